Background: an optimization exercise with open tools, aiming at small area, a short achievable clock period and few clock cycles. Do not read the settings as production practice.
Where RTL was checked, it was by simulation tests only, not by an equivalence proof against the original.
Runs are listed by start time; runs that overlapped did not see each other's results, and the first one shown may already differ from the original design.
Not every run is shown, and edits may drop behaviour that the tests do not exercise.
No functional check of the RTL was part of runs 10 to 16, 25, 36 and 37.
Power figures rest on the tool's default switching activity, not on a simulated workload.

### flow/config.mk
export PLATFORM = sky130hd
export DESIGN_NAME = bch_encoder
export DESIGN_NICKNAME = bch_encoder
export VERILOG_FILES = /design/flow/design.v
export SDC_FILE = /design/flow/constraint.sdc
export NUM_CORES = 4
export LEC_CHECK = 0
export CAP_MARGIN = 20
export CORE_MARGIN = 2
export CORE_UTILIZATION = 40
export SLEW_MARGIN = 20
### flow/constraint.sdc
create_clock -name core_clock -period 6.0 [get_ports {clk}]
set_input_delay 1.2000 -clock core_clock [delete_from_list [all_inputs] [get_ports {clk}]]
set_output_delay 1.2000 -clock core_clock [all_outputs]
set_load 0.01 [all_outputs]
### flow/design.v
module bch_encoder(rst, clk, msg, bch_dataout, done);
    input rst;
    input clk;
    input [190:0] msg;
    output [254:0] bch_dataout;
    output reg done;
    reg [190:0] m;
    always @(posedge clk) begin
        if (rst) done <= 1'b0;
        else done <= 1'b1;
        if (!done) m <= msg;
    end
    wire x191 = m[121] ^ m[147];
    wire x192 = m[51] ^ m[75];
    wire x193 = m[30] ^ m[33];
    wire x194 = m[52] ^ m[179];
    wire x195 = m[80] ^ m[122];
    wire x196 = m[74] ^ m[177];
    wire x197 = m[73] ^ m[176];
    wire x198 = m[2] ^ m[174];
    wire x199 = m[63] ^ m[98];
    wire x200 = m[0] ^ m[175];
    wire x201 = m[107] ^ m[136];
    wire x202 = m[32] ^ m[137];
    wire x203 = m[22] ^ m[44];
    wire x204 = m[76] ^ m[139];
    wire x205 = m[78] ^ m[84];
    wire x206 = m[9] ^ m[25];
    wire x207 = m[10] ^ m[26];
    wire x208 = m[48] ^ m[165];
    wire x209 = m[178] ^ m[190];
    wire x210 = m[138] ^ m[185];
    wire x211 = m[5] ^ m[85];
    wire x212 = m[123] ^ m[128];
    wire x213 = m[1] ^ m[135];
    wire x214 = m[6] ^ m[86];
    wire x215 = m[8] ^ m[166];
    wire x216 = m[61] ^ m[96];
    wire x217 = m[7] ^ m[88];
    wire x218 = m[24] ^ m[116];
    wire x219 = m[62] ^ m[97];
    wire x220 = m[124] ^ m[129];
    wire x221 = m[11] ^ m[115];
    wire x222 = m[157] ^ m[164];
    wire x223 = m[27] ^ m[172];
    wire x224 = m[106] ^ m[183];
    wire x225 = m[53] ^ m[146];
    wire x226 = m[23] ^ m[45];
    wire x227 = m[4] ^ m[156];
    wire x228 = m[89] ^ m[169];
    wire x229 = m[108] ^ m[114];
    wire x230 = m[28] ^ m[173];
    wire x231 = m[134] ^ m[184];
    wire x232 = m[14] ^ m[90];
    wire x233 = m[13] ^ m[110];
    wire x234 = m[56] ^ m[150];
    wire x235 = m[127] ^ m[186];
    wire x236 = m[29] ^ m[120];
    wire x237 = m[111] ^ m[119];
    wire x238 = m[47] ^ m[112];
    wire x239 = m[125] ^ x191;
    wire x240 = m[105] ^ m[109];
    wire x241 = m[31] ^ m[91];
    wire x242 = m[126] ^ m[151];
    wire x243 = m[153] ^ m[188];
    wire x244 = m[148] ^ m[171];
    wire x245 = m[55] ^ m[79];
    wire x246 = m[154] ^ m[189];
    wire x247 = m[66] ^ x199;
    wire x248 = m[155] ^ x192;
    wire x249 = m[87] ^ m[149];
    wire x250 = m[99] ^ m[152];
    wire x251 = m[50] ^ m[104];
    wire x252 = m[20] ^ m[42];
    wire x253 = m[21] ^ m[43];
    wire x254 = m[170] ^ x196;
    wire x255 = m[38] ^ x206;
    wire x256 = m[40] ^ x195;
    wire x257 = m[113] ^ x205;
    wire x258 = m[39] ^ x207;
    wire x259 = m[35] ^ x198;
    wire x260 = m[140] ^ m[167];
    wire x261 = m[58] ^ m[103];
    wire x262 = m[36] ^ m[168];
    wire x263 = m[59] ^ m[94];
    wire x264 = m[60] ^ m[95];
    wire x265 = m[81] ^ m[145];
    wire x266 = m[57] ^ m[92];
    wire x267 = m[77] ^ m[83];
    wire x268 = m[34] ^ m[144];
    wire x269 = m[54] ^ x194;
    wire x270 = m[37] ^ x211;
    wire x271 = m[101] ^ m[117];
    wire x272 = m[141] ^ m[161];
    wire x273 = m[41] ^ m[132];
    wire x274 = m[102] ^ m[143];
    wire x275 = m[72] ^ m[100];
    wire x276 = m[46] ^ m[93];
    wire x277 = m[49] ^ m[69];
    wire x278 = m[142] ^ m[162];
    wire x279 = m[67] ^ x210;
    wire x280 = m[3] ^ m[187];
    wire x281 = m[15] ^ m[118];
    wire x282 = x202 ^ x230;
    wire x283 = m[71] ^ x201;
    wire x284 = m[68] ^ x215;
    wire x285 = m[82] ^ x197;
    wire x286 = m[64] ^ m[159];
    wire x287 = m[158] ^ m[181];
    wire x288 = m[65] ^ m[160];
    wire x289 = m[182] ^ x213;
    wire x290 = m[133] ^ x200;
    wire x291 = x193 ^ x216;
    wire x292 = x203 ^ x204;
    wire x293 = m[12] ^ x217;
    wire x294 = m[17] ^ m[163];
    wire x295 = m[19] ^ m[70];
    wire x296 = m[131] ^ x209;
    wire x297 = x214 ^ x220;
    wire x298 = m[130] ^ x247;
    wire x299 = m[16] ^ m[180];
    wire x300 = m[18] ^ x221;
    wire x301 = x208 ^ x219;
    wire x302 = x224 ^ x231;
    wire x303 = x228 ^ x233;
    wire x304 = x226 ^ x239;
    wire x305 = x212 ^ x267;
    wire x306 = x218 ^ x235;
    wire x307 = x223 ^ x232;
    wire x308 = x241 ^ x268;
    wire x309 = x222 ^ x244;
    wire x310 = x238 ^ x270;
    wire x311 = x227 ^ x285;
    wire x312 = x262 ^ x266;
    wire x313 = m[18] ^ x229;
    wire x314 = m[61] ^ x249;
    wire x315 = x246 ^ x272;
    wire x316 = m[111] ^ x240;
    wire x317 = m[80] ^ x264;
    wire x318 = x250 ^ x275;
    wire x319 = x261 ^ x276;
    wire x320 = m[128] ^ x252;
    wire x321 = x237 ^ x278;
    wire x322 = m[73] ^ x225;
    wire x323 = m[126] ^ x256;
    wire x324 = x248 ^ x257;
    wire x325 = m[155] ^ x258;
    wire x326 = m[1] ^ m[182];
    wire x327 = m[125] ^ x243;
    wire x328 = m[62] ^ x234;
    wire x329 = m[175] ^ x265;
    wire x330 = m[55] ^ x273;
    wire x331 = x245 ^ x253;
    wire x332 = x254 ^ x255;
    wire x333 = x263 ^ x300;
    wire x334 = x269 ^ x282;
    wire x335 = m[75] ^ m[152];
    wire x336 = m[76] ^ m[143];
    wire x337 = m[94] ^ m[153];
    wire x338 = m[4] ^ m[167];
    wire x339 = m[65] ^ m[122];
    wire x340 = m[137] ^ m[146];
    wire x341 = m[95] ^ m[154];
    wire x342 = m[142] ^ m[185];
    wire x343 = m[56] ^ m[148];
    wire x344 = m[60] ^ m[164];
    wire x345 = m[106] ^ m[158];
    wire x346 = m[114] ^ m[178];
    wire x347 = m[53] ^ m[129];
    wire x348 = m[100] ^ m[141];
    wire x349 = m[41] ^ x260;
    wire x350 = m[104] ^ x200;
    wire x351 = m[71] ^ x242;
    wire x352 = m[138] ^ x236;
    wire x353 = m[69] ^ x271;
    wire x354 = m[151] ^ x277;
    wire x355 = m[74] ^ x281;
    wire x356 = x237 ^ x251;
    wire x357 = m[145] ^ x292;
    wire x358 = m[77] ^ x259;
    wire x359 = m[177] ^ x306;
    wire x360 = x197 ^ x283;
    wire x361 = m[109] ^ x289;
    wire x362 = m[16] ^ m[110];
    wire x363 = m[78] ^ m[97];
    wire x364 = m[28] ^ m[102];
    wire x365 = m[46] ^ m[98];
    wire x366 = m[49] ^ m[183];
    wire x367 = m[113] ^ m[159];
    wire x368 = m[12] ^ m[149];
    wire x369 = m[58] ^ m[168];
    wire x370 = m[11] ^ m[190];
    wire x371 = m[13] ^ m[163];
    wire x372 = m[70] ^ m[179];
    wire x373 = m[88] ^ m[96];
    wire x374 = m[57] ^ m[105];
    wire x375 = m[116] ^ m[127];
    wire x376 = m[31] ^ m[108];
    wire x377 = m[33] ^ m[144];
    wire x378 = m[87] ^ m[103];
    wire x379 = m[27] ^ m[184];
    wire x380 = m[101] ^ m[165];
    wire x381 = m[17] ^ m[67];
    wire x382 = m[121] ^ m[130];
    wire x383 = m[86] ^ m[112];
    wire x384 = m[48] ^ m[180];
    wire x385 = m[166] ^ x234;
    wire x386 = m[30] ^ x235;
    wire x387 = m[83] ^ x287;
    wire x388 = m[81] ^ x232;
    wire x389 = x212 ^ x227;
    wire x390 = m[93] ^ x286;
    wire x391 = m[123] ^ x274;
    wire x392 = m[174] ^ x208;
    wire x393 = m[2] ^ x228;
    wire x394 = m[9] ^ x193;
    wire x395 = m[3] ^ x226;
    wire x396 = m[32] ^ x280;
    wire x397 = m[47] ^ x294;
    wire x398 = m[52] ^ x279;
    wire x399 = x290 ^ x291;
    wire x400 = m[19] ^ x293;
    wire x401 = m[188] ^ x296;
    wire x402 = m[189] ^ x269;
    wire x403 = m[59] ^ m[118];
    wire x404 = m[32] ^ m[120];
    wire x405 = m[35] ^ m[45];
    wire x406 = m[10] ^ m[89];
    wire x407 = m[34] ^ m[136];
    wire x408 = m[82] ^ m[132];
    wire x409 = m[0] ^ m[119];
    wire x410 = m[51] ^ m[162];
    wire x411 = m[99] ^ m[115];
    wire x412 = m[90] ^ m[172];
    wire x413 = m[14] ^ m[171];
    wire x414 = m[37] ^ m[63];
    wire x415 = m[133] ^ m[154];
    wire x416 = m[140] ^ m[143];
    wire x417 = m[29] ^ m[38];
    wire x418 = m[15] ^ m[131];
    wire x419 = m[79] ^ m[150];
    wire x420 = m[5] ^ m[186];
    wire x421 = m[40] ^ x209;
    wire x422 = m[160] ^ x243;
    wire x423 = m[42] ^ x240;
    wire x424 = m[181] ^ x204;
    wire x425 = m[84] ^ x246;
    wire x426 = m[46] ^ x288;
    wire x427 = x217 ^ x231;
    wire x428 = x205 ^ x229;
    wire x429 = m[139] ^ x201;
    wire x430 = m[157] ^ x264;
    wire x431 = m[11] ^ x218;
    wire x432 = m[31] ^ x236;
    wire x433 = x245 ^ x252;
    wire x434 = m[23] ^ x250;
    wire x435 = m[43] ^ x220;
    wire x436 = m[12] ^ x219;
    wire x437 = m[85] ^ x223;
    wire x438 = m[39] ^ x233;
    wire x439 = m[179] ^ x242;
    wire x440 = m[64] ^ x322;
    wire x441 = m[187] ^ x303;
    wire x442 = m[92] ^ x284;
    wire x443 = x196 ^ x259;
    wire x444 = x288 ^ x318;
    wire x445 = m[134] ^ x321;
    wire x446 = x221 ^ x239;
    wire x447 = x202 ^ x297;
    wire x448 = m[72] ^ x258;
    wire x449 = x222 ^ x293;
    wire x450 = x298 ^ x305;
    wire x451 = m[50] ^ x304;
    wire x452 = m[124] ^ m[135];
    wire x453 = m[59] ^ m[68];
    wire x454 = m[156] ^ m[167];
    wire x455 = m[71] ^ m[85];
    wire x456 = m[159] ^ m[170];
    wire x457 = m[8] ^ m[136];
    wire x458 = m[6] ^ m[91];
    wire x459 = m[20] ^ m[24];
    wire x460 = m[22] ^ m[161];
    wire x461 = m[36] ^ m[105];
    wire x462 = m[64] ^ m[183];
    wire x463 = m[131] ^ m[190];
    wire x464 = m[19] ^ m[107];
    wire x465 = m[7] ^ m[75];
    wire x466 = m[50] ^ m[120];
    wire x467 = x249 ^ x287;
    wire x468 = m[141] ^ x225;
    wire x469 = x277 ^ x295;
    wire x470 = m[173] ^ x280;
    wire x471 = x278 ^ x299;
    wire x472 = x195 ^ x341;
    wire x473 = x224 ^ x418;
    wire x474 = x213 ^ x266;
    wire x475 = x212 ^ x274;
    wire x476 = x191 ^ x251;
    wire x477 = x198 ^ x263;
    wire x478 = x241 ^ x370;
    wire x479 = m[36] ^ x253;
    wire x480 = m[54] ^ x260;
    wire x481 = m[176] ^ x194;
    wire x482 = x216 ^ x238;
    wire x483 = x206 ^ x295;
    wire x484 = m[112] ^ x268;
    wire x485 = m[153] ^ x273;
    wire x486 = m[44] ^ x267;
    wire x487 = m[124] ^ x263;
    wire x488 = m[129] ^ x214;
    wire x489 = m[115] ^ x248;
    wire x490 = x302 ^ x318;
    wire x491 = m[109] ^ x355;
    wire x492 = x284 ^ x301;
    wire x493 = x199 ^ x291;
    wire x494 = x308 ^ x313;
    wire x495 = x192 ^ x255;
    wire x496 = x279 ^ x317;
    wire x497 = x312 ^ x352;
    wire x498 = m[117] ^ x301;
    wire x499 = x281 ^ x309;
    wire x500 = m[82] ^ x283;
    wire x501 = x244 ^ x290;
    wire x502 = x203 ^ x297;
    wire x503 = x254 ^ x314;
    wire x504 = m[145] ^ x311;
    wire x505 = x307 ^ x310;
    wire x506 = x332 ^ x400;
    wire x507 = m[76] ^ m[160];
    wire x508 = m[79] ^ m[156];
    wire x509 = m[13] ^ m[140];
    wire x510 = m[144] ^ m[158];
    wire x511 = m[25] ^ m[180];
    wire x512 = m[14] ^ m[169];
    wire x513 = m[66] ^ m[88];
    wire x514 = m[30] ^ m[99];
    wire x515 = m[106] ^ m[176];
    wire x516 = m[16] ^ m[90];
    wire x517 = m[0] ^ m[26];
    wire x518 = m[107] ^ m[139];
    wire x519 = m[7] ^ m[134];
    wire x520 = m[101] ^ m[151];
    wire x521 = m[10] ^ m[169];
    wire x522 = m[68] ^ m[165];
    wire x523 = m[33] ^ m[157];
    wire x524 = m[152] ^ m[170];
    wire x525 = m[122] ^ m[162];
    wire x526 = m[40] ^ m[178];
    wire x527 = m[2] ^ m[172];
    wire x528 = m[19] ^ m[182];
    wire x529 = m[37] ^ m[126];
    wire x530 = m[98] ^ m[105];
    wire x531 = m[66] ^ m[174];
    wire x532 = m[3] ^ m[24];
    wire x533 = m[118] ^ m[147];
    wire x534 = m[21] ^ m[137];
    wire x535 = m[41] ^ m[42];
    wire x536 = m[1] ^ m[29];
    wire x537 = m[57] ^ m[93];
    wire x538 = m[35] ^ m[130];
    wire x539 = m[63] ^ m[146];
    wire x540 = m[121] ^ m[161];
    wire x541 = m[65] ^ m[149];
    wire x542 = m[9] ^ m[89];
    wire x543 = m[127] ^ m[146];
    wire x544 = m[49] ^ m[113];
    wire x545 = m[17] ^ m[56];
    wire x546 = m[55] ^ m[84];
    wire x547 = m[10] ^ m[150];
    wire x548 = m[103] ^ m[187];
    wire x549 = m[22] ^ m[34];
    wire x550 = m[110] ^ m[125];
    wire x551 = m[53] ^ m[168];
    wire x552 = m[70] ^ m[116];
    wire x553 = x230 ^ x271;
    wire x554 = m[108] ^ x207;
    wire x555 = m[54] ^ x362;
    wire x556 = m[102] ^ x194;
    wire x557 = x340 ^ x364;
    wire x558 = m[184] ^ x275;
    wire x559 = x215 ^ x375;
    wire x560 = x201 ^ x272;
    wire x561 = x209 ^ x382;
    wire x562 = x225 ^ x287;
    wire x563 = x346 ^ x380;
    wire x564 = x295 ^ x299;
    wire x565 = x199 ^ x343;
    wire x566 = x276 ^ x379;
    wire x567 = x265 ^ x335;
    wire x568 = m[86] ^ x208;
    wire x569 = m[166] ^ x210;
    wire x570 = m[117] ^ x384;
    wire x571 = x220 ^ x344;
    wire x572 = x211 ^ x378;
    wire x573 = m[144] ^ x408;
    wire x574 = x231 ^ x262;
    wire x575 = x326 ^ x338;
    wire x576 = x223 ^ x413;
    wire x577 = x261 ^ x415;
    wire x578 = m[119] ^ x342;
    wire x579 = x326 ^ x345;
    wire x580 = x251 ^ x348;
    wire x581 = m[181] ^ x368;
    wire x582 = m[72] ^ x347;
    wire x583 = m[96] ^ x242;
    wire x584 = x210 ^ x363;
    wire x585 = x218 ^ x372;
    wire x586 = m[92] ^ x383;
    wire x587 = m[164] ^ x336;
    wire x588 = m[171] ^ x412;
    wire x589 = m[74] ^ x381;
    wire x590 = x371 ^ x464;
    wire x591 = m[188] ^ x227;
    wire x592 = x252 ^ x299;
    wire x593 = x204 ^ x241;
    wire x594 = x373 ^ x529;
    wire x595 = m[139] ^ x193;
    wire x596 = x197 ^ x274;
    wire x597 = x194 ^ x374;
    wire x598 = x319 ^ x342;
    wire x599 = x254 ^ x423;
    wire x600 = x256 ^ x316;
    wire x601 = m[52] ^ x350;
    wire x602 = x249 ^ x259;
    wire x603 = x307 ^ x385;
    wire x604 = x257 ^ x284;
    wire x605 = x285 ^ x390;
    wire x606 = x270 ^ x387;
    wire x607 = x392 ^ x396;
    wire x608 = x269 ^ x291;
    wire x609 = x328 ^ x483;
    wire x610 = x353 ^ x579;
    wire x611 = x203 ^ x302;
    wire x612 = x395 ^ x404;
    wire x613 = x279 ^ x292;
    wire x614 = x218 ^ x303;
    wire x615 = x391 ^ x417;
    wire x616 = m[113] ^ x425;
    wire x617 = x234 ^ x308;
    wire x618 = x224 ^ x248;
    wire x619 = m[39] ^ x479;
    wire x620 = x257 ^ x419;
    wire x621 = x250 ^ x484;
    wire x622 = x331 ^ x482;
    wire x623 = m[123] ^ x327;
    wire x624 = m[160] ^ x320;
    wire x625 = m[181] ^ x386;
    wire x626 = x397 ^ x437;
    wire x627 = x315 ^ x426;
    wire x628 = x349 ^ x407;
    wire x629 = m[111] ^ x289;
    wire x630 = x195 ^ x577;
    wire x631 = x331 ^ x432;
    wire x632 = x354 ^ x455;
    wire x633 = x323 ^ x334;
    wire x634 = x305 ^ x325;
    wire x635 = x333 ^ x401;
    wire x636 = x402 ^ x436;
    wire x637 = x244 ^ x448;
    wire x638 = x377 ^ x443;
    wire x639 = x323 ^ x475;
    wire x640 = m[156] ^ m[189];
    wire x641 = m[87] ^ m[104];
    wire x642 = m[8] ^ m[82];
    wire x643 = m[23] ^ m[115];
    wire x644 = m[13] ^ m[77];
    wire x645 = m[64] ^ m[141];
    wire x646 = m[118] ^ m[138];
    wire x647 = m[17] ^ m[116];
    wire x648 = m[83] ^ m[91];
    wire x649 = m[68] ^ m[153];
    wire x650 = m[60] ^ m[70];
    wire x651 = m[18] ^ m[108];
    wire x652 = m[26] ^ m[79];
    wire x653 = m[41] ^ m[167];
    wire x654 = m[70] ^ m[84];
    wire x655 = m[72] ^ m[156];
    wire x656 = m[51] ^ m[67];
    wire x657 = m[4] ^ m[134];
    wire x658 = m[44] ^ m[45];
    wire x659 = m[120] ^ m[189];
    wire x660 = m[1] ^ m[110];
    wire x661 = m[15] ^ m[58];
    wire x662 = m[50] ^ m[56];
    wire x663 = m[36] ^ m[83];
    wire x664 = m[47] ^ m[140];
    wire x665 = m[54] ^ m[80];
    wire x666 = m[92] ^ m[123];
    wire x667 = m[5] ^ m[161];
    wire x668 = m[133] ^ m[162];
    wire x669 = m[6] ^ m[150];
    wire x670 = m[94] ^ m[136];
    wire x671 = m[27] ^ m[143];
    wire x672 = m[104] ^ m[114];
    wire x673 = m[174] ^ m[177];
    wire x674 = m[25] ^ m[173];
    wire x675 = m[37] ^ m[109];
    wire x676 = m[9] ^ m[176];
    wire x677 = m[16] ^ m[20];
    wire x678 = m[110] ^ m[170];
    wire x679 = m[27] ^ m[49];
    wire x680 = m[21] ^ m[103];
    wire x681 = m[91] ^ m[95];
    wire x682 = m[33] ^ m[155];
    wire x683 = m[14] ^ m[127];
    wire x684 = m[32] ^ m[86];
    wire x685 = m[101] ^ m[102];
    wire x686 = m[78] ^ m[142];
    wire x687 = m[100] ^ m[166];
    wire x688 = m[76] ^ m[135];
    wire x689 = m[34] ^ m[62];
    wire x690 = m[24] ^ m[133];
    wire x691 = m[142] ^ m[169];
    wire x692 = m[76] ^ m[81];
    wire x693 = m[164] ^ m[187];
    wire x694 = m[0] ^ m[61];
    wire x695 = m[63] ^ m[140];
    wire x696 = m[93] ^ m[170];
    wire x697 = m[15] ^ m[51];
    wire x698 = m[38] ^ m[188];
    wire x699 = m[7] ^ m[147];
    wire x700 = m[43] ^ m[87];
    wire x701 = m[4] ^ m[151];
    wire x702 = m[39] ^ m[97];
    wire x703 = m[67] ^ m[163];
    wire x704 = m[48] ^ m[119];
    wire x705 = m[69] ^ m[125];
    wire x706 = m[43] ^ m[138];
    wire x707 = m[18] ^ m[69];
    wire x708 = x346 ^ x510;
    wire x709 = m[122] ^ x265;
    wire x710 = x245 ^ x382;
    wire x711 = x253 ^ x679;
    wire x712 = x271 ^ x281;
    wire x713 = x260 ^ x262;
    wire x714 = x210 ^ x238;
    wire x715 = x262 ^ x280;
    wire x716 = m[127] ^ x213;
    wire x717 = x462 ^ x540;
    wire x718 = m[99] ^ x229;
    wire x719 = x196 ^ x278;
    wire x720 = m[128] ^ x344;
    wire x721 = x228 ^ x246;
    wire x722 = x452 ^ x519;
    wire x723 = x212 ^ x534;
    wire x724 = x207 ^ x527;
    wire x725 = m[185] ^ x406;
    wire x726 = x215 ^ x405;
    wire x727 = x240 ^ x662;
    wire x728 = x240 ^ x414;
    wire x729 = x261 ^ x341;
    wire x730 = x339 ^ x547;
    wire x731 = x294 ^ x552;
    wire x732 = x198 ^ x367;
    wire x733 = x192 ^ x550;
    wire x734 = x211 ^ x365;
    wire x735 = x203 ^ x542;
    wire x736 = x337 ^ x465;
    wire x737 = x345 ^ x466;
    wire x738 = x366 ^ x460;
    wire x739 = x348 ^ x371;
    wire x740 = m[175] ^ x337;
    wire x741 = m[48] ^ x411;
    wire x742 = x458 ^ x538;
    wire x743 = x458 ^ x700;
    wire x744 = m[88] ^ x227;
    wire x745 = x243 ^ x409;
    wire x746 = x381 ^ x688;
    wire x747 = m[185] ^ x665;
    wire x748 = m[187] ^ x367;
    wire x749 = m[163] ^ x232;
    wire x750 = x217 ^ x460;
    wire x751 = x216 ^ x383;
    wire x752 = x193 ^ x232;
    wire x753 = x452 ^ x541;
    wire x754 = m[175] ^ x532;
    wire x755 = x242 ^ x286;
    wire x756 = x513 ^ x704;
    wire x757 = m[74] ^ x463;
    wire x758 = m[3] ^ x275;
    wire x759 = x233 ^ x286;
    wire x760 = x277 ^ x462;
    wire x761 = x233 ^ x403;
    wire x762 = m[121] ^ x403;
    wire x763 = x453 ^ x544;
    wire x764 = m[30] ^ x202;
    wire x765 = x219 ^ x526;
    wire x766 = m[95] ^ x376;
    wire x767 = x222 ^ x271;
    wire x768 = m[148] ^ x642;
    wire x769 = x253 ^ x266;
    wire x770 = x230 ^ x236;
    wire x771 = x221 ^ x276;
    wire x772 = m[135] ^ x416;
    wire x773 = x198 ^ x420;
    wire x774 = x208 ^ x288;
    wire x775 = m[96] ^ x465;
    wire x776 = x222 ^ x651;
    wire x777 = x214 ^ x640;
    wire x778 = x209 ^ x288;
    wire x779 = x378 ^ x524;
    wire x780 = x326 ^ x369;
    wire x781 = x339 ^ x543;
    wire x782 = x226 ^ x294;
    wire x783 = m[52] ^ x528;
    wire x784 = x273 ^ x694;
    wire x785 = m[60] ^ x237;
    wire x786 = x238 ^ x454;
    wire x787 = x236 ^ x546;
    wire x788 = x338 ^ x380;
    wire x789 = x208 ^ x514;
    wire x790 = x223 ^ x234;
    wire x791 = m[114] ^ x461;
    wire x792 = x200 ^ x687;
    wire x793 = m[15] ^ x228;
    wire x794 = x251 ^ x647;
    wire x795 = x340 ^ x655;
    wire x796 = x251 ^ x416;
    wire x797 = m[12] ^ x224;
    wire x798 = m[68] ^ x375;
    wire x799 = m[77] ^ x225;
    wire x800 = x264 ^ x539;
    wire x801 = m[65] ^ x652;
    wire x802 = x246 ^ x339;
    wire x803 = m[173] ^ x191;
    wire x804 = x243 ^ x549;
    wire x805 = x213 ^ x377;
    wire x806 = x367 ^ x692;
    wire x807 = x200 ^ x219;
    wire x808 = x268 ^ x411;
    wire x809 = x459 ^ x698;
    wire x810 = m[149] ^ x272;
    wire x811 = m[78] ^ x214;
    wire x812 = x213 ^ x531;
    wire x813 = x229 ^ x276;
    wire x814 = x366 ^ x667;
    wire x815 = x336 ^ x663;
    wire x816 = m[23] ^ x347;
    wire x817 = m[6] ^ x202;
    wire x818 = x191 ^ x364;
    wire x819 = x412 ^ x641;
    wire x820 = x294 ^ x372;
    wire x821 = m[97] ^ x522;
    wire x822 = x466 ^ x705;
    wire x823 = x362 ^ x525;
    wire x824 = x405 ^ x410;
    wire x825 = x215 ^ x701;
    wire x826 = x348 ^ x557;
    wire x827 = x247 ^ x435;
    wire x828 = x356 ^ x752;
    wire x829 = x296 ^ x428;
    wire x830 = x317 ^ x329;
    wire x831 = x328 ^ x511;
    wire x832 = x429 ^ x583;
    wire x833 = x315 ^ x520;
    wire x834 = x315 ^ x676;
    wire x835 = x248 ^ x309;
    wire x836 = x309 ^ x438;
    wire x837 = x239 ^ x597;
    wire x838 = x431 ^ x789;
    wire x839 = x319 ^ x594;
    wire x840 = x420 ^ x421;
    wire x841 = x297 ^ x329;
    wire x842 = m[42] ^ x356;
    wire x843 = x206 ^ x425;
    wire x844 = x256 ^ x284;
    wire x845 = x385 ^ x515;
    wire x846 = x472 ^ x563;
    wire x847 = x301 ^ x785;
    wire x848 = x259 ^ x801;
    wire x849 = x320 ^ x424;
    wire x850 = x322 ^ x533;
    wire x851 = x468 ^ x530;
    wire x852 = x335 ^ x476;
    wire x853 = x394 ^ x469;
    wire x854 = x270 ^ x393;
    wire x855 = x306 ^ x750;
    wire x856 = x349 ^ x351;
    wire x857 = x235 ^ x582;
    wire x858 = x319 ^ x814;
    wire x859 = x297 ^ x320;
    wire x860 = x488 ^ x712;
    wire x861 = x296 ^ x431;
    wire x862 = x303 ^ x330;
    wire x863 = x316 ^ x422;
    wire x864 = x292 ^ x312;
    wire x865 = x293 ^ x302;
    wire x866 = x427 ^ x564;
    wire x867 = x393 ^ x439;
    wire x868 = x735 ^ x795;
    wire x869 = x387 ^ x487;
    wire x870 = x296 ^ x353;
    wire x871 = x421 ^ x585;
    wire x872 = x282 ^ x555;
    wire x873 = x299 ^ x569;
    wire x874 = x390 ^ x477;
    wire x875 = x313 ^ x454;
    wire x876 = x574 ^ x718;
    wire x877 = x254 ^ x467;
    wire x878 = x282 ^ x816;
    wire x879 = x430 ^ x778;
    wire x880 = x196 ^ x756;
    wire x881 = x715 ^ x797;
    wire x882 = x257 ^ x575;
    wire x883 = x558 ^ x788;
    wire x884 = x559 ^ x565;
    wire x885 = x236 ^ x724;
    wire x886 = x351 ^ x572;
    wire x887 = x434 ^ x470;
    wire x888 = x329 ^ x507;
    wire x889 = x374 ^ x745;
    wire x890 = x221 ^ x748;
    wire x891 = x388 ^ x773;
    wire x892 = x457 ^ x717;
    wire x893 = x312 ^ x709;
    wire x894 = x485 ^ x596;
    wire x895 = x308 ^ x352;
    wire x896 = x350 ^ x434;
    wire x897 = x316 ^ x413;
    wire x898 = x578 ^ x730;
    wire x899 = x394 ^ x481;
    wire x900 = x433 ^ x770;
    wire x901 = x389 ^ x571;
    wire x902 = x389 ^ x587;
    wire x903 = x290 ^ x351;
    wire x904 = x256 ^ x289;
    wire x905 = x321 ^ x354;
    wire x906 = x258 ^ x808;
    wire x907 = x314 ^ x397;
    wire x908 = x430 ^ x590;
    wire x909 = x388 ^ x820;
    wire x910 = x239 ^ x436;
    wire x911 = x255 ^ x786;
    wire x912 = x664 ^ x811;
    wire x913 = x586 ^ x723;
    wire x914 = x751 ^ x761;
    wire x915 = x247 ^ x473;
    wire x916 = x593 ^ x708;
    wire x917 = x270 ^ x719;
    wire x918 = x491 ^ x800;
    wire x919 = x497 ^ x779;
    wire x920 = x445 ^ x910;
    wire x921 = x298 ^ x602;
    wire x922 = x359 ^ x361;
    wire x923 = x324 ^ x793;
    wire x924 = x255 ^ x617;
    wire x925 = x489 ^ x523;
    wire x926 = x298 ^ x310;
    wire x927 = x611 ^ x913;
    wire x928 = x446 ^ x619;
    wire x929 = x399 ^ x911;
    wire x930 = x311 ^ x492;
    wire x931 = x498 ^ x622;
    wire x932 = x327 ^ x601;
    wire x933 = x603 ^ x729;
    wire x934 = x360 ^ x477;
    wire x935 = x343 ^ x360;
    wire x936 = x295 ^ x830;
    wire x937 = x490 ^ x885;
    wire x938 = x444 ^ x907;
    wire x939 = x500 ^ x606;
    wire x940 = x417 ^ x447;
    wire x941 = x489 ^ x554;
    wire x942 = x358 ^ x361;
    wire x943 = x325 ^ x855;
    wire x944 = x332 ^ x859;
    wire x945 = x442 ^ x517;
    wire x946 = x428 ^ x440;
    wire x947 = x444 ^ x612;
    wire x948 = x300 ^ x324;
    wire x949 = x304 ^ x499;
    wire x950 = x424 ^ x494;
    wire x951 = x357 ^ x358;
    wire x952 = x359 ^ x916;
    wire x953 = x503 ^ x863;
    wire x954 = x441 ^ x605;
    wire x955 = x324 ^ x836;
    wire x956 = x501 ^ x901;
    wire x957 = x398 ^ x878;
    wire x958 = x304 ^ x874;
    wire x959 = x357 ^ x614;
    wire x960 = x311 ^ x344;
    wire x961 = x442 ^ x856;
    wire x962 = x360 ^ x495;
    wire x963 = x310 ^ x620;
    wire x964 = x398 ^ x630;
    wire x965 = m[80] ^ x500;
    wire x966 = x443 ^ x740;
    wire x967 = x298 ^ x615;
    wire x968 = x480 ^ x827;
    wire x969 = x449 ^ x625;
    wire x970 = x637 ^ x950;
    wire x971 = x450 ^ x506;
    wire x972 = m[112] ^ x212;
    wire x973 = x216 ^ x366;
    wire x974 = x459 ^ x514;
    wire x975 = x542 ^ x644;
    wire x976 = x657 ^ x697;
    wire x977 = x467 ^ x478;
    wire x978 = x565 ^ x570;
    wire x979 = x580 ^ x710;
    wire x980 = x747 ^ x972;
    wire x981 = x973 ^ x974;
    wire x982 = x975 ^ x976;
    wire x983 = x449 ^ x502;
    wire x984 = x612 ^ x628;
    wire x985 = x889 ^ x891;
    wire x986 = x977 ^ x978;
    wire x987 = x979 ^ x980;
    wire x988 = x981 ^ x982;
    wire x989 = x946 ^ x983;
    wire x990 = x984 ^ x985;
    wire x991 = x986 ^ x987;
    wire x992 = x988 ^ x989;
    wire x993 = x990 ^ x991;
    wire x994 = x992 ^ x993;
    wire x995 = m[46] ^ m[85];
    wire x996 = x229 ^ x369;
    wire x997 = x995 ^ x301;
    wire x998 = x592 ^ x757;
    wire x999 = x767 ^ x768;
    wire x1000 = x996 ^ x493;
    wire x1001 = x628 ^ x843;
    wire x1002 = x850 ^ x890;
    wire x1003 = x898 ^ x997;
    wire x1004 = x998 ^ x999;
    wire x1005 = x927 ^ x932;
    wire x1006 = x942 ^ x1000;
    wire x1007 = x1001 ^ x1002;
    wire x1008 = x1003 ^ x1004;
    wire x1009 = x1005 ^ x1006;
    wire x1010 = x1007 ^ x1008;
    wire x1011 = x1009 ^ x1010;
    wire x1012 = m[4] ^ m[59];
    wire x1013 = m[80] ^ m[107];
    wire x1014 = m[138] ^ m[146];
    wire x1015 = m[180] ^ x211;
    wire x1016 = x222 ^ x242;
    wire x1017 = x537 ^ x545;
    wire x1018 = x1012 ^ x1013;
    wire x1019 = x1014 ^ x388;
    wire x1020 = x427 ^ x476;
    wire x1021 = x486 ^ x713;
    wire x1022 = x742 ^ x764;
    wire x1023 = x792 ^ x812;
    wire x1024 = x1015 ^ x1016;
    wire x1025 = x1017 ^ x1018;
    wire x1026 = x491 ^ x614;
    wire x1027 = x616 ^ x624;
    wire x1028 = x894 ^ x1019;
    wire x1029 = x1020 ^ x1021;
    wire x1030 = x1022 ^ x1023;
    wire x1031 = x1024 ^ x1025;
    wire x1032 = x931 ^ x941;
    wire x1033 = x1026 ^ x1027;
    wire x1034 = x1028 ^ x1029;
    wire x1035 = x1030 ^ x1031;
    wire x1036 = x1032 ^ x1033;
    wire x1037 = x1034 ^ x1035;
    wire x1038 = x1036 ^ x1037;
    wire x1039 = m[25] ^ m[45];
    wire x1040 = m[82] ^ m[131];
    wire x1041 = m[152] ^ m[175];
    wire x1042 = m[176] ^ x272;
    wire x1043 = x287 ^ x362;
    wire x1044 = x670 ^ x699;
    wire x1045 = x1039 ^ x1040;
    wire x1046 = x1041 ^ x388;
    wire x1047 = x478 ^ x711;
    wire x1048 = x805 ^ x1042;
    wire x1049 = x1043 ^ x1044;
    wire x1050 = x1045 ^ x324;
    wire x1051 = x599 ^ x847;
    wire x1052 = x854 ^ x860;
    wire x1053 = x864 ^ x875;
    wire x1054 = x884 ^ x1046;
    wire x1055 = x1047 ^ x1048;
    wire x1056 = x1049 ^ x964;
    wire x1057 = x1050 ^ x1051;
    wire x1058 = x1052 ^ x1053;
    wire x1059 = x1054 ^ x1055;
    wire x1060 = x1056 ^ x1057;
    wire x1061 = x1058 ^ x1059;
    wire x1062 = x1060 ^ x1061;
    wire x1063 = m[30] ^ m[48];
    wire x1064 = m[164] ^ x204;
    wire x1065 = x205 ^ x209;
    wire x1066 = x369 ^ x373;
    wire x1067 = x456 ^ x545;
    wire x1068 = x673 ^ x1063;
    wire x1069 = x435 ^ x471;
    wire x1070 = x747 ^ x762;
    wire x1071 = x766 ^ x771;
    wire x1072 = x783 ^ x809;
    wire x1073 = x1064 ^ x1065;
    wire x1074 = x1066 ^ x1067;
    wire x1075 = x1068 ^ x606;
    wire x1076 = x618 ^ x826;
    wire x1077 = x862 ^ x897;
    wire x1078 = x1069 ^ x1070;
    wire x1079 = x1071 ^ x1072;
    wire x1080 = x1073 ^ x1074;
    wire x1081 = x504 ^ x945;
    wire x1082 = x1075 ^ x1076;
    wire x1083 = x1077 ^ x1078;
    wire x1084 = x1079 ^ x1080;
    wire x1085 = x1081 ^ x1082;
    wire x1086 = x1083 ^ x1084;
    wire x1087 = x1085 ^ x1086;
    wire x1088 = m[3] ^ m[38];
    wire x1089 = m[51] ^ m[73];
    wire x1090 = x195 ^ x199;
    wire x1091 = x201 ^ x209;
    wire x1092 = x236 ^ x336;
    wire x1093 = x511 ^ x535;
    wire x1094 = x549 ^ x648;
    wire x1095 = x680 ^ x691;
    wire x1096 = x1088 ^ x1089;
    wire x1097 = x313 ^ x427;
    wire x1098 = x438 ^ x580;
    wire x1099 = x584 ^ x1090;
    wire x1100 = x1091 ^ x1092;
    wire x1101 = x1093 ^ x1094;
    wire x1102 = x1095 ^ x1096;
    wire x1103 = x402 ^ x610;
    wire x1104 = x626 ^ x838;
    wire x1105 = x1097 ^ x1098;
    wire x1106 = x1099 ^ x1100;
    wire x1107 = x1101 ^ x1102;
    wire x1108 = x953 ^ x956;
    wire x1109 = x958 ^ x1103;
    wire x1110 = x1104 ^ x1105;
    wire x1111 = x1106 ^ x1107;
    wire x1112 = x1108 ^ x1109;
    wire x1113 = x1110 ^ x1111;
    wire x1114 = x1112 ^ x1113;
    wire x1115 = m[26] ^ m[44];
    wire x1116 = m[94] ^ m[174];
    wire x1117 = x200 ^ x237;
    wire x1118 = x268 ^ x456;
    wire x1119 = x686 ^ x1115;
    wire x1120 = x1116 ^ x300;
    wire x1121 = x320 ^ x327;
    wire x1122 = x349 ^ x429;
    wire x1123 = x438 ^ x474;
    wire x1124 = x563 ^ x588;
    wire x1125 = x596 ^ x726;
    wire x1126 = x737 ^ x743;
    wire x1127 = x775 ^ x1117;
    wire x1128 = x1118 ^ x1119;
    wire x1129 = x609 ^ x627;
    wire x1130 = x1120 ^ x1121;
    wire x1131 = x1122 ^ x1123;
    wire x1132 = x1124 ^ x1125;
    wire x1133 = x1126 ^ x1127;
    wire x1134 = x1128 ^ x633;
    wire x1135 = x918 ^ x1129;
    wire x1136 = x1130 ^ x1131;
    wire x1137 = x1132 ^ x1133;
    wire x1138 = x1134 ^ x1135;
    wire x1139 = x1136 ^ x1137;
    wire x1140 = x1138 ^ x1139;
    wire x1141 = m[40] ^ m[63];
    wire x1142 = m[66] ^ m[97];
    wire x1143 = m[137] ^ m[190];
    wire x1144 = x286 ^ x347;
    wire x1145 = x658 ^ x660;
    wire x1146 = x681 ^ x1141;
    wire x1147 = x1142 ^ x1143;
    wire x1148 = x283 ^ x319;
    wire x1149 = x321 ^ x349;
    wire x1150 = x391 ^ x439;
    wire x1151 = x559 ^ x576;
    wire x1152 = x592 ^ x803;
    wire x1153 = x1144 ^ x1145;
    wire x1154 = x1146 ^ x1147;
    wire x1155 = x400 ^ x497;
    wire x1156 = x622 ^ x834;
    wire x1157 = x888 ^ x1148;
    wire x1158 = x1149 ^ x1150;
    wire x1159 = x1151 ^ x1152;
    wire x1160 = x1153 ^ x1154;
    wire x1161 = x638 ^ x941;
    wire x1162 = x1155 ^ x1156;
    wire x1163 = x1157 ^ x1158;
    wire x1164 = x1159 ^ x1160;
    wire x1165 = x1161 ^ x1162;
    wire x1166 = x1163 ^ x1164;
    wire x1167 = x1165 ^ x1166;
    wire x1168 = m[50] ^ m[123];
    wire x1169 = x214 ^ x243;
    wire x1170 = x263 ^ x414;
    wire x1171 = x416 ^ x457;
    wire x1172 = x521 ^ x1168;
    wire x1173 = x307 ^ x331;
    wire x1174 = x423 ^ x807;
    wire x1175 = x1169 ^ x1170;
    wire x1176 = x1171 ^ x1172;
    wire x1177 = x311 ^ x324;
    wire x1178 = x445 ^ x449;
    wire x1179 = x858 ^ x893;
    wire x1180 = x1173 ^ x1174;
    wire x1181 = x1175 ^ x1176;
    wire x1182 = x938 ^ x952;
    wire x1183 = x957 ^ x1177;
    wire x1184 = x1178 ^ x1179;
    wire x1185 = x1180 ^ x1181;
    wire x1186 = x1182 ^ x1183;
    wire x1187 = x1184 ^ x1185;
    wire x1188 = x1186 ^ x1187;
    wire x1189 = m[8] ^ m[24];
    wire x1190 = m[92] ^ m[100];
    wire x1191 = m[124] ^ m[163];
    wire x1192 = m[184] ^ m[186];
    wire x1193 = x217 ^ x225;
    wire x1194 = x345 ^ x346;
    wire x1195 = x410 ^ x508;
    wire x1196 = x649 ^ x661;
    wire x1197 = x1189 ^ x1190;
    wire x1198 = x1191 ^ x1192;
    wire x1199 = x305 ^ x315;
    wire x1200 = x317 ^ x328;
    wire x1201 = x352 ^ x392;
    wire x1202 = x743 ^ x767;
    wire x1203 = x796 ^ x805;
    wire x1204 = x1193 ^ x1194;
    wire x1205 = x1195 ^ x1196;
    wire x1206 = x1197 ^ x1198;
    wire x1207 = x332 ^ x333;
    wire x1208 = x334 ^ x357;
    wire x1209 = x1199 ^ x1200;
    wire x1210 = x1201 ^ x1202;
    wire x1211 = x1203 ^ x1204;
    wire x1212 = x1205 ^ x1206;
    wire x1213 = x926 ^ x954;
    wire x1214 = x1207 ^ x1208;
    wire x1215 = x1209 ^ x1210;
    wire x1216 = x1211 ^ x1212;
    wire x1217 = x1213 ^ x1214;
    wire x1218 = x1215 ^ x1216;
    wire x1219 = x1217 ^ x1218;
    wire x1220 = m[29] ^ m[55];
    wire x1221 = m[89] ^ m[105];
    wire x1222 = m[111] ^ m[116];
    wire x1223 = m[118] ^ m[154];
    wire x1224 = m[158] ^ m[163];
    wire x1225 = m[171] ^ m[187];
    wire x1226 = x215 ^ x222;
    wire x1227 = x232 ^ x266;
    wire x1228 = x685 ^ x695;
    wire x1229 = x1220 ^ x1221;
    wire x1230 = x1222 ^ x1223;
    wire x1231 = x1224 ^ x1225;
    wire x1232 = x354 ^ x429;
    wire x1233 = x468 ^ x471;
    wire x1234 = x486 ^ x774;
    wire x1235 = x1226 ^ x1227;
    wire x1236 = x1228 ^ x1229;
    wire x1237 = x1230 ^ x1231;
    wire x1238 = x324 ^ x401;
    wire x1239 = x496 ^ x608;
    wire x1240 = x841 ^ x906;
    wire x1241 = x1232 ^ x1233;
    wire x1242 = x1234 ^ x1235;
    wire x1243 = x1236 ^ x1237;
    wire x1244 = x506 ^ x958;
    wire x1245 = x1238 ^ x1239;
    wire x1246 = x1240 ^ x1241;
    wire x1247 = x1242 ^ x1243;
    wire x1248 = x1244 ^ x1245;
    wire x1249 = x1246 ^ x1247;
    wire x1250 = x1248 ^ x1249;
    wire x1251 = m[88] ^ m[134];
    wire x1252 = m[136] ^ m[159];
    wire x1253 = m[161] ^ x211;
    wire x1254 = x273 ^ x337;
    wire x1255 = x368 ^ x659;
    wire x1256 = x1251 ^ x1252;
    wire x1257 = x247 ^ x258;
    wire x1258 = x576 ^ x731;
    wire x1259 = x1253 ^ x1254;
    wire x1260 = x1255 ^ x1256;
    wire x1261 = x447 ^ x598;
    wire x1262 = x618 ^ x837;
    wire x1263 = x879 ^ x896;
    wire x1264 = x1257 ^ x1258;
    wire x1265 = x1259 ^ x1260;
    wire x1266 = x639 ^ x930;
    wire x1267 = x951 ^ x1261;
    wire x1268 = x1262 ^ x1263;
    wire x1269 = x1264 ^ x1265;
    wire x1270 = x1266 ^ x1267;
    wire x1271 = x1268 ^ x1269;
    wire x1272 = x1270 ^ x1271;
    wire x1273 = m[57] ^ m[84];
    wire x1274 = x193 ^ x238;
    wire x1275 = x245 ^ x272;
    wire x1276 = x410 ^ x1273;
    wire x1277 = x279 ^ x290;
    wire x1278 = x581 ^ x591;
    wire x1279 = x716 ^ x815;
    wire x1280 = x822 ^ x1274;
    wire x1281 = x1275 ^ x1276;
    wire x1282 = x494 ^ x611;
    wire x1283 = x624 ^ x880;
    wire x1284 = x1277 ^ x1278;
    wire x1285 = x1279 ^ x1280;
    wire x1286 = x1281 ^ x633;
    wire x1287 = x933 ^ x934;
    wire x1288 = x1282 ^ x1283;
    wire x1289 = x1284 ^ x1285;
    wire x1290 = x1286 ^ x1287;
    wire x1291 = x1288 ^ x1289;
    wire x1292 = x1290 ^ x1291;
    wire x1293 = m[89] ^ m[104];
    wire x1294 = m[108] ^ m[176];
    wire x1295 = m[178] ^ m[189];
    wire x1296 = x212 ^ x231;
    wire x1297 = x371 ^ x384;
    wire x1298 = x540 ^ x653;
    wire x1299 = x661 ^ x1293;
    wire x1300 = x1294 ^ x1295;
    wire x1301 = x282 ^ x395;
    wire x1302 = x763 ^ x769;
    wire x1303 = x787 ^ x1296;
    wire x1304 = x1297 ^ x1298;
    wire x1305 = x1299 ^ x1300;
    wire x1306 = x398 ^ x617;
    wire x1307 = x832 ^ x857;
    wire x1308 = x917 ^ x1301;
    wire x1309 = x1302 ^ x1303;
    wire x1310 = x1304 ^ x1305;
    wire x1311 = x925 ^ x936;
    wire x1312 = x942 ^ x1306;
    wire x1313 = x1307 ^ x1308;
    wire x1314 = x1309 ^ x1310;
    wire x1315 = x1311 ^ x1312;
    wire x1316 = x1313 ^ x1314;
    wire x1317 = x1315 ^ x1316;
    wire x1318 = m[58] ^ m[183];
    wire x1319 = x280 ^ x335;
    wire x1320 = x407 ^ x453;
    wire x1321 = x1318 ^ x259;
    wire x1322 = x320 ^ x329;
    wire x1323 = x561 ^ x562;
    wire x1324 = x584 ^ x727;
    wire x1325 = x749 ^ x772;
    wire x1326 = x813 ^ x823;
    wire x1327 = x1319 ^ x1320;
    wire x1328 = x359 ^ x608;
    wire x1329 = x632 ^ x864;
    wire x1330 = x1321 ^ x1322;
    wire x1331 = x1323 ^ x1324;
    wire x1332 = x1325 ^ x1326;
    wire x1333 = x1327 ^ x940;
    wire x1334 = x960 ^ x1328;
    wire x1335 = x1329 ^ x1330;
    wire x1336 = x1331 ^ x1332;
    wire x1337 = x1333 ^ x1334;
    wire x1338 = x1335 ^ x1336;
    wire x1339 = x1337 ^ x1338;
    wire x1340 = m[58] ^ m[120];
    wire x1341 = m[182] ^ x195;
    wire x1342 = x206 ^ x277;
    wire x1343 = x343 ^ x368;
    wire x1344 = x373 ^ x459;
    wire x1345 = x653 ^ x1340;
    wire x1346 = x292 ^ x350;
    wire x1347 = x714 ^ x728;
    wire x1348 = x817 ^ x1341;
    wire x1349 = x1342 ^ x1343;
    wire x1350 = x1344 ^ x1345;
    wire x1351 = x490 ^ x829;
    wire x1352 = x847 ^ x869;
    wire x1353 = x909 ^ x1346;
    wire x1354 = x1347 ^ x1348;
    wire x1355 = x1349 ^ x1350;
    wire x1356 = x638 ^ x928;
    wire x1357 = x954 ^ x1351;
    wire x1358 = x1352 ^ x1353;
    wire x1359 = x1354 ^ x1355;
    wire x1360 = x1356 ^ x1357;
    wire x1361 = x1358 ^ x1359;
    wire x1362 = x1360 ^ x1361;
    wire x1363 = m[21] ^ m[31];
    wire x1364 = m[32] ^ m[54];
    wire x1365 = m[87] ^ m[130];
    wire x1366 = m[138] ^ m[145];
    wire x1367 = x207 ^ x237;
    wire x1368 = x271 ^ x338;
    wire x1369 = x363 ^ x373;
    wire x1370 = x1363 ^ x1364;
    wire x1371 = x1365 ^ x1366;
    wire x1372 = x330 ^ x350;
    wire x1373 = x468 ^ x585;
    wire x1374 = x595 ^ x732;
    wire x1375 = x733 ^ x1367;
    wire x1376 = x1368 ^ x1369;
    wire x1377 = x1370 ^ x1371;
    wire x1378 = x323 ^ x333;
    wire x1379 = x361 ^ x845;
    wire x1380 = x876 ^ x879;
    wire x1381 = x1372 ^ x1373;
    wire x1382 = x1374 ^ x1375;
    wire x1383 = x1376 ^ x1377;
    wire x1384 = x939 ^ x944;
    wire x1385 = x1378 ^ x1379;
    wire x1386 = x1380 ^ x1381;
    wire x1387 = x1382 ^ x1383;
    wire x1388 = x1384 ^ x1385;
    wire x1389 = x1386 ^ x1387;
    wire x1390 = x1388 ^ x1389;
    wire x1391 = m[91] ^ m[124];
    wire x1392 = m[137] ^ x197;
    wire x1393 = x363 ^ x414;
    wire x1394 = x464 ^ x531;
    wire x1395 = x551 ^ x657;
    wire x1396 = x691 ^ x1391;
    wire x1397 = x296 ^ x317;
    wire x1398 = x422 ^ x486;
    wire x1399 = x556 ^ x711;
    wire x1400 = x741 ^ x759;
    wire x1401 = x810 ^ x1392;
    wire x1402 = x1393 ^ x1394;
    wire x1403 = x1395 ^ x1396;
    wire x1404 = x448 ^ x495;
    wire x1405 = x828 ^ x849;
    wire x1406 = x903 ^ x1397;
    wire x1407 = x1398 ^ x1399;
    wire x1408 = x1400 ^ x1401;
    wire x1409 = x1402 ^ x1403;
    wire x1410 = x922 ^ x949;
    wire x1411 = x1404 ^ x1405;
    wire x1412 = x1406 ^ x1407;
    wire x1413 = x1408 ^ x1409;
    wire x1414 = x1410 ^ x1411;
    wire x1415 = x1412 ^ x1413;
    wire x1416 = x1414 ^ x1415;
    wire x1417 = m[28] ^ m[114];
    wire x1418 = m[116] ^ m[124];
    wire x1419 = x214 ^ x278;
    wire x1420 = x336 ^ x338;
    wire x1421 = x378 ^ x516;
    wire x1422 = x539 ^ x1417;
    wire x1423 = x1418 ^ x279;
    wire x1424 = x481 ^ x561;
    wire x1425 = x769 ^ x790;
    wire x1426 = x1419 ^ x1420;
    wire x1427 = x1421 ^ x1422;
    wire x1428 = x323 ^ x332;
    wire x1429 = x448 ^ x607;
    wire x1430 = x623 ^ x627;
    wire x1431 = x629 ^ x862;
    wire x1432 = x896 ^ x1423;
    wire x1433 = x1424 ^ x1425;
    wire x1434 = x1426 ^ x1427;
    wire x1435 = x969 ^ x1428;
    wire x1436 = x1429 ^ x1430;
    wire x1437 = x1431 ^ x1432;
    wire x1438 = x1433 ^ x1434;
    wire x1439 = x1435 ^ x1436;
    wire x1440 = x1437 ^ x1438;
    wire x1441 = x1439 ^ x1440;
    wire x1442 = m[139] ^ m[177];
    wire x1443 = m[178] ^ m[185];
    wire x1444 = x418 ^ x543;
    wire x1445 = x671 ^ x696;
    wire x1446 = x1442 ^ x1443;
    wire x1447 = x397 ^ x428;
    wire x1448 = x439 ^ x480;
    wire x1449 = x488 ^ x581;
    wire x1450 = x780 ^ x1444;
    wire x1451 = x1445 ^ x1446;
    wire x1452 = x298 ^ x399;
    wire x1453 = x445 ^ x607;
    wire x1454 = x834 ^ x835;
    wire x1455 = x844 ^ x900;
    wire x1456 = x906 ^ x1447;
    wire x1457 = x1448 ^ x1449;
    wire x1458 = x1450 ^ x1451;
    wire x1459 = x451 ^ x1452;
    wire x1460 = x1453 ^ x1454;
    wire x1461 = x1455 ^ x1456;
    wire x1462 = x1457 ^ x1458;
    wire x1463 = x1459 ^ x1460;
    wire x1464 = x1461 ^ x1462;
    wire x1465 = x1463 ^ x1464;
    wire x1466 = m[28] ^ m[46];
    wire x1467 = m[130] ^ m[155];
    wire x1468 = m[158] ^ m[168];
    wire x1469 = x191 ^ x244;
    wire x1470 = x260 ^ x273;
    wire x1471 = x519 ^ x521;
    wire x1472 = x656 ^ x1466;
    wire x1473 = x1467 ^ x1468;
    wire x1474 = x301 ^ x329;
    wire x1475 = x385 ^ x437;
    wire x1476 = x471 ^ x739;
    wire x1477 = x760 ^ x1469;
    wire x1478 = x1470 ^ x1471;
    wire x1479 = x1472 ^ x1473;
    wire x1480 = x323 ^ x602;
    wire x1481 = x621 ^ x631;
    wire x1482 = x899 ^ x902;
    wire x1483 = x1474 ^ x1475;
    wire x1484 = x1476 ^ x1477;
    wire x1485 = x1478 ^ x1479;
    wire x1486 = x635 ^ x922;
    wire x1487 = x1480 ^ x1481;
    wire x1488 = x1482 ^ x1483;
    wire x1489 = x1484 ^ x1485;
    wire x1490 = x1486 ^ x1487;
    wire x1491 = x1488 ^ x1489;
    wire x1492 = x1490 ^ x1491;
    wire x1493 = m[7] ^ m[105];
    wire x1494 = m[132] ^ m[170];
    wire x1495 = x264 ^ x286;
    wire x1496 = x510 ^ x520;
    wire x1497 = x697 ^ x1493;
    wire x1498 = x1494 ^ x290;
    wire x1499 = x392 ^ x482;
    wire x1500 = x483 ^ x742;
    wire x1501 = x772 ^ x782;
    wire x1502 = x819 ^ x1495;
    wire x1503 = x1496 ^ x1497;
    wire x1504 = x359 ^ x401;
    wire x1505 = x402 ^ x441;
    wire x1506 = x604 ^ x876;
    wire x1507 = x898 ^ x900;
    wire x1508 = x1498 ^ x1499;
    wire x1509 = x1500 ^ x1501;
    wire x1510 = x1502 ^ x1503;
    wire x1511 = x504 ^ x1504;
    wire x1512 = x1505 ^ x1506;
    wire x1513 = x1507 ^ x1508;
    wire x1514 = x1509 ^ x1510;
    wire x1515 = x1511 ^ x1512;
    wire x1516 = x1513 ^ x1514;
    wire x1517 = x1515 ^ x1516;
    wire x1518 = m[16] ^ m[29];
    wire x1519 = m[51] ^ m[115];
    wire x1520 = m[178] ^ x207;
    wire x1521 = x226 ^ x265;
    wire x1522 = x267 ^ x286;
    wire x1523 = x376 ^ x455;
    wire x1524 = x509 ^ x674;
    wire x1525 = x675 ^ x707;
    wire x1526 = x1518 ^ x1519;
    wire x1527 = x257 ^ x356;
    wire x1528 = x393 ^ x396;
    wire x1529 = x426 ^ x473;
    wire x1530 = x474 ^ x479;
    wire x1531 = x825 ^ x1520;
    wire x1532 = x1521 ^ x1522;
    wire x1533 = x1523 ^ x1524;
    wire x1534 = x1525 ^ x1526;
    wire x1535 = x298 ^ x501;
    wire x1536 = x502 ^ x621;
    wire x1537 = x877 ^ x894;
    wire x1538 = x1527 ^ x1528;
    wire x1539 = x1529 ^ x1530;
    wire x1540 = x1531 ^ x1532;
    wire x1541 = x1533 ^ x1534;
    wire x1542 = x636 ^ x1535;
    wire x1543 = x1536 ^ x1537;
    wire x1544 = x1538 ^ x1539;
    wire x1545 = x1540 ^ x1541;
    wire x1546 = x1542 ^ x1543;
    wire x1547 = x1544 ^ x1545;
    wire x1548 = x1546 ^ x1547;
    wire x1549 = m[26] ^ m[38];
    wire x1550 = m[86] ^ m[114];
    wire x1551 = m[145] ^ m[150];
    wire x1552 = m[171] ^ x192;
    wire x1553 = x203 ^ x225;
    wire x1554 = x245 ^ x381;
    wire x1555 = x415 ^ x1549;
    wire x1556 = x1550 ^ x1551;
    wire x1557 = x319 ^ x327;
    wire x1558 = x560 ^ x573;
    wire x1559 = x759 ^ x1552;
    wire x1560 = x1553 ^ x1554;
    wire x1561 = x1555 ^ x1556;
    wire x1562 = x599 ^ x861;
    wire x1563 = x866 ^ x882;
    wire x1564 = x899 ^ x1557;
    wire x1565 = x1558 ^ x1559;
    wire x1566 = x1560 ^ x1561;
    wire x1567 = x505 ^ x921;
    wire x1568 = x947 ^ x1562;
    wire x1569 = x1563 ^ x1564;
    wire x1570 = x1565 ^ x1566;
    wire x1571 = x1567 ^ x1568;
    wire x1572 = x1569 ^ x1570;
    wire x1573 = x1571 ^ x1572;
    wire x1574 = m[49] ^ m[68];
    wire x1575 = m[90] ^ m[101];
    wire x1576 = m[149] ^ m[186];
    wire x1577 = x203 ^ x238;
    wire x1578 = x265 ^ x457;
    wire x1579 = x547 ^ x673;
    wire x1580 = x699 ^ x1574;
    wire x1581 = x1575 ^ x1576;
    wire x1582 = x255 ^ x282;
    wire x1583 = x321 ^ x330;
    wire x1584 = x351 ^ x435;
    wire x1585 = x437 ^ x597;
    wire x1586 = x713 ^ x737;
    wire x1587 = x746 ^ x1577;
    wire x1588 = x1578 ^ x1579;
    wire x1589 = x1580 ^ x1581;
    wire x1590 = x399 ^ x627;
    wire x1591 = x1582 ^ x1583;
    wire x1592 = x1584 ^ x1585;
    wire x1593 = x1586 ^ x1587;
    wire x1594 = x1588 ^ x1589;
    wire x1595 = x450 ^ x635;
    wire x1596 = x955 ^ x1590;
    wire x1597 = x1591 ^ x1592;
    wire x1598 = x1593 ^ x1594;
    wire x1599 = x1595 ^ x1596;
    wire x1600 = x1597 ^ x1598;
    wire x1601 = x1599 ^ x1600;
    wire x1602 = m[8] ^ m[47];
    wire x1603 = m[117] ^ m[152];
    wire x1604 = m[181] ^ m[189];
    wire x1605 = x252 ^ x260;
    wire x1606 = x275 ^ x280;
    wire x1607 = x369 ^ x374;
    wire x1608 = x522 ^ x536;
    wire x1609 = x669 ^ x1602;
    wire x1610 = x1603 ^ x1604;
    wire x1611 = x327 ^ x330;
    wire x1612 = x475 ^ x590;
    wire x1613 = x765 ^ x776;
    wire x1614 = x806 ^ x819;
    wire x1615 = x1605 ^ x1606;
    wire x1616 = x1607 ^ x1608;
    wire x1617 = x1609 ^ x1610;
    wire x1618 = x311 ^ x334;
    wire x1619 = x399 ^ x496;
    wire x1620 = x854 ^ x905;
    wire x1621 = x915 ^ x1611;
    wire x1622 = x1612 ^ x1613;
    wire x1623 = x1614 ^ x1615;
    wire x1624 = x1616 ^ x1617;
    wire x1625 = x943 ^ x1618;
    wire x1626 = x1619 ^ x1620;
    wire x1627 = x1621 ^ x1622;
    wire x1628 = x1623 ^ x1624;
    wire x1629 = x1625 ^ x1626;
    wire x1630 = x1627 ^ x1628;
    wire x1631 = x1629 ^ x1630;
    wire x1632 = m[40] ^ m[112];
    wire x1633 = x222 ^ x229;
    wire x1634 = x253 ^ x261;
    wire x1635 = x267 ^ x370;
    wire x1636 = x403 ^ x518;
    wire x1637 = x551 ^ x645;
    wire x1638 = x668 ^ x671;
    wire x1639 = x703 ^ x1632;
    wire x1640 = x330 ^ x422;
    wire x1641 = x439 ^ x721;
    wire x1642 = x727 ^ x1633;
    wire x1643 = x1634 ^ x1635;
    wire x1644 = x1636 ^ x1637;
    wire x1645 = x1638 ^ x1639;
    wire x1646 = x493 ^ x610;
    wire x1647 = x866 ^ x887;
    wire x1648 = x891 ^ x895;
    wire x1649 = x1640 ^ x1641;
    wire x1650 = x1642 ^ x1643;
    wire x1651 = x1644 ^ x1645;
    wire x1652 = x930 ^ x944;
    wire x1653 = x1646 ^ x1647;
    wire x1654 = x1648 ^ x1649;
    wire x1655 = x1650 ^ x1651;
    wire x1656 = x1652 ^ x1653;
    wire x1657 = x1654 ^ x1655;
    wire x1658 = x1656 ^ x1657;
    wire x1659 = m[35] ^ m[88];
    wire x1660 = m[106] ^ m[139];
    wire x1661 = m[142] ^ m[144];
    wire x1662 = x235 ^ x346;
    wire x1663 = x364 ^ x512;
    wire x1664 = x650 ^ x1659;
    wire x1665 = x1660 ^ x1661;
    wire x1666 = x315 ^ x322;
    wire x1667 = x331 ^ x567;
    wire x1668 = x753 ^ x782;
    wire x1669 = x822 ^ x1662;
    wire x1670 = x1663 ^ x1664;
    wire x1671 = x1665 ^ x442;
    wire x1672 = x498 ^ x501;
    wire x1673 = x599 ^ x890;
    wire x1674 = x914 ^ x1666;
    wire x1675 = x1667 ^ x1668;
    wire x1676 = x1669 ^ x1670;
    wire x1677 = x634 ^ x965;
    wire x1678 = x1671 ^ x1672;
    wire x1679 = x1673 ^ x1674;
    wire x1680 = x1675 ^ x1676;
    wire x1681 = x1677 ^ x1678;
    wire x1682 = x1679 ^ x1680;
    wire x1683 = x1681 ^ x1682;
    wire x1684 = m[126] ^ x265;
    wire x1685 = x277 ^ x536;
    wire x1686 = x548 ^ x678;
    wire x1687 = x314 ^ x355;
    wire x1688 = x422 ^ x576;
    wire x1689 = x720 ^ x813;
    wire x1690 = x815 ^ x1684;
    wire x1691 = x1685 ^ x1686;
    wire x1692 = x845 ^ x868;
    wire x1693 = x871 ^ x1687;
    wire x1694 = x1688 ^ x1689;
    wire x1695 = x1690 ^ x1691;
    wire x1696 = x920 ^ x948;
    wire x1697 = x965 ^ x968;
    wire x1698 = x1692 ^ x1693;
    wire x1699 = x1694 ^ x1695;
    wire x1700 = x1696 ^ x1697;
    wire x1701 = x1698 ^ x1699;
    wire x1702 = x1700 ^ x1701;
    wire x1703 = m[0] ^ m[163];
    wire x1704 = m[172] ^ m[190];
    wire x1705 = x192 ^ x195;
    wire x1706 = x246 ^ x249;
    wire x1707 = x337 ^ x406;
    wire x1708 = x551 ^ x677;
    wire x1709 = x1703 ^ x1704;
    wire x1710 = x279 ^ x308;
    wire x1711 = x392 ^ x583;
    wire x1712 = x722 ^ x738;
    wire x1713 = x758 ^ x1705;
    wire x1714 = x1706 ^ x1707;
    wire x1715 = x1708 ^ x1709;
    wire x1716 = x334 ^ x359;
    wire x1717 = x446 ^ x609;
    wire x1718 = x897 ^ x902;
    wire x1719 = x912 ^ x1710;
    wire x1720 = x1711 ^ x1712;
    wire x1721 = x1713 ^ x1714;
    wire x1722 = x1715 ^ x939;
    wire x1723 = x1716 ^ x1717;
    wire x1724 = x1718 ^ x1719;
    wire x1725 = x1720 ^ x1721;
    wire x1726 = x1722 ^ x1723;
    wire x1727 = x1724 ^ x1725;
    wire x1728 = x1726 ^ x1727;
    wire x1729 = m[17] ^ m[21];
    wire x1730 = m[119] ^ m[149];
    wire x1731 = m[155] ^ x286;
    wire x1732 = x340 ^ x382;
    wire x1733 = x530 ^ x683;
    wire x1734 = x1729 ^ x1730;
    wire x1735 = x289 ^ x291;
    wire x1736 = x387 ^ x470;
    wire x1737 = x584 ^ x824;
    wire x1738 = x1731 ^ x1732;
    wire x1739 = x1733 ^ x1734;
    wire x1740 = x846 ^ x1735;
    wire x1741 = x1736 ^ x1737;
    wire x1742 = x1738 ^ x1739;
    wire x1743 = x924 ^ x932;
    wire x1744 = x937 ^ x959;
    wire x1745 = x961 ^ x1740;
    wire x1746 = x1741 ^ x1742;
    wire x1747 = x1743 ^ x1744;
    wire x1748 = x1745 ^ x1746;
    wire x1749 = x1747 ^ x1748;
    wire x1750 = m[31] ^ m[42];
    wire x1751 = x197 ^ x219;
    wire x1752 = x260 ^ x419;
    wire x1753 = x456 ^ x1750;
    wire x1754 = x300 ^ x353;
    wire x1755 = x386 ^ x389;
    wire x1756 = x473 ^ x556;
    wire x1757 = x566 ^ x569;
    wire x1758 = x749 ^ x803;
    wire x1759 = x804 ^ x1751;
    wire x1760 = x1752 ^ x1753;
    wire x1761 = x325 ^ x358;
    wire x1762 = x629 ^ x832;
    wire x1763 = x843 ^ x851;
    wire x1764 = x893 ^ x1754;
    wire x1765 = x1755 ^ x1756;
    wire x1766 = x1757 ^ x1758;
    wire x1767 = x1759 ^ x1760;
    wire x1768 = x947 ^ x1761;
    wire x1769 = x1762 ^ x1763;
    wire x1770 = x1764 ^ x1765;
    wire x1771 = x1766 ^ x1767;
    wire x1772 = x1768 ^ x1769;
    wire x1773 = x1770 ^ x1771;
    wire x1774 = x1772 ^ x1773;
    wire x1775 = m[100] ^ m[160];
    wire x1776 = m[169] ^ x202;
    wire x1777 = x363 ^ x379;
    wire x1778 = x408 ^ x682;
    wire x1779 = x1775 ^ x256;
    wire x1780 = x306 ^ x322;
    wire x1781 = x389 ^ x429;
    wire x1782 = x434 ^ x478;
    wire x1783 = x554 ^ x564;
    wire x1784 = x818 ^ x1776;
    wire x1785 = x1777 ^ x1778;
    wire x1786 = x310 ^ x499;
    wire x1787 = x598 ^ x833;
    wire x1788 = x881 ^ x1779;
    wire x1789 = x1780 ^ x1781;
    wire x1790 = x1782 ^ x1783;
    wire x1791 = x1784 ^ x1785;
    wire x1792 = x966 ^ x968;
    wire x1793 = x1786 ^ x1787;
    wire x1794 = x1788 ^ x1789;
    wire x1795 = x1790 ^ x1791;
    wire x1796 = x1792 ^ x1793;
    wire x1797 = x1794 ^ x1795;
    wire x1798 = x1796 ^ x1797;
    wire x1799 = m[28] ^ m[56];
    wire x1800 = m[137] ^ x225;
    wire x1801 = x241 ^ x267;
    wire x1802 = x274 ^ x693;
    wire x1803 = x1799 ^ x307;
    wire x1804 = x427 ^ x471;
    wire x1805 = x589 ^ x728;
    wire x1806 = x738 ^ x1800;
    wire x1807 = x1801 ^ x1802;
    wire x1808 = x846 ^ x1803;
    wire x1809 = x1804 ^ x1805;
    wire x1810 = x1806 ^ x1807;
    wire x1811 = x451 ^ x919;
    wire x1812 = x923 ^ x929;
    wire x1813 = x934 ^ x1808;
    wire x1814 = x1809 ^ x1810;
    wire x1815 = x1811 ^ x1812;
    wire x1816 = x1813 ^ x1814;
    wire x1817 = x1815 ^ x1816;
    wire x1818 = m[30] ^ m[64];
    wire x1819 = m[81] ^ m[85];
    wire x1820 = m[90] ^ m[168];
    wire x1821 = x210 ^ x231;
    wire x1822 = x243 ^ x294;
    wire x1823 = x508 ^ x515;
    wire x1824 = x643 ^ x1818;
    wire x1825 = x1819 ^ x1820;
    wire x1826 = x254 ^ x430;
    wire x1827 = x474 ^ x476;
    wire x1828 = x754 ^ x823;
    wire x1829 = x1821 ^ x1822;
    wire x1830 = x1823 ^ x1824;
    wire x1831 = x1825 ^ x334;
    wire x1832 = x492 ^ x615;
    wire x1833 = x839 ^ x1826;
    wire x1834 = x1827 ^ x1828;
    wire x1835 = x1829 ^ x1830;
    wire x1836 = x923 ^ x1831;
    wire x1837 = x1832 ^ x1833;
    wire x1838 = x1834 ^ x1835;
    wire x1839 = x970 ^ x1836;
    wire x1840 = x1837 ^ x1838;
    wire x1841 = x1839 ^ x1840;
    wire x1842 = m[29] ^ m[53];
    wire x1843 = m[90] ^ m[104];
    wire x1844 = x201 ^ x245;
    wire x1845 = x260 ^ x261;
    wire x1846 = x277 ^ x666;
    wire x1847 = x684 ^ x696;
    wire x1848 = x702 ^ x1842;
    wire x1849 = x1843 ^ x309;
    wire x1850 = x721 ^ x753;
    wire x1851 = x783 ^ x1844;
    wire x1852 = x1845 ^ x1846;
    wire x1853 = x1847 ^ x1848;
    wire x1854 = x333 ^ x358;
    wire x1855 = x493 ^ x495;
    wire x1856 = x600 ^ x626;
    wire x1857 = x873 ^ x1849;
    wire x1858 = x1850 ^ x1851;
    wire x1859 = x1852 ^ x1853;
    wire x1860 = x504 ^ x952;
    wire x1861 = x1854 ^ x1855;
    wire x1862 = x1856 ^ x1857;
    wire x1863 = x1858 ^ x1859;
    wire x1864 = x1860 ^ x1861;
    wire x1865 = x1862 ^ x1863;
    wire x1866 = x1864 ^ x1865;
    wire x1867 = m[20] ^ m[25];
    wire x1868 = m[66] ^ m[78];
    wire x1869 = x193 ^ x234;
    wire x1870 = x411 ^ x550;
    wire x1871 = x1867 ^ x1868;
    wire x1872 = x390 ^ x487;
    wire x1873 = x586 ^ x588;
    wire x1874 = x593 ^ x776;
    wire x1875 = x794 ^ x1869;
    wire x1876 = x1870 ^ x1871;
    wire x1877 = x334 ^ x498;
    wire x1878 = x628 ^ x840;
    wire x1879 = x851 ^ x877;
    wire x1880 = x881 ^ x1872;
    wire x1881 = x1873 ^ x1874;
    wire x1882 = x1875 ^ x1876;
    wire x1883 = x634 ^ x936;
    wire x1884 = x1877 ^ x1878;
    wire x1885 = x1879 ^ x1880;
    wire x1886 = x1881 ^ x1882;
    wire x1887 = x1883 ^ x1884;
    wire x1888 = x1885 ^ x1886;
    wire x1889 = x1887 ^ x1888;
    wire x1890 = m[113] ^ m[142];
    wire x1891 = m[168] ^ x218;
    wire x1892 = x236 ^ x517;
    wire x1893 = x528 ^ x538;
    wire x1894 = x675 ^ x1890;
    wire x1895 = x283 ^ x394;
    wire x1896 = x470 ^ x581;
    wire x1897 = x736 ^ x774;
    wire x1898 = x1891 ^ x1892;
    wire x1899 = x1893 ^ x1894;
    wire x1900 = x496 ^ x603;
    wire x1901 = x605 ^ x840;
    wire x1902 = x842 ^ x867;
    wire x1903 = x875 ^ x1895;
    wire x1904 = x1896 ^ x1897;
    wire x1905 = x1898 ^ x1899;
    wire x1906 = x927 ^ x949;
    wire x1907 = x1900 ^ x1901;
    wire x1908 = x1902 ^ x1903;
    wire x1909 = x1904 ^ x1905;
    wire x1910 = x1906 ^ x1907;
    wire x1911 = x1908 ^ x1909;
    wire x1912 = x1910 ^ x1911;
    wire x1913 = m[0] ^ m[5];
    wire x1914 = m[10] ^ m[44];
    wire x1915 = x245 ^ x337;
    wire x1916 = x463 ^ x683;
    wire x1917 = x693 ^ x706;
    wire x1918 = x1913 ^ x1914;
    wire x1919 = x424 ^ x472;
    wire x1920 = x560 ^ x568;
    wire x1921 = x574 ^ x771;
    wire x1922 = x790 ^ x796;
    wire x1923 = x1915 ^ x1916;
    wire x1924 = x1917 ^ x1918;
    wire x1925 = x361 ^ x440;
    wire x1926 = x444 ^ x604;
    wire x1927 = x867 ^ x872;
    wire x1928 = x1919 ^ x1920;
    wire x1929 = x1921 ^ x1922;
    wire x1930 = x1923 ^ x1924;
    wire x1931 = x1925 ^ x1926;
    wire x1932 = x1927 ^ x1928;
    wire x1933 = x1929 ^ x1930;
    wire x1934 = x971 ^ x1931;
    wire x1935 = x1932 ^ x1933;
    wire x1936 = x1934 ^ x1935;
    wire x1937 = m[23] ^ m[94];
    wire x1938 = x341 ^ x512;
    wire x1939 = x541 ^ x678;
    wire x1940 = x1937 ^ x282;
    wire x1941 = x289 ^ x309;
    wire x1942 = x562 ^ x568;
    wire x1943 = x589 ^ x595;
    wire x1944 = x784 ^ x825;
    wire x1945 = x1938 ^ x1939;
    wire x1946 = x445 ^ x852;
    wire x1947 = x870 ^ x895;
    wire x1948 = x1940 ^ x1941;
    wire x1949 = x1942 ^ x1943;
    wire x1950 = x1944 ^ x1945;
    wire x1951 = x926 ^ x943;
    wire x1952 = x1946 ^ x1947;
    wire x1953 = x1948 ^ x1949;
    wire x1954 = x1950 ^ x1951;
    wire x1955 = x1952 ^ x1953;
    wire x1956 = x1954 ^ x1955;
    wire x1957 = m[77] ^ m[134];
    wire x1958 = m[165] ^ m[171];
    wire x1959 = m[181] ^ m[186];
    wire x1960 = x220 ^ x266;
    wire x1961 = x280 ^ x372;
    wire x1962 = x405 ^ x456;
    wire x1963 = x463 ^ x668;
    wire x1964 = x681 ^ x682;
    wire x1965 = x1957 ^ x1958;
    wire x1966 = x1959 ^ x307;
    wire x1967 = x313 ^ x356;
    wire x1968 = x433 ^ x567;
    wire x1969 = x591 ^ x739;
    wire x1970 = x784 ^ x1960;
    wire x1971 = x1961 ^ x1962;
    wire x1972 = x1963 ^ x1964;
    wire x1973 = x1965 ^ x449;
    wire x1974 = x604 ^ x613;
    wire x1975 = x831 ^ x850;
    wire x1976 = x904 ^ x1966;
    wire x1977 = x1967 ^ x1968;
    wire x1978 = x1969 ^ x1970;
    wire x1979 = x1971 ^ x1972;
    wire x1980 = x967 ^ x1973;
    wire x1981 = x1974 ^ x1975;
    wire x1982 = x1976 ^ x1977;
    wire x1983 = x1978 ^ x1979;
    wire x1984 = x1980 ^ x1981;
    wire x1985 = x1982 ^ x1983;
    wire x1986 = x1984 ^ x1985;
    wire x1987 = m[62] ^ m[73];
    wire x1988 = m[98] ^ x347;
    wire x1989 = x376 ^ x546;
    wire x1990 = x690 ^ x703;
    wire x1991 = x1987 ^ x292;
    wire x1992 = x314 ^ x553;
    wire x1993 = x573 ^ x580;
    wire x1994 = x588 ^ x757;
    wire x1995 = x777 ^ x1988;
    wire x1996 = x1989 ^ x1990;
    wire x1997 = x361 ^ x400;
    wire x1998 = x598 ^ x607;
    wire x1999 = x624 ^ x632;
    wire x2000 = x1991 ^ x1992;
    wire x2001 = x1993 ^ x1994;
    wire x2002 = x1995 ^ x1996;
    wire x2003 = x928 ^ x945;
    wire x2004 = x1997 ^ x1998;
    wire x2005 = x1999 ^ x2000;
    wire x2006 = x2001 ^ x2002;
    wire x2007 = x2003 ^ x2004;
    wire x2008 = x2005 ^ x2006;
    wire x2009 = x2007 ^ x2008;
    wire x2010 = m[70] ^ m[98];
    wire x2011 = m[121] ^ x384;
    wire x2012 = x537 ^ x660;
    wire x2013 = x669 ^ x674;
    wire x2014 = x689 ^ x2010;
    wire x2015 = x284 ^ x353;
    wire x2016 = x431 ^ x485;
    wire x2017 = x567 ^ x578;
    wire x2018 = x758 ^ x810;
    wire x2019 = x2011 ^ x2012;
    wire x2020 = x2013 ^ x2014;
    wire x2021 = x399 ^ x491;
    wire x2022 = x631 ^ x869;
    wire x2023 = x2015 ^ x2016;
    wire x2024 = x2017 ^ x2018;
    wire x2025 = x2019 ^ x2020;
    wire x2026 = x505 ^ x639;
    wire x2027 = x946 ^ x2021;
    wire x2028 = x2022 ^ x2023;
    wire x2029 = x2024 ^ x2025;
    wire x2030 = x2026 ^ x2027;
    wire x2031 = x2028 ^ x2029;
    wire x2032 = x2030 ^ x2031;
    wire x2033 = x404 ^ x535;
    wire x2034 = x654 ^ x285;
    wire x2035 = x391 ^ x553;
    wire x2036 = x555 ^ x575;
    wire x2037 = x736 ^ x741;
    wire x2038 = x806 ^ x2033;
    wire x2039 = x502 ^ x625;
    wire x2040 = x630 ^ x632;
    wire x2041 = x848 ^ x2034;
    wire x2042 = x2035 ^ x2036;
    wire x2043 = x2037 ^ x2038;
    wire x2044 = x918 ^ x920;
    wire x2045 = x924 ^ x2039;
    wire x2046 = x2040 ^ x2041;
    wire x2047 = x2042 ^ x2043;
    wire x2048 = x2044 ^ x2045;
    wire x2049 = x2046 ^ x2047;
    wire x2050 = x2048 ^ x2049;
    wire x2051 = m[16] ^ m[27];
    wire x2052 = m[43] ^ m[55];
    wire x2053 = m[64] ^ m[114];
    wire x2054 = m[182] ^ x274;
    wire x2055 = x275 ^ x335;
    wire x2056 = x366 ^ x2051;
    wire x2057 = x2052 ^ x2053;
    wire x2058 = x312 ^ x396;
    wire x2059 = x432 ^ x472;
    wire x2060 = x722 ^ x731;
    wire x2061 = x768 ^ x2054;
    wire x2062 = x2055 ^ x2056;
    wire x2063 = x2057 ^ x304;
    wire x2064 = x325 ^ x842;
    wire x2065 = x886 ^ x888;
    wire x2066 = x914 ^ x2058;
    wire x2067 = x2059 ^ x2060;
    wire x2068 = x2061 ^ x2062;
    wire x2069 = x450 ^ x638;
    wire x2070 = x2063 ^ x2064;
    wire x2071 = x2065 ^ x2066;
    wire x2072 = x2067 ^ x2068;
    wire x2073 = x2069 ^ x2070;
    wire x2074 = x2071 ^ x2072;
    wire x2075 = x2073 ^ x2074;
    wire x2076 = m[28] ^ m[43];
    wire x2077 = m[71] ^ m[72];
    wire x2078 = m[131] ^ x249;
    wire x2079 = x271 ^ x343;
    wire x2080 = x379 ^ x404;
    wire x2081 = x461 ^ x512;
    wire x2082 = x532 ^ x2076;
    wire x2083 = x2077 ^ x356;
    wire x2084 = x394 ^ x486;
    wire x2085 = x746 ^ x765;
    wire x2086 = x781 ^ x2078;
    wire x2087 = x2079 ^ x2080;
    wire x2088 = x2081 ^ x2082;
    wire x2089 = x621 ^ x623;
    wire x2090 = x839 ^ x841;
    wire x2091 = x892 ^ x2083;
    wire x2092 = x2084 ^ x2085;
    wire x2093 = x2086 ^ x2087;
    wire x2094 = x2088 ^ x948;
    wire x2095 = x960 ^ x2089;
    wire x2096 = x2090 ^ x2091;
    wire x2097 = x2092 ^ x2093;
    wire x2098 = x2094 ^ x2095;
    wire x2099 = x2096 ^ x2097;
    wire x2100 = x2098 ^ x2099;
    wire x2101 = m[18] ^ m[44];
    wire x2102 = m[76] ^ m[106];
    wire x2103 = m[126] ^ x281;
    wire x2104 = x375 ^ x407;
    wire x2105 = x523 ^ x672;
    wire x2106 = x2101 ^ x2102;
    wire x2107 = x314 ^ x432;
    wire x2108 = x485 ^ x487;
    wire x2109 = x557 ^ x558;
    wire x2110 = x725 ^ x802;
    wire x2111 = x821 ^ x824;
    wire x2112 = x2103 ^ x2104;
    wire x2113 = x2105 ^ x2106;
    wire x2114 = x837 ^ x2107;
    wire x2115 = x2108 ^ x2109;
    wire x2116 = x2110 ^ x2111;
    wire x2117 = x2112 ^ x2113;
    wire x2118 = x504 ^ x963;
    wire x2119 = x2114 ^ x2115;
    wire x2120 = x2116 ^ x2117;
    wire x2121 = x971 ^ x2118;
    wire x2122 = x2119 ^ x2120;
    wire x2123 = x2121 ^ x2122;
    wire x2124 = m[75] ^ m[89];
    wire x2125 = m[90] ^ m[99];
    wire x2126 = x242 ^ x244;
    wire x2127 = x345 ^ x689;
    wire x2128 = x2124 ^ x2125;
    wire x2129 = x386 ^ x592;
    wire x2130 = x726 ^ x734;
    wire x2131 = x791 ^ x2126;
    wire x2132 = x2127 ^ x2128;
    wire x2133 = x440 ^ x446;
    wire x2134 = x620 ^ x870;
    wire x2135 = x880 ^ x908;
    wire x2136 = x2129 ^ x2130;
    wire x2137 = x2131 ^ x2132;
    wire x2138 = x634 ^ x940;
    wire x2139 = x964 ^ x2133;
    wire x2140 = x2134 ^ x2135;
    wire x2141 = x2136 ^ x2137;
    wire x2142 = x2138 ^ x2139;
    wire x2143 = x2140 ^ x2141;
    wire x2144 = x2142 ^ x2143;
    wire x2145 = m[34] ^ m[73];
    wire x2146 = m[102] ^ m[141];
    wire x2147 = m[152] ^ x201;
    wire x2148 = x223 ^ x224;
    wire x2149 = x365 ^ x453;
    wire x2150 = x509 ^ x545;
    wire x2151 = x2145 ^ x2146;
    wire x2152 = x330 ^ x355;
    wire x2153 = x396 ^ x570;
    wire x2154 = x744 ^ x755;
    wire x2155 = x781 ^ x2147;
    wire x2156 = x2148 ^ x2149;
    wire x2157 = x2150 ^ x2151;
    wire x2158 = x310 ^ x358;
    wire x2159 = x613 ^ x619;
    wire x2160 = x871 ^ x889;
    wire x2161 = x2152 ^ x2153;
    wire x2162 = x2154 ^ x2155;
    wire x2163 = x2156 ^ x2157;
    wire x2164 = x451 ^ x925;
    wire x2165 = x2158 ^ x2159;
    wire x2166 = x2160 ^ x2161;
    wire x2167 = x2162 ^ x2163;
    wire x2168 = x2164 ^ x2165;
    wire x2169 = x2166 ^ x2167;
    wire x2170 = x2168 ^ x2169;
    wire x2171 = m[1] ^ m[13];
    wire x2172 = m[37] ^ m[81];
    wire x2173 = m[100] ^ x204;
    wire x2174 = x261 ^ x342;
    wire x2175 = x516 ^ x707;
    wire x2176 = x2171 ^ x2172;
    wire x2177 = x283 ^ x355;
    wire x2178 = x426 ^ x433;
    wire x2179 = x478 ^ x571;
    wire x2180 = x791 ^ x798;
    wire x2181 = x2173 ^ x2174;
    wire x2182 = x2175 ^ x2176;
    wire x2183 = x440 ^ x616;
    wire x2184 = x852 ^ x865;
    wire x2185 = x2177 ^ x2178;
    wire x2186 = x2179 ^ x2180;
    wire x2187 = x2181 ^ x2182;
    wire x2188 = x633 ^ x921;
    wire x2189 = x929 ^ x2183;
    wire x2190 = x2184 ^ x2185;
    wire x2191 = x2186 ^ x2187;
    wire x2192 = x2188 ^ x2189;
    wire x2193 = x2190 ^ x2191;
    wire x2194 = x2192 ^ x2193;
    wire x2195 = m[8] ^ m[59];
    wire x2196 = x221 ^ x253;
    wire x2197 = x339 ^ x340;
    wire x2198 = x516 ^ x2195;
    wire x2199 = x285 ^ x467;
    wire x2200 = x560 ^ x587;
    wire x2201 = x589 ^ x716;
    wire x2202 = x775 ^ x807;
    wire x2203 = x809 ^ x2196;
    wire x2204 = x2197 ^ x2198;
    wire x2205 = x325 ^ x497;
    wire x2206 = x502 ^ x853;
    wire x2207 = x883 ^ x915;
    wire x2208 = x2199 ^ x2200;
    wire x2209 = x2201 ^ x2202;
    wire x2210 = x2203 ^ x2204;
    wire x2211 = x451 ^ x963;
    wire x2212 = x2205 ^ x2206;
    wire x2213 = x2207 ^ x2208;
    wire x2214 = x2209 ^ x2210;
    wire x2215 = x2211 ^ x2212;
    wire x2216 = x2213 ^ x2214;
    wire x2217 = x2215 ^ x2216;
    wire x2218 = m[2] ^ m[17];
    wire x2219 = m[87] ^ m[113];
    wire x2220 = m[132] ^ m[148];
    wire x2221 = x419 ^ x521;
    wire x2222 = x534 ^ x650;
    wire x2223 = x677 ^ x685;
    wire x2224 = x702 ^ x2218;
    wire x2225 = x2219 ^ x2220;
    wire x2226 = x293 ^ x566;
    wire x2227 = x755 ^ x777;
    wire x2228 = x780 ^ x2221;
    wire x2229 = x2222 ^ x2223;
    wire x2230 = x2224 ^ x2225;
    wire x2231 = x494 ^ x613;
    wire x2232 = x838 ^ x844;
    wire x2233 = x917 ^ x2226;
    wire x2234 = x2227 ^ x2228;
    wire x2235 = x2229 ^ x2230;
    wire x2236 = x450 ^ x451;
    wire x2237 = x962 ^ x2231;
    wire x2238 = x2232 ^ x2233;
    wire x2239 = x2234 ^ x2235;
    wire x2240 = x2236 ^ x2237;
    wire x2241 = x2238 ^ x2239;
    wire x2242 = x2240 ^ x2241;
    wire x2243 = m[22] ^ m[28];
    wire x2244 = m[31] ^ m[35];
    wire x2245 = m[109] ^ m[117];
    wire x2246 = m[148] ^ m[157];
    wire x2247 = x192 ^ x204;
    wire x2248 = x235 ^ x265;
    wire x2249 = x365 ^ x644;
    wire x2250 = x680 ^ x690;
    wire x2251 = x2243 ^ x2244;
    wire x2252 = x2245 ^ x2246;
    wire x2253 = x256 ^ x258;
    wire x2254 = x391 ^ x393;
    wire x2255 = x395 ^ x760;
    wire x2256 = x2247 ^ x2248;
    wire x2257 = x2249 ^ x2250;
    wire x2258 = x2251 ^ x2252;
    wire x2259 = x333 ^ x398;
    wire x2260 = x447 ^ x829;
    wire x2261 = x2253 ^ x2254;
    wire x2262 = x2255 ^ x2256;
    wire x2263 = x2257 ^ x2258;
    wire x2264 = x506 ^ x938;
    wire x2265 = x961 ^ x2259;
    wire x2266 = x2260 ^ x2261;
    wire x2267 = x2262 ^ x2263;
    wire x2268 = x2264 ^ x2265;
    wire x2269 = x2266 ^ x2267;
    wire x2270 = x2268 ^ x2269;
    wire x2271 = m[57] ^ m[65];
    wire x2272 = m[115] ^ m[157];
    wire x2273 = m[188] ^ x198;
    wire x2274 = x211 ^ x262;
    wire x2275 = x408 ^ x409;
    wire x2276 = x524 ^ x548;
    wire x2277 = x658 ^ x2271;
    wire x2278 = x2272 ^ x247;
    wire x2279 = x317 ^ x421;
    wire x2280 = x423 ^ x469;
    wire x2281 = x566 ^ x714;
    wire x2282 = x733 ^ x787;
    wire x2283 = x798 ^ x2273;
    wire x2284 = x2274 ^ x2275;
    wire x2285 = x2276 ^ x2277;
    wire x2286 = x608 ^ x831;
    wire x2287 = x860 ^ x892;
    wire x2288 = x2278 ^ x2279;
    wire x2289 = x2280 ^ x2281;
    wire x2290 = x2282 ^ x2283;
    wire x2291 = x2284 ^ x2285;
    wire x2292 = x2286 ^ x2287;
    wire x2293 = x2288 ^ x2289;
    wire x2294 = x2290 ^ x2291;
    wire x2295 = x970 ^ x2292;
    wire x2296 = x2293 ^ x2294;
    wire x2297 = x2295 ^ x2296;
    wire x2298 = m[16] ^ m[58];
    wire x2299 = m[67] ^ m[190];
    wire x2300 = x229 ^ x365;
    wire x2301 = x410 ^ x513;
    wire x2302 = x643 ^ x648;
    wire x2303 = x666 ^ x670;
    wire x2304 = x2298 ^ x2299;
    wire x2305 = x302 ^ x435;
    wire x2306 = x469 ^ x2300;
    wire x2307 = x2301 ^ x2302;
    wire x2308 = x2303 ^ x2304;
    wire x2309 = x499 ^ x600;
    wire x2310 = x826 ^ x848;
    wire x2311 = x882 ^ x903;
    wire x2312 = x2305 ^ x2306;
    wire x2313 = x2307 ^ x2308;
    wire x2314 = x505 ^ x636;
    wire x2315 = x959 ^ x2309;
    wire x2316 = x2310 ^ x2311;
    wire x2317 = x2312 ^ x2313;
    wire x2318 = x2314 ^ x2315;
    wire x2319 = x2316 ^ x2317;
    wire x2320 = x2318 ^ x2319;
    wire x2321 = m[93] ^ m[106];
    wire x2322 = m[128] ^ m[129];
    wire x2323 = x216 ^ x552;
    wire x2324 = x645 ^ x656;
    wire x2325 = x686 ^ x2321;
    wire x2326 = x2322 ^ x255;
    wire x2327 = x316 ^ x763;
    wire x2328 = x766 ^ x804;
    wire x2329 = x812 ^ x2323;
    wire x2330 = x2324 ^ x2325;
    wire x2331 = x446 ^ x601;
    wire x2332 = x626 ^ x872;
    wire x2333 = x883 ^ x2326;
    wire x2334 = x2327 ^ x2328;
    wire x2335 = x2329 ^ x2330;
    wire x2336 = x919 ^ x935;
    wire x2337 = x969 ^ x2331;
    wire x2338 = x2332 ^ x2333;
    wire x2339 = x2334 ^ x2335;
    wire x2340 = x2336 ^ x2337;
    wire x2341 = x2338 ^ x2339;
    wire x2342 = x2340 ^ x2341;
    wire x2343 = m[5] ^ m[29];
    wire x2344 = m[31] ^ m[142];
    wire x2345 = x274 ^ x368;
    wire x2346 = x369 ^ x383;
    wire x2347 = x537 ^ x2343;
    wire x2348 = x2344 ^ x313;
    wire x2349 = x316 ^ x594;
    wire x2350 = x595 ^ x710;
    wire x2351 = x720 ^ x794;
    wire x2352 = x802 ^ x2345;
    wire x2353 = x2346 ^ x2347;
    wire x2354 = x360 ^ x441;
    wire x2355 = x492 ^ x610;
    wire x2356 = x2348 ^ x2349;
    wire x2357 = x2350 ^ x2351;
    wire x2358 = x2352 ^ x2353;
    wire x2359 = x637 ^ x957;
    wire x2360 = x966 ^ x2354;
    wire x2361 = x2355 ^ x2356;
    wire x2362 = x2357 ^ x2358;
    wire x2363 = x2359 ^ x2360;
    wire x2364 = x2361 ^ x2362;
    wire x2365 = x2363 ^ x2364;
    wire x2366 = m[36] ^ m[117];
    wire x2367 = x197 ^ x376;
    wire x2368 = x518 ^ x646;
    wire x2369 = x2366 ^ x303;
    wire x2370 = x480 ^ x484;
    wire x2371 = x732 ^ x754;
    wire x2372 = x817 ^ x821;
    wire x2373 = x2367 ^ x2368;
    wire x2374 = x503 ^ x600;
    wire x2375 = x618 ^ x853;
    wire x2376 = x857 ^ x2369;
    wire x2377 = x2370 ^ x2371;
    wire x2378 = x2372 ^ x2373;
    wire x2379 = x635 ^ x933;
    wire x2380 = x967 ^ x2374;
    wire x2381 = x2375 ^ x2376;
    wire x2382 = x2377 ^ x2378;
    wire x2383 = x2379 ^ x2380;
    wire x2384 = x2381 ^ x2382;
    wire x2385 = x2383 ^ x2384;
    wire x2386 = m[132] ^ m[168];
    wire x2387 = x226 ^ x230;
    wire x2388 = x377 ^ x406;
    wire x2389 = x414 ^ x420;
    wire x2390 = x508 ^ x548;
    wire x2391 = x659 ^ x2386;
    wire x2392 = x283 ^ x302;
    wire x2393 = x354 ^ x481;
    wire x2394 = x488 ^ x562;
    wire x2395 = x570 ^ x762;
    wire x2396 = x792 ^ x2387;
    wire x2397 = x2388 ^ x2389;
    wire x2398 = x2390 ^ x2391;
    wire x2399 = x496 ^ x609;
    wire x2400 = x861 ^ x2392;
    wire x2401 = x2393 ^ x2394;
    wire x2402 = x2395 ^ x2396;
    wire x2403 = x2397 ^ x2398;
    wire x2404 = x951 ^ x953;
    wire x2405 = x955 ^ x2399;
    wire x2406 = x2400 ^ x2401;
    wire x2407 = x2402 ^ x2403;
    wire x2408 = x2404 ^ x2405;
    wire x2409 = x2406 ^ x2407;
    wire x2410 = x2408 ^ x2409;
    wire x2411 = m[122] ^ m[147];
    wire x2412 = m[159] ^ m[177];
    wire x2413 = x194 ^ x241;
    wire x2414 = x281 ^ x461;
    wire x2415 = x526 ^ x649;
    wire x2416 = x654 ^ x2411;
    wire x2417 = x2412 ^ x328;
    wire x2418 = x330 ^ x568;
    wire x2419 = x734 ^ x764;
    wire x2420 = x2413 ^ x2414;
    wire x2421 = x2415 ^ x2416;
    wire x2422 = x357 ^ x441;
    wire x2423 = x629 ^ x833;
    wire x2424 = x2417 ^ x2418;
    wire x2425 = x2419 ^ x2420;
    wire x2426 = x2421 ^ x937;
    wire x2427 = x956 ^ x962;
    wire x2428 = x2422 ^ x2423;
    wire x2429 = x2424 ^ x2425;
    wire x2430 = x2426 ^ x2427;
    wire x2431 = x2428 ^ x2429;
    wire x2432 = x2430 ^ x2431;
    wire x2433 = m[2] ^ m[11];
    wire x2434 = m[157] ^ m[173];
    wire x2435 = x193 ^ x376;
    wire x2436 = x380 ^ x415;
    wire x2437 = x507 ^ x535;
    wire x2438 = x695 ^ x2433;
    wire x2439 = x2434 ^ x395;
    wire x2440 = x474 ^ x556;
    wire x2441 = x561 ^ x799;
    wire x2442 = x2435 ^ x2436;
    wire x2443 = x2437 ^ x2438;
    wire x2444 = x325 ^ x447;
    wire x2445 = x490 ^ x503;
    wire x2446 = x623 ^ x873;
    wire x2447 = x905 ^ x2439;
    wire x2448 = x2440 ^ x2441;
    wire x2449 = x2442 ^ x2443;
    wire x2450 = x505 ^ x935;
    wire x2451 = x2444 ^ x2445;
    wire x2452 = x2446 ^ x2447;
    wire x2453 = x2448 ^ x2449;
    wire x2454 = x2450 ^ x2451;
    wire x2455 = x2452 ^ x2453;
    wire x2456 = x2454 ^ x2455;
    wire x2457 = m[38] ^ m[41];
    wire x2458 = m[129] ^ m[135];
    wire x2459 = m[166] ^ x196;
    wire x2460 = x240 ^ x250;
    wire x2461 = x379 ^ x409;
    wire x2462 = x509 ^ x518;
    wire x2463 = x672 ^ x706;
    wire x2464 = x2457 ^ x2458;
    wire x2465 = x328 ^ x433;
    wire x2466 = x553 ^ x2459;
    wire x2467 = x2460 ^ x2461;
    wire x2468 = x2462 ^ x2463;
    wire x2469 = x2464 ^ x304;
    wire x2470 = x401 ^ x493;
    wire x2471 = x616 ^ x835;
    wire x2472 = x858 ^ x868;
    wire x2473 = x909 ^ x2465;
    wire x2474 = x2466 ^ x2467;
    wire x2475 = x2468 ^ x639;
    wire x2476 = x2469 ^ x2470;
    wire x2477 = x2471 ^ x2472;
    wire x2478 = x2473 ^ x2474;
    wire x2479 = x2475 ^ x2476;
    wire x2480 = x2477 ^ x2478;
    wire x2481 = x2479 ^ x2480;
    wire x2482 = m[3] ^ m[9];
    wire x2483 = m[22] ^ m[49];
    wire x2484 = m[178] ^ x205;
    wire x2485 = x365 ^ x406;
    wire x2486 = x409 ^ x525;
    wire x2487 = x527 ^ x536;
    wire x2488 = x646 ^ x684;
    wire x2489 = x2482 ^ x2483;
    wire x2490 = x248 ^ x386;
    wire x2491 = x438 ^ x573;
    wire x2492 = x591 ^ x799;
    wire x2493 = x818 ^ x2484;
    wire x2494 = x2485 ^ x2486;
    wire x2495 = x2487 ^ x2488;
    wire x2496 = x2489 ^ x333;
    wire x2497 = x402 ^ x849;
    wire x2498 = x865 ^ x886;
    wire x2499 = x2490 ^ x2491;
    wire x2500 = x2492 ^ x2493;
    wire x2501 = x2494 ^ x2495;
    wire x2502 = x931 ^ x2496;
    wire x2503 = x2497 ^ x2498;
    wire x2504 = x2499 ^ x2500;
    wire x2505 = x2501 ^ x2502;
    wire x2506 = x2503 ^ x2504;
    wire x2507 = x2505 ^ x2506;
    wire x2508 = m[2] ^ m[133];
    wire x2509 = m[184] ^ x370;
    wire x2510 = x384 ^ x533;
    wire x2511 = x544 ^ x2508;
    wire x2512 = x305 ^ x572;
    wire x2513 = x582 ^ x725;
    wire x2514 = x744 ^ x2509;
    wire x2515 = x2510 ^ x2511;
    wire x2516 = x357 ^ x631;
    wire x2517 = x828 ^ x884;
    wire x2518 = x887 ^ x904;
    wire x2519 = x908 ^ x912;
    wire x2520 = x2512 ^ x2513;
    wire x2521 = x2514 ^ x2515;
    wire x2522 = x636 ^ x2516;
    wire x2523 = x2517 ^ x2518;
    wire x2524 = x2519 ^ x2520;
    wire x2525 = x2521 ^ x2522;
    wire x2526 = x2523 ^ x2524;
    wire x2527 = x2525 ^ x2526;
    wire [63:0] p;
    assign p[0] = x994;
    assign p[1] = x1011;
    assign p[2] = x1038;
    assign p[3] = x1062;
    assign p[4] = x1087;
    assign p[5] = x1114;
    assign p[6] = x1140;
    assign p[7] = x1167;
    assign p[8] = x1188;
    assign p[9] = x1219;
    assign p[10] = x1250;
    assign p[11] = x1272;
    assign p[12] = x1292;
    assign p[13] = x1317;
    assign p[14] = x1339;
    assign p[15] = x1362;
    assign p[16] = x1390;
    assign p[17] = x1416;
    assign p[18] = x1441;
    assign p[19] = x1465;
    assign p[20] = x1492;
    assign p[21] = x1517;
    assign p[22] = x1548;
    assign p[23] = x1573;
    assign p[24] = x1601;
    assign p[25] = x1631;
    assign p[26] = x1658;
    assign p[27] = x1683;
    assign p[28] = x1702;
    assign p[29] = x1728;
    assign p[30] = x1749;
    assign p[31] = x1774;
    assign p[32] = x1798;
    assign p[33] = x1817;
    assign p[34] = x1841;
    assign p[35] = x1866;
    assign p[36] = x1889;
    assign p[37] = x1912;
    assign p[38] = x1936;
    assign p[39] = x1956;
    assign p[40] = x1986;
    assign p[41] = x2009;
    assign p[42] = x2032;
    assign p[43] = x2050;
    assign p[44] = x2075;
    assign p[45] = x2100;
    assign p[46] = x2123;
    assign p[47] = x2144;
    assign p[48] = x2170;
    assign p[49] = x2194;
    assign p[50] = x2217;
    assign p[51] = x2242;
    assign p[52] = x2270;
    assign p[53] = x2297;
    assign p[54] = x2320;
    assign p[55] = x2342;
    assign p[56] = x2365;
    assign p[57] = x2385;
    assign p[58] = x2410;
    assign p[59] = x2432;
    assign p[60] = x2456;
    assign p[61] = x2481;
    assign p[62] = x2507;
    assign p[63] = x2527;
    assign bch_dataout = {m, p};
endmodule
### flow/run.sh
#!/bin/bash
# synth_recipe.tcl (not shown) runs the flow's synth.tcl, then flattens the netlist and writes it again
# the make line also repeats each setting of config.mk as NAME=value (left out here)
make -C /OpenROAD-flow-scripts/flow DESIGN_CONFIG=/design/flow/config.mk WORK_HOME=/design/flow/orfs CLKGATE_MAP_FILE= SYNTH_SCRIPT=/design/flow/synth_recipe.tcl finish
==> results.tsv, run 1 <==
metric	value	unit
worst-path fanout max	4	
Clk Latency, worst-skew pair	0.54	ns
Synth warnings	1	
Antenna Nets Post-Route	0	
Worst path max stage delay	0.94	ns
die area	77600	µm²
Tcrit/Tclk final	1.05	
Post-CTS Hold Buffers	0	
Setup crit end	bch_dataout[47]	
Tot GR Track Use	0.559	
CTS sink cnt	192	
Syn Area/Cell	12.6	µm²
Worst Hold Class	reg -> reg	
Bufs on Longest Clock Path	2	
Vias	25429	
Sw Ratio	0.476	
post-synth top area cell	xnor2_1	
Final TNS setup	-2.19	ns
WL final	219	mm
first-pass GRT wire length	269	mm
reg2reg path depth	2	
crit path DAT	5.08	ns
Die Ht	279	µm
layout violations	negative setup slack	
largest net degree at the start of global routing	103	
# fillers	6533	
share of layout cells above drive strength 1	0.166	
leading cell type in the layout, fill and taps excluded	xnor2_1	
switching pwr	12.9	mW
Peak Freq	159	MHz
crit path cell chain	xnor3_1 > buf_4 > xor3_1 > xnor2_1 > xnor3_1 > xnor2_1 > xnor3_1 > clkdlybuf4s50_1	
initial antenna violation count	16	
RSZ-0062 raised after global routing	no	
sequential-to-total area share from yosys stat	0.191	
max_cap viols	0	
Worst path depth	8	
Initial Utilization	0.404	
H-tree levels	4	
internal power	14.2	mW
Slew HR	0.0778	
Max Slew Vio Count	0	
worst reg2reg endpoint	m[9]	
clock group share of total power	0.049	
CP Launch Type	flop	
CP Capture Type	output pin	
maximum vdd drop	675	µV
Setup Skew	0.0314	ns
worst setup path category	reg -> out	
Setup WS post-layout	-0.279	ns
most frequent cells in the layout	xnor2_1, clkdlybuf4s50_1, buf_4	
crit-path most repeated cell	xnor3_1	
DR pass1 iterations	7	
LEAKAGE	16.6	nW
crit path buf inv count	2	
IO buf count	448	
Area Growth Syn to Fin	27.9	%
synth unique cells	16	
Core ar.	74600	µm²
final count of hold timing violations	0	
Slowest-stage cell, CP	edfxtp_1	
Die X	279	µm
Synth Register Bits	192	
Cells after Synth	2384	
dpl hpwl	179	mm
Worst R2R Setup Slack	4.09	ns
pwr/cell area	704	nW/µm²
pin slew with the least headroom to its limit	1.37	ns
post-route cell area	38600	µm²
post-route minimum period	6.28	ns
TritonCTS Buffers	17	
combinational power share	0.885	
worst path required time	4.80	ns
vias in the first global route	24091	
Syn Std Cell Area	30200	µm²
DR vias/cell	6.37	
part of the power in registers	0.066	
GRT overflow	0	
mean routed wirelength per cell	54.9	µm
TritonCTS clock tree	done	
CP Launch Point	m[113]	
Mapped Nets	2577	
Placer Congestion	1.29	
CP delay by family, top	XOR/XNOR gates	
detailed-route DRC error count	0	
placed inst area	37600	µm²
Setup violations, final	26	
hold depth	1	
Reg clk slew, reported paths	0.10	ns
Top-Level Pins	449	
root buffer cell	clkbuf_16	
Synth area leaders	xnor2_1, xnor3_1, edfxtp_1, xor2_1, xor3_1	
status	finished with violations	
Rows	100	
Iteration-0 DRC Markers	4791	
Reg-to-Reg Start	done	
post-synth top area share	0.331	
Layout Nets	3186	
[cell families (layout without fill, tap and decap cells)]
| kind of cell | Yosys count | after routing | share of synthesized area |
|---|---|---|---|
| flip-flops | 192 | 192 | 0.191 |
| other | 0 | 14 | 0 |
| buffers and inverters | 256 | 878 | 0.0436 |
| XOR/XNOR | 1936 | 1936 | 0.765 |
[cells in the mapped netlist, drive strengths merged]
cell	instances
buf	151
inv	7
xor2	348
xnor3	374
xor3	40
xnor2	1174
clkbuf	98
edfxtp	191
dfxtp	1
[worst min path at each step]
stage | from | end | slack [ns]
after floorplan | rst | done | 1.26
after global placement | done | m[53] | 0.92
after detailed placement | done | m[78] | 0.94
after CTS | done | m[78] | 0.99
after global routing | done | m[78] | 1.00
final | done | m[78] | 0.91
[final cells by class]
cell class | instances | area, µm² | share of cell area
multi-input combinational | 1936 | 23400 | 0.606
timing repair buffer | 839 | 7490 | 0.194
sequential | 192 | 5760 | 0.149
tap | 969 | 1210 | 0.0314
clock buffer | 17 | 425 | 0.0110
clock inverter | 15 | 226 | 0.00587
antenna | 14 | 35.0 | 0.000908
inverter | 7 | 33.8 | 0.000876
[state kept, by name (all words and copies together), names as in the netlist]
signal and cells:
done 1, m 191
[stage by stage]
step | hold slack (ns) | utilization | instances | total power [mW] | setup WS [ns]
floorplan | 1.26 | - | 2384 | 16.7 | 1.42
global placement | 0.917 | 0.504 | 3933 | 24.7 | 0.184
detailed placement | 0.940 | 0.504 | 3933 | 24.4 | 0.251
CTS | 0.993 | 0.513 | 3967 | 25.9 | 0.0198
global route | 1.00 | 0.517 | 3980 | 27.0 | 0.00777
finish | 0.911 | 0.517 | 3989 | 27.1 | -0.279
[power groups by stage]
| stage | logic (mW) | clock network (mW) | registers, mW |
|---|---|---|---|
| final | 24.0 | 1.34 | 1.80 |
| after global placement | 22.9 | 0 | 1.81 |
| after floorplan | 15.0 | 0 | 1.67 |
| after CTS | 22.8 | 1.37 | 1.78 |
| after global routing | 23.8 | 1.39 | 1.78 |
| after detailed placement | 22.6 | 0 | 1.81 |
[layer usage]
metal  global-route usage  vias to the layer above  share of wire
li1                     -                     8797              -
met1                0.587                    12647           0.32
met2                0.728                     2922           0.38
met3                0.384                     1033           0.18
met4                0.504                       30           0.12
met5                0.118                        -         0.0061
[timing repair]
action	in CTS	in global routing
hold endpoints to repair	0	0
endpoints found under the setup margin	7	12
gates resized for setup	4	9
buffers inserted	2	6
Testbench counts, summed over its fixed seeds: cycles 480.
--- run 2: outline of the changes from run 1 ---
flow/design.v: 2416 -> 2414 lines; modules unchanged: 0
  bch_encoder: edited, 2416 -> 2414 lines, shown in part
==> module bch_encoder as of run 2, first 51 of 2414 lines <==
module bch_encoder(rst, clk, msg, bch_dataout, done);
    input rst;
    input clk;
    input [190:0] msg;
    output reg [254:0] bch_dataout;
    output reg done;
    wire x191 = msg[121] ^ msg[147];
    wire x192 = msg[51] ^ msg[75];
    wire x193 = msg[30] ^ msg[33];
    wire x194 = msg[52] ^ msg[179];
    wire x195 = msg[80] ^ msg[122];
    wire x196 = msg[74] ^ msg[177];
    wire x197 = msg[73] ^ msg[176];
    wire x198 = msg[2] ^ msg[174];
    wire x199 = msg[63] ^ msg[98];
    wire x200 = msg[0] ^ msg[175];
    wire x201 = msg[107] ^ msg[136];
    wire x202 = msg[32] ^ msg[137];
    wire x203 = msg[22] ^ msg[44];
    wire x204 = msg[76] ^ msg[139];
    wire x205 = msg[78] ^ msg[84];
    wire x206 = msg[9] ^ msg[25];
    wire x207 = msg[10] ^ msg[26];
    wire x208 = msg[48] ^ msg[165];
    wire x209 = msg[178] ^ msg[190];
    wire x210 = msg[138] ^ msg[185];
    wire x211 = msg[5] ^ msg[85];
    wire x212 = msg[123] ^ msg[128];
    wire x213 = msg[1] ^ msg[135];
    wire x214 = msg[6] ^ msg[86];
    wire x215 = msg[8] ^ msg[166];
    wire x216 = msg[61] ^ msg[96];
    wire x217 = msg[7] ^ msg[88];
    wire x218 = msg[24] ^ msg[116];
    wire x219 = msg[62] ^ msg[97];
    wire x220 = msg[124] ^ msg[129];
    wire x221 = msg[11] ^ msg[115];
    wire x222 = msg[157] ^ msg[164];
    wire x223 = msg[27] ^ msg[172];
    wire x224 = msg[106] ^ msg[183];
    wire x225 = msg[53] ^ msg[146];
    wire x226 = msg[23] ^ msg[45];
    wire x227 = msg[4] ^ msg[156];
    wire x228 = msg[89] ^ msg[169];
    wire x229 = msg[108] ^ msg[114];
    wire x230 = msg[28] ^ msg[173];
    wire x231 = msg[134] ^ msg[184];
    wire x232 = msg[14] ^ msg[90];
    wire x233 = msg[13] ^ msg[110];
    wire x234 = msg[56] ^ msg[150];
    wire x235 = msg[127] ^ msg[186];
==> run 2 against run 1 <==
Net effect: now clean on timing, DRC and antenna; clock skew is 0.00062 ns lower; non-clock buffer count is 6 higher; core utilization is 0.32 points higher; synthesized cell count fell by 0.17%; wire length increased by 4.7%; global-route usage is 0.80 points lower; sequential share of layout area grew 3.7 points; die area grew 5.8%; critical path depth is 1 lower; maximum frequency is 8.0% higher; hold slack worse by 0.10 ns; first-iteration DRC count is 8.0% higher; critical endpoint is now bch_dataout[46].
==> results.tsv, run 2 <==
metric	value	unit	change
register area	7680	µm²	+33%
Initial Utilization	0.404		about the same
Reg-to-Reg Start	done		
Reg clk slew, reported paths	0.08	ns	-0.02 ns
CP Launch Type	input port		
Post-CTS Hold Buffers	0		unchanged
Syn Area/Cell	13.4	µm²	+6.1%
TritonCTS clock tree	done		
DR pass1 iterations	7		unchanged
post-synth top area cell	xnor2_1		
Placed Instances	4090		+4.0%
synth cell count leaders	xnor2_1, xnor3_1, xor2_1		
max_cap viols	0		unchanged
Slew HR	0.0419		-0.0360
Tot GR Track Use	0.550		-0.00803
# fillers	6818		+4.4%
Placer Congestion	1.30		+0.42%
mux contribution to synthesized area	0		unchanged
GRT overflow	0		unchanged
vias in the first global route	24610		+2.2%
Peak Freq	172	MHz	+8.0%
leading cell type in the layout, fill and taps excluded	xnor2_1		
reg2reg path depth	2		unchanged
share of layout cells above drive strength 1	0.185		+0.0191
pwr/cell area	589	nW/µm²	-16%
Max Slew Vio Count	0		unchanged
TritonCTS Buffers	34		+17
Mapped Nets	2573		-0.16%
Setup Skew	0.0308	ns	-0.000622 ns
Synth Area in XOR/XNOR	0.730		-0.0350
Rows	103		+3.0%
post-CTS setup repair buffer count	0		-2
mean routed wirelength per cell	55.1	µm	+0.39%
WL final	229	mm	+4.7%
Post-Place Worst Slack	0.0969	ns	-0.154 ns
Antenna Nets Post-Route	0		unchanged
CP Capture Type	flop		
fin util	0.521		+0.00324
Min-Delay Endpoint	bch_dataout[15]		
Syn Std Cell Area	31900	µm²	+5.9%
DR vias/cell	6.41		+0.61%
worst path required time	6.32	ns	+1.52 ns
Area Growth Syn to Fin	28.7	%	
LEAKAGE	17.4	nW	+4.5%
Post-synth EDFFs	255		+34%
post-synth top area share	0.312		-0.0194
Synth warnings	1		unchanged
maximum vdd drop	565	µV	-16%
worst hold start	done		
detailed-route DRC error count	0		unchanged
Largest Register	bch_dataout		
Layout Cells excl Fill	4162		+4.3%
worst setup path category	in -> reg		
Synth Area in Adders	0		unchanged
worst reg2reg endpoint	bch_dataout[118]		
placed inst area	39900	µm²	+6.1%
first-pass GRT wire length	281	mm	+4.3%
IO buf count	448		unchanged
main combinational cell family by area after synthesis	XOR/XNOR gates		
Worst Hold Class	reg -> reg		
hold depth	1		unchanged
sequential-to-total area share from yosys stat	0.240		+0.0495
root buffer cell	clkbuf_16		
Final TNS setup	0	ns	+2.19 ns
Tcrit/Tclk final	0.969		-0.0778
Top-Level Pins	449		unchanged
RSZ-0062 raised after global routing	no		
Iteration-0 DRC Markers	5175		+8.0%
CP Launch Point	msg[63]		
Setup WS post-layout	0.188	ns	+0.467 ns
Die Ht	287	µm	+2.9%
Cells after Synth	2380		-0.17%
initial antenna violation count	9		-7
Setup violations, final	0		-100%
H-tree levels	2		-2
worst-path fanout max	7		+3
Layout Nets	3273		+2.7%
Resize count post-CTS	0		-4
Post-synth ARST share	0		unchanged
max reg flops	255		+34%
Vias	26693		+5.0%
Core ar.	79000	µm²	+5.9%
most frequent cell after synthesis	xnor2_1		
dpl hpwl	186	mm	+4.0%
final count of hold timing violations	0		unchanged
Post-Synth Simple-Gate Area	0		unchanged
Synth Flop Type	edfxtp_1		
most frequent cells in the layout	xnor2_1, clkdlybuf4s50_1, buf_4		
Synth Register Bits	256		+33%
complex-gate fraction of the synthesized area	0		unchanged
Bufs on Longest Clock Path	3		+1
crit path DAT	6.13	ns	+1.05 ns
Largest regs	bch_dataout: 255 flops, done: 1 flops		
Multi-input gate area	23500	µm²	+0.56%
die area	82100	µm²	+5.8%
pin slew with the least headroom to its limit	1.43	ns	+0.0536 ns
Clk Latency, worst-skew pair	0.59	ns	+0.05 ns
Die X	287	µm	+2.9%
Worst R2R Setup Slack	3.99	ns	-0.10 ns
post-route cell area	41100	µm²	+6.6%
CTS sink cnt	256		+33%
status	timing/DRC/antenna clean		
synth unique cells	18		+2
post-route minimum period	5.81	ns	-0.467 ns
largest net degree at the start of global routing	151		+47%
Synth area leaders	xnor2_1, xnor3_1, edfxtp_1, xor2_1, xor3_1		
[run 2: changes by cell type in the layout (fill, tap and decap cells not counted), moves of 6 or more]
| cell | previous run | this run |
|---|---|---|
| clkinv_2 | 0 | 7 |
| edfxtp_1 | 191 | 255 |
| diode_2 | 14 | 6 |
| xor2_2 | 7 | 31 |
| xnor3_1 | 369 | 344 |
| clkbuf_16 | 17 | 34 |
| xnor2_4 | 8 | 17 |
| xnor2_2 | 46 | 62 |
| xor2_4 | 7 | 1 |
| xor2_1 | 334 | 314 |
| buf_4 | 384 | 392 |
[run 2: cells by family after synthesis]
group,Yosys count
buffers and inverters,185
xor gates and xnor gates,1939
DFF,256
[run 2: layer usage]
layer | global-route usage | part of all wire
met3 | 0.378 | 0.18
met5 | 0.0645 | 0.0033
met2 | 0.714 | 0.37
met4 | 0.487 | 0.12
met1 | 0.591 | 0.32
[run 2: area by class of cell]
type / instances / area share
multi-input cells: 1939 / 0.572
flip-flops and latches: 256 / 0.187
repair buffers: 845 / 0.182
well taps: 1050 / 0.0319
clock buffers: 40 / 0.0217
clock inverters: 22 / 0.00472
inverters: 4 / 0.000548
diodes: 6 / 0.000365
[run 2: worst max-delay path, cell delays in order]
cell,delay (ns)
clkdlybuf4s50_1,1.08
xnor3_1,1.11
xor2_2,0.65
xnor2_1,0.29
xor2_1,0.78
xor2_1,0.50
xnor3_1,0.49
[run 2: how the worst max path moves through the flow]
stage	endpoint	slack (ns)
global route	bch_dataout[46]	0.55
global placement	bch_dataout[46]	0.0007
finish	bch_dataout[46]	0.19
CTS	bch_dataout[46]	0.70
floorplan	bch_dataout[0]	0.13
detailed placement	bch_dataout[46]	0.1
[run 2: report_power, final]
part	internal, mW	leakage [nW]	switching [mW]
registers	2.98	2.50	0.180
clock network	1.17	0.534	0.914
logic	8.96	14.3	10.0
[run 2: through the flow]
step / hold WS [ns] / power (mW)
after floorplan: 1.26 / 14.1
after global placement: 0.815 / 21.0
after detailed placement: 0.819 / 20.7
after CTS: 0.816 / 23.0
after global routing: 0.849 / 24.0
final: 0.809 / 24.2
Testbench counts for the RTL of run 2, summed over its fixed seeds: cycles 480.
==> run 3: changes to the inputs <==
--- a/flow/config.mk
+++ b/flow/config.mk
@@ -5,7 +5,9 @@
 export SDC_FILE = /design/flow/constraint.sdc
 export NUM_CORES = 4
 export LEC_CHECK = 0
+export ABC_CLOCK_PERIOD_IN_PS = 2500
 export CAP_MARGIN = 20
 export CORE_MARGIN = 2
-export CORE_UTILIZATION = 40
+export CORE_UTILIZATION = 55
+export SETUP_SLACK_MARGIN = 3.5
 export SLEW_MARGIN = 20
==> run 3 against run 2 <==
Net effect: the run now fails in 5_1_grt; synthesized cell count unchanged; synthesized area stayed put.
==> results.tsv, run 3 <==
metric	value	unit	change
post-synth top area cell	xnor2_1		
status	aborted with a tool error		
Initial Utilization	0.555		+0.150
post-synth top area share	0.312		unchanged
Rows	88		-15%
synth unique cells	18		unchanged
synth cell count leaders	xnor2_1, xnor3_1, xor2_1		
IO buf count	448		unchanged
most frequent cell after synthesis	xnor2_1		
Post-synth ARST share	0		unchanged
sequential-to-total area share from yosys stat	0.240		unchanged
Syn Std Cell Area	31900	µm²	unchanged
complex-gate fraction of the synthesized area	0		unchanged
Synth warnings	1		unchanged
Post-synth EDFFs	255		unchanged
Synth Area in XOR/XNOR	0.730		unchanged
vias in the first global route	38439		
CTS sink cnt	256		unchanged
mux contribution to synthesized area	0		unchanged
GRT overflow	1779		
Die X	245	µm	-15%
H-tree levels	1		-1
Mapped Nets	2573		unchanged
Tot GR Track Use	0.926		
dpl hpwl	159	mm	-15%
first-pass GRT wire length	381	mm	
placed inst area	40400	µm²	+1.4%
Syn Area/Cell	13.4	µm²	unchanged
root buffer cell	clkbuf_16		
Top-Level Pins	449		unchanged
Die Ht	245	µm	-15%
main combinational cell family by area after synthesis	XOR/XNOR gates		
Tool Error	[ERROR GRT-0116] Global routing finished with congestion. Check the congestion regions in the DRC Viewer.		
Cells after Synth	2380		unchanged
largest net degree at the start of global routing	145		
Exit stage	5_1_grt		
Synth Flop Type	edfxtp_1		
Placer Congestion	1.43		+10%
Post-Synth Simple-Gate Area	0		unchanged
Synth area leaders	xnor2_1, xnor3_1, edfxtp_1, xor2_1, xor3_1		
Synth Register Bits	256		unchanged
TritonCTS Buffers	29		-15%
Synth Area in Adders	0		unchanged
Bufs on Longest Clock Path	3		unchanged
[run 3: cell counts after synthesis]
Identical to the previous run, type by type.
[run 3: stage by stage]
stage | cells | setup WS (ns) | hold slack [ns]
after CTS | 4255 | 2.50 | 0.806
after floorplan | 2380 | 1.45 | 1.26
after global placement | 3627 | 0.334 | 0.981
after detailed placement | 3627 | 0.370 | 1.01
[run 3: kinds of logic after synthesis]
family	count (synthesis)
xor gates and xnor gates	1939
buffers and inverters	185
DFF	256
[run 3: worst min-delay path by stage]
stage                     startpoint                to  depth (start not counted)
after global placement          done   bch_dataout[19]                          2
after CTS                   msg[135]  bch_dataout[199]                          1
after detailed placement        done  bch_dataout[232]                          2
after floorplan                  rst              done                          1
[run 3: repair_timing]
item	4_1_cts
endpoints found under the hold margin	0
setup buffers	576
pin swaps	496
hold buffers	0
gates resized for setup	2479
endpoints found under the setup margin	320
[run 3: routing by layer]
layer  GRT overflow  GRT usage
met1             94      0.898
met2           1096       1.06
met3             67      0.839
met4            509      0.912
met5             13      0.671
[run 3: power groups by stage]
stage / registers [mW] / logic, mW / clock network (mW)
floorplan: 3.27 / 11.1 / 0
global placement: 3.16 / 16.8 / 0
detailed placement: 3.16 / 16.7 / 0
CTS: 3.13 / 20.9 / 1.83
==> run 4: changes to the inputs <==
==> flow/flow/run.sh (new file) <==
#!/bin/bash
# Standard ORFS layout, with two changes:
#  - the 3-input XOR/XNOR cells are added to the platform's don't-use list,
#    so the parity network maps to 2-input XOR/XNOR cells (smaller here);
#  - ports are buffered with buf_2 instead of the resizer's default pick.
set -euo pipefail
DU="sky130_fd_sc_hd__probe_p_8 sky130_fd_sc_hd__probec_p_8 sky130_fd_sc_hd__lpflow_bleeder_1 sky130_fd_sc_hd__lpflow_clkbufkapwr_1 sky130_fd_sc_hd__lpflow_clkbufkapwr_16 sky130_fd_sc_hd__lpflow_clkbufkapwr_2 sky130_fd_sc_hd__lpflow_clkbufkapwr_4 sky130_fd_sc_hd__lpflow_clkbufkapwr_8 sky130_fd_sc_hd__lpflow_clkinvkapwr_1 sky130_fd_sc_hd__lpflow_clkinvkapwr_16 sky130_fd_sc_hd__lpflow_clkinvkapwr_2 sky130_fd_sc_hd__lpflow_clkinvkapwr_4 sky130_fd_sc_hd__lpflow_clkinvkapwr_8 sky130_fd_sc_hd__lpflow_decapkapwr_12 sky130_fd_sc_hd__lpflow_decapkapwr_3 sky130_fd_sc_hd__lpflow_decapkapwr_4 sky130_fd_sc_hd__lpflow_decapkapwr_6 sky130_fd_sc_hd__lpflow_decapkapwr_8 sky130_fd_sc_hd__lpflow_inputiso0n_1 sky130_fd_sc_hd__lpflow_inputiso0p_1 sky130_fd_sc_hd__lpflow_inputiso1n_1 sky130_fd_sc_hd__lpflow_inputiso1p_1 sky130_fd_sc_hd__lpflow_inputisolatch_1 sky130_fd_sc_hd__lpflow_isobufsrc_1 sky130_fd_sc_hd__lpflow_isobufsrc_16 sky130_fd_sc_hd__lpflow_isobufsrc_2 sky130_fd_sc_hd__lpflow_isobufsrc_4 sky130_fd_sc_hd__lpflow_isobufsrc_8 sky130_fd_sc_hd__lpflow_isobufsrckapwr_16 sky130_fd_sc_hd__lpflow_lsbuf_lh_hl_isowell_tap_1 sky130_fd_sc_hd__lpflow_lsbuf_lh_hl_isowell_tap_2 sky130_fd_sc_hd__lpflow_lsbuf_lh_hl_isowell_tap_4 sky130_fd_sc_hd__lpflow_lsbuf_lh_isowell_4 sky130_fd_sc_hd__lpflow_lsbuf_lh_isowell_tap_1 sky130_fd_sc_hd__lpflow_lsbuf_lh_isowell_tap_2 sky130_fd_sc_hd__lpflow_lsbuf_lh_isowell_tap_4 sky130_fd_sc_hd__fill_1 sky130_fd_sc_hd__fill_2 sky130_fd_sc_hd__fill_4 sky130_fd_sc_hd__fill_8 "
DU="$DU sky130_fd_sc_hd__xor3_1 sky130_fd_sc_hd__xor3_2 sky130_fd_sc_hd__xor3_4"
DU="$DU sky130_fd_sc_hd__xnor3_1 sky130_fd_sc_hd__xnor3_2 sky130_fd_sc_hd__xnor3_4"
BP="${BP:-sky130_fd_sc_hd__buf_2}"
bash standard.sh "DONT_USE_CELLS=$DU" "BUFFER_PORTS_ARGS=-buffer_cell $BP" finish > make.log 2>&1
==> flow/standard.sh (new file) <==
#!/bin/bash
# synth_recipe.tcl (not shown) runs the flow's synth.tcl, then flattens the netlist and writes it again
# the make line also repeats each setting of config.mk as NAME=value (left out here)
make -C /OpenROAD-flow-scripts/flow DESIGN_CONFIG=/design/flow/config.mk WORK_HOME=/design/flow/orfs CLKGATE_MAP_FILE= SYNTH_SCRIPT=/design/flow/synth_recipe.tcl "${@:-finish}"
==> flow/config.mk (replaced) <==
export PLATFORM = sky130hd
export DESIGN_NAME = bch_encoder
export DESIGN_NICKNAME = bch_encoder
export VERILOG_FILES = /design/flow/design.v
export SDC_FILE = /design/flow/constraint.sdc
export NUM_CORES = 4
export LEC_CHECK = 0
export CAP_MARGIN = 20
export CORE_MARGIN = 2
export CORE_UTILIZATION = 40
export SETUP_SLACK_MARGIN = 3.0
export SLEW_MARGIN = 20
removed: flow/run.sh
==> run 4 against run 3 <==
Net effect: the run now finishes clean; synthesized area decreased by 3.3%; synthesized cell count increased by 13%.
==> results.tsv, run 4 <==
metric	value	unit	change
Slew HR	0.325		
Initial Utilization	0.406		-0.149
Synth warnings	1		unchanged
Reg clk slew, reported paths	0.06	ns	
post-route cell area	51100	µm²	
CP Capture Type	flop		
Post-synth ARST share	0		unchanged
detailed-route DRC error count	0		
max_cap viols	0		
placed inst area	35100	µm²	-13%
Cells after Synth	2678		+13%
Mapped Nets	2871		+12%
WL final	221	mm	
most frequent cells in the layout	xnor2_1, xnor2_2, buf_4		
worst setup path category	in -> reg		
Layout Nets	3716		
Met2 Routed Length	84.9	mm	
WL met3	36.3	mm	
crit path buf inv count	1		
TritonCTS clock tree	done		
total power draw	28.4	mW	
leading cell type in the layout, fill and taps excluded	xnor2_1		
vias in the first global route	25078		
RSZ-0062 raised after global routing	yes		
Top-Level Pins	449		unchanged
Post-synth EDFFs	255		unchanged
CP Launch Type	input port		
post-synth top area share	0.502		+0.190
worst path required time	6.37	ns	
maximum vdd drop	284	µV	
crit path DAT	3.75	ns	
DR pass1 iterations	5		
mean routed wirelength per cell	48.3	µm	
Core ar.	76200	µm²	
Peak Freq	296	MHz	
Iteration-0 DRC Markers	4241		
die area	79500	µm²	
Largest Register	bch_dataout		
Tot GR Track Use	0.542		
Placer Congestion	1.23		-14%
root buffer cell	clkbuf_16		
M1 WL	72.5	mm	
Setup violations, final	0		
worst-path fanout max	7		
crit path cell chain	buf_4 > xnor2_4 > xor2_2 > xnor2_4 > xnor2_2 > xnor2_2 > xnor2_1 > xnor2_1		
Synth Flop Type	edfxtp_1		
CTS sink cnt	256		unchanged
Max Slew Vio Count	0		
Antenna Nets Post-Route	0		
Post-CTS Hold Buffers	0		unchanged
H-tree levels	1		unchanged
max reg flops	255		
dpl hpwl	175	mm	+10%
Tcrit/Tclk final	0.564		
Bufs on Longest Clock Path	3		unchanged
Setup Skew	0.0236	ns	
post-synth top area cell	xnor2_1		
sequential-to-total area share from yosys stat	0.248		+0.00807
LEAKAGE	19.6	nW	
Reg-to-Reg Start	done		
pin slew with the least headroom to its limit	1.01	ns	
Worst Hold Class	in -> reg		
Largest regs	bch_dataout: 255 flops, done: 1 flops		
top sig layer	met5		
final count of hold timing violations	0		
IO buf count	448		unchanged
Worst path max stage delay	0.68	ns	
post-route minimum period	3.38	ns	
Syn Std Cell Area	30900	µm²	-3.3%
worst hold start	rst		
CP Launch Point	msg[40]		
synth cell count leaders	xnor2_1, xor2_1, edfxtp_1		
Syn Area/Cell	11.5	µm²	-14%
synth unique cells	15		-3
Synth Register Bits	256		unchanged
initial antenna violation count	4		
Vias	27066		
Final TNS setup	0	ns	
TritonCTS Buffers	30		+3.4%
most frequent cell after synthesis	xnor2_1		
Die Ht	282	µm	+15%
pwr/cell area	556	nW/µm²	
Rows	101		+15%
Area Growth Syn to Fin	65.4	%	
Synth area leaders	xnor2_1, edfxtp_1, xnor2_4, xor2_1, xnor2_2		
status	timing/DRC/antenna clean		
CP delay by family, top	XOR/XNOR gates		
share of layout cells above drive strength 1	0.569		
GRT overflow	0		
Clk Latency, worst-skew pair	0.64	ns	
Hold WS	0.719	ns	
DR vias/cell	5.91		
first-pass GRT wire length	270	mm	
Die X	282	µm	+15%
largest net degree at the start of global routing	135		
Slowest-stage cell, CP	xnor2_4		
==> run 4: timing repair <==
action,CTS,global route
setup endpoints to repair,64,64
gates resized for setup,815,509
cloned,0,0
pin swaps,267,306
setup buffers,353,129
==> run 4: kinds of logic (layout without fill, tap and decap cells) <==
family | after synthesis | in the layout | synth area share
XOR/XNOR | 2237 | 2237 | 0.715
buffers and inverters | 185 | 1054 | 0.0368
flip-flops | 256 | 256 | 0.248
other | 0 | 3 | 0
==> run 4: final cells by class <==
class | count | area, µm²
Antenna cell | 3 | 7.51
Clock buffer | 35 | 791
Clock inverter | 21 | 241
Fill cell | 5484 | 25100
Inverter | 2 | 11.3
Multi-Input combinational cell | 2237 | 31400
Sequential cell | 256 | 7680
Tap cell | 1030 | 1290
Timing Repair Buffer | 996 | 9730
==> run 4: per-stage QoR <==
stage | cells | util | setup slack (ns)
floorplan | 2678 | - | 1.45
global placement | 4039 | 0.460 | 0.703
detailed placement | 4039 | 0.461 | 0.799
CTS | 4448 | 0.605 | 2.96
global route | 4577 | 0.671 | 2.67
finish | 4580 | 0.671 | 2.62
==> run 4: worst paths after layout <==
path | endpoint | slack [ns] | depth (start not counted)
worst max register to register | bch_dataout[41] | 3.65 | 3
worst max-delay path | bch_dataout[42] | 2.62 | 8
worst min register to register | bch_dataout[116] | 0.92 | 2
worst min-delay path | done | 0.72 | 2
==> run 4: report_power, final <==
part	switching, mW	internal, mW	total, mW
registers	0.124	2.98	3.10
logic	12.8	10.5	23.4
clock network	0.831	1.15	1.98
total	13.8	14.7	28.4
==> run 4: layer usage <==
layer	GRT usage	vias to the layer above
met5	0.00488	-
met4	0.499	16
met3	0.314	1023
met2	0.730	2777
met1	0.594	13299
li1	-	9951
==> run 5: changes to the inputs <==
--- a/flow/config.mk
+++ b/flow/config.mk
@@ -8,5 +8,5 @@
 export CAP_MARGIN = 20
 export CORE_MARGIN = 2
 export CORE_UTILIZATION = 40
-export SETUP_SLACK_MARGIN = 3.0
+export SETUP_SLACK_MARGIN = 1.5
 export SLEW_MARGIN = 20
==> run 5 against run 4 <==
Net effect: highest routed layer unchanged; non-clock buffer count decreased by 425; wire length down 3.4%; sequential share of layout area increased by 6.6 points; largest power group unchanged; clock power is 7% lower; setup slack got worse by 1.4 ns.
==> results.tsv, run 5 <==
metric	value	unit	change
mux contribution to synthesized area	0		unchanged
Layout Nets	3290		-11%
Die X	282	µm	unchanged
Largest regs	bch_dataout: 255 flops, done: 1 flops		
Post-synth EDFFs	255		unchanged
Post-Place Worst Slack	0.670	ns	-0.129 ns
Worst Hold Class	in -> reg		
vias in the first global route	22773		-9.2%
Setup WS post-layout	1.20	ns	-1.42 ns
CP Capture Type	flop		
Cells after Synth	2678		unchanged
post-synth top area share	0.502		unchanged
die area	79500	µm²	unchanged
Worst path max stage delay	0.91	ns	+0.23 ns
Synth Area in Adders	0		unchanged
CP Launch Point	msg[43]		
dpl hpwl	179	mm	+2.6%
Slowest-stage cell, CP	xnor2_1		
Tcrit/Tclk final	0.800		+0.236
Final TNS setup	0	ns	unchanged
most frequent cells in the layout	xnor2_1, buf_2, xor2_1		
worst setup path category	in -> reg		
first-pass GRT wire length	262	mm	-2.9%
Largest Register	bch_dataout		
initial antenna violation count	6		+2
crit path cell chain	buf_2 > xnor2_4 > xnor2_1 > xnor2_1 > xor2_1 > xnor2_2 > xnor2_1 > xnor2_1 > xnor2_1		
Initial Utilization	0.406		unchanged
Post-synth ARST share	0		unchanged
synth unique cells	15		unchanged
reg2reg path depth	3		unchanged
worst reg2reg endpoint	bch_dataout[156]		
sequential-to-total area share from yosys stat	0.248		unchanged
Mapped Nets	2871		unchanged
main combinational cell family by area after synthesis	XOR/XNOR gates		
Rows	101		unchanged
worst hold start	rst		
Syn Std Cell Area	30900	µm²	unchanged
Met2 Routed Length	82.4	mm	-2.9%
Synth warnings	1		unchanged
Vias	24354		-10%
complex-gate fraction of the synthesized area	0		unchanged
worst path required time	6.42	ns	+0.05 ns
Setup crit end	bch_dataout[50]		
Worst path depth	9		+1
Synth Register Bits	256		unchanged
Tot GR Track Use	0.531		-0.0114
status	timing/DRC/antenna clean		
post-synth top area cell	xnor2_1		
LEAKAGE	11.9	nW	-39%
TritonCTS clock tree	done		
Synth Flop Type	edfxtp_1		
Bufs on Longest Clock Path	3		unchanged
root buffer cell	clkbuf_16		
post-CTS setup repair buffer count	0		-100%
fin util	0.466		-0.205
CTS sink cnt	256		unchanged
Top-Level Pins	449		unchanged
worst-path fanout max	4		-3
top sig layer	met5		
mean routed wirelength per cell	51.5	µm	+6.6%
pwr/cell area	643	nW/µm²	+16%
most frequent cell after synthesis	xnor2_1		
Reg clk slew, reported paths	0.07	ns	about the same
Peak Freq	208	MHz	-30%
Antenna Nets Post-Route	0		unchanged
Placer Congestion	1.24		+1.1%
RSZ-0062 raised after global routing	yes		
Synth area leaders	xnor2_1, edfxtp_1, xnor2_4, xor2_1, xnor2_2		
CP Launch Type	input port		
DR vias/cell	5.87		-0.74%
WL final	214	mm	-3.4%
post-route minimum period	4.80	ns	+1.42 ns
M1 WL	75.0	mm	+3.4%
Die Ht	282	µm	unchanged
GRT overflow	0		unchanged
share of layout cells above drive strength 1	0.271		-0.299
Worst R2R Setup Slack	3.61	ns	-0.04 ns
Slew HR	0.0724		-0.252
IO buf count	448		unchanged
max reg flops	255		unchanged
Clk Latency, worst-skew pair	0.62	ns	-0.02 ns
max_cap viols	0		unchanged
Syn Area/Cell	11.5	µm²	unchanged
# fillers	7218		+32%
Setup Skew	0.0112	ns	-0.0124 ns
leading cell type in the layout, fill and taps excluded	xnor2_1		
final count of hold timing violations	0		unchanged
DR pass1 iterations	6		+1
crit path DAT	5.22	ns	+1.47 ns
synth cell count leaders	xnor2_1, xor2_1, edfxtp_1		
Reg-to-Reg Start	done		
WL met3	31.4	mm	-13%
Setup violations, final	0		unchanged
TritonCTS Buffers	29		-3.3%
pin slew with the least headroom to its limit	1.38	ns	+0.368 ns
CP delay by family, top	XOR/XNOR gates		
Max Slew Vio Count	0		unchanged
largest net degree at the start of global routing	131		-3.0%
Synth Area in XOR/XNOR	0.715		unchanged
Post-Synth Simple-Gate Area	0		unchanged
crit-path most repeated cell	xnor2_1		
crit path buf inv count	1		unchanged
maximum vdd drop	214	µV	-24%
Core ar.	76200	µm²	unchanged
Iteration-0 DRC Markers	4332		+2.1%
Area Growth Syn to Fin	14.8	%	
detailed-route DRC error count	0		unchanged
H-tree levels	1		unchanged
## run 5: cell counts after synthesis
No cell type changed its count.
## run 5: worst min path at each step
stage,slack (ns),endpoint,depth (start not counted)
floorplan,1.26,done,1
global placement,0.97,bch_dataout[249],2
detailed placement,1.01,bch_dataout[68],2
CTS,0.70,done,2
global route,0.72,done,2
finish,0.71,done,2
## run 5: final cells by class
cell class / count / area (µm²) / share of cell area
antenna: 4 / 10.0 / 0.000282
clock buffer: 36 / 752 / 0.0212
clock inverter: 16 / 168 / 0.00472
inverter: 2 / 11.3 / 0.000317
multi-input combinational: 2237 / 22400 / 0.631
sequential: 256 / 7680 / 0.216
tap: 1030 / 1290 / 0.0363
timing repair buffer: 571 / 3200 / 0.0902
## run 5: cells by family (layout without fill, tap and decap cells)
logic type | count (synthesis) | in the layout
flip-flops | 256 | 256
XOR/XNOR | 2237 | 2237
other | 0 | 4
buffers and inverters | 185 | 625
## run 5: per-stage QoR
stage / std cells / area (µm²) / power, mW / hold WS [ns]
global placement: 4091 / 34300 / 20.2 / 0.967
CTS: 4147 / 35300 / 21.9 / 0.704
detailed placement: 4095 / 34400 / 20.1 / 1.01
floorplan: 2678 / 30900 / 14.0 / 1.26
global route: 4148 / 35500 / 22.9 / 0.723
finish: 4152 / 35500 / 22.8 / 0.714
## run 5: report_power, final
group	switching, mW	total (mW)	internal (mW)
Clock	0.821	1.84	1.01
Combinational	11.0	17.9	6.86
Sequential	0.135	3.11	2.98
## run 5: repair_timing
| item | in CTS | in global routing |
|---|---|---|
| hold endpoints to repair | 0 | 0 |
| hold buffers | 0 | 0 |
| setup endpoints to repair | 2 | 2 |
| resized for setup | 2 | 2 |
| gates cloned | 0 | 0 |
## run 5: metal layers
layer	GRT usage	vias up
li1	-	9077
met1	0.608	12023
met2	0.712	2461
met3	0.268	789
met4	0.486	4
met5	0.00672	-
==> run 6: changes to the inputs <==
==> flow/flow/run.sh (replaced) <==
#!/bin/bash
# Standard ORFS layout with these changes:
#  - synthesis maps the XOR network cell for cell (flow/synth_xor.tcl and
#    flow/xormap.v, through a copy of ORFS's scripts whose synth.tcl calls
#    techmap in place of abc);
#  - the 3-input XOR/XNOR cells are added to the don't-use list;
#  - ports are buffered with buf_2 instead of the resizer's default pick.
# Each make run logs to its own file here; ORFS's own logs are under orfs/logs.
set -euo pipefail
here=$(pwd)
DU="sky130_fd_sc_hd__probe_p_8 sky130_fd_sc_hd__probec_p_8 sky130_fd_sc_hd__lpflow_bleeder_1 sky130_fd_sc_hd__lpflow_clkbufkapwr_1 sky130_fd_sc_hd__lpflow_clkbufkapwr_16 sky130_fd_sc_hd__lpflow_clkbufkapwr_2 sky130_fd_sc_hd__lpflow_clkbufkapwr_4 sky130_fd_sc_hd__lpflow_clkbufkapwr_8 sky130_fd_sc_hd__lpflow_clkinvkapwr_1 sky130_fd_sc_hd__lpflow_clkinvkapwr_16 sky130_fd_sc_hd__lpflow_clkinvkapwr_2 sky130_fd_sc_hd__lpflow_clkinvkapwr_4 sky130_fd_sc_hd__lpflow_clkinvkapwr_8 sky130_fd_sc_hd__lpflow_decapkapwr_12 sky130_fd_sc_hd__lpflow_decapkapwr_3 sky130_fd_sc_hd__lpflow_decapkapwr_4 sky130_fd_sc_hd__lpflow_decapkapwr_6 sky130_fd_sc_hd__lpflow_decapkapwr_8 sky130_fd_sc_hd__lpflow_inputiso0n_1 sky130_fd_sc_hd__lpflow_inputiso0p_1 sky130_fd_sc_hd__lpflow_inputiso1n_1 sky130_fd_sc_hd__lpflow_inputiso1p_1 sky130_fd_sc_hd__lpflow_inputisolatch_1 sky130_fd_sc_hd__lpflow_isobufsrc_1 sky130_fd_sc_hd__lpflow_isobufsrc_16 sky130_fd_sc_hd__lpflow_isobufsrc_2 sky130_fd_sc_hd__lpflow_isobufsrc_4 sky130_fd_sc_hd__lpflow_isobufsrc_8 sky130_fd_sc_hd__lpflow_isobufsrckapwr_16 sky130_fd_sc_hd__lpflow_lsbuf_lh_hl_isowell_tap_1 sky130_fd_sc_hd__lpflow_lsbuf_lh_hl_isowell_tap_2 sky130_fd_sc_hd__lpflow_lsbuf_lh_hl_isowell_tap_4 sky130_fd_sc_hd__lpflow_lsbuf_lh_isowell_4 sky130_fd_sc_hd__lpflow_lsbuf_lh_isowell_tap_1 sky130_fd_sc_hd__lpflow_lsbuf_lh_isowell_tap_2 sky130_fd_sc_hd__lpflow_lsbuf_lh_isowell_tap_4 sky130_fd_sc_hd__fill_1 sky130_fd_sc_hd__fill_2 sky130_fd_sc_hd__fill_4 sky130_fd_sc_hd__fill_8 "
DU="$DU sky130_fd_sc_hd__xor3_1 sky130_fd_sc_hd__xor3_2 sky130_fd_sc_hd__xor3_4"
DU="$DU sky130_fd_sc_hd__xnor3_1 sky130_fd_sc_hd__xnor3_2 sky130_fd_sc_hd__xnor3_4"
BP=sky130_fd_sc_hd__buf_2
rm -rf scripts_xor; cp -r "$FLOW_HOME/scripts" scripts_xor
sed -i 's|^  log_cmd abc {\*}$abc_args|  techmap -map '"$here"'/flow/xormap.v|' scripts_xor/synth.tcl
grep -q "flow/xormap.v" scripts_xor/synth.tcl
bash standard.sh "DONT_USE_CELLS=$DU" "BUFFER_PORTS_ARGS=-buffer_cell $BP" \
  "SCRIPTS_DIR=$here/scripts_xor" "SYNTH_SCRIPT=$here/flow/synth_xor.tcl" synth > make_synth.log 2>&1
bash standard.sh "DONT_USE_CELLS=$DU" "BUFFER_PORTS_ARGS=-buffer_cell $BP" finish > make_finish.log 2>&1
==> flow/flow/synth_xor.tcl (new file) <==
# synth_recipe.tcl with two changes: Yosys's synth skips its internal ABC pass
# (-noabc), and synth.tcl (a patched copy, see run.sh) maps the XOR network
# gate for gate with xormap.v instead of ABC, so the generated depth-7 XOR
# network reaches the layout as written.
proc synth {args} { yosys synth -nofsm -noshare -noabc {*}$args }
source $::env(SCRIPTS_DIR)/synth.tcl
# left out here: clear keep_hierarchy, flatten, clean up, hide names made inside functions, write 1_2_yosys.v
==> flow/flow/xormap.v (new file) <==
module \$_XOR_ (input A, input B, output Y);
  sky130_fd_sc_hd__xor2_1 _TECHMAP_REPLACE_ (.A(A), .B(B), .X(Y));
endmodule
module \$_XNOR_ (input A, input B, output Y);
  sky130_fd_sc_hd__xnor2_1 _TECHMAP_REPLACE_ (.A(A), .B(B), .Y(Y));
endmodule
module \$_NOT_ (input A, output Y);
  sky130_fd_sc_hd__inv_1 _TECHMAP_REPLACE_ (.A(A), .Y(Y));
endmodule
--- a/flow/config.mk
+++ b/flow/config.mk
@@ -8,5 +8,5 @@
 export CAP_MARGIN = 20
 export CORE_MARGIN = 2
 export CORE_UTILIZATION = 40
-export SETUP_SLACK_MARGIN = 1.5
+export SETUP_SLACK_MARGIN = 3.0
 export SLEW_MARGIN = 20
==> run 6 against run 5 <==
Net effect: synthesized cell count is 3.1% lower; the run now fails in 5_1_grt; synthesized area shrank 8.9%.
==> results.tsv, run 6 <==
metric	value	unit	change
synth cell count leaders	xor2_1, edfxtp_1, inv_1		
Top-Level Pins	449		unchanged
Post-CTS Hold Buffers	0		unchanged
Mapped Nets	2788		-2.9%
Post-synth EDFFs	255		unchanged
Exit stage	5_1_grt		
GRT worst endpoint	bch_dataout[49]$_DFFE_PN_/D		
Post-synth ARST share	0		unchanged
dpl hpwl	158	mm	-12%
placed inst area	35200	µm²	+2.2%
Tot GR Track Use	0.631		
Post-Place Worst Slack	1.26	ns	+0.594 ns
status	aborted with a tool error		
Bufs on Longest Clock Path	3		unchanged
Synth Flop Type	edfxtp_1		
root buffer cell	clkbuf_16		
GRT overflow	215		
largest net degree at the start of global routing	131		
IO buf count	448		unchanged
H-tree levels	1		unchanged
post-synth top area share	0.727		+0.225
Synth Register Bits	256		unchanged
post-synth top area cell	xor2_1		
Worst endpoint type	register input		
Cells after Synth	2595		-3.1%
Die Ht	269	µm	-4.5%
Tool Error	[ERROR GRT-0232] Routing congestion too high. Check the congestion heatmap in the GUI.		
Placer Congestion	1.29		+4.4%
Initial Utilization	0.403		-0.00289
CTS sink cnt	256		unchanged
synth unique cells	4		-11
Die X	269	µm	-4.5%
TritonCTS Buffers	29		unchanged
most frequent cell after synthesis	xor2_1		
Synth warnings	1		unchanged
Rows	97		-4.0%
Synth area leaders	xor2_1, edfxtp_1, dfxtp_1, inv_1		
sequential-to-total area share from yosys stat	0.273		+0.0243
Syn Area/Cell	10.8	µm²	-6.0%
Syn Std Cell Area	28200	µm²	-8.9%
## run 6: changes by cell type after synthesis, sizes merged
cell    change
xor2     +2060
buf       -169
clkbuf     -14
xnor2    -1960
## run 6: how the worst max path moves through the flow
stage	end	startpoint
4_1_cts	bch_dataout[61]	msg[28]
2_1_floorplan	bch_dataout[0]	done
3_3_place_gp	bch_dataout[43]	msg[94]
3_5_place_dp	bch_dataout[61]	msg[80]
## run 6: power by group through the flow
stage / Clock, mW / Combinational [mW] / Sequential, mW
after CTS: 1.85 / 16.9 / 3.09
after detailed placement: 0 / 13.8 / 3.13
after global placement: 0 / 13.9 / 3.12
after floorplan: 0 / 7.98 / 3.27
## run 6: cell families after synthesis
logic type,count (synthesis),synth area share
buf+inv,2,0.000267
flops,256,0.273
xor+xnor,2337,0.727
## run 6: per-stage QoR
step,power [mW],utilization,instances
floorplan,11.2,-,2595
global placement,17.1,0.503,4046
detailed placement,16.9,0.503,4046
CTS,21.8,0.705,4492
## run 6: repair_timing
action	CTS
pin swaps	297
endpoints found under the setup margin	64
setup buffers	394
endpoints found under the hold margin	0
cloned	0
gates resized for setup	1172
## run 6: metal layers
metal / GRT overflow / global-route usage
met4: 96 / 0.573
met1: 0 / 0.670
met5: 1 / 0.107
met2: 114 / 0.818
met3: 4 / 0.431
==> run 7: changes to the inputs <==
--- a/flow/config.mk
+++ b/flow/config.mk
@@ -8,5 +8,5 @@
 export CAP_MARGIN = 20
 export CORE_MARGIN = 2
 export CORE_UTILIZATION = 40
-export SETUP_SLACK_MARGIN = 3.0
+export SETUP_SLACK_MARGIN = 2.0
 export SLEW_MARGIN = 20
==> run 7 against run 6 <==
Net effect: the run now finishes clean; synthesized cell count unchanged; synthesized area did not move.
==> results.tsv, run 7 <==
metric	value	unit	change
worst reg2reg endpoint	bch_dataout[30]		
first-pass GRT wire length	250	mm	
largest net degree at the start of global routing	129		
Slew HR	0.124		
LEAKAGE	15.9	nW	
post-route minimum period	4.29	ns	
Tot GR Track Use	0.535		
worst path required time	6.35	ns	
Post-CTS Hold Buffers	0		unchanged
max reg flops	255		
WL final	200	mm	
DR pass1 iterations	5		
worst setup path category	in -> reg		
post-route cell area	34900	µm²	
post-synth top area share	0.727		unchanged
Initial Utilization	0.403		unchanged
Tcrit/Tclk final	0.715		
CP Launch Type	input port		
TritonCTS Buffers	29		unchanged
IO buf count	448		unchanged
sequential-to-total area share from yosys stat	0.273		unchanged
synth unique cells	4		unchanged
Syn Area/Cell	10.8	µm²	unchanged
initial antenna violation count	4		
mean routed wirelength per cell	47.0	µm	
maximum vdd drop	312	µV	
Slowest-stage cell, CP	xor2_1		
Synth warnings	1		unchanged
H-tree levels	1		unchanged
Final TNS setup	0	ns	
Top-Level Pins	449		unchanged
pin slew with the least headroom to its limit	1.31	ns	
Reg clk slew, reported paths	0.07	ns	
crit-path most repeated cell	xor2_1		
Synth Flop Type	edfxtp_1		
Largest Register	bch_dataout		
worst-path fanout max	7		
crit path cell chain	buf_2 > xor2_1 > xor2_1 > xor2_1 > xor2_1 > xor2_1 > xor2_1 > xor2_1		
pwr/cell area	557	nW/µm²	
max_cap viols	0		
Vias	24674		
CP Launch Point	msg[70]		
final count of hold timing violations	0		
Clk Latency, worst-skew pair	0.62	ns	
Worst path max stage delay	0.76	ns	
Setup Skew	0.0224	ns	
Iteration-0 DRC Markers	3840		
Reg-to-Reg Start	done		
synth cell count leaders	xor2_1, edfxtp_1, inv_1		
Core ar.	69900	µm²	
GRT overflow	0		
Die X	269	µm	unchanged
die area	72500	µm²	
vias in the first global route	23699		
dpl hpwl	168	mm	+6.1%
Rows	97		unchanged
Setup violations, final	0		
post-synth top area cell	xor2_1		
Layout Nets	3488		
placed inst area	33500	µm²	-4.7%
TritonCTS clock tree	done		
Peak Freq	233	MHz	
Antenna Nets Post-Route	0		
Post-synth EDFFs	255		unchanged
most frequent cell after synthesis	xor2_1		
RSZ-0062 raised after global routing	yes		
status	timing/DRC/antenna clean		
Layout Cells excl Fill	4259		
share of layout cells above drive strength 1	0.237		
Die Ht	269	µm	unchanged
Largest regs	bch_dataout: 255 flops, done: 1 flops		
crit path DAT	4.65	ns	
detailed-route DRC error count	0		
Bufs on Longest Clock Path	3		unchanged
Area Growth Syn to Fin	24.1	%	
Setup crit end	bch_dataout[40]		
Placed Instances	4203		+3.9%
root buffer cell	clkbuf_16		
Max Slew Vio Count	0		
Syn Std Cell Area	28200	µm²	unchanged
Worst R2R Setup Slack	3.82	ns	
Worst Hold Class	in -> reg		
CTS sink cnt	256		unchanged
leading cell type in the layout, fill and taps excluded	xor2_1		
Synth area leaders	xor2_1, edfxtp_1, dfxtp_1, inv_1		
Placer Congestion	1.19		-8.3%
reg2reg path depth	3		
Post-synth ARST share	0		unchanged
Post-Place Worst Slack	0.685	ns	-0.579 ns
Setup WS post-layout	1.71	ns	
most frequent cells in the layout	xor2_1, buf_2, edfxtp_1		
CP Capture Type	flop		
Synth Register Bits	256		unchanged
Mapped Nets	2788		unchanged
Cells after Synth	2595		unchanged
DR vias/cell	5.79		
-- run 7: layout make-up --
class | instances | area [µm²]
repair buffers | 669 | 3940
multi-input cells | 2337 | 21100
clock buffers | 32 | 737
fillers | 6621 | 35000
clock inverters | 21 | 249
diodes | 2 | 5.00
flip-flops and latches | 256 | 7680
inverters | 2 | 11.3
well taps | 940 | 1180
-- run 7: per-stage QoR --
stage | util | total power, mW | hold WS (ns)
4_1_cts | 0.497 | 18.6 | 0.734
3_5_place_dp | 0.479 | 16.7 | 1.35
2_1_floorplan | - | 10.9 | 1.26
3_3_place_gp | 0.477 | 16.6 | 1.28
6_report | 0.500 | 19.5 | 0.736
5_1_grt | 0.500 | 19.6 | 0.739
-- run 7: where the power goes --
part / switching (mW) / leakage (nW) / internal [mW]
registers: 0.113 / 2.50 / 2.98
clock network: 0.799 / 0.481 / 1.10
logic: 10.1 / 13.0 / 4.38
total: 11.0 / 15.9 / 8.45
-- run 7: routing by layer --
metal | GRT usage | part of all wire | up-vias
met1 | 0.628 | 0.36 | 12199
li1 | - | - | 9458
met4 | 0.508 | 0.12 | 4
met3 | 0.202 | 0.12 | 799
met5 | 0.0118 | 0.00047 | -
met2 | 0.742 | 0.39 | 2214
-- run 7: repair_timing --
| action | 4_1_cts | 5_1_grt |
|---|---|---|
| resized for setup | 30 | 22 |
| setup endpoints to repair | 43 | 23 |
| cloned | 0 | 0 |
| setup buffers | 0 | 0 |
-- run 7: worst min-delay path by stage --
stage | start | to | slack (ns) | cells after the start
floorplan | rst | done | 1.26 | 1
global placement | done | bch_dataout[216] | 1.28 | 1
detailed placement | rst | done | 1.35 | 2
CTS | rst | done | 0.73 | 2
global route | rst | done | 0.74 | 2
finish | rst | done | 0.74 | 2
-- run 7: worst max-delay path, delay by kind of cell --
kind | cells | cell delay, ns
xor gates and xnor gates | 7 | 3.00
buffers and inverters | 1 | 0.42
-- run 7: kinds of logic after synthesis --
family	share of synthesized area
XOR/XNOR	0.727
buffers and inverters	0.000267
flip-flops	0.273
==> run 8: changes to the inputs <==
--- a/flow/config.mk
+++ b/flow/config.mk
@@ -7,6 +7,6 @@
 export LEC_CHECK = 0
 export CAP_MARGIN = 20
 export CORE_MARGIN = 2
-export CORE_UTILIZATION = 40
-export SETUP_SLACK_MARGIN = 2.0
+export CORE_UTILIZATION = 35
+export SETUP_SLACK_MARGIN = 2.5
 export SLEW_MARGIN = 20
==> run 8 against run 7 <==
Net effect: combinational power increased by 8%; count of clock-buffer cells in the layout is the same; die area is 14% higher; synthesized cell count unchanged; largest power group unchanged; hold slack worse by 0.0083 ns; sequential share of layout area shrank 2.1 points.
==> results.tsv, run 8 <==
metric	value	unit	change
fin util	0.482		-0.0177
max_cap viols	0		unchanged
GRT overflow	0		unchanged
Syn Area/Cell	10.8	µm²	unchanged
RSZ-0062 raised after global routing	yes		
Tcrit/Tclk final	0.620		-0.0958
Max Slew Vio Count	0		unchanged
max reg flops	255		unchanged
top sig layer	met5		
Iteration-0 DRC Markers	3180		-17%
Bufs on Longest Clock Path	3		unchanged
Worst Hold Class	in -> reg		
Slew HR	0.119		-0.00536
Worst path depth	8		unchanged
maximum vdd drop	256	µV	-18%
Cells after Synth	2595		unchanged
Met2 Routed Length	86.5	mm	+10%
Rows	104		+7.2%
hold depth	2		unchanged
clock group share of total power	0.097		about the same
most frequent cell after synthesis	xor2_1		
worst hold start	rst		
TritonCTS clock tree	done		
WL final	212	mm	+5.9%
DR vias/cell	5.46		-5.7%
Die X	288	µm	+6.8%
Reg-to-Reg Start	done		
final count of hold timing violations	0		unchanged
initial antenna violation count	6		+2
crit-path most repeated cell	xor2_1		
Synth Flop Type	edfxtp_1		
most frequent cells in the layout	xor2_1, buf_2, buf_4		
Clk Latency, worst-skew pair	0.64	ns	+0.02 ns
Initial Utilization	0.352		-0.0509
synth unique cells	4		unchanged
Setup violations, final	0		unchanged
post-route minimum period	3.72	ns	-0.575 ns
WL met3	20.2	mm	-18%
detailed-route DRC error count	0		unchanged
root buffer cell	clkbuf_16		
Sw Ratio	0.562		-0.00348
share of layout cells above drive strength 1	0.332		+0.0943
crit path buf inv count	1		unchanged
sequential-to-total area share from yosys stat	0.273		unchanged
crit path DAT	4.07	ns	-0.58 ns
worst path required time	6.36	ns	about the same
internal power	9.04	mW	+7.0%
M1 WL	80.2	mm	+10%
Worst path max stage delay	0.66	ns	-0.10 ns
mean routed wirelength per cell	47.6	µm	+1.4%
Post-synth EDFFs	255		unchanged
IO buf count	448		unchanged
Post-CTS Hold Buffers	0		unchanged
Area Growth Syn to Fin	37.0	%	
Antenna Nets Post-Route	0		unchanged
TritonCTS Buffers	29		unchanged
synth cell count leaders	xor2_1, edfxtp_1, inv_1		
pin slew with the least headroom to its limit	1.32	ns	+0.00801 ns
reg2reg path depth	2		-1
Placer Congestion	1.13		-4.9%
dpl hpwl	180	mm	+7.4%
post-synth top area cell	xor2_1		
die area	82700	µm²	+14%
worst setup path category	in -> reg		
combinational power share	0.754		+0.010
CP Capture Type	flop		
Hold WS	0.727	ns	-0.00827 ns
Layout Nets	3554		+1.9%
Final TNS setup	0	ns	unchanged
status	timing/DRC/antenna clean		
post-synth top area share	0.727		unchanged
total power draw	20.6	mW	+6.1%
Slowest-stage cell, CP	xor2_1		
Synth area leaders	xor2_1, edfxtp_1, dfxtp_1, inv_1		
Peak Freq	269	MHz	+15%
CP Launch Point	msg[4]		
part of the power in registers	0.149		-0.010
Die Ht	288	µm	+6.8%
Tot GR Track Use	0.504		-0.0307
Syn Std Cell Area	28200	µm²	unchanged
Vias	24295		-1.5%
CP delay by family, top	XOR/XNOR gates		
Synth Register Bits	256		unchanged
# fillers	7672		+16%
first-pass GRT wire length	261	mm	+4.5%
CTS sink cnt	256		unchanged
worst-path fanout max	6		-1
largest net degree at the start of global routing	134		+3.9%
LEAKAGE	16.8	nW	+5.5%
H-tree levels	1		unchanged
Largest Register	bch_dataout		
Largest regs	bch_dataout: 255 flops, done: 1 flops		
Setup Skew	0.0343	ns	+0.0118 ns
vias in the first global route	23647		-0.22%
crit path cell chain	buf_2 > xor2_2 > xor2_1 > xor2_1 > xor2_1 > xor2_1 > xor2_1 > xor2_1		
Post-synth ARST share	0		unchanged
Mapped Nets	2788		unchanged
DR pass1 iterations	5		unchanged
Top-Level Pins	449		unchanged
Core ar.	80000	µm²	+14%
Synth warnings	1		unchanged
Reg clk slew, reported paths	0.06	ns	about the same
pwr/cell area	535	nW/µm²	-3.9%
leading cell type in the layout, fill and taps excluded	xor2_1		
CP Launch Type	input port		
switching pwr	11.6	mW	+5.5%
==> run 8: layer usage <==
layer,track usage,vias to the layer above
met4,0.460,2
met5,0,-
li1,-,9397
met2,0.726,1995
met1,0.620,12215
met3,0.123,686
==> run 8: power groups by stage <==
stage | combinational [mW] | sequential, mW | clock, mW
floorplan | 7.69 | 3.27 | 0
global placement | 14.2 | 3.12 | 0
detailed placement | 14.2 | 3.12 | 0
CTS | 14.7 | 3.08 | 2.02
global route | 15.8 | 3.11 | 2.07
finish | 15.6 | 3.08 | 2.00
==> run 8: what timing repair did <==
action / CTS / global route
resized for setup: 270 / 137
endpoints found under the setup margin: 64 / 62
setup buffers: 26 / 11
pin swaps: 9 / 11
==> run 8: layout make-up <==
class                      count  area, µm²  area share
clock inverter                22        303     0.00785
sequential                   256       7680       0.199
inverter                       2       11.3    0.000292
antenna                        5       12.5    0.000324
clock buffer                  32        737      0.0191
timing repair buffer         735       4670       0.121
tap                         1060       1330      0.0344
multi-input combinational   2337      23800       0.618
==> run 8: metrics by stage <==
stage                     setup WS, ns  std cells  instance area (µm²)
after CTS                         2.39       4433                37400
after detailed placement         0.956       4353                33900
after floorplan                   1.45       2595                28300
after global routing              2.40       4444                38600
final                             2.28       4449                38600
after global placement           0.557       4352                33900
==> run 8: path summary, 6_finish.rpt <==
kind / endpoint / slack [ns]
max: bch_dataout[54] / 2.28
min: done / 0.73
max reg2reg: bch_dataout[19] / 4.43
min reg2reg: bch_dataout[178] / 0.94
==> run 8: cells by family (layout without fill, tap and decap cells) <==
logic type	Yosys count	after routing	share of synthesized area
xor+xnor	2337	2337	0.727
flops	256	256	0.273
other cells	0	5	0
buf+inv	2	791	0.000267
==> run 8: worst register-to-register path: stages, from the launching register on <==
cell	delay, ns
dfxtp_4	0.35
clkinvlp_4	0.10
buf_12	0.45
==> run 9: changes to the inputs <==
--- a/flow/config.mk
+++ b/flow/config.mk
@@ -7,6 +7,6 @@
 export LEC_CHECK = 0
 export CAP_MARGIN = 20
 export CORE_MARGIN = 2
-export CORE_UTILIZATION = 35
-export SETUP_SLACK_MARGIN = 2.5
+export CORE_UTILIZATION = 30
+export SETUP_SLACK_MARGIN = 3.0
 export SLEW_MARGIN = 20
==> run 9 against run 8 <==
Net effect: still clean; final area up 48%; combinational power up 31%; die area increased by 16%; register-to-register slack worse by 0.13 ns; critical path depth unchanged; synthesized cell count unchanged; clock skew shrank 0.022 ns; via count up 5.9%; global-route usage fell by 2.7 points; largest power group unchanged.
==> results.tsv, run 9 <==
metric	value	unit	change
status	timing/DRC/antenna clean		
Slew HR	0.280		+0.161
crit path DAT	3.56	ns	-0.51 ns
crit path buf inv count	1		unchanged
Worst Hold Class	in -> reg		
worst hold start	rst		
Reg-to-Reg Start	done		
Ant. Diodes	0		-5
Post-synth EDFFs	255		unchanged
share of layout cells above drive strength 1	0.606		+0.274
most frequent cells in the layout	xor2_1, xor2_2, xor2_4		
initial antenna violation count	4		-2
fin util	0.612		+0.130
CP delay by family, top	XOR/XNOR gates		
Mapped Nets	2788		unchanged
synth cell count leaders	xor2_1, edfxtp_1, inv_1		
Antenna Nets Post-Route	0		unchanged
WL final	231	mm	+9.0%
mean routed wirelength per cell	45.7	µm	-4.1%
Final TNS setup	0	ns	unchanged
max reg flops	255		unchanged
Cells after Synth	2595		unchanged
Synth Register Bits	256		unchanged
Layout Nets	3976		+12%
LEAKAGE	22.2	nW	+32%
post-synth top area cell	xor2_1		
CP Launch Type	input port		
Setup violations, final	0		unchanged
TritonCTS Buffers	30		+3.4%
Initial Utilization	0.302		-0.0497
GR Util met2	0.699		-0.0275
pwr/cell area	447	nW/µm²	-16%
Clk Latency, worst-skew pair	0.63	ns	about the same
DR vias/cell	5.09		-6.8%
Slowest-stage cell, CP	xor2_1		
Reg clk slew, reported paths	0.06	ns	about the same
Die Ht	310	µm	+7.9%
Largest regs	bch_dataout: 255 flops, done: 1 flops		
Largest Register	bch_dataout		
Bufs on Longest Clock Path	3		unchanged
TritonCTS clock tree	done		
post-synth top area share	0.727		unchanged
Post-synth ARST share	0		unchanged
sequential-to-total area share from yosys stat	0.273		unchanged
CTS sink cnt	256		unchanged
DR pass1 iterations	5		unchanged
worst path required time	6.36	ns	about the same
GRT met1 Usage	0.588		-0.0317
Syn Std Cell Area	28200	µm²	unchanged
Vias	25734		+5.9%
IO buf count	448		unchanged
root buffer cell	clkbuf_16		
Tcrit/Tclk final	0.532		-0.0876
Worst path max stage delay	0.41	ns	-0.25 ns
CP Launch Point	msg[155]		
pin slew with the least headroom to its limit	1.08	ns	-0.241 ns
Die X	310	µm	+7.9%
Top-Level Pins	449		unchanged
leading cell type in the layout, fill and taps excluded	xor2_1		
H-tree levels	1		unchanged
max_cap viols	0		unchanged
Synth area leaders	xor2_1, edfxtp_1, dfxtp_1, inv_1		
Area Growth Syn to Fin	103	%	
post-route minimum period	3.19	ns	-0.525 ns
Placer Congestion	1.09		-3.7%
Synth warnings	1		unchanged
CP Capture Type	flop		
Max Slew Vio Count	0		unchanged
Tot GR Track Use	0.477		-0.0271
largest net degree at the start of global routing	125		-6.7%
first-pass GRT wire length	284	mm	+8.7%
worst-path fanout max	6		unchanged
met3 Usage GRT	0.108		-0.0152
Setup Skew	0.0122	ns	-0.0221 ns
maximum vdd drop	278	µV	+8.5%
Core ar.	93200	µm²	+16%
RSZ-0062 raised after global routing	yes		
Iteration-0 DRC Markers	3000		-5.7%
worst setup path category	in -> reg		
GRT overflow	0		unchanged
die area	96300	µm²	+16%
vias in the first global route	25588		+8.2%
crit path cell chain	buf_4 > xor2_1 > xor2_1 > xor2_2 > xor2_2 > xor2_4 > xor2_2 > xor2_1		
dpl hpwl	192	mm	+6.6%
Syn Area/Cell	10.8	µm²	unchanged
most frequent cell after synthesis	xor2_1		
busiest layer in global routing	met2		
Rows	112		+7.7%
Peak Freq	313	MHz	+16%
detailed-route DRC error count	0		unchanged
final count of hold timing violations	0		unchanged
synth unique cells	4		unchanged
Synth Flop Type	edfxtp_1		
-- run 9: final cells by class --
cell class | count | area, µm²
Timing Repair Buffer | 1156 | 12400
Fill cell | 7245 | 36200
Clock inverter | 22 | 223
Tap cell | 1254 | 1570
Inverter | 2 | 11.3
Sequential cell | 256 | 7680
Clock buffer | 32 | 758
Multi-Input combinational cell | 2337 | 34400
-- run 9: report_power, final --
part / switching (mW) / internal, mW
Clock: 0.807 / 1.08
Sequential: 0.0884 / 2.97
Combinational: 12.9 / 7.62
-- run 9: final timing paths --
path	cells after the start	slack [ns]	endpoint
max	8	2.81	bch_dataout[20]
min	2	0.71	done
max reg2reg	2	4.30	bch_dataout[4]
min reg2reg	1	0.73	bch_dataout[72]
-- run 9: logic make-up (layout without fill, tap and decap cells) --
family | after synthesis | count (layout) | synth area share
buffers and inverters | 2 | 1212 | 0.000267
flip-flops | 256 | 256 | 0.273
XOR/XNOR | 2337 | 2337 | 0.727
-- run 9: metrics by stage --
step	cell area [µm²]	hold WS (ns)	std cells	total power, mW	setup WS [ns]
5_1_grt	57000	0.693	5059	26.0	2.90
6_report	57000	0.707	5059	25.5	2.81
3_3_place_gp	36300	0.700	4460	18.0	0.972
4_1_cts	52300	0.679	4929	23.7	2.96
2_1_floorplan	31200	1.26	2595	11.2	1.45
3_5_place_dp	36400	0.716	4460	18.0	1.10
-- run 9: worst reg2reg max path, stage by stage, from the launching register on --
cell and delay, ns:
dfxtp_4 0.35, clkinvlp_4 0.21, buf_12 0.47
-- run 9: layer usage --
metal  vias up  share of wire
met5         -              0
met4         0           0.12
met3       695          0.094
met2      1965           0.42
met1     13327           0.37
li1       9747              -
-- run 9: timing repair --
| item | CTS | global route |
|---|---|---|
| buffers inserted | 415 | 130 |
| hold buffers | 0 | 0 |
| pin swaps | 365 | 277 |
| resized for setup | 1392 | 502 |
| endpoints found under the setup margin | 64 | 64 |
| hold endpoints to repair | 0 | 0 |
==> run 10: too many edits to list; what changed since run 9 <==
flow/design.v: 2414 -> 2414 lines; modules unchanged: 0
  bch_encoder: edited, 2414 -> 2414 lines, shown in part
==> module bch_encoder as of run 10, first 50 of 2414 lines <==
module bch_encoder(rst, clk, msg, bch_dataout, done);
    input rst;
    input clk;
    input [190:0] msg;
    output reg [254:0] bch_dataout;
    output reg done;
    wire x191 = msg[121] ~^ msg[147];
    wire x192 = msg[51] ~^ msg[75];
    wire x193 = msg[30] ~^ msg[33];
    wire x194 = msg[52] ~^ msg[179];
    wire x195 = msg[80] ~^ msg[122];
    wire x196 = msg[74] ~^ msg[177];
    wire x197 = msg[73] ~^ msg[176];
    wire x198 = msg[2] ~^ msg[174];
    wire x199 = msg[63] ~^ msg[98];
    wire x200 = msg[0] ~^ msg[175];
    wire x201 = msg[107] ~^ msg[136];
    wire x202 = msg[32] ~^ msg[137];
    wire x203 = msg[22] ~^ msg[44];
    wire x204 = msg[76] ~^ msg[139];
    wire x205 = msg[78] ~^ msg[84];
    wire x206 = msg[9] ~^ msg[25];
    wire x207 = msg[10] ~^ msg[26];
    wire x208 = msg[48] ~^ msg[165];
    wire x209 = msg[178] ~^ msg[190];
    wire x210 = msg[138] ~^ msg[185];
    wire x211 = msg[5] ~^ msg[85];
    wire x212 = msg[123] ~^ msg[128];
    wire x213 = msg[1] ~^ msg[135];
    wire x214 = msg[6] ~^ msg[86];
    wire x215 = msg[8] ~^ msg[166];
    wire x216 = msg[61] ~^ msg[96];
    wire x217 = msg[7] ~^ msg[88];
    wire x218 = msg[24] ~^ msg[116];
    wire x219 = msg[62] ~^ msg[97];
    wire x220 = msg[124] ~^ msg[129];
    wire x221 = msg[11] ~^ msg[115];
    wire x222 = msg[157] ~^ msg[164];
    wire x223 = msg[27] ~^ msg[172];
    wire x224 = msg[106] ~^ msg[183];
    wire x225 = msg[53] ~^ msg[146];
    wire x226 = msg[23] ~^ msg[45];
    wire x227 = msg[4] ~^ msg[156];
    wire x228 = msg[89] ~^ msg[169];
    wire x229 = msg[108] ~^ msg[114];
    wire x230 = msg[28] ~^ msg[173];
    wire x231 = msg[134] ~^ msg[184];
    wire x232 = msg[14] ~^ msg[90];
    wire x233 = msg[13] ~^ msg[110];
    wire x234 = msg[56] ~^ msg[150];
--- a/flow/config.mk
+++ b/flow/config.mk
@@ -7,6 +7,6 @@
 export LEC_CHECK = 0
 export CAP_MARGIN = 20
 export CORE_MARGIN = 2
-export CORE_UTILIZATION = 30
-export SETUP_SLACK_MARGIN = 3.0
+export CORE_UTILIZATION = 40
+export SETUP_SLACK_MARGIN = 2.0
 export SLEW_MARGIN = 20
==> run 10 against run 9 <==
Net effect: count of clock-buffer cells in the layout is 2 higher; via count down 3.7%; core utilization down 12 points; clock power about the same; critical path depth unchanged; clock skew rose by 0.0063 ns; sequential share of layout area is 8.8 points higher; maximum frequency decreased by 26%; wire length is 14% lower; setup slack worse by 1.1 ns; synthesized area unchanged; non-clock buffer count down 517; critical endpoint is now bch_dataout[15]; highest routed layer is now met5.
==> results.tsv, run 10 <==
metric	value	unit	change
Syn Area/Cell	10.8	µm²	unchanged
reg2reg path depth	3		+1
RSZ-0062 raised after global routing	yes		
Setup WS post-layout	1.67	ns	-1.13 ns
Post-synth EDFFs	255		unchanged
Bufs on Longest Clock Path	3		unchanged
Setup violations, final	0		unchanged
worst setup path category	in -> reg		
Die X	269	µm	-13%
Worst R2R Setup Slack	3.68	ns	-0.62 ns
TritonCTS Buffers	29		-3.3%
worst reg2reg endpoint	bch_dataout[141]		
crit path cell chain	buf_2 > xnor2_1 > xnor2_1 > xnor2_1 > xnor2_1 > xnor2_1 > xnor2_1 > xnor2_1		
Antenna Nets Post-Route	0		unchanged
Ant. Diodes	0		unchanged
crit path DAT	4.67	ns	+1.11 ns
Largest Register	bch_dataout		
clock group share of total power	0.086		+0.012
max_cap viols	0		unchanged
Reg clk slew, reported paths	0.06	ns	about the same
synth cell count leaders	xnor2_1, edfxtp_1, inv_1		
sequential-to-total area share from yosys stat	0.273		unchanged
pwr/cell area	635	nW/µm²	+42%
CP Launch Type	input port		
max reg flops	255		unchanged
Slowest-stage cell, CP	xnor2_1		
Peak Freq	231	MHz	-26%
Top-Level Pins	449		unchanged
worst-path fanout max	6		unchanged
Post-Place Worst Slack	1.02	ns	-0.0800 ns
combinational power share	0.773		-0.033
post-route cell area	34600	µm²	-39%
H-tree levels	1		unchanged
pin slew with the least headroom to its limit	1.37	ns	+0.298 ns
CP delay by family, top	XOR/XNOR gates		
crit path buf inv count	1		unchanged
most frequent cells in the layout	xnor2_1, buf_2, edfxtp_1		
Worst path max stage delay	1.11	ns	+0.70 ns
DR vias/cell	5.86		+15%
worst path required time	6.34	ns	-0.02 ns
Layout Nets	3458		-13%
Iteration-0 DRC Markers	4521		+51%
TritonCTS clock tree	done		
Synth warnings	1		unchanged
final count of hold timing violations	0		unchanged
Synth Register Bits	256		unchanged
WL final	199	mm	-14%
status	timing/DRC/antenna clean		
Syn Std Cell Area	28200	µm²	unchanged
most frequent cell after synthesis	xnor2_1		
LEAKAGE	10.9	nW	-51%
hold depth	2		unchanged
Final TNS setup	0	ns	unchanged
Setup crit end	bch_dataout[15]		
Post-synth ARST share	0		unchanged
detailed-route DRC error count	0		unchanged
Sw Ratio	0.505		-0.0371
maximum vdd drop	352	µV	+27%
Cells after Synth	2595		unchanged
internal power	10.9	mW	-7.0%
Hold WS	0.723	ns	+0.0162 ns
vias in the first global route	24049		-6.0%
Largest regs	bch_dataout: 255 flops, done: 1 flops		
DR pass1 iterations	5		unchanged
root buffer cell	clkbuf_16		
CP Capture Type	flop		
Vias	24788		-3.7%
Die Ht	269	µm	-13%
Slew HR	0.0772		-0.203
Layout Cells excl Fill	4227		-16%
leading cell type in the layout, fill and taps excluded	xnor2_1		
Max Slew Vio Count	0		unchanged
fin util	0.494		-0.118
CTS sink cnt	256		unchanged
Tot GR Track Use	0.533		+0.0558
dpl hpwl	167	mm	-13%
Initial Utilization	0.403		+0.101
share of layout cells above drive strength 1	0.228		-0.377
Setup Skew	0.0185	ns	+0.00634 ns
total power draw	21.9	mW	-14%
Worst path depth	8		unchanged
Reg-to-Reg Start	done		
switching pwr	11.1	mW	-20%
mean routed wirelength per cell	47.1	µm	+3.2%
Worst Hold Class	in -> reg		
die area	72500	µm²	-25%
post-synth top area share	0.727		unchanged
Synth area leaders	xnor2_1, edfxtp_1, dfxtp_1, inv_1		
CP Launch Point	msg[37]		
Placed Instances	4174		-6.4%
Synth Flop Type	edfxtp_1		
initial antenna violation count	2		-2
Tcrit/Tclk final	0.721		+0.189
post-route minimum period	4.33	ns	+1.13 ns
post-synth top area cell	xnor2_1		
Area Growth Syn to Fin	22.7	%	
Mapped Nets	2788		unchanged
Clk Latency, worst-skew pair	0.61	ns	-0.02 ns
crit-path most repeated cell	xnor2_1		
part of the power in registers	0.141		+0.021
Placer Congestion	1.19		+9.5%
Post-CTS Hold Buffers	0		unchanged
Core ar.	69900	µm²	-25%
GRT overflow	0		unchanged
IO buf count	448		unchanged
placed inst area	33400	µm²	-8.1%
Rows	97		-13%
first-pass GRT wire length	250	mm	-12%
synth unique cells	4		unchanged
largest net degree at the start of global routing	133		+6.4%
run 10: cell count changes after synthesis:
cell | previous run | this run
xnor2_1 | 0 | 2337
xor2_1 | 2337 | 0
run 10: layout make-up:
class / instances / area [µm²]
clock inverters: 19 / 228
multi-input cells: 2337 / 21000
repair buffers: 639 / 3700
clock buffers: 34 / 744
flip-flops and latches: 256 / 7680
inverters: 2 / 11.3
fillers: 6655 / 35400
well taps: 940 / 1180
run 10: what timing repair did:
item | 4_1_cts | 5_1_grt
resized for setup | 7 | 7
setup buffers | 0 | 0
setup endpoints to repair | 11 | 12
run 10: worst min path at each step:
| stage | start | to | slack, ns |
|---|---|---|---|
| after global routing | rst | done | 0.73 |
| after detailed placement | done | bch_dataout[65] | 1.03 |
| after floorplan | rst | done | 1.26 |
| final | rst | done | 0.72 |
| after CTS | rst | done | 0.69 |
| after global placement | done | bch_dataout[178] | 0.99 |
run 10: cell families (layout without fill, tap and decap cells):
group,Yosys count,after routing,share of synthesized area
DFF,256,256,0.273
buffers and inverters,2,694,0.000267
xor gates and xnor gates,2337,2337,0.727
run 10: power groups by stage:
stage | combinational [mW] | clock (mW) | sequential [mW]
2_1_floorplan | 10.2 | 0 | 3.27
3_3_place_gp | 16.1 | 0 | 3.12
3_5_place_dp | 16.1 | 0 | 3.12
4_1_cts | 16.2 | 1.92 | 3.09
5_1_grt | 17.0 | 1.96 | 3.11
6_report | 17.0 | 1.88 | 3.09
run 10: routing by layer:
metal,part of all wire,GRT usage
met5,0.00012,0.00132
met4,0.12,0.523
met3,0.13,0.192
met2,0.39,0.744
met1,0.35,0.622
==> run 11: changes to the inputs <==
--- a/flow/config.mk
+++ b/flow/config.mk
@@ -7,6 +7,6 @@
 export LEC_CHECK = 0
 export CAP_MARGIN = 20
 export CORE_MARGIN = 2
-export CORE_UTILIZATION = 40
-export SETUP_SLACK_MARGIN = 2.0
+export CORE_UTILIZATION = 35
+export SETUP_SLACK_MARGIN = 2.5
 export SLEW_MARGIN = 20
==> run 11 against run 10 <==
Net effect: largest cell class unchanged; core utilization down 4.3 points; flip-flop and latch count unchanged; clock power down 8%; global-route usage down 3.3 points; register-to-register slack better by 0.72 ns; final area up 4.5%; critical endpoint is now bch_dataout[29]; wire length up 6.3%.
==> results.tsv, run 11 <==
metric	value	unit	change
Synth area leaders	xnor2_1, edfxtp_1, dfxtp_1, inv_1		
worst setup path category	in -> reg		
Final TNS setup	0	ns	unchanged
Rows	104		+7.2%
Tcrit/Tclk final	0.627		-0.0939
complex-gate fraction of the synthesized area	0		unchanged
post-synth top area cell	xnor2_1		
internal power	11.0	mW	+1.2%
Area Growth Syn to Fin	28.2	%	
Setup Skew	0.0260	ns	+0.00745 ns
M1 WL	79.1	mm	+14%
H-tree levels	1		unchanged
Antenna Nets Post-Route	0		unchanged
post-route minimum period	3.76	ns	-0.564 ns
post-synth top area share	0.727		unchanged
TritonCTS Buffers	30		+3.4%
Reg-to-Reg Start	done		
Initial Utilization	0.352		-0.0509
Iteration-0 DRC Markers	3552		-21%
Placed Instances	4319		+3.5%
Post-CTS Hold Buffers	0		unchanged
Largest Register	bch_dataout		
Tot GR Track Use	0.500		-0.0330
synth cell count leaders	xnor2_1, edfxtp_1, inv_1		
share of layout cells above drive strength 1	0.271		+0.0429
sequential-to-total area share from yosys stat	0.273		unchanged
reg2reg path depth	2		-1
WL final	212	mm	+6.3%
part of the power in registers	0.137		-0.004
final count of hold timing violations	0		unchanged
detailed-route DRC error count	0		unchanged
RSZ-0062 raised after global routing	yes		
Reg clk slew, reported paths	0.06	ns	about the same
Die Ht	288	µm	+6.8%
Post-synth ARST share	0		unchanged
root buffer cell	clkbuf_16		
DR pass1 iterations	5		unchanged
Setup violations, final	0		unchanged
Vias	24331		-1.8%
DR vias/cell	5.56		-5.2%
worst hold start	rst		
Layout Cells excl Fill	4378		+3.6%
Mapped Nets	2788		unchanged
max reg flops	255		unchanged
Post-synth EDFFs	255		unchanged
IO buf count	448		unchanged
Placer Congestion	1.13		-5.4%
initial antenna violation count	3		+1
Core ar.	80000	µm²	+14%
Synth warnings	1		unchanged
pin slew with the least headroom to its limit	1.17	ns	-0.200 ns
Synth Register Bits	256		unchanged
worst reg2reg endpoint	bch_dataout[23]		
Clk Latency, worst-skew pair	0.62	ns	about the same
die area	82700	µm²	+14%
switching pwr	11.5	mW	+3.8%
clock group share of total power	0.077		-0.009
CP Capture Type	flop		
Syn Std Cell Area	28200	µm²	unchanged
Synth Flop Type	edfxtp_1		
vias in the first global route	23008		-4.3%
GRT overflow	0		unchanged
TritonCTS clock tree	done		
Bufs on Longest Clock Path	3		unchanged
Post-Synth Simple-Gate Area	0		unchanged
pwr/cell area	623	nW/µm²	-1.9%
WL met3	21.8	mm	-19%
Slew HR	0.211		+0.134
Sw Ratio	0.511		+0.00623
mux contribution to synthesized area	0		unchanged
leading cell type in the layout, fill and taps excluded	xnor2_1		
Die X	288	µm	+6.8%
mean routed wirelength per cell	48.4	µm	+2.6%
worst-path fanout max	5		-1
Peak Freq	266	MHz	+15%
Synth Area in XOR/XNOR	0.727		unchanged
Worst R2R Setup Slack	4.40	ns	+0.72 ns
Cells after Synth	2595		unchanged
Post-Place Worst Slack	0.896	ns	-0.123 ns
dpl hpwl	179	mm	+7.7%
Largest regs	bch_dataout: 255 flops, done: 1 flops		
Max Slew Vio Count	0		unchanged
Synth Area in Adders	0		unchanged
crit path DAT	4.08	ns	-0.59 ns
LEAKAGE	11.7	nW	+7.7%
main combinational cell family by area after synthesis	XOR/XNOR gates		
Setup WS post-layout	2.24	ns	+0.564 ns
first-pass GRT wire length	259	mm	+3.6%
largest net degree at the start of global routing	138		+3.8%
max_cap viols	0		unchanged
status	timing/DRC/antenna clean		
fin util	0.451		-0.0432
worst path required time	6.32	ns	-0.02 ns
synth unique cells	4		unchanged
combinational power share	0.785		+0.012
maximum vdd drop	265	µV	-25%
Syn Area/Cell	10.8	µm²	unchanged
most frequent cells in the layout	xnor2_1, buf_2, edfxtp_1		
CP Launch Type	input port		
Met2 Routed Length	87.3	mm	+12%
hold depth	2		unchanged
CTS sink cnt	256		unchanged
Min-Delay Endpoint	done		
most frequent cell after synthesis	xnor2_1		
# fillers	7826		+18%
Worst Hold Class	in -> reg		
top sig layer	met5		
Layout Nets	3486		+0.81%
Top-Level Pins	449		unchanged
[run 11: cell families after synthesis]
family | Yosys count
xor gates and xnor gates | 2337
buffers and inverters | 2
DFF | 256
[run 11: area by class of cell]
class / count / area [µm²] / area share
clock inverter: 16 / 90.1 / 0.00250
inverter: 2 / 11.3 / 0.000312
multi-input combinational: 2337 / 22300 / 0.617
sequential: 256 / 7680 / 0.213
antenna: 2 / 5.00 / 0.000139
timing repair buffer: 666 / 3910 / 0.108
tap: 1060 / 1330 / 0.0367
clock buffer: 39 / 806 / 0.0223
[run 11: worst max-delay path: stages]
cell and delay, ns:
buf_2 0.22, xnor2_2 0.78, xnor2_1 0.46, xnor2_1 0.48
xnor2_1 0.19, xnor2_1 0.11, xnor2_1 0.42, xnor2_1 0.20
[run 11: power groups by stage]
stage               registers, mW  clock network, mW  logic, mW
CTS                          3.10               1.77       16.9
global route                 3.11               1.81       17.8
detailed placement           3.13                  0       16.7
global placement             3.13                  0       16.7
floorplan                    3.27                  0       10.2
finish                       3.09               1.73       17.7
[run 11: worst max path at each step]
| stage | start | slack (ns) | depth (start not counted) | endpoint |
|---|---|---|---|---|
| final | msg[143] | 2.24 | 8 | bch_dataout[29] |
| after global routing | msg[143] | 2.44 | 8 | bch_dataout[29] |
| after CTS | msg[85] | 2.36 | 9 | bch_dataout[23] |
| after detailed placement | msg[85] | 0.90 | 9 | bch_dataout[23] |
| after global placement | msg[11] | 0.56 | 8 | bch_dataout[24] |
| after floorplan | done | 1.45 | 1 | bch_dataout[0] |
[run 11: timing repair]
action	4_1_cts	5_1_grt
pin swaps	0	2
buffers inserted	0	2
cloned	0	0
resized for setup	114	54
endpoints found under the setup margin	63	47
[run 11: per-stage QoR]
stage          hold slack, ns  power (mW)  cell area [µm²]
2_1_floorplan            1.26        13.5            28200
3_3_place_gp            0.969        19.8            33800
3_5_place_dp            0.976        19.8            33800
4_1_cts                 0.719        21.8            35600
5_1_grt                 0.745        22.7            36100
6_report                0.736        22.5            36100
[run 11: per-layer routing]
| layer | track usage | vias to the layer above |
|---|---|---|
| met3 | 0.120 | 624 |
| met5 | 0 | - |
| met2 | 0.733 | 2064 |
| li1 | - | 9543 |
| met1 | 0.610 | 12098 |
| met4 | 0.438 | 2 |
==> run 12: changes to the inputs <==
--- a/flow/config.mk
+++ b/flow/config.mk
@@ -8,5 +8,5 @@
 export CAP_MARGIN = 20
 export CORE_MARGIN = 2
 export CORE_UTILIZATION = 35
-export SETUP_SLACK_MARGIN = 2.5
+export SETUP_SLACK_MARGIN = 3.0
 export SLEW_MARGIN = 20
==> run 12 against run 11 <==
Net effect: synthesized area unchanged; wire length is 1.7% higher; count of clock-buffer cells in the layout fell by 4; global-route usage up 1.1 points; die area unchanged; final cell count increased by 4.1%; first-iteration DRC count up 6.5%; largest cell class unchanged; via count up 6.0%; hold slack got worse by 0.0061 ns; final area is 26% higher.
==> results.tsv, run 12 <==
metric	value	unit	change
status	timing/DRC/antenna clean		
Initial Utilization	0.352		unchanged
final count of hold timing violations	0		unchanged
vias in the first global route	24219		+5.3%
Die X	288	µm	unchanged
TritonCTS Buffers	30		unchanged
synth unique cells	4		unchanged
max reg flops	255		unchanged
Largest regs	bch_dataout: 255 flops, done: 1 flops		
root buffer cell	clkbuf_16		
Largest Register	bch_dataout		
Rows	104		unchanged
synth cell count leaders	xnor2_1, edfxtp_1, inv_1		
Antenna Nets Post-Route	0		unchanged
Top-Level Pins	449		unchanged
leading cell type in the layout, fill and taps excluded	xnor2_1		
switching pwr	12.4	mW	+7.9%
Final TNS setup	0	ns	unchanged
max_cap viols	0		unchanged
CTS sink cnt	256		unchanged
first-pass GRT wire length	266	mm	+2.8%
Vias	25785		+6.0%
crit path cell chain	buf_4 > xnor2_4 > xnor2_1 > xnor2_1 > xnor2_1 > xnor2_1 > xnor2_1 > xnor2_1		
worst-path fanout max	8		+3
Bufs on Longest Clock Path	3		unchanged
Placer Congestion	1.15		+1.9%
reg2reg path depth	2		unchanged
largest net degree at the start of global routing	132		-4.3%
internal power	13.0	mW	+19%
worst path required time	6.37	ns	+0.05 ns
Tot GR Track Use	0.511		+0.0109
combinational power share	0.804		+0.019
clock group share of total power	0.074		-0.003
worst setup path category	in -> reg		
Layout Nets	3667		+5.2%
dpl hpwl	179	mm	-0.17%
Post-synth EDFFs	255		unchanged
maximum vdd drop	263	µV	-0.88%
post-route minimum period	3.17	ns	-0.595 ns
most frequent cell after synthesis	xnor2_1		
DR pass1 iterations	6		+1
Synth Register Bits	256		unchanged
crit path DAT	3.53	ns	-0.55 ns
crit-path most repeated cell	xnor2_1		
Synth warnings	1		unchanged
Tcrit/Tclk final	0.528		-0.0991
Area Growth Syn to Fin	61.7	%	
Max Slew Vio Count	0		unchanged
Setup Skew	0.0189	ns	-0.00708 ns
pwr/cell area	558	nW/µm²	-10%
RSZ-0062 raised after global routing	yes		
Worst path max stage delay	0.56	ns	-0.22 ns
placed inst area	34100	µm²	+0.85%
Sw Ratio	0.488		-0.0234
Peak Freq	316	MHz	+19%
Post-synth ARST share	0		unchanged
share of layout cells above drive strength 1	0.463		+0.192
post-synth top area cell	xnor2_1		
die area	82700	µm²	unchanged
Die Ht	288	µm	unchanged
post-synth top area share	0.727		unchanged
Clk Latency, worst-skew pair	0.62	ns	about the same
WL final	215	mm	+1.7%
part of the power in registers	0.121		-0.016
hold depth	2		unchanged
Iteration-0 DRC Markers	3782		+6.5%
# fillers	6849		-12%
IO buf count	448		unchanged
Syn Area/Cell	10.8	µm²	unchanged
pin slew with the least headroom to its limit	0.977	ns	-0.197 ns
mean routed wirelength per cell	47.3	µm	-2.3%
detailed-route DRC error count	0		unchanged
LEAKAGE	16.5	nW	+40%
most frequent cells in the layout	xnor2_1, xnor2_2, buf_4		
Cells after Synth	2595		unchanged
H-tree levels	1		unchanged
Slew HR	0.349		+0.137
post-route cell area	45500	µm²	+26%
Mapped Nets	2788		unchanged
CP Capture Type	flop		
GRT overflow	0		unchanged
Slowest-stage cell, CP	xnor2_1		
Hold WS	0.730	ns	-0.00614 ns
Core ar.	80000	µm²	unchanged
Synth area leaders	xnor2_1, edfxtp_1, dfxtp_1, inv_1		
TritonCTS clock tree	done		
Setup violations, final	0		unchanged
Reg clk slew, reported paths	0.07	ns	about the same
Syn Std Cell Area	28200	µm²	unchanged
CP Launch Type	input port		
Synth Flop Type	edfxtp_1		
DR vias/cell	5.66		+1.8%
Worst Hold Class	in -> reg		
sequential-to-total area share from yosys stat	0.273		unchanged
fin util	0.569		+0.118
initial antenna violation count	6		+3
==> run 12: layer usage <==
| metal | wire length, µm | up-vias | GRT usage |
|---|---|---|---|
| met5 | 22 | - | 0.000581 |
| met4 | 26400 | 4 | 0.490 |
| met3 | 24900 | 837 | 0.146 |
| met2 | 87800 | 2264 | 0.736 |
| met1 | 76300 | 12687 | 0.604 |
| li1 | - | 9993 | - |
==> run 12: cell families after synthesis <==
family | share of synthesized area
buffers and inverters | 0.000267
DFF | 0.273
xor gates and xnor gates | 0.727
==> run 12: worst paths after layout <==
kind	start	to	slack, ns
max reg2reg	done	bch_dataout[20]	4.42
max	msg[16]	bch_dataout[47]	2.83
min	rst	done	0.73
min reg2reg	done	bch_dataout[71]	0.93
==> run 12: power groups by stage <==
stage	Combinational [mW]	Clock [mW]	Sequential (mW)
floorplan	10.3	0	3.27
global placement	16.6	0	3.13
detailed placement	16.5	0	3.13
CTS	18.6	1.92	3.10
global route	20.6	1.96	3.11
finish	20.4	1.89	3.09
==> run 12: per-stage QoR <==
stage	worst slack [ns]	instances	total power [mW]
6_report	2.83	4556	25.4
5_1_grt	2.90	4556	25.7
4_1_cts	2.90	4477	23.6
3_5_place_dp	1.17	4243	19.7
3_3_place_gp	0.822	4241	19.7
2_1_floorplan	1.45	2595	13.6
==> run 12: worst max-delay path: cells and delay by family <==
kind	cells	cell delay (ns)
xor+xnor	7	2.09
buf+inv	1	0.22
==> run 12: what timing repair did <==
item                                   in CTS  in global routing
hold buffers                                0                  0
setup endpoints to repair                  64                 64
resized for setup                         688                280
buffers inserted                          181                 78
endpoints found under the hold margin       0                  0
pin swaps                                  98                107
==> run 12: final cells by class <==
cell class / count / area (µm²) / share of cell area
diodes: 1 / 2.50 / 0.0000550
repair buffers: 847 / 6750 / 0.148
multi-input cells: 2337 / 28800 / 0.632
clock buffers: 35 / 791 / 0.0174
flip-flops and latches: 256 / 7680 / 0.169
clock inverters: 18 / 186 / 0.00409
well taps: 1060 / 1330 / 0.0291
inverters: 2 / 11.3 / 0.000247
==> run 13: changes to the inputs <==
--- a/flow/config.mk
+++ b/flow/config.mk
@@ -8,5 +8,5 @@
 export CAP_MARGIN = 20
 export CORE_MARGIN = 2
 export CORE_UTILIZATION = 35
-export SETUP_SLACK_MARGIN = 3.0
+export SETUP_SLACK_MARGIN = 3.5
 export SLEW_MARGIN = 20
==> run 13 against run 12 <==
Net effect: non-clock buffer count increased by 520; register-to-register slack lost 0.09 ns; largest cell class unchanged; clock power increased by 12%; critical path type unchanged; final area rose by 42%; critical path depth unchanged; setup slack gained 0.19 ns; count of clock-buffer cells in the layout is 2 higher; still clean on timing, DRC and antenna; hold slack got worse by 0.072 ns; largest power group unchanged.
==> results.tsv, run 13 <==
metric	value	unit	change
Layout Nets	4187		+14%
TritonCTS clock tree	done		
root buffer cell	clkbuf_16		
Reg clk slew, reported paths	0.06	ns	about the same
detailed-route DRC error count	0		unchanged
Core ar.	80000	µm²	unchanged
post-route minimum period	2.97	ns	-0.192 ns
Synth warnings	1		unchanged
RSZ-0062 raised after global routing	yes		
worst setup path category	in -> reg		
final count of hold timing violations	0		unchanged
post-synth top area cell	xnor2_1		
Slew HR	0.274		-0.0751
Hold WS	0.657	ns	-0.0724 ns
Synth Flop Type	edfxtp_1		
max_cap viols	0		unchanged
Reg-to-Reg Start	done		
die area	82700	µm²	unchanged
crit path DAT	3.40	ns	-0.13 ns
GRT overflow	0		unchanged
Layout Cells excl Fill	5078		+11%
leading cell type in the layout, fill and taps excluded	xnor2_1		
Placer Congestion	1.17		+1.7%
Die Ht	288	µm	unchanged
post-synth top area share	0.727		unchanged
synth unique cells	4		unchanged
largest net degree at the start of global routing	137		+3.8%
total power draw	33.2	mW	+30%
CTS sink cnt	256		unchanged
Tcrit/Tclk final	0.496		-0.0321
WL final	239	mm	+11%
CP Capture Type	flop		
Area Growth Syn to Fin	130	%	
Max Slew Vio Count	0		unchanged
vias in the first global route	28632		+18%
H-tree levels	1		unchanged
register area	7680	µm²	unchanged
Post-synth ARST share	0		unchanged
Setup Skew	0.0263	ns	+0.00739 ns
Peak Freq	336	MHz	+6.5%
sequential-to-total area share from yosys stat	0.273		unchanged
Cells after Synth	2595		unchanged
Top-Level Pins	449		unchanged
DR pass1 iterations	7		+1
Largest Register	bch_dataout		
dpl hpwl	176	mm	-1.6%
Syn Std Cell Area	28200	µm²	unchanged
worst path required time	6.42	ns	+0.05 ns
pwr/cell area	512	nW/µm²	-8.3%
Rows	104		unchanged
Die X	288	µm	unchanged
Multi-input gate area	38700	µm²	+34%
Synth Register Bits	256		unchanged
Min-Delay Endpoint	done		
most frequent cells in the layout	xnor2_1, xnor2_2, xnor2_4		
max reg flops	255		unchanged
Worst R2R Setup Slack	4.33	ns	-0.09 ns
reg2reg path depth	2		unchanged
TritonCTS Buffers	30		unchanged
worst-path fanout max	6		-2
# fillers	4117		-40%
worst hold start	rst		
Initial Utilization	0.352		unchanged
status	timing/DRC/antenna clean		
pin slew with the least headroom to its limit	1.08	ns	+0.105 ns
CP Launch Type	input port		
LEAKAGE	25.5	nW	+55%
Synth area leaders	xnor2_1, edfxtp_1, dfxtp_1, inv_1		
DR vias/cell	6.11		+7.9%
mean routed wirelength per cell	47.1	µm	-0.33%
Placed Instances	4174		-1.6%
Final TNS setup	0	ns	unchanged
most frequent cell after synthesis	xnor2_1		
maximum vdd drop	285	µV	+8.6%
Post-synth EDFFs	255		unchanged
Bufs on Longest Clock Path	3		unchanged
worst reg2reg endpoint	bch_dataout[39]		
hold depth	2		unchanged
Worst Hold Class	in -> reg		
Clk Latency, worst-skew pair	0.67	ns	+0.05 ns
Ant. Diodes	0		-1
Vias	31010		+20%
Mapped Nets	2788		unchanged
IO buf count	448		unchanged
Tot GR Track Use	0.552		+0.0418
first-pass GRT wire length	293	mm	+10%
synth cell count leaders	xnor2_1, edfxtp_1, inv_1		
Iteration-0 DRC Markers	4947		+31%
Largest regs	bch_dataout: 255 flops, done: 1 flops		
Antenna Nets Post-Route	0		unchanged
share of layout cells above drive strength 1	0.708		+0.245
Setup violations, final	0		unchanged
initial antenna violation count	3		-3
Syn Area/Cell	10.8	µm²	unchanged
-- run 13: cell counts after synthesis --
No cell type changed its count.
-- run 13: worst max-delay path by stage --
stage	from	to	slack (ns)	cells past startpoint
after global routing	msg[142]	bch_dataout[49]	2.97	9
after detailed placement	msg[142]	bch_dataout[21]	0.92	8
after CTS	msg[122]	bch_dataout[61]	3.27	11
after floorplan	done	bch_dataout[0]	1.45	1
after global placement	msg[142]	bch_dataout[21]	0.85	8
final	msg[91]	bch_dataout[7]	3.03	8
-- run 13: cells by family after synthesis --
| group | share of synthesized area |
|---|---|
| flip-flops | 0.273 |
| buffers and inverters | 0.000267 |
| XOR/XNOR | 0.727 |
-- run 13: critical path, cell delays in order --
cell	delay, ns
buf_8	0.14
xnor2_1	0.39
xnor2_1	0.19
xnor2_2	0.58
xnor2_2	0.29
xnor2_2	0.31
xnor2_1	0.17
xnor2_1	0.10
-- run 13: where the power goes --
part | switching, mW | internal, mW
Combinational | 14.5 | 13.5
Clock | 0.914 | 1.20
Sequential | 0.122 | 2.98
-- run 13: routing by layer --
metal  track usage  wire length, µm  up-vias  share of wire
met3         0.232            33400     1353           0.14
met5        0.0128              503        -         0.0021
met2         0.784            97000     3258           0.41
met1         0.619            77400    15259           0.32
met4         0.528            31000       16           0.13
li1              -                -    11124              -
-- run 13: layout make-up --
class | count | area share
timing repair buffer | 1367 | 0.247
clock inverter | 19 | 0.00398
sequential | 256 | 0.119
clock buffer | 37 | 0.0123
inverter | 2 | 0.000174
tap | 1060 | 0.0205
multi-input combinational | 2337 | 0.597
-- run 13: what timing repair did --
item / 4_1_cts / 5_1_grt
hold buffers: 0 / 0
endpoints found under the setup margin: 70 / 66
gates resized for setup: 2000 / 542
buffers inserted: 667 / 181
pin swaps: 726 / 461
-- run 13: metrics by stage --
step | utilization | worst slack, ns | instance area [µm²]
2_1_floorplan | - | 1.45 | 31700
3_3_place_gp | 0.449 | 0.851 | 35900
3_5_place_dp | 0.450 | 0.924 | 36000
4_1_cts | 0.738 | 3.27 | 59100
5_1_grt | 0.810 | 2.97 | 64800
6_report | 0.810 | 3.03 | 64800
==> run 14: changes to the inputs <==
==> flow/flow/run.sh (replaced) <==
#!/bin/bash
# Standard ORFS layout with these changes:
#  - synthesis maps the XOR network cell for cell (flow/synth_xor.tcl and
#    flow/xormap.v, through a copy of ORFS's scripts whose synth.tcl calls
#    techmap in place of abc);
#  - the 3-input XOR/XNOR cells are added to the don't-use list;
#  - every input port is buffered with buf_4 and every output port with
#    buf_1 (global_place.tcl's one buffer_ports call becomes two), instead of
#    the resizer's default pick for both.
# Each make run logs to its own file here; ORFS's own logs are under orfs/logs.
set -euo pipefail
here=$(pwd)
DU="sky130_fd_sc_hd__probe_p_8 sky130_fd_sc_hd__probec_p_8 sky130_fd_sc_hd__lpflow_bleeder_1 sky130_fd_sc_hd__lpflow_clkbufkapwr_1 sky130_fd_sc_hd__lpflow_clkbufkapwr_16 sky130_fd_sc_hd__lpflow_clkbufkapwr_2 sky130_fd_sc_hd__lpflow_clkbufkapwr_4 sky130_fd_sc_hd__lpflow_clkbufkapwr_8 sky130_fd_sc_hd__lpflow_clkinvkapwr_1 sky130_fd_sc_hd__lpflow_clkinvkapwr_16 sky130_fd_sc_hd__lpflow_clkinvkapwr_2 sky130_fd_sc_hd__lpflow_clkinvkapwr_4 sky130_fd_sc_hd__lpflow_clkinvkapwr_8 sky130_fd_sc_hd__lpflow_decapkapwr_12 sky130_fd_sc_hd__lpflow_decapkapwr_3 sky130_fd_sc_hd__lpflow_decapkapwr_4 sky130_fd_sc_hd__lpflow_decapkapwr_6 sky130_fd_sc_hd__lpflow_decapkapwr_8 sky130_fd_sc_hd__lpflow_inputiso0n_1 sky130_fd_sc_hd__lpflow_inputiso0p_1 sky130_fd_sc_hd__lpflow_inputiso1n_1 sky130_fd_sc_hd__lpflow_inputiso1p_1 sky130_fd_sc_hd__lpflow_inputisolatch_1 sky130_fd_sc_hd__lpflow_isobufsrc_1 sky130_fd_sc_hd__lpflow_isobufsrc_16 sky130_fd_sc_hd__lpflow_isobufsrc_2 sky130_fd_sc_hd__lpflow_isobufsrc_4 sky130_fd_sc_hd__lpflow_isobufsrc_8 sky130_fd_sc_hd__lpflow_isobufsrckapwr_16 sky130_fd_sc_hd__lpflow_lsbuf_lh_hl_isowell_tap_1 sky130_fd_sc_hd__lpflow_lsbuf_lh_hl_isowell_tap_2 sky130_fd_sc_hd__lpflow_lsbuf_lh_hl_isowell_tap_4 sky130_fd_sc_hd__lpflow_lsbuf_lh_isowell_4 sky130_fd_sc_hd__lpflow_lsbuf_lh_isowell_tap_1 sky130_fd_sc_hd__lpflow_lsbuf_lh_isowell_tap_2 sky130_fd_sc_hd__lpflow_lsbuf_lh_isowell_tap_4 sky130_fd_sc_hd__fill_1 sky130_fd_sc_hd__fill_2 sky130_fd_sc_hd__fill_4 sky130_fd_sc_hd__fill_8 "
DU="$DU sky130_fd_sc_hd__xor3_1 sky130_fd_sc_hd__xor3_2 sky130_fd_sc_hd__xor3_4"
DU="$DU sky130_fd_sc_hd__xnor3_1 sky130_fd_sc_hd__xnor3_2 sky130_fd_sc_hd__xnor3_4"
IBUF=${IBUF:-sky130_fd_sc_hd__buf_4}
OBUF=${OBUF:-sky130_fd_sc_hd__buf_1}
rm -rf scripts_xor; cp -r "$FLOW_HOME/scripts" scripts_xor
sed -i 's|^  log_cmd abc {\*}$abc_args|  techmap -map '"$here"'/flow/xormap.v|' scripts_xor/synth.tcl
grep -q "flow/xormap.v" scripts_xor/synth.tcl
sed -i 's|^    buffer_ports {\*}\[env_var_or_empty BUFFER_PORTS_ARGS\]|    buffer_ports -inputs -buffer_cell '"$IBUF"'; buffer_ports -outputs -buffer_cell '"$OBUF"'|' scripts_xor/global_place.tcl
grep -q "buffer_ports -inputs" scripts_xor/global_place.tcl
bash standard.sh "DONT_USE_CELLS=$DU" "SCRIPTS_DIR=$here/scripts_xor" \
  "SYNTH_SCRIPT=$here/flow/synth_xor.tcl" synth > make_synth.log 2>&1
bash standard.sh "DONT_USE_CELLS=$DU" "SCRIPTS_DIR=$here/scripts_xor" finish > make_finish.log 2>&1
--- a/flow/config.mk
+++ b/flow/config.mk
@@ -8,5 +8,5 @@
 export CAP_MARGIN = 20
 export CORE_MARGIN = 2
 export CORE_UTILIZATION = 35
-export SETUP_SLACK_MARGIN = 3.5
+export SETUP_SLACK_MARGIN = 2.5
 export SLEW_MARGIN = 20
==> run 14 against run 13 <==
Net effect: still clean; synthesized cell count stayed put; flip-flop and latch count did not move; wire length decreased by 12%; count of clock-buffer cells in the layout shrank 1; final area fell by 45%; critical path depth up 1; core utilization fell by 36 points; hold slack improved by 0.080 ns; clock power shrank 16%; setup slack worse by 0.84 ns; sequential power about the same; first-iteration DRC count shrank 24%.
==> results.tsv, run 14 <==
metric	value	unit	change
status	timing/DRC/antenna clean		
pin slew with the least headroom to its limit	1.22	ns	+0.134 ns
Tot GR Track Use	0.497		-0.0554
synth cell count leaders	xnor2_1, edfxtp_1, inv_1		
register area	7680	µm²	unchanged
Final TNS setup	0	ns	unchanged
Peak Freq	262	MHz	-22%
pwr/cell area	625	nW/µm²	+22%
post-synth top area cell	xnor2_1		
Layout Nets	3473		-17%
CP Launch Type	input port		
worst setup path category	in -> reg		
largest net degree at the start of global routing	132		-3.6%
Die X	288	µm	unchanged
root buffer cell	clkbuf_16		
crit path cell chain	buf_4 > xnor2_1 > buf_4 > xnor2_2 > xnor2_1 > xnor2_1 > xnor2_1 > xnor2_1 > xnor2_1		
mean routed wirelength per cell	48.1	µm	+2.1%
Vias	24071		-22%
part of the power in registers	0.138		+0.045
H-tree levels	1		unchanged
IO buf count	448		unchanged
post-synth top area share	0.727		unchanged
Synth warnings	1		unchanged
clock group share of total power	0.079		+0.015
hold depth	2		unchanged
Iteration-0 DRC Markers	3750		-24%
Synth Register Bits	256		unchanged
Largest regs	bch_dataout: 255 flops, done: 1 flops		
vias in the first global route	23165		-19%
LEAKAGE	10.9	nW	-57%
Slowest-stage cell, CP	xnor2_1		
reg2reg path depth	2		unchanged
Tcrit/Tclk final	0.636		+0.140
Max Slew Vio Count	0		unchanged
Syn Std Cell Area	28200	µm²	unchanged
Reg clk slew, reported paths	0.06	ns	about the same
WL final	210	mm	-12%
Slew HR	0.184		-0.0898
sequential-to-total area share from yosys stat	0.273		unchanged
Antenna Nets Post-Route	0		unchanged
TritonCTS clock tree	done		
Setup Skew	0.0249	ns	-0.00143 ns
initial antenna violation count	5		+2
Largest Register	bch_dataout		
Setup WS post-layout	2.18	ns	-0.842 ns
DR pass1 iterations	5		-2
crit-path most repeated cell	xnor2_1		
maximum vdd drop	258	µV	-9.5%
most frequent cell after synthesis	xnor2_1		
Post-Place Worst Slack	1.18	ns	+0.253 ns
Mapped Nets	2788		unchanged
CP Capture Type	flop		
final count of hold timing violations	0		unchanged
Placer Congestion	1.12		-4.4%
share of layout cells above drive strength 1	0.181		-0.527
synth unique cells	4		unchanged
detailed-route DRC error count	0		unchanged
Post-synth EDFFs	255		unchanged
Sw Ratio	0.514		+0.0466
Initial Utilization	0.352		unchanged
Post-CTS Hold Buffers	0		unchanged
worst hold start	rst		
Die Ht	288	µm	unchanged
max_cap viols	0		unchanged
dpl hpwl	179	mm	+1.3%
Rows	104		unchanged
post-route minimum period	3.82	ns	+0.842 ns
placed inst area	33800	µm²	-5.9%
TritonCTS Buffers	29		-3.3%
worst-path fanout max	6		unchanged
worst reg2reg endpoint	bch_dataout[9]		
Worst Hold Class	in -> reg		
Multi-input gate area	21900	µm²	-43%
max reg flops	255		unchanged
internal power	10.9	mW	-39%
first-pass GRT wire length	258	mm	-12%
Worst R2R Setup Slack	4.43	ns	+0.10 ns
# fillers	7821		+90%
switching pwr	11.5	mW	-26%
RSZ-0062 raised after global routing	yes		
GRT overflow	0		unchanged
Syn Area/Cell	10.8	µm²	unchanged
combinational power share	0.783		-0.060
DR vias/cell	5.52		-9.6%
Clk Latency, worst-skew pair	0.62	ns	-0.05 ns
Top-Level Pins	449		unchanged
Cells after Synth	2595		unchanged
CTS sink cnt	256		unchanged
worst path required time	6.33	ns	-0.09 ns
Worst path max stage delay	0.65	ns	+0.07 ns
Core ar.	80000	µm²	unchanged
Synth Flop Type	edfxtp_1		
Reg-to-Reg Start	done		
post-route cell area	35800	µm²	-45%
crit path DAT	4.14	ns	+0.74 ns
die area	82700	µm²	unchanged
Setup violations, final	0		unchanged
Post-synth ARST share	0		unchanged
Min-Delay Endpoint	done		
Synth area leaders	xnor2_1, edfxtp_1, dfxtp_1, inv_1		
leading cell type in the layout, fill and taps excluded	xnor2_1		
most frequent cells in the layout	xnor2_1, buf_4, buf_1		
Area Growth Syn to Fin	27.1	%	
Bufs on Longest Clock Path	3		unchanged
[run 14: final cells by class]
| cell class | instances | share of cell area |
|---|---|---|
| tap | 1060 | 0.0371 |
| clock buffer | 36 | 0.0210 |
| sequential | 256 | 0.215 |
| multi-input combinational | 2337 | 0.612 |
| timing repair buffer | 654 | 0.111 |
| inverter | 2 | 0.000315 |
| clock inverter | 14 | 0.00388 |
| antenna | 3 | 0.000210 |
[run 14: cell families (layout without fill, tap and decap cells)]
group                  count (synthesis)  after routing  share of synthesized area
buffers and inverters                  2            706                   0.000267
XOR/XNOR                            2337           2337                      0.727
flip-flops                           256            256                      0.273
other                                  0              3                          0
[run 14: worst max-delay path by stage]
stage          startpoint              end  slack [ns]  depth (start not counted)
6_report         msg[121]  bch_dataout[62]        2.18                          9
5_1_grt          msg[139]  bch_dataout[62]        2.37                          9
4_1_cts           msg[52]  bch_dataout[62]        2.40                          9
3_5_place_dp      msg[96]  bch_dataout[33]        1.18                          8
3_3_place_gp       msg[5]  bch_dataout[51]        1.16                          8
2_1_floorplan        done   bch_dataout[0]        1.45                          1
[run 14: critical path, delay by kind of cell]
family,cells,cell delay [ns]
xor+xnor,7,2.43
buf+inv,2,0.50
[run 14: repair_timing]
action	in CTS	in global routing
pin swaps	0	1
setup buffers	0	6
resized for setup	78	43
setup endpoints to repair	58	44
[run 14: power groups by stage]
stage	registers [mW]	logic, mW	clock network (mW)
final	3.08	17.5	1.77
after global routing	3.12	17.6	1.86
after CTS	3.09	16.8	1.82
after detailed placement	3.13	16.6	0
after global placement	3.13	16.7	0
after floorplan	3.27	10.2	0
[run 14: per-stage QoR]
| step | hold WS (ns) | cells | total power [mW] | util |
|---|---|---|---|---|
| 6_report | 0.738 | 4362 | 22.4 | 0.447 |
| 5_1_grt | 0.725 | 4359 | 22.6 | 0.447 |
| 4_1_cts | 0.694 | 4353 | 21.7 | 0.442 |
| 3_5_place_dp | 0.996 | 4303 | 19.8 | 0.423 |
| 3_3_place_gp | 0.980 | 4301 | 19.8 | 0.422 |
| 2_1_floorplan | 1.26 | 2595 | 13.5 | - |
[run 14: metal layers]
| layer | part of all wire | up-vias | global-route usage | routed length, µm |
|---|---|---|---|---|
| met2 | 0.41 | 2030 | 0.723 | 85900 |
| met1 | 0.37 | 11880 | 0.603 | 77900 |
| met3 | 0.10 | 646 | 0.115 | 21200 |
| met4 | 0.12 | 4 | 0.465 | 24800 |
| li1 | - | 9511 | - | - |
| met5 | 0.00012 | - | 0 | 26 |
==> run 15: changes to the inputs <==
==> flow/flow/run.sh: back to that of run 6 <==
--- a/flow/config.mk
+++ b/flow/config.mk
@@ -8,5 +8,6 @@
 export CAP_MARGIN = 20
 export CORE_MARGIN = 2
 export CORE_UTILIZATION = 35
+export PLACE_DENSITY = 0.75
 export SETUP_SLACK_MARGIN = 2.5
 export SLEW_MARGIN = 20
==> run 15 against run 14 <==
Net effect: power grew 1.6%; setup slack gained 0.0047 ns; clock skew grew 0.00067 ns; largest cell class unchanged.
==> results.tsv, run 15 <==
metric	value	unit	change
Top-Level Pins	449		unchanged
WL final	213	mm	+1.6%
maximum vdd drop	246	µV	-4.6%
Synth Flop Type	edfxtp_1		
Setup Skew	0.0255	ns	+0.000667 ns
Reg clk slew, reported paths	0.06	ns	about the same
placed inst area	33900	µm²	+0.28%
worst path required time	6.32	ns	about the same
CP Capture Type	flop		
synth cell count leaders	xnor2_1, edfxtp_1, inv_1		
worst reg2reg endpoint	bch_dataout[0]		
crit path DAT	4.14	ns	about the same
Worst Hold Class	in -> reg		
CP Launch Type	input port		
first-pass GRT wire length	261	mm	+0.89%
Layout Nets	3507		+0.98%
worst setup path category	in -> reg		
Initial Utilization	0.352		unchanged
vias in the first global route	23023		-0.61%
DR pass1 iterations	5		unchanged
Syn Area/Cell	10.8	µm²	unchanged
post-synth top area cell	xnor2_1		
LEAKAGE	12.0	nW	+9.8%
max reg flops	255		unchanged
worst hold start	rst		
Cells after Synth	2595		unchanged
Bufs on Longest Clock Path	3		unchanged
DR vias/cell	5.53		+0.18%
Final TNS setup	0	ns	unchanged
TritonCTS clock tree	done		
Min-Delay Endpoint	done		
total power draw	22.7	mW	+1.6%
Die Ht	288	µm	unchanged
post-route cell area	36700	µm²	+2.4%
IO buf count	448		unchanged
CTS sink cnt	256		unchanged
Area Growth Syn to Fin	30.2	%	
# fillers	7781		-0.51%
Tcrit/Tclk final	0.635		-0.000790
dpl hpwl	180	mm	+0.78%
Max Slew Vio Count	0		unchanged
Multi-input gate area	22500	µm²	+2.8%
Reg-to-Reg Start	done		
Post-CTS Hold Buffers	0		unchanged
final count of hold timing violations	0		unchanged
Largest regs	bch_dataout: 255 flops, done: 1 flops		
Largest Register	bch_dataout		
RSZ-0062 raised after global routing	yes		
Mapped Nets	2788		unchanged
Slew HR	0.185		+0.00153
hold depth	2		unchanged
Clk Latency, worst-skew pair	0.63	ns	about the same
Setup violations, final	0		unchanged
Placed Instances	4332		+0.67%
share of layout cells above drive strength 1	0.282		+0.101
synth unique cells	4		unchanged
Layout Cells excl Fill	4401		+0.89%
die area	82700	µm²	unchanged
pin slew with the least headroom to its limit	1.21	ns	-0.00228 ns
Tot GR Track Use	0.503		+0.00631
leading cell type in the layout, fill and taps excluded	xnor2_1		
worst-path fanout max	8		+2
Placer Congestion	1.13		+0.82%
initial antenna violation count	4		-1
TritonCTS Buffers	30		+3.4%
GRT overflow	0		unchanged
Post-synth ARST share	0		unchanged
Synth area leaders	xnor2_1, edfxtp_1, dfxtp_1, inv_1		
post-synth top area share	0.727		unchanged
root buffer cell	clkbuf_16		
register area	7680	µm²	unchanged
reg2reg path depth	3		+1
Worst R2R Setup Slack	3.74	ns	-0.69 ns
Core ar.	80000	µm²	unchanged
most frequent cells in the layout	xnor2_1, buf_2, edfxtp_1		
sequential-to-total area share from yosys stat	0.273		unchanged
Synth warnings	1		unchanged
max_cap viols	0		unchanged
Die X	288	µm	unchanged
Syn Std Cell Area	28200	µm²	unchanged
post-route minimum period	3.81	ns	-0.00474 ns
H-tree levels	1		unchanged
Antenna Nets Post-Route	0		unchanged
Post-synth EDFFs	255		unchanged
mean routed wirelength per cell	48.5	µm	+0.71%
status	timing/DRC/antenna clean		
detailed-route DRC error count	0		unchanged
Rows	104		unchanged
Peak Freq	262	MHz	+0.12%
largest net degree at the start of global routing	143		+8.3%
Iteration-0 DRC Markers	4028		+7.4%
most frequent cell after synthesis	xnor2_1		
Vias	24330		+1.1%
Synth Register Bits	256		unchanged
pwr/cell area	620	nW/µm²	-0.81%
[run 15: cell families after synthesis]
logic type | Yosys count | synth area share
xor gates and xnor gates | 2337 | 0.727
DFF | 256 | 0.273
buffers and inverters | 2 | 0.000267
[run 15: repair_timing]
action | CTS | global route
endpoints found under the setup margin | 63 | 49
pin swaps | 1 | 4
hold endpoints to repair | 0 | 0
buffers inserted | 3 | 7
resized for setup | 119 | 69
[run 15: cell type report]
type | instances | area share
timing repair buffer | 687 | 0.111
multi-input combinational | 2337 | 0.614
inverter | 2 | 0.000307
sequential | 256 | 0.210
clock inverter | 23 | 0.00771
clock buffer | 33 | 0.0208
tap | 1060 | 0.0362
antenna | 3 | 0.000205
[run 15: worst max-delay path, stage by stage]
cell and delay (ns):
buf_2 0.25, xnor2_1 0.75, xnor2_1 0.19, xnor2_1 0.18
xnor2_1 0.55, xnor2_1 0.28, xnor2_1 0.52, xnor2_1 0.20
[run 15: stage by stage]
step                setup slack, ns  hold slack (ns)  utilization
finish                         2.19            0.699        0.458
global route                   2.39            0.706        0.458
CTS                            2.34            0.683        0.450
detailed placement             1.00            0.975        0.424
global placement              0.864            0.954        0.423
floorplan                      1.45             1.26            -
[run 15: worst max path at each step]
stage                  start         endpoint  slack (ns)  cells past startpoint
global route         msg[46]  bch_dataout[61]        2.39                      9
CTS                 msg[178]  bch_dataout[24]        2.34                     10
floorplan               done   bch_dataout[0]        1.45                      1
finish              msg[114]  bch_dataout[46]        2.19                      8
detailed placement   msg[98]  bch_dataout[24]        1.00                      9
global placement    msg[177]  bch_dataout[38]        0.86                      8
[run 15: layer usage]
metal	GRT usage	vias to the layer above	wire (µm)
met5	0	-	175
met4	0.451	4	23300
met3	0.140	642	23700
met2	0.720	2083	86900
met1	0.614	12009	79300
li1	-	9592	-
[run 15: power by group]
group | leakage [nW] | internal (mW) | switching [mW]
clock network | 0.499 | 1.17 | 0.838
logic | 8.98 | 7.13 | 10.5
registers | 2.50 | 2.97 | 0.100
total | 12.0 | 11.3 | 11.4
==> run 16: too many edits to list; what changed since run 15 <==
flow/design.v: 2414 -> 2287 lines; modules unchanged: 0
  bch_encoder: edited, 2414 -> 2287 lines, shown in part
==> module bch_encoder, changes in run 16, first 49 of 4315 lines <==
@@ -175,2237 +175,2110 @@
     wire x359 = msg[177] ~^ x306;
     wire x360 = x197 ~^ x283;
     wire x361 = msg[109] ~^ x289;
-    wire x362 = msg[16] ~^ msg[110];
-    wire x363 = msg[78] ~^ msg[97];
-    wire x364 = msg[28] ~^ msg[102];
-    wire x365 = msg[46] ~^ msg[98];
-    wire x366 = msg[49] ~^ msg[183];
-    wire x367 = msg[113] ~^ msg[159];
-    wire x368 = msg[12] ~^ msg[149];
-    wire x369 = msg[58] ~^ msg[168];
-    wire x370 = msg[11] ~^ msg[190];
-    wire x371 = msg[13] ~^ msg[163];
-    wire x372 = msg[70] ~^ msg[179];
-    wire x373 = msg[88] ~^ msg[96];
-    wire x374 = msg[57] ~^ msg[105];
-    wire x375 = msg[116] ~^ msg[127];
-    wire x376 = msg[31] ~^ msg[108];
-    wire x377 = msg[33] ~^ msg[144];
-    wire x378 = msg[87] ~^ msg[103];
-    wire x379 = msg[27] ~^ msg[184];
-    wire x380 = msg[101] ~^ msg[165];
-    wire x381 = msg[17] ~^ msg[67];
-    wire x382 = msg[121] ~^ msg[130];
-    wire x383 = msg[86] ~^ msg[112];
-    wire x384 = msg[48] ~^ msg[180];
-    wire x385 = msg[166] ~^ x234;
-    wire x386 = msg[30] ~^ x235;
-    wire x387 = msg[83] ~^ x287;
-    wire x388 = msg[81] ~^ x232;
-    wire x389 = x212 ~^ x227;
-    wire x390 = msg[93] ~^ x286;
-    wire x391 = msg[123] ~^ x274;
-    wire x392 = msg[174] ~^ x208;
-    wire x393 = msg[2] ~^ x228;
-    wire x394 = msg[9] ~^ x193;
-    wire x395 = msg[3] ~^ x226;
-    wire x396 = msg[32] ~^ x280;
-    wire x397 = msg[47] ~^ x294;
-    wire x398 = msg[52] ~^ x279;
-    wire x399 = x290 ~^ x291;
-    wire x400 = msg[19] ~^ x293;
+    wire x362 = msg[101] ~^ msg[165];
+    wire x363 = msg[64] ~^ msg[183];
+    wire x364 = msg[87] ~^ msg[103];
+    wire x365 = msg[27] ~^ msg[184];
+    wire x366 = msg[88] ~^ msg[157];
+    wire x367 = msg[105] ~^ msg[150];
--- a/flow/config.mk
+++ b/flow/config.mk
@@ -8,6 +8,5 @@
 export CAP_MARGIN = 20
 export CORE_MARGIN = 2
 export CORE_UTILIZATION = 35
-export PLACE_DENSITY = 0.75
 export SETUP_SLACK_MARGIN = 2.5
 export SLEW_MARGIN = 20
==> run 16 against run 15 <==
Net effect: still clean; register-to-register slack better by 0.08 ns; flip-flop and latch count stayed put; wire length is 1.1% higher; clock skew is 0.0019 ns lower; clock power is 9% lower; core utilization is 1.9 points higher; sequential power hardly changed; global-route usage is 3.0 points higher; final area is 0.93% lower; non-clock buffer count is 65 higher; first-iteration DRC count is 5.8% higher; critical path type unchanged.
==> results.tsv, run 16 <==
metric	value	unit	change
status	timing/DRC/antenna clean		
placed inst area	33100	µm²	-2.3%
CP delay by family, top	XOR/XNOR gates		
Synth Flop Type	edfxtp_1		
Layout Cells excl Fill	4303		-2.2%
max reg flops	255		unchanged
Initial Utilization	0.355		+0.00306
synth cell count leaders	xnor2_1, edfxtp_1, inv_1		
pin slew with the least headroom to its limit	1.28	ns	+0.0668 ns
Placed Instances	4225		-2.5%
post-synth top area share	0.716		-0.0112
Die Ht	282	µm	-2.0%
post-route minimum period	3.79	ns	-0.0193 ns
TritonCTS clock tree	done		
Reg clk slew, reported paths	0.06	ns	about the same
Syn Std Cell Area	27000	µm²	-4.0%
root buffer cell	clkbuf_16		
Hold WS	0.706	ns	+0.00665 ns
Mapped Nets	2661		-4.6%
Tcrit/Tclk final	0.632		-0.00322
Synth Register Bits	256		unchanged
TritonCTS Buffers	30		unchanged
Peak Freq	264	MHz	+0.51%
crit path buf inv count	1		unchanged
DR pass1 iterations	6		+1
Synth area leaders	xnor2_1, edfxtp_1, dfxtp_1, inv_1		
sequential-to-total area share from yosys stat	0.284		+0.0112
leading cell type in the layout, fill and taps excluded	xnor2_1		
Synth warnings	1		unchanged
CP Launch Type	input port		
CP Capture Type	flop		
maximum vdd drop	248	µV	+0.64%
Die X	282	µm	-2.0%
detailed-route DRC error count	0		unchanged
Core ar.	76200	µm²	-4.8%
Top-Level Pins	449		unchanged
Iteration-0 DRC Markers	4263		+5.8%
most frequent cells in the layout	xnor2_1, buf_2, buf_4		
most frequent cell after synthesis	xnor2_1		
Bufs on Longest Clock Path	3		unchanged
worst path required time	6.35	ns	+0.03 ns
Largest regs	bch_dataout: 255 flops, done: 1 flops		
Vias	24498		+0.69%
final count of hold timing violations	0		unchanged
Syn Area/Cell	11.0	µm²	+0.99%
Clk Latency, worst-skew pair	0.62	ns	about the same
Post-synth EDFFs	255		unchanged
Cells after Synth	2468		-4.9%
largest net degree at the start of global routing	140		-2.1%
crit path cell chain	buf_2 > xnor2_1 > xnor2_1 > xnor2_2 > xnor2_1 > xnor2_1 > xnor2_1 > xnor2_1		
worst setup path category	in -> reg		
Worst Hold Class	in -> reg		
crit path DAT	4.14	ns	about the same
Post-synth ARST share	0		unchanged
post-route cell area	36300	µm²	-0.93%
WL final	216	mm	+1.1%
Area Growth Syn to Fin	34.3	%	
share of layout cells above drive strength 1	0.321		+0.0389
Slew HR	0.140		-0.0449
vias in the first global route	22905		-0.51%
Final TNS setup	0	ns	unchanged
Antenna Nets Post-Route	0		unchanged
Setup Skew	0.0236	ns	-0.00190 ns
worst-path fanout max	6		-2
first-pass GRT wire length	262	mm	+0.69%
synth unique cells	4		unchanged
Setup violations, final	0		unchanged
Post-CTS Hold Buffers	0		unchanged
dpl hpwl	185	mm	+2.8%
LEAKAGE	12.3	nW	+2.6%
post-synth top area cell	xnor2_1		
initial antenna violation count	7		+3
Rows	101		-2.9%
crit-path most repeated cell	xnor2_1		
Layout Nets	3445		-1.8%
Slowest-stage cell, CP	xnor2_1		
IO buf count	448		unchanged
Worst path max stage delay	0.67	ns	-0.08 ns
max_cap viols	0		unchanged
Tot GR Track Use	0.533		+0.0302
die area	79500	µm²	-3.9%
DR vias/cell	5.69		+3.0%
Placer Congestion	1.20		+6.8%
Largest Register	bch_dataout		
RSZ-0062 raised after global routing	yes		
Max Slew Vio Count	0		unchanged
pwr/cell area	647	nW/µm²	+4.4%
mean routed wirelength per cell	50.1	µm	+3.4%
GRT overflow	0		unchanged
H-tree levels	1		unchanged
CTS sink cnt	256		unchanged
[run 16: cell families after synthesis]
logic type / count (synthesis) / synth area share
buffers and inverters: 2 / 0.000278
XOR/XNOR: 2210 / 0.716
flip-flops: 256 / 0.284
[run 16: metrics by stage]
| stage | utilization | worst slack [ns] | total power [mW] |
|---|---|---|---|
| after floorplan | - | 1.45 | 13.4 |
| after global placement | 0.433 | 0.253 | 20.3 |
| after detailed placement | 0.435 | 0.816 | 20.2 |
| after CTS | 0.468 | 2.36 | 22.5 |
| after global routing | 0.476 | 2.39 | 23.6 |
| final | 0.477 | 2.21 | 23.5 |
[run 16: power by group]
| part | switching [mW] | internal [mW] | total, mW | leakage (nW) |
|---|---|---|---|---|
| combinational | 11.1 | 7.49 | 18.6 | 9.34 |
| sequential | 0.108 | 2.98 | 3.09 | 2.50 |
| clock | 0.786 | 1.03 | 1.82 | 0.449 |
[run 16: final timing paths]
kind	startpoint	endpoint	slack, ns	depth (start not counted)
max	msg[82]	bch_dataout[27]	2.21	8
min	rst	done	0.71	2
max reg2reg	done	bch_dataout[58]	3.82	3
min reg2reg	done	bch_dataout[234]	0.89	2
[run 16: final cells by class]
cell class / instances / area (µm²)
fillers: 7304 / 39900
multi-input cells: 2210 / 21800
flip-flops and latches: 256 / 7680
repair buffers: 752 / 4630
well taps: 1030 / 1290
clock buffers: 37 / 777
clock inverters: 13 / 149
inverters: 2 / 11.3
diodes: 3 / 7.51
[run 16: repair_timing]
action / CTS / global route
endpoints found under the setup margin: 64 / 54
pin swaps: 9 / 5
resized for setup: 180 / 71
setup buffers: 14 / 11
[run 16: per-layer routing]
layer | part of all wire | wire length, µm | GRT usage
met1 | 0.36 | 76900 | 0.626
met2 | 0.38 | 81700 | 0.713
met3 | 0.15 | 32100 | 0.259
met4 | 0.11 | 24700 | 0.472
met5 | 0.0013 | 281 | 0
==> run 17: changes to the inputs <==
==> flow/design.v: back to that of run 2 <==
==> flow/flow/run.sh (replaced) <==
#!/bin/bash
# Standard ORFS layout with these changes:
#  - synthesis maps the XOR network cell for cell (flow/synth_xor.tcl and
#    flow/xormap.v, through a copy of ORFS's scripts whose synth.tcl calls
#    techmap in place of abc), then flow/xnorize.py turns the XOR cells
#    into the faster XNOR cells, complementing internal nodes, with the
#    value at every flip-flop unchanged;
#  - the 3-input XOR/XNOR cells are added to the don't-use list;
#  - every input port is buffered with buf_4 and every output port with
#    buf_1 (global_place.tcl's one buffer_ports call becomes two), instead of
#    the resizer's default pick for both.
# Each make run logs to its own file here; ORFS's own logs are under orfs/logs.
set -euo pipefail
here=$(pwd)
DU="sky130_fd_sc_hd__probe_p_8 sky130_fd_sc_hd__probec_p_8 sky130_fd_sc_hd__lpflow_bleeder_1 sky130_fd_sc_hd__lpflow_clkbufkapwr_1 sky130_fd_sc_hd__lpflow_clkbufkapwr_16 sky130_fd_sc_hd__lpflow_clkbufkapwr_2 sky130_fd_sc_hd__lpflow_clkbufkapwr_4 sky130_fd_sc_hd__lpflow_clkbufkapwr_8 sky130_fd_sc_hd__lpflow_clkinvkapwr_1 sky130_fd_sc_hd__lpflow_clkinvkapwr_16 sky130_fd_sc_hd__lpflow_clkinvkapwr_2 sky130_fd_sc_hd__lpflow_clkinvkapwr_4 sky130_fd_sc_hd__lpflow_clkinvkapwr_8 sky130_fd_sc_hd__lpflow_decapkapwr_12 sky130_fd_sc_hd__lpflow_decapkapwr_3 sky130_fd_sc_hd__lpflow_decapkapwr_4 sky130_fd_sc_hd__lpflow_decapkapwr_6 sky130_fd_sc_hd__lpflow_decapkapwr_8 sky130_fd_sc_hd__lpflow_inputiso0n_1 sky130_fd_sc_hd__lpflow_inputiso0p_1 sky130_fd_sc_hd__lpflow_inputiso1n_1 sky130_fd_sc_hd__lpflow_inputiso1p_1 sky130_fd_sc_hd__lpflow_inputisolatch_1 sky130_fd_sc_hd__lpflow_isobufsrc_1 sky130_fd_sc_hd__lpflow_isobufsrc_16 sky130_fd_sc_hd__lpflow_isobufsrc_2 sky130_fd_sc_hd__lpflow_isobufsrc_4 sky130_fd_sc_hd__lpflow_isobufsrc_8 sky130_fd_sc_hd__lpflow_isobufsrckapwr_16 sky130_fd_sc_hd__lpflow_lsbuf_lh_hl_isowell_tap_1 sky130_fd_sc_hd__lpflow_lsbuf_lh_hl_isowell_tap_2 sky130_fd_sc_hd__lpflow_lsbuf_lh_hl_isowell_tap_4 sky130_fd_sc_hd__lpflow_lsbuf_lh_isowell_4 sky130_fd_sc_hd__lpflow_lsbuf_lh_isowell_tap_1 sky130_fd_sc_hd__lpflow_lsbuf_lh_isowell_tap_2 sky130_fd_sc_hd__lpflow_lsbuf_lh_isowell_tap_4 sky130_fd_sc_hd__fill_1 sky130_fd_sc_hd__fill_2 sky130_fd_sc_hd__fill_4 sky130_fd_sc_hd__fill_8 "
DU="$DU sky130_fd_sc_hd__xor3_1 sky130_fd_sc_hd__xor3_2 sky130_fd_sc_hd__xor3_4"
DU="$DU sky130_fd_sc_hd__xnor3_1 sky130_fd_sc_hd__xnor3_2 sky130_fd_sc_hd__xnor3_4"
IBUF=${IBUF:-sky130_fd_sc_hd__buf_4}
OBUF=${OBUF:-sky130_fd_sc_hd__buf_1}
rm -rf scripts_xor; cp -r "$FLOW_HOME/scripts" scripts_xor
sed -i 's|^  log_cmd abc {\*}$abc_args|  techmap -map '"$here"'/flow/xormap.v|' scripts_xor/synth.tcl
grep -q "flow/xormap.v" scripts_xor/synth.tcl
sed -i 's|^    buffer_ports {\*}\[env_var_or_empty BUFFER_PORTS_ARGS\]|    buffer_ports -inputs -buffer_cell '"$IBUF"'; buffer_ports -outputs -buffer_cell '"$OBUF"'|' scripts_xor/global_place.tcl
grep -q "buffer_ports -inputs" scripts_xor/global_place.tcl
bash standard.sh "DONT_USE_CELLS=$DU" "SCRIPTS_DIR=$here/scripts_xor" \
  "SYNTH_SCRIPT=$here/flow/synth_xor.tcl" synth > make_synth.log 2>&1
python3 flow/xnorize.py orfs/results/sky130hd/bch_encoder/base/1_2_yosys.v > xnorize.log 2>&1
bash standard.sh "DONT_USE_CELLS=$DU" "SCRIPTS_DIR=$here/scripts_xor" finish > make_finish.log 2>&1
==> flow/flow/xnorize.py (new file) <==
# Rewrites the synthesized netlist's 2-input XOR cells (sky130 xor2_1, slow
# here) as xnor2_1 cells: every XOR node whose output only feeds other XOR
# nodes is implemented as XNOR and so carries its value complemented; a node
# that feeds anything else (a flip-flop) gets the cell that makes its value
# true again. The logic function at every non-XOR load is unchanged.
import re, sys
path = sys.argv[1]
txt = open(path).read()
cell_re = re.compile(r'(  sky130_fd_sc_hd__(\w+) (\S+)\s+\((.*?)\n  \);)', re.S)
pin_re = re.compile(r'\.(\w+)\(([^()]*)\)')
if re.search(r'^\s*assign\b', txt, re.M):
    sys.exit("xnorize: netlist has assign statements; left unchanged")
ports = set(re.findall(r'^\s*output\s+(?:\[[^]]*\]\s*)?(\w+);', txt, re.M))
xors = {}      # output net -> (cell text, name, a, b)
loads = {}     # net -> list of (celltype)
for full, typ, name, body in cell_re.findall(txt):
    pins = pin_re.findall(body)
    for p, net in pins:
        net = net.strip()
        if p in ('X', 'Y', 'Q'):
            continue
        loads.setdefault(net, []).append(typ)
    if typ == 'xor2_1':
        d = dict((p, n.strip()) for p, n in pins)
        xors[d['X']] = (full, name, d['A'], d['B'])
comp = {}
def c(net):
    if net not in xors:
        return 0
    if net in comp:
        return comp[net]
    full, name, a, b = xors[net]
    cin = c(a) ^ c(b)
    if re.sub(r'\[.*', '', net).lstrip('\\') in ports:
        comp[net] = 0
        return 0
    only_xor = all(t == 'xor2_1' for t in loads.get(net, []))
    # the node's loads must also not be an output port directly
    comp[net] = (cin ^ 1) if (only_xor and loads.get(net)) else 0
    return comp[net]
sys.setrecursionlimit(100000)
out = txt
nx = 0
for net, (full, name, a, b) in xors.items():
    cin = c(a) ^ c(b)
    if c(net) == cin:
        continue       # stays an XOR cell
    nx += 1
    new = full.replace('sky130_fd_sc_hd__xor2_1 ', 'sky130_fd_sc_hd__xnor2_1 ', 1)
    new = new.replace('.X(', '.Y(', 1)
    out = out.replace(full, new, 1)
open(path, 'w').write(out)
print(f"xnorize: {nx} of {len(xors)} XOR cells now XNOR")
--- a/flow/config.mk
+++ b/flow/config.mk
@@ -8,5 +8,5 @@
 export CAP_MARGIN = 20
 export CORE_MARGIN = 2
 export CORE_UTILIZATION = 35
-export SETUP_SLACK_MARGIN = 2.5
+export SETUP_SLACK_MARGIN = 2.75
 export SLEW_MARGIN = 20
==> run 17 against run 16 <==
Net effect: still clean on timing, DRC and antenna; power shrank 3.0%; sequential share of layout area fell by 0.79 points; flip-flop and latch count unchanged; synthesized area grew 4.1%; first-iteration DRC count fell by 13%; synthesized cell count is 5.1% higher; count of clock-buffer cells in the layout down 5; final area rose by 3.9%; setup slack improved by 0.38 ns; core utilization fell by 0.52 points; critical path type unchanged.
==> results.tsv, run 17 <==
metric	value	unit	change
IO buf count	448		unchanged
CTS sink cnt	256		unchanged
WL final	210	mm	-2.4%
met3 Usage GRT	0.116		-0.142
DR pass1 iterations	5		-1
Largest regs	bch_dataout: 255 flops, done: 1 flops		
Die Ht	288	µm	+2.0%
Placer Congestion	1.15		-4.1%
mean routed wirelength per cell	48.3	µm	-3.7%
Vias	24352		-0.60%
crit path DAT	3.77	ns	-0.37 ns
GR Util met2	0.735		+0.0220
Reg-to-Reg Start	done		
Setup WS post-layout	2.58	ns	+0.375 ns
Synth Flop Type	edfxtp_1		
worst path required time	6.35	ns	about the same
synth cell count leaders	xor2_1, edfxtp_1, inv_1		
reg2reg path depth	3		unchanged
Slew HR	0.237		+0.0970
placed inst area	33900	µm²	+2.4%
initial antenna violation count	10		+3
Tot GR Track Use	0.498		-0.0353
Setup violations, final	0		unchanged
die area	82700	µm²	+4.1%
Min-Delay Endpoint	done		
H-tree levels	1		unchanged
RSZ-0062 raised after global routing	yes		
GRT met1 Usage	0.610		-0.0166
Die X	288	µm	+2.0%
Synth warnings	1		unchanged
Core ar.	80000	µm²	+5.0%
first-pass GRT wire length	258	mm	-1.6%
largest net degree at the start of global routing	141		+0.71%
dpl hpwl	178	mm	-3.6%
Synth area leaders	xor2_1, edfxtp_1, dfxtp_1, inv_1		
Clk Latency, worst-skew pair	0.63	ns	about the same
detailed-route DRC error count	0		unchanged
root buffer cell	clkbuf_16		
Final TNS setup	0	ns	unchanged
Post-Place Worst Slack	1.19	ns	+0.374 ns
leading cell type in the layout, fill and taps excluded	xnor2_1		
CP Launch Type	input port		
busiest layer in global routing	met2		
Reg clk slew, reported paths	0.06	ns	about the same
vias in the first global route	23154		+1.1%
# fillers	7697		+5.4%
Setup Skew	0.0260	ns	+0.00236 ns
pwr/cell area	604	nW/µm²	-6.6%
worst-path fanout max	7		+1
GRT overflow	0		unchanged
Layout Nets	3471		+0.75%
pin slew with the least headroom to its limit	1.14	ns	-0.144 ns
Syn Area/Cell	10.8	µm²	-0.98%
Antenna Nets Post-Route	0		unchanged
synth unique cells	4		unchanged
Initial Utilization	0.352		-0.00306
TritonCTS Buffers	30		unchanged
sequential-to-total area share from yosys stat	0.273		-0.0112
LEAKAGE	12.0	nW	-2.5%
Hold WS	0.722	ns	+0.0161 ns
final count of hold timing violations	0		unchanged
max_cap viols	0		unchanged
Tcrit/Tclk final	0.570		-0.0625
Iteration-0 DRC Markers	3688		-13%
Mapped Nets	2788		+4.8%
post-synth top area share	0.727		+0.0112
post-route minimum period	3.42	ns	-0.375 ns
share of layout cells above drive strength 1	0.234		-0.0865
Worst R2R Setup Slack	3.65	ns	-0.17 ns
Synth Register Bits	256		unchanged
CP Capture Type	flop		
status	timing/DRC/antenna clean		
Syn Std Cell Area	28200	µm²	+4.1%
Worst Hold Class	in -> reg		
fin util	0.471		-0.00519
TritonCTS clock tree	done		
Post-synth ARST share	0		unchanged
Cells after Synth	2595		+5.1%
Rows	104		+3.0%
worst setup path category	in -> reg		
most frequent cells in the layout	xnor2_1, buf_4, xnor2_2		
Peak Freq	293	MHz	+11%
hold depth	2		unchanged
maximum vdd drop	265	µV	+6.8%
Max Slew Vio Count	0		unchanged
Bufs on Longest Clock Path	3		unchanged
worst hold start	rst		
DR vias/cell	5.59		-1.9%
Largest Register	bch_dataout		
most frequent cell after synthesis	xor2_1		
post-route cell area	37700	µm²	+3.9%
max reg flops	255		unchanged
Top-Level Pins	449		unchanged
post-synth top area cell	xor2_1		
Post-synth EDFFs	255		unchanged
worst reg2reg endpoint	bch_dataout[11]		
Area Growth Syn to Fin	34.0	%	
==> run 17: cell count changes after synthesis, sizes merged <==
| cell | delta |
|---|---|
| xor2 | +2337 |
| xnor2 | -2210 |
==> run 17: logic make-up after synthesis <==
group and share of synthesized area:
buf+inv 0.000267, xor+xnor 0.727, flops 0.273
==> run 17: what timing repair did <==
action                                 4_1_cts  5_1_grt
setup buffers                               17       13
endpoints found under the hold margin        0        0
pin swaps                                    7        5
gates resized for setup                    224       83
setup endpoints to repair                   64       48
hold buffers                                 0        0
gates cloned                                 0        0
==> run 17: worst max-delay path: stages <==
cell and delay [ns]:
buf_4 0.20, xnor2_1 0.59, buf_4 0.28, xnor2_1 0.14, xnor2_1 0.13, xnor2_2 0.82, xnor2_1 0.20, xnor2_1 0.18
==> run 17: report_power, final <==
part / internal (mW) / switching [mW]
registers: 2.98 / 0.111
clock network: 0.979 / 0.828
logic: 7.25 / 10.6
==> run 17: worst max-delay path by stage <==
stage / startpoint / end
global placement: msg[51] / bch_dataout[58]
global route: msg[87] / bch_dataout[46]
finish: msg[89] / bch_dataout[62]
detailed placement: msg[9] / bch_dataout[46]
CTS: msg[9] / bch_dataout[46]
floorplan: done / bch_dataout[0]
==> run 17: layout make-up <==
class	instances	area [µm²]	area share
multi-input combinational	2337	23800	0.630
sequential	256	7680	0.204
timing repair buffer	651	4000	0.106
tap	1060	1330	0.0352
clock buffer	32	779	0.0207
clock inverter	21	146	0.00388
inverter	2	11.3	0.000299
antenna	1	2.50	0.0000663
==> run 17: per-layer routing <==
metal | vias to the layer above | part of all wire
li1 | 9567 | -
met4 | 8 | 0.11
met5 | - | 0.00028
met3 | 677 | 0.11
met2 | 2064 | 0.42
met1 | 12036 | 0.37
==> run 17: through the flow <==
step	std cells	power, mW
final	4360	22.8
after global routing	4359	23.1
after CTS	4346	22.0
after detailed placement	4276	19.7
after global placement	4272	19.7
after floorplan	2595	13.5
Testbench counts for the RTL of run 17, summed over its fixed seeds: cycles 480.
==> run 18: changes to the inputs <==
--- a/flow/config.mk
+++ b/flow/config.mk
@@ -8,5 +8,5 @@
 export CAP_MARGIN = 20
 export CORE_MARGIN = 2
 export CORE_UTILIZATION = 35
-export SETUP_SLACK_MARGIN = 2.75
+export SETUP_SLACK_MARGIN = 3.0
 export SLEW_MARGIN = 20
==> run 18 against run 17 <==
Net effect: final cell count up 2.3%; critical path type unchanged; wire length up 0.18%; clock skew down 0.013 ns; clock power up 4%; flip-flop and latch count unchanged; highest routed layer unchanged.
==> results.tsv, run 18 <==
metric	value	unit	change
Initial Utilization	0.352		unchanged
Vias	25010		+2.7%
Worst path max stage delay	0.48	ns	-0.34 ns
detailed-route DRC error count	0		unchanged
crit path cell chain	buf_4 > xnor2_2 > xnor2_2 > xnor2_1 > xnor2_1 > xnor2_1 > xnor2_1 > xnor2_1		
Post-synth EDFFs	255		unchanged
status	timing/DRC/antenna clean		
TritonCTS Buffers	30		unchanged
Largest regs	bch_dataout: 255 flops, done: 1 flops		
maximum vdd drop	257	µV	-2.9%
WL final	211	mm	+0.18%
most frequent cell after synthesis	xor2_1		
RSZ-0062 raised after global routing	yes		
worst setup path category	in -> reg		
Antenna Nets Post-Route	0		unchanged
crit path DAT	3.53	ns	-0.24 ns
CP Launch Type	input port		
pin slew with the least headroom to its limit	0.975	ns	-0.160 ns
Max Slew Vio Count	0		unchanged
post-route minimum period	3.18	ns	-0.240 ns
final count of hold timing violations	0		unchanged
DR vias/cell	5.61		+0.42%
TritonCTS clock tree	done		
Mapped Nets	2788		unchanged
IO buf count	448		unchanged
die area	82700	µm²	unchanged
sequential-to-total area share from yosys stat	0.273		unchanged
DR pass1 iterations	5		unchanged
vias in the first global route	23627		+2.0%
top sig layer	met5		
LEAKAGE	14.7	nW	+23%
Syn Area/Cell	10.8	µm²	unchanged
Cells after Synth	2595		unchanged
Slowest-stage cell, CP	xnor2_2		
Tcrit/Tclk final	0.530		-0.0400
leading cell type in the layout, fill and taps excluded	xnor2_1		
complex-gate fraction of the synthesized area	0		unchanged
post-synth top area cell	xor2_1		
max_cap viols	0		unchanged
Iteration-0 DRC Markers	3397		-7.9%
Post-Synth Simple-Gate Area	0		unchanged
Clk Latency, worst-skew pair	0.61	ns	-0.02 ns
largest net degree at the start of global routing	130		-7.8%
Synth Area in Adders	0		unchanged
Syn Std Cell Area	28200	µm²	unchanged
max reg flops	255		unchanged
Peak Freq	315	MHz	+7.6%
first-pass GRT wire length	260	mm	+0.61%
dpl hpwl	176	mm	-1.5%
Synth Flop Type	edfxtp_1		
Reg clk slew, reported paths	0.06	ns	about the same
Synth area leaders	xor2_1, edfxtp_1, dfxtp_1, inv_1		
most frequent cells in the layout	xnor2_1, xnor2_2, buf_4		
Hold WS	0.734	ns	+0.0123 ns
Layout Cells excl Fill	4459		+2.3%
initial antenna violation count	6		-4
Die X	288	µm	unchanged
Bufs on Longest Clock Path	3		unchanged
worst-path fanout max	6		-1
CP delay by family, top	XOR/XNOR gates		
Synth warnings	1		unchanged
Setup violations, final	0		unchanged
Synth Register Bits	256		unchanged
mean routed wirelength per cell	47.3	µm	-2.0%
Rows	104		unchanged
crit path buf inv count	1		-1
synth cell count leaders	xor2_1, edfxtp_1, inv_1		
pwr/cell area	574	nW/µm²	-5.0%
placed inst area	34200	µm²	+0.69%
fin util	0.536		+0.0651
crit-path most repeated cell	xnor2_1		
Placer Congestion	1.12		-2.5%
Placed Instances	4233		-1.0%
root buffer cell	clkbuf_16		
synth unique cells	4		unchanged
CP Capture Type	flop		
Top-Level Pins	449		unchanged
Worst Hold Class	in -> reg		
main combinational cell family by area after synthesis	XOR/XNOR gates		
Setup Skew	0.0131	ns	-0.0129 ns
Final TNS setup	0	ns	unchanged
share of layout cells above drive strength 1	0.350		+0.115
post-route cell area	42900	µm²	+14%
post-synth top area share	0.727		unchanged
Layout Nets	3566		+2.7%
Synth Area in XOR/XNOR	0.727		unchanged
GRT overflow	0		unchanged
H-tree levels	1		unchanged
mux contribution to synthesized area	0		unchanged
Largest Register	bch_dataout		
Slew HR	0.345		+0.108
Core ar.	80000	µm²	unchanged
Post-synth ARST share	0		unchanged
Die Ht	288	µm	unchanged
Area Growth Syn to Fin	52.5	%	
M1 WL	76.5	mm	-1.6%
Met2 Routed Length	88.3	mm	+0.65%
CTS sink cnt	256		unchanged
Tot GR Track Use	0.498		about the same
WL met3	22.0	mm	-0.90%
worst path required time	6.35	ns	about the same
## run 18: cell counts after synthesis
Identical to the previous run, type by type.
## run 18: area by class of cell
class                      count  area [µm²]
inverter                       2        11.3
fill                        7251       37100
multi-input combinational   2337       27500
clock buffer                  35         791
clock inverter                21         191
sequential                   256        7680
timing repair buffer         746        5450
tap                         1060        1330
antenna                        2        5.00
## run 18: report_power, final
part / leakage (nW) / switching, mW / internal [mW]
Clock: 0.480 / 0.813 / 1.07
Sequential: 2.50 / 0.116 / 2.98
Combinational: 11.7 / 11.3 / 8.37
Total: 14.7 / 12.2 / 12.4
## run 18: cell families (layout without fill, tap and decap cells)
logic type | Yosys count | count (layout)
DFF | 256 | 256
buffers and inverters | 2 | 804
other | 0 | 2
xor gates and xnor gates | 2337 | 2337
## run 18: timing repair
| item | CTS | global route |
|---|---|---|
| setup endpoints to repair | 64 | 64 |
| resized for setup | 532 | 179 |
| buffers inserted | 123 | 45 |
| pin swaps | 82 | 60 |
| hold buffers | 0 | 0 |
## run 18: worst paths after layout
kind | start | cells past startpoint | slack [ns] | endpoint
setup reg to reg | done | 2 | 4.43 | bch_dataout[35]
hold / removal | rst | 2 | 0.73 | done
hold reg to reg | done | 2 | 0.93 | bch_dataout[93]
setup / recovery | msg[160] | 8 | 2.82 | bch_dataout[60]
## run 18: routing by layer
layer | vias up | track usage
met5 | - | 0
met4 | 6 | 0.455
met3 | 700 | 0.118
met2 | 2041 | 0.734
met1 | 12478 | 0.601
li1 | 9785 | -
## run 18: through the flow
stage | power, mW | setup slack (ns)
floorplan | 13.6 | 1.45
global placement | 19.7 | 1.06
detailed placement | 19.7 | 1.14
CTS | 23.4 | 2.93
global route | 24.9 | 2.90
finish | 24.6 | 2.82
==> run 19: changes to the inputs <==
--- a/flow/flow/run.sh
+++ b/flow/flow/run.sh
@@ -1,11 +1,7 @@
 #!/bin/bash
-# Standard ORFS layout with these changes:
-#  - synthesis maps the XOR network cell for cell (flow/synth_xor.tcl and
-#    flow/xormap.v, through a copy of ORFS's scripts whose synth.tcl calls
-#    techmap in place of abc), then flow/xnorize.py turns the XOR cells
-#    into the faster XNOR cells, complementing internal nodes, with the
-#    value at every flip-flop unchanged;
-#  - the 3-input XOR/XNOR cells are added to the don't-use list;
+# Standard ORFS layout (standard synthesis) with these changes:
+#  - the 3-input XOR/XNOR cells are added to the don't-use list, so the
+#    parity network maps to 2-input XNOR/XOR cells (smaller here);
 #  - every input port is buffered with buf_4 and every output port with
 #    buf_1 (global_place.tcl's one buffer_ports call becomes two), instead of
 #    the resizer's default pick for both.
@@ -18,11 +14,6 @@
 IBUF=${IBUF:-sky130_fd_sc_hd__buf_4}
 OBUF=${OBUF:-sky130_fd_sc_hd__buf_1}
 rm -rf scripts_xor; cp -r "$FLOW_HOME/scripts" scripts_xor
-sed -i 's|^  log_cmd abc {\*}$abc_args|  techmap -map '"$here"'/flow/xormap.v|' scripts_xor/synth.tcl
-grep -q "flow/xormap.v" scripts_xor/synth.tcl
 sed -i 's|^    buffer_ports {\*}\[env_var_or_empty BUFFER_PORTS_ARGS\]|    buffer_ports -inputs -buffer_cell '"$IBUF"'; buffer_ports -outputs -buffer_cell '"$OBUF"'|' scripts_xor/global_place.tcl
 grep -q "buffer_ports -inputs" scripts_xor/global_place.tcl
-bash standard.sh "DONT_USE_CELLS=$DU" "SCRIPTS_DIR=$here/scripts_xor" \
-  "SYNTH_SCRIPT=$here/flow/synth_xor.tcl" synth > make_synth.log 2>&1
-python3 flow/xnorize.py orfs/results/sky130hd/bch_encoder/base/1_2_yosys.v > xnorize.log 2>&1
 bash standard.sh "DONT_USE_CELLS=$DU" "SCRIPTS_DIR=$here/scripts_xor" finish > make_finish.log 2>&1
--- a/flow/config.mk
+++ b/flow/config.mk
@@ -8,5 +8,5 @@
 export CAP_MARGIN = 20
 export CORE_MARGIN = 2
 export CORE_UTILIZATION = 35
-export SETUP_SLACK_MARGIN = 3.0
+export SETUP_SLACK_MARGIN = 2.75
 export SLEW_MARGIN = 20
removed: flow/flow/synth_xor.tcl
removed: flow/flow/xnorize.py
removed: flow/flow/xormap.v
==> run 19 against run 18 <==
Net effect: maximum frequency decreased by 9.2%; largest cell class unchanged; sequential share of layout area increased by 0.70 points; synthesized cell count increased by 3.2%; still clean on timing, DRC and antenna; highest routed layer is now met4; non-clock buffer count increased by 9; critical path depth increased by 2; setup slack got worse by 0.32 ns; flip-flop and latch count unchanged; synthesized area increased by 9.8%; hold slack got worse by 0.027 ns; die area increased by 9.6%; combinational power about the same.
==> results.tsv, run 19 <==
metric	value	unit	change
status	timing/DRC/antenna clean		
initial antenna violation count	2		-4
Peak Freq	286	MHz	-9.2%
Setup Skew	0.00837	ns	-0.00472 ns
LEAKAGE	14.3	nW	-2.7%
Worst Hold Class	in -> reg		
root buffer cell	clkbuf_16		
TritonCTS Buffers	30		unchanged
Die Ht	301	µm	+4.7%
post-route minimum period	3.50	ns	+0.322 ns
RSZ-0062 raised after global routing	yes		
Synth area leaders	xnor2_1, edfxtp_1, xnor2_4, xor2_1, xnor2_2		
worst hold start	rst		
leading cell type in the layout, fill and taps excluded	xnor2_1		
sequential-to-total area share from yosys stat	0.248		-0.0243
Max Slew Vio Count	0		unchanged
most frequent cells in the layout	xnor2_1, buf_4, xnor2_2		
IO buf count	448		unchanged
die area	90700	µm²	+9.6%
crit path DAT	3.88	ns	+0.35 ns
post-synth top area cell	xnor2_1		
Setup violations, final	0		unchanged
largest net degree at the start of global routing	135		+3.8%
worst-path fanout max	8		+2
top sig layer	met4		
Mapped Nets	2871		+3.0%
reg2reg path depth	2		unchanged
pwr/cell area	588	nW/µm²	+2.5%
pin slew with the least headroom to its limit	1.22	ns	+0.244 ns
Largest Register	bch_dataout		
Reg-to-Reg Start	done		
DR vias/cell	5.44		-3.0%
Placer Congestion	1.14		+1.0%
M1 WL	83.6	mm	+9.3%
fin util	0.474		-0.0625
Layout Nets	3475		-2.6%
maximum vdd drop	395	µV	+54%
Tot GR Track Use	0.485		-0.0128
CP Launch Point	msg[85]		
synth cell count leaders	xnor2_1, xor2_1, edfxtp_1		
max reg flops	255		unchanged
Bufs on Longest Clock Path	3		unchanged
detailed-route DRC error count	0		unchanged
Die X	301	µm	+4.7%
final count of hold timing violations	0		unchanged
Post-synth EDFFs	255		unchanged
Post-synth ARST share	0		unchanged
WL final	223	mm	+5.9%
CTS sink cnt	256		unchanged
DR pass1 iterations	7		+2
Reg clk slew, reported paths	0.06	ns	about the same
Largest regs	bch_dataout: 255 flops, done: 1 flops		
share of layout cells above drive strength 1	0.323		-0.0263
WL met3	27.7	mm	+26%
Top-Level Pins	449		unchanged
total power draw	24.3	mW	-1.4%
H-tree levels	1		unchanged
Clk Latency, worst-skew pair	0.63	ns	+0.02 ns
Core ar.	87200	µm²	+8.9%
TritonCTS clock tree	done		
dpl hpwl	188	mm	+7.1%
Vias	24273		-2.9%
worst path required time	6.38	ns	+0.03 ns
Tcrit/Tclk final	0.583		+0.0536
Placed Instances	4204		-0.69%
Met2 Routed Length	88.7	mm	+0.38%
GRT overflow	0		unchanged
Synth Register Bits	256		unchanged
worst setup path category	in -> reg		
Syn Std Cell Area	30900	µm²	+9.8%
synth unique cells	15		+11
most frequent cell after synthesis	xnor2_1		
vias in the first global route	22782		-3.6%
Slew HR	0.183		-0.162
CP Launch Type	input port		
Final TNS setup	0	ns	unchanged
max_cap viols	0		unchanged
Syn Area/Cell	11.5	µm²	+6.4%
Cells after Synth	2678		+3.2%
Rows	108		+3.8%
Antenna Nets Post-Route	0		unchanged
first-pass GRT wire length	273	mm	+5.0%
Post-CTS Hold Buffers	0		unchanged
post-synth top area share	0.502		-0.225
Iteration-0 DRC Markers	3712		+9.3%
CP Capture Type	flop		
Area Growth Syn to Fin	33.7	%	
Synth warnings	1		unchanged
Layout Cells excl Fill	4460		+0.022%
Initial Utilization	0.355		+0.00282
Synth Flop Type	edfxtp_1		
hold depth	2		unchanged
mean routed wirelength per cell	50.1	µm	+5.9%
## run 19: changes by cell type after synthesis, sizes merged
cell    delta
buf      +169
xnor2   +1960
xor2    -2060
clkbuf    +14
## run 19: stage by stage
stage | hold slack, ns | setup WS [ns] | cell area, µm²
after floorplan | 1.26 | 1.45 | 30900
after global placement | 0.965 | 0.811 | 34500
after detailed placement | 0.984 | 1.13 | 34600
after CTS | 0.686 | 2.61 | 39300
after global routing | 0.701 | 2.61 | 41300
final | 0.707 | 2.50 | 41300
## run 19: area by class of cell
class	instances	area, µm²
Antenna cell	3	7.51
Clock buffer	36	773
Clock inverter	16	169
Fill cell	8089	45800
Inverter	2	11.3
Multi-Input combinational cell	2237	25700
Sequential cell	256	7680
Tap cell	1155	1450
Timing Repair Buffer	755	5520
## run 19: layer usage
layer / vias to the layer above / track usage
met1: 12168 / 0.605
met4: 0 / 0.377
met2: 2020 / 0.679
li1: 9443 / -
met5: - / 0.00106
met3: 642 / 0.170
## run 19: worst paths after layout
check | endpoint | slack (ns)
worst max-delay path | bch_dataout[47] | 2.50
worst min-delay path | done | 0.71
worst max register to register | bch_dataout[28] | 4.39
worst min register to register | bch_dataout[64] | 0.93
## run 19: cell families (layout without fill, tap and decap cells)
logic type             count (synthesis)  in the layout  synth area share
other                                  0              3                 0
flip-flops                           256            256             0.248
buffers and inverters                185            809            0.0368
XOR/XNOR                            2237           2237             0.715
## run 19: report_power, final
| part | switching (mW) | internal, mW | leakage, nW | total [mW] |
|---|---|---|---|---|
| clock | 0.792 | 1.04 | 0.446 | 1.83 |
| combinational | 11.4 | 8.03 | 11.3 | 19.4 |
| sequential | 0.102 | 2.98 | 2.50 | 3.08 |
## run 19: repair_timing
action | 4_1_cts | 5_1_grt
setup endpoints to repair | 64 | 60
pin swaps | 67 | 53
setup buffers | 131 | 70
gates resized for setup | 272 | 150
## run 19: critical path, cell delays in order
cell and delay [ns]:
buf_4 0.33, xnor2_4 0.17, buf_12 0.18, xnor2_4 0.55
xnor2_1 0.16, xnor2_1 0.44, xnor2_1 0.31, xnor2_1 0.21
xnor2_1 0.21, xnor2_1 0.10
==> run 20: changes to the inputs <==
--- a/flow/config.mk
+++ b/flow/config.mk
@@ -8,5 +8,5 @@
 export CAP_MARGIN = 20
 export CORE_MARGIN = 2
 export CORE_UTILIZATION = 35
-export SETUP_SLACK_MARGIN = 2.75
+export SETUP_SLACK_MARGIN = 2.5
 export SLEW_MARGIN = 20
==> run 20 against run 19 <==
Net effect: register-to-register slack lost 0.02 ns; largest power group unchanged; combinational power shrank 6%; flip-flop and latch count is the same; die area is the same; count of clock-buffer cells in the layout is the same; core utilization shrank 4.0 points; maximum frequency shrank 8.2%.
==> results.tsv, run 20 <==
metric	value	unit	change
status	timing/DRC/antenna clean		
TritonCTS Buffers	30		unchanged
share of layout cells above drive strength 1	0.236		-0.0876
Sw Ratio	0.514		+0.0102
WL final	222	mm	-0.60%
combinational power share	0.789		-0.009
Bufs on Longest Clock Path	3		unchanged
internal power	11.3	mW	-6.4%
CTS sink cnt	256		unchanged
Die X	301	µm	unchanged
Worst path depth	9		-1
IO buf count	448		unchanged
Synth area leaders	xnor2_1, edfxtp_1, xnor2_4, xor2_1, xnor2_2		
Max Slew Vio Count	0		unchanged
switching pwr	11.9	mW	-2.6%
Cells after Synth	2678		unchanged
reg2reg path depth	2		unchanged
largest net degree at the start of global routing	135		unchanged
Peak Freq	262	MHz	-8.2%
CP Capture Type	flop		
pwr/cell area	614	nW/µm²	+4.4%
fin util	0.434		-0.0405
GRT overflow	0		unchanged
Hold WS	0.709	ns	+0.00133 ns
crit-path most repeated cell	xnor2_1		
Largest Register	bch_dataout		
Synth Flop Type	edfxtp_1		
Tot GR Track Use	0.483		-0.00291
Post-synth ARST share	0		unchanged
crit path DAT	4.16	ns	+0.28 ns
Iteration-0 DRC Markers	3823		+3.0%
CP Launch Type	input port		
crit path buf inv count	1		-1
Post-Place Worst Slack	1.13	ns	unchanged
most frequent cells in the layout	xnor2_1, buf_4, xor2_1		
clock group share of total power	0.079		+0.004
Antenna Nets Post-Route	0		unchanged
Worst Hold Class	in -> reg		
total power draw	23.2	mW	-4.5%
Core ar.	87200	µm²	unchanged
worst path required time	6.35	ns	-0.03 ns
register area	7680	µm²	unchanged
Slew HR	0.131		-0.0523
Largest regs	bch_dataout: 255 flops, done: 1 flops		
Mapped Nets	2871		unchanged
Placer Congestion	1.14		unchanged
Post-synth EDFFs	255		unchanged
root buffer cell	clkbuf_16		
most frequent cell after synthesis	xnor2_1		
mean routed wirelength per cell	51.4	µm	+2.6%
vias in the first global route	22241		-2.4%
Initial Utilization	0.355		unchanged
TritonCTS clock tree	done		
Ant. Diodes	0		-3
RSZ-0062 raised after global routing	yes		
final count of hold timing violations	0		unchanged
synth unique cells	15		unchanged
Syn Std Cell Area	30900	µm²	unchanged
first-pass GRT wire length	271	mm	-0.76%
Die Ht	301	µm	unchanged
hold depth	2		unchanged
Clk Latency, worst-skew pair	0.62	ns	about the same
dpl hpwl	188	mm	unchanged
worst-path fanout max	6		-2
Setup WS post-layout	2.19	ns	-0.311 ns
part of the power in registers	0.133		+0.006
Multi-input gate area	23700	µm²	-7.9%
detailed-route DRC error count	0		unchanged
Worst path max stage delay	0.63	ns	+0.08 ns
Layout Nets	3340		-3.9%
maximum vdd drop	396	µV	+0.25%
Synth Register Bits	256		unchanged
post-synth top area share	0.502		unchanged
Rows	108		unchanged
max reg flops	255		unchanged
synth cell count leaders	xnor2_1, xor2_1, edfxtp_1		
DR vias/cell	5.43		-0.25%
LEAKAGE	12.4	nW	-13%
Final TNS setup	0	ns	unchanged
max_cap viols	0		unchanged
Setup violations, final	0		unchanged
pin slew with the least headroom to its limit	1.29	ns	+0.0752 ns
DR pass1 iterations	5		-2
Area Growth Syn to Fin	22.3	%	
Reg clk slew, reported paths	0.06	ns	about the same
Setup Skew	0.00827	ns	-0.000100 ns
worst setup path category	in -> reg		
leading cell type in the layout, fill and taps excluded	xnor2_1		
# fillers	8360		+3.4%
post-synth top area cell	xnor2_1		
Slowest-stage cell, CP	xor2_2		
die area	90700	µm²	unchanged
initial antenna violation count	5		+3
H-tree levels	1		unchanged
Top-Level Pins	449		unchanged
Vias	23462		-3.3%
post-route minimum period	3.81	ns	+0.311 ns
Syn Area/Cell	11.5	µm²	unchanged
CP delay by family, top	XOR/XNOR gates		
crit path cell chain	buf_4 > xnor2_4 > xnor2_4 > xor2_2 > xnor2_1 > xnor2_1 > xnor2_1 > xnor2_1 > xnor2_1		
Tcrit/Tclk final	0.635		+0.0518
Synth warnings	1		unchanged
sequential-to-total area share from yosys stat	0.248		unchanged
==> run 20: per-layer routing <==
layer,wire [µm],GRT usage
met4,21800,0.370
met1,84500,0.599
met3,26600,0.176
met2,89000,0.675
met5,24,0
==> run 20: area by class of cell <==
type / instances / area share
Multi-Input combinational cell: 2237 / 0.627
Sequential cell: 256 / 0.203
Timing Repair Buffer: 620 / 0.107
Tap cell: 1155 / 0.0382
Clock buffer: 36 / 0.0205
Clock inverter: 16 / 0.00447
Inverter: 2 / 0.000298
==> run 20: cell families after synthesis <==
group / share of synthesized area
xor gates and xnor gates: 0.715
buffers and inverters: 0.0368
DFF: 0.248
==> run 20: stage by stage <==
step	instance area [µm²]	instances
after global routing	37800	4322
after global placement	34500	4202
after detailed placement	34600	4204
final	37800	4322
after floorplan	30900	2678
after CTS	37000	4296
==> run 20: timing repair <==
item / CTS / global route
hold buffers: 0 / 0
pin swaps: 21 / 14
endpoints found under the setup margin: 60 / 45
resized for setup: 116 / 54
setup buffers: 40 / 26
==> run 20: power groups by stage <==
stage	logic (mW)	registers, mW	clock network (mW)
after floorplan	10.7	3.27	0
final	18.3	3.08	1.82
after CTS	17.4	3.09	1.86
after detailed placement	17.0	3.12	0
after global placement	17.1	3.12	0
after global routing	18.5	3.11	1.91
==> run 20: final timing paths <==
check | end | slack [ns] | from
worst max-delay path | bch_dataout[41] | 2.19 | msg[103]
worst min-delay path | done | 0.71 | rst
worst max register to register | bch_dataout[223] | 4.37 | done
worst min register to register | bch_dataout[64] | 0.92 | done
==> run 20: worst reg2reg max path, stage by stage (launching register included) <==
cell and delay (ns):
dfxtp_4 0.35, clkinvlp_4 0.11, buf_12 0.44
==> run 21: too many edits to list; what changed since run 20 <==
flow/design.v: 2414 -> 2426 lines; modules unchanged: 0
  bch_encoder: edited, 2414 -> 2414 lines, shown in part
  bch_xn: new, 6 lines
  bch_xo: new, 6 lines
==> module bch_encoder as of run 21, first 31 of 2414 lines <==
module bch_encoder(rst, clk, msg, bch_dataout, done);
    input rst;
    input clk;
    input [190:0] msg;
    output reg [254:0] bch_dataout;
    output reg done;
    wire x191; bch_xn u191(.a(msg[121]), .b(msg[147]), .y(x191));
    wire x192; bch_xn u192(.a(msg[51]), .b(msg[75]), .y(x192));
    wire x193; bch_xn u193(.a(msg[30]), .b(msg[33]), .y(x193));
    wire x194; bch_xn u194(.a(msg[52]), .b(msg[179]), .y(x194));
    wire x195; bch_xn u195(.a(msg[80]), .b(msg[122]), .y(x195));
    wire x196; bch_xn u196(.a(msg[74]), .b(msg[177]), .y(x196));
    wire x197; bch_xn u197(.a(msg[73]), .b(msg[176]), .y(x197));
    wire x198; bch_xn u198(.a(msg[2]), .b(msg[174]), .y(x198));
    wire x199; bch_xn u199(.a(msg[63]), .b(msg[98]), .y(x199));
    wire x200; bch_xn u200(.a(msg[0]), .b(msg[175]), .y(x200));
    wire x201; bch_xn u201(.a(msg[107]), .b(msg[136]), .y(x201));
    wire x202; bch_xn u202(.a(msg[32]), .b(msg[137]), .y(x202));
    wire x203; bch_xn u203(.a(msg[22]), .b(msg[44]), .y(x203));
    wire x204; bch_xn u204(.a(msg[76]), .b(msg[139]), .y(x204));
    wire x205; bch_xn u205(.a(msg[78]), .b(msg[84]), .y(x205));
    wire x206; bch_xn u206(.a(msg[9]), .b(msg[25]), .y(x206));
    wire x207; bch_xn u207(.a(msg[10]), .b(msg[26]), .y(x207));
    wire x208; bch_xn u208(.a(msg[48]), .b(msg[165]), .y(x208));
    wire x209; bch_xn u209(.a(msg[178]), .b(msg[190]), .y(x209));
    wire x210; bch_xn u210(.a(msg[138]), .b(msg[185]), .y(x210));
    wire x211; bch_xn u211(.a(msg[5]), .b(msg[85]), .y(x211));
    wire x212; bch_xn u212(.a(msg[123]), .b(msg[128]), .y(x212));
    wire x213; bch_xn u213(.a(msg[1]), .b(msg[135]), .y(x213));
    wire x214; bch_xn u214(.a(msg[6]), .b(msg[86]), .y(x214));
    wire x215; bch_xn u215(.a(msg[8]), .b(msg[166]), .y(x215));
==> module bch_xn as of run 21 <==
module bch_xn(a, b, y);
    input a;
    input b;
    output y;
    assign y = ~a ^ b;
endmodule
==> module bch_xo as of run 21 <==
module bch_xo(a, b, y);
    input a;
    input b;
    output y;
    assign y = a ^ b;
endmodule
==> flow/flow/run.sh (replaced) <==
#!/bin/bash
# Standard ORFS layout (standard synthesis) with one change: every input port
# is buffered with buf_4 and every output port with buf_1 (global_place.tcl's
# one buffer_ports call becomes two, in a copy of ORFS's scripts), instead of
# the resizer's default pick for both.
# make's output goes to make_finish.log here; ORFS's own logs are under orfs/logs.
set -euo pipefail
here=$(pwd)
IBUF=sky130_fd_sc_hd__buf_4
OBUF=sky130_fd_sc_hd__buf_1
rm -rf scripts_bp; cp -r "$FLOW_HOME/scripts" scripts_bp
sed -i 's|^    buffer_ports {\*}\[env_var_or_empty BUFFER_PORTS_ARGS\]|    buffer_ports -inputs -buffer_cell '"$IBUF"'; buffer_ports -outputs -buffer_cell '"$OBUF"'|' scripts_bp/global_place.tcl
grep -q "buffer_ports -inputs" scripts_bp/global_place.tcl
bash standard.sh "SCRIPTS_DIR=$here/scripts_bp" finish > make_finish.log 2>&1
--- a/flow/config.mk
+++ b/flow/config.mk
@@ -8,5 +8,7 @@
 export CAP_MARGIN = 20
 export CORE_MARGIN = 2
 export CORE_UTILIZATION = 35
-export SETUP_SLACK_MARGIN = 2.5
+export SETUP_SLACK_MARGIN = 2.75
 export SLEW_MARGIN = 20
+export SYNTH_HIERARCHICAL = 1
+export SYNTH_MINIMUM_KEEP_SIZE = 0
==> run 21 against run 20 <==
Net effect: critical path type unchanged; count of clock-buffer cells in the layout is 6 lower; non-clock buffer count is 35 higher; critical endpoint is now bch_dataout[42]; core utilization is 4.3 points higher; global-route usage is 0.70 points higher; first-iteration DRC count is 6.4% lower; highest routed layer is now met4; hold slack better by 0.027 ns.
==> results.tsv, run 21 <==
metric	value	unit	change
# fillers	7652		-8.5%
CP Launch Type	input port		
switching pwr	11.6	mW	-2.4%
detailed-route DRC error count	0		unchanged
Clk Latency, worst-skew pair	0.61	ns	about the same
Slew HR	0.111		-0.0203
clock group share of total power	0.084		+0.005
Core ar.	80000	µm²	-8.2%
Placed Instances	4280		+1.8%
Setup WS post-layout	2.47	ns	+0.277 ns
root buffer cell	clkbuf_16		
Reg-to-Reg Start	done		
most frequent cell after synthesis	xnor2_1		
Setup crit end	bch_dataout[42]		
post-synth top area share	0.727		+0.225
Top-Level Pins	449		unchanged
mean routed wirelength per cell	47.3	µm	-7.9%
Syn Std Cell Area	28200	µm²	-8.9%
die area	82700	µm²	-8.8%
worst setup path category	in -> reg		
Largest regs	bch_dataout: 255 flops, done: 1 flops		
max_cap viols	0		unchanged
TritonCTS clock tree	done		
Antenna Nets Post-Route	0		unchanged
Post-Place Worst Slack	1.37	ns	+0.239 ns
CP delay by family, top	XOR/XNOR gates		
CTS sink cnt	256		unchanged
CP Capture Type	flop		
Synth area leaders	xnor2_1, edfxtp_1, dfxtp_1, inv_1		
Initial Utilization	0.352		-0.00282
max reg flops	255		unchanged
final count of hold timing violations	0		unchanged
Worst Hold Class	in -> reg		
Layout Cells excl Fill	4367		+1.0%
post-route minimum period	3.53	ns	-0.277 ns
Cells after Synth	2595		-3.1%
Bufs on Longest Clock Path	3		unchanged
Worst path max stage delay	0.57	ns	-0.06 ns
crit path cell chain	buf_4 > xnor2_1 > buf_4 > xnor2_1 > xnor2_1 > xnor2_1 > xnor2_1 > xnor2_1 > xnor2_1		
post-synth top area cell	xnor2_1		
Max Slew Vio Count	0		unchanged
Worst R2R Setup Slack	3.55	ns	-0.82 ns
Worst path depth	9		unchanged
post-route cell area	38100	µm²	+0.86%
placed inst area	33900	µm²	-1.9%
Synth warnings	7		+6
Placer Congestion	1.13		about the same
synth unique cells	4		-11
vias in the first global route	23308		+4.8%
internal power	11.5	mW	+1.9%
Layout Nets	3474		+4.0%
pin slew with the least headroom to its limit	1.32	ns	+0.0302 ns
largest net degree at the start of global routing	136		+0.74%
RSZ-0062 raised after global routing	yes		
Setup violations, final	0		unchanged
WL final	207	mm	-6.9%
share of layout cells above drive strength 1	0.244		+0.00838
Post-CTS Hold Buffers	0		unchanged
Post-synth EDFFs	255		unchanged
DR pass1 iterations	7		+2
Die X	288	µm	-4.5%
Tcrit/Tclk final	0.589		-0.0461
crit path DAT	3.86	ns	-0.30 ns
CP Launch Point	msg[48]		
status	timing/DRC/antenna clean		
GRT overflow	0		unchanged
Slowest-stage cell, CP	xnor2_1		
TritonCTS Buffers	29		-3.3%
worst-path fanout max	6		unchanged
first-pass GRT wire length	255	mm	-5.8%
Peak Freq	283	MHz	+7.8%
Syn Area/Cell	10.8	µm²	-6.0%
crit-path most repeated cell	xnor2_1		
maximum vdd drop	277	µV	-30%
Area Growth Syn to Fin	35.4	%	
Iteration-0 DRC Markers	3579		-6.4%
Tot GR Track Use	0.490		+0.00704
Die Ht	288	µm	-4.5%
Vias	24189		+3.1%
leading cell type in the layout, fill and taps excluded	xnor2_1		
sequential-to-total area share from yosys stat	0.273		+0.0243
Reg clk slew, reported paths	0.06	ns	about the same
Synth Register Bits	256		unchanged
fin util	0.476		+0.0427
Mapped Nets	2788		-2.9%
initial antenna violation count	7		+2
dpl hpwl	176	mm	-6.7%
worst reg2reg endpoint	bch_dataout[54]		
IO buf count	448		unchanged
Setup Skew	0.00813	ns	-0.000132 ns
Sw Ratio	0.504		-0.0107
worst path required time	6.33	ns	-0.02 ns
H-tree levels	1		unchanged
Rows	104		-3.7%
Synth Flop Type	edfxtp_1		
LEAKAGE	12.2	nW	-1.5%
part of the power in registers	0.133		about the same
DR vias/cell	5.54		+2.0%
Final TNS setup	0	ns	unchanged
crit path buf inv count	2		+1
most frequent cells in the layout	xnor2_1, buf_4, xnor2_2		
pwr/cell area	607	nW/µm²	-1.2%
reg2reg path depth	3		+1
Largest Register	bch_dataout		
combinational power share	0.784		-0.005
Post-synth ARST share	0		unchanged
synth cell count leaders	xnor2_1, edfxtp_1, inv_1		
==> run 21: changes by cell type after synthesis, sizes merged <==
cell    before   now
xnor2     1960  2337
xor2       277     0
buf        169     0
clkbuf      14     0
==> run 21: cell type report <==
class,instances,area (µm²),area share
multi-input combinational,2337,24000,0.630
sequential,256,7680,0.202
timing repair buffer,655,4080,0.107
tap,1060,1330,0.0348
clock buffer,30,729,0.0191
clock inverter,24,280,0.00735
inverter,2,11.3,0.000295
antenna,3,7.51,0.000197
==> run 21: Yosys stat by module (local to each module, per instance) <==
module	area (µm²)	copies in the design	cells	flip-flops and latches
bch_xn	8.76	2337	1	0
bch_encoder	7680	1	258	256
==> run 21: worst min-delay path by stage <==
stage	cells past startpoint	slack (ns)	startpoint	end
after floorplan	1	1.26	rst	done
after global placement	2	0.97	done	bch_dataout[122]
after detailed placement	2	0.99	done	bch_dataout[80]
after CTS	2	0.72	rst	done
after global routing	2	0.74	rst	done
final	2	0.74	rst	done
==> run 21: power by group through the flow <==
stage | logic (mW) | registers [mW] | clock network [mW]
floorplan | 10.3 | 3.27 | 0
global placement | 16.6 | 3.11 | 0
detailed placement | 16.6 | 3.11 | 0
CTS | 17.3 | 3.08 | 1.96
global route | 18.3 | 3.10 | 2.02
finish | 18.1 | 3.07 | 1.93
==> run 21: logic make-up after synthesis <==
family,count (synthesis),share of synthesized area
xor gates and xnor gates,2337,0.727
buffers and inverters,2,0.000267
DFF,256,0.273
==> run 21: per-stage QoR <==
step | total power [mW] | hold slack (ns)
global route | 23.4 | 0.738
global placement | 19.8 | 0.967
detailed placement | 19.7 | 0.990
floorplan | 13.5 | 1.26
finish | 23.1 | 0.735
CTS | 22.3 | 0.720
==> run 21: routing by layer <==
| layer | global-route usage | wire length (µm) | vias to the layer above |
|---|---|---|---|
| met4 | 0.423 | 21800 | 0 |
| met3 | 0.116 | 21200 | 596 |
| met2 | 0.719 | 86600 | 2059 |
| met5 | 0 | 0 | - |
| li1 | - | - | 9549 |
| met1 | 0.601 | 77000 | 11985 |
==> run 21: timing repair <==
| item | 4_1_cts | 5_1_grt |
|---|---|---|
| endpoints found under the setup margin | 64 | 51 |
| buffers inserted | 17 | 13 |
| pin swaps | 9 | 8 |
| gates resized for setup | 254 | 86 |
Testbench counts for the RTL of run 21, summed over its fixed seeds: cycles 480.
==> run 22: changes to the inputs <==
==> flow/run.sh (new file) <==
#!/bin/bash
# synth_recipe.tcl (not shown) runs the flow's synth.tcl, then flattens the netlist and writes it again
# the make line also repeats each setting of config.mk as NAME=value (left out here)
make -C /OpenROAD-flow-scripts/flow DESIGN_CONFIG=/design/flow/config.mk WORK_HOME=/design/flow/orfs CLKGATE_MAP_FILE= SYNTH_SCRIPT=/design/flow/synth_recipe.tcl finish
removed: flow/flow/run.sh
removed: flow/standard.sh
==> run 22 against run 21 <==
Net effect: maximum frequency rose by 1.0%; count of clock-buffer cells in the layout increased by 9; clock power rose by 19%; sequential share of layout area is 5.2 points lower; flip-flop and latch count unchanged; die area unchanged; final cell count up 13%; critical endpoint is now bch_dataout[12]; largest power group unchanged.
==> results.tsv, run 22 <==
metric	value	unit	change
Max Slew Vio Count	0		unchanged
Largest regs	bch_dataout: 255 flops, done: 1 flops		
Iteration-0 DRC Markers	3940		+10%
RSZ-0062 raised after global routing	yes		
most frequent cells in the layout	xnor2_1, xnor2_2, buf_4		
dpl hpwl	187	mm	+6.4%
first-pass GRT wire length	281	mm	+10%
post-synth top area cell	xnor2_1		
total power draw	28.6	mW	+23%
Bufs on Longest Clock Path	3		unchanged
CP Capture Type	flop		
WL final	227	mm	+9.9%
max_cap viols	0		unchanged
final count of hold timing violations	0		unchanged
GRT overflow	0		unchanged
Rows	104		unchanged
die area	82700	µm²	unchanged
Syn Area/Cell	10.8	µm²	unchanged
LEAKAGE	19.3	nW	+58%
Post-synth ARST share	0		unchanged
Top-Level Pins	449		unchanged
Synth area leaders	xnor2_1, edfxtp_1, dfxtp_1, inv_1		
detailed-route DRC error count	0		unchanged
Syn Std Cell Area	28200	µm²	unchanged
Synth Flop Type	edfxtp_1		
Ant. Diodes	0		-3
TritonCTS Buffers	34		+17%
Peak Freq	286	MHz	+1.0%
worst-path fanout max	4		-2
maximum vdd drop	334	µV	+20%
crit path DAT	3.82	ns	-0.04 ns
Worst Hold Class	reg -> reg		
Area Growth Syn to Fin	82.7	%	
CP Launch Type	input port		
Layout Nets	4049		+17%
Setup Skew	0.0169	ns	+0.00880 ns
Reg clk slew, reported paths	0.06	ns	about the same
Die X	288	µm	unchanged
Clk Latency, worst-skew pair	0.57	ns	-0.04 ns
TritonCTS clock tree	done		
DR pass1 iterations	6		-1
largest net degree at the start of global routing	125		-8.1%
Die Ht	288	µm	unchanged
most frequent cell after synthesis	xnor2_1		
# fillers	6214		-19%
pin slew with the least headroom to its limit	1.05	ns	-0.274 ns
synth cell count leaders	xnor2_1, edfxtp_1, inv_1		
post-route minimum period	3.50	ns	-0.0366 ns
fin util	0.643		+0.167
Initial Utilization	0.352		unchanged
Multi-input gate area	29300	µm²	+22%
CTS sink cnt	256		unchanged
status	timing/DRC/antenna clean		
DR vias/cell	5.69		+2.8%
mean routed wirelength per cell	46.0	µm	-2.8%
Slew HR	0.295		+0.184
H-tree levels	2		+1
pwr/cell area	555	nW/µm²	-8.5%
Post-synth EDFFs	255		unchanged
max reg flops	255		unchanged
Setup violations, final	0		unchanged
vias in the first global route	26828		+15%
Synth Register Bits	256		unchanged
worst path required time	6.33	ns	about the same
IO buf count	448		unchanged
root buffer cell	clkbuf_16		
register area	7680	µm²	unchanged
Vias	28127		+16%
initial antenna violation count	6		-1
Cells after Synth	2595		unchanged
sequential-to-total area share from yosys stat	0.273		unchanged
Tcrit/Tclk final	0.583		-0.00611
post-synth top area share	0.727		unchanged
worst setup path category	in -> reg		
share of layout cells above drive strength 1	0.444		+0.200
leading cell type in the layout, fill and taps excluded	xnor2_1		
Hold WS	0.789	ns	+0.0537 ns
synth unique cells	4		unchanged
Tot GR Track Use	0.536		+0.0466
Antenna Nets Post-Route	0		unchanged
Core ar.	80000	µm²	unchanged
Synth warnings	7		unchanged
Mapped Nets	2788		unchanged
Placer Congestion	1.17		+3.6%
Largest Register	bch_dataout		
[run 22: cell counts after synthesis]
Identical to the previous run, type by type.
[run 22: worst paths after layout]
check	endpoint	startpoint	slack, ns	cells after the start
setup reg to reg	bch_dataout[62]	done	4.19	2
hold reg to reg	bch_dataout[80]	done	0.79	1
setup / recovery	bch_dataout[12]	msg[95]	2.50	9
hold / removal	bch_dataout[80]	done	0.79	1
[run 22: power breakdown]
| part | total [mW] | switching (mW) | internal (mW) |
|---|---|---|---|
| Clock | 2.30 | 0.923 | 1.37 |
| Sequential | 3.17 | 0.188 | 2.98 |
| Combinational | 23.1 | 12.4 | 10.7 |
| Total | 28.6 | 13.5 | 15.1 |
[run 22: layer usage]
| layer | GRT usage | vias up | part of all wire |
|---|---|---|---|
| met5 | 0.00116 | - | 0.00036 |
| met4 | 0.522 | 8 | 0.12 |
| met3 | 0.206 | 958 | 0.13 |
| met2 | 0.756 | 2669 | 0.40 |
| met1 | 0.612 | 13746 | 0.34 |
| li1 | - | 10746 | - |
[run 22: worst max-delay path, stage by stage]
cell,delay (ns)
clkdlybuf4s15_2,0.41
buf_4,0.30
xnor2_1,0.11
buf_4,0.22
xnor2_1,0.59
xnor2_2,0.24
xnor2_1,0.36
xnor2_2,0.19
xnor2_1,0.18
[run 22: stage by stage]
| step | std cells | area [µm²] | TNS (ns) | worst slack [ns] |
|---|---|---|---|---|
| CTS | 4828 | 48100 | 0 | 2.71 |
| finish | 4940 | 51400 | 0 | 2.50 |
| global route | 4940 | 51400 | 0 | 2.59 |
| detailed placement | 4587 | 38300 | 0 | 0.563 |
| global placement | 4586 | 38200 | -0.949 | -0.491 |
| floorplan | 2595 | 28500 | 0 | 1.45 |
[run 22: kinds of logic (layout without fill, tap and decap cells)]
family,Yosys count,in the layout,share of synthesized area
buffers and inverters,2,1287,0.000267
flip-flops,256,256,0.273
XOR/XNOR,2337,2337,0.727
[run 22: area by class of cell]
class,instances,share of cell area
inverter,2,0.000219
clock inverter,21,0.00598
tap,1060,0.0258
timing repair buffer,1225,0.232
sequential,256,0.149
clock buffer,39,0.0173
multi-input combinational,2337,0.569
[run 22: timing repair]
item	CTS	global route
resized for setup	1156	400
setup endpoints to repair	64	64
buffers inserted	181	112
pin swaps	175	177
hold buffers	0	0
[run 22: modules after synthesis (local to each module, per instance)]
module,times used,cells,flip-flops and latches
bch_encoder,1,258,256
bch_xn,2337,1,0
==> run 23: changes to the inputs <==
==> flow/flow/run.sh (new file) <==
#!/bin/bash
# Standard ORFS layout (standard synthesis) with one change: every input port
# is buffered with buf_4 and every output port with buf_1 (global_place.tcl's
# one buffer_ports call becomes two, in a copy of ORFS's scripts), instead of
# the resizer's default pick for both.
# make's output goes to make_finish.log here; ORFS's own logs are under orfs/logs.
set -euo pipefail
here=$(pwd)
IBUF=sky130_fd_sc_hd__buf_4
OBUF=sky130_fd_sc_hd__buf_1
rm -rf scripts_bp; cp -r "$FLOW_HOME/scripts" scripts_bp
sed -i 's|^    buffer_ports {\*}\[env_var_or_empty BUFFER_PORTS_ARGS\]|    buffer_ports -inputs -buffer_cell '"$IBUF"'; buffer_ports -outputs -buffer_cell '"$OBUF"'|' scripts_bp/global_place.tcl
grep -q "buffer_ports -inputs" scripts_bp/global_place.tcl
bash standard.sh "SCRIPTS_DIR=$here/scripts_bp" finish > make_finish.log 2>&1
==> flow/standard.sh (new file) <==
#!/bin/bash
# synth_recipe.tcl (not shown) runs the flow's synth.tcl, then flattens the netlist and writes it again
# the make line also repeats each setting of config.mk as NAME=value (left out here)
make -C /OpenROAD-flow-scripts/flow DESIGN_CONFIG=/design/flow/config.mk WORK_HOME=/design/flow/orfs CLKGATE_MAP_FILE= SYNTH_SCRIPT=/design/flow/synth_recipe.tcl "${@:-finish}"
--- a/flow/config.mk
+++ b/flow/config.mk
@@ -7,7 +7,7 @@
 export LEC_CHECK = 0
 export CAP_MARGIN = 20
 export CORE_MARGIN = 2
-export CORE_UTILIZATION = 35
+export CORE_UTILIZATION = 40
 export SETUP_SLACK_MARGIN = 2.75
 export SLEW_MARGIN = 20
 export SYNTH_HIERARCHICAL = 1
removed: flow/run.sh
==> run 23 against run 22 <==
Net effect: still clean on timing, DRC and antenna; critical path depth unchanged; power decreased by 20%; combinational power down 23%; clock skew fell by 0.0069 ns; sequential power fell by 3%; synthesized area unchanged; core utilization down 11 points; hold slack got worse by 0.048 ns; count of clock-buffer cells in the layout decreased by 6; via count shrank 10%; die area shrank 12%.
==> results.tsv, run 23 <==
metric	value	unit	change
CP Launch Point	msg[146]		
leading cell type in the layout, fill and taps excluded	xnor2_1		
Setup violations, final	0		unchanged
Synth Flop Type	edfxtp_1		
Synth area leaders	xnor2_1, edfxtp_1, dfxtp_1, inv_1		
CP Capture Type	flop		
Setup crit end	bch_dataout[50]		
Antenna Nets Post-Route	0		unchanged
detailed-route DRC error count	0		unchanged
Tcrit/Tclk final	0.593		+0.00999
most frequent cell after synthesis	xnor2_1		
pin slew with the least headroom to its limit	1.15	ns	+0.0985 ns
share of layout cells above drive strength 1	0.228		-0.216
DR pass1 iterations	8		+2
CP Launch Type	input port		
Bufs on Longest Clock Path	3		unchanged
crit-path most repeated cell	xnor2_1		
worst path required time	6.32	ns	about the same
fin util	0.535		-0.108
Die Ht	269	µm	-6.4%
maximum vdd drop	284	µV	-15%
dpl hpwl	155	mm	-17%
Worst path max stage delay	0.59	ns	about the same
Tot GR Track Use	0.514		-0.0222
IO buf count	448		unchanged
post-synth top area cell	xnor2_1		
RSZ-0062 raised after global routing	yes		
Peak Freq	281	MHz	-1.7%
CP delay by family, top	XOR/XNOR gates		
largest net degree at the start of global routing	123		-1.6%
status	timing/DRC/antenna clean		
Reg-to-Reg Start	done		
Area Growth Syn to Fin	32.7	%	
initial antenna violation count	5		-1
total power draw	22.7	mW	-20%
Syn Std Cell Area	28200	µm²	unchanged
worst-path fanout max	6		+2
Synth warnings	7		unchanged
Iteration-0 DRC Markers	4037		+2.5%
vias in the first global route	24488		-8.7%
max reg flops	255		unchanged
reg2reg path depth	3		+1
crit path DAT	3.88	ns	+0.06 ns
Max Slew Vio Count	0		unchanged
worst reg2reg endpoint	bch_dataout[146]		
TritonCTS clock tree	done		
TritonCTS Buffers	28		-18%
most frequent cells in the layout	xnor2_1, buf_4, xnor2_2		
pwr/cell area	608	nW/µm²	+9.5%
Clk Latency, worst-skew pair	0.59	ns	+0.02 ns
LEAKAGE	11.9	nW	-39%
Cells after Synth	2595		unchanged
Largest Register	bch_dataout		
WL final	192	mm	-16%
Vias	25304		-10%
Core ar.	69900	µm²	-13%
GRT overflow	0		unchanged
Post-synth EDFFs	255		unchanged
root buffer cell	clkbuf_16		
Final TNS setup	0	ns	unchanged
Slew HR	0.228		-0.0661
CTS sink cnt	256		unchanged
Largest regs	bch_dataout: 255 flops, done: 1 flops		
Worst Hold Class	in -> reg		
synth cell count leaders	xnor2_1, edfxtp_1, inv_1		
crit path cell chain	buf_4 > xnor2_2 > buf_4 > xnor2_1 > xnor2_1 > xnor2_1 > xnor2_1 > xnor2_2 > xnor2_1		
Post-CTS Hold Buffers	0		unchanged
Worst R2R Setup Slack	3.60	ns	-0.59 ns
worst setup path category	in -> reg		
post-route minimum period	3.56	ns	+0.0599 ns
post-synth top area share	0.727		unchanged
Setup Skew	0.0101	ns	-0.00687 ns
Syn Area/Cell	10.8	µm²	unchanged
Mapped Nets	2788		unchanged
final count of hold timing violations	0		unchanged
Rows	97		-6.7%
Reg clk slew, reported paths	0.06	ns	about the same
mean routed wirelength per cell	45.7	µm	-0.58%
first-pass GRT wire length	244	mm	-13%
Die X	269	µm	-6.4%
Synth Register Bits	256		unchanged
Layout Nets	3421		-16%
Initial Utilization	0.403		+0.0509
Placer Congestion	1.23		+4.9%
die area	72500	µm²	-12%
DR vias/cell	6.04		+6.0%
Slowest-stage cell, CP	xnor2_1		
max_cap viols	0		unchanged
Worst path depth	9		unchanged
crit path buf inv count	2		-1
sequential-to-total area share from yosys stat	0.273		unchanged
Top-Level Pins	449		unchanged
synth unique cells	4		unchanged
Post-synth ARST share	0		unchanged
H-tree levels	1		-1
==> run 23: logic make-up after synthesis <==
group | share of synthesized area
flip-flops | 0.273
XOR/XNOR | 0.727
buffers and inverters | 0.000267
==> run 23: how the worst min path moves through the flow <==
stage	from	to	slack (ns)	cells past startpoint
global placement	done	bch_dataout[123]	0.95	2
CTS	rst	done	0.72	2
detailed placement	done	bch_dataout[165]	0.98	2
global route	rst	done	0.73	2
finish	rst	done	0.74	2
floorplan	rst	done	1.26	1
==> run 23: through the flow <==
stage	area, µm²	hold slack [ns]	cells	setup slack, ns
floorplan	28500	1.26	2595	1.45
global placement	33200	0.947	4113	0.887
detailed placement	33300	0.977	4114	1.15
CTS	36100	0.722	4173	2.67
global route	37400	0.730	4189	2.51
finish	37400	0.741	4191	2.44
==> run 23: power by group <==
group,total [mW],internal (mW),switching (mW)
registers,3.09,2.98,0.112
clock network,1.76,1.01,0.757
logic,17.9,7.25,10.6
==> run 23: area by class of cell <==
cell class              count  area (µm²)
multi-input cells        2337       23900
clock inverters            18         174
well taps                 940        1180
fillers                  6293       32500
clock buffers              33         741
flip-flops and latches    256        7680
diodes                      2        5.00
repair buffers            603        3640
inverters                   2        11.3
==> run 23: per-module statistics from Yosys (local to each module, per instance) <==
module,times used,flip-flops and latches
bch_xn,2337,0
bch_encoder,1,256
==> run 23: what timing repair did <==
action | in CTS | in global routing
resized for setup | 223 | 129
pin swaps | 5 | 11
endpoints found under the setup margin | 64 | 57
buffers inserted | 8 | 15
==> run 23: layer usage <==
metal  vias to the layer above  track usage  wire length, µm  part of all wire
met3                       948        0.241            29400              0.15
met1                     12244        0.585            64500              0.34
met5                         -      0.00592                9          0.000047
met4                         2        0.474            22700              0.12
met2                      2666        0.707            75000              0.39
li1                       9444            -                -                 -
==> run 23: worst reg2reg max path, delay by kind of cell, from the launching register on <==
kind                   cells  cell delay [ns]
buffers and inverters      3             1.57
flip-flops                 1             0.35
==> run 24: changes to the inputs <==
--- a/flow/config.mk
+++ b/flow/config.mk
@@ -7,7 +7,7 @@
 export LEC_CHECK = 0
 export CAP_MARGIN = 20
 export CORE_MARGIN = 2
-export CORE_UTILIZATION = 40
+export CORE_UTILIZATION = 30
 export SETUP_SLACK_MARGIN = 2.75
 export SLEW_MARGIN = 20
 export SYNTH_HIERARCHICAL = 1
==> run 24 against run 23 <==
Net effect: still clean; non-clock buffer count up 75; register-to-register slack gained 0.69 ns; count of clock-buffer cells in the layout grew 1; flip-flop and latch count unchanged; clock power rose by 4%; sequential share of layout area is 0.53 points lower; critical path type unchanged; largest cell class unchanged.
==> results.tsv, run 24 <==
metric	value	unit	change
Largest regs	bch_dataout: 255 flops, done: 1 flops		
Peak Freq	287	MHz	+2.1%
pwr/cell area	614	nW/µm²	+0.98%
Synth Area in Adders	0		unchanged
DR vias/cell	5.27		-13%
CP Capture Type	flop		
GRT overflow	0		unchanged
# fillers	9210		+46%
worst path required time	6.36	ns	+0.04 ns
Hold WS	0.662	ns	-0.0788 ns
sequential-to-total area share from yosys stat	0.273		unchanged
status	timing/DRC/antenna clean		
most frequent cells in the layout	xnor2_1, buf_4, xnor2_2		
die area	96300	µm²	+33%
crit path DAT	3.85	ns	-0.03 ns
TritonCTS Buffers	31		+11%
Synth Flop Type	edfxtp_1		
Worst path max stage delay	0.57	ns	-0.02 ns
Bufs on Longest Clock Path	3		unchanged
main combinational cell family by area after synthesis	XOR/XNOR gates		
post-route minimum period	3.49	ns	-0.0717 ns
Slowest-stage cell, CP	xnor2_1		
WL final	220	mm	+15%
Post-synth ARST share	0		unchanged
Reg-to-Reg Start	done		
post-synth top area cell	xnor2_1		
worst-path fanout max	7		+1
dpl hpwl	186	mm	+20%
initial antenna violation count	7		+2
Tcrit/Tclk final	0.581		-0.0119
H-tree levels	1		unchanged
DR pass1 iterations	5		-3
Placer Congestion	1.12		-9.2%
Worst path depth	8		-1
most frequent cell after synthesis	xnor2_1		
total power draw	23.5	mW	+3.6%
Top-Level Pins	449		unchanged
mean routed wirelength per cell	47.9	µm	+4.8%
Antenna Nets Post-Route	0		unchanged
Largest Register	bch_dataout		
synth unique cells	4		unchanged
CP Launch Type	input port		
Tot GR Track Use	0.450		-0.0641
Post-synth EDFFs	255		unchanged
worst setup path category	in -> reg		
first-pass GRT wire length	270	mm	+11%
detailed-route DRC error count	0		unchanged
Syn Area/Cell	10.8	µm²	unchanged
CP Launch Point	msg[170]		
Die X	310	µm	+15%
met3 Usage GRT	0.0884		-0.153
reg2reg path depth	2		-1
Post-CTS Hold Buffers	0		unchanged
Iteration-0 DRC Markers	3607		-11%
Syn Std Cell Area	28200	µm²	unchanged
complex-gate fraction of the synthesized area	0		unchanged
crit path buf inv count	1		-1
Slew HR	0.0997		-0.129
max reg flops	255		unchanged
CTS sink cnt	256		unchanged
Worst Hold Class	in -> reg		
Setup crit end	bch_dataout[35]		
crit path cell chain	buf_4 > xnor2_1 > xnor2_1 > xnor2_1 > xnor2_1 > xnor2_1 > xnor2_1 > xnor2_1		
mux contribution to synthesized area	0		unchanged
LEAKAGE	12.2	nW	+3.1%
maximum vdd drop	257	µV	-9.3%
Mapped Nets	2788		unchanged
RSZ-0062 raised after global routing	yes		
Post-Synth Simple-Gate Area	0		unchanged
Synth area leaders	xnor2_1, edfxtp_1, dfxtp_1, inv_1		
Core ar.	93200	µm²	+33%
Synth Register Bits	256		unchanged
Layout Nets	3499		+2.3%
max_cap viols	0		unchanged
Area Growth Syn to Fin	36.2	%	
Initial Utilization	0.302		-0.101
Clk Latency, worst-skew pair	0.67	ns	+0.08 ns
largest net degree at the start of global routing	137		+11%
GRT met1 Usage	0.565		-0.0199
GR Util met2	0.654		-0.0528
Die Ht	310	µm	+15%
final count of hold timing violations	0		unchanged
root buffer cell	clkbuf_16		
Reg clk slew, reported paths	0.06	ns	about the same
Vias	24160		-4.5%
Rows	112		+15%
Setup violations, final	0		unchanged
crit-path most repeated cell	xnor2_1		
IO buf count	448		unchanged
Worst R2R Setup Slack	4.29	ns	+0.69 ns
synth cell count leaders	xnor2_1, edfxtp_1, inv_1		
worst reg2reg endpoint	bch_dataout[15]		
Synth Area in XOR/XNOR	0.727		unchanged
busiest layer in global routing	met2		
share of layout cells above drive strength 1	0.245		+0.0167
Max Slew Vio Count	0		unchanged
CP delay by family, top	XOR/XNOR gates		
vias in the first global route	23363		-4.6%
pin slew with the least headroom to its limit	1.34	ns	+0.192 ns
leading cell type in the layout, fill and taps excluded	xnor2_1		
Cells after Synth	2595		unchanged
TritonCTS clock tree	done		
post-synth top area share	0.727		unchanged
Setup Skew	0.0583	ns	+0.0482 ns
Final TNS setup	0	ns	unchanged
Synth warnings	7		unchanged
-- run 24: metrics by stage --
step	setup slack [ns]	utilization	area (µm²)	std cells
2_1_floorplan	1.45	-	28500	2595
3_3_place_gp	0.527	0.368	34300	4501
3_5_place_dp	1.05	0.371	34500	4506
4_1_cts	2.68	0.404	37700	4581
5_1_grt	2.68	0.411	38300	4584
6_report	2.51	0.412	38300	4586
-- run 24: final cells by class --
class	instances	area [µm²]	share of cell area
well taps	1254	1570	0.0409
inverters	2	11.3	0.000294
clock inverters	23	165	0.00431
flip-flops and latches	256	7680	0.200
multi-input cells	2337	23900	0.622
repair buffers	678	4260	0.111
clock buffers	34	787	0.0205
diodes	2	5.00	0.000131
-- run 24: worst min path at each step --
stage                  endpoint  start  depth (start not counted)  slack (ns)
6_report                   done    rst                          2        0.66
3_5_place_dp    bch_dataout[67]   done                          2        0.97
5_1_grt                    done    rst                          2        0.66
4_1_cts                    done    rst                          2        0.64
3_3_place_gp   bch_dataout[128]   done                          2        0.96
2_1_floorplan              done    rst                          1        1.26
-- run 24: timing repair --
action | in CTS | in global routing
pin swaps | 7 | 5
endpoints found under the setup margin | 64 | 54
gates resized for setup | 237 | 77
buffers inserted | 18 | 3
hold endpoints to repair | 0 | 0
-- run 24: kinds of logic (layout without fill, tap and decap cells) --
group | after synthesis | count (layout)
DFF | 256 | 256
buffers and inverters | 2 | 737
xor gates and xnor gates | 2337 | 2337
other | 0 | 2
-- run 24: modules after synthesis, one instance, submodules excluded --
module       flops+latches  cells  area [µm²]  times used
bch_xn                   0      1        8.76        2337
bch_encoder            256    258        7680           1
-- run 24: metal layers --
layer,up-vias,part of all wire
met3,599,0.091
met5,-,0.000059
met2,1926,0.41
met1,12009,0.39
li1,9624,-
met4,2,0.11
-- run 24: where the power goes --
part,switching (mW),total (mW),internal (mW)
clock,0.841,1.83,0.989
sequential,0.119,3.10,2.98
combinational,11.1,18.6,7.49
total,12.1,23.5,11.5
--- run 25: outline of the changes from run 24 ---
flow/design.v: 2426 -> 2602 lines; modules unchanged: 2
  bch_encoder: edited, 2414 -> 2590 lines, shown in part
==> module bch_encoder, changes in run 25, first 29 of 4924 lines <==
@@ -4,2408 +4,2584 @@
     input [190:0] msg;
     output reg [254:0] bch_dataout;
     output reg done;
-    wire x191; bch_xn u191(.a(msg[121]), .b(msg[147]), .y(x191));
-    wire x192; bch_xn u192(.a(msg[51]), .b(msg[75]), .y(x192));
+    wire x191; bch_xn u191(.a(msg[75]), .b(msg[80]), .y(x191));
+    wire x192; bch_xn u192(.a(msg[179]), .b(msg[190]), .y(x192));
     wire x193; bch_xn u193(.a(msg[30]), .b(msg[33]), .y(x193));
-    wire x194; bch_xn u194(.a(msg[52]), .b(msg[179]), .y(x194));
-    wire x195; bch_xn u195(.a(msg[80]), .b(msg[122]), .y(x195));
-    wire x196; bch_xn u196(.a(msg[74]), .b(msg[177]), .y(x196));
-    wire x197; bch_xn u197(.a(msg[73]), .b(msg[176]), .y(x197));
-    wire x198; bch_xn u198(.a(msg[2]), .b(msg[174]), .y(x198));
-    wire x199; bch_xn u199(.a(msg[63]), .b(msg[98]), .y(x199));
-    wire x200; bch_xn u200(.a(msg[0]), .b(msg[175]), .y(x200));
-    wire x201; bch_xn u201(.a(msg[107]), .b(msg[136]), .y(x201));
-    wire x202; bch_xn u202(.a(msg[32]), .b(msg[137]), .y(x202));
-    wire x203; bch_xn u203(.a(msg[22]), .b(msg[44]), .y(x203));
-    wire x204; bch_xn u204(.a(msg[76]), .b(msg[139]), .y(x204));
-    wire x205; bch_xn u205(.a(msg[78]), .b(msg[84]), .y(x205));
+    wire x194; bch_xn u194(.a(msg[52]), .b(msg[76]), .y(x194));
+    wire x195; bch_xn u195(.a(msg[176]), .b(msg[177]), .y(x195));
+    wire x196; bch_xn u196(.a(msg[114]), .b(msg[122]), .y(x196));
+    wire x197; bch_xn u197(.a(msg[63]), .b(msg[74]), .y(x197));
+    wire x198; bch_xn u198(.a(msg[174]), .b(msg[175]), .y(x198));
+    wire x199; bch_xn u199(.a(msg[121]), .b(msg[138]), .y(x199));
+    wire x200; bch_xn u200(.a(msg[107]), .b(msg[136]), .y(x200));
+    wire x201; bch_xn u201(.a(msg[98]), .b(msg[139]), .y(x201));
--- a/flow/config.mk
+++ b/flow/config.mk
@@ -7,7 +7,7 @@
 export LEC_CHECK = 0
 export CAP_MARGIN = 20
 export CORE_MARGIN = 2
-export CORE_UTILIZATION = 30
+export CORE_UTILIZATION = 35
 export SETUP_SLACK_MARGIN = 2.75
 export SLEW_MARGIN = 20
 export SYNTH_HIERARCHICAL = 1
==> run 25 against run 24 <==
Net effect: still clean; non-clock buffer count down 31; final area up 5.8%; global-route usage up 7.0 points; final cell count up 0.65%; core utilization up 7.2 points; wire length up 5.0%; clock skew down 0.045 ns; critical path depth unchanged; flip-flop and latch count unchanged; hold slack worse by 0.042 ns; maximum frequency down 0.54%; highest routed layer unchanged.
==> results.tsv, run 25 <==
metric	value	unit	change
post-route minimum period	3.50	ns	+0.0190 ns
status	timing/DRC/antenna clean		
Vias	26355		+9.1%
CTS sink cnt	256		unchanged
Reg-to-Reg Start	done		
Placer Congestion	1.14		+2.1%
Top-Level Pins	449		unchanged
combinational power share	0.787		-0.004
Largest Register	bch_dataout		
Syn Area/Cell	10.7	µm²	-1.2%
sequential-to-total area share from yosys stat	0.259		-0.0142
largest net degree at the start of global routing	136		-0.73%
vias in the first global route	24700		+5.7%
Initial Utilization	0.354		+0.0522
GRT overflow	0		unchanged
Final TNS setup	0	ns	unchanged
Syn Std Cell Area	29700	µm²	+5.5%
Synth area leaders	xnor2_1, edfxtp_1, dfxtp_1, inv_1		
max reg flops	255		unchanged
Largest regs	bch_dataout: 255 flops, done: 1 flops		
total power draw	24.3	mW	+3.4%
H-tree levels	1		unchanged
most frequent cell after synthesis	xnor2_1		
DR vias/cell	5.71		+8.4%
Setup crit end	bch_dataout[56]		
worst-path fanout max	7		unchanged
CP Launch Point	msg[53]		
Slew HR	0.139		+0.0394
Setup Skew	0.0133	ns	-0.0450 ns
Setup violations, final	0		unchanged
part of the power in registers	0.128		-0.004
post-synth top area cell	xnor2_1		
Worst R2R Setup Slack	4.27	ns	-0.02 ns
Rows	106		-5.4%
Post-synth EDFFs	255		unchanged
die area	87200	µm²	-9.5%
worst path required time	6.40	ns	+0.04 ns
Sw Ratio	0.514		about the same
Layout Nets	3644		+4.1%
synth cell count leaders	xnor2_1, edfxtp_1, inv_1		
first-pass GRT wire length	282	mm	+4.4%
LEAKAGE	13.0	nW	+6.0%
crit path DAT	3.90	ns	+0.05 ns
reg2reg path depth	2		unchanged
root buffer cell	clkbuf_16		
DR pass1 iterations	5		unchanged
IO buf count	448		unchanged
Synth warnings	7		unchanged
Iteration-0 DRC Markers	4043		+12%
Post-synth ARST share	0		unchanged
Cells after Synth	2771		+6.8%
Core ar.	83800	µm²	-10%
detailed-route DRC error count	0		unchanged
TritonCTS Buffers	31		unchanged
maximum vdd drop	291	µV	+13%
post-synth top area share	0.741		+0.0142
pin slew with the least headroom to its limit	1.28	ns	-0.0586 ns
Post-CTS Hold Buffers	0		unchanged
Hold WS	0.620	ns	-0.0425 ns
synth unique cells	4		unchanged
worst reg2reg endpoint	bch_dataout[34]		
share of layout cells above drive strength 1	0.248		+0.00331
hold depth	1		-1
placed inst area	35700	µm²	+3.2%
post-route cell area	40600	µm²	+5.8%
initial antenna violation count	14		+7
dpl hpwl	192	mm	+3.2%
pwr/cell area	600	nW/µm²	-2.3%
leading cell type in the layout, fill and taps excluded	xnor2_1		
Die X	295	µm	-4.9%
switching pwr	12.5	mW	+3.4%
Bufs on Longest Clock Path	3		unchanged
Die Ht	295	µm	-4.9%
TritonCTS clock tree	done		
RSZ-0062 raised after global routing	yes		
WL final	231	mm	+5.0%
Worst Hold Class	reg -> reg		
Tot GR Track Use	0.520		+0.0701
Peak Freq	285	MHz	-0.54%
clock group share of total power	0.085		+0.007
Synth Register Bits	256		unchanged
# fillers	7898		-14%
Clk Latency, worst-skew pair	0.65	ns	-0.02 ns
Area Growth Syn to Fin	36.6	%	
internal power	11.8	mW	+3.3%
CP Launch Type	input port		
worst setup path category	in -> reg		
final count of hold timing violations	0		unchanged
Synth Flop Type	edfxtp_1		
most frequent cells in the layout	xnor2_1, buf_4, xnor2_2		
Antenna Nets Post-Route	0		unchanged
Tcrit/Tclk final	0.584		+0.00316
max_cap viols	0		unchanged
Reg clk slew, reported paths	0.07	ns	about the same
CP Capture Type	flop		
mean routed wirelength per cell	50.0	µm	+4.3%
Max Slew Vio Count	0		unchanged
Mapped Nets	2964		+6.3%
## run 25: changes by cell type in the layout (fill, tap and decap cells not counted), moves of 2 or more
cell,change
diode_2,+5
bufinv_16,+4
clkinv_2,-3
inv_8,+2
buf_4,-39
xnor2_1,+103
xnor2_4,+26
xnor2_2,+47
buf_12,+7
clkinv_1,-4
clkinvlp_4,+3
## run 25: repair_timing
item | 4_1_cts | 5_1_grt
pin swaps | 15 | 15
setup endpoints to repair | 64 | 55
setup buffers | 26 | 19
resized for setup | 315 | 81
## run 25: per-layer routing
| layer | vias up | track usage | part of all wire |
|---|---|---|---|
| li1 | 10094 | - | - |
| met1 | 13031 | 0.626 | 0.36 |
| met2 | 2453 | 0.741 | 0.41 |
| met3 | 775 | 0.142 | 0.11 |
| met4 | 2 | 0.500 | 0.12 |
| met5 | - | 0 | 0.000056 |
## run 25: worst min-delay path by stage
stage               startpoint          endpoint  slack [ns]
floorplan                  rst              done        1.26
global placement          done  bch_dataout[195]        0.59
detailed placement        done  bch_dataout[195]        0.60
CTS                       done  bch_dataout[195]        0.62
global route              done  bch_dataout[195]        0.64
finish                    done  bch_dataout[195]        0.62
## run 25: cell families (layout without fill, tap and decap cells)
family / Yosys count / count (layout) / share of synthesized area
flops: 256 / 256 / 0.259
other cells: 0 / 7 / 0
xor+xnor: 2513 / 2513 / 0.741
buf+inv: 2 / 706 / 0.000253
## run 25: Yosys stat by module (local to each module, per instance)
module       flip-flops and latches  times used
bch_encoder                     256           1
bch_xn                            0        2513
## run 25: metrics by stage
step / setup WS (ns) / std cells / util
4_1_cts: 2.60 / 4590 / 0.473
3_3_place_gp: 0.770 / 4503 / 0.423
6_report: 2.50 / 4616 / 0.484
3_5_place_dp: 1.00 / 4507 / 0.425
2_1_floorplan: 1.45 / 2771 / -
5_1_grt: 2.63 / 4609 / 0.484
## run 25: power groups by stage
stage	clock network, mW	registers (mW)	logic, mW
global placement	0	3.16	17.3
global route	2.13	3.15	19.1
detailed placement	0	3.16	17.2
finish	2.06	3.12	19.1
floorplan	0	3.27	10.6
CTS	2.08	3.13	18.0
## run 25: critical path, cell delays in order
cell,delay (ns)
buf_4,0.26
xnor2_2,0.24
xnor2_1,0.79
xnor2_1,0.27
xnor2_1,0.64
xnor2_1,0.18
xnor2_1,0.17
xnor2_1,0.12
## run 25: final cells by class
cell class / count / area [µm²] / area share
diodes: 7 / 17.5 / 0.000432
flip-flops and latches: 256 / 7680 / 0.189
well taps: 1134 / 1420 / 0.0350
multi-input cells: 2513 / 26300 / 0.647
repair buffers: 647 / 4120 / 0.102
inverters: 2 / 11.3 / 0.000278
clock buffers: 33 / 783 / 0.0193
clock inverters: 24 / 280 / 0.00691
==> run 26: changes to the inputs <==
==> flow/design.v: back to that of run 21 <==
--- a/flow/config.mk
+++ b/flow/config.mk
@@ -12,3 +12,4 @@
 export SLEW_MARGIN = 20
 export SYNTH_HIERARCHICAL = 1
 export SYNTH_MINIMUM_KEEP_SIZE = 0
+export TNS_END_PERCENT = 0
==> run 26 against run 25 <==
Net effect: still clean on timing, DRC and antenna; register-to-register slack gained 0.11 ns; power shrank 7.2%; hold slack gained 0.11 ns; sequential share of layout area grew 2.1 points; setup slack lost 0.10 ns; synthesized cell count shrank 6.4%; flip-flop and latch count is the same; via count shrank 9.1%; synthesized area shrank 5.2%; core utilization shrank 2.7 points; first-iteration DRC count shrank 11%; critical path type unchanged; critical endpoint is now bch_dataout[38]; highest routed layer unchanged.
==> results.tsv, run 26 <==
metric	value	unit	change
Post-synth ARST share	0		unchanged
max_cap viols	0		unchanged
post-synth top area cell	xnor2_1		
Bufs on Longest Clock Path	3		unchanged
share of layout cells above drive strength 1	0.203		-0.0448
Rows	104		-1.9%
Core ar.	80000	µm²	-4.5%
# fillers	7762		-1.7%
Max Slew Vio Count	0		unchanged
most frequent cells in the layout	xnor2_1, buf_4, buf_1		
Die Ht	288	µm	-2.6%
initial antenna violation count	7		-7
most frequent cell after synthesis	xnor2_1		
DR pass1 iterations	5		unchanged
Syn Std Cell Area	28200	µm²	-5.2%
worst-path fanout max	7		unchanged
reg2reg path depth	2		unchanged
TritonCTS clock tree	done		
Top-Level Pins	449		unchanged
DR vias/cell	5.52		-3.3%
Reg clk slew, reported paths	0.06	ns	about the same
Initial Utilization	0.352		-0.00247
dpl hpwl	170	mm	-12%
LEAKAGE	11.4	nW	-12%
sequential-to-total area share from yosys stat	0.273		+0.0142
Synth warnings	7		unchanged
maximum vdd drop	254	µV	-13%
crit path DAT	3.95	ns	+0.05 ns
hold depth	2		+1
Clk Latency, worst-skew pair	0.61	ns	-0.04 ns
CP Capture Type	flop		
pin slew with the least headroom to its limit	1.10	ns	-0.178 ns
CTS sink cnt	256		unchanged
Final TNS setup	0	ns	unchanged
IO buf count	448		unchanged
Synth Flop Type	edfxtp_1		
combinational power share	0.778		-0.009
leading cell type in the layout, fill and taps excluded	xnor2_1		
pwr/cell area	618	nW/µm²	+3.0%
Antenna Nets Post-Route	0		unchanged
die area	82700	µm²	-5.1%
synth unique cells	4		unchanged
max reg flops	255		unchanged
Synth Register Bits	256		unchanged
internal power	11.2	mW	-5.5%
Layout Nets	3451		-5.3%
root buffer cell	clkbuf_16		
CP Launch Type	input port		
Vias	23966		-9.1%
Synth area leaders	xnor2_1, edfxtp_1, dfxtp_1, inv_1		
post-synth top area share	0.727		-0.0142
synth cell count leaders	xnor2_1, edfxtp_1, inv_1		
part of the power in registers	0.138		+0.010
total power draw	22.6	mW	-7.2%
Sw Ratio	0.505		-0.00902
TritonCTS Buffers	30		-3.2%
switching pwr	11.4	mW	-8.8%
Post-CTS Hold Buffers	0		unchanged
GRT overflow	0		unchanged
Tcrit/Tclk final	0.601		+0.0169
worst setup path category	in -> reg		
Iteration-0 DRC Markers	3592		-11%
H-tree levels	1		unchanged
largest net degree at the start of global routing	133		-2.2%
Syn Area/Cell	10.8	µm²	+1.2%
Slew HR	0.259		+0.120
Setup violations, final	0		unchanged
WL final	203	mm	-12%
RSZ-0062 raised after global routing	yes		
Worst Hold Class	in -> reg		
first-pass GRT wire length	252	mm	-11%
Mapped Nets	2788		-5.9%
mean routed wirelength per cell	46.7	µm	-6.5%
Post-synth EDFFs	255		unchanged
vias in the first global route	23081		-6.6%
Largest regs	bch_dataout: 255 flops, done: 1 flops		
Area Growth Syn to Fin	29.8	%	
status	timing/DRC/antenna clean		
Die X	288	µm	-2.6%
worst path required time	6.35	ns	-0.05 ns
clock group share of total power	0.085		about the same
final count of hold timing violations	0		unchanged
detailed-route DRC error count	0		unchanged
Placer Congestion	1.11		-3.0%
post-route minimum period	3.61	ns	+0.102 ns
Largest Register	bch_dataout		
Tot GR Track Use	0.481		-0.0386
Setup Skew	0.0108	ns	-0.00250 ns
Cells after Synth	2595		-6.4%
Peak Freq	277	MHz	-2.8%
## run 26: cell count changes after synthesis, sizes merged
| cell | before | now |
|---|---|---|
| xnor2 | 2513 | 2337 |
## run 26: stage by stage
stage	std cells	util	hold WS, ns	area, µm²	setup WS (ns)
3_3_place_gp	4270	0.418	0.972	33400	1.02
5_1_grt	4341	0.457	0.725	36500	2.63
6_report	4342	0.457	0.731	36500	2.39
2_1_floorplan	2595	-	1.26	28200	1.45
4_1_cts	4325	0.442	0.713	35400	2.54
3_5_place_dp	4270	0.418	0.981	33500	0.994
## run 26: final timing paths
kind                  from                to  slack, ns
setup / recovery  msg[187]   bch_dataout[38]       2.39
hold / removal         rst              done       0.73
setup reg to reg      done   bch_dataout[44]       4.38
hold reg to reg       done  bch_dataout[108]       0.94
## run 26: Yosys stat by module (local to each module, per instance)
| module | cell area [µm²] | copies in the design | cells | flops+latches |
|---|---|---|---|---|
| bch_xn | 8.76 | 2337 | 1 | 0 |
| bch_encoder | 7680 | 1 | 258 | 256 |
## run 26: cells by family (layout without fill, tap and decap cells)
family                    count (synthesis)  after routing  share of synthesized area
buffers and inverters                     2            688                   0.000267
xor gates and xnor gates               2337           2337                      0.727
other                                     0              1                          0
DFF                                     256            256                      0.273
## run 26: power by group through the flow
stage | clock [mW] | sequential, mW | combinational, mW
after floorplan | 0 | 3.27 | 10.2
after global placement | 0 | 3.16 | 16.4
after detailed placement | 0 | 3.16 | 16.3
after CTS | 1.95 | 3.12 | 16.6
after global routing | 2.01 | 3.14 | 17.8
final | 1.92 | 3.11 | 17.6
## run 26: routing by layer
metal  vias to the layer above  wire (µm)  GRT usage
met5                         -         32          0
met4                         4      22900      0.429
met3                       632      22700      0.116
met2                      2084      83300      0.697
met1                     11755      73800      0.593
li1                       9491          -          -
## run 26: cell type report
cell class              instances  area [µm²]  share of cell area
diodes                          1        2.50           0.0000685
clock buffers                  37         798              0.0218
clock inverters                18         210             0.00575
inverters                       2        11.3            0.000308
multi-input cells            2337       22700               0.620
flip-flops and latches        256        7680               0.210
well taps                    1060        1330              0.0363
repair buffers                631        3850               0.105
## run 26: worst max-delay path, cell delays in order
cell     delay, ns
buf_4         0.23
xnor2_1       0.67
xnor2_1       0.26
xnor2_1       0.25
xnor2_1       0.18
xnor2_1       0.67
xnor2_1       0.28
xnor2_1       0.19
## run 26: timing repair
item	4_1_cts	5_1_grt
resized for setup	109	127
endpoints found under the hold margin	0	0
pin swaps	1	8
setup buffers	0	16
setup endpoints to repair	64	63
Testbench counts for the RTL of run 26, summed over its fixed seeds: cycles 480.
==> run 27: too many edits to list; what changed since run 26 <==
flow/design.v: 2426 -> 2391 lines; modules unchanged: 2
  bch_encoder: edited, 2414 -> 2379 lines, shown in part
==> module bch_encoder as of run 27, first 31 of 2379 lines <==
module bch_encoder(rst, clk, msg, bch_dataout, done);
    input rst;
    input clk;
    input [190:0] msg;
    output reg [254:0] bch_dataout;
    output reg done;
    wire x191; bch_xn u191(.a(msg[30]), .b(msg[121]), .y(x191));
    wire x192; bch_xn u192(.a(msg[52]), .b(msg[76]), .y(x192));
    wire x193; bch_xn u193(.a(msg[75]), .b(msg[80]), .y(x193));
    wire x194; bch_xn u194(.a(msg[73]), .b(msg[176]), .y(x194));
    wire x195; bch_xn u195(.a(msg[2]), .b(msg[136]), .y(x195));
    wire x196; bch_xn u196(.a(msg[174]), .b(msg[175]), .y(x196));
    wire x197; bch_xn u197(.a(msg[74]), .b(msg[177]), .y(x197));
    wire x198; bch_xn u198(.a(msg[51]), .b(msg[178]), .y(x198));
    wire x199; bch_xn u199(.a(msg[179]), .b(msg[190]), .y(x199));
    wire x200; bch_xn u200(.a(msg[63]), .b(msg[98]), .y(x200));
    wire x201; bch_xn u201(.a(msg[114]), .b(msg[122]), .y(x201));
    wire x202; bch_xn u202(.a(msg[106]), .b(msg[137]), .y(x202));
    wire x203; bch_xn u203(.a(msg[33]), .b(msg[138]), .y(x203));
    wire x204; bch_xn u204(.a(msg[10]), .b(msg[26]), .y(x204));
    wire x205; bch_xn u205(.a(msg[9]), .b(msg[25]), .y(x205));
    wire x206; bch_xn u206(.a(msg[48]), .b(msg[165]), .y(x206));
    wire x207; bch_xn u207(.a(msg[22]), .b(msg[44]), .y(x207));
    wire x208; bch_xn u208(.a(msg[5]), .b(msg[85]), .y(x208));
    wire x209; bch_xn u209(.a(msg[1]), .b(msg[135]), .y(x209));
    wire x210; bch_xn u210(.a(msg[0]), .b(msg[164]), .y(x210));
    wire x211; bch_xn u211(.a(msg[78]), .b(msg[84]), .y(x211));
    wire x212; bch_xn u212(.a(msg[32]), .b(msg[86]), .y(x212));
    wire x213; bch_xn u213(.a(msg[123]), .b(msg[128]), .y(x213));
    wire x214; bch_xn u214(.a(msg[139]), .b(msg[166]), .y(x214));
    wire x215; bch_xn u215(.a(msg[116]), .b(msg[185]), .y(x215));
==> run 27 against run 26 <==
Net effect: clock power is 12% lower; synthesized area shrank 1.1%; clock skew is 0.0027 ns lower; global-route usage up 1.8 points; non-clock buffer count down 2; sequential power shrank 2%; critical path depth is the same; hold slack lost 0.016 ns; core utilization down 0.55 points; power is 0.40% lower; final area is 2.6% lower.
==> results.tsv, run 27 <==
metric	value	unit	change
Worst Hold Class	in -> reg		
crit path DAT	4.07	ns	+0.12 ns
combinational power share	0.789		+0.011
max reg flops	255		unchanged
DR vias/cell	5.58		+1.1%
max_cap viols	0		unchanged
Worst path max stage delay	0.66	ns	about the same
synth cell count leaders	xnor2_1, edfxtp_1, inv_1		
Post-Place Worst Slack	1.11	ns	+0.118 ns
switching pwr	11.6	mW	+1.5%
H-tree levels	1		unchanged
TritonCTS Buffers	29		-3.3%
first-pass GRT wire length	257	mm	+2.3%
worst path required time	6.36	ns	about the same
Final TNS setup	0	ns	unchanged
sequential-to-total area share from yosys stat	0.276		+0.00300
Iteration-0 DRC Markers	3738		+4.1%
Setup violations, final	0		unchanged
vias in the first global route	23058		-0.10%
CP delay by family, top	XOR/XNOR gates		
maximum vdd drop	347	µV	+37%
crit path cell chain	buf_4 > xnor2_1 > xnor2_1 > xnor2_1 > xnor2_1 > xnor2_2 > xnor2_1 > xnor2_1		
Tot GR Track Use	0.499		+0.0175
initial antenna violation count	7		unchanged
clock group share of total power	0.075		-0.010
CP Launch Type	input port		
Core ar.	78900	µm²	-1.4%
most frequent cell after synthesis	xnor2_1		
dpl hpwl	177	mm	+4.1%
post-synth top area cell	xnor2_1		
Post-synth EDFFs	255		unchanged
Synth Flop Type	edfxtp_1		
Slew HR	0.172		-0.0871
Mapped Nets	2753		-1.3%
Vias	23964		-0.0083%
CP Capture Type	flop		
leading cell type in the layout, fill and taps excluded	xnor2_1		
Reg clk slew, reported paths	0.06	ns	about the same
Cells after Synth	2560		-1.3%
Peak Freq	270	MHz	-2.7%
Syn Area/Cell	10.9	µm²	+0.26%
Sw Ratio	0.514		+0.00979
post-CTS setup repair buffer count	0		unchanged
Initial Utilization	0.353		+0.00127
WL final	209	mm	+3.0%
post-synth top area share	0.724		-0.00300
Rows	103		-0.96%
IO buf count	448		unchanged
post-route cell area	35600	µm²	-2.6%
most frequent cells in the layout	xnor2_1, buf_4, buf_1		
largest net degree at the start of global routing	154		+16%
RSZ-0062 raised after global routing	yes		
worst-path fanout max	8		+1
crit-path most repeated cell	xnor2_1		
Area Growth Syn to Fin	27.8	%	
detailed-route DRC error count	0		unchanged
Bufs on Longest Clock Path	3		unchanged
Synth Register Bits	256		unchanged
synth unique cells	4		unchanged
CTS sink cnt	256		unchanged
root buffer cell	clkbuf_16		
LEAKAGE	10.9	nW	-4.1%
pwr/cell area	632	nW/µm²	+2.3%
Antenna Nets Post-Route	0		unchanged
crit path buf inv count	1		unchanged
TritonCTS clock tree	done		
Post-CTS Hold Buffers	0		unchanged
DR pass1 iterations	6		+1
Placer Congestion	1.14		+3.3%
Largest regs	bch_dataout: 255 flops, done: 1 flops		
share of layout cells above drive strength 1	0.186		-0.0172
GRT overflow	0		unchanged
Die X	286	µm	-0.54%
Die Ht	286	µm	-0.54%
Synth area leaders	xnor2_1, edfxtp_1, dfxtp_1, inv_1		
internal power	10.9	mW	-2.4%
Clk Latency, worst-skew pair	0.63	ns	+0.02 ns
placed inst area	33300	µm²	-0.37%
Largest Register	bch_dataout		
post-route minimum period	3.71	ns	+0.102 ns
pin slew with the least headroom to its limit	1.23	ns	+0.130 ns
Max Slew Vio Count	0		unchanged
status	timing/DRC/antenna clean		
Setup Skew	0.00811	ns	-0.00267 ns
Setup WS post-layout	2.29	ns	-0.102 ns
Slowest-stage cell, CP	xnor2_1		
Layout Nets	3413		-1.1%
final count of hold timing violations	0		unchanged
Tcrit/Tclk final	0.618		+0.0169
Syn Std Cell Area	27800	µm²	-1.1%
part of the power in registers	0.136		-0.002
Synth warnings	7		unchanged
total power draw	22.5	mW	-0.40%
Post-synth ARST share	0		unchanged
Top-Level Pins	449		unchanged
mean routed wirelength per cell	48.6	µm	+4.1%
die area	81800	µm²	-1.1%
worst setup path category	in -> reg		
run 27: changes by cell type in the layout (fill, tap and decap cells not counted), moves of 4 or more:
cell	delta
xnor2_2	-49
xnor2_1	+17
buf_12	-5
clkinv_1	+5
diode_2	+4
run 27: final timing paths:
kind / from / end / slack [ns] / depth (start not counted)
worst max-delay path: msg[107] / bch_dataout[16] / 2.29 / 8
worst min-delay path: rst / done / 0.71 / 2
worst max register to register: done / bch_dataout[1] / 3.77 / 3
worst min register to register: done / bch_dataout[171] / 1.02 / 2
run 27: through the flow:
stage	utilization	cells	hold slack [ns]
CTS	0.445	4290	0.667
detailed placement	0.423	4239	1.04
finish	0.451	4295	0.714
global placement	0.422	4238	1.03
global route	0.451	4290	0.716
floorplan	-	2560	1.26
run 27: cell families after synthesis:
| kind of cell | Yosys count | synth area share |
|---|---|---|
| buffers and inverters | 2 | 0.000270 |
| XOR/XNOR | 2302 | 0.724 |
| flip-flops | 256 | 0.276 |
run 27: what timing repair did:
item,CTS,global route
endpoints found under the hold margin,0,0
resized for setup,107,61
setup endpoints to repair,64,64
run 27: final cells by class:
type                            count  area [µm²]
Clock buffer                       36         752
Fill cell                        7689       43300
Antenna cell                        5        12.5
Sequential cell                   256        7680
Tap cell                         1050        1310
Clock inverter                     15         109
Timing Repair Buffer              629        3770
Inverter                            2        11.3
Multi-Input combinational cell   2302       21900
run 27: metal layers:
| metal | GRT usage | vias to the layer above | part of all wire |
|---|---|---|---|
| met2 | 0.706 | 1986 | 0.40 |
| li1 | - | 9367 | - |
| met4 | 0.432 | 2 | 0.11 |
| met3 | 0.159 | 695 | 0.12 |
| met5 | 0 | - | 0.000062 |
| met1 | 0.608 | 11914 | 0.37 |
run 27: power groups by stage:
stage	clock (mW)	combinational, mW	sequential, mW
2_1_floorplan	0	10.2	3.27
3_3_place_gp	0	16.6	3.10
3_5_place_dp	0	16.6	3.11
4_1_cts	1.72	16.8	3.07
5_1_grt	1.76	17.9	3.10
6_report	1.68	17.8	3.06
run 27: modules after synthesis (local to each module, per instance):
module / cell area (µm²) / flops+latches / copies in the design
bch_encoder: 7680 / 256 / 1
bch_xn: 8.76 / 0 / 2302
Testbench counts for the RTL of run 27, summed over its fixed seeds: cycles 480.
==> run 28: changes to the inputs <==
--- a/flow/config.mk
+++ b/flow/config.mk
@@ -8,7 +8,7 @@
 export CAP_MARGIN = 20
 export CORE_MARGIN = 2
 export CORE_UTILIZATION = 35
-export SETUP_SLACK_MARGIN = 2.75
+export SETUP_SLACK_MARGIN = 3.0
 export SLEW_MARGIN = 20
 export SYNTH_HIERARCHICAL = 1
 export SYNTH_MINIMUM_KEEP_SIZE = 0
==> run 28 against run 27 <==
Net effect: power increased by 8.1%; still clean; global-route usage increased by 0.40 points; critical path type unchanged; critical endpoint is now bch_dataout[12]; die area unchanged.
==> results.tsv, run 28 <==
metric	value	unit	change
total power draw	24.3	mW	+8.1%
Layout Cells excl Fill	4382		+2.0%
largest net degree at the start of global routing	154		unchanged
Core ar.	78900	µm²	unchanged
max_cap viols	0		unchanged
sequential-to-total area share from yosys stat	0.276		unchanged
crit path buf inv count	1		unchanged
Slew HR	0.239		+0.0671
reg2reg path depth	3		unchanged
post-synth top area cell	xnor2_1		
status	timing/DRC/antenna clean		
hold depth	2		unchanged
Placed Instances	4239		unchanged
Placer Congestion	1.14		unchanged
most frequent cells in the layout	xnor2_1, xnor2_2, buf_4		
Worst Hold Class	in -> reg		
H-tree levels	1		unchanged
LEAKAGE	13.8	nW	+26%
worst path required time	6.35	ns	about the same
Rows	103		unchanged
Antenna Nets Post-Route	0		unchanged
CP delay by family, top	XOR/XNOR gates		
Max Slew Vio Count	0		unchanged
Die X	286	µm	unchanged
worst-path fanout max	7		-1
initial antenna violation count	7		unchanged
Synth warnings	7		unchanged
crit-path most repeated cell	xnor2_1		
synth unique cells	4		unchanged
detailed-route DRC error count	0		unchanged
Synth area leaders	xnor2_1, edfxtp_1, dfxtp_1, inv_1		
Die Ht	286	µm	unchanged
CP Launch Type	input port		
WL final	210	mm	+0.63%
Top-Level Pins	449		unchanged
Mapped Nets	2753		unchanged
TritonCTS Buffers	29		unchanged
Worst path max stage delay	0.54	ns	-0.12 ns
dpl hpwl	177	mm	unchanged
Setup Skew	0.0199	ns	+0.0118 ns
pwr/cell area	596	nW/µm²	-5.8%
Largest Register	bch_dataout		
post-synth top area share	0.724		unchanged
CTS sink cnt	256		unchanged
Post-synth EDFFs	255		unchanged
Clk Latency, worst-skew pair	0.62	ns	about the same
post-route minimum period	3.23	ns	-0.482 ns
worst setup path category	in -> reg		
first-pass GRT wire length	259	mm	+0.79%
die area	81800	µm²	unchanged
Syn Std Cell Area	27800	µm²	unchanged
Peak Freq	310	MHz	+15%
Worst path depth	8		unchanged
Hold WS	0.712	ns	-0.00215 ns
Slowest-stage cell, CP	xnor2_2		
Post-synth ARST share	0		unchanged
Tot GR Track Use	0.503		+0.00401
Post-CTS Hold Buffers	0		unchanged
Setup violations, final	0		unchanged
Initial Utilization	0.353		unchanged
Largest regs	bch_dataout: 255 flops, done: 1 flops		
Cells after Synth	2560		unchanged
max reg flops	255		unchanged
TritonCTS clock tree	done		
leading cell type in the layout, fill and taps excluded	xnor2_1		
RSZ-0062 raised after global routing	yes		
GRT overflow	0		unchanged
pin slew with the least headroom to its limit	1.13	ns	-0.100 ns
maximum vdd drop	334	µV	-3.7%
most frequent cell after synthesis	xnor2_1		
Bufs on Longest Clock Path	3		unchanged
CP Capture Type	flop		
Reg clk slew, reported paths	0.06	ns	about the same
Area Growth Syn to Fin	46.6	%	
share of layout cells above drive strength 1	0.320		+0.134
root buffer cell	clkbuf_16		
final count of hold timing violations	0		unchanged
synth cell count leaders	xnor2_1, edfxtp_1, inv_1		
DR vias/cell	5.58		about the same
vias in the first global route	23450		+1.7%
Vias	24459		+2.1%
crit path cell chain	buf_4 > xnor2_1 > xnor2_2 > xnor2_1 > xnor2_1 > xnor2_2 > xnor2_1 > xnor2_1		
DR pass1 iterations	5		-1
Synth Register Bits	256		unchanged
mean routed wirelength per cell	48.0	µm	-1.4%
IO buf count	448		unchanged
Tcrit/Tclk final	0.538		-0.0804
crit path DAT	3.58	ns	-0.49 ns
Syn Area/Cell	10.9	µm²	unchanged
Final TNS setup	0	ns	unchanged
Synth Flop Type	edfxtp_1		
Layout Nets	3504		+2.7%
Iteration-0 DRC Markers	3690		-1.3%
[run 28: worst paths after layout]
path,endpoint,startpoint,slack [ns]
hold / removal,done,rst,0.71
setup / recovery,bch_dataout[12],msg[127],2.77
hold reg to reg,bch_dataout[93],done,1.03
setup reg to reg,bch_dataout[1],done,3.76
[run 28: per-module statistics from Yosys, one instance, submodules excluded]
module	cells inside	times used	area [µm²]	flops+latches
bch_xn	1	2302	8.76	0
bch_encoder	258	1	7680	256
[run 28: cell families after synthesis]
logic type  Yosys count  share of synthesized area
xor+xnor           2302                      0.724
flops               256                      0.276
buf+inv               2                   0.000270
[run 28: cell type report]
| class | count | area (µm²) |
|---|---|---|
| Fill cell | 7249 | 38000 |
| Multi-Input combinational cell | 2302 | 26000 |
| Sequential cell | 256 | 7680 |
| Timing Repair Buffer | 720 | 4950 |
| Tap cell | 1050 | 1310 |
| Clock buffer | 36 | 752 |
| Clock inverter | 15 | 109 |
| Inverter | 2 | 11.3 |
| Antenna cell | 1 | 2.50 |
[run 28: worst reg2reg max path, delay by kind of cell (launching register included)]
kind     cells  cell delay [ns]
buf+inv      3             1.49
flops        1             0.35
[run 28: what timing repair did]
action                     4_1_cts  5_1_grt
setup buffers                   37       54
setup endpoints to repair       64       64
gates resized for setup        419      274
pin swaps                       27       53
[run 28: layer usage]
| metal | GRT usage | vias up | share of wire |
|---|---|---|---|
| met1 | 0.613 | 12115 | 0.37 |
| met4 | 0.437 | 10 | 0.11 |
| met5 | 0.0157 | - | 0.0011 |
| met3 | 0.168 | 721 | 0.12 |
| li1 | - | 9591 | - |
| met2 | 0.705 | 2022 | 0.40 |
[run 28: through the flow]
step	area, µm²	setup WS, ns	util
final	40800	2.77	0.518
after detailed placement	33300	1.11	0.423
after global placement	33300	0.823	0.422
after CTS	38000	2.90	0.482
after floorplan	27900	1.45	-
after global routing	40800	2.84	0.518
[run 28: report_power, final]
group	leakage [nW]	internal, mW	switching (mW)
Combinational	10.9	8.28	11.3
Clock	0.422	0.923	0.749
Sequential	2.50	2.97	0.0898
Total	13.8	12.2	12.1
==> run 29: changes to the inputs <==
==> flow/flow/run.sh (replaced) <==
#!/bin/bash
# Standard ORFS layout (standard synthesis) with one change: every input port
# is buffered with buf_2 and every output port with buf_1 (global_place.tcl's
# one buffer_ports call becomes two, in a copy of ORFS's scripts), instead of
# the resizer's default pick for both.
# make's output goes to make_finish.log here; ORFS's own logs are under orfs/logs.
set -euo pipefail
here=$(pwd)
IBUF=sky130_fd_sc_hd__buf_2
OBUF=sky130_fd_sc_hd__buf_1
rm -rf scripts_bp; cp -r "$FLOW_HOME/scripts" scripts_bp
sed -i 's|^    buffer_ports {\*}\[env_var_or_empty BUFFER_PORTS_ARGS\]|    buffer_ports -inputs -buffer_cell '"$IBUF"'; buffer_ports -outputs -buffer_cell '"$OBUF"'|' scripts_bp/global_place.tcl
grep -q "buffer_ports -inputs" scripts_bp/global_place.tcl
bash standard.sh "SCRIPTS_DIR=$here/scripts_bp" finish > make_finish.log 2>&1
--- a/flow/config.mk
+++ b/flow/config.mk
@@ -8,8 +8,7 @@
 export CAP_MARGIN = 20
 export CORE_MARGIN = 2
 export CORE_UTILIZATION = 35
-export SETUP_SLACK_MARGIN = 3.0
+export SETUP_SLACK_MARGIN = 2.75
 export SLEW_MARGIN = 20
 export SYNTH_HIERARCHICAL = 1
 export SYNTH_MINIMUM_KEEP_SIZE = 0
-export TNS_END_PERCENT = 0
==> run 29 against run 28 <==
Net effect: register-to-register slack better by 0.63 ns; clock power rose by 24%; die area stayed put; largest cell class unchanged; highest routed layer unchanged; largest power group unchanged; critical endpoint is now bch_dataout[49]; critical path type unchanged.
==> results.tsv, run 29 <==
metric	value	unit	change
first-pass GRT wire length	265	mm	+2.1%
Largest regs	bch_dataout: 255 flops, done: 1 flops		
post-route cell area	38800	µm²	-5.1%
Largest Register	bch_dataout		
post-synth top area share	0.724		unchanged
Tcrit/Tclk final	0.571		+0.0338
most frequent cells in the layout	xnor2_1, xnor2_2, buf_4		
Iteration-0 DRC Markers	3898		+5.6%
mean routed wirelength per cell	49.0	µm	+2.1%
Antenna Nets Post-Route	0		unchanged
Setup Skew	0.0373	ns	+0.0174 ns
Layout Cells excl Fill	4390		+0.18%
Rows	103		unchanged
worst hold start	rst		
synth unique cells	4		unchanged
Mapped Nets	2753		unchanged
Hold WS	0.708	ns	-0.00383 ns
largest net degree at the start of global routing	131		-15%
main combinational cell family by area after synthesis	XOR/XNOR gates		
Min-Delay Endpoint	done		
# fillers	7513		+3.6%
Clk Latency, worst-skew pair	0.62	ns	about the same
Area Growth Syn to Fin	39.2	%	
GRT overflow	0		unchanged
Placed Instances	4281		+0.99%
status	timing/DRC/antenna clean		
root buffer cell	clkbuf_16		
Vias	24562		+0.42%
initial antenna violation count	8		+1
Placer Congestion	1.17		+2.2%
Synth area leaders	xnor2_1, edfxtp_1, dfxtp_1, inv_1		
Worst Hold Class	in -> reg		
Bufs on Longest Clock Path	3		unchanged
Post-synth ARST share	0		unchanged
Final TNS setup	0	ns	unchanged
Synth warnings	7		unchanged
register area	7680	µm²	unchanged
worst-path fanout max	6		-1
maximum vdd drop	376	µV	+13%
Post-Synth Simple-Gate Area	0		unchanged
Syn Area/Cell	10.9	µm²	unchanged
dpl hpwl	182	mm	+3.3%
pin slew with the least headroom to its limit	1.19	ns	+0.0561 ns
hold depth	2		unchanged
Initial Utilization	0.353		unchanged
Worst R2R Setup Slack	4.39	ns	+0.63 ns
CP Capture Type	flop		
Layout Nets	3506		+0.057%
CP Launch Type	input port		
worst setup path category	in -> reg		
CTS sink cnt	256		unchanged
post-route minimum period	3.43	ns	+0.203 ns
Setup WS post-layout	2.57	ns	-0.203 ns
most frequent cell after synthesis	xnor2_1		
complex-gate fraction of the synthesized area	0		unchanged
TritonCTS Buffers	30		+3.4%
DR vias/cell	5.59		+0.24%
share of layout cells above drive strength 1	0.281		-0.0389
reg2reg path depth	2		-1
die area	81800	µm²	unchanged
synth cell count leaders	xnor2_1, edfxtp_1, inv_1		
Synth Register Bits	256		unchanged
post-synth top area cell	xnor2_1		
sequential-to-total area share from yosys stat	0.276		unchanged
Max Slew Vio Count	0		unchanged
Reg clk slew, reported paths	0.07	ns	about the same
crit path DAT	3.78	ns	+0.20 ns
Top-Level Pins	449		unchanged
Post-Place Worst Slack	1.04	ns	-0.0737 ns
max_cap viols	0		unchanged
WL final	215	mm	+2.3%
TritonCTS clock tree	done		
Tot GR Track Use	0.515		+0.0123
Synth Area in Adders	0		unchanged
Die X	286	µm	unchanged
Synth Area in XOR/XNOR	0.724		unchanged
total power draw	23.9	mW	-1.9%
Setup violations, final	0		unchanged
Multi-input gate area	24300	µm²	-6.5%
placed inst area	33400	µm²	+0.22%
RSZ-0062 raised after global routing	yes		
detailed-route DRC error count	0		unchanged
Cells after Synth	2560		unchanged
pwr/cell area	615	nW/µm²	+3.3%
leading cell type in the layout, fill and taps excluded	xnor2_1		
Reg-to-Reg Start	done		
H-tree levels	1		unchanged
worst reg2reg endpoint	bch_dataout[6]		
fin util	0.491		-0.0264
Peak Freq	292	MHz	-5.9%
DR pass1 iterations	5		unchanged
final count of hold timing violations	0		unchanged
IO buf count	448		unchanged
max reg flops	255		unchanged
Slew HR	0.201		-0.0376
Post-synth EDFFs	255		unchanged
LEAKAGE	12.8	nW	-7.3%
vias in the first global route	23350		-0.43%
mux contribution to synthesized area	0		unchanged
Die Ht	286	µm	unchanged
Syn Std Cell Area	27800	µm²	unchanged
Synth Flop Type	edfxtp_1		
worst path required time	6.35	ns	about the same
Core ar.	78900	µm²	unchanged
[run 29: layer usage]
metal | track usage | routed length [µm] | vias up
li1 | - | - | 9597
met1 | 0.624 | 78300 | 12077
met2 | 0.725 | 86300 | 2216
met4 | 0.477 | 24800 | 6
met5 | 0.00116 | 29 | -
met3 | 0.159 | 25600 | 666
[run 29: cell type report]
| class | count | share of cell area |
|---|---|---|
| Clock inverter | 23 | 0.00827 |
| Timing Repair Buffer | 721 | 0.111 |
| Multi-Input combinational cell | 2302 | 0.628 |
| Inverter | 2 | 0.000291 |
| Tap cell | 1050 | 0.0339 |
| Clock buffer | 33 | 0.0202 |
| Antenna cell | 3 | 0.000194 |
| Sequential cell | 256 | 0.198 |
[run 29: logic make-up after synthesis]
group     count (synthesis)
flops                   256
buf+inv                   2
xor+xnor               2302
[run 29: critical path, cell delays in order]
cell	delay, ns
clkbuf_4	0.28
xnor2_4	0.54
buf_4	0.24
xnor2_2	0.13
xnor2_1	0.55
xnor2_1	0.18
xnor2_1	0.31
xnor2_1	0.23
xnor2_1	0.11
[run 29: timing repair]
item | 4_1_cts | 5_1_grt
resized for setup | 309 | 152
endpoints found under the setup margin | 64 | 64
pin swaps | 20 | 17
hold buffers | 0 | 0
endpoints found under the hold margin | 0 | 0
buffers inserted | 36 | 14
[run 29: worst max-delay path by stage]
| stage | start | end |
|---|---|---|
| finish | msg[2] | bch_dataout[49] |
| global route | msg[188] | bch_dataout[4] |
| CTS | msg[146] | bch_dataout[49] |
| detailed placement | msg[75] | bch_dataout[53] |
| global placement | msg[75] | bch_dataout[53] |
| floorplan | done | bch_dataout[0] |
[run 29: power breakdown]
group / total (mW) / switching, mW / internal, mW / leakage, nW
clock network: 2.07 / 0.821 / 1.25 / 0.540
registers: 3.10 / 0.122 / 2.98 / 2.50
logic: 18.7 / 11.0 / 7.63 / 9.74
total: 23.9 / 12.0 / 11.9 / 12.8
[run 29: per-module statistics from Yosys, one instance, submodules excluded]
module / cells / flip-flops and latches
bch_encoder: 258 / 256
bch_xn: 1 / 0
==> run 30: changes to the inputs <==
==> flow/flow/run.sh (replaced) <==
#!/bin/bash
# Standard ORFS layout (standard synthesis) with one change: every input port
# is buffered with buf_1 and every output port with buf_1 (global_place.tcl's
# one buffer_ports call becomes two, in a copy of ORFS's scripts), instead of
# the resizer's default pick for both.
# make's output goes to make_finish.log here; ORFS's own logs are under orfs/logs.
set -euo pipefail
here=$(pwd)
IBUF=sky130_fd_sc_hd__buf_1
OBUF=sky130_fd_sc_hd__buf_1
rm -rf scripts_bp; cp -r "$FLOW_HOME/scripts" scripts_bp
sed -i 's|^    buffer_ports {\*}\[env_var_or_empty BUFFER_PORTS_ARGS\]|    buffer_ports -inputs -buffer_cell '"$IBUF"'; buffer_ports -outputs -buffer_cell '"$OBUF"'|' scripts_bp/global_place.tcl
grep -q "buffer_ports -inputs" scripts_bp/global_place.tcl
bash standard.sh "SCRIPTS_DIR=$here/scripts_bp" finish > make_finish.log 2>&1
==> run 30 against run 29 <==
Net effect: count of clock-buffer cells in the layout is 3 higher; clock skew is 0.026 ns lower; synthesized area stayed put; hold slack better by 0.019 ns; via count is 3.4% higher; critical path type unchanged; largest cell class unchanged; setup slack worse by 0.062 ns; final cell count is 3.1% higher; clock power is 9% lower; maximum frequency is 1.8% lower.
==> results.tsv, run 30 <==
metric	value	unit	change
mean routed wirelength per cell	47.8	µm	-2.4%
Placer Congestion	1.17		-0.11%
CTS sink cnt	256		unchanged
reg2reg path depth	2		unchanged
most frequent cell after synthesis	xnor2_1		
max_cap viols	0		unchanged
Mapped Nets	2753		unchanged
internal power	11.9	mW	about the same
DR vias/cell	5.61		+0.25%
RSZ-0062 raised after global routing	yes		
detailed-route DRC error count	0		unchanged
Largest Register	bch_dataout		
TritonCTS clock tree	done		
Iteration-0 DRC Markers	3928		+0.77%
Slew HR	0.245		+0.0438
vias in the first global route	24107		+3.2%
Post-CTS Hold Buffers	0		unchanged
synth cell count leaders	xnor2_1, edfxtp_1, inv_1		
Synth Flop Type	edfxtp_1		
largest net degree at the start of global routing	135		+3.1%
share of layout cells above drive strength 1	0.283		+0.00166
Hold WS	0.728	ns	+0.0192 ns
initial antenna violation count	8		unchanged
status	timing/DRC/antenna clean		
DR pass1 iterations	5		unchanged
Die X	286	µm	unchanged
Top-Level Pins	449		unchanged
pin slew with the least headroom to its limit	1.12	ns	-0.0653 ns
worst setup path category	in -> reg		
most frequent cells in the layout	xnor2_1, buf_4, buf_1		
post-synth top area cell	xnor2_1		
max reg flops	255		unchanged
Rows	103		unchanged
root buffer cell	clkbuf_16		
Setup Skew	0.0109	ns	-0.0264 ns
WL final	216	mm	+0.58%
Area Growth Syn to Fin	42.4	%	
Tot GR Track Use	0.517		+0.00225
combinational power share	0.792		+0.009
Bufs on Longest Clock Path	3		unchanged
TritonCTS Buffers	30		unchanged
Synth area leaders	xnor2_1, edfxtp_1, dfxtp_1, inv_1		
Cells after Synth	2560		unchanged
clock group share of total power	0.079		-0.008
Tcrit/Tclk final	0.582		+0.0104
Placed Instances	4406		+2.9%
Peak Freq	286	MHz	-1.8%
leading cell type in the layout, fill and taps excluded	xnor2_1		
Die Ht	286	µm	unchanged
Vias	25385		+3.4%
dpl hpwl	183	mm	+0.48%
Worst Hold Class	in -> reg		
GRT overflow	0		unchanged
Synth Register Bits	256		unchanged
Layout Nets	3642		+3.9%
Syn Std Cell Area	27800	µm²	unchanged
worst hold start	rst		
Initial Utilization	0.353		unchanged
CP Capture Type	flop		
maximum vdd drop	313	µV	-17%
Post-synth EDFFs	255		unchanged
Min-Delay Endpoint	done		
fin util	0.503		+0.0114
final count of hold timing violations	0		unchanged
Reg-to-Reg Start	done		
Antenna Nets Post-Route	0		unchanged
Largest regs	bch_dataout: 255 flops, done: 1 flops		
LEAKAGE	13.2	nW	+3.2%
post-synth top area share	0.724		unchanged
Syn Area/Cell	10.9	µm²	unchanged
Final TNS setup	0	ns	unchanged
CP Launch Type	input port		
Sw Ratio	0.503		+0.000676
crit path DAT	3.85	ns	+0.07 ns
part of the power in registers	0.129		about the same
Layout Cells excl Fill	4526		+3.1%
Setup violations, final	0		unchanged
synth unique cells	4		unchanged
IO buf count	448		unchanged
Max Slew Vio Count	0		unchanged
worst reg2reg endpoint	bch_dataout[33]		
pwr/cell area	602	nW/µm²	-2.1%
worst path required time	6.36	ns	about the same
post-route minimum period	3.49	ns	+0.0623 ns
worst-path fanout max	4		-2
Clk Latency, worst-skew pair	0.62	ns	about the same
Reg clk slew, reported paths	0.06	ns	about the same
hold depth	2		unchanged
Synth warnings	7		unchanged
Post-synth ARST share	0		unchanged
Worst R2R Setup Slack	4.36	ns	-0.03 ns
Core ar.	78900	µm²	unchanged
die area	81800	µm²	unchanged
switching pwr	12.0	mW	+0.30%
first-pass GRT wire length	266	mm	+0.67%
sequential-to-total area share from yosys stat	0.276		unchanged
H-tree levels	1		unchanged
## run 30: cells by family after synthesis
| family | Yosys count | share of synthesized area |
|---|---|---|
| xor+xnor | 2302 | 0.724 |
| buf+inv | 2 | 0.000270 |
| flops | 256 | 0.276 |
## run 30: area by class of cell
| class | instances | area, µm² |
|---|---|---|
| Fill cell | 7423 | 39200 |
| Multi-Input combinational cell | 2302 | 24500 |
| Sequential cell | 256 | 7680 |
| Timing Repair Buffer | 857 | 5130 |
| Tap cell | 1050 | 1310 |
| Clock buffer | 36 | 795 |
| Clock inverter | 20 | 188 |
| Inverter | 2 | 11.3 |
| Antenna cell | 3 | 7.51 |
## run 30: worst max-delay path, cell delays in order
cell	delay (ns)
buf_1	0.24
buf_4	0.28
xnor2_4	0.18
xnor2_1	0.67
xnor2_1	0.40
xnor2_1	0.52
xnor2_1	0.19
xnor2_1	0.15
## run 30: worst max-delay path by stage
stage,startpoint,endpoint,slack (ns),cells after the start
finish,msg[103],bch_dataout[44],2.51,8
global route,msg[87],bch_dataout[52],2.68,10
CTS,msg[117],bch_dataout[53],2.65,8
detailed placement,msg[146],bch_dataout[38],1.00,8
global placement,msg[144],bch_dataout[34],0.47,9
floorplan,done,bch_dataout[0],1.45,1
## run 30: repair_timing
| action | 4_1_cts | 5_1_grt |
|---|---|---|
| gates resized for setup | 405 | 163 |
| endpoints found under the setup margin | 64 | 63 |
| buffers inserted | 39 | 22 |
| pin swaps | 23 | 25 |
## run 30: metrics by stage
| stage | cell area (µm²) | total power, mW | worst slack, ns |
|---|---|---|---|
| final | 39700 | 23.9 | 2.51 |
| after global routing | 39600 | 24.1 | 2.68 |
| after floorplan | 28100 | 13.5 | 1.45 |
| after CTS | 38300 | 22.7 | 2.65 |
| after global placement | 34000 | 20.0 | 0.466 |
| after detailed placement | 34100 | 19.9 | 1.00 |
## run 30: per-layer routing
layer	GRT usage	share of wire	wire length (µm)
met2	0.727	0.40	85900
met1	0.617	0.36	77500
met3	0.175	0.13	27100
met4	0.482	0.12	25600
met5	0	0.0013	278
## run 30: power groups by stage
stage / clock, mW / combinational (mW) / sequential, mW
2_1_floorplan: 0 / 10.2 / 3.27
3_3_place_gp: 0 / 16.8 / 3.13
3_5_place_dp: 0 / 16.8 / 3.13
4_1_cts: 1.92 / 17.7 / 3.09
5_1_grt: 1.96 / 19.0 / 3.11
6_report: 1.89 / 18.9 / 3.08
## run 30: modules after synthesis (local to each module, per instance)
module	cells	flip-flops and latches	copies in the design	area, µm²
bch_xn	1	0	2302	8.76
bch_encoder	258	256	1	7680
==> run 31: changes to the inputs <==
==> flow/flow/run.sh (replaced) <==
#!/bin/bash
# Standard ORFS layout (standard synthesis) with one change: every input port
# is buffered with buf_4 and every output port with buf_1 (global_place.tcl's
# one buffer_ports call becomes two, in a copy of ORFS's scripts), instead of
# the resizer's default pick for both.
# Also: after global-route timing repair, gates off the critical paths are
# downsized again (ORFS's RECOVER_POWER step, with its repair_timing call
# patched to keep SETUP_SLACK_MARGIN as its setup margin).
# make's output goes to make_finish.log here; ORFS's own logs are under orfs/logs.
set -euo pipefail
here=$(pwd)
IBUF=sky130_fd_sc_hd__buf_4
OBUF=sky130_fd_sc_hd__buf_1
rm -rf scripts_bp; cp -r "$FLOW_HOME/scripts" scripts_bp
sed -i 's|^    buffer_ports {\*}\[env_var_or_empty BUFFER_PORTS_ARGS\]|    buffer_ports -inputs -buffer_cell '"$IBUF"'; buffer_ports -outputs -buffer_cell '"$OBUF"'|' scripts_bp/global_place.tcl
grep -q "buffer_ports -inputs" scripts_bp/global_place.tcl
sed -i 's|^  append_env_var additional_args RECOVER_POWER -recover_power 1|  append_env_var additional_args RECOVER_POWER -recover_power 1\n  append_env_var additional_args SETUP_SLACK_MARGIN -setup_margin 1|' scripts_bp/util.tcl
grep -q "SETUP_SLACK_MARGIN -setup_margin 1" scripts_bp/util.tcl
bash standard.sh "SCRIPTS_DIR=$here/scripts_bp" RECOVER_POWER=100 finish > make_finish.log 2>&1
==> run 31 against run 30 <==
Net effect: now fails the layout checks on max-capacitance violations, max-slew violations; count of clock-buffer cells in the layout down 1; via count shrank 4.0%; final area down 7.9%; clock skew up 0.012 ns; largest power group unchanged.
==> results.tsv, run 31 <==
metric	value	unit	change
clock group share of total power	0.079		about the same
internal power	11.2	mW	-5.9%
max reg flops	255		unchanged
CTS sink cnt	256		unchanged
worst-path fanout max	7		+3
Tcrit/Tclk final	0.811		+0.229
die area	81800	µm²	unchanged
final count of hold timing violations	0		unchanged
crit path DAT	5.24	ns	+1.39 ns
worst setup path category	in -> reg		
sequential-to-total area share from yosys stat	0.276		unchanged
post-route minimum period	4.87	ns	+1.37 ns
Placer Congestion	1.15		-1.9%
Initial Utilization	0.353		unchanged
combinational power share	0.786		-0.006
Max Slew Vio Count	317		+317
total power draw	22.9	mW	-4.0%
Worst Hold Class	in -> reg		
Largest regs	bch_dataout: 255 flops, done: 1 flops		
worst reg2reg endpoint	bch_dataout[1]		
Post-synth EDFFs	255		unchanged
Sw Ratio	0.513		+0.00974
Mapped Nets	2753		unchanged
vias in the first global route	23195		-3.8%
hold depth	2		unchanged
Final TNS setup	0	ns	unchanged
Reg-to-Reg Start	done		
initial antenna violation count	5		-3
H-tree levels	1		unchanged
first-pass GRT wire length	261	mm	-1.9%
Top-Level Pins	449		unchanged
largest net degree at the start of global routing	130		-3.7%
Bufs on Longest Clock Path	3		unchanged
Met2 Routed Length	84.7	mm	-1.4%
synth unique cells	4		unchanged
Die X	286	µm	unchanged
pin slew with the least headroom to its limit	3.79	ns	+2.66 ns
Clk Latency, worst-skew pair	0.63	ns	about the same
Syn Std Cell Area	27800	µm²	unchanged
root buffer cell	clkbuf_16		
synth cell count leaders	xnor2_1, edfxtp_1, inv_1		
Antenna Nets Post-Route	0		unchanged
TritonCTS clock tree	done		
Synth Register Bits	256		unchanged
max_cap viols	12		+12
Tot GR Track Use	0.509		-0.00818
Core ar.	78900	µm²	unchanged
RSZ-0062 raised after global routing	yes		
DR pass1 iterations	5		unchanged
DR vias/cell	5.64		+0.63%
Setup violations, final	0		unchanged
WL met3	26.7	mm	-1.1%
reg2reg path depth	2		unchanged
Iteration-0 DRC Markers	3698		-5.9%
Post-synth ARST share	0		unchanged
post-synth top area cell	xnor2_1		
Rows	103		unchanged
Area Growth Syn to Fin	31.1	%	
Cells after Synth	2560		unchanged
detailed-route DRC error count	0		unchanged
Die Ht	286	µm	unchanged
GRT overflow	0		unchanged
most frequent cell after synthesis	xnor2_1		
Syn Area/Cell	10.9	µm²	unchanged
Min-Delay Endpoint	done		
Setup Skew	0.0232	ns	+0.0123 ns
CP Capture Type	flop		
mean routed wirelength per cell	49.4	µm	+3.5%
# fillers	7720		+4.0%
Largest Register	bch_dataout		
Synth area leaders	xnor2_1, edfxtp_1, dfxtp_1, inv_1		
Worst R2R Setup Slack	2.31	ns	-2.05 ns
Reg clk slew, reported paths	0.07	ns	about the same
top sig layer	met5		
TritonCTS Buffers	30		unchanged
Layout Nets	3440		-5.5%
Synth Flop Type	edfxtp_1		
part of the power in registers	0.135		+0.006
LEAKAGE	11.2	nW	-15%
Synth warnings	7		unchanged
maximum vdd drop	263	µV	-16%
post-synth top area share	0.724		unchanged
dpl hpwl	180	mm	-1.9%
M1 WL	77.3	mm	-0.23%
Peak Freq	206	MHz	-28%
share of layout cells above drive strength 1	0.174		-0.109
pwr/cell area	628	nW/µm²	+4.2%
leading cell type in the layout, fill and taps excluded	xnor2_1		
worst hold start	rst		
Slew HR	-1.53		-1.77
CP Launch Type	input port		
worst path required time	6.38	ns	+0.02 ns
most frequent cells in the layout	xnor2_1, xnor2_2, buf_1		
Vias	24376		-4.0%
IO buf count	448		unchanged
Post-CTS Hold Buffers	0		unchanged
status	finished with violations		
layout violations	max-capacitance violations, max-slew violations		
switching pwr	11.8	mW	-2.2%
WL final	214	mm	-1.3%
[run 31: cell counts after synthesis]
Identical to the previous run, type by type.
[run 31: Yosys stat by module (local to each module, per instance)]
module | times used | flip-flops and latches | area, µm² | cells inside
bch_encoder | 1 | 256 | 7680 | 258
bch_xn | 2302 | 0 | 8.76 | 1
[run 31: power groups by stage]
stage / combinational, mW / clock [mW] / sequential [mW]
2_1_floorplan: 10.2 / 0 / 3.27
3_3_place_gp: 16.6 / 0 / 3.13
3_5_place_dp: 16.6 / 0 / 3.13
4_1_cts: 17.2 / 1.85 / 3.10
5_1_grt: 18.1 / 1.88 / 3.13
6_report: 18.0 / 1.81 / 3.10
[run 31: cells by family after synthesis]
| logic type | after synthesis | share of synthesized area |
|---|---|---|
| xor+xnor | 2302 | 0.724 |
| flops | 256 | 0.276 |
| buf+inv | 2 | 0.000270 |
[run 31: stage by stage]
| step | area, µm² | worst slack (ns) | cells | util | hold slack, ns |
|---|---|---|---|---|---|
| after global placement | 33600 | 0.709 | 4242 | 0.426 | 0.996 |
| after detailed placement | 33600 | 1.16 | 4243 | 0.426 | 1.02 |
| after floorplan | 28100 | 1.45 | 2560 | - | 1.26 |
| final | 36500 | 1.13 | 4319 | 0.463 | 0.737 |
| after CTS | 36700 | 2.65 | 4311 | 0.465 | 0.682 |
| after global routing | 36500 | 1.37 | 4318 | 0.463 | 0.735 |
[run 31: worst max path at each step]
stage                  start         endpoint  slack (ns)  cells after the start
floorplan               done   bch_dataout[0]        1.45                      1
global placement    msg[189]  bch_dataout[21]        0.71                      8
detailed placement  msg[128]  bch_dataout[61]        1.16                      8
CTS                 msg[174]  bch_dataout[33]        2.65                      8
global route        msg[149]  bch_dataout[24]        1.37                      9
finish              msg[102]  bch_dataout[57]        1.13                      8
[run 31: cell type report]
type / instances / area, µm² / share of cell area
repair buffers: 655 / 3310 / 0.0905
multi-input cells: 2302 / 23300 / 0.638
inverters: 2 / 11.3 / 0.000308
clock buffers: 35 / 769 / 0.0211
diodes: 1 / 2.50 / 0.0000685
well taps: 1050 / 1310 / 0.0360
clock inverters: 18 / 153 / 0.00418
flip-flops and latches: 256 / 7680 / 0.210
[run 31: routing by layer]
layer  vias up  track usage
li1       9448            -
met1     11997        0.618
met2      2241        0.721
met3       686        0.162
met4         4        0.449
met5         -            0
[run 31: timing repair]
action,in CTS,in global routing
cloned,0,0
setup buffers,15,7
resized for setup,238,92
pin swaps,10,9
setup endpoints to repair,64,61
[run 31: critical path, stage by stage]
cell	delay (ns)
clkbuf_1	1.17
xnor2_1	0.52
xnor2_1	0.33
xnor2_1	1.07
xnor2_1	0.17
xnor2_1	0.46
xnor2_1	0.15
xnor2_1	0.16
==> run 32: changes to the inputs <==
--- a/flow/config.mk
+++ b/flow/config.mk
@@ -8,7 +8,7 @@
 export CAP_MARGIN = 20
 export CORE_MARGIN = 2
 export CORE_UTILIZATION = 35
-export SETUP_SLACK_MARGIN = 2.75
+export SETUP_SLACK_MARGIN = 3.0
 export SLEW_MARGIN = 20
 export SYNTH_HIERARCHICAL = 1
 export SYNTH_MINIMUM_KEEP_SIZE = 0
==> run 32 against run 31 <==
Net effect: core utilization grew 6.7 points; highest routed layer unchanged; still fails the layout checks on max-capacitance violations, max-slew violations; largest cell class unchanged; critical path depth grew 1; critical endpoint is now bch_dataout[23]; synthesized cell count is the same.
==> results.tsv, run 32 <==
metric	value	unit	change
crit path DAT	5.12	ns	-0.12 ns
largest net degree at the start of global routing	135		+3.8%
Synth Area in XOR/XNOR	0.724		unchanged
mux contribution to synthesized area	0		unchanged
initial antenna violation count	8		+3
Syn Std Cell Area	27800	µm²	unchanged
Synth Area in Adders	0		unchanged
# fillers	7304		-5.4%
Placed Instances	4197		-1.1%
first-pass GRT wire length	262	mm	+0.16%
Reg clk slew, reported paths	0.05	ns	-0.02 ns
DR vias/cell	5.65		about the same
TritonCTS Buffers	30		unchanged
root buffer cell	clkbuf_16		
WL final	214	mm	about the same
post-route minimum period	4.79	ns	-0.0728 ns
Post-synth ARST share	0		unchanged
IO buf count	448		unchanged
most frequent cells in the layout	xnor2_1, xnor2_2, buf_1		
detailed-route DRC error count	0		unchanged
Layout Cells excl Fill	4426		+2.5%
Mapped Nets	2753		unchanged
Tcrit/Tclk final	0.799		-0.0121
DR pass1 iterations	5		unchanged
Setup Skew	0.0240	ns	+0.000812 ns
Final TNS setup	0	ns	unchanged
Synth warnings	7		unchanged
post-synth top area cell	xnor2_1		
Post-synth EDFFs	255		unchanged
Synth area leaders	xnor2_1, edfxtp_1, dfxtp_1, inv_1		
Rows	103		unchanged
pwr/cell area	581	nW/µm²	-7.4%
Synth Flop Type	edfxtp_1		
Max Slew Vio Count	440		+39%
Die Ht	286	µm	unchanged
Core ar.	78900	µm²	unchanged
Hold WS	0.748	ns	+0.0116 ns
Slew HR	-1.54		-0.00964
busiest layer in global routing	met2		
vias in the first global route	23557		+1.6%
dpl hpwl	178	mm	-0.80%
Syn Area/Cell	10.9	µm²	unchanged
Bufs on Longest Clock Path	3		unchanged
CP Capture Type	flop		
layout violations	max-capacitance violations, max-slew violations		
Largest Register	bch_dataout		
RSZ-0062 raised after global routing	yes		
CP Launch Type	input port		
max reg flops	255		unchanged
Post-CTS Hold Buffers	0		unchanged
final count of hold timing violations	0		unchanged
maximum vdd drop	322	µV	+23%
combinational power share	0.799		+0.013
GRT met1 Usage	0.612		-0.00660
Antenna Nets Post-Route	0		unchanged
status	finished with violations		
Iteration-0 DRC Markers	3557		-3.8%
die area	81800	µm²	unchanged
GRT overflow	0		unchanged
Tot GR Track Use	0.509		about the same
H-tree levels	1		unchanged
synth unique cells	4		unchanged
internal power	12.2	mW	+9.6%
most frequent cell after synthesis	xnor2_1		
Area Growth Syn to Fin	50.0	%	
CTS sink cnt	256		unchanged
Placer Congestion	1.15		+0.70%
Initial Utilization	0.353		unchanged
switching pwr	12.0	mW	+2.4%
met3 Usage GRT	0.156		-0.00598
TritonCTS clock tree	done		
worst-path fanout max	6		-1
max_cap viols	28		+16
share of layout cells above drive strength 1	0.285		+0.111
Worst Hold Class	in -> reg		
mean routed wirelength per cell	48.3	µm	-2.4%
synth cell count leaders	xnor2_1, edfxtp_1, inv_1		
main combinational cell family by area after synthesis	XOR/XNOR gates		
Peak Freq	209	MHz	+1.5%
complex-gate fraction of the synthesized area	0		unchanged
worst path required time	6.33	ns	-0.05 ns
clock group share of total power	0.073		-0.006
Vias	24997		+2.5%
leading cell type in the layout, fill and taps excluded	xnor2_1		
Cells after Synth	2560		unchanged
Post-Synth Simple-Gate Area	0		unchanged
GR Util met2	0.724		+0.00303
Clk Latency, worst-skew pair	0.62	ns	about the same
Setup violations, final	0		unchanged
Die X	286	µm	unchanged
LEAKAGE	13.8	nW	+23%
post-synth top area share	0.724		unchanged
Worst R2R Setup Slack	2.30	ns	about the same
sequential-to-total area share from yosys stat	0.276		unchanged
Synth Register Bits	256		unchanged
worst setup path category	in -> reg		
Sw Ratio	0.496		-0.0171
Largest regs	bch_dataout: 255 flops, done: 1 flops		
Top-Level Pins	449		unchanged
Layout Nets	3544		+3.0%
part of the power in registers	0.128		-0.007
pin slew with the least headroom to its limit	3.80	ns	+0.0145 ns
==> run 32: cell counts after synthesis <==
No cell type changed its count.
==> run 32: power groups by stage <==
stage,Combinational [mW],Sequential [mW],Clock [mW]
CTS,18.1,3.10,1.80
floorplan,10.3,3.27,0
global route,19.6,3.13,1.86
finish,19.4,3.10,1.78
detailed placement,16.5,3.13,0
global placement,16.6,3.13,0
==> run 32: worst paths after layout <==
kind,startpoint,to,depth (start not counted)
setup / recovery,msg[113],bch_dataout[23],9
hold / removal,rst,done,2
setup reg to reg,done,bch_dataout[3],2
hold reg to reg,done,bch_dataout[208],2
==> run 32: Yosys stat by module (local to each module, per instance) <==
module	cells	times used
bch_xn	1	2302
bch_encoder	258	1
==> run 32: per-layer routing <==
layer | vias up | part of all wire
met5 | - | 0.00015
met4 | 4 | 0.12
li1 | 9694 | -
met1 | 12336 | 0.36
met3 | 759 | 0.12
met2 | 2204 | 0.40
==> run 32: through the flow <==
step	worst slack (ns)	instance area [µm²]	utilization	power, mW
final	1.21	41800	0.530	24.3
after global routing	1.46	41800	0.530	24.6
after CTS	2.92	40500	0.514	23.0
after detailed placement	0.956	33900	0.430	19.6
after global placement	0.954	33900	0.429	19.7
after floorplan	1.45	29000	-	13.6
==> run 32: cell type report <==
class,instances,area (µm²),share of cell area
Antenna cell,2,5.00,0.000120
Clock buffer,39,785,0.0188
Clock inverter,16,139,0.00333
Inverter,2,8.76,0.000210
Multi-Input combinational cell,2302,27000,0.647
Tap cell,1050,1310,0.0315
Sequential cell,256,7680,0.184
Timing Repair Buffer,759,4800,0.115
==> run 32: cell families after synthesis <==
group / Yosys count
buffers and inverters: 2
flip-flops: 256
XOR/XNOR: 2302
==> run 32: critical path, cell delays in order <==
cell and delay (ns):
clkbuf_1 1.15, xnor2_1 0.70, clkbuf_1 0.37, xnor2_4 0.44
xnor2_1 0.25, xnor2_1 0.34, xnor2_1 0.11, xnor2_1 0.39
xnor2_1 0.16
==> run 32: what timing repair did <==
item,in CTS,in global routing
endpoints found under the setup margin,64,64
setup buffers,112,60
pin swaps,75,76
resized for setup,517,203
==> run 33: changes to the inputs <==
==> flow/flow/run.sh (replaced) <==
#!/bin/bash
# Standard ORFS layout (standard synthesis) with one change: every input port
# is buffered with buf_4 and every output port with buf_1 (global_place.tcl's
# one buffer_ports call becomes two, in a copy of ORFS's scripts), instead of
# the resizer's default pick for both.
# make's output goes to make_finish.log here; ORFS's own logs are under orfs/logs.
set -euo pipefail
here=$(pwd)
IBUF=sky130_fd_sc_hd__buf_4
OBUF=sky130_fd_sc_hd__buf_1
rm -rf scripts_bp; cp -r "$FLOW_HOME/scripts" scripts_bp
sed -i 's|^    buffer_ports {\*}\[env_var_or_empty BUFFER_PORTS_ARGS\]|    buffer_ports -inputs -buffer_cell '"$IBUF"'; buffer_ports -outputs -buffer_cell '"$OBUF"'|' scripts_bp/global_place.tcl
grep -q "buffer_ports -inputs" scripts_bp/global_place.tcl
bash standard.sh "SCRIPTS_DIR=$here/scripts_bp" finish > make_finish.log 2>&1
--- a/flow/config.mk
+++ b/flow/config.mk
@@ -8,7 +8,7 @@
 export CAP_MARGIN = 20
 export CORE_MARGIN = 2
 export CORE_UTILIZATION = 35
-export SETUP_SLACK_MARGIN = 3.0
+export SETUP_SLACK_MARGIN = 2.75
 export SLEW_MARGIN = 20
 export SYNTH_HIERARCHICAL = 1
 export SYNTH_MINIMUM_KEEP_SIZE = 0
==> run 33 against run 32 <==
Net effect: now clean on timing, DRC and antenna; maximum frequency rose by 38%; setup slack improved by 1.3 ns; via count fell by 2.3%; sequential power barely moved; combinational power fell by 7%; synthesized cell count did not move; synthesized area did not move; final area fell by 10%; global-route usage barely moved; critical endpoint is now bch_dataout[18]; largest cell class unchanged.
==> results.tsv, run 33 <==
metric	value	unit	change
Layout Cells excl Fill	4320		-2.4%
most frequent cell after synthesis	xnor2_1		
worst setup path category	in -> reg		
largest net degree at the start of global routing	130		-3.7%
Sw Ratio	0.511		+0.0146
initial antenna violation count	5		-3
max_cap viols	0		-100%
Synth area leaders	xnor2_1, edfxtp_1, dfxtp_1, inv_1		
total power draw	23.0	mW	-5.2%
Tot GR Track Use	0.509		about the same
Worst path max stage delay	0.50	ns	-0.65 ns
Final TNS setup	0	ns	unchanged
Die X	286	µm	unchanged
first-pass GRT wire length	261	mm	-0.16%
detailed-route DRC error count	0		unchanged
Synth Flop Type	edfxtp_1		
Peak Freq	287	MHz	+38%
Setup violations, final	0		unchanged
vias in the first global route	23195		-1.5%
Post-Place Worst Slack	1.16	ns	+0.207 ns
root buffer cell	clkbuf_16		
worst-path fanout max	6		unchanged
combinational power share	0.787		-0.012
synth unique cells	4		unchanged
Cells after Synth	2560		unchanged
Reg clk slew, reported paths	0.06	ns	about the same
crit path cell chain	buf_4 > xnor2_1 > xnor2_1 > buf_4 > xnor2_1 > xnor2_2 > xnor2_2 > xnor2_1 > xnor2_1		
clock group share of total power	0.079		+0.006
Clk Latency, worst-skew pair	0.63	ns	about the same
maximum vdd drop	263	µV	-18%
TritonCTS Buffers	30		unchanged
Area Growth Syn to Fin	34.8	%	
post-synth top area cell	xnor2_1		
switching pwr	11.8	mW	-2.4%
worst path required time	6.41	ns	+0.08 ns
crit-path most repeated cell	xnor2_1		
part of the power in registers	0.134		+0.006
pwr/cell area	614	nW/µm²	+5.5%
CP Capture Type	flop		
GRT overflow	0		unchanged
TritonCTS clock tree	done		
final count of hold timing violations	0		unchanged
post-route cell area	37500	µm²	-10%
share of layout cells above drive strength 1	0.243		-0.0428
Top-Level Pins	449		unchanged
Bufs on Longest Clock Path	3		unchanged
Initial Utilization	0.353		unchanged
Synth warnings	7		unchanged
CTS sink cnt	256		unchanged
mean routed wirelength per cell	49.3	µm	+2.2%
Post-synth EDFFs	255		unchanged
LEAKAGE	12.1	nW	-12%
Largest regs	bch_dataout: 255 flops, done: 1 flops		
Placer Congestion	1.15		-0.69%
RSZ-0062 raised after global routing	yes		
Placed Instances	4243		+1.1%
Post-synth ARST share	0		unchanged
pin slew with the least headroom to its limit	1.21	ns	-2.59 ns
Slew HR	0.187		+1.72
GRT met1 Usage	0.618		+0.00660
Setup Skew	0.0186	ns	-0.00536 ns
IO buf count	448		unchanged
DR pass1 iterations	6		+1
most frequent cells in the layout	xnor2_1, buf_4, xnor2_2		
WL final	213	mm	-0.25%
Syn Std Cell Area	27800	µm²	unchanged
Core ar.	78900	µm²	unchanged
Die Ht	286	µm	unchanged
Vias	24412		-2.3%
Largest Register	bch_dataout		
internal power	11.3	mW	-7.9%
Slowest-stage cell, CP	xnor2_1		
Iteration-0 DRC Markers	3753		+5.5%
busiest layer in global routing	met2		
Hold WS	0.707	ns	-0.0417 ns
placed inst area	33600	µm²	-0.82%
H-tree levels	1		unchanged
Setup WS post-layout	2.52	ns	+1.31 ns
Tcrit/Tclk final	0.581		-0.218
synth cell count leaders	xnor2_1, edfxtp_1, inv_1		
Antenna Nets Post-Route	0		unchanged
Max Slew Vio Count	0		-100%
crit path DAT	3.89	ns	-1.23 ns
post-synth top area share	0.724		unchanged
post-route minimum period	3.48	ns	-1.31 ns
Post-CTS Hold Buffers	0		unchanged
Rows	103		unchanged
Worst Hold Class	in -> reg		
GR Util met2	0.721		-0.00303
dpl hpwl	180	mm	+0.80%
Syn Area/Cell	10.9	µm²	unchanged
Synth Register Bits	256		unchanged
CP Launch Type	input port		
Layout Nets	3440		-2.9%
die area	81800	µm²	unchanged
met3 Usage GRT	0.162		+0.00598
sequential-to-total area share from yosys stat	0.276		unchanged
DR vias/cell	5.65		about the same
status	timing/DRC/antenna clean		
leading cell type in the layout, fill and taps excluded	xnor2_1		
fin util	0.476		-0.0538
Mapped Nets	2753		unchanged
max reg flops	255		unchanged
run 33: final timing paths:
kind                            startpoint                to  slack, ns  cells past startpoint
worst min register to register        done  bch_dataout[243]       0.93                      2
worst max-delay path               msg[28]   bch_dataout[18]       2.52                      9
worst max register to register        done    bch_dataout[1]       4.38                      2
worst min-delay path                   rst              done       0.71                      2
run 33: routing by layer:
layer | share of wire | vias up
met4 | 0.11 | 4
li1 | - | 9451
met1 | 0.36 | 12129
met2 | 0.40 | 2188
met5 | 0.00011 | -
met3 | 0.12 | 640
run 33: modules after synthesis, one instance, submodules excluded:
module / cell area, µm² / cells inside / times used
bch_xn: 8.76 / 1 / 2302
bch_encoder: 7680 / 258 / 1
run 33: layout make-up:
cell class / instances / area (µm²)
Sequential cell: 256 / 7680
Inverter: 2 / 11.3
Fill cell: 7492 / 41300
Multi-Input combinational cell: 2302 / 23500
Clock inverter: 18 / 153
Timing Repair Buffer: 655 / 4100
Antenna cell: 2 / 5.00
Clock buffer: 35 / 769
Tap cell: 1050 / 1310
run 33: repair_timing:
action	4_1_cts	5_1_grt
hold endpoints to repair	0	0
resized for setup	238	92
endpoints found under the setup margin	64	61
pin swaps	10	9
buffers inserted	15	7
run 33: critical path, delay by kind of cell:
kind / cells / cell delay [ns]
xor gates and xnor gates: 7 / 2.21
buffers and inverters: 2 / 0.45
run 33: kinds of logic after synthesis:
| logic type | after synthesis | synth area share |
|---|---|---|
| buffers and inverters | 2 | 0.000270 |
| flip-flops | 256 | 0.276 |
| XOR/XNOR | 2302 | 0.724 |
run 33: power groups by stage:
| stage | Sequential [mW] | Combinational, mW | Clock [mW] |
|---|---|---|---|
| 4_1_cts | 3.10 | 17.2 | 1.85 |
| 3_5_place_dp | 3.13 | 16.6 | 0 |
| 5_1_grt | 3.12 | 18.2 | 1.88 |
| 3_3_place_gp | 3.13 | 16.6 | 0 |
| 6_report | 3.09 | 18.1 | 1.81 |
| 2_1_floorplan | 3.27 | 10.2 | 0 |
==> run 34: changes to the inputs <==
--- a/flow/config.mk
+++ b/flow/config.mk
@@ -5,10 +5,10 @@
 export SDC_FILE = /design/flow/constraint.sdc
 export NUM_CORES = 4
 export LEC_CHECK = 0
-export CAP_MARGIN = 20
+export CAP_MARGIN = 0
 export CORE_MARGIN = 2
 export CORE_UTILIZATION = 35
 export SETUP_SLACK_MARGIN = 2.75
-export SLEW_MARGIN = 20
+export SLEW_MARGIN = 0
 export SYNTH_HIERARCHICAL = 1
 export SYNTH_MINIMUM_KEEP_SIZE = 0
==> run 34 against run 33 <==
Net effect: synthesized area stayed put; critical path depth shrank 1; sequential power barely moved; highest routed layer unchanged; via count increased by 0.66%; first-iteration DRC count increased by 8.2%; count of clock-buffer cells in the layout grew 1.
==> results.tsv, run 34 <==
metric	value	unit	change
WL final	214	mm	+0.58%
Final TNS setup	0	ns	unchanged
maximum vdd drop	248	µV	-5.9%
post-synth top area share	0.724		unchanged
CP Capture Type	flop		
Post-synth ARST share	0		unchanged
share of layout cells above drive strength 1	0.241		-0.00152
Peak Freq	284	MHz	-1.1%
Setup Skew	0.0187	ns	+0.0000524 ns
pwr/cell area	620	nW/µm²	+1.0%
detailed-route DRC error count	0		unchanged
Core ar.	78900	µm²	unchanged
max_cap viols	0		unchanged
Worst Hold Class	in -> reg		
CTS sink cnt	256		unchanged
post-synth top area cell	xnor2_1		
Placed Instances	4243		unchanged
Initial Utilization	0.353		unchanged
crit path DAT	3.90	ns	about the same
worst hold start	rst		
Antenna Nets Post-Route	0		unchanged
post-route cell area	37500	µm²	about the same
Clk Latency, worst-skew pair	0.65	ns	+0.02 ns
Top-Level Pins	449		unchanged
TritonCTS Buffers	31		+3.3%
Setup WS post-layout	2.48	ns	-0.0403 ns
Layout Nets	3443		+0.087%
synth unique cells	4		unchanged
Reg-to-Reg Start	done		
Rows	103		unchanged
Max Slew Vio Count	0		unchanged
Slew HR	0.192		+0.00412
H-tree levels	1		unchanged
Synth Register Bits	256		unchanged
first-pass GRT wire length	262	mm	+0.29%
Worst R2R Setup Slack	4.40	ns	+0.02 ns
Largest regs	bch_dataout: 255 flops, done: 1 flops		
combinational power share	0.781		-0.006
Die X	286	µm	unchanged
Iteration-0 DRC Markers	4059		+8.2%
LEAKAGE	12.0	nW	about the same
clock group share of total power	0.086		+0.007
status	timing/DRC/antenna clean		
final count of hold timing violations	0		unchanged
root buffer cell	clkbuf_16		
initial antenna violation count	6		+1
dpl hpwl	180	mm	about the same
worst setup path category	in -> reg		
max reg flops	255		unchanged
Largest Register	bch_dataout		
Synth area leaders	xnor2_1, edfxtp_1, dfxtp_1, inv_1		
Reg clk slew, reported paths	0.06	ns	about the same
Die Ht	286	µm	unchanged
most frequent cells in the layout	xnor2_1, buf_4, xnor2_2		
Synth warnings	7		unchanged
worst path required time	6.38	ns	-0.03 ns
Min-Delay Endpoint	done		
Sw Ratio	0.509		-0.00186
Area Growth Syn to Fin	34.8	%	about the same
CP Launch Type	input port		
Syn Std Cell Area	27800	µm²	unchanged
switching pwr	11.8	mW	+0.71%
Synth Flop Type	edfxtp_1		
most frequent cell after synthesis	xnor2_1		
TritonCTS clock tree	done		
Bufs on Longest Clock Path	3		unchanged
worst-path fanout max	6		unchanged
GRT overflow	0		unchanged
sequential-to-total area share from yosys stat	0.276		unchanged
RSZ-0062 raised after global routing	yes		
Vias	24573		+0.66%
Tcrit/Tclk final	0.587		+0.00672
largest net degree at the start of global routing	130		unchanged
part of the power in registers	0.133		about the same
IO buf count	448		unchanged
Post-Place Worst Slack	1.16	ns	-0.00145 ns
vias in the first global route	23106		-0.38%
Syn Area/Cell	10.9	µm²	unchanged
worst reg2reg endpoint	bch_dataout[54]		
Cells after Synth	2560		unchanged
placed inst area	33600	µm²	-0.17%
mean routed wirelength per cell	49.6	µm	+0.44%
Layout Cells excl Fill	4326		+0.14%
die area	81800	µm²	unchanged
pin slew with the least headroom to its limit	1.20	ns	-0.00613 ns
Post-synth EDFFs	255		unchanged
hold depth	2		unchanged
Mapped Nets	2753		unchanged
synth cell count leaders	xnor2_1, edfxtp_1, inv_1		
reg2reg path depth	2		unchanged
internal power	11.4	mW	+1.5%
leading cell type in the layout, fill and taps excluded	xnor2_1		
fin util	0.476		about the same
DR pass1 iterations	6		unchanged
post-route minimum period	3.52	ns	+0.0403 ns
DR vias/cell	5.68		+0.52%
Setup violations, final	0		unchanged
Placer Congestion	1.15		unchanged
Tot GR Track Use	0.511		+0.00148
[run 34: cell count changes in the layout (fill, tap and decap cells not counted), moves of 2 or more]
| cell | before | now |
|---|---|---|
| xnor2_4 | 62 | 60 |
| xnor2_1 | 1951 | 1962 |
| buf_6 | 4 | 2 |
| diode_2 | 2 | 4 |
| xnor2_2 | 289 | 280 |
| buf_4 | 385 | 390 |
| clkinv_1 | 7 | 4 |
| bufinv_16 | 2 | 5 |
[run 34: worst max-delay path by stage]
| stage | startpoint | end | slack [ns] | cells past startpoint |
|---|---|---|---|---|
| 6_report | msg[153] | bch_dataout[46] | 2.48 | 8 |
| 5_1_grt | msg[153] | bch_dataout[46] | 2.63 | 8 |
| 4_1_cts | msg[138] | bch_dataout[15] | 2.71 | 9 |
| 3_5_place_dp | msg[128] | bch_dataout[61] | 1.16 | 8 |
| 3_3_place_gp | msg[189] | bch_dataout[21] | 0.71 | 8 |
| 2_1_floorplan | done | bch_dataout[0] | 1.45 | 1 |
[run 34: power by group through the flow]
stage	logic, mW	registers (mW)	clock network (mW)
after floorplan	10.2	3.27	0
after global placement	16.6	3.13	0
after detailed placement	16.5	3.14	0
after CTS	17.1	3.10	2.05
after global routing	18.2	3.12	2.08
final	18.2	3.09	2.01
[run 34: per-module statistics from Yosys (local to each module, per instance)]
module,copies in the design,area (µm²),cells,flops+latches
bch_encoder,1,7680,258,256
bch_xn,2302,8.76,1,0
[run 34: area by class of cell]
cell class | instances | area, µm²
clock buffers | 36 | 795
multi-input cells | 2302 | 23400
fillers | 7561 | 41300
diodes | 4 | 10.0
inverters | 2 | 11.3
repair buffers | 657 | 4090
clock inverters | 19 | 244
flip-flops and latches | 256 | 7680
well taps | 1050 | 1310
[run 34: kinds of logic after synthesis]
family,count (synthesis),share of synthesized area
xor+xnor,2302,0.724
flops,256,0.276
buf+inv,2,0.000270
[run 34: what timing repair did]
action,CTS,global route
pin swaps,9,7
endpoints found under the setup margin,64,56
buffers inserted,16,8
hold buffers,0,0
gates resized for setup,227,95
[run 34: per-stage QoR]
stage	hold slack, ns	total power, mW
3_3_place_gp	0.996	19.7
2_1_floorplan	1.26	13.5
4_1_cts	0.669	22.3
6_report	0.702	23.3
3_5_place_dp	1.02	19.7
5_1_grt	0.698	23.4
[run 34: metal layers]
metal / part of all wire / vias up / track usage
met2: 0.40 / 2303 / 0.720
met3: 0.12 / 693 / 0.159
met1: 0.37 / 12117 / 0.622
met4: 0.11 / 4 / 0.459
met5: 0.00014 / - / 0
li1: - / 9456 / -
[run 34: critical path, stage by stage]
cell	delay (ns)
buf_4	0.19
xnor2_2	0.53
xnor2_2	0.37
xnor2_2	0.70
xnor2_1	0.22
xnor2_1	0.19
xnor2_1	0.33
xnor2_1	0.12
==> run 35: changes to the inputs <==
--- a/flow/config.mk
+++ b/flow/config.mk
@@ -5,10 +5,10 @@
 export SDC_FILE = /design/flow/constraint.sdc
 export NUM_CORES = 4
 export LEC_CHECK = 0
-export CAP_MARGIN = 0
+export CAP_MARGIN = 40
 export CORE_MARGIN = 2
 export CORE_UTILIZATION = 35
 export SETUP_SLACK_MARGIN = 2.75
-export SLEW_MARGIN = 0
+export SLEW_MARGIN = 40
 export SYNTH_HIERARCHICAL = 1
 export SYNTH_MINIMUM_KEEP_SIZE = 0
==> run 35 against run 34 <==
Net effect: clock power barely moved; critical endpoint is now bch_dataout[25]; register-to-register slack worse by 0.08 ns; die area unchanged; largest power group unchanged.
==> results.tsv, run 35 <==
metric	value	unit	change
status	timing/DRC/antenna clean		
post-route minimum period	3.53	ns	+0.00462 ns
Placer Congestion	1.15		unchanged
top sig layer	met5		
maximum vdd drop	294	µV	+19%
Layout Cells excl Fill	4331		+0.12%
Reg clk slew, reported paths	0.06	ns	about the same
Tot GR Track Use	0.509		-0.00136
Tcrit/Tclk final	0.588		+0.000770
Final TNS setup	0	ns	unchanged
synth cell count leaders	xnor2_1, edfxtp_1, inv_1		
Met2 Routed Length	86.3	mm	+0.22%
Die X	286	µm	unchanged
Top-Level Pins	449		unchanged
Post-synth ARST share	0		unchanged
largest net degree at the start of global routing	130		unchanged
vias in the first global route	23195		+0.39%
Mapped Nets	2753		unchanged
mean routed wirelength per cell	49.3	µm	-0.49%
max_cap viols	0		unchanged
Die Ht	286	µm	unchanged
Rows	103		unchanged
GRT overflow	0		unchanged
crit path DAT	3.90	ns	about the same
Synth area leaders	xnor2_1, edfxtp_1, dfxtp_1, inv_1		
sequential-to-total area share from yosys stat	0.276		unchanged
Syn Std Cell Area	27800	µm²	unchanged
post-synth top area share	0.724		unchanged
synth unique cells	4		unchanged
Slew HR	0.279		+0.0880
pwr/cell area	616	nW/µm²	-0.74%
Synth Register Bits	256		unchanged
initial antenna violation count	5		-1
DR vias/cell	5.70		+0.37%
most frequent cell after synthesis	xnor2_1		
Area Growth Syn to Fin	35.6	%	
worst-path fanout max	7		+1
Synth warnings	7		unchanged
Peak Freq	283	MHz	-0.13%
detailed-route DRC error count	0		unchanged
Synth Flop Type	edfxtp_1		
first-pass GRT wire length	261	mm	-0.24%
Largest Register	bch_dataout		
IO buf count	448		unchanged
Antenna Nets Post-Route	0		unchanged
# fillers	7466		-1.3%
Layout Nets	3445		+0.058%
Clk Latency, worst-skew pair	0.66	ns	about the same
Syn Area/Cell	10.9	µm²	unchanged
Largest regs	bch_dataout: 255 flops, done: 1 flops		
WL met3	26.1	mm	+1.4%
DR pass1 iterations	6		unchanged
final count of hold timing violations	0		unchanged
share of layout cells above drive strength 1	0.250		+0.00909
Vias	24693		+0.49%
complex-gate fraction of the synthesized area	0		unchanged
Post-Synth Simple-Gate Area	0		unchanged
Placed Instances	4243		unchanged
Multi-input gate area	23600	µm²	+0.83%
H-tree levels	1		unchanged
Setup Skew	0.0328	ns	+0.0141 ns
root buffer cell	clkbuf_16		
Setup violations, final	0		unchanged
max reg flops	255		unchanged
leading cell type in the layout, fill and taps excluded	xnor2_1		
Iteration-0 DRC Markers	3926		-3.3%
Initial Utilization	0.353		unchanged
Post-CTS Hold Buffers	0		unchanged
Worst Hold Class	in -> reg		
fin util	0.479		+0.00295
TritonCTS Buffers	31		unchanged
CP Launch Type	input port		
Hold WS	0.678	ns	-0.0247 ns
mux contribution to synthesized area	0		unchanged
worst path required time	6.38	ns	about the same
Synth Area in Adders	0		unchanged
post-synth top area cell	xnor2_1		
Bufs on Longest Clock Path	3		unchanged
worst setup path category	in -> reg		
main combinational cell family by area after synthesis	XOR/XNOR gates		
CP Capture Type	flop		
die area	81800	µm²	unchanged
Max Slew Vio Count	0		unchanged
register area	7680	µm²	unchanged
pin slew with the least headroom to its limit	1.07	ns	-0.131 ns
most frequent cells in the layout	xnor2_1, buf_4, xnor2_2		
TritonCTS clock tree	done		
Post-synth EDFFs	255		unchanged
LEAKAGE	12.2	nW	+1.4%
M1 WL	77.7	mm	-0.76%
RSZ-0062 raised after global routing	yes		
Synth Area in XOR/XNOR	0.724		unchanged
CTS sink cnt	256		unchanged
Core ar.	78900	µm²	unchanged
dpl hpwl	180	mm	about the same
WL final	214	mm	-0.37%
Cells after Synth	2560		unchanged
==> run 35: cell counts after synthesis <==
Identical to the previous run, type by type.
==> run 35: worst paths after layout <==
kind | from | to | cells after the start | slack [ns]
worst max-delay path | msg[102] | bch_dataout[25] | 8 | 2.47
worst min-delay path | rst | done | 2 | 0.68
worst max register to register | done | bch_dataout[61] | 3 | 4.32
worst min register to register | done | bch_dataout[243] | 2 | 0.84
==> run 35: cell type report <==
cell class / count / share of cell area
multi-input combinational: 2302 / 0.624
sequential: 256 / 0.203
timing repair buffer: 659 / 0.109
tap: 1050 / 0.0348
clock buffer: 36 / 0.0210
clock inverter: 22 / 0.00629
inverter: 2 / 0.000298
antenna: 4 / 0.000265
==> run 35: per-module statistics from Yosys (local to each module, per instance) <==
module       area (µm²)  copies in the design  flops+latches  cells
bch_encoder        7680                     1            256    258
bch_xn             8.76                  2302              0      1
==> run 35: critical path: stages <==
cell,delay [ns]
buf_4,0.37
xnor2_1,0.22
xnor2_1,0.58
xnor2_1,0.19
xnor2_1,0.54
xnor2_1,0.39
xnor2_1,0.24
xnor2_1,0.16
==> run 35: metrics by stage <==
stage | cell area (µm²) | total power, mW | setup slack, ns
finish | 37800 | 23.2 | 2.47
global route | 37800 | 23.4 | 2.69
CTS | 36700 | 22.2 | 2.59
detailed placement | 34300 | 19.8 | 1.42
global placement | 33600 | 19.7 | 0.709
floorplan | 28100 | 13.5 | 1.45
==> run 35: per-layer routing <==
layer / global-route usage / vias up
li1: - / 9475
met1: 0.617 / 12182
met2: 0.720 / 2342
met3: 0.168 / 690
met4: 0.445 / 4
met5: 0.00233 / -
==> run 35: timing repair <==
item	CTS	global route
pin swaps	6	9
setup buffers	13	12
resized for setup	145	101
setup endpoints to repair	63	56
==> run 35: cells by family (layout without fill, tap and decap cells) <==
group	after synthesis	after routing
xor+xnor	2302	2302
flops	256	256
other cells	0	4
buf+inv	2	719
==> run 35: power by group <==
| group | switching (mW) | leakage, nW | total [mW] | internal [mW] |
|---|---|---|---|---|
| Combinational | 10.8 | 9.20 | 18.2 | 7.33 |
| Clock | 0.868 | 0.502 | 1.99 | 1.12 |
| Sequential | 0.118 | 2.50 | 3.09 | 2.98 |
| Total | 11.8 | 12.2 | 23.2 | 11.4 |
## Run 36: large edit since run 35, in outline
flow/design.v: 2391 -> 2463 lines; modules unchanged: 2
  bch_encoder: edited, 2379 -> 2451 lines, shown in part
==> module bch_encoder, changes in run 36, first 35 of 791 lines <==
@@ -2,7 +2,7 @@
     input rst;
     input clk;
     input [190:0] msg;
-    output reg [254:0] bch_dataout;
+    output [254:0] bch_dataout;
     output reg done;
     wire x191; bch_xn u191(.a(msg[30]), .b(msg[121]), .y(x191));
     wire x192; bch_xn u192(.a(msg[52]), .b(msg[76]), .y(x192));
@@ -832,7 +832,6 @@
     wire x1016; bch_xn u1016(.a(x1011), .b(x1012), .y(x1016));
     wire x1017; bch_xn u1017(.a(x1013), .b(x1014), .y(x1017));
     wire x1018; bch_xn u1018(.a(x1015), .b(x1016), .y(x1018));
-    wire x1019; bch_xn u1019(.a(x1017), .b(x1018), .y(x1019));
     wire x1020; bch_xn u1020(.a(msg[41]), .b(msg[46]), .y(x1020));
     wire x1021; bch_xn u1021(.a(msg[52]), .b(msg[159]), .y(x1021));
     wire x1022; bch_xn u1022(.a(x195), .b(x334), .y(x1022));
@@ -855,7 +854,6 @@
     wire x1039; bch_xn u1039(.a(x1034), .b(x1035), .y(x1039));
     wire x1040; bch_xn u1040(.a(x1036), .b(x1037), .y(x1040));
     wire x1041; bch_xn u1041(.a(x1038), .b(x1039), .y(x1041));
-    wire x1042; bch_xn u1042(.a(x1040), .b(x1041), .y(x1042));
     wire x1043; bch_xn u1043(.a(msg[6]), .b(msg[59]), .y(x1043));
     wire x1044; bch_xn u1044(.a(x204), .b(x209), .y(x1044));
     wire x1045; bch_xn u1045(.a(x266), .b(x379), .y(x1045));
@@ -878,7 +876,6 @@
     wire x1062; bch_xn u1062(.a(x1057), .b(x1058), .y(x1062));
     wire x1063; bch_xn u1063(.a(x1059), .b(x1060), .y(x1063));
     wire x1064; bch_xn u1064(.a(x1061), .b(x1062), .y(x1064));
-    wire x1065; bch_xn u1065(.a(x1063), .b(x1064), .y(x1065));
     wire x1066; bch_xn u1066(.a(msg[94]), .b(msg[176]), .y(x1066));
     wire x1067; bch_xn u1067(.a(msg[190]), .b(x207), .y(x1067));
     wire x1068; bch_xn u1068(.a(x209), .b(x342), .y(x1068));
@@ -904,7 +901,6 @@
     wire x1088; bch_xn u1088(.a(x1083), .b(x1084), .y(x1088));
--- a/flow/config.mk
+++ b/flow/config.mk
@@ -5,10 +5,10 @@
 export SDC_FILE = /design/flow/constraint.sdc
 export NUM_CORES = 4
 export LEC_CHECK = 0
-export CAP_MARGIN = 40
+export CAP_MARGIN = 20
 export CORE_MARGIN = 2
 export CORE_UTILIZATION = 35
 export SETUP_SLACK_MARGIN = 2.75
-export SLEW_MARGIN = 40
+export SLEW_MARGIN = 20
 export SYNTH_HIERARCHICAL = 1
 export SYNTH_MINIMUM_KEEP_SIZE = 0
==> run 36 against run 35 <==
Net effect: wire length increased by 0.95%; critical endpoint is now rb[25]; die area increased by 6.8%; highest routed layer unchanged; power shrank 2.8%; via count hardly changed; count of clock-buffer cells in the layout increased by 12; sequential power grew 31%; sequential share of layout area grew 4.6 points; largest power group unchanged; largest cell class unchanged.
==> results.tsv, run 36 <==
metric	value	unit	change
Slew HR	0.141		-0.138
Final TNS setup	0	ns	unchanged
Peak Freq	289	MHz	+1.9%
H-tree levels	2		+1
DR vias/cell	5.54		-2.9%
Synth warnings	7		unchanged
Area Growth Syn to Fin	29.1	%	
crit path buf inv count	1		unchanged
Syn Area/Cell	11.3	µm²	+4.3%
GR Util met2	0.691		-0.0283
met3 Usage GRT	0.135		-0.0338
TritonCTS Buffers	38		+23%
largest net degree at the start of global routing	139		+6.9%
worst path required time	6.24	ns	-0.14 ns
Synth area leaders	xnor2_1, edfxtp_1, dfxtp_1, inv_1		
Worst Hold Class	in -> reg		
Iteration-0 DRC Markers	3890		-0.92%
Syn Std Cell Area	29800	µm²	+6.9%
post-synth top area share	0.677		-0.0467
Slowest-stage cell, CP	xnor2_1		
Initial Utilization	0.355		+0.00152
Vias	24694		+0.0040%
max_cap viols	0		unchanged
Mapped Nets	2817		+2.3%
Post-synth EDFFs	319		+25%
Worst R2R Setup Slack	3.85	ns	-0.47 ns
most frequent cell after synthesis	xnor2_1		
initial antenna violation count	8		+3
Hold WS	0.758	ns	+0.0801 ns
Synth Register Bits	320		+25%
IO buf count	448		unchanged
status	timing/DRC/antenna clean		
Clk Latency, worst-skew pair	0.58	ns	-0.08 ns
DR pass1 iterations	5		-1
placed inst area	35400	µm²	+3.2%
worst-path fanout max	6		-1
Synth Flop Type	edfxtp_1		
leading cell type in the layout, fill and taps excluded	xnor2_1		
CP Capture Type	flop		
Tot GR Track Use	0.486		-0.0229
pin slew with the least headroom to its limit	1.28	ns	+0.206 ns
Antenna Nets Post-Route	0		unchanged
share of layout cells above drive strength 1	0.201		-0.0490
final count of hold timing violations	0		unchanged
post-route cell area	38400	µm²	+1.8%
TritonCTS clock tree	done		
synth cell count leaders	xnor2_1, edfxtp_1, inv_1		
Setup violations, final	0		unchanged
crit-path most repeated cell	xnor2_1		
CTS sink cnt	320		+25%
Worst path max stage delay	0.60	ns	+0.02 ns
sequential-to-total area share from yosys stat	0.322		+0.0468
max reg flops	191		-25%
Max Slew Vio Count	0		unchanged
fin util	0.458		-0.0211
die area	87400	µm²	+6.8%
CP delay by family, top	XOR/XNOR gates		
pwr/cell area	588	nW/µm²	-4.5%
maximum vdd drop	290	µV	-1.3%
post-route minimum period	3.46	ns	-0.0656 ns
crit path cell chain	buf_4 > xnor2_1 > xnor2_1 > xnor2_1 > xnor2_1 > xnor2_1 > xnor2_1		
Placer Congestion	1.13		-1.6%
mean routed wirelength per cell	48.4	µm	-2.0%
Rows	106		+2.9%
GRT overflow	0		unchanged
LEAKAGE	12.0	nW	-1.8%
crit path DAT	3.71	ns	-0.19 ns
Tcrit/Tclk final	0.577		-0.0109
Largest regs	m: 191 flops, ra: 64 flops, rb: 64 flops		
most frequent cells in the layout	xnor2_1, buf_4, edfxtp_1		
Bufs on Longest Clock Path	3		unchanged
post-synth top area cell	xnor2_1		
Setup Skew	0.0127	ns	-0.0202 ns
worst setup path category	in -> reg		
WL final	216	mm	+0.95%
dpl hpwl	182	mm	+1.4%
Layout Nets	3489		+1.3%
first-pass GRT wire length	265	mm	+1.5%
RSZ-0062 raised after global routing	yes		
Largest Register	m		
Core ar.	84000	µm²	+6.4%
CP Launch Type	input port		
Reg clk slew, reported paths	0.06	ns	about the same
root buffer cell	clkbuf_16		
Die X	296	µm	+3.3%
GRT met1 Usage	0.598		-0.0190
Die Ht	296	µm	+3.3%
Post-synth ARST share	0		unchanged
Cells after Synth	2624		+2.5%
vias in the first global route	23520		+1.4%
detailed-route DRC error count	0		unchanged
synth unique cells	4		unchanged
busiest layer in global routing	met2		
Top-Level Pins	449		unchanged
## run 36: changes by cell type in the layout (fill, tap and decap cells not counted), sizes merged
cell / change
clkinvlp: -2
bufinv: -2
buf: -27
diode: -2
clkbuf: +12
inv: +2
edfxtp: +64
## run 36: through the flow
stage	instances	worst slack, ns	total power [mW]
6_report	4460	2.54	22.6
5_1_grt	4458	2.74	22.8
4_1_cts	4452	2.60	21.9
3_5_place_dp	4381	1.37	19.3
3_3_place_gp	4379	0.931	19.4
2_1_floorplan	2624	0.483	12.7
## run 36: modules after synthesis, one instance, submodules excluded
module       flops+latches  cell area (µm²)  cells
bch_xn                   0             8.76      1
bch_encoder            320             9610    322
## run 36: per-layer routing
layer / vias to the layer above / routed length [µm]
li1: 9670 / -
met1: 12137 / 80400
met2: 2206 / 87600
met3: 679 / 23300
met4: 2 / 24200
met5: - / 8
## run 36: final timing paths
kind	from	cells past startpoint	end
max	msg[133]	7	rb[25]
max reg2reg	done	3	rb[18]
min reg2reg	done	2	m[172]
min	rst	2	done
## run 36: kinds of logic after synthesis
group and share of synthesized area:
xor+xnor 0.677, buf+inv 0.000252, flops 0.322
## run 36: cell type report
| class | count | area, µm² |
|---|---|---|
| diodes | 2 | 5.00 |
| clock buffers | 48 | 988 |
| clock inverters | 20 | 174 |
| fillers | 8160 | 45500 |
| inverters | 2 | 11.3 |
| multi-input cells | 2302 | 22400 |
| flip-flops and latches | 320 | 9600 |
| well taps | 1134 | 1420 |
| repair buffers | 632 | 3840 |
## run 36: power breakdown
| part | internal [mW] | switching [mW] | leakage [nW] | total [mW] |
|---|---|---|---|---|
| Clock | 1.26 | 0.980 | 0.571 | 2.24 |
| Combinational | 6.21 | 10.1 | 8.29 | 16.3 |
| Sequential | 3.72 | 0.339 | 3.13 | 4.05 |
## run 36: repair_timing
item	in CTS	in global routing
gates resized for setup	168	43
endpoints found under the hold margin	0	0
setup endpoints to repair	121	52
hold buffers	0	0
buffers inserted	3	6
pin swaps	3	2
==> run 37: changes to the inputs <==
--- a/flow/config.mk
+++ b/flow/config.mk
@@ -8,7 +8,7 @@
 export CAP_MARGIN = 20
 export CORE_MARGIN = 2
 export CORE_UTILIZATION = 35
-export SETUP_SLACK_MARGIN = 2.75
+export SETUP_SLACK_MARGIN = 3.0
 export SLEW_MARGIN = 20
 export SYNTH_HIERARCHICAL = 1
 export SYNTH_MINIMUM_KEEP_SIZE = 0
==> run 37 against run 36 <==
Net effect: still clean on timing, DRC and antenna; synthesized area is the same; first-iteration DRC count shrank 16%; non-clock buffer count grew 37; count of clock-buffer cells in the layout shrank 7; core utilization grew 4.0 points; flip-flop and latch count is the same; power grew 3.2%; combinational power grew 4%; global-route usage shrank 0.095 points; hold slack lost 0.0081 ns.
==> results.tsv, run 37 <==
metric	value	unit	change
status	timing/DRC/antenna clean		
die area	87400	µm²	unchanged
Die Ht	296	µm	unchanged
final count of hold timing violations	0		unchanged
CP Launch Type	input port		
Post-CTS Hold Buffers	0		unchanged
maximum vdd drop	310	µV	+6.6%
worst path required time	6.30	ns	+0.06 ns
RSZ-0062 raised after global routing	yes		
Antenna Nets Post-Route	0		unchanged
Mapped Nets	2817		unchanged
Iteration-0 DRC Markers	3270		-16%
vias in the first global route	23757		+1.0%
Bufs on Longest Clock Path	3		unchanged
DR vias/cell	5.54		about the same
placed inst area	35500	µm²	+0.11%
Post-synth EDFFs	319		unchanged
Post-synth ARST share	0		unchanged
Setup Skew	0.0323	ns	+0.0197 ns
Clk Latency, worst-skew pair	0.58	ns	about the same
pwr/cell area	558	nW/µm²	-5.0%
post-synth top area share	0.677		unchanged
Worst path max stage delay	0.64	ns	+0.04 ns
Reg clk slew, reported paths	0.06	ns	about the same
crit path cell chain	buf_4 > xnor2_2 > xnor2_2 > buf_4 > xnor2_1 > xnor2_1 > xnor2_2 > xnor2_1		
synth cell count leaders	xnor2_1, edfxtp_1, inv_1		
hold depth	2		unchanged
worst-path fanout max	8		+2
Tot GR Track Use	0.486		-0.000947
Worst R2R Setup Slack	3.93	ns	+0.08 ns
Synth warnings	7		unchanged
WL final	215	mm	-0.22%
Cells after Synth	2624		unchanged
Die X	296	µm	unchanged
largest net degree at the start of global routing	143		+2.9%
Slowest-stage cell, CP	xnor2_2		
Initial Utilization	0.355		unchanged
IO buf count	448		unchanged
share of layout cells above drive strength 1	0.278		+0.0763
Top-Level Pins	449		unchanged
Synth area leaders	xnor2_1, edfxtp_1, dfxtp_1, inv_1		
TritonCTS Buffers	37		-2.6%
most frequent cells in the layout	xnor2_1, buf_4, xnor2_2		
post-route cell area	41800	µm²	+8.7%
Core ar.	84000	µm²	unchanged
Syn Std Cell Area	29800	µm²	unchanged
Slew HR	0.198		+0.0565
max reg flops	191		unchanged
worst setup path category	in -> reg		
root buffer cell	clkbuf_16		
sequential-to-total area share from yosys stat	0.322		unchanged
Largest Register	m		
DR pass1 iterations	7		+2
Layout Nets	3525		+1.0%
most frequent cell after synthesis	xnor2_1		
dpl hpwl	181	mm	-0.46%
synth unique cells	4		unchanged
Placer Congestion	1.13		-0.14%
max_cap viols	0		unchanged
post-synth top area cell	xnor2_1		
reg2reg path depth	2		-1
leading cell type in the layout, fill and taps excluded	xnor2_1		
CP Capture Type	flop		
H-tree levels	2		unchanged
Peak Freq	312	MHz	+8.1%
Worst Hold Class	in -> reg		
CTS sink cnt	320		unchanged
LEAKAGE	13.7	nW	+14%
Rows	106		unchanged
initial antenna violation count	7		-1
Max Slew Vio Count	0		unchanged
Synth Register Bits	320		unchanged
Largest regs	m: 191 flops, ra: 64 flops, rb: 64 flops		
detailed-route DRC error count	0		unchanged
first-pass GRT wire length	264	mm	-0.34%
TritonCTS clock tree	done		
Syn Area/Cell	11.3	µm²	unchanged
Synth Flop Type	edfxtp_1		
mean routed wirelength per cell	47.9	µm	-1.0%
post-route minimum period	3.20	ns	-0.259 ns
Tcrit/Tclk final	0.534		-0.0432
Setup violations, final	0		unchanged
GRT overflow	0		unchanged
Vias	24902		+0.84%
Area Growth Syn to Fin	40.3	%	
pin slew with the least headroom to its limit	1.19	ns	-0.0841 ns
Final TNS setup	0	ns	unchanged
crit path DAT	3.50	ns	-0.21 ns
run 37: cell counts after synthesis:
Identical to the previous run, type by type.
run 37: critical path, delay by kind of cell:
kind / cells / cell delay [ns]
buf+inv: 2 / 0.53
xor+xnor: 6 / 1.73
run 37: layout make-up:
type	count	area (µm²)
Fill cell	7823	42200
Multi-Input combinational cell	2302	25000
Sequential cell	320	9600
Timing Repair Buffer	669	4460
Tap cell	1134	1420
Clock buffer	41	983
Clock inverter	27	244
Inverter	2	11.3
Antenna cell	1	2.50
run 37: path summary, 6_finish.rpt:
path / from / end
worst min register to register: done / m[76]
worst max register to register: done / rb[19]
worst min-delay path: rst / done
worst max-delay path: msg[107] / rb[10]
run 37: timing repair:
item | in CTS | in global routing
cloned | 0 | 0
pin swaps | 24 | 38
setup endpoints to repair | 128 | 91
setup buffers | 41 | 44
resized for setup | 355 | 124
run 37: kinds of logic after synthesis:
logic type,share of synthesized area
xor gates and xnor gates,0.677
buffers and inverters,0.000252
DFF,0.322
run 37: report_power, final:
part | internal, mW | leakage [nW] | total, mW | switching [mW]
clock | 1.36 | 0.606 | 2.35 | 0.989
sequential | 3.71 | 3.13 | 4.03 | 0.321
combinational | 6.73 | 9.97 | 16.9 | 10.2
total | 11.8 | 13.7 | 23.3 | 11.5
run 37: modules after synthesis (local to each module, per instance):
module / times used / flip-flops and latches / cell area, µm²
bch_xn: 2302 / 0 / 8.76
bch_encoder: 1 / 320 / 9610
run 37: routing by layer:
metal / vias up / track usage / wire length (µm)
met2: 2058 / 0.690 / 87900
met1: 12413 / 0.595 / 80300
li1: 9761 / - / -
met4: 6 / 0.434 / 23400
met3: 664 / 0.140 / 23600
met5: - / 0 / 45
run 37: metrics by stage:
stage               utilization  power, mW  cells  setup slack, ns  hold WS [ns]
detailed placement        0.423       19.0   4341             1.42         0.945
global placement          0.421       19.0   4341            0.979         0.932
finish                    0.497       23.3   4496             2.80         0.750
CTS                       0.479       22.3   4450             2.89         0.743
floorplan                     -       12.8   2624            0.483          1.26
global route              0.497       23.6   4495             2.90         0.758
==> run 38: changes to the inputs <==
==> flow/design.v: back to that of run 27 <==
--- a/flow/config.mk
+++ b/flow/config.mk
@@ -7,8 +7,8 @@
 export LEC_CHECK = 0
 export CAP_MARGIN = 20
 export CORE_MARGIN = 2
-export CORE_UTILIZATION = 35
-export SETUP_SLACK_MARGIN = 3.0
+export CORE_UTILIZATION = 38
+export SETUP_SLACK_MARGIN = 2.75
 export SLEW_MARGIN = 20
 export SYNTH_HIERARCHICAL = 1
 export SYNTH_MINIMUM_KEEP_SIZE = 0
==> run 38 against run 37 <==
Net effect: die area decreased by 14%; final area down 10%; non-clock buffer count shrank 22; first-iteration DRC count is 39% higher; maximum frequency down 8.2%; core utilization rose by 1.9 points; count of clock-buffer cells in the layout decreased by 8; final cell count fell by 6.0%; sequential share of layout area decreased by 2.5 points; synthesized cell count is 2.4% lower.
==> results.tsv, run 38 <==
metric	value	unit	change
Bufs on Longest Clock Path	3		unchanged
synth unique cells	4		unchanged
Die X	275	µm	-7.1%
Post-Synth Simple-Gate Area	0		unchanged
main combinational cell family by area after synthesis	XOR/XNOR gates		
Synth Register Bits	256		-20%
Setup violations, final	0		unchanged
hold depth	2		unchanged
max reg flops	255		+34%
first-pass GRT wire length	254	mm	-3.9%
Die Ht	275	µm	-7.1%
combinational power share	0.784		+0.057
Syn Std Cell Area	27800	µm²	-6.5%
reg2reg path depth	3		+1
internal power	11.5	mW	-2.5%
Placer Congestion	1.21		+7.6%
LEAKAGE	12.1	nW	-12%
CP Launch Type	input port		
Synth warnings	7		unchanged
Layout Nets	3431		-2.7%
Slew HR	0.190		-0.00780
Clk Latency, worst-skew pair	0.63	ns	+0.05 ns
WL final	205	mm	-4.6%
Cells after Synth	2560		-2.4%
Reg clk slew, reported paths	0.06	ns	about the same
Post-synth EDFFs	255		-20%
most frequent cells in the layout	xnor2_1, buf_4, xnor2_2		
IO buf count	448		unchanged
Rows	99		-6.6%
dpl hpwl	172	mm	-5.5%
status	timing/DRC/antenna clean		
worst reg2reg endpoint	bch_dataout[17]		
crit path DAT	3.85	ns	+0.35 ns
sequential-to-total area share from yosys stat	0.276		-0.0468
worst-path fanout max	7		-1
Core ar.	72700	µm²	-13%
H-tree levels	1		-1
RSZ-0062 raised after global routing	yes		
DR vias/cell	5.98		+7.9%
max_cap viols	0		unchanged
Worst path max stage delay	0.71	ns	+0.07 ns
largest net degree at the start of global routing	133		-7.0%
Synth Flop Type	edfxtp_1		
Hold WS	0.711	ns	-0.0384 ns
Sw Ratio	0.509		+0.0150
DR pass1 iterations	5		-2
Max Slew Vio Count	0		unchanged
post-synth top area share	0.724		+0.0467
Antenna Nets Post-Route	0		unchanged
post-synth top area cell	xnor2_1		
Largest regs	bch_dataout: 255 flops, done: 1 flops		
maximum vdd drop	465	µV	+50%
Top-Level Pins	449		unchanged
Initial Utilization	0.383		+0.0284
Area Growth Syn to Fin	35.0	%	
TritonCTS clock tree	done		
vias in the first global route	23639		-0.50%
Largest Register	bch_dataout		
Iteration-0 DRC Markers	4556		+39%
share of layout cells above drive strength 1	0.241		-0.0362
die area	75500	µm²	-14%
Synth Area in XOR/XNOR	0.724		+0.0467
switching pwr	11.9	mW	+3.5%
CTS sink cnt	256		-20%
worst path required time	6.36	ns	+0.06 ns
Peak Freq	287	MHz	-8.2%
Synth Area in Adders	0		unchanged
Syn Area/Cell	10.9	µm²	-4.1%
Worst path depth	8		unchanged
Post-Place Worst Slack	1.22	ns	-0.199 ns
CP delay by family, top	XOR/XNOR gates		
complex-gate fraction of the synthesized area	0		unchanged
Min-Delay Endpoint	done		
clock group share of total power	0.084		-0.017
TritonCTS Buffers	29		-22%
Synth area leaders	xnor2_1, edfxtp_1, dfxtp_1, inv_1		
Setup WS post-layout	2.51	ns	-0.286 ns
pwr/cell area	624	nW/µm²	+12%
Post-CTS Hold Buffers	0		unchanged
initial antenna violation count	4		-3
crit path cell chain	buf_4 > xnor2_1 > xnor2_1 > xnor2_1 > xnor2_2 > xnor2_1 > xnor2_1 > xnor2_1		
Final TNS setup	0	ns	unchanged
Worst R2R Setup Slack	3.67	ns	-0.26 ns
Post-synth ARST share	0		unchanged
post-route minimum period	3.49	ns	+0.286 ns
crit path buf inv count	1		-1
Setup Skew	0.0142	ns	-0.0182 ns
Reg-to-Reg Start	done		
part of the power in registers	0.132		-0.041
detailed-route DRC error count	0		unchanged
pin slew with the least headroom to its limit	1.21	ns	+0.0116 ns
GRT overflow	0		unchanged
Tcrit/Tclk final	0.582		+0.0477
worst hold start	rst		
leading cell type in the layout, fill and taps excluded	xnor2_1		
most frequent cell after synthesis	xnor2_1		
mux contribution to synthesized area	0		unchanged
Vias	25241		+1.4%
Slowest-stage cell, CP	xnor2_1		
Mapped Nets	2753		-2.3%
total power draw	23.4	mW	+0.49%
Tot GR Track Use	0.533		+0.0475
worst setup path category	in -> reg		
CP Capture Type	flop		
synth cell count leaders	xnor2_1, edfxtp_1, inv_1		
mean routed wirelength per cell	48.6	µm	+1.5%
final count of hold timing violations	0		unchanged
Worst Hold Class	in -> reg		
crit-path most repeated cell	xnor2_1		
root buffer cell	clkbuf_16		
## run 38: changes by cell type after synthesis
cell	previous run	this run
edfxtp_1	319	255
## run 38: final cells by class
cell class / count / area (µm²)
tap: 959 / 1200
clock inverter: 20 / 256
inverter: 2 / 11.3
sequential: 256 / 7680
fill: 6677 / 35100
antenna: 5 / 12.5
timing repair buffer: 647 / 4050
multi-input combinational: 2302 / 23600
clock buffer: 33 / 741
## run 38: kinds of logic (layout without fill, tap and decap cells)
family | count (synthesis) | in the layout
xor gates and xnor gates | 2302 | 2302
DFF | 256 | 256
other | 0 | 5
buffers and inverters | 2 | 702
## run 38: Yosys stat by module, one instance, submodules excluded
module	area [µm²]	cells
bch_encoder	7680	258
bch_xn	8.76	1
## run 38: how the worst max path moves through the flow
stage | from | to | slack (ns)
finish | msg[93] | bch_dataout[9] | 2.51
global route | msg[15] | bch_dataout[28] | 2.65
CTS | msg[122] | bch_dataout[47] | 2.64
detailed placement | msg[98] | bch_dataout[32] | 1.22
global placement | msg[121] | bch_dataout[55] | 0.33
floorplan | done | bch_dataout[0] | 1.45
## run 38: repair_timing
action                                  CTS  global route
pin swaps                                 8            16
gates resized for setup                 243            86
gates cloned                              0             0
endpoints found under the setup margin   64            55
setup buffers                            17            16
endpoints found under the hold margin     0             0
## run 38: metrics by stage
| step | utilization | instance area [µm²] | instances |
|---|---|---|---|
| 2_1_floorplan | - | 28100 | 2560 |
| 3_3_place_gp | 0.457 | 33200 | 4126 |
| 3_5_place_dp | 0.461 | 33500 | 4133 |
| 4_1_cts | 0.505 | 36700 | 4203 |
| 5_1_grt | 0.517 | 37600 | 4219 |
| 6_report | 0.517 | 37600 | 4224 |
## run 38: worst register-to-register path, cell delays in order (launching register included)
cell        delay [ns]
dfxtp_4           0.35
clkinvlp_4        0.08
buf_4             0.52
buf_4             0.91
## run 38: power by group through the flow
| stage | logic [mW] | registers [mW] | clock network [mW] |
|---|---|---|---|
| 2_1_floorplan | 10.2 | 3.27 | 0 |
| 3_3_place_gp | 16.6 | 3.13 | 0 |
| 3_5_place_dp | 16.5 | 3.14 | 0 |
| 4_1_cts | 17.2 | 3.10 | 1.97 |
| 5_1_grt | 18.4 | 3.13 | 2.02 |
| 6_report | 18.4 | 3.10 | 1.96 |
## run 38: metal layers
| layer | part of all wire | up-vias | global-route usage |
|---|---|---|---|
| li1 | - | 9413 | - |
| met1 | 0.35 | 12390 | 0.631 |
| met2 | 0.39 | 2553 | 0.737 |
| met3 | 0.14 | 883 | 0.205 |
| met4 | 0.12 | 2 | 0.494 |
| met5 | 0.000063 | - | 0.00125 |
Testbench counts for the RTL of run 38, summed over its fixed seeds: cycles 480.
==> run 39: changes to the inputs <==
--- a/flow/config.mk
+++ b/flow/config.mk
@@ -7,7 +7,7 @@
 export LEC_CHECK = 0
 export CAP_MARGIN = 20
 export CORE_MARGIN = 2
-export CORE_UTILIZATION = 38
+export CORE_UTILIZATION = 32
 export SETUP_SLACK_MARGIN = 2.75
 export SLEW_MARGIN = 20
 export SYNTH_HIERARCHICAL = 1
==> run 39 against run 38 <==
Net effect: combinational power hardly changed; critical path depth is 1 higher; sequential power hardly changed; via count is 4.3% lower; final area is 2.7% higher; maximum frequency is 1.3% higher; non-clock buffer count is 27 higher; hold slack better by 0.018 ns; critical path type unchanged; largest power group unchanged; highest routed layer unchanged.
==> results.tsv, run 39 <==
metric	value	unit	change
Post-synth EDFFs	255		unchanged
Initial Utilization	0.322		-0.0610
Vias	24163		-4.3%
Post-synth ARST share	0		unchanged
crit path cell chain	buf_4 > xnor2_1 > buf_4 > xnor2_1 > xnor2_1 > xnor2_1 > xnor2_1 > xnor2_1 > xnor2_1		
Syn Std Cell Area	27800	µm²	unchanged
Worst path max stage delay	0.60	ns	-0.11 ns
Slew HR	0.295		+0.105
Setup violations, final	0		unchanged
Core ar.	86500	µm²	+19%
Synth Flop Type	edfxtp_1		
Largest Register	bch_dataout		
Post-Place Worst Slack	0.945	ns	-0.271 ns
Post-Synth Simple-Gate Area	0		unchanged
Synth warnings	7		unchanged
vias in the first global route	22973		-2.8%
status	timing/DRC/antenna clean		
Worst Hold Class	in -> reg		
met3 Usage GRT	0.125		-0.0804
final count of hold timing violations	0		unchanged
Cells after Synth	2560		unchanged
Placer Congestion	1.13		-6.8%
synth unique cells	4		unchanged
Synth Register Bits	256		unchanged
GR Util met2	0.702		-0.0350
Synth area leaders	xnor2_1, edfxtp_1, dfxtp_1, inv_1		
Synth Area in Adders	0		unchanged
worst setup path category	in -> reg		
Rows	108		+9.1%
Syn Area/Cell	10.9	µm²	unchanged
detailed-route DRC error count	0		unchanged
Final TNS setup	0	ns	unchanged
dpl hpwl	188	mm	+9.7%
Reg clk slew, reported paths	0.07	ns	about the same
Mapped Nets	2753		unchanged
main combinational cell family by area after synthesis	XOR/XNOR gates		
crit-path most repeated cell	xnor2_1		
LEAKAGE	12.5	nW	+3.3%
maximum vdd drop	357	µV	-23%
post-route minimum period	3.45	ns	-0.0439 ns
Synth Area in XOR/XNOR	0.724		unchanged
root buffer cell	clkbuf_16		
complex-gate fraction of the synthesized area	0		unchanged
Top-Level Pins	449		unchanged
mux contribution to synthesized area	0		unchanged
IO buf count	448		unchanged
RSZ-0062 raised after global routing	yes		
GRT met1 Usage	0.597		-0.0338
Iteration-0 DRC Markers	3699		-19%
worst-path fanout max	6		-1
Slowest-stage cell, CP	xnor2_1		
worst path required time	6.35	ns	about the same
crit path buf inv count	2		+1
mean routed wirelength per cell	49.7	µm	+2.4%
first-pass GRT wire length	270	mm	+6.3%
Setup Skew	0.0106	ns	-0.00355 ns
TritonCTS Buffers	29		unchanged
Largest regs	bch_dataout: 255 flops, done: 1 flops		
Bufs on Longest Clock Path	3		unchanged
total power draw	23.8	mW	+1.4%
GRT overflow	0		unchanged
# fillers	8448		+27%
H-tree levels	1		unchanged
DR vias/cell	5.44		-8.9%
Layout Nets	3458		+0.79%
Area Growth Syn to Fin	38.5	%	
max_cap viols	0		unchanged
CP Capture Type	flop		
share of layout cells above drive strength 1	0.262		+0.0204
max reg flops	255		unchanged
Die Ht	299	µm	+8.8%
busiest layer in global routing	met2		
most frequent cell after synthesis	xnor2_1		
Tcrit/Tclk final	0.574		-0.00732
DR pass1 iterations	6		+1
post-synth top area cell	xnor2_1		
CTS sink cnt	256		unchanged
Clk Latency, worst-skew pair	0.61	ns	-0.02 ns
die area	89400	µm²	+18%
initial antenna violation count	5		+1
TritonCTS clock tree	done		
synth cell count leaders	xnor2_1, edfxtp_1, inv_1		
pwr/cell area	616	nW/µm²	-1.3%
Antenna Nets Post-Route	0		unchanged
WL final	221	mm	+7.7%
Die X	299	µm	+8.8%
fin util	0.446		-0.0708
Peak Freq	290	MHz	+1.3%
Tot GR Track Use	0.483		-0.0501
CP Launch Type	input port		
leading cell type in the layout, fill and taps excluded	xnor2_1		
crit path DAT	3.79	ns	-0.06 ns
pin slew with the least headroom to its limit	1.05	ns	-0.157 ns
Max Slew Vio Count	0		unchanged
sequential-to-total area share from yosys stat	0.276		unchanged
CP delay by family, top	XOR/XNOR gates		
Setup WS post-layout	2.55	ns	+0.0439 ns
most frequent cells in the layout	xnor2_1, buf_4, xnor2_2		
post-synth top area share	0.724		unchanged
largest net degree at the start of global routing	130		-2.3%
[run 39: power by group]
group          switching (mW)  internal (mW)
combinational            11.2           7.58
sequential              0.112           2.98
clock                   0.800           1.14
[run 39: what timing repair did]
action / in CTS / in global routing
hold buffers: 0 / 0
resized for setup: 295 / 93
setup buffers: 22 / 21
endpoints found under the setup margin: 64 / 56
pin swaps: 16 / 16
[run 39: modules after synthesis (local to each module, per instance)]
| module | flip-flops and latches | area, µm² |
|---|---|---|
| bch_encoder | 256 | 7680 |
| bch_xn | 0 | 8.76 |
[run 39: logic make-up after synthesis]
group | Yosys count
XOR/XNOR | 2302
flip-flops | 256
buffers and inverters | 2
[run 39: metal layers]
layer  up-vias  part of all wire
met5         -           0.00015
met4         6              0.11
met3       615              0.11
met2      2079              0.41
met1     11969              0.37
li1       9494                 -
[run 39: cell type report]
class	instances	area, µm²	share of cell area
multi-input combinational	2302	24200	0.627
clock buffer	30	729	0.0189
clock inverter	21	269	0.00697
sequential	256	7680	0.199
timing repair buffer	674	4260	0.110
tap	1155	1450	0.0375
antenna	1	2.50	0.0000649
inverter	2	11.3	0.000292
[run 39: final timing paths]
| kind | startpoint | end | slack (ns) | cells past startpoint |
|---|---|---|---|---|
| worst max-delay path | msg[138] | bch_dataout[25] | 2.55 | 9 |
| worst min-delay path | rst | done | 0.73 | 2 |
| worst max register to register | done | bch_dataout[245] | 4.43 | 2 |
| worst min register to register | done | bch_dataout[140] | 0.94 | 2 |
[run 39: per-stage QoR]
stage / area (µm²) / hold WS (ns) / instances
final: 38600 / 0.730 / 4441
after global routing: 38600 / 0.734 / 4440
after CTS: 37600 / 0.707 / 4419
after detailed placement: 33900 / 0.997 / 4346
after global placement: 33800 / 0.981 / 4345
after floorplan: 28100 / 1.26 / 2560
[run 39: worst register-to-register path: stages, from the launching register on]
cell	delay, ns
dfxtp_4	0.35
clkinvlp_4	0.11
buf_12	0.38

==> afterwards: timing with drivers on the ports <==
The flow's constraints put no driver on any port. The routed layouts listed below were extracted and timed again, unchanged, in two steps.
Step 1: set_driving_cell puts a clkbuf_16 on clk and a buf_2 on each other input, an assumption about the parent block.
Step 2 also shifts input and output timing later by t, the mid clock arrival at the registers, as if the neighbouring blocks saw the same clock.
Slacks: ideal ports / drivers / drivers and shift; pairs: ideal ports / drivers.
run | t, ns | setup slack, ns | worst data-port slew with drivers (ns) | slew violations
run 1 | 0.599 | -0.279 / -0.351 / 0.248 | 0.08 | 0 / 0
run 2 | 0.645 | 0.188 / 0.231 / -0.414 | 0.05 | 0 / 0
run 4 | 0.705 | 2.617 / 2.666 / 1.961 | 0.08 | 0 / 0
run 5 | 0.691 | 1.201 / 1.241 / 0.551 | 0.07 | 0 / 0
run 7 | 0.678 | 1.707 / 1.755 / 1.077 | 0.04 | 0 / 0
run 8 | 0.688 | 2.282 / 2.320 / 1.632 | 0.08 | 0 / 0
run 9 | 0.705 | 2.807 / 2.855 / 2.150 | 0.09 | 0 / 0
run 10 | 0.677 | 1.675 / 1.724 / 1.047 | 0.05 | 0 / 0
run 11 | 0.680 | 2.238 / 2.296 / 1.615 | 0.04 | 0 / 0
run 12 | 0.680 | 2.833 / 2.884 / 2.203 | 0.08 | 0 / 0
run 13 | 0.742 | 3.025 / 3.048 / 2.306 | 0.12 | 0 / 0
run 14 | 0.681 | 2.183 / 2.236 / 1.555 | 0.04 | 0 / 0
run 15 | 0.696 | 2.188 / 2.234 / 1.539 | 0.05 | 0 / 0
run 16 | 0.686 | 2.207 / 2.259 / 1.573 | 0.05 | 0 / 0
run 17 | 0.694 | 2.582 / 2.635 / 1.941 | 0.05 | 0 / 0
run 18 | 0.677 | 2.822 / 2.862 / 2.185 | 0.05 | 0 / 0
run 19 | 0.701 | 2.500 / 2.554 / 1.853 | 0.05 | 0 / 0
run 20 | 0.700 | 2.189 / 2.240 / 1.539 | 0.05 | 0 / 0
run 21 | 0.675 | 2.466 / 2.508 / 1.834 | 0.04 | 0 / 0
run 22 | 0.647 | 2.503 / 2.527 / 1.879 | 0.06 | 0 / 0
run 23 | 0.659 | 2.443 / 2.489 / 1.830 | 0.05 | 0 / 0
run 24 | 0.714 | 2.515 / 2.559 / 1.845 | 0.04 | 0 / 0
run 25 | 0.717 | 2.496 / 2.545 / 1.828 | 0.05 | 0 / 0
run 26 | 0.675 | 2.394 / 2.441 / 1.765 | 0.04 | 0 / 0
run 27 | 0.689 | 2.292 / 2.343 / 1.654 | 0.05 | 0 / 0
run 28 | 0.680 | 2.775 / 2.815 / 2.135 | 0.06 | 0 / 0
run 29 | 0.680 | 2.571 / 2.590 / 1.910 | 0.05 | 0 / 0
run 30 | 0.681 | 2.509 / 2.547 / 1.866 | 0.06 | 0 / 0
run 31 | 0.693 | 1.135 / 1.155 / 0.462 | 0.04 | 317 / 324
run 32 | 0.682 | 1.207 / 1.246 / 0.564 | 0.04 | 440 / 449
run 33 | 0.694 | 2.517 / 2.559 / 1.866 | 0.05 | 0 / 0
run 34 | 0.710 | 2.477 / 2.527 / 1.817 | 0.05 | 0 / 0
run 35 | 0.716 | 2.472 / 2.508 / 1.793 | 0.05 | 0 / 0
run 36 | 0.649 | 2.538 / 2.585 / 1.936 | 0.05 | 0 / 0
run 37 | 0.639 | 2.797 / 2.839 / 2.200 | 0.05 | 0 / 0
run 38 | 0.690 | 2.511 / 2.554 / 1.865 | 0.05 | 0 / 0
run 39 | 0.677 | 2.555 / 2.605 / 1.928 | 0.05 | 0 / 0
Met with ideal ports but missed after step 2: setup timing in run 2. The drivers bring new slew violations in run 31 and run 32. For run 13, which loses most, drivers alone change the setup slack by +0.023 ns; drivers and shift together by -0.719 ns.
